Source: an optimization exercise on an open RTL-to-GDS flow (aim: small area, a short achievable clock period and few clock cycles per item). Production flows keep margins and buffers that such runs may drop.
RTL that was checked went through simulation tests only; none was proved equivalent to the original.
Runs are listed by start time; runs that overlapped did not see each other's results, and the first one shown may already differ from the original design.
The series may have gaps, and a smaller design here may also do less where the tests do not look.
Function not checked in runs 3 to 6, 15, 21, 22, 27, 28 and 32: the RTL went through the layout flow alone.
Power figures rest on the tool's default switching activity, not on a simulated workload.

### flow/run.sh
#!/bin/bash
# synth_recipe.tcl (not shown) runs the flow's synth.tcl, then flattens the netlist and writes it again
# the make line also repeats each setting of config.mk as NAME=value (left out here)
make -C /OpenROAD-flow-scripts/flow DESIGN_CONFIG=/design/flow/config.mk WORK_HOME=/design/flow/orfs CLKGATE_MAP_FILE= SYNTH_SCRIPT=/design/flow/synth_recipe.tcl finish
### flow/config.mk
export PLATFORM = sky130hd
export DESIGN_NAME = MODULE_STATIC_PROCESS
export DESIGN_NICKNAME = MODULE_STATIC_PROCESS
export VERILOG_FILES = /design/flow/design.v
export SDC_FILE = /design/flow/constraint.sdc
export NUM_CORES = 4
export LEC_CHECK = 0
export CAP_MARGIN = 20
export CORE_MARGIN = 2
export CORE_UTILIZATION = 40
export PLACE_DENSITY = 0.6
export SLEW_MARGIN = 20
### flow/constraint.sdc
create_clock -name core_clock -period 29.0 [get_ports {clk}]
set_input_delay 5.8000 -clock core_clock [delete_from_list [all_inputs] [get_ports {clk}]]
set_output_delay 5.8000 -clock core_clock [all_outputs]
set_load 0.01 [all_outputs]
### flow/design.v
`timescale 1ns/1ps
module MODULE_STATIC_PROCESS (
    input clk,
    input rst,
    input [3:0] state_info,
    input [11:0] read_from_aux,
    input [11:0] read_from_ram,
    output reg [11:0] write2aux,
    output reg [11:0] write2ram,
    output reg [9:0] write2aux_addr,
    output reg [9:0] read_from_aux_addr,
    output reg [18:0] write2ram_addr,
    output reg[18:0] read_from_ram_addr,
    output reg ena_write_ram,
    output done
);
reg [18:0] cnt;
reg done_;
assign done=done_;
reg [4:0] cnt_buffer;
reg [11:0] color_buffer;
reg [11:0] buffer;
reg [11:0] color_reduced;
reg [15:0] color_cnt_1;
reg [15:0] color_cnt_2;
reg [15:0] color_cnt_3;
reg [15:0] color_cnt_4;
reg [15:0] color_cnt_5;
reg [15:0] color_cnt_6;
reg [15:0] color_cnt_7;
reg [15:0] color_cnt_8;
reg [15:0] color_cnt_9;
reg [15:0] color_cnt_10;
reg [15:0] color_cnt_11;
reg [15:0] color_cnt_12;
reg [15:0] color_cnt_13;
reg [15:0] color_cnt_14;
reg [15:0] color_cnt_15;
reg [15:0] color_cnt_16;
reg is_read_done;
always @(posedge clk) 
begin
    if(!rst)
    begin
      cnt=0;
      done_=0;
      cnt_buffer=0;
      color_buffer=0;
      buffer=0;
      color_reduced=0;
      color_cnt_1=0;
      color_cnt_2=0;
      color_cnt_3=0;
      color_cnt_4=0;
      color_cnt_5=0;
      color_cnt_6=0;
      color_cnt_7=0;
      color_cnt_8=0;
      color_cnt_9=0;
      color_cnt_10=0;
      color_cnt_11=0;
      color_cnt_12=0;
      color_cnt_13=0;
      color_cnt_14=0;
      color_cnt_15=0;
      color_cnt_16=0;
      is_read_done=0;
      write2aux=0;
      write2ram=0;
      write2aux_addr=0;
      read_from_aux_addr=0;
      write2ram_addr=0;
      read_from_ram_addr=0;
      ena_write_ram=0;
    end
    else if(done_==0&&(state_info==4'b1000||state_info==4'b1001))
    begin
      if(cnt_buffer==4'b0000)
      begin
        if(state_info==4'b1000)
          color_buffer=(read_from_ram[11:8]*8'd30+read_from_ram[7:4]*8'd59+read_from_ram[3:0]*8'd11)*9/8'd100;
        else if(state_info==4'b1001)
          color_buffer=(read_from_ram[11:8]*8'd30+read_from_ram[7:4]*8'd59+read_from_ram[3:0]*8'd11)*8/8'd100;
        read_from_ram_addr=cnt-641;
        cnt_buffer=cnt_buffer+1;
      end
      else if(cnt_buffer==4'b0001)  
      begin
        if(cnt%640==0||cnt<640)
            color_buffer=color_buffer-0;
        else
        begin
          color_reduced=(read_from_ram[11:8]*8'd30+read_from_ram[7:4]*8'd59+read_from_ram[3:0]*8'd11)/8'd100;
          if(color_buffer<color_reduced)
            color_buffer=0;
          else
            color_buffer=color_buffer-color_reduced;
        end
        read_from_ram_addr=cnt-640;
        cnt_buffer=cnt_buffer+1;
      end
      else if(cnt_buffer==4'b0010)  
      begin
        if(cnt<640)
            color_buffer=color_buffer-0;
        else
        begin
          color_reduced=(read_from_ram[11:8]*8'd30+read_from_ram[7:4]*8'd59+read_from_ram[3:0]*8'd11)/8'd100;
          if(color_buffer<color_reduced)
            color_buffer=0;
          else
            color_buffer=color_buffer-color_reduced;
        end
        read_from_ram_addr=cnt-639;
        cnt_buffer=cnt_buffer+1;
      end
      else if(cnt_buffer==4'b0011)  
      begin
        if(cnt<640||(cnt-639)%640==0)
            color_buffer=color_buffer-0;
        else
        begin
          color_reduced=(read_from_ram[11:8]*8'd30+read_from_ram[7:4]*8'd59+read_from_ram[3:0]*8'd11)/8'd100;
          if(color_buffer<color_reduced)
            color_buffer=0;
          else
            color_buffer=color_buffer-color_reduced;
        end
        read_from_ram_addr=cnt-1;
        cnt_buffer=cnt_buffer+1;
      end
      else if(cnt_buffer==4'b0100)  
      begin
        if(cnt%640==0)
            color_buffer=color_buffer-0;
        else
        begin
        color_reduced=(read_from_ram[11:8]*8'd30+read_from_ram[7:4]*8'd59+read_from_ram[3:0]*8'd11)/8'd100;
          if(color_buffer<color_reduced)
            color_buffer=0;
          else
            color_buffer=color_buffer-color_reduced;
        end
        read_from_ram_addr=cnt+1;
        cnt_buffer=cnt_buffer+1;
      end
      else if(cnt_buffer==4'b0101)  
      begin
        if(cnt>=639&&(cnt-639)%640==0)
          color_buffer=color_buffer-0;
        else 
        begin
          color_reduced=(read_from_ram[11:8]*8'd30+read_from_ram[7:4]*8'd59+read_from_ram[3:0]*8'd11)/8'd100;
          if(color_buffer<color_reduced)
            color_buffer=0;
          else
            color_buffer=color_buffer-color_reduced;
        end
        read_from_ram_addr=cnt+640-1;
        cnt_buffer=cnt_buffer+1;
      end
      else if(cnt_buffer==4'b0110)  
      begin
        if(cnt%640==0||cnt>640*479)
            color_buffer=color_buffer-0;
        else 
        begin
          color_reduced=(read_from_ram[11:8]*8'd30+read_from_ram[7:4]*8'd59+read_from_ram[3:0]*8'd11)/8'd100;
          if(color_buffer<color_reduced)
            color_buffer=0;
          else
            color_buffer=color_buffer-color_reduced;
        end
        read_from_ram_addr=cnt+640;
        cnt_buffer=cnt_buffer+1;
      end
      else if(cnt_buffer==4'b0111) 
      begin
        if(cnt>640*479)
            color_buffer=color_buffer-0;
        else
        begin
          color_reduced=(read_from_ram[11:8]*8'd30+read_from_ram[7:4]*8'd59+read_from_ram[3:0]*8'd11)/8'd100;
          if(color_buffer<color_reduced)
            color_buffer=0;
          else
            color_buffer=color_buffer-color_reduced;
        end
        read_from_aux_addr=(cnt-1)%640;  
        read_from_ram_addr=cnt+640+1;
        cnt_buffer=cnt_buffer+1;
      end
      else if(cnt_buffer==4'b1000)   
      begin
        if(cnt>640*479||(cnt>=630&&(cnt-639)%640==0))
            color_buffer=color_buffer-0;
        else
        begin
          color_reduced=(read_from_ram[11:8]*8'd30+read_from_ram[7:4]*8'd59+read_from_ram[3:0]*8'd11)/8'd100;
          if(color_buffer<color_reduced)
            color_buffer=0;
          else
            color_buffer=color_buffer-color_reduced;
        end
        color_buffer={color_buffer[3:0],color_buffer[3:0],color_buffer[3:0]};
        cnt=cnt+1;
        ena_write_ram=1;
        read_from_ram_addr=cnt; 
        cnt_buffer=0;
        write2ram_addr=cnt-640-2;
        read_from_aux_addr=(cnt-2)%640;
        write2ram=read_from_aux;   
        write2aux_addr=(cnt-2)%640;
        write2aux=buffer;
        buffer=color_buffer;
        if(cnt==640*480)
        begin
            done_=1;
            ena_write_ram=0;
            cnt=0;
            cnt_buffer=0;
        end
      end
    end
    else if(done_==0&& state_info==4'b1010)
    begin
          if(cnt_buffer==4'b0000)
          begin
            color_buffer=(read_from_ram[11:8]*8'd30+read_from_ram[7:4]*8'd59+read_from_ram[3:0]*8'd11)*4/8'd100;
            read_from_ram_addr=cnt-641;
            cnt_buffer=cnt_buffer+1;
          end
          else if(cnt_buffer==4'b0001)  
          begin
            if(cnt%640==0||cnt<640)
                color_buffer=color_buffer+0;
            else
            begin
              color_reduced=(read_from_ram[11:8]*8'd30+read_from_ram[7:4]*8'd59+read_from_ram[3:0]*8'd11)/8'd100;
              color_buffer=color_buffer+color_reduced;
            end
            read_from_ram_addr=cnt-640;
            cnt_buffer=cnt_buffer+1;
          end
          else if(cnt_buffer==4'b0010)  
          begin
            if(cnt<640)
                color_buffer=color_buffer-0;
            else
            begin
              color_reduced=(read_from_ram[11:8]*8'd30+read_from_ram[7:4]*8'd59+read_from_ram[3:0]*8'd11)*2/8'd100;
              color_buffer=color_buffer+color_reduced;
            end
            read_from_ram_addr=cnt-639;
            cnt_buffer=cnt_buffer+1;
          end
          else if(cnt_buffer==4'b0011)  
          begin
            if(cnt<640||(cnt-639)%640==0)
                color_buffer=color_buffer-0;
            else
            begin
              color_reduced=(read_from_ram[11:8]*8'd30+read_from_ram[7:4]*8'd59+read_from_ram[3:0]*8'd11)/8'd100;
              color_buffer=color_buffer+color_reduced;
            end
            read_from_ram_addr=cnt-1;
            cnt_buffer=cnt_buffer+1;
          end
          else if(cnt_buffer==4'b0100)  
          begin
            if(cnt%640==0)
                color_buffer=color_buffer-0;
            else
            begin
              color_reduced=(read_from_ram[11:8]*8'd30+read_from_ram[7:4]*8'd59+read_from_ram[3:0]*8'd11)*2/8'd100;
              color_buffer=color_buffer+color_reduced;
            end
            read_from_ram_addr=cnt+1;
            cnt_buffer=cnt_buffer+1;
          end
          else if(cnt_buffer==4'b0101)  
          begin
            if(cnt>=639&&(cnt-639)%640==0)
              color_buffer=color_buffer-0;
            else 
            begin
              color_reduced=(read_from_ram[11:8]*8'd30+read_from_ram[7:4]*8'd59+read_from_ram[3:0]*8'd11)*2/8'd100;
              color_buffer=color_buffer+color_reduced;
            end
            read_from_ram_addr=cnt+640-1;
            cnt_buffer=cnt_buffer+1;
          end
          else if(cnt_buffer==4'b0110)  
          begin
            if(cnt%640==0||cnt>640*479)
                color_buffer=color_buffer-0;
            else 
            begin
              color_reduced=(read_from_ram[11:8]*8'd30+read_from_ram[7:4]*8'd59+read_from_ram[3:0]*8'd11)/8'd100;
              color_buffer=color_buffer+color_reduced;
            end
            read_from_ram_addr=cnt+640;
            cnt_buffer=cnt_buffer+1;
          end
          else if(cnt_buffer==4'b0111) 
          begin
            if(cnt>640*479)
                color_buffer=color_buffer-0;
            else
            begin
              color_reduced=(read_from_ram[11:8]*8'd30+read_from_ram[7:4]*8'd59+read_from_ram[3:0]*8'd11)*2/8'd100;
              color_buffer=color_buffer+color_reduced;
            end
            read_from_aux_addr=(cnt-1)%640;  
            read_from_ram_addr=cnt+640+1;
            cnt_buffer=cnt_buffer+1;
          end
          else if(cnt_buffer==4'b1000)   
          begin
            if(cnt>640*479||(cnt>=630&&(cnt-639)%640==0))
                color_buffer=color_buffer-0;
            else
            begin
              color_reduced=(read_from_ram[11:8]*8'd30+read_from_ram[7:4]*8'd59+read_from_ram[3:0]*8'd11)/8'd100;
              color_buffer=color_buffer+color_reduced;
            end
            color_buffer=color_buffer/16;
            color_buffer={color_buffer[3:0],color_buffer[3:0],color_buffer[3:0]};
            cnt=cnt+1;
            ena_write_ram=1;
            read_from_ram_addr=cnt;  
            cnt_buffer=0;
            write2ram_addr=cnt-640-2; 
            read_from_aux_addr=(cnt-2)%640;
            write2ram=read_from_aux;   
            write2aux_addr=(cnt-2)%640;
            write2aux=buffer;
            buffer=color_buffer;
            if(cnt==640*480)
            begin
                done_=1;
                ena_write_ram=0;
                    cnt=0;
                cnt_buffer=0;
            end
          end
    end
    else if(done_==0&& state_info==4'b1011)
    begin
          if(cnt_buffer==4'b0000)
          begin
            color_buffer=12'b000000000111;
            read_from_ram_addr=cnt-641;
            cnt_buffer=cnt_buffer+1;
          end
          else if(cnt_buffer==4'b0001)  
          begin
            if(cnt%640==0||cnt<640)
                color_buffer=color_buffer+0;
            else
            begin
              color_reduced=(read_from_ram[11:8]*8'd30+read_from_ram[7:4]*8'd59+read_from_ram[3:0]*8'd11)/8'd100;
              color_buffer=color_buffer+color_reduced;
            end
            read_from_ram_addr=cnt-640;
            cnt_buffer=cnt_buffer+1;
          end
          else if(cnt_buffer==4'b0010)  
          begin
            color_buffer=color_buffer-0;
            read_from_ram_addr=cnt-639;
            cnt_buffer=cnt_buffer+1;
          end
          else if(cnt_buffer==4'b0011)  
          begin
            color_buffer=color_buffer-0;
            read_from_ram_addr=cnt-1;
            cnt_buffer=cnt_buffer+1;
          end
          else if(cnt_buffer==4'b0100)  
          begin
            color_buffer=color_buffer-0;
            read_from_ram_addr=cnt+1;
            cnt_buffer=cnt_buffer+1;
          end
          else if(cnt_buffer==4'b0101)  
          begin
            color_buffer=color_buffer-0;
            read_from_ram_addr=cnt+640-1;
            cnt_buffer=cnt_buffer+1;
          end
          else if(cnt_buffer==4'b0110)  
          begin
            color_buffer=color_buffer-0;
            read_from_ram_addr=cnt+640;
            cnt_buffer=cnt_buffer+1;
          end
          else if(cnt_buffer==4'b0111) 
          begin
            color_buffer=color_buffer-0;
            read_from_aux_addr=(cnt-1)%640;  
            read_from_ram_addr=cnt+640+1;
            cnt_buffer=cnt_buffer+1;
          end
          else if(cnt_buffer==4'b1000)   
          begin
            if(cnt>640*479||(cnt>=630&&(cnt-639)%640==0))
                color_buffer=color_buffer-0;
            else
            begin
              color_reduced=(read_from_ram[11:8]*8'd30+read_from_ram[7:4]*8'd59+read_from_ram[3:0]*8'd11)/8'd100;
              if(color_buffer>color_reduced)
                color_buffer=color_buffer-color_reduced;
              else
                color_buffer=0;
            end
            color_buffer={color_buffer[3:0],color_buffer[3:0],color_buffer[3:0]};
            cnt=cnt+1;
            ena_write_ram=1;
            read_from_ram_addr=cnt;  
            cnt_buffer=0;
            write2ram_addr=cnt-640-2; 
            read_from_aux_addr=(cnt-2)%640;
            write2ram=read_from_aux;   
            write2aux_addr=(cnt-2)%640;
            write2aux=buffer;
            buffer=color_buffer;
            if(cnt==640*480)
            begin
                done_=1;
                ena_write_ram=0;
                    cnt=0;
                cnt_buffer=0;
            end
          end
    end
    else if(done_==1'b1&&state_info<4'b1000)
    begin
      done_=1'b0;
      read_from_aux_addr=0;
      read_from_ram_addr=0;
      cnt=0;
      color_cnt_1=0;
      color_cnt_2=0;
      color_cnt_3=0;
      color_cnt_4=0;
      color_cnt_5=0;
      color_cnt_6=0;
      color_cnt_7=0;
      color_cnt_8=0;
      color_cnt_9=0;
      color_cnt_10=0;
      color_cnt_11=0;
      color_cnt_12=0;
      color_cnt_13=0;
      color_cnt_14=0;
      color_cnt_15=0;
      color_cnt_16=0;
      is_read_done=0;
    end
    else if(done_==1'b0 && state_info==4'b1100)
    begin
      if(cnt==480*640&&is_read_done==0)
      begin
        is_read_done=1;
        cnt=0;
      end
      if(is_read_done==0&&cnt<480*640)
      begin
        read_from_ram_addr=cnt;
        color_reduced=(read_from_ram[11:8]*8'd30+read_from_ram[7:4]*8'd59+read_from_ram[3:0]*8'd11)/8'd100;
        if(color_reduced[3:0]==4'b0000)
          color_cnt_1=color_cnt_1+1;
        else if(color_reduced[3:0]==4'b0001)
          color_cnt_2=color_cnt_2+1;
        else if(color_reduced[3:0]==4'b0010)
          color_cnt_3=color_cnt_3+1;
        else if(color_reduced[3:0]==4'b0011)
          color_cnt_4=color_cnt_4+1;
        else if(color_reduced[3:0]==4'b0100)
          color_cnt_5=color_cnt_5+1;
        else if(color_reduced[3:0]==4'b0101)
          color_cnt_6=color_cnt_6+1;
        else if(color_reduced[3:0]==4'b0110)
          color_cnt_7=color_cnt_7+1;
        else if(color_reduced[3:0]==4'b0111)
          color_cnt_8=color_cnt_8+1;
        else if(color_reduced[3:0]==4'b1000)
          color_cnt_9=color_cnt_9+1;
        else if(color_reduced[3:0]==4'b1001)
          color_cnt_10=color_cnt_10+1;
        else if(color_reduced[3:0]==4'b1010)
          color_cnt_11=color_cnt_11+1;
        else if(color_reduced[3:0]==4'b1011)
          color_cnt_12=color_cnt_12+1;
        else if(color_reduced[3:0]==4'b1100)
          color_cnt_13=color_cnt_13+1;
        else if(color_reduced[3:0]==4'b1101)
          color_cnt_14=color_cnt_14+1;
        else if(color_reduced[3:0]==4'b1110)
          color_cnt_15=color_cnt_15+1;
        else if(color_reduced[3:0]==4'b1111)
          color_cnt_16=color_cnt_16+1;
        cnt=cnt+1;
      end
      else if(is_read_done==1&&done_==0)
      begin
        if(cnt==640*480)
        begin
          done_=1;
          ena_write_ram=0;
        end
        else
        begin
          ena_write_ram=1;
          write2ram_addr=cnt;
          if(cnt%640<40)  
          begin
            if((480-(cnt/640))<color_cnt_1/160)
              write2ram=12'hFFD;
            else
              write2ram=12'b000000000000;
          end
          else if(cnt%640<80)
          begin
            if((480-(cnt/640))<color_cnt_2/160)
              write2ram=12'hFF0;
            else
              write2ram=12'b000000000000;
          end
          else if(cnt%640<120)
          begin
            if((480-(cnt/640))<color_cnt_3/160)
              write2ram=12'hFFF;
            else
              write2ram=12'b000000000000;
          end
          else if(cnt%640<160)
          begin
            if((480-(cnt/640))<color_cnt_4/160)
              write2ram=12'h0f0;
            else
              write2ram=12'b000000000000;
          end
          else if(cnt%640<200)
          begin
            if((480-(cnt/640))<color_cnt_5/160)
              write2ram=12'hFFE;
            else
              write2ram=12'b000000000000;
          end
          else if(cnt%640<240)
          begin
            if((480-(cnt/640))<color_cnt_6/160)
              write2ram=12'hCFC;
            else
              write2ram=12'b000000000000;
          end
          else if(cnt%640<280)
          begin
            if((480-(cnt/640))<color_cnt_7/160)
              write2ram=12'hfed;
            else
              write2ram=12'b000000000000;
          end
          else if(cnt%640<320)
          begin
            if((480-(cnt/640))<color_cnt_8/160)
              write2ram=12'h9ff;
            else
              write2ram=12'b000000000000;
          end
          else if(cnt%640<360)
          begin
            if((480-(cnt/640))<color_cnt_9/160)
              write2ram=12'hfdb;
            else
              write2ram=12'b000000000000;
          end
          else if(cnt%640<400)
          begin
            if((480-(cnt/640))<color_cnt_10/160)
              write2ram=12'hbff;
            else
              write2ram=12'b000000000000;
          end
          else if(cnt%640<440)
          begin
            if((480-(cnt/640))<color_cnt_11/160)
              write2ram=12'hfeb;
            else
              write2ram=12'b000000000000;
          end
          else if(cnt%640<480)
          begin
            if((480-(cnt/640))<color_cnt_12/160)
              write2ram=12'h8cf;
            else
              write2ram=12'b000000000000;
          end
          else if(cnt%640<520)
          begin
            if((480-(cnt/640))<color_cnt_13/160)
              write2ram=12'heef;
            else
              write2ram=12'b000000000000;
          end
          else if(cnt%640<560)
          begin
            if((480-(cnt/640))<color_cnt_14/160)
              write2ram=12'h9f9;
            else
              write2ram=12'b000000000000;
          end
          else if(cnt%640<600)
          begin
            if((480-(cnt/640))<color_cnt_15/160)
              write2ram=12'hfee;
            else
              write2ram=12'b000000000000;
          end
          else if(cnt%640<640)
          begin
            if((480-(cnt/640))<color_cnt_16/160)
              write2ram=12'hfcc;
            else
              write2ram=12'b000000000000;
          end
          cnt=cnt+1;
        end
      end
    end
end
endmodule  
==> impl_results.md, run 1 <==
* Status: finished clean
* Number of cells produced by synthesis at 8903
* Final number of setup-violating endpoints at 0
* Placer's final routability congestion estimate at 1.03
* Clock tree from TritonCTS: done
* Setup CP Type: input port to flop
* CTS sink cnt at roughly 370
* Min-delay worst type: flop to flop
* Port Buffer Count at around 110
* Vias per cell at approximately 6.3
* Boundary Pins at approximately 110
* Number of resized instances in the post-cts repair step at 0
* CTS hold repair buffers at 0
* Critical path launch point type: input port
* Total gr overflow at 0
* Share of synthesized area occupied by flip-flops and latches at 12.5%
* Critical path's slowest cell: sky130_fd_sc_hd__nor4_2
* Cell Rows at between 100 and 150
* Max clock buf depth at 3
* Final Slew Violations at 0
* Cell type contributing the most total cell area after synthesis: sky130_fd_sc_hd__dfxtp_1
* Final ANT Viol Nets at 0
* Summed negative setup slack over all endpoints at 0 ns
* Worst clock skew at just under 0.04 ns
* Post-synth net total at roughly 9.2k
* Die area at approximately 150000 µm²
* Number of violations of the max-capacitance limit at 0
* Max H-tree Level at 2
* Drt pass-1 iters at 9
* Setup repair after global routing missed its margin: no
* Final period demand of the worst path at 22.28 ns
* Antenna violations before repair at 3
* Synth Register Bits at about 370
* Total of warnings raised by yosys at 1
* Buffer cell driving the clock tree root: sky130_fd_sc_hd__clkbuf_16
* TritonCTS buffer count at ~50
* Synth top area cells: sky130_fd_sc_hd__dfxtp_1, sky130_fd_sc_hd__xnor2_1, sky130_fd_sc_hd__nor2_1
* Die Span Y at 391 µm
* Hold violation count in the final report at 0
* Initial core utilization at 40.4%
* Relative area change from synthesis to final layout at 6.85%
* Average instance area after synthesis at around 6.7 µm²
* CP Data Required Time at 29.49 ns
* CP endpoint kind: flop
* Total number of nets in the final design at roughly 9k
* Most common cell on crit path: sky130_fd_sc_hd__a21oi_1
* Synth async-reset ratio at 0%
* Setup fix buffers added after clock tree synthesis at 0
* Vias in the first global route at between 60k and 70k
* Max incr delay on CP at roughly 0.68 ns
* Synth cell types at between 100 and 150
* Total non-filler cell area in the finished layout at 63900 µm²
* Total half-perimeter wirelength after legalization and detailed placement at 154000 µm
* Drt initial violations at between 7k and 8k
* Core region area at approximately 150000 µm²
* Share of Yosys cell area claimed by the top area cell type at approximately 12%
* Routed Wire Length at 211000 µm
* Maximum number of pins on one net before global-route repair at 91
* Relative slew slack at between 20% and 30%
* Commonest register cell after synthesis: sky130_fd_sc_hd__dfxtp_1
* Maximum achievable frequency at 44.9 MHz
* Total standard cell area after synthesis at around 60000 µm²
* Number of inserted diodes at 0
* Post-detailed-placement cell area at 62100 µm²
* First-pass GRT wire length at 333000 µm
* Clock transition at the register clock pins on the worst setup and hold paths after CTS at roughly 0.06 ns
* Period utilisation layout at slightly below 80%
* Insertion delay to the later sink of the worst-skew pair at 0.67 ns
* Worst-Margin Slew at roughly 1.1 ns
* Average detailed-routed wire length per instance at slightly below 20 µm
* Post-route DRC at 0
* Die outline width at roughly 400 µm
* Share of cells above drive strength 1 at 5.64%
* Worst Path Arrival at between 20 and 25 ns
* Count of flip-flops with a built-in enable after synthesis at 0
* Critical Path Fanout Max at 13
* Total GRT Usage at between 20% and 30%
* Routed via count at around 67k
==> critical path: cells and delay by family <==
family	cells	cell delay [ns]
AOI/OAI and AO/OA	27	5.94
xor gates and xnor gates	1	0.65
adders and majority gates	14	5.57
buffers and inverters	6	1.13
and+or+nand+nor	11	3.66
==> per-stage QoR <==
step	setup WS (ns)	std cells	util, %	hold WS [ns]
floorplan	8.79	8903	-	0.432
global placement	6.44	10505	41.9	0.441
detailed placement	6.08	10505	41.9	0.447
CTS	6.73	10596	43.1	0.453
global route	5.44	10598	43.1	0.479
finish	6.72	10598	43.1	0.448
==> worst paths after layout <==
path / startpoint / to / slack (ns) / depth (start not counted)
worst min register to register: buffer[9]$_SDFFE_PN0P_ / write2aux[9]$_SDFFE_PN0P_ / 0.45 / 2
worst max-delay path: read_from_ram[10] / color_buffer[0]$_SDFFE_PN0P_ / 6.72 / 59
worst max register to register: cnt[1]$_SDFFE_PN0P_ / write2ram[6]$_SDFFE_PN0P_ / 14.41 / 44
worst min-delay path: buffer[9]$_SDFFE_PN0P_ / write2aux[9]$_SDFFE_PN0P_ / 0.45 / 2
==> per-layer routing <==
| metal | share of wire, % | GRT usage, % | wire [µm] | vias to the layer above |
|---|---|---|---|---|
| li1 | - | - | - | 32288 |
| met2 | 44 | 41.9 | 92400 | 2670 |
| met5 | 0.0033 | 0 | 7 | - |
| met1 | 44 | 35.1 | 93200 | 31663 |
| met4 | 3.5 | 8.64 | 7440 | 2 |
| met3 | 8.4 | 5.09 | 17700 | 479 |
==> cells in the final DEF, fill, tap and decap left out, types with 98 or more instances in the layout <==
cell,synthesis,layout
sky130_fd_sc_hd__a211oi_1,144,143
sky130_fd_sc_hd__a21o_1,98,98
sky130_fd_sc_hd__a21oi_1,698,697
sky130_fd_sc_hd__a31oi_1,131,130
sky130_fd_sc_hd__and3_1,111,110
sky130_fd_sc_hd__buf_4,18,111
sky130_fd_sc_hd__clkdlybuf4s50_1,0,112
sky130_fd_sc_hd__dfxtp_1,373,373
sky130_fd_sc_hd__ha_1,274,274
sky130_fd_sc_hd__inv_1,322,321
sky130_fd_sc_hd__mux2i_1,108,108
sky130_fd_sc_hd__nand2_1,861,860
sky130_fd_sc_hd__nand2b_1,111,111
sky130_fd_sc_hd__nand3_1,299,298
sky130_fd_sc_hd__nand4_1,108,108
sky130_fd_sc_hd__nor2_1,1047,1042
sky130_fd_sc_hd__nor3_1,302,298
sky130_fd_sc_hd__o211ai_1,116,116
sky130_fd_sc_hd__o21ai_0,636,636
sky130_fd_sc_hd__o22ai_1,98,98
sky130_fd_sc_hd__or3_1,103,103
sky130_fd_sc_hd__xnor2_1,480,473
sky130_fd_sc_hd__xor2_1,203,202
==> logic make-up (layout without fill, tap and decap cells) <==
| logic type | count (synthesis) | in the layout | synth area share [%] |
|---|---|---|---|
| mux | 144 | 144 | 2.50 |
| buf+inv | 907 | 672 | 6.04 |
| xor+xnor | 692 | 692 | 10.3 |
| flops | 373 | 373 | 12.5 |
| simple gates | 3537 | 3537 | 28.7 |
| fa+ha+maj | 391 | 391 | 8.22 |
| compound gates | 2859 | 2859 | 31.8 |
==> cell type report <==
class / count / area, µm²
fillers: 15399 / 84300
multi-input cells: 7623 / 49000
flip-flops and latches: 373 / 7470
well taps: 1930 / 2410
repair buffers: 226 / 1970
clock buffers: 61 / 1360
inverters: 355 / 1330
clock inverters: 30 / 393
==> cells in the mapped netlist, drive strengths merged (43+ instances only) <==
master / number
nor4: 97
ha: 274
a221oi: 64
inv: 325
o2111ai: 46
o21ai: 657
or3: 103
o221ai: 58
nand3: 301
nand2b: 111
nand2: 862
a21boi: 59
a211oi: 150
and2: 92
xnor2: 485
mux2i: 108
a31oi: 132
o21a: 70
nor3: 310
and3: 113
dfxtp: 373
maj3: 85
nor3b: 43
o31ai: 56
buf: 82
a21oi: 704
nor2b: 89
a22oi: 58
o22ai: 99
clkbuf: 465
nor2: 1055
or2: 91
a2111oi: 47
xor2: 205
nand4: 110
a21o: 98
o211ai: 120
Testbench counts, summed over its fixed seeds: cycles 27,033,624, frames 16.
Power of run 1 is left out: the tool's default activity adds up to more than one toggle a clock period on the data nets, which glitch-free logic cannot reach.
==> run 2: changes to the inputs <==
==> flow/design.v (replaced) <==
`timescale 1ns/1ps
module MODULE_STATIC_PROCESS (
    input clk,
    input rst,
    input [3:0] state_info,
    input [11:0] read_from_aux,
    input [11:0] read_from_ram,
    output reg [11:0] write2aux,
    output reg [11:0] write2ram,
    output reg [9:0] write2aux_addr,
    output reg [9:0] read_from_aux_addr,
    output reg [18:0] write2ram_addr,
    output reg [18:0] read_from_ram_addr,
    output reg ena_write_ram,
    output done
);
localparam [2:0] S_IDLE = 3'd0, S_FILT = 3'd1, S_HCLR = 3'd2, S_HCNT = 3'd3,
                 S_TL   = 3'd4, S_TC   = 3'd5, S_TW   = 3'd6, S_DONE = 3'd7;
reg [2:0] state;
reg       done_r;
assign done = done_r;
reg [1:0] op;             
wire op_blur   = (op == 2'd2);
wire op_emboss = (op == 2'd3);
wire [18:0] t = read_from_ram_addr;
reg [11:0] px;
wire [10:0] S = px[11:8] * 7'd30 + px[7:4] * 7'd59 + px[3:0] * 7'd11;
wire [3:0]  g1 = S / 11'd100;
wire [6:0]  m1 = S - g1 * 7'd100;
reg  [3:0]  e1;
always @* begin
  case (op)
    2'd0: e1 = ({4'd0, m1} * 11'd9) / 11'd100;
    2'd1: e1 = ({4'd0, m1} * 11'd8) / 11'd100;
    2'd2: e1 = m1 / 7'd25;
    default: e1 = 4'd0;
  endcase
end
reg [11:0] ea;
reg [3:0]  eg, ee;
reg        lf, rf;        
reg        topf;          
reg [11:0] c1a;
reg [3:0]  c1g, c1e;
reg [3:0]  c0tg, c0mg, c0bg;
reg        c0mh;
wire [3:0] LU = c0tg, L = c0mg, LD = c0bg;
wire [3:0] U  = c1a[11:8], CG = c1a[7:4], D = c1g;
wire [3:0] UR = ea[11:8], R = ea[7:4], DR = eg;
wire       Uh = c1a[3], Lh = c0mh, Rh = ea[1], Dh = c1e[1];
wire [3:0] CE = op_blur ? {2'b00, c1a[1:0]} : c1a[3:0];
wire mLU = ~(lf | topf);
wire mU  = ~topf;
wire mUR = ~(rf | topf);
wire mL  = ~lf;
wire mR  = ~rf;
wire mDR = ~rf;
wire [4:0] sU = op_blur ? {U, Uh} : {1'b0, U};
wire [4:0] sL = op_blur ? {L, Lh} : {1'b0, L};
wire [4:0] sR = op_blur ? {R, Rh} : {1'b0, R};
wire [4:0] sD = op_blur ? {D, Dh} : {1'b0, D};
reg [7:0] vc;
reg [7:0] tsum;
always @* begin
  case (op)
    2'd0: vc = CG * 4'd9 + CE;
    2'd1: vc = {1'b0, CG, CE[2:0]};
    2'd2: vc = {2'b00, CG, CE[1:0]};
    default: vc = 8'd7 + (mLU ? LU : 4'd0);
  endcase
  if (op_emboss)
    tsum = mDR ? DR : 4'd0;
  else
    tsum = (mLU ? LU : 4'd0) + (mU ? sU : 5'd0) + (mUR ? UR : 4'd0)
         + (mL ? sL : 5'd0) + (mR ? sR : 5'd0) + (mL ? LD : 4'd0)
         + sD + (mDR ? DR : 4'd0);
end
wire [7:0] dif = vc - tsum;
wire [7:0] sm  = vc + tsum;
wire [3:0] res = op_blur ? sm[7:4] : ((vc < tsum) ? 4'd0 : dif[3:0]);
reg [3:0]  hi [0:15];
reg [11:0] hr;            
reg [3:0]  hg;            
reg [9:0]  wd2a;          
reg [11:0] wd2d;
reg        hv3, hfirst;
wire [11:0] hbase = (hg == write2aux_addr[3:0]) ? write2aux :
                    (hg == wd2a[3:0]) ? wd2d : hr;
wire [12:0] hnew = hbase + (hfirst ? 13'd2 : 13'd1);
reg [15:0] cnt16;
reg [16:0] thr;
reg        rowok, firstrow;
reg [5:0]  col;
wire [3:0] bin = read_from_aux_addr[3:0];
wire [16:0] thr_n = thr + 17'd160;
reg [11:0] colour;
always @* begin
  case (bin)
    4'd0: colour = 12'hFFD;  4'd1: colour = 12'hFF0;
    4'd2: colour = 12'hFFF;  4'd3: colour = 12'h0F0;
    4'd4: colour = 12'hFFE;  4'd5: colour = 12'hCFC;
    4'd6: colour = 12'hFED;  4'd7: colour = 12'h9FF;
    4'd8: colour = 12'hFDB;  4'd9: colour = 12'hBFF;
    4'd10: colour = 12'hFEB; 4'd11: colour = 12'h8CF;
    4'd12: colour = 12'hEEF; 4'd13: colour = 12'h9F9;
    4'd14: colour = 12'hFEE; default: colour = 12'hFCC;
  endcase
end
localparam [18:0] T_WON  = 19'd643;       
localparam [18:0] T_WOFF = 19'd307201;    
localparam [18:0] T_TOP  = 19'd1282;      
always @(posedge clk) begin
  px <= read_from_ram;
  wd2a <= write2aux_addr;
  wd2d <= write2aux;
  if (!rst) begin
    state <= S_IDLE;
    done_r <= 1'b0;
    ena_write_ram <= 1'b0;
    read_from_ram_addr <= 19'd0;
    read_from_aux_addr <= 10'd0;
  end else begin
    case (state)
      S_IDLE: begin
        read_from_aux_addr <= 10'd0;
        if (state_info[3] && state_info[2:0] < 3'd4) begin
          op <= state_info[1:0];
          state <= S_FILT;
          read_from_ram_addr <= 19'd1;
          topf <= 1'b1;
        end else if (state_info == 4'd12) begin
          op <= 2'd3;
          state <= S_HCLR;
          write2aux_addr <= 10'd0;
          write2aux <= 12'd0;
        end
      end
      S_FILT: begin
        read_from_ram_addr <= t + 19'd1;
        read_from_aux_addr <= (read_from_aux_addr == 10'd639) ? 10'd0 : read_from_aux_addr + 10'd1;
        lf <= (read_from_aux_addr == 10'd1);
        rf <= (read_from_aux_addr == 10'd0);
        ea <= read_from_aux;
        eg <= g1;
        ee <= e1;
        write2aux_addr <= read_from_aux_addr;
        write2aux <= {read_from_aux[7:4], g1, op_blur ? {read_from_aux[1], 1'b0, e1[1:0]} : e1};
        c1a <= ea; c1g <= eg; c1e <= ee;
        c0tg <= c1a[11:8]; c0mg <= c1a[7:4]; c0bg <= c1g;
        c0mh <= c1a[1];
        if (t == T_TOP) topf <= 1'b0;
        write2ram <= {res, res, res};
        write2ram_addr <= ena_write_ram ? write2ram_addr + 19'd1 : 19'd0;
        if (t == T_WON) ena_write_ram <= 1'b1;
        if (t == T_WOFF) begin
          ena_write_ram <= 1'b0;
          done_r <= 1'b1;
          state <= S_DONE;
        end
      end
      S_HCLR: begin
        hv3 <= 1'b0;
        hi[write2aux_addr[3:0]] <= 4'd0;
        if (write2aux_addr[3:0] == 4'd15) state <= S_HCNT;
        else write2aux_addr <= write2aux_addr + 10'd1;
      end
      S_HCNT: begin
        read_from_ram_addr <= t + 19'd1;
        ena_write_ram <= (t < 19'd307200);
        write2ram_addr <= t;
        write2ram <= 12'd0;
        read_from_aux_addr <= (t == 19'd307202) ? 10'd0 : {6'd0, g1};
        hr <= read_from_aux;
        hg <= read_from_aux_addr[3:0];
        hfirst <= (t == 19'd2);
        hv3 <= (t >= 19'd2 && t <= 19'd307200);
        if (hv3) begin
          write2aux <= hnew[11:0];
          write2aux_addr <= {6'd0, hg};
          if (hnew[12]) hi[hg] <= hi[hg] + 4'd1;
        end
        if (t == 19'd307202) state <= S_TL;
      end
      S_TL: begin
        cnt16 <= {hi[bin], read_from_aux};
        thr <= 17'd320;
        firstrow <= 1'b1;
        col <= 6'd0;
        write2ram_addr <= 19'd306559 + {bin, 5'd0} + {bin, 3'd0};
        state <= S_TC;
      end
      S_TC: begin
        rowok <= (thr <= {1'b0, cnt16});
        state <= S_TW;
      end
      S_TW: begin
        if (rowok) begin
          ena_write_ram <= 1'b1;
          write2ram <= colour;
          write2ram_addr <= write2ram_addr + ((col == 6'd0 && !firstrow) ? -19'd679 : 19'd1);
          if (col == 6'd39) begin
            col <= 6'd0;
            firstrow <= 1'b0;
            thr <= thr_n;
            rowok <= (thr_n <= {1'b0, cnt16});
          end else begin
            col <= col + 6'd1;
          end
        end else begin
          ena_write_ram <= 1'b0;
          if (bin == 4'd15) begin
            done_r <= 1'b1;
            state <= S_DONE;
          end else begin
            read_from_aux_addr <= read_from_aux_addr + 10'd1;
            state <= S_TL;
          end
        end
      end
      S_DONE: begin
        if (!state_info[3]) begin
          done_r <= 1'b0;
          state <= S_IDLE;
          read_from_ram_addr <= 19'd0;
          read_from_aux_addr <= 10'd0;
        end
      end
    endcase
  end
end
endmodule
==> run 2 against run 1 <==
  * Setup slack better by 8.5 ns
  * Via count down 77%
  * First-iteration DRC count down 85%
  * Worst hold slack worse by 0.041 ns
  * Wire length down 74%
  * Clock skew down 0.019 ns
  * Fmax up 62%
  * Sequential share of layout area up 23 points
  * Critical path type is now flop to flop
  * Cell area down 63%
  * Highest routed layer is now met4
  * Critical path depth down 5
  * Flip-flop and latch count down 74
==> impl_results.md, run 2 <==
* Status: finished clean
* Count of flip-flops with a built-in enable after synthesis at between 200 and 250
* CP endpoint kind: flop
* Drt initial violations at roughly 1.1k
* CP Data Required Time at roughly 29 ns
* Post-route DRC at 0
* Boundary Pins at between 100 and 150
* Drt pass-1 iters at 6
* Final number of setup-violating endpoints at 0
* Routed Wire Length at ~54000 µm
* Number of inserted diodes at 0
* Most frequent cell after synthesis: sky130_fd_sc_hd__edfxtp_1
* Max incr delay on CP at between 0.5 and 0.6 ns
* Number of cells produced by synthesis at 1967
* Die outline width at 230 µm
* Commonest register cell after synthesis: sky130_fd_sc_hd__edfxtp_1
* Worst Path Arrival at 14.07 ns
* Average detailed-routed wire length per instance at roughly 19 µm
* Average instance area after synthesis at 10.4 µm²
* Total half-perimeter wirelength after legalization and detailed placement at around 40000 µm
* Setup CP Type: flop to flop
* Top cell types by occurrence after synthesis: sky130_fd_sc_hd__edfxtp_1, sky130_fd_sc_hd__nand2_1, sky130_fd_sc_hd__inv_1
* Most common cell on crit path: sky130_fd_sc_hd__fa_1
* Cell Rows at between 80 and 90
* Clock transition at the register clock pins on the worst setup and hold paths after CTS at roughly 0.06 ns
* Die Span Y at 230 µm
* Worst clock skew at 0.0205 ns
* Initial core utilization at 40.6%
* Relative area change from synthesis to final layout at 14.9%
* Routed via count at approximately 15k
* Synth top area cells: sky130_fd_sc_hd__edfxtp_1, sky130_fd_sc_hd__ha_1, sky130_fd_sc_hd__dfxtp_1
* CTS sink cnt at between 200 and 300
* Share of cells above drive strength 1 at 8.35%
* Total standard cell area after synthesis at between 20000 and 25000 µm²
* Die area at 52800 µm²
* Relative slew slack at slightly below 30%
* Final Slew Violations at 0
* Placer's final routability congestion estimate at 0.892
* Most common library cell in the layout ignoring fill and taps: sky130_fd_sc_hd__edfxtp_1
* Hold violation count in the final report at 0
* Number of resized instances in the post-cts repair step at 0
* Register name with the most flops: hi
* CTS hold repair buffers at 0
* Number of fill cells in the layout at between 4k and 5k
* Final ANT Viol Nets at 0
* Synth Register Bits at ~300
* Insertion delay to the later sink of the worst-skew pair at between 0.5 and 0.6 ns
* Post-synth net total at ~2.2k
* Setup repair after global routing missed its margin: no
* Critical path launch point type: flop
* Final period demand of the worst path at approximately 14 ns
* Total of warnings raised by yosys at 1
* Area of combinational cells with multiple inputs at 11300 µm²
* Max clock buf depth at 3
* Cell type contributing the most total cell area after synthesis: sky130_fd_sc_hd__edfxtp_1
* Clock tree from TritonCTS: done
* Share of synthesized area occupied by flip-flops and latches at 40.3%
* Setup fix buffers added after clock tree synthesis at 0
* Synth cell types at 97
* First-pass GRT wire length at between 80000 and 90000 µm
* Commonest non-fill, non-tap cells in the layout: sky130_fd_sc_hd__edfxtp_1, sky130_fd_sc_hd__nand2_1, sky130_fd_sc_hd__inv_1, sky130_fd_sc_hd__nor2_1, sky130_fd_sc_hd__ha_1
* Critical Path Fanout Max at 12
* Area taken by flip-flops and latches at roughly 8200 µm²
* Core region area at about 50000 µm²
* Total number of nets in the final design at about 2.3k
* Total gr overflow at 0
* Max H-tree Level at 2
* Vias in the first global route at 15.4k
* Summed negative setup slack over all endpoints at 0 ns
* Min-delay worst type: flop to flop
* Max reg flops at 64
* Number of violations of the max-capacitance limit at 0
* Critical path's slowest cell: sky130_fd_sc_hd__fa_1
* Period utilisation layout at about 48%
* Antenna violations before repair at 1
* Maximum achievable frequency at 72.6 MHz
* Buffer cell driving the clock tree root: sky130_fd_sc_hd__clkbuf_16
* TritonCTS buffer count at 35
* Port Buffer Count at approximately 110
* Vias per cell at 5.55
* Utilization after layout at a little under half
* Share of Yosys cell area claimed by the top area cell type at roughly a third
* Total GRT Usage at 20.4%
* Worst-Margin Slew at roughly 1.1 ns
* Synth async-reset ratio at 0%
* Maximum number of pins on one net before global-route repair at 50
-- run 2: cell types whose count changed in the layout (fill, tap and decap cells not counted), moves of 254 or more --
cell,delta
sky130_fd_sc_hd__nand3_1,-254
sky130_fd_sc_hd__nand2_1,-683
sky130_fd_sc_hd__o21ai_0,-563
sky130_fd_sc_hd__a21oi_1,-571
sky130_fd_sc_hd__xnor2_1,-408
sky130_fd_sc_hd__nor3_1,-270
sky130_fd_sc_hd__nor2_1,-889
sky130_fd_sc_hd__dfxtp_1,-297
-- run 2: final timing paths --
kind	slack [ns]	from	end	cells past startpoint
setup / recovery	15.22	px[10]$_DFF_P_	write2aux[0]$_SDFFCE_PP0P_	54
hold / removal	0.41	write2aux[9]$_SDFFCE_PP0P_	wd2d[9]$_DFF_P_	0
setup reg to reg	15.22	px[10]$_DFF_P_	write2aux[0]$_SDFFCE_PP0P_	54
hold reg to reg	0.41	write2aux[9]$_SDFFCE_PP0P_	wd2d[9]$_DFF_P_	0
-- run 2: critical path: cells and delay by family, from the launching register on --
family / cells / cell delay (ns)
fa+ha+maj: 11 / 4.48
compound gates: 19 / 4.15
xor+xnor: 5 / 0.67
mux: 1 / 0.19
flops: 1 / 0.48
buf+inv: 7 / 0.56
simple gates: 11 / 2.97
-- run 2: area by class of cell --
type,instances,area share (%)
Clock buffer,49,4.36
Clock inverter,15,0.539
Inverter,173,2.80
Multi-Input combinational cell,1423,48.0
Sequential cell,299,35.1
Tap cell,672,3.59
Timing Repair Buffer,138,5.63
-- run 2: cell families (layout without fill, tap and decap cells) --
logic type | count (synthesis) | count (layout) | share of synthesized area (%)
AND/OR/NAND/NOR | 591 | 591 | 14.0
XOR/XNOR | 131 | 131 | 5.95
adder cells (fa/ha/maj) | 210 | 210 | 15.1
flip-flops | 299 | 299 | 40.3
buffers and inverters | 245 | 375 | 4.68
multiplexers | 76 | 76 | 6.51
AO/OA/AOI/OAI | 415 | 415 | 13.5
-- run 2: per-stage QoR --
step,setup WS (ns),area [µm²],hold slack (ns),std cells
finish,15.22,23400,0.407,2769
global route,14.37,23400,0.415,2769
CTS,15.28,23400,0.406,2769
detailed placement,15.28,22300,0.392,2705
global placement,15.66,22300,0.379,2705
floorplan,16.50,20400,0.400,1967
-- run 2: routing by layer --
layer / part of all wire, % / track usage (%) / wire length (µm)
met5: 0 / 0 / 0
met4: 2.2 / 5.75 / 1190
met3: 5.7 / 2.98 / 3050
met2: 47 / 33.4 / 25300
met1: 45 / 28.1 / 24300
Testbench counts for the RTL of run 2, summed over its fixed seeds: cycles 5,409,376, frames 16.
Power of run 2 is left out for the same reason.
==> run 3: changes to the inputs <==
==> flow/design.v (replaced) <==
`timescale 1ns/1ps
module MODULE_STATIC_PROCESS (
    input clk,
    input rst,
    input [3:0] state_info,
    input [11:0] read_from_aux,
    input [11:0] read_from_ram,
    output reg [11:0] write2aux,
    output reg [11:0] write2ram,
    output reg [9:0] write2aux_addr,
    output reg [9:0] read_from_aux_addr,
    output reg [18:0] write2ram_addr,
    output reg [18:0] read_from_ram_addr,
    output reg ena_write_ram,
    output done
);
localparam [2:0] S_IDLE = 3'd0, S_FILT = 3'd1, S_HCLR = 3'd2, S_HCNT = 3'd3,
                 S_TL   = 3'd4, S_TC   = 3'd5, S_TW   = 3'd6, S_DONE = 3'd7;
reg [2:0] state;
reg       done_r;
assign done = done_r;
reg [3:0] st;             
reg [1:0] op;             
wire op_blur   = (op == 2'd2);
wire op_emboss = (op == 2'd3);
wire [18:0] t = read_from_ram_addr;
reg [11:0] px;
wire [3:0] R = px[11:8], G = px[7:4], B = px[3:0];
wire [47:0]  hR_T, hB_T;
wire [63:0]  hG_T;
wire [111:0] rR_T, rG_T, rB_T;
genvar gi;
generate
  for (gi = 0; gi < 16; gi = gi + 1) begin : tabs
    assign hR_T[gi*3 +: 3] = (30 * gi) / 100;
    assign hG_T[gi*4 +: 4] = (59 * gi) / 100;
    assign hB_T[gi*3 +: 3] = (11 * gi) / 100;
    assign rR_T[gi*7 +: 7] = (30 * gi) % 100;
    assign rG_T[gi*7 +: 7] = (59 * gi) % 100;
    assign rB_T[gi*7 +: 7] = (11 * gi) % 100;
  end
endgenerate
wire [2:0] hR = hR_T[R*3 +: 3], hB = hB_T[B*3 +: 3];
wire [3:0] hG = hG_T[G*4 +: 4];
wire [6:0] rR = rR_T[R*7 +: 7], rG = rG_T[G*7 +: 7], rB = rB_T[B*7 +: 7];
wire [8:0] sr = rR + rG + rB;
wire c2 = (sr >= 9'd200), c1 = (sr >= 9'd100);
wire [6:0] m1 = c2 ? sr - 9'd200 : c1 ? sr - 9'd100 : sr;
wire [3:0] g1 = hR + hG + hB + {c2, c1 & ~c2};
reg [3:0] pg;             
reg [6:0] pm;             
reg [3:0] e2;
integer j;
always @* begin
  e2 = 4'd0;
  case (op)
    2'd0: for (j = 1; j < 9; j = j + 1) if (pm >= (100 * j + 8) / 9) e2 = j;
    2'd1: for (j = 1; j < 8; j = j + 1) if (pm >= (100 * j + 7) / 8) e2 = j;
    2'd2: for (j = 1; j < 4; j = j + 1) if (pm >= 25 * j) e2 = j;
    default: e2 = 4'd0;
  endcase
end
reg [11:0] ea;
reg [3:0]  eg, ee;
reg        ez, ew, et;    
reg        row1;
wire [3:0] nTg = ea[11:8], nMg = ea[7:4], nBg = eg;
wire       nTh = ea[3],    nMh = ea[1],   nBh = ee[1];
wire [3:0] nMe = op_blur ? {2'b00, ea[1:0]} : ea[3:0];
wire [4:0] sT = op_blur ? {nTg, nTh} : {1'b0, nTg};
wire [4:0] sM = op_blur ? {nMg, nMh} : {1'b0, nMg};
wire [4:0] sB = op_blur ? {nBg, nBh} : {1'b0, nBg};
wire [3:0] dT = et ? 4'd0 : nTg;
wire [6:0] pN = dT + sM + nBg;                           
wire [6:0] plN = op_emboss ? {3'd0, dT} : pN;            
wire [6:0] prN = op_emboss ? {3'd0, nBg} : pN;           
wire [6:0] udN = op_emboss ? 7'd0 : (et ? 5'd0 : sT) + sB;
reg  [7:0] vN;
always @* begin
  case (op)
    2'd0: vN = nMg * 4'd9 + nMe;
    2'd1: vN = {1'b0, nMg, nMe[2:0]};
    2'd2: vN = {2'b00, nMg, nMe[1:0]};
    default: vN = 8'd7;
  endcase
end
reg [6:0] pl1, ud1, pl0;
reg [7:0] v1;
reg       z1, w1;
wire [6:0] aL = z1 ? 7'd0 : pl0;
wire [6:0] bR = w1 ? 7'd0 : prN;
wire [7:0] vc = op_emboss ? v1 + aL : v1;
wire [7:0] ts = op_emboss ? bR : aL + bR + ud1;
wire [7:0] dif = vc - ts;
wire [7:0] sm  = vc + ts;
wire [3:0] res = op_blur ? sm[7:4] : ((vc < ts) ? 4'd0 : dif[3:0]);
reg [3:0]  hi [0:15];
reg [3:0]  hg;            
reg [3:0]  wd2a;          
reg [11:0] wd2d;
reg        hv3, hfirst;
wire [11:0] hbase = (hg == write2aux_addr[3:0]) ? write2aux :
                    (hg == wd2a) ? wd2d : ea;
wire [12:0] hnew = hbase + (hfirst ? 13'd2 : 13'd1);
wire [3:0]  bin = read_from_aux_addr[3:0];
reg  [11:0] dcnt;         
reg         rowok, firstrow, tc1;
reg  [5:0]  col;
wire [11:0] dnext = (tc1 ? {1'b0, hi[bin], ea[11:5]} : dcnt) - 12'd5;
reg [11:0] colour;
always @* begin
  case (bin)
    4'd0: colour = 12'hFFD;  4'd1: colour = 12'hFF0;
    4'd2: colour = 12'hFFF;  4'd3: colour = 12'h0F0;
    4'd4: colour = 12'hFFE;  4'd5: colour = 12'hCFC;
    4'd6: colour = 12'hFED;  4'd7: colour = 12'h9FF;
    4'd8: colour = 12'hFDB;  4'd9: colour = 12'hBFF;
    4'd10: colour = 12'hFEB; 4'd11: colour = 12'h8CF;
    4'd12: colour = 12'hEEF; 4'd13: colour = 12'h9F9;
    4'd14: colour = 12'hFEE; default: colour = 12'hFCC;
  endcase
end
localparam [18:0] T_WON  = 19'd644;       
localparam [18:0] T_WOFF = 19'd307202;    
always @(posedge clk) begin
  px <= read_from_ram;
  st <= rst ? state_info : 4'd0;
  ea <= read_from_aux;
  pg <= g1;
  pm <= m1;
  wd2a <= write2aux_addr[3:0];
  wd2d <= write2aux;
  if (!rst) begin
    state <= S_IDLE;
    done_r <= 1'b0;
    ena_write_ram <= 1'b0;
    read_from_ram_addr <= 19'd0;
    read_from_aux_addr <= 10'd0;
  end else begin
    case (state)
      S_IDLE: begin
        read_from_aux_addr <= 10'd0;
        write2ram_addr <= 19'd0;
        if (st[3] && !st[2]) begin
          op <= st[1:0];
          state <= S_FILT;
          read_from_ram_addr <= 19'd1;
          row1 <= 1'b0;
        end else if (st == 4'd12) begin
          op <= 2'd3;
          state <= S_HCLR;
          write2aux_addr <= 10'd0;
          write2aux <= 12'd0;
        end
      end
      S_FILT: begin
        read_from_ram_addr <= t + 19'd1;
        if (t[18:1] != 18'd0)
          read_from_aux_addr <= (read_from_aux_addr == 10'd639) ? 10'd0 : read_from_aux_addr + 10'd1;
        if (t == 19'd641) row1 <= 1'b1;
        if (t == 19'd1281) row1 <= 1'b0;
        eg <= pg;
        ee <= e2;
        ez <= (read_from_aux_addr == 10'd0);
        ew <= (read_from_aux_addr == 10'd639);
        et <= row1;
        write2aux_addr <= read_from_aux_addr;
        write2aux <= {read_from_aux[7:4], pg, op_blur ? {read_from_aux[1], 1'b0, e2[1:0]} : e2};
        pl1 <= plN; ud1 <= udN; v1 <= vN; z1 <= ez; w1 <= ew;
        pl0 <= pl1;
        write2ram <= {res, res, res};
        if (ena_write_ram) write2ram_addr <= write2ram_addr + 19'd1;
        if (t == T_WON) ena_write_ram <= 1'b1;
        if (t == T_WOFF) begin
          ena_write_ram <= 1'b0;
          done_r <= 1'b1;
          state <= S_DONE;
        end
      end
      S_HCLR: begin
        hv3 <= 1'b0;
        hi[write2aux_addr[3:0]] <= 4'd0;
        if (write2aux_addr[3:0] == 4'd15) state <= S_HCNT;
        else write2aux_addr <= write2aux_addr + 10'd1;
      end
      S_HCNT: begin
        read_from_ram_addr <= t + 19'd1;
        ena_write_ram <= (t < 19'd307200);
        if (ena_write_ram) write2ram_addr <= write2ram_addr + 19'd1;
        write2ram <= 12'd0;
        read_from_aux_addr <= (t == 19'd307202) ? 10'd0 : {6'd0, g1};
        hg <= read_from_aux_addr[3:0];
        hfirst <= (t == 19'd2);
        hv3 <= (t >= 19'd2 && t <= 19'd307200);
        if (hv3) begin
          write2aux <= hnew[11:0];
          write2aux_addr <= {6'd0, hg};
          if (hnew[12]) hi[hg] <= hi[hg] + 4'd1;
        end
        if (t == 19'd307202) state <= S_TL;
      end
      S_TL: begin
        tc1 <= 1'b1;
        firstrow <= 1'b1;
        col <= 6'd0;
        write2ram_addr <= 19'd306559 + {bin, 5'd0} + {bin, 3'd0};
        state <= S_TC;
      end
      S_TC: begin
        dcnt <= dnext;
        tc1 <= 1'b0;
        rowok <= ~dnext[11];
        if (!tc1) state <= S_TW;
      end
      S_TW: begin
        if (rowok) begin
          ena_write_ram <= 1'b1;
          write2ram <= colour;
          write2ram_addr <= write2ram_addr + ((col == 6'd0 && !firstrow) ? -19'd679 : 19'd1);
          if (col == 6'd39) begin
            col <= 6'd0;
            firstrow <= 1'b0;
            dcnt <= dnext;
            rowok <= ~dnext[11];
          end else begin
            col <= col + 6'd1;
          end
        end else begin
          ena_write_ram <= 1'b0;
          if (bin == 4'd15) begin
            done_r <= 1'b1;
            state <= S_DONE;
          end else begin
            read_from_aux_addr <= read_from_aux_addr + 10'd1;
            state <= S_TL;
          end
        end
      end
      S_DONE: begin
        if (!st[3]) begin
          done_r <= 1'b0;
          state <= S_IDLE;
          read_from_ram_addr <= 19'd0;
        end
      end
    endcase
  end
end
endmodule
==> run 3 against run 2 <==
  * Final cell count down 12%
  * Global-route usage down 0.91 points
  * Sequential share of layout area up 2.3 points
  * Fmax up 55%
  * Critical path depth down 45
  * Core utilization down 0.13 points
  * Register-to-register slack better by 6.8 ns
  * Synthesized area down 13%
  * First-iteration DRC count up 2.2%
  * Setup slack better by 4.9 ns
  * Clock skew up 0.0052 ns
  * Synthesized cell count down 12%
==> impl_results.md, run 3 <==
* Status: finished clean
* Min-delay worst type: flop to flop
* Placer's final routability congestion estimate at about 0.87
* Die outline width at around 210 µm
* Final period demand of the worst path at around 8.9 ns
* Buffer cell driving the clock tree root: sky130_fd_sc_hd__clkbuf_16
* Top cell types by occurrence after synthesis: sky130_fd_sc_hd__edfxtp_1, sky130_fd_sc_hd__nand2_1, sky130_fd_sc_hd__nor2_1
* Share of synthesized area occupied by flip-flops and latches at 42.9%
* Vias per cell at around 5.5
* Cell Rows at 77
* Average detailed-routed wire length per instance at about 19 µm
* Relative area change from synthesis to final layout at 15.1%
* CTS sink cnt at 290
* Clock transition at the register clock pins on the worst setup and hold paths after CTS at 0.06 ns
* Worst R2R Path Depth at 22
* Boundary Pins at around 110
* Maximum number of pins on one net before global-route repair at 37
* Synth cell types at 85
* First-pass GRT wire length at 71600 µm
* Commonest non-fill, non-tap cells in the layout: sky130_fd_sc_hd__edfxtp_1, sky130_fd_sc_hd__nand2_1, sky130_fd_sc_hd__nor2_1, sky130_fd_sc_hd__ha_1, sky130_fd_sc_hd__clkdlybuf4s50_1
* Max incr delay on CP at about 0.73 ns
* Start of the worst register-to-register path: op[0]$_SDFFCE_PN1P_
* Total gr overflow at 0
* Most common cell on crit path: sky130_fd_sc_hd__nand2_1
* Commonest register cell after synthesis: sky130_fd_sc_hd__edfxtp_1
* Die Span Y at roughly 210 µm
* Cell type contributing the most total cell area after synthesis: sky130_fd_sc_hd__edfxtp_1
* Die area at ~46000 µm²
* Chain of cells forming the critical path: clkdlybuf4s50_1, buf_4, nand2b_1, or2_2, inv_2, nand2_1, a211oi_2, nand2_1, o32ai_1
* CTS hold repair buffers at 0
* CP Data Required Time at roughly 30 ns
* Total number of nets in the final design at a little under 2k
* Area taken by flip-flops and latches at 7640 µm²
* Total GRT Usage at 19.5%
* Worst flop-to-flop path endpoint: write2ram[7]$_DFFE_PP_
* Drt pass-1 iters at 7
* Total half-perimeter wirelength after legalization and detailed placement at 33500 µm
* Critical path launch point type: input port
* Post-synth net total at 1908
* Number of fill cells in the layout at between 4k and 5k
* Setup repair after global routing missed its margin: no
* Relative slew slack at between 30% and 40%
* Number of buffers and inverters on the critical path at 3
* Core region area at approximately 44000 µm²
* Synth top area cells: sky130_fd_sc_hd__edfxtp_1, sky130_fd_sc_hd__dfxtp_1, sky130_fd_sc_hd__ha_1
* Share of Yosys cell area claimed by the top area cell type at between 30% and 40%
* Maximum achievable frequency at ~110 MHz
* Number of violations of the max-capacitance limit at 0
* Antenna violations before repair at 1
* Power consumption at 1.55 mW
* Insertion delay to the later sink of the worst-skew pair at 0.53 ns
* Area of combinational cells with multiple inputs at ~9500 µm²
* Vias in the first global route at between 10k and 15k
* Average instance area after synthesis at 10.3 µm²
* Critical Path Fanout Max at 23
* Summed negative setup slack over all endpoints at 0 ns
* R2r setup slk at 22.00 ns
* Port Buffer Count at ~110
* Share of cells above drive strength 1 at roughly 7.5%
* Number of cells produced by synthesis at 1733
* Setup fix buffers added after clock tree synthesis at 0
* Count of flip-flops with a built-in enable after synthesis at between 150 and 200
* Routed via count at 13.3k
* Most common library cell in the layout ignoring fill and taps: sky130_fd_sc_hd__edfxtp_1
* Hold Path Stages at 0
* Synth Register Bits at 290
* Total leakage power at between 7 and 8 nW
* Routed Wire Length at 45300 µm
* Launch point of the worst hold path: pl1[0]$_DFFE_PP_
* Final hold slack at between 0.4 and 0.5 ns
* Max clock buf depth at 3
* Critical path's slowest cell: sky130_fd_sc_hd__o32ai_1
* Worst VDD drop at about 0.045 mV
* TritonCTS buffer count at 34
* Final Slew Violations at 0
* Synth async-reset ratio at 0%
* Worst clock skew at about 0.026 ns
* Hold violation count in the final report at 0
* Final number of setup-violating endpoints at 0
* Category of cells accounting for the largest share of critical-path delay: compound AO/OA/AOI/OAI gates
* Period utilisation layout at between 30% and 40%
* Post-route DRC at 0
* Max H-tree Level at 2
* Worst-Margin Slew at around 1 ns
* Max reg flops at 64
* Total of warnings raised by yosys at 1
* Register name with the most flops: hi
* Clock tree from TritonCTS: done
* Setup CP Type: input port to flop
* Initial core utilization at 40.4%
* Final ANT Viol Nets at 0
* Worst Path Arrival at 9.01 ns
* Total standard cell area after synthesis at between 15000 and 20000 µm²
* Power per unit of standard cell area at between 70 and 80 nW/µm²
* Number of resized instances in the post-cts repair step at 0
* End of the worst hold path: pl0[0]$_DFFE_PP_
* Drt initial violations at about 1.2k
* CP endpoint kind: flop
* Most frequent cell after synthesis: sky130_fd_sc_hd__edfxtp_1
-- run 3: cell types whose count changed in the layout (fill, tap and decap cells not counted), sizes merged, moves of 19 or more --
cell	delta
o21ai	+21
edfxtp	-40
inv	-70
dfxtp	+31
fa	-32
nand2	-19
a21oi	-41
ha	-31
-- run 3: logic make-up after synthesis --
kind of cell	synth area share, %
adder cells (fa/ha/maj)	11.4
AO/OA/AOI/OAI	13.2
flip-flops	42.9
multiplexers	7.91
XOR/XNOR	5.50
AND/OR/NAND/NOR	15.0
buffers and inverters	4.09
-- run 3: per-layer routing --
layer | track usage [%] | up-vias | share of wire [%]
li1 | - | 6427 | -
met1 | 26.5 | 6407 | 45
met2 | 30.8 | 378 | 45
met3 | 3.64 | 88 | 6.5
met4 | 7.55 | 0 | 3.5
met5 | 0 | - | 0
-- run 3: power breakdown --
part	internal (mW)	leakage (nW)	switching (mW)
Combinational	0.251	4.58	0.317
Sequential	0.511	2.46	0.0713
Clock	0.234	0.500	0.167
Total	0.996	7.54	0.555
-- run 3: worst max path at each step --
stage,start,end,slack (ns),cells past startpoint
5_1_grt,rst,hi[8][0]$_DFFE_PP_,19.90,9
3_5_place_dp,rst,hi[8][0]$_DFFE_PP_,19.64,9
6_report,rst,hi[8][1]$_DFFE_PP_,20.13,9
4_1_cts,rst,hi[8][0]$_DFFE_PP_,20.20,9
3_3_place_gp,rst,hi[2][0]$_DFFE_PP_,19.69,8
2_1_floorplan,rst,ee[1]$_DFFE_PP_,20.54,4
-- run 3: metrics by stage --
| step | setup WS [ns] | utilization, % | cells | instance area, µm² |
|---|---|---|---|---|
| 2_1_floorplan | 20.54 | - | 1733 | 17800 |
| 3_3_place_gp | 19.69 | 44.1 | 2370 | 19400 |
| 3_5_place_dp | 19.64 | 44.1 | 2370 | 19400 |
| 4_1_cts | 20.20 | 46.5 | 2431 | 20500 |
| 5_1_grt | 19.90 | 46.5 | 2431 | 20500 |
| 6_report | 20.13 | 46.5 | 2432 | 20500 |
-- run 3: area by class of cell --
class	instances	share of cell area [%]
clock inverters	13	0.464
inverters	104	1.91
repair buffers	124	5.93
clock buffers	48	4.57
multi-input cells	1260	46.2
well taps	592	3.62
diodes	1	0.0122
flip-flops and latches	290	37.3
-- run 3: worst register-to-register path, cell delays in order (launching register included) --
cell and delay, ns:
sky130_fd_sc_hd__edfxtp_1 0.88, sky130_fd_sc_hd__nand2b_1 0.74, sky130_fd_sc_hd__a21boi_0 0.27, sky130_fd_sc_hd__fa_1 0.55
sky130_fd_sc_hd__inv_1 0.07, sky130_fd_sc_hd__fa_1 0.47, sky130_fd_sc_hd__xor2_1 0.15, sky130_fd_sc_hd__nor2_1 0.08
sky130_fd_sc_hd__a211oi_1 0.33, sky130_fd_sc_hd__fa_1 0.49, sky130_fd_sc_hd__ha_1 0.35, sky130_fd_sc_hd__a21o_1 0.20
sky130_fd_sc_hd__a21o_1 0.19, sky130_fd_sc_hd__a21oi_1 0.17, sky130_fd_sc_hd__xnor2_1 0.15, sky130_fd_sc_hd__nand2_1 0.10
sky130_fd_sc_hd__ha_1 0.38, sky130_fd_sc_hd__nor2b_1 0.15, sky130_fd_sc_hd__o21ai_0 0.08, sky130_fd_sc_hd__a21boi_0 0.12
sky130_fd_sc_hd__o211ai_1 0.43, sky130_fd_sc_hd__o22ai_1 0.21, sky130_fd_sc_hd__nand2b_1 0.19
==> run 4: changes to the inputs <==
==> flow/design.v (replaced) <==
`timescale 1ns/1ps
module MODULE_STATIC_PROCESS (
    input clk,
    input rst,
    input [3:0] state_info,
    input [11:0] read_from_aux,
    input [11:0] read_from_ram,
    output reg [11:0] write2aux,
    output reg [11:0] write2ram,
    output reg [9:0] write2aux_addr,
    output reg [9:0] read_from_aux_addr,
    output reg [18:0] write2ram_addr,
    output reg [18:0] read_from_ram_addr,
    output reg ena_write_ram,
    output done
);
localparam [2:0] S_IDLE = 3'd0, S_FILT = 3'd1, S_HCLR = 3'd2, S_HCNT = 3'd3,
                 S_TA   = 3'd4, S_TC   = 3'd5, S_TW   = 3'd6, S_DONE = 3'd7;
reg [2:0] state;
reg       done_r;
assign done = done_r;
reg [3:0] st;             
reg [1:0] op;             
wire op_blur   = (op == 2'd2);
wire op_emboss = (op == 2'd3);
wire [18:0] t = read_from_ram_addr;
wire [9:0]  ra = read_from_aux_addr;
wire in_filt = (state == S_FILT);
wire in_hcnt = (state == S_HCNT);
reg [11:0] px;
wire [3:0] R = px[11:8], G = px[7:4], B = px[3:0];
wire [47:0]  hR_T, hB_T;
wire [63:0]  hG_T;
wire [111:0] rR_T, rG_T, rB_T;
genvar gi;
generate
  for (gi = 0; gi < 16; gi = gi + 1) begin : tabs
    assign hR_T[gi*3 +: 3] = (30 * gi) / 100;
    assign hG_T[gi*4 +: 4] = (59 * gi) / 100;
    assign hB_T[gi*3 +: 3] = (11 * gi) / 100;
    assign rR_T[gi*7 +: 7] = (30 * gi) % 100;
    assign rG_T[gi*7 +: 7] = (59 * gi) % 100;
    assign rB_T[gi*7 +: 7] = (11 * gi) % 100;
  end
endgenerate
wire [2:0] hR = hR_T[R*3 +: 3], hB = hB_T[B*3 +: 3];
wire [3:0] hG = hG_T[G*4 +: 4];
wire [6:0] rR = rR_T[R*7 +: 7], rG = rG_T[G*7 +: 7], rB = rB_T[B*7 +: 7];
wire [8:0] sr = rR + rG + rB;
wire c2 = (sr >= 9'd200), c1 = (sr >= 9'd100);
wire [6:0] m1 = c2 ? sr - 9'd200 : c1 ? sr - 9'd100 : sr;
wire [3:0] g1 = hR + hG + hB + {c2, c1 & ~c2};
reg [3:0] pg;             
reg [6:0] pm;             
reg [3:0] e2;
integer j;
always @* begin
  e2 = 4'd0;
  case (op)
    2'd0: for (j = 1; j < 9; j = j + 1) if (pm >= (100 * j + 8) / 9) e2 = j;
    2'd1: for (j = 1; j < 8; j = j + 1) if (pm >= (100 * j + 7) / 8) e2 = j;
    2'd2: for (j = 1; j < 4; j = j + 1) if (pm >= 25 * j) e2 = j;
    default: e2 = 4'd0;
  endcase
end
reg [11:0] ea;
reg [3:0]  eg, ee;
reg        ez, ew, et;    
reg        row1;
wire [3:0] nTg = ea[11:8], nMg = ea[7:4], nBg = eg;
wire       nTh = ea[3],    nMh = ea[1],   nBh = ee[1];
wire [3:0] nMe = op_blur ? {2'b00, ea[1:0]} : ea[3:0];
wire [4:0] sT = op_blur ? {nTg, nTh} : {1'b0, nTg};
wire [4:0] sM = op_blur ? {nMg, nMh} : {1'b0, nMg};
wire [4:0] sB = op_blur ? {nBg, nBh} : {1'b0, nBg};
wire [3:0] dT = et ? 4'd0 : nTg;
wire [6:0] pN = dT + sM + nBg;                            
wire [6:0] plN = ew ? 7'd0 : op_emboss ? {3'd0, dT} : pN;
wire [6:0] prN = ez ? 7'd0 : op_emboss ? {3'd0, nBg} : pN;
wire [6:0] udN = (et ? 5'd0 : sT) + sB;
reg  [7:0] vN;
always @* begin
  case (op)
    2'd0: vN = nMg * 4'd9 + nMe;
    2'd1: vN = {1'b0, nMg, nMe[2:0]};
    default: vN = {2'b00, nMg, nMe[1:0]};
  endcase
end
wire [8:0] wN = op_emboss ? 9'd7 : op_blur ? vN + udN : vN - udN;
reg [8:0] w1;
reg [6:0] pl1, pl0;
wire [8:0] acc = (op_blur | op_emboss) ? w1 + pl0 : w1 - pl0;
wire [8:0] tot = op_blur ? acc + prN : acc - prN;
wire [3:0] res = op_blur ? tot[7:4] : (tot[8] ? 4'd0 : tot[3:0]);
reg        cp;            
reg [3:0]  cpb;           
reg        hb1;           
reg [3:0]  hbb;           
reg        hv1, hv2, hv3, hfirst;
reg [4:0]  hg;            
reg [4:0]  wd2a;          
reg [11:0] wd2d;
wire [11:0] hbase = (hg == write2aux_addr[4:0]) ? write2aux :
                    (hg == wd2a) ? wd2d : ea;
wire [12:0] hnew = hbase + (hfirst ? 13'd2 : 13'd1);
wire        hcarry = hv3 & ~hg[4] & hnew[12];
wire        hold = in_hcnt & cp;
wire [3:0]  bin = ra[3:0];
reg  [11:0] dcnt;         
reg         rowok, firstrow, tc1;
reg  [5:0]  col;
wire [11:0] dnext = (tc1 ? {1'b0, ea[3:0], dcnt[6:0]} : dcnt) - 12'd5;
wire [191:0] colour_T = {12'hFCC, 12'hFEE, 12'h9F9, 12'hEEF, 12'h8CF, 12'hFEB,
                         12'hBFF, 12'hFDB, 12'h9FF, 12'hFED, 12'hCFC, 12'hFFE,
                         12'h0F0, 12'hFFF, 12'hFF0, 12'hFFD};
wire [11:0] colour = colour_T[bin*12 +: 12];
localparam [18:0] T_WON  = 19'd644;       
localparam [18:0] T_WOFF = 19'd307202;    
localparam [18:0] T_HEND = 19'd307206;    
always @(posedge clk) begin
  px <= read_from_ram;
  ea <= read_from_aux;
  pg <= g1;
  pm <= m1;
  eg <= pg;
  ee <= e2;
  ez <= (ra == 10'd0);
  ew <= (ra == 10'd639);
  et <= row1;
  w1 <= wN;
  pl1 <= plN;
  pl0 <= pl1;
  wd2a <= write2aux_addr[4:0];
  wd2d <= write2aux;
  hg <= ra[4:0];
  hv2 <= hv1;
  hv3 <= hv2;
  hfirst <= (t == 19'd2);
  hb1 <= hold;
  hbb <= cpb;
  if (hcarry) cpb <= hg[3:0];
  cp <= in_hcnt & hcarry;
  hv1 <= hold | (in_hcnt & (t <= 19'd307198));
  case (state)
    S_FILT: write2ram <= {res, res, res};
    S_TW:   write2ram <= colour;
    default: write2ram <= 12'd0;
  endcase
  case (state)
    S_FILT: begin
      write2aux_addr <= ra;
      write2aux <= {read_from_aux[7:4], pg, op_blur ? {read_from_aux[1], 1'b0, e2[1:0]} : e2};
    end
    S_HCLR: begin
      if (write2aux_addr[4:0] != 5'd31) write2aux_addr <= write2aux_addr + 10'd1;
      write2aux <= 12'd0;
    end
    S_HCNT: if (hv3) begin
      write2aux_addr <= {5'd0, hg};
      write2aux <= hnew[11:0];
    end
    S_IDLE: begin
      write2aux_addr <= 10'd0;
      write2aux <= 12'd0;
    end
    default: ;
  endcase
  case (state)
    S_IDLE: begin
      read_from_aux_addr <= 10'd0;
      write2ram_addr <= 19'd0;
      row1 <= 1'b0;
      read_from_ram_addr <= (st[3] && !st[2]) ? 19'd1 : 19'd0;
      if (st[3]) op <= st[1:0];
    end
    S_FILT: begin
      read_from_ram_addr <= t + 19'd1;
      if (t[18:1] != 18'd0)
        read_from_aux_addr <= (ra == 10'd639) ? 10'd0 : ra + 10'd1;
      if (t == 19'd641) row1 <= 1'b1;
      if (t == 19'd1281) row1 <= 1'b0;
      if (ena_write_ram) write2ram_addr <= write2ram_addr + 19'd1;
    end
    S_HCLR: read_from_ram_addr <= 19'd0;
    S_HCNT: begin
      if (!cp) read_from_ram_addr <= t + 19'd1;
      write2ram_addr <= t;
      read_from_aux_addr <= (t == T_HEND) ? 10'd0 : {5'd0, hb1, hb1 ? hbb : g1};
    end
    S_TA: begin
      read_from_aux_addr <= {5'd0, 1'b1, bin};
      tc1 <= 1'b1;
      firstrow <= 1'b1;
      col <= 6'd0;
      write2ram_addr <= 19'd306559 + {bin, 5'd0} + {bin, 3'd0};
    end
    S_TC: begin
      if (read_from_aux_addr[4]) begin
        dcnt <= {5'd0, ea[11:5]};
        read_from_aux_addr <= {6'd0, bin};
      end else begin
        dcnt <= dnext;
        tc1 <= 1'b0;
        rowok <= ~dnext[11];
      end
    end
    S_TW: begin
      if (rowok) begin
        write2ram_addr <= write2ram_addr + ((col == 6'd0 && !firstrow) ? -19'd679 : 19'd1);
        if (col == 6'd39) begin
          col <= 6'd0;
          firstrow <= 1'b0;
          dcnt <= dnext;
          rowok <= ~dnext[11];
        end else begin
          col <= col + 6'd1;
        end
      end else begin
        read_from_aux_addr <= {6'd0, bin + 4'd1};
      end
    end
    S_DONE: read_from_ram_addr <= 19'd0;
    default: ;
  endcase
end
always @(posedge clk) begin
  if (!rst) begin
    st <= 4'd0;
    state <= S_IDLE;
    done_r <= 1'b0;
    ena_write_ram <= 1'b0;
  end else begin
    st <= state_info;
    case (state)
      S_IDLE:
        if (st[3] && !st[2]) state <= S_FILT;
        else if (st == 4'd12) state <= S_HCLR;
      S_FILT: begin
        if (t == T_WON) ena_write_ram <= 1'b1;
        if (t == T_WOFF) begin
          ena_write_ram <= 1'b0;
          done_r <= 1'b1;
          state <= S_DONE;
        end
      end
      S_HCLR:
        if (write2aux_addr[4:0] == 5'd31) state <= S_HCNT;
      S_HCNT: begin
        ena_write_ram <= (t < 19'd307200);
        if (t == T_HEND) state <= S_TA;
      end
      S_TA: state <= S_TC;
      S_TC: if (!tc1) state <= S_TW;
      S_TW: begin
        ena_write_ram <= rowok;
        if (!rowok) begin
          if (bin == 4'd15) begin
            done_r <= 1'b1;
            state <= S_DONE;
          end else begin
            state <= S_TA;
          end
        end
      end
      S_DONE:
        if (!st[3]) begin
          done_r <= 1'b0;
          state <= S_IDLE;
        end
      default: ;
    endcase
  end
end
endmodule
==> run 4 against run 3 <==
  * Sequential share of layout area decreased by 5.8 points
  * Die area down 20%
  * Cell area decreased by 18%
  * Power increased by 32%
  * Non-clock buffer count grew 4
  * Combinational power grew 110%
  * First-iteration DRC count shrank 32%
  * Synthesized area decreased by 20%
  * Fmax up 15%
  * Flip-flop and latch count shrank 75
  * Critical path type is now flop to output port
  * Largest cell class unchanged
==> impl_results.md, run 4 <==
* Synth top area cells: sky130_fd_sc_hd__edfxtp_1, sky130_fd_sc_hd__dfxtp_1, sky130_fd_sc_hd__ha_1
* Routed Wire Length at between 40000 and 50000 µm
* Number of inserted diodes at 0
* Vias per cell at around 5.5
* Final period demand of the worst path at 7.73 ns
* Total gr overflow at 0
* Total standard cell area after synthesis at around 14000 µm²
* Insertion delay to the later sink of the worst-skew pair at ~0.56 ns
* Sequential fraction of design power at ~25%
* Routed via count at 11.8k
* Total half-perimeter wirelength after legalization and detailed placement at between 20000 and 30000 µm
* Share of cells above drive strength 1 at under 10%
* Antenna violations before repair at 0
* Critical path's slowest cell: sky130_fd_sc_hd__edfxtp_1
* Period utilisation layout at between 20% and 30%
* Power per unit of standard cell area at roughly 120 nW/µm²
* Total leakage power at 6.86 nW
* CTS hold repair buffers at 0
* Cell type contributing the most total cell area after synthesis: sky130_fd_sc_hd__edfxtp_1
* Max H-tree Level at 1
* Setup fix buffers added after clock tree synthesis at 0
* Combinational fraction of design power at between 50 and 60%
* Category of cells accounting for the largest share of critical-path delay: flip-flops
* Count of flip-flops with a built-in enable after synthesis at between 90 and 100
* Post-synth net total at 1726
* CP endpoint kind: output port
* Min-delay worst type: flop to flop
* Clock tree from TritonCTS: done
* Average detailed-routed wire length per instance at about 19 µm
* Boundary Pins at between 100 and 150
* Buffer cell driving the clock tree root: sky130_fd_sc_hd__clkbuf_16
* Port Buffer Count at ~110
* Initial core utilization at approximately two fifths
* Clock transition at the register clock pins on the worst setup and hold paths after CTS at roughly 0.06 ns
* Commonest non-fill, non-tap cells in the layout: sky130_fd_sc_hd__nor2_1, sky130_fd_sc_hd__nand2_1, sky130_fd_sc_hd__dfxtp_1, sky130_fd_sc_hd__ha_1, sky130_fd_sc_hd__clkdlybuf4s50_1
* Setup CP Type: flop to output port
* Number of cells produced by synthesis at 1558
* Die area at 37100 µm²
* Summed negative setup slack over all endpoints at 0 ns
* Status: finished clean
* Share of Yosys cell area claimed by the top area cell type at between 20 and 25%
* Top cell types by occurrence after synthesis: sky130_fd_sc_hd__nor2_1, sky130_fd_sc_hd__nand2_1, sky130_fd_sc_hd__dfxtp_1
* Final ANT Viol Nets at 0
* Post-route DRC at 0
* Number of violations of the max-capacitance limit at 0
* Worst clock skew at 0.0131 ns
* Worst Path Arrival at approximately 1.9 ns
* Die outline width at between 150 and 200 µm
* Most common library cell in the layout ignoring fill and taps: sky130_fd_sc_hd__nor2_1
* Internal power of the cells at between 1 and 1.5 mW
* Setup repair after global routing missed its margin: no
* Die Span Y at about 190 µm
* Hold violation count in the final report at 0
* Clock power frac at 17.2%
* Synth Register Bits at 215
* Maximum number of pins on one net before global-route repair at 45
* Synth cell types at between 80 and 90
* Placer's final routability congestion estimate at just over 0.9
* CTS sink cnt at around 220
* Max incr delay on CP at just over 0.7 ns
* Hold Path Stages at 0
* Drt pass-1 iters at 5
* Relative slew slack at between 15 and 20%
* Number of resized instances in the post-cts repair step at 0
* Total GRT Usage at ~21%
* End of the worst hold path: pl0[1]$_DFF_P_
* Worst flop-to-flop path endpoint: read_from_aux_addr[3]$_SDFFCE_PN0P_
* Final Slew Violations at 0
* Number of buffers and inverters on the critical path at 1
* Launch point of the worst hold path: pl1[1]$_SDFF_PP0_
* Share of synthesized area occupied by flip-flops and latches at 37.1%
* Average instance area after synthesis at 9.14 µm²
* Synth async-reset ratio at 0%
* Critical Path Fanout Max at 19
* Total number of nets in the final design at 1824
* Vias in the first global route at between 10k and 15k
* Chain of cells forming the critical path: clkdlybuf4s50_1
* Most frequent cell after synthesis: sky130_fd_sc_hd__nor2_1
* Worst R2R Path Depth at 26
* Utilization after layout at 47.5%
* Critical path launch point type: flop
* Net switching power at around 900 µW
* Cell Rows at 69
* Switching part of the total power at between 40 and 50%
* TritonCTS buffer count at 27
* Max clock buf depth at 3
* Start of the worst register-to-register path: px[9]$_DFF_P_
* Final number of setup-violating endpoints at 0
* First-pass GRT wire length at 61800 µm
* Worst-Margin Slew at 1.21 ns
* Drt initial violations at 796
* CP Data Required Time at 23.20 ns
* Maximum achievable frequency at approximately 130 MHz
* Core region area at approximately 35000 µm²
* Relative area change from synthesis to final layout at 17.7%
* R2r setup slk at 22.69 ns
* Commonest register cell after synthesis: sky130_fd_sc_hd__dfxtp_1
* Number of fill cells in the layout at around 3.3k
* Total of warnings raised by yosys at 1
* Worst VDD drop at 0.0874 mV
run 4: power groups by stage:
| stage | clock network, mW | logic, mW | registers, mW |
|---|---|---|---|
| after global placement | 0 | 1.15 | 0.513 |
| after CTS | 0.359 | 1.18 | 0.511 |
| after detailed placement | 0 | 1.17 | 0.518 |
| final | 0.352 | 1.18 | 0.512 |
| after global routing | 0.371 | 1.32 | 0.525 |
| after floorplan | 0 | 0.858 | 0.494 |
run 4: worst max path at each step:
stage | start | to | depth (start not counted) | slack (ns)
2_1_floorplan | read_from_aux_addr[0]$_SDFFCE_PN0P_ | read_from_aux_addr[0] | 0 | 22.68
3_3_place_gp | read_from_aux_addr[2]$_SDFFCE_PN0P_ | read_from_aux_addr[2] | 1 | 21.87
3_5_place_dp | read_from_aux_addr[2]$_SDFFCE_PN0P_ | read_from_aux_addr[2] | 1 | 21.83
4_1_cts | read_from_aux_addr[2]$_SDFFCE_PN0P_ | read_from_aux_addr[2] | 1 | 21.25
5_1_grt | read_from_aux_addr[3]$_SDFFCE_PN0P_ | read_from_aux_addr[3] | 1 | 21.16
6_report | read_from_aux_addr[2]$_SDFFCE_PN0P_ | read_from_aux_addr[2] | 1 | 21.27
run 4: cells by family after synthesis:
| kind of cell | after synthesis | synth area share (%) |
|---|---|---|
| xor gates and xnor gates | 126 | 7.85 |
| muxes | 41 | 2.96 |
| adders and majority gates | 138 | 13.3 |
| and+or+nand+nor | 487 | 16.8 |
| buffers and inverters | 171 | 4.59 |
| DFF | 215 | 37.1 |
| AOI/OAI and AO/OA | 380 | 17.4 |
run 4: worst reg2reg max path: cells and delay by family (launching register included):
| kind | cells | cell delay [ns] |
|---|---|---|
| xor gates and xnor gates | 4 | 0.96 |
| DFF | 1 | 0.46 |
| AOI/OAI and AO/OA | 7 | 1.33 |
| adders and majority gates | 7 | 2.45 |
| buffers and inverters | 7 | 0.56 |
| muxes | 1 | 0.29 |
run 4: metrics by stage:
stage	hold slack, ns	setup slack, ns	cell area (µm²)	power (mW)	instances
after floorplan	0.310	22.68	14200	1.35	1558
after global placement	0.313	21.87	15800	1.67	2088
after detailed placement	0.316	21.83	15800	1.68	2088
after CTS	0.331	21.25	16800	2.05	2137
after global routing	0.339	21.16	16800	2.21	2137
final	0.330	21.27	16800	2.04	2137
run 4: cell type report:
cell class / instances / area [µm²] / share of cell area (%)
sequential: 215 / 5290 / 31.5
clock inverter: 10 / 136 / 0.813
tap: 461 / 577 / 3.44
multi-input combinational: 1172 / 8310 / 49.6
timing repair buffer: 128 / 1240 / 7.42
clock buffer: 39 / 793 / 4.73
inverter: 112 / 420 / 2.51
run 4: layer usage:
metal | vias up | track usage (%) | share of wire, %
met5 | - | 0 | 0
met4 | 0 | 6.02 | 2.7
met3 | 61 | 3.55 | 6.7
met2 | 365 | 34.4 | 45
met1 | 5617 | 29.6 | 45
li1 | 5797 | - | -
==> run 5: changes to the inputs <==
==> flow/flow/run.sh (new file) <==
#!/bin/bash
# Standard ORFS layout, with timing repair asked to leave 21.5 ns of setup
# slack at the design's 29 ns clock (the margin ORFS documents for finding a
# design's minimum period without editing the SDC).
set -euo pipefail
bash standard.sh SETUP_SLACK_MARGIN=21.5 finish > standard.log 2>&1
==> flow/standard.sh (new file) <==
#!/bin/bash
# synth_recipe.tcl (not shown) runs the flow's synth.tcl, then flattens the netlist and writes it again
# the make line also repeats each setting of config.mk as NAME=value (left out here)
make -C /OpenROAD-flow-scripts/flow DESIGN_CONFIG=/design/flow/config.mk WORK_HOME=/design/flow/orfs CLKGATE_MAP_FILE= SYNTH_SCRIPT=/design/flow/synth_recipe.tcl "${@:-finish}"
removed: flow/run.sh
==> run 5 against run 4 <==
  * Fmax is 3.6% higher
  * Setup slack gained 0.27 ns
  * Critical endpoint is now read_from_ram_addr[4]
  * Critical path type unchanged
  * Largest cell class unchanged
  * Sequential share of layout area decreased by 0.49 points
  * Via count up 0.80%
  * Power grew 0.83%
==> impl_results.md, run 5 <==
* Die area at about 37000 µm²
* Routed Wire Length at roughly 40000 µm
* Critical path's slowest cell: sky130_fd_sc_hd__clkdlybuf4s50_1
* Total standard cell area after synthesis at between 10000 and 15000 µm²
* Internal power of the cells at approximately 1.2 mW
* Post-synth net total at 1726
* Synth async-reset ratio at 0%
* Synthesized-area fraction occupied by adder cells at around an eighth
* Clock power frac at between 10% and 20%
* Count of flip-flops with a built-in enable after synthesis at 98
* Worst-Margin Slew at 1.15 ns
* Maximum achievable frequency at 134 MHz
* Core region area at approximately 35000 µm²
* Max clock buf depth at 3
* Hold violation count in the final report at 0
* Number of buffers and inverters on the critical path at 1
* Critical path launch point type: flop
* Cell Rows at a little under 70
* CP Data Required Time at about 23 ns
* Synthesized-area fraction occupied by xor and xnor cells at between 7 and 8%
* Total GRT Usage at between 20% and 30%
* Buffer cell driving the clock tree root: sky130_fd_sc_hd__clkbuf_16
* First-pass GRT wire length at 62300 µm
* Status: finished clean
* Drt initial violations at 840
* Clock transition at the register clock pins on the worst setup and hold paths after CTS at 0.06 ns
* Placer's final routability congestion estimate at 0.933
* Relative area change from synthesis to final layout at 19.6%
* Top cell types by occurrence after synthesis: sky130_fd_sc_hd__nor2_1, sky130_fd_sc_hd__nand2_1, sky130_fd_sc_hd__dfxtp_1
* Max incr delay on CP at around 0.60 ns
* Synth Register Bits at 215
* Share of cells above drive strength 1 at 7.42%
* Post-synthesis compound-gate area fraction at 17.4%
* Total number of nets in the final design at about 1.9k
* Max H-tree Level at 1
* Number of fill cells in the layout at 3332
* Chain of cells forming the critical path: clkdlybuf4s50_1
* Worst VDD drop at 0.0874 mV
* Commonest non-fill, non-tap cells in the layout: sky130_fd_sc_hd__nor2_1, sky130_fd_sc_hd__nand2_1, sky130_fd_sc_hd__dfxtp_1, sky130_fd_sc_hd__ha_1, sky130_fd_sc_hd__clkdlybuf4s50_1
* Total gr overflow at 0
* Sequential fraction of design power at roughly a quarter
* Maximum number of pins on one net before global-route repair at 45
* Antenna violations before repair at 0
* Number of inserted diodes at 0
* Setup repair after global routing missed its margin: no
* Setup CP Type: flop to output port
* Category of cells accounting for the largest share of critical-path delay: buffers and inverters
* Share of synthesized area occupied by flip-flops and latches at 37.1%
* Vias per cell at between 5 and 6
* Die Span Y at roughly 190 µm
* Area taken by flip-flops and latches at around 5300 µm²
* TritonCTS buffer count at 27
* Net switching power at about 910 µW
* Cell type contributing the most total cell area after synthesis: sky130_fd_sc_hd__edfxtp_1
* Vias in the first global route at 11.1k
* Total of warnings raised by yosys at 1
* Drt pass-1 iters at 5
* Most common library cell in the layout ignoring fill and taps: sky130_fd_sc_hd__nor2_1
* Clock tree from TritonCTS: done
* Number of cells produced by synthesis at between 1.5k and 2k
* Routed via count at approximately 12k
* Worst clock skew at between 0.01 and 0.015 ns
* Share of Yosys cell area claimed by the top area cell type at between 20% and 30%
* Post-route DRC at 0
* Power per unit of standard cell area at about 120 nW/µm²
* Average detailed-routed wire length per instance at 18.7 µm
* Switching part of the total power at 44.0%
* Worst Path Arrival at approximately 1.7 ns
* Final number of setup-violating endpoints at 0
* Total leakage power at a little over 7 nW
* Post-detailed-placement cell area at 15800 µm²
* Relative slew slack at a little under a quarter
* Boundary Pins at 114
* Die outline width at roughly 190 µm
* Most frequent cell after synthesis: sky130_fd_sc_hd__nor2_1
* CTS sink cnt at 215
* Multiplexer share of the synthesized area at ~3.0%
* CTS hold repair buffers at 0
* Final ANT Viol Nets at 0
* Synth cell types at between 80 and 90
* CP endpoint kind: output port
* Summed negative setup slack over all endpoints at 0 ns
* Share of synthesized cell area in and, or, nand and nor gates at around 17%
* Port Buffer Count at ~110
* Final Slew Violations at 0
* Min-delay worst type: flop to flop
* Synth top area cells: sky130_fd_sc_hd__edfxtp_1, sky130_fd_sc_hd__dfxtp_1, sky130_fd_sc_hd__ha_1
* Critical Path Fanout Max at 6
* Commonest register cell after synthesis: sky130_fd_sc_hd__dfxtp_1
* Area of combinational cells with multiple inputs at slightly above 8000 µm²
* Average instance area after synthesis at approximately 9.1 µm²
* Initial core utilization at 40.3%
* Insertion delay to the later sink of the worst-skew pair at ~0.55 ns
* Combinational fraction of design power at roughly 60%
* Dominant combinational cell family by area after synthesis: compound AO/OA/AOI/OAI gates
* Period utilisation layout at between 20 and 30%
* Total half-perimeter wirelength after legalization and detailed placement at 29900 µm
* Final period demand of the worst path at about 7.5 ns
* Number of violations of the max-capacitance limit at 0
* Total non-filler cell area in the finished layout at about 17000 µm²
run 5: cell count changes in the layout (fill, tap and decap cells not counted):
cell                              previous run  this run
sky130_fd_sc_hd__clkdlybuf4s50_1           113       112
sky130_fd_sc_hd__dlymetal6s2s_1              0         1
sky130_fd_sc_hd__buf_4                      15        50
run 5: timing repair:
| item | CTS | global route |
|---|---|---|
| setup buffers | 10 | 25 |
| setup endpoints to repair | 10 | 13 |
| resized for setup | 0 | 1 |
run 5: final cells by class:
type                            count  area share, %
Tap cell                          461           3.39
Timing Repair Buffer              163           8.86
Inverter                          112           2.47
Sequential cell                   215           31.0
Clock buffer                       39           4.66
Clock inverter                     10          0.801
Multi-Input combinational cell   1172           48.8
run 5: cell families (layout without fill, tap and decap cells):
logic type,count (synthesis),after routing
simple gates,487,487
flops,215,215
buf+inv,171,324
fa+ha+maj,138,138
xor+xnor,126,126
mux,41,41
compound gates,380,380
run 5: power groups by stage:
stage	combinational, mW	clock (mW)	sequential, mW
floorplan	0.858	0	0.494
global placement	1.15	0	0.513
detailed placement	1.17	0	0.518
CTS	1.20	0.359	0.500
global route	1.35	0.371	0.509
finish	1.21	0.352	0.498
run 5: path summary, 6_finish.rpt:
path	from	slack (ns)	cells past startpoint	end
max	read_from_ram_addr[4]$_SDFFCE_PP0P_	21.54	1	read_from_ram_addr[4]
min	pl1[1]$_SDFF_PP0_	0.33	0	pl0[1]$_DFF_P_
max reg2reg	px[9]$_DFF_P_	22.67	26	read_from_aux_addr[3]$_SDFFCE_PN0P_
min reg2reg	pl1[1]$_SDFF_PP0_	0.33	0	pl0[1]$_DFF_P_
run 5: stage by stage:
stage | util (%) | total power, mW | setup WS [ns] | hold slack [ns] | std cells
after CTS | 47.7 | 2.06 | 21.50 | 0.331 | 2147
after global placement | 44.8 | 1.67 | 21.87 | 0.313 | 2088
final | 48.2 | 2.06 | 21.54 | 0.330 | 2172
after global routing | 48.2 | 2.23 | 21.50 | 0.339 | 2172
after floorplan | - | 1.35 | 22.68 | 0.310 | 1558
after detailed placement | 44.8 | 1.68 | 21.83 | 0.316 | 2088
run 5: layer usage:
layer | vias to the layer above | wire length [µm] | global-route usage, %
met2 | 384 | 18500 | 35.0
met5 | - | 0 | 0
met4 | 0 | 1160 | 6.11
met3 | 67 | 2770 | 3.66
met1 | 5618 | 18300 | 29.7
li1 | 5866 | - | -
==> run 6: changes to the inputs <==
==> flow/flow/run.sh (replaced) <==
#!/bin/bash
# Standard ORFS layout, with timing repair asked to leave extra setup slack
# at the design's 29 ns clock (the margin ORFS documents for finding a
# design's minimum period without editing the SDC), and port buffers of a
# stronger cell.
set -euo pipefail
bash standard.sh SETUP_SLACK_MARGIN=23 "BUFFER_PORTS_ARGS=-buffer_cell sky130_fd_sc_hd__buf_4" finish > standard.log 2>&1
==> run 6 against run 5 <==
  * First-iteration DRC count increased by 20%
  * Synthesized area unchanged
  * Clock skew increased by 0.0037 ns
  * Combinational power increased by 7%
  * Cell area increased by 2.9%
  * Flip-flop and latch count unchanged
  * Via count increased by 2.8%
  * Die area unchanged
  * Core utilization increased by 1.4 points
  * Final cell count increased by 2.7%
  * Sequential power decreased by 1%
  * Wire length increased by 2.9%
  * Critical path type unchanged
  * Critical endpoint is now write2aux_addr[4]
==> impl_results.md, run 6 <==
* Antenna violations before repair at 0
* Max clock buf depth at 3
* Top cell types by occurrence after synthesis: sky130_fd_sc_hd__nor2_1, sky130_fd_sc_hd__nand2_1, sky130_fd_sc_hd__dfxtp_1
* Worst clock skew at between 0.015 and 0.02 ns
* Summed negative setup slack over all endpoints at 0 ns
* Total standard cell area after synthesis at 14200 µm²
* Cell type contributing the most total cell area after synthesis: sky130_fd_sc_hd__edfxtp_1
* CP endpoint kind: output port
* Worst-Margin Slew at around 1.0 ns
* Share of Yosys cell area claimed by the top area cell type at about a fifth
* Total leakage power at ~7.6 nW
* Maximum achievable frequency at 142 MHz
* Worst Path Arrival at 1.23 ns
* R2r setup slk at approximately 23 ns
* Setup repair after global routing missed its margin: yes
* Power consumption at around 2.1 mW
* Share of synthesized cell area in and, or, nand and nor gates at roughly 17%
* Length of routed met2 wiring at 19000 µm
* Maximum number of pins on one net before global-route repair at between 40 and 50
* Die Span Y at approximately 190 µm
* Total non-filler cell area in the finished layout at roughly 18000 µm²
* Clock transition at the register clock pins on the worst setup and hold paths after CTS at 0.06 ns
* Period utilisation layout at about a quarter
* Relative area change from synthesis to final layout at 23.1%
* Power per unit of standard cell area at about 120 nW/µm²
* Min-delay worst type: flop to flop
* Most frequent cell after synthesis: sky130_fd_sc_hd__nor2_1
* Total half-perimeter wirelength after legalization and detailed placement at 29900 µm
* Synth top area cells: sky130_fd_sc_hd__edfxtp_1, sky130_fd_sc_hd__dfxtp_1, sky130_fd_sc_hd__ha_1
* Max H-tree Level at 1
* Cell Rows at 69
* Placer's final routability congestion estimate at 0.886
* Synthesized-area fraction occupied by xor and xnor cells at under 10%
* Final number of setup-violating endpoints at 0
* Critical path launch point type: flop
* Total GRT Usage at between 20 and 25%
* Critical path's slowest cell: sky130_fd_sc_hd__edfxtp_1
* CTS hold repair buffers at 0
* Final std cells w/o fill at approximately 2.2k
* Total of warnings raised by yosys at 1
* Commonest non-fill, non-tap cells in the layout: sky130_fd_sc_hd__buf_4, sky130_fd_sc_hd__nor2_1, sky130_fd_sc_hd__nand2_1, sky130_fd_sc_hd__ha_1, sky130_fd_sc_hd__inv_1
* Hold violation count in the final report at 0
* Max incr delay on CP at around 0.50 ns
* Relative slew slack at slightly below 30%
* Initial core utilization at 40.3%
* Final period demand of the worst path at 7.03 ns
* Final Slew Violations at 0
* Core region area at 35300 µm²
* Number of fill cells in the layout at 3252
* Synth async-reset ratio at 0%
* Number of violations of the max-capacitance limit at 0
* Setup CP Type: flop to output port
* Chain of cells forming the critical path: buf_6
* TritonCTS buffer count at 25
* Total number of nets in the final design at around 1.9k
* Vias per cell at between 5 and 6
* Average detailed-routed wire length per instance at 18.8 µm
* Multiplexer share of the synthesized area at around 3%
* Worst VDD drop at 0.0783 mV
* Synth Register Bits at around 220
* Critical Path Fanout Max at 2
* Count of flip-flops with a built-in enable after synthesis at between 90 and 100
* Die area at between 30000 and 40000 µm²
* Average instance area after synthesis at just over 9 µm²
* Most common library cell in the layout ignoring fill and taps: sky130_fd_sc_hd__buf_4
* Final ANT Viol Nets at 0
* Post-synthesis compound-gate area fraction at roughly 17%
* Post-route DRC at 0
* Die outline width at ~190 µm
* Drt initial violations at approximately 1.0k
* Post-synth net total at about 1.7k
* Clock tree from TritonCTS: done
* Insertion delay to the later sink of the worst-skew pair at 0.56 ns
* Routed Wire Length at about 42000 µm
* Dominant combinational cell family by area after synthesis: compound AO/OA/AOI/OAI gates
* Share of cells above drive strength 1 at a little under 20%
* Port Buffer Count at roughly 110
* CTS sink cnt at 215
* CP Data Required Time at between 20 and 25 ns
* Drt pass-1 iters at 5
* Synth cell types at just under 90
* Vias in the first global route at approximately 12k
* Sum of met3 wire segment lengths after detailed routing at approximately 2800 µm
* Number of buffers and inverters on the critical path at 1
* Synthesized-area fraction occupied by adder cells at 13.3%
* Category of cells accounting for the largest share of critical-path delay: flip-flops
* Number of inserted diodes at 0
* Share of synthesized area occupied by flip-flops and latches at 37.1%
* Number of cells produced by synthesis at roughly 1.6k
* Status: finished clean
* Buffer cell driving the clock tree root: sky130_fd_sc_hd__clkbuf_16
* Post-detailed-placement cell area at between 15000 and 20000 µm²
* Boundary Pins at 114
* Routed via count at 12.3k
* Highest metal layer with signal wires: met4
* Commonest register cell after synthesis: sky130_fd_sc_hd__dfxtp_1
* Total gr overflow at 0
* First-pass GRT wire length at 64600 µm
* Number of placed cells counting well taps at 2089
* Wl on met1 at between 15000 and 20000 µm
==> run 6: cell counts after synthesis <==
No cell type changed its count.
==> run 6: metal layers <==
| layer | up-vias | track usage [%] |
|---|---|---|
| met3 | 75 | 4.02 |
| met2 | 395 | 35.5 |
| met5 | - | 0 |
| met1 | 5820 | 31.4 |
| li1 | 5975 | - |
| met4 | 0 | 5.84 |
==> run 6: path summary, 6_finish.rpt <==
| path | to | from | depth (start not counted) |
|---|---|---|---|
| setup / recovery | write2aux_addr[4] | write2aux_addr[4]$_DFFE_PP_ | 1 |
| hold / removal | pl0[1]$_DFF_P_ | pl1[1]$_SDFF_PP0_ | 0 |
| setup reg to reg | read_from_aux_addr[3]$_SDFFCE_PN0P_ | px[7]$_DFF_P_ | 23 |
| hold reg to reg | pl0[1]$_DFF_P_ | pl1[1]$_SDFF_PP0_ | 0 |
==> run 6: final cells by class <==
type	count	area [µm²]	share of cell area (%)
Tap cell	461	577	3.29
Inverter	112	420	2.40
Sequential cell	215	5310	30.3
Clock buffer	40	763	4.35
Timing Repair Buffer	224	1990	11.3
Clock inverter	6	33.8	0.193
Multi-Input combinational cell	1172	8440	48.1
==> run 6: where the power goes <==
part | total, mW | internal [mW] | switching (mW)
clock network | 0.310 | 0.180 | 0.130
logic | 1.30 | 0.568 | 0.727
registers | 0.493 | 0.418 | 0.0752
total | 2.10 | 1.17 | 0.933
==> run 6: through the flow <==
step | worst slack [ns] | utilization (%) | hold WS, ns
floorplan | 22.68 | - | 0.310
detailed placement | 22.29 | 44.2 | 0.312
global route | 21.95 | 49.7 | 0.343
finish | 21.97 | 49.7 | 0.326
global placement | 22.32 | 44.2 | 0.313
CTS | 21.96 | 48.8 | 0.326
==> run 6: cell families (layout without fill, tap and decap cells) <==
logic type / after synthesis / after routing
and+or+nand+nor: 487 / 487
AOI/OAI and AO/OA: 380 / 380
DFF: 215 / 215
buffers and inverters: 171 / 382
adders and majority gates: 138 / 138
xor gates and xnor gates: 126 / 126
muxes: 41 / 41
==> run 6: what timing repair did <==
| action | CTS | global route |
|---|---|---|
| buffers inserted | 70 | 25 |
| resized for setup | 80 | 29 |
| endpoints found under the hold margin | 0 | 0 |
| pin swaps | 2 | 5 |
| setup endpoints to repair | 99 | 89 |
==> run 6: worst reg2reg max path, cell delays in order, from the launching register on <==
cell and delay [ns]:
sky130_fd_sc_hd__dfxtp_1 0.66, sky130_fd_sc_hd__nor2_1 0.14, sky130_fd_sc_hd__a21oi_1 0.16, sky130_fd_sc_hd__o22ai_1 0.12, sky130_fd_sc_hd__fa_1 0.61, sky130_fd_sc_hd__inv_1 0.05
sky130_fd_sc_hd__ha_1 0.32, sky130_fd_sc_hd__a211oi_2 0.24, sky130_fd_sc_hd__nor2_1 0.10, sky130_fd_sc_hd__o31ai_2 0.26, sky130_fd_sc_hd__o311a_1 0.33, sky130_fd_sc_hd__o311ai_2 0.15
sky130_fd_sc_hd__a32oi_2 0.30, sky130_fd_sc_hd__inv_2 0.08, sky130_fd_sc_hd__fa_1 0.43, sky130_fd_sc_hd__inv_1 0.07, sky130_fd_sc_hd__ha_1 0.13, sky130_fd_sc_hd__inv_1 0.05
sky130_fd_sc_hd__fa_1 0.36, sky130_fd_sc_hd__xor2_1 0.16, sky130_fd_sc_hd__xnor2_1 0.25, sky130_fd_sc_hd__xnor2_2 0.14, sky130_fd_sc_hd__mux2i_1 0.26, sky130_fd_sc_hd__o22ai_1 0.12
==> run 7: changes to the inputs <==
--- a/flow/design.v
+++ b/flow/design.v
@@ -87,9 +87,12 @@
   endcase
 end
-wire [8:0] wN = op_emboss ? 9'd7 : op_blur ? vN + udN : vN - udN;
+wire subL = ~op[1];               
+wire subR = ~op_blur;
+wire [8:0] wN = op_emboss ? 9'd8 : vN + ({2'b00, udN} ^ {9{subL}}) + {subL, subL};
+wire [8:0] lN = {2'b00, plN} ^ {9{subL}};
+wire [8:0] rN = {2'b00, prN} ^ {9{subR}};
 reg [8:0] w1;
-reg [6:0] pl1, pl0;
-wire [8:0] acc = (op_blur | op_emboss) ? w1 + pl0 : w1 - pl0;
-wire [8:0] tot = op_blur ? acc + prN : acc - prN;
+reg [8:0] pl1, pl0;
+wire [8:0] tot = w1 + pl0 + rN;
 wire [3:0] res = op_blur ? tot[7:4] : (tot[8] ? 4'd0 : tot[3:0]);
 reg        cp;            
@@ -97,17 +100,16 @@
 reg        hb1;           
 reg [3:0]  hbb;           
-reg        hv1, hv2, hv3, hfirst;
-reg [4:0]  hg;            
-reg [4:0]  wd2a;          
-reg [11:0] wd2d;
-wire [11:0] hbase = (hg == write2aux_addr[4:0]) ? write2aux :
-                    (hg == wd2a) ? wd2d : ea;
-wire [12:0] hnew = hbase + (hfirst ? 13'd2 : 13'd1);
-wire        hcarry = hv3 & ~hg[4] & hnew[12];
+reg        hv1, hv2;
+wire [11:0] hbase = ({1'b0, ra[4:0]} == write2aux_addr[5:0]) ? write2aux : read_from_aux;
+wire [12:0] hnew = hbase + 13'd1;
+wire        hcarry = hv2 & ~ra[4] & hnew[12];
 wire        hold = in_hcnt & cp;
+wire        hclr_last = (state == S_HCLR) && (write2aux_addr[4:0] == 5'd31);
 wire [3:0]  bin = ra[3:0];
-reg  [11:0] dcnt;         
+wire        tw_jump = (state == S_TW) && (t[17:12] == 6'd0) && !firstrow;
+wire [18:0] wa_next = write2ram_addr + (tw_jump ? -19'd679 : 19'd1);
+wire [11:0] dcnt = t[11:0];
+wire [5:0]  col = t[17:12];
 reg         rowok, firstrow, tc1;
-reg  [5:0]  col;
 wire [11:0] dnext = (tc1 ? {1'b0, ea[3:0], dcnt[6:0]} : dcnt) - 12'd5;
 wire [191:0] colour_T = {12'hFCC, 12'hFEE, 12'h9F9, 12'hEEF, 12'h8CF, 12'hFEB,
@@ -129,17 +131,12 @@
   et <= row1;
   w1 <= wN;
-  pl1 <= plN;
+  pl1 <= lN;
   pl0 <= pl1;
-  wd2a <= write2aux_addr[4:0];
-  wd2d <= write2aux;
-  hg <= ra[4:0];
   hv2 <= hv1;
-  hv3 <= hv2;
-  hfirst <= (t == 19'd2);
   hb1 <= hold;
   hbb <= cpb;
-  if (hcarry) cpb <= hg[3:0];
+  cpb <= ra[3:0];
   cp <= in_hcnt & hcarry;
-  hv1 <= hold | (in_hcnt & (t <= 19'd307198));
+  hv1 <= hold | (in_hcnt & (t <= 19'd307198)) | hclr_last;
   case (state)
     S_FILT: write2ram <= {res, res, res};
@@ -156,13 +153,12 @@
       write2aux <= 12'd0;
     end
-    S_HCNT: if (hv3) begin
-      write2aux_addr <= {5'd0, hg};
-      write2aux <= hnew[11:0];
-    end
     S_IDLE: begin
       write2aux_addr <= 10'd0;
       write2aux <= 12'd0;
     end
-    default: ;
+    default: begin
+      write2aux_addr <= (in_hcnt & hv2) ? {5'd0, ra[4:0]} : 10'd32;
+      write2aux <= hnew[11:0];
+    end
   endcase
   case (state)
@@ -180,7 +176,10 @@
       if (t == 19'd641) row1 <= 1'b1;
       if (t == 19'd1281) row1 <= 1'b0;
-      if (ena_write_ram) write2ram_addr <= write2ram_addr + 19'd1;
-    end
-    S_HCLR: read_from_ram_addr <= 19'd0;
+      if (ena_write_ram) write2ram_addr <= wa_next;
+    end
+    S_HCLR: begin
+      read_from_ram_addr <= 19'd0;
+      read_from_aux_addr <= {6'd0, g1};
+    end
     S_HCNT: begin
       if (!cp) read_from_ram_addr <= t + 19'd1;
@@ -192,13 +191,13 @@
       tc1 <= 1'b1;
       firstrow <= 1'b1;
-      col <= 6'd0;
+      read_from_ram_addr[17:12] <= 6'd0;
       write2ram_addr <= 19'd306559 + {bin, 5'd0} + {bin, 3'd0};
     end
     S_TC: begin
       if (read_from_aux_addr[4]) begin
-        dcnt <= {5'd0, ea[11:5]};
+        read_from_ram_addr[11:0] <= {5'd0, ea[11:5]};
         read_from_aux_addr <= {6'd0, bin};
       end else begin
-        dcnt <= dnext;
+        read_from_ram_addr[11:0] <= dnext;
         tc1 <= 1'b0;
         rowok <= ~dnext[11];
@@ -207,15 +206,15 @@
     S_TW: begin
       if (rowok) begin
-        write2ram_addr <= write2ram_addr + ((col == 6'd0 && !firstrow) ? -19'd679 : 19'd1);
+        write2ram_addr <= wa_next;
         if (col == 6'd39) begin
-          col <= 6'd0;
+          read_from_ram_addr[17:12] <= 6'd0;
           firstrow <= 1'b0;
-          dcnt <= dnext;
+          read_from_ram_addr[11:0] <= dnext;
           rowok <= ~dnext[11];
         end else begin
-          col <= col + 6'd1;
+          read_from_ram_addr[17:12] <= col + 6'd1;
         end
       end else begin
-        read_from_aux_addr <= {6'd0, bin + 4'd1};
+        read_from_aux_addr <= ra + 10'd1;
       end
     end
==> flow/flow/run.sh (replaced) <==
#!/bin/bash
# Standard ORFS layout, with timing repair asked to leave extra setup slack
# at the design's 29 ns clock (the margin ORFS documents for finding a
# design's minimum period without editing the SDC), and port buffers of a
# stronger cell than the default pick.
set -euo pipefail
bash standard.sh SETUP_SLACK_MARGIN=22 "BUFFER_PORTS_ARGS=-buffer_cell sky130_fd_sc_hd__buf_4" finish > standard.log 2>&1
==> run 7 against run 6 <==
  * Largest power group unchanged
  * Highest routed layer unchanged
  * Clock skew shrank 0.0041 ns
  * Largest cell class unchanged
  * Worst hold slack worse by 0.0036 ns
  * Wire length down 12%
  * Setup slack better by 0.059 ns
  * Still clean on timing, DRC and antenna
==> impl_results.md, run 7 <==
* Total GRT Usage at about 22%
* Total half-perimeter wirelength after legalization and detailed placement at 27300 µm
* Buffer cell driving the clock tree root: sky130_fd_sc_hd__clkbuf_16
* Number of buffers and inverters on the critical path at 1
* Synth Register Bits at about 180
* Count of flip-flops with a built-in enable after synthesis at 64
* Setup CP Type: flop to output port
* Max clock buf depth at 2
* Critical path's slowest cell: sky130_fd_sc_hd__edfxtp_1
* Die area at approximately 33000 µm²
* CP Data Required Time at roughly 23 ns
* Final Slew Violations at 0
* Final ANT Viol Nets at 0
* Post-synth net total at around 1.6k
* Total gr overflow at 0
* Commonest register cell after synthesis: sky130_fd_sc_hd__dfxtp_1
* Insertion delay to the later sink of the worst-skew pair at 0.45 ns
* Worst VDD drop at approximately 0.054 mV
* Max H-tree Level at 4
* Routed via count at 11.2k
* Critical Path Fanout Max at 6
* Routed Wire Length at about 37000 µm
* Total of warnings raised by yosys at 1
* Total standard cell area after synthesis at 12800 µm²
* Vias in the first global route at 10.6k
* Worst clock skew at 0.0124 ns
* Share of cells above drive strength 1 at 13.8%
* Relative area change from synthesis to final layout at 16.1%
* Status: finished clean
* Synth top area cells: sky130_fd_sc_hd__dfxtp_1, sky130_fd_sc_hd__edfxtp_1, sky130_fd_sc_hd__ha_1
* CTS sink cnt at 175
* Clock transition at the register clock pins on the worst setup and hold paths after CTS at around 0.08 ns
* Boundary Pins at around 110
* Die Span Y at ~180 µm
* Number of placed cells counting well taps at 1922
* Most frequent cell after synthesis: sky130_fd_sc_hd__inv_1
* CP endpoint kind: output port
* Max incr delay on CP at 0.52 ns
* Drt initial violations at roughly 870
* Maximum number of pins on one net before global-route repair at 45
* Hold violation count in the final report at 0
* Post-route DRC at 0
* Most common library cell in the layout ignoring fill and taps: sky130_fd_sc_hd__buf_4
* TritonCTS buffer count at 17
* Maximum achievable frequency at 143 MHz
* Vias per cell at 5.67
* Setup repair after global routing missed its margin: yes
* Worst-Margin Slew at slightly below 0.9 ns
* Drt pass-1 iters at 7
* Number of cells produced by synthesis at roughly 1.5k
* Number of violations of the max-capacitance limit at 0
* Power consumption at about 1.5 mW
* Synth cell types at between 70 and 80
* Initial core utilization at 40.6%
* Category of cells accounting for the largest share of critical-path delay: flip-flops
* Cell Rows at 65
* Final std cells w/o fill at a little under 2k
* Placer's final routability congestion estimate at 0.878
* Relative slew slack at approximately 42%
* Chain of cells forming the critical path: buf_4
* Average detailed-routed wire length per instance at 18.6 µm
* Final number of setup-violating endpoints at 0
* Final period demand of the worst path at around 7 ns
* Clock tree from TritonCTS: done
* Share of Yosys cell area claimed by the top area cell type at 17.4%
* Antenna violations before repair at 1
* First-pass GRT wire length at a little under 60000 µm
* Period utilisation layout at roughly 24%
* Die outline width at 183 µm
* Power per unit of standard cell area at ~100 nW/µm²
* Total leakage power at ~6.7 nW
* Number of fill cells in the layout at 3064
* Summed negative setup slack over all endpoints at 0 ns
* Synth async-reset ratio at 0%
* Total number of nets in the final design at ~1.7k
* Critical path launch point type: flop
* Min-delay worst type: flop to flop
* Average instance area after synthesis at about 8.7 µm²
* Worst Path Arrival at 1.17 ns
* Share of synthesized area occupied by flip-flops and latches at about a third
* Top cell types by occurrence after synthesis: sky130_fd_sc_hd__inv_1, sky130_fd_sc_hd__nor2_1, sky130_fd_sc_hd__ha_1
* Cell type contributing the most total cell area after synthesis: sky130_fd_sc_hd__dfxtp_1
* Port Buffer Count at roughly 110
* Core region area at about 31000 µm²
* Commonest non-fill, non-tap cells in the layout: sky130_fd_sc_hd__buf_4, sky130_fd_sc_hd__inv_1, sky130_fd_sc_hd__nor2_1, sky130_fd_sc_hd__ha_1, sky130_fd_sc_hd__dfxtp_1
-- run 7: changes by cell type after synthesis, sizes merged, moves of 8 or more --
cell and change:
nor2 -16, edfxtp -34, a21oi +8, a22oi +12, inv +13, a31oi -12, o21ai +20, o22ai -8
nor3 -18, nand2b -10, xor2 -23, nand4 -10, nand2 -17
-- run 7: report_power, final --
| group | switching [mW] | internal, mW | total [mW] |
|---|---|---|---|
| Clock | 0.120 | 0.118 | 0.238 |
| Sequential | 0.0584 | 0.329 | 0.388 |
| Combinational | 0.489 | 0.372 | 0.861 |
| Total | 0.668 | 0.820 | 1.49 |
-- run 7: path summary, 6_finish.rpt --
path | start | end | slack (ns) | cells past startpoint
max | read_from_aux_addr[6]$_DFFE_PP_ | read_from_aux_addr[6] | 22.03 | 1
min | hv1$_DFF_P_ | hv2$_DFF_P_ | 0.32 | 0
max reg2reg | px[8]$_DFF_P_ | read_from_aux_addr[3]$_DFFE_PP_ | 22.46 | 24
min reg2reg | hv1$_DFF_P_ | hv2$_DFF_P_ | 0.32 | 0
-- run 7: per-layer routing --
layer,GRT usage (%),up-vias,routed length [µm]
li1,-,5422,-
met1,30.2,5376,16800
met2,35.1,382,16600
met3,3.34,61,2170
met4,9.12,0,1290
met5,0,-,0
-- run 7: logic make-up after synthesis --
kind of cell	Yosys count	synth area share, %
xor gates and xnor gates	98	6.71
muxes	48	4.14
and+or+nand+nor	399	15.2
buffers and inverters	195	5.80
adders and majority gates	142	15.5
DFF	175	32.4
AOI/OAI and AO/OA	405	20.2
-- run 7: final cells by class --
cell class | count | area, µm² | area share, %
repair buffers | 151 | 1180 | 7.94
flip-flops and latches | 175 | 4140 | 27.9
inverters | 128 | 482 | 3.24
diodes | 1 | 2.50 | 0.0169
clock inverters | 15 | 186 | 1.26
well taps | 402 | 503 | 3.39
clock buffers | 17 | 425 | 2.87
multi-input cells | 1092 | 7920 | 53.4
-- run 7: worst register-to-register path: cells and delay by family, from the launching register on --
family	cells	cell delay, ns
xor gates and xnor gates	4	1.13
DFF	1	0.49
adders and majority gates	6	2.11
AOI/OAI and AO/OA	9	2.02
buffers and inverters	5	0.51
-- run 7: through the flow --
stage          utilization [%]  hold WS (ns)  worst slack, ns  cell area [µm²]
2_1_floorplan                -         0.310            22.05            12800
3_3_place_gp              44.4         0.310            21.80            14000
3_5_place_dp              44.4         0.314            21.72            14000
4_1_cts                   47.0         0.324            22.01            14800
5_1_grt                   47.2         0.328            22.00            14800
6_report                  47.2         0.323            22.03            14800
-- run 7: timing repair --
| item | CTS | global route |
|---|---|---|
| setup endpoints to repair | 34 | 16 |
| cloned | 1 | 0 |
| buffers inserted | 23 | 2 |
| hold buffers | 0 | 0 |
| gates resized for setup | 4 | 5 |
Testbench counts for the RTL of run 7, summed over its fixed seeds: cycles 5,410,382, frames 16.
==> run 8: changes to the inputs <==
--- a/flow/flow/run.sh
+++ b/flow/flow/run.sh
@@ -5,3 +5,3 @@
 # stronger cell than the default pick.
 set -euo pipefail
-bash standard.sh SETUP_SLACK_MARGIN=22 "BUFFER_PORTS_ARGS=-buffer_cell sky130_fd_sc_hd__buf_4" finish > standard.log 2>&1
+bash standard.sh SETUP_SLACK_MARGIN=22 "BUFFER_PORTS_ARGS=-buffer_cell sky130_fd_sc_hd__buf_2" finish > standard.log 2>&1
==> run 8 against run 7 <==
  * Still clean
  * Fmax is essentially flat
  * Global-route usage shrank 0.073 points
  * Register-to-register slack gained 0.04 ns
  * Flip-flop and latch count is the same
  * Final cell count grew 0.10%
  * Cell area shrank 2.3%
  * Sequential power is essentially flat
==> impl_results.md, run 8 <==
* Count of flip-flops with a built-in enable after synthesis at 64
* Vias per cell at between 5 and 6
* CTS sink cnt at approximately 180
* Max clock buf depth at 2
* Max H-tree Level at 4
* Final period demand of the worst path at about 7 ns
* Total gr overflow at 0
* Total half-perimeter wirelength after legalization and detailed placement at 27000 µm
* Total standard cell area after synthesis at between 10000 and 15000 µm²
* Hold violation count in the final report at 0
* Initial core utilization at around 41%
* Total number of nets in the final design at ~1.7k
* Final Slew Violations at 0
* Maximum achievable frequency at 143 MHz
* Final ANT Viol Nets at 0
* Die outline width at between 150 and 200 µm
* Commonest non-fill, non-tap cells in the layout: sky130_fd_sc_hd__inv_1, sky130_fd_sc_hd__nor2_1, sky130_fd_sc_hd__ha_1, sky130_fd_sc_hd__buf_2, sky130_fd_sc_hd__dfxtp_1
* Synth async-reset ratio at 0%
* Pre-CTS WS at between 20 and 25 ns
* Synth Register Bits at 175
* Most frequent cell after synthesis: sky130_fd_sc_hd__inv_1
* Post-route DRC at 0
* Area of combinational cells with multiple inputs at 7910 µm²
* Number of violations of the max-capacitance limit at 0
* Worst VDD drop at approximately 0.045 mV
* Final std cells w/o fill at about 2.0k
* TritonCTS buffer count at 17
* Total of warnings raised by yosys at 1
* Average detailed-routed wire length per instance at approximately 18 µm
* Worst R2R Path Depth at 24
* Relative slew slack at between 20 and 30%
* Total leakage power at between 6 and 7 nW
* Number of fill cells in the layout at 3046
* Antenna violations before repair at 2
* Drt initial violations at about 810
* First-pass GRT wire length at around 57000 µm
* Critical Path Fanout Max at 6
* Vias in the first global route at roughly 10k
* Area taken by flip-flops and latches at just over 4000 µm²
* Final number of setup-violating endpoints at 0
* Buffer cell driving the clock tree root: sky130_fd_sc_hd__clkbuf_16
* Critical path launch point type: flop
* Die Span Y at 183 µm
* Drt pass-1 iters at 5
* Boundary Pins at ~110
* Number of cells produced by synthesis at 1462
* Status: finished clean
* Share of cells above drive strength 1 at approximately 14%
* Most common library cell in the layout ignoring fill and taps: sky130_fd_sc_hd__inv_1
* Relative area change from synthesis to final layout at 13.5%
* Final hold slack at ~0.33 ns
* Cell Rows at between 60 and 70
* Core region area at 31500 µm²
* Hold Path Stages at 0
* Maximum number of pins on one net before global-route repair at 45
* Worst clock skew at 0.0169 ns
* Synth top area cells: sky130_fd_sc_hd__dfxtp_1, sky130_fd_sc_hd__edfxtp_1, sky130_fd_sc_hd__ha_1
* Insertion delay to the later sink of the worst-skew pair at 0.46 ns
* Worst setup margin at roughly 22 ns
* Post-synth net total at approximately 1.6k
* Share of synthesized area occupied by flip-flops and latches at roughly 32%
* Routed via count at 11.1k
* Commonest register cell after synthesis: sky130_fd_sc_hd__dfxtp_1
* Clock transition at the register clock pins on the worst setup and hold paths after CTS at around 0.070 ns
* Die area at between 30000 and 40000 µm²
* CP endpoint kind: output port
* Min-delay worst type: flop to flop
* Placer's final routability congestion estimate at 0.871
* Setup CP Type: flop to output port
* Top cell types by occurrence after synthesis: sky130_fd_sc_hd__inv_1, sky130_fd_sc_hd__nor2_1, sky130_fd_sc_hd__ha_1
* Port Buffer Count at 113
* Average instance area after synthesis at just under 9 µm²
* Number of placed cells counting well taps at ~1.9k
* Period utilisation layout at about a quarter
* Routed Wire Length at 36500 µm
* Cell type contributing the most total cell area after synthesis: sky130_fd_sc_hd__dfxtp_1
* Synth cell types at slightly below 80
* Summed negative setup slack over all endpoints at 0 ns
* Share of Yosys cell area claimed by the top area cell type at 17.4%
* Power per unit of standard cell area at approximately 100 nW/µm²
* Worst Path Arrival at about 1.2 ns
* CTS hold repair buffers at 0
* Clock tree from TritonCTS: done
* Setup repair after global routing missed its margin: no
* Total GRT Usage at 22.0%
* Worst-Margin Slew at around 1.1 ns
* CP Data Required Time at between 20 and 25 ns
[run 8: where the power goes]
group | switching [mW] | leakage (nW) | internal (mW)
Combinational | 0.487 | 4.68 | 0.356
Clock | 0.111 | 0.277 | 0.118
Sequential | 0.0570 | 1.67 | 0.330
[run 8: what timing repair did]
action,in CTS,in global routing
setup endpoints to repair,26,16
buffers inserted,20,7
resized for setup,2,5
cloned,0,1
[run 8: path summary, 6_finish.rpt]
| check | to | startpoint | slack (ns) |
|---|---|---|---|
| setup / recovery | read_from_aux_addr[2] | read_from_aux_addr[2]$_DFFE_PP_ | 22.02 |
| hold / removal | pl0[3]$_DFF_P_ | pl1[3]$_DFF_P_ | 0.33 |
| setup reg to reg | read_from_aux_addr[3]$_DFFE_PP_ | px[8]$_DFF_P_ | 22.50 |
| hold reg to reg | pl0[3]$_DFF_P_ | pl1[3]$_DFF_P_ | 0.33 |
[run 8: cell type report]
cell class	instances	area share [%]
antenna	1	0.0173
clock buffer	18	3.11
clock inverter	14	0.802
inverter	128	3.32
multi-input combinational	1092	54.5
sequential	175	28.6
tap	402	3.47
timing repair buffer	153	6.20
[run 8: logic make-up after synthesis]
| group | after synthesis | share of synthesized area [%] |
|---|---|---|
| and+or+nand+nor | 399 | 15.2 |
| buffers and inverters | 195 | 5.80 |
| DFF | 175 | 32.4 |
| adders and majority gates | 142 | 15.5 |
| xor gates and xnor gates | 98 | 6.71 |
| AOI/OAI and AO/OA | 405 | 20.2 |
| muxes | 48 | 4.14 |
[run 8: metal layers]
metal | up-vias | global-route usage [%] | part of all wire, %
li1 | 5431 | - | -
met1 | 5223 | 29.4 | 45
met2 | 349 | 35.5 | 46
met4 | 2 | 8.83 | 2.9
met5 | - | 0 | 0.030
met3 | 55 | 3.81 | 6.3
[run 8: critical path, stage by stage, from the launching register on]
cell,delay (ns)
sky130_fd_sc_hd__edfxtp_1,0.43
sky130_fd_sc_hd__buf_12,0.16
sky130_fd_sc_hd__buf_2,0.14
[run 8: per-stage QoR]
stage | utilization, % | power [mW] | cell area (µm²)
after detailed placement | 43.5 | 1.21 | 13700
after global placement | 43.5 | 1.19 | 13700
after CTS | 45.8 | 1.45 | 14400
after floorplan | - | 1.01 | 12800
final | 46.1 | 1.46 | 14500
after global routing | 46.1 | 1.58 | 14500
==> run 9: changes to the inputs <==
--- a/flow/config.mk
+++ b/flow/config.mk
@@ -8,5 +8,5 @@
 export CAP_MARGIN = 20
 export CORE_MARGIN = 2
-export CORE_UTILIZATION = 40
-export PLACE_DENSITY = 0.6
+export CORE_UTILIZATION = 65
+export PLACE_DENSITY = 0.75
 export SLEW_MARGIN = 20
==> run 9 against run 8 <==
  * Clock power increased by 4%
  * Synthesized cell count did not move
  * Sequential power about the same
  * Sequential share of layout area rose by 0.31 points
  * Clock skew decreased by 0.0028 ns
  * First-iteration DRC count is 31% higher
  * Power rose by 1.6%
  * Fmax barely moved
  * Cell area is 1.1% lower
  * Register-to-register slack worse by 0.19 ns
  * Core utilization is 28 points higher
  * Non-clock buffer count decreased by 2
  * Critical path type unchanged
  * Largest power group unchanged
  * Highest routed layer is now met4
==> impl_results.md, run 9 <==
* First-pass GRT wire length at about 54000 µm
* Die outline width at 144 µm
* Total half-perimeter wirelength after legalization and detailed placement at between 20000 and 30000 µm
* Max incr delay on CP at about 0.55 ns
* Switching part of the total power at roughly 45%
* Share of cells above drive strength 1 at ~14%
* CP Data Required Time at roughly 23 ns
* Share of synthesized cell area in and, or, nand and nor gates at 15.2%
* Maximum number of pins on one net before global-route repair at 46
* Hold violation count in the final report at 0
* Period utilisation layout at between 20% and 30%
* Routed via count at approximately 11k
* Core region area at 19400 µm²
* Final Slew Violations at 0
* Dominant combinational cell family by area after synthesis: compound AO/OA/AOI/OAI gates
* Total gr overflow at 0
* Port Buffer Count at 113
* Setup repair after global routing missed its margin: yes
* Synth async-reset ratio at 0%
* Boundary Pins at about 110
* Min-delay worst type: flop to flop
* Clock tree from TritonCTS: done
* Maximum achievable frequency at 143 MHz
* Synth Register Bits at ~180
* Synthesized-area fraction occupied by xor and xnor cells at under 10%
* TritonCTS buffer count at 17
* Relative area change from synthesis to final layout at 12.3%
* Worst VDD drop at 0.0605 mV
* Final ANT Viol Nets at 0
* Post-synth net total at between 1.5k and 2k
* Number of cells produced by synthesis at roughly 1.5k
* Critical Path Fanout Max at 9
* Max H-tree Level at 4
* Critical path launch point type: flop
* Chain of cells forming the critical path: buf_2
* Sequential fraction of design power at 26.2%
* Total leakage power at between 6 and 7 nW
* Most frequent cell after synthesis: sky130_fd_sc_hd__inv_1
* Insertion delay to the later sink of the worst-skew pair at 0.44 ns
* Relative slew slack at 40.4%
* Vias per cell at 6.17
* Placer's final routability congestion estimate at just under 1
* Power per unit of standard cell area at ~100 nW/µm²
* Drt initial violations at between 1k and 1.5k
* CTS hold repair buffers at 0
* CTS sink cnt at about 180
* Average detailed-routed wire length per instance at around 19 µm
* Combinational fraction of design power at 57.6%
* Worst clock skew at 0.0141 ns
* Drt pass-1 iters at 8
* Share of Yosys cell area claimed by the top area cell type at approximately 17%
* Synth top area cells: sky130_fd_sc_hd__dfxtp_1, sky130_fd_sc_hd__edfxtp_1, sky130_fd_sc_hd__ha_1
* Average instance area after synthesis at slightly below 9 µm²
* Critical path's slowest cell: sky130_fd_sc_hd__edfxtp_1
* Post-route DRC at 0
* Share of synthesized area occupied by flip-flops and latches at 32.4%
* Max clock buf depth at 2
* Worst-Margin Slew at slightly below 0.9 ns
* Cell Rows at 51
* Final period demand of the worst path at around 7.0 ns
* Internal power of the cells at between 800 and 900 µW
* Cell type contributing the most total cell area after synthesis: sky130_fd_sc_hd__dfxtp_1
* CP endpoint kind: output port
* Post-synthesis compound-gate area fraction at 20.2%
* Clock power frac at 16.1%
* Worst Path Arrival at 1.18 ns
* Number of violations of the max-capacitance limit at 0
* Pre-CTS WS at between 20 and 25 ns
* Net switching power at roughly 660 µW
* Commonest register cell after synthesis: sky130_fd_sc_hd__dfxtp_1
* Number of fill cells in the layout at ~1.6k
* Count of flip-flops with a built-in enable after synthesis at 64
* Total of warnings raised by yosys at 1
* Status: finished clean
* Routed Wire Length at approximately 35000 µm
* Die area at ~21000 µm²
* Multiplexer share of the synthesized area at between 4 and 5%
* Synthesized-area fraction occupied by adder cells at between 10% and 20%
* Clock transition at the register clock pins on the worst setup and hold paths after CTS at about 0.070 ns
* Total GRT Usage at between 30% and 40%
* Commonest non-fill, non-tap cells in the layout: sky130_fd_sc_hd__inv_1, sky130_fd_sc_hd__nor2_1, sky130_fd_sc_hd__ha_1, sky130_fd_sc_hd__buf_2, sky130_fd_sc_hd__dfxtp_1
* Setup CP Type: flop to output port
* Most common library cell in the layout ignoring fill and taps: sky130_fd_sc_hd__inv_1
* Final number of setup-violating endpoints at 0
* Number of buffers and inverters on the critical path at 1
* Synth cell types at between 70 and 80
* Vias in the first global route at 10.5k
* Buffer cell driving the clock tree root: sky130_fd_sc_hd__clkbuf_16
* Power consumption at roughly 1.5 mW
* Worst setup margin at 22.02 ns
* Total number of nets in the final design at between 1.5k and 2k
* Summed negative setup slack over all endpoints at 0 ns
* Die Span Y at 144 µm
* Category of cells accounting for the largest share of critical-path delay: flip-flops
* Top cell types by occurrence after synthesis: sky130_fd_sc_hd__inv_1, sky130_fd_sc_hd__nor2_1, sky130_fd_sc_hd__ha_1
* Number of inserted diodes at 0
* Antenna violations before repair at 0
* Initial core utilization at roughly 66%
* Total standard cell area after synthesis at 12800 µm²
==> run 9: final timing paths <==
kind / startpoint / end / slack, ns / depth (start not counted)
worst min register to register: pl1[4]$_DFF_P_ / pl0[4]$_DFF_P_ / 0.33 / 0
worst max register to register: op[0]$_DFFE_PP_ / write2ram[4]$_DFF_P_ / 22.31 / 22
worst min-delay path: pl1[4]$_DFF_P_ / pl0[4]$_DFF_P_ / 0.33 / 0
worst max-delay path: read_from_ram_addr[7]$_DFFE_PP_ / read_from_ram_addr[7] / 22.02 / 1
==> run 9: timing repair <==
action,4_1_cts,5_1_grt
pin swaps,0,1
cloned,0,1
setup buffers,8,17
setup endpoints to repair,9,22
gates resized for setup,1,5
==> run 9: power by group through the flow <==
stage | Clock, mW | Combinational, mW | Sequential, mW
global placement | 0 | 0.793 | 0.399
finish | 0.239 | 0.854 | 0.389
detailed placement | 0 | 0.808 | 0.400
global route | 0.249 | 0.948 | 0.395
floorplan | 0 | 0.627 | 0.382
CTS | 0.240 | 0.831 | 0.388
==> run 9: cell type report <==
cell class              count  area [µm²]  share of cell area (%)
clock inverters            13         148                    1.03
multi-input cells        1092        7910                    55.1
well taps                 265         332                    2.31
repair buffers            151         881                    6.14
clock buffers              19         454                    3.17
inverters                 128         484                    3.37
flip-flops and latches    175        4140                    28.9
==> run 9: routing by layer <==
metal	track usage, %	up-vias	share of wire [%]
li1	-	5405	-
met1	44.4	5407	42
met2	53.8	482	46
met3	5.76	84	8.0
met4	12.9	0	3.9
met5	0	-	0
==> run 9: per-stage QoR <==
stage          std cells  hold WS [ns]  util (%)  cell area, µm²
4_1_cts             1825         0.328      73.1           14200
6_report            1843         0.326      74.0           14400
5_1_grt             1843         0.334      74.0           14400
2_1_floorplan       1462         0.310         -           12800
3_5_place_dp        1785         0.312      69.6           13500
3_3_place_gp        1785         0.310      69.6           13500
==> run 9: worst register-to-register path, delay by kind of cell, from the launching register on <==
| family | cells | cell delay [ns] |
|---|---|---|
| compound gates | 10 | 2.43 |
| fa+ha+maj | 5 | 1.92 |
| buf+inv | 5 | 1.24 |
| flops | 1 | 0.33 |
| mux | 1 | 0.23 |
| simple gates | 1 | 0.43 |
==> run 9: logic make-up (layout without fill, tap and decap cells) <==
family          Yosys count  in the layout
simple gates            399            399
buf+inv                 195            311
compound gates          405            405
xor+xnor                 98             98
fa+ha+maj               142            142
mux                      48             48
flops                   175            175
==> run 10: changes to the inputs <==
--- a/flow/config.mk
+++ b/flow/config.mk
@@ -9,4 +9,5 @@
 export CORE_MARGIN = 2
 export CORE_UTILIZATION = 65
+export CTS_BUF_LIST = sky130_fd_sc_hd__clkbuf_4 sky130_fd_sc_hd__clkbuf_8
 export PLACE_DENSITY = 0.75
 export SLEW_MARGIN = 20
==> run 10 against run 9 <==
  * Wire length increased by 0.40%
  * Cell area fell by 0.18%
  * First-iteration DRC count up 13%
  * Worst hold slack improved by 0.0045 ns
  * Combinational power rose by 2%
  * Sequential power shrank 2%
  * Highest routed layer unchanged
==> impl_results.md, run 10 <==
* Status: finished clean
* Drt pass-1 iters at 6
* Sequential fraction of design power at 26.6%
* Worst Path Arrival at around 1.2 ns
* Synth async-reset ratio at 0%
* Average detailed-routed wire length per instance at around 19 µm
* Multiplexer share of the synthesized area at slightly above 4%
* Total standard cell area after synthesis at 12800 µm²
* Net switching power at between 600 and 700 µW
* Total of warnings raised by yosys at 1
* Share of cells above drive strength 1 at between 10 and 15%
* Most common library cell in the layout ignoring fill and taps: sky130_fd_sc_hd__inv_1
* Max H-tree Level at 4
* Worst clock skew at 0.0212 ns
* Worst setup margin at between 20 and 25 ns
* Period utilisation layout at 24.1%
* Pre-CTS WS at ~22 ns
* Maximum number of pins on one net before global-route repair at 46
* Min-delay worst type: flop to flop
* Number of cells produced by synthesis at 1462
* Share of synthesized cell area in and, or, nand and nor gates at ~15%
* Synthesized-area fraction occupied by adder cells at between 10% and 20%
* TritonCTS buffer count at 17
* Top cell types by occurrence after synthesis: sky130_fd_sc_hd__inv_1, sky130_fd_sc_hd__nor2_1, sky130_fd_sc_hd__ha_1
* Final ANT Viol Nets at 0
* Max clock buf depth at 2
* Clock power frac at a little over an eighth
* CTS hold repair buffers at 0
* Internal power of the cells at about 800 µW
* Number of placed cells counting well taps at roughly 1.8k
* Die Span Y at about 140 µm
* Final period demand of the worst path at about 7 ns
* Synth cell types at between 70 and 80
* Cell type contributing the most total cell area after synthesis: sky130_fd_sc_hd__dfxtp_1
* Synth Register Bits at 175
* Combinational fraction of design power at about three fifths
* Worst VDD drop at about 0.059 mV
* Clock transition at the register clock pins on the worst setup and hold paths after CTS at approximately 0.090 ns
* Core region area at 19400 µm²
* Setup CP Type: flop to output port
* Number of inserted diodes at 0
* Post-synth net total at roughly 1.6k
* Average instance area after synthesis at 8.74 µm²
* Die outline width at around 140 µm
* Worst-Margin Slew at 0.977 ns
* Total non-filler cell area in the finished layout at about 14000 µm²
* Relative slew slack at between 30% and 40%
* Die area at ~21000 µm²
* Final Slew Violations at 0
* Most frequent cell after synthesis: sky130_fd_sc_hd__inv_1
* Number of violations of the max-capacitance limit at 0
* Final std cells w/o fill at about 1.9k
* Summed negative setup slack over all endpoints at 0 ns
* Post-synthesis compound-gate area fraction at 20.2%
* Dominant combinational cell family by area after synthesis: compound AO/OA/AOI/OAI gates
* Placer's final routability congestion estimate at ~1
* Commonest non-fill, non-tap cells in the layout: sky130_fd_sc_hd__inv_1, sky130_fd_sc_hd__nor2_1, sky130_fd_sc_hd__ha_1, sky130_fd_sc_hd__buf_2, sky130_fd_sc_hd__dfxtp_1
* Boundary Pins at between 100 and 150
* Antenna violations before repair at 0
* Critical Path Fanout Max at 2
* Relative area change from synthesis to final layout at 12.0%
* Routed Wire Length at 34700 µm
* Switching part of the total power at roughly 46%
* Routed via count at between 10k and 15k
* Clock tree from TritonCTS: done
* R2r setup slk at about 22 ns
* Count of flip-flops with a built-in enable after synthesis at 64
* Port Buffer Count at 113
* Synthesized-area fraction occupied by xor and xnor cells at between 6 and 7%
* Utilization after layout at between 70 and 80%
* Maximum achievable frequency at between 100 and 150 MHz
* Insertion delay to the later sink of the worst-skew pair at between 0.4 and 0.5 ns
* Total GRT Usage at between 30% and 40%
* Vias in the first global route at roughly 11k
* CP Data Required Time at 23.20 ns
* Hold violation count in the final report at 0
* Synth top area cells: sky130_fd_sc_hd__dfxtp_1, sky130_fd_sc_hd__edfxtp_1, sky130_fd_sc_hd__ha_1
* Cell Rows at a little over 50
* Total leakage power at ~6.6 nW
* Setup repair after global routing missed its margin: yes
* Total number of nets in the final design at about 1.8k
* Total gr overflow at 0
* CTS sink cnt at approximately 180
* Share of synthesized area occupied by flip-flops and latches at 32.4%
* Vias per cell at slightly above 6
* Initial core utilization at ~66%
* Power per unit of standard cell area at 100 nW/µm²
* Final number of setup-violating endpoints at 0
* First-pass GRT wire length at about 54000 µm
* Commonest register cell after synthesis: sky130_fd_sc_hd__dfxtp_1
* Total half-perimeter wirelength after legalization and detailed placement at roughly 25000 µm
* CP endpoint kind: output port
* Share of Yosys cell area claimed by the top area cell type at 17.4%
* Critical path launch point type: flop
* Post-route DRC at 0
* Post-detailed-placement cell area at 13500 µm²
* Buffer cell driving the clock tree root: sky130_fd_sc_hd__clkbuf_8
* Drt initial violations at 1202
run 10: changes by cell type in the layout (fill, tap and decap cells not counted), sizes merged:
| cell | delta |
|---|---|
| buf | +19 |
| bufbuf | +1 |
| bufinv | +1 |
| clkbuf | -2 |
run 10: worst max-delay path, stage by stage (launching register included):
cell                       delay, ns
sky130_fd_sc_hd__edfxtp_1       0.44
sky130_fd_sc_hd__buf_12         0.16
sky130_fd_sc_hd__buf_6          0.11
run 10: path summary, 6_finish.rpt:
path                                                 startpoint               endpoint  cells after the start
worst max-delay path            read_from_aux_addr[2]$_DFFE_PP_  read_from_aux_addr[2]                      2
worst min-delay path                             pl1[4]$_DFF_P_         pl0[4]$_DFF_P_                      0
worst max register to register                  op[0]$_DFFE_PP_   write2ram[4]$_DFF_P_                     23
worst min register to register                   pl1[4]$_DFF_P_         pl0[4]$_DFF_P_                      0
run 10: per-layer routing:
| metal | track usage, % | vias to the layer above | share of wire, % | routed length [µm] |
|---|---|---|---|---|
| met5 | 0 | - | 0 | 0 |
| met4 | 12.9 | 0 | 3.1 | 1070 |
| met3 | 5.26 | 71 | 7.9 | 2740 |
| met2 | 53.9 | 507 | 46 | 16000 |
| met1 | 45.9 | 5377 | 43 | 14900 |
| li1 | - | 5443 | - | - |
run 10: per-stage QoR:
stage	hold WS, ns	power [mW]
finish	0.331	1.44
global route	0.341	1.55
CTS	0.334	1.41
detailed placement	0.312	1.21
global placement	0.310	1.19
floorplan	0.310	1.01
run 10: repair_timing:
item / 4_1_cts / 5_1_grt
pin swaps: 0 / 1
setup endpoints to repair: 23 / 26
resized for setup: 4 / 3
gates cloned: 1 / 0
buffers inserted: 24 / 20
run 10: logic make-up (layout without fill, tap and decap cells):
| kind of cell | after synthesis | in the layout |
|---|---|---|
| mux | 48 | 48 |
| flops | 175 | 175 |
| compound gates | 405 | 405 |
| simple gates | 399 | 399 |
| fa+ha+maj | 142 | 142 |
| xor+xnor | 98 | 98 |
| buf+inv | 195 | 330 |
run 10: cell type report:
| cell class | count | area [µm²] |
|---|---|---|
| clock inverter | 14 | 178 |
| tap | 265 | 332 |
| timing repair buffer | 170 | 1040 |
| multi-input combinational | 1092 | 7910 |
| clock buffer | 18 | 241 |
| sequential | 175 | 4140 |
| inverter | 128 | 484 |
| fill | 1560 | 5070 |
run 10: power by group through the flow:
| stage | clock, mW | combinational, mW | sequential (mW) |
|---|---|---|---|
| detailed placement | 0 | 0.808 | 0.400 |
| global placement | 0 | 0.793 | 0.399 |
| CTS | 0.186 | 0.843 | 0.383 |
| floorplan | 0 | 0.627 | 0.382 |
| global route | 0.197 | 0.964 | 0.389 |
| finish | 0.186 | 0.867 | 0.383 |
==> run 11: changes to the inputs <==
--- a/flow/design.v
+++ b/flow/design.v
@@ -20,5 +20,4 @@
 reg       done_r;
 assign done = done_r;
-reg [3:0] st;             
 reg [1:0] op;             
 wire op_blur   = (op == 2'd2);
@@ -66,6 +65,6 @@
 reg [11:0] ea;
 reg [3:0]  eg, ee;
-reg        ez, ew, et;    
-reg        row1;
+reg        ez, ew;        
+reg        row0;          
 wire [3:0] nTg = ea[11:8], nMg = ea[7:4], nBg = eg;
 wire       nTh = ea[3],    nMh = ea[1],   nBh = ee[1];
@@ -74,9 +73,9 @@
 wire [4:0] sM = op_blur ? {nMg, nMh} : {1'b0, nMg};
 wire [4:0] sB = op_blur ? {nBg, nBh} : {1'b0, nBg};
-wire [3:0] dT = et ? 4'd0 : nTg;
+wire [3:0] dT = nTg;
 wire [6:0] pN = dT + sM + nBg;                            
 wire [6:0] plN = ew ? 7'd0 : op_emboss ? {3'd0, dT} : pN;
 wire [6:0] prN = ez ? 7'd0 : op_emboss ? {3'd0, nBg} : pN;
-wire [6:0] udN = (et ? 5'd0 : sT) + sB;
+wire [6:0] udN = sT + sB;
 reg  [7:0] vN;
 always @* begin
@@ -105,6 +104,10 @@
 wire        hcarry = hv2 & ~ra[4] & hnew[12];
 wire        hold = in_hcnt & cp;
-wire        hclr_last = (state == S_HCLR) && (write2aux_addr[4:0] == 5'd31);
+wire        hclr_last = (state == S_HCLR) && (ra[4:0] == 5'd31);
 wire [3:0]  bin = ra[3:0];
+wire [9:0]  ra_inc = ra + 10'd1;
+wire [11:0] t_lo = t[11:0] + 12'd1;
+wire [6:0]  t_hi = t[18:12] + {6'd0, (state == S_TW) | (&t[11:0])};
+wire [18:0] t_inc = {t_hi, t_lo};
 wire        tw_jump = (state == S_TW) && (t[17:12] == 6'd0) && !firstrow;
 wire [18:0] wa_next = write2ram_addr + (tw_jump ? -19'd679 : 19'd1);
@@ -129,5 +132,4 @@
   ez <= (ra == 10'd0);
   ew <= (ra == 10'd639);
-  et <= row1;
   w1 <= wN;
   pl1 <= lN;
@@ -147,12 +149,9 @@
     S_FILT: begin
       write2aux_addr <= ra;
-      write2aux <= {read_from_aux[7:4], pg, op_blur ? {read_from_aux[1], 1'b0, e2[1:0]} : e2};
+      write2aux <= {row0 ? 4'd0 : read_from_aux[7:4], pg,
+                    op_blur ? {~row0 & read_from_aux[1], 1'b0, e2[1:0]} : e2};
     end
     S_HCLR: begin
-      if (write2aux_addr[4:0] != 5'd31) write2aux_addr <= write2aux_addr + 10'd1;
-      write2aux <= 12'd0;
-    end
-    S_IDLE: begin
-      write2aux_addr <= 10'd0;
+      write2aux_addr <= ra;
       write2aux <= 12'd0;
     end
@@ -166,22 +165,21 @@
       read_from_aux_addr <= 10'd0;
       write2ram_addr <= 19'd0;
-      row1 <= 1'b0;
-      read_from_ram_addr <= (st[3] && !st[2]) ? 19'd1 : 19'd0;
-      if (st[3]) op <= st[1:0];
+      row0 <= 1'b1;
+      read_from_ram_addr <= (state_info[3] && !state_info[2]) ? 19'd1 : 19'd0;
+      if (state_info[3]) op <= state_info[1:0];
     end
     S_FILT: begin
-      read_from_ram_addr <= t + 19'd1;
+      read_from_ram_addr <= t_inc;
       if (t[18:1] != 18'd0)
-        read_from_aux_addr <= (ra == 10'd639) ? 10'd0 : ra + 10'd1;
-      if (t == 19'd641) row1 <= 1'b1;
-      if (t == 19'd1281) row1 <= 1'b0;
+        read_from_aux_addr <= (ra == 10'd639) ? 10'd0 : ra_inc;
+      if (t == 19'd641) row0 <= 1'b0;
       if (ena_write_ram) write2ram_addr <= wa_next;
     end
     S_HCLR: begin
       read_from_ram_addr <= 19'd0;
-      read_from_aux_addr <= {6'd0, g1};
+      read_from_aux_addr <= ra_inc;
     end
     S_HCNT: begin
-      if (!cp) read_from_ram_addr <= t + 19'd1;
+      if (!cp) read_from_ram_addr <= t_inc;
       write2ram_addr <= t;
       read_from_aux_addr <= (t == T_HEND) ? 10'd0 : {5'd0, hb1, hb1 ? hbb : g1};
@@ -213,8 +211,8 @@
           rowok <= ~dnext[11];
         end else begin
-          read_from_ram_addr[17:12] <= col + 6'd1;
+          read_from_ram_addr[17:12] <= t_hi[5:0];
         end
       end else begin
-        read_from_aux_addr <= ra + 10'd1;
+        read_from_aux_addr <= ra_inc;
       end
     end
@@ -225,14 +223,12 @@
 always @(posedge clk) begin
   if (!rst) begin
-    st <= 4'd0;
     state <= S_IDLE;
     done_r <= 1'b0;
     ena_write_ram <= 1'b0;
   end else begin
-    st <= state_info;
     case (state)
       S_IDLE:
-        if (st[3] && !st[2]) state <= S_FILT;
-        else if (st == 4'd12) state <= S_HCLR;
+        if (state_info[3] && !state_info[2]) state <= S_FILT;
+        else if (state_info == 4'd12) state <= S_HCLR;
       S_FILT: begin
         if (t == T_WON) ena_write_ram <= 1'b1;
@@ -244,5 +240,5 @@
       end
       S_HCLR:
-        if (write2aux_addr[4:0] == 5'd31) state <= S_HCNT;
+        if (ra[4:0] == 5'd31) state <= S_HCNT;
       S_HCNT: begin
         ena_write_ram <= (t < 19'd307200);
@@ -263,5 +259,5 @@
       end
       S_DONE:
-        if (!st[3]) begin
+        if (!state_info[3]) begin
           done_r <= 1'b0;
           state <= S_IDLE;
--- a/flow/flow/run.sh
+++ b/flow/flow/run.sh
@@ -5,3 +5,3 @@
 # stronger cell than the default pick.
 set -euo pipefail
-bash standard.sh SETUP_SLACK_MARGIN=22 "BUFFER_PORTS_ARGS=-buffer_cell sky130_fd_sc_hd__buf_2" finish > standard.log 2>&1
+bash standard.sh "BUFFER_PORTS_ARGS=-buffer_cell sky130_fd_sc_hd__buf_2" finish > standard.log 2>&1
--- a/flow/config.mk
+++ b/flow/config.mk
@@ -8,6 +8,5 @@
 export CAP_MARGIN = 20
 export CORE_MARGIN = 2
-export CORE_UTILIZATION = 65
-export CTS_BUF_LIST = sky130_fd_sc_hd__clkbuf_4 sky130_fd_sc_hd__clkbuf_8
-export PLACE_DENSITY = 0.75
+export CORE_UTILIZATION = 40
+export PLACE_DENSITY = 0.6
 export SLEW_MARGIN = 20
==> run 11 against run 10 <==
  * Still clean
  * Clock-buffer cell count is the same
  * Clock skew shrank 0.0059 ns
  * Core utilization shrank 29 points
  * Synthesized cell count shrank 2.4%
  * Sequential power grew 4%
  * Register-to-register slack gained 0.29 ns
  * Via count shrank 6.7%
  * Clock power grew 23%
  * Worst hold slack lost 0.014 ns
  * Fmax shrank 4.1%
  * Non-clock buffer count shrank 47
  * Critical path type unchanged
  * Largest cell class unchanged
  * Highest routed layer is now met5
==> impl_results.md, run 11 <==
* CTS hold repair buffers at 0
* Core region area at 30400 µm²
* Number of placed cells counting well taps at roughly 1.9k
* Setup CP Type: flop to output port
* Power consumption at between 1 and 1.5 mW
* Setup repair after global routing missed its margin: no
* Pre-CTS WS at about 22 ns
* Post-synthesis compound-gate area fraction at about a fifth
* First-pass GRT wire length at around 53000 µm
* Commonest register cell after synthesis: sky130_fd_sc_hd__dfxtp_1
* Clock tree from TritonCTS: done
* Area of combinational cells with multiple inputs at about 7600 µm²
* Number of violations of the max-capacitance limit at 0
* Synthesized-area fraction occupied by adder cells at 16.1%
* Synth cell types at just over 70
* Final std cells w/o fill at between 1.5k and 2k
* Most frequent cell after synthesis: sky130_fd_sc_hd__nand2_1
* Boundary Pins at approximately 110
* Maximum number of pins on one net before global-route repair at 32
* Summed negative setup slack over all endpoints at 0 ns
* Max incr delay on CP at 0.80 ns
* Synth Register Bits at 170
* Min-delay worst type: flop to flop
* Vias in the first global route at approximately 10k
* Switching part of the total power at 44.9%
* Final period demand of the worst path at between 7 and 8 ns
* Critical path's slowest cell: sky130_fd_sc_hd__edfxtp_1
* Post-route DRC at 0
* Sequential fraction of design power at around 29%
* Number of buffers and inverters on the critical path at 1
* Port Buffer Count at 113
* Cell Rows at between 60 and 70
* Status: finished clean
* CP endpoint kind: output port
* TritonCTS buffer count at 17
* Drt initial violations at between 800 and 900
* Total number of nets in the final design at around 1.7k
* Drt pass-1 iters at 7
* Worst setup margin at 21.71 ns
* Die area at about 32000 µm²
* Setup fix buffers added after clock tree synthesis at 0
* Hold violation count in the final report at 0
* Area taken by flip-flops and latches at between 3000 and 4000 µm²
* Top cell types by occurrence after synthesis: sky130_fd_sc_hd__nand2_1, sky130_fd_sc_hd__nor2_1, sky130_fd_sc_hd__dfxtp_1
* Final ANT Viol Nets at 0
* Category of cells accounting for the largest share of critical-path delay: flip-flops
* Initial core utilization at ~40%
* Average instance area after synthesis at 8.61 µm²
* Most common library cell in the layout ignoring fill and taps: sky130_fd_sc_hd__nand2_1
* Routed via count at ~11k
* Total leakage power at about 6.2 nW
* Vias per cell at 5.57
* Worst Path Arrival at roughly 1.5 ns
* Total GRT Usage at between 20% and 30%
* Total gr overflow at 0
* Antenna violations before repair at 2
* Number of fill cells in the layout at roughly 3k
* Share of cells above drive strength 1 at ~12%
* Die Span Y at about 180 µm
* Insertion delay to the later sink of the worst-skew pair at 0.44 ns
* Number of resized instances in the post-cts repair step at 0
* Critical Path Fanout Max at 22
* Worst-Margin Slew at 1.12 ns
* Buffer cell driving the clock tree root: sky130_fd_sc_hd__clkbuf_16
* Die outline width at 179 µm
* Total standard cell area after synthesis at 12300 µm²
* Net switching power at just over 600 µW
* Share of Yosys cell area claimed by the top area cell type at about a fifth
* Worst VDD drop at around 0.06 mV
* CP Data Required Time at 23.20 ns
* Synth top area cells: sky130_fd_sc_hd__dfxtp_1, sky130_fd_sc_hd__edfxtp_1, sky130_fd_sc_hd__ha_1
* Combinational fraction of design power at a little over half
* Clock power frac at between 10% and 20%
* Maximum achievable frequency at ~140 MHz
* Count of flip-flops with a built-in enable after synthesis at 54
* Final number of setup-violating endpoints at 0
* Worst clock skew at ~0.015 ns
* Share of synthesized cell area in and, or, nand and nor gates at between 15 and 20%
* Multiplexer share of the synthesized area at 3.37%
* Routed Wire Length at ~34000 µm
* Cell type contributing the most total cell area after synthesis: sky130_fd_sc_hd__dfxtp_1
* Total of warnings raised by yosys at 1
* R2r setup slk at 22.67 ns
* Dominant combinational cell family by area after synthesis: compound AO/OA/AOI/OAI gates
* Period utilisation layout at between 20% and 30%
* Average detailed-routed wire length per instance at about 18 µm
* Final Slew Violations at 0
* Clock transition at the register clock pins on the worst setup and hold paths after CTS at 0.08 ns
* Total half-perimeter wirelength after legalization and detailed placement at about 26000 µm
* Share of synthesized area occupied by flip-flops and latches at approximately a third
* Synth async-reset ratio at 0%
* CTS sink cnt at 170
* Relative area change from synthesis to final layout at 11.9%
* Internal power of the cells at 748 µW
* Max clock buf depth at 2
* Chain of cells forming the critical path: buf_2
* Number of cells produced by synthesis at 1427
* Relative slew slack at 25.0%
* Max H-tree Level at 4
* Post-synth net total at around 1.6k
* Synthesized-area fraction occupied by xor and xnor cells at between 7 and 8%
* Placer's final routability congestion estimate at between 0.8 and 0.9
* Power per unit of standard cell area at 98.7 nW/µm²
* Critical path launch point type: flop
* Commonest non-fill, non-tap cells in the layout: sky130_fd_sc_hd__nand2_1, sky130_fd_sc_hd__nor2_1, sky130_fd_sc_hd__dfxtp_1, sky130_fd_sc_hd__ha_1, sky130_fd_sc_hd__buf_2
-- run 11: cell count changes in the layout (fill, tap and decap cells not counted), moves of 7 or more --
cell | previous run | this run
sky130_fd_sc_hd__inv_1 | 122 | 110
sky130_fd_sc_hd__a211oi_1 | 17 | 7
sky130_fd_sc_hd__clkbuf_16 | 0 | 17
sky130_fd_sc_hd__a21oi_1 | 108 | 89
sky130_fd_sc_hd__edfxtp_1 | 64 | 54
sky130_fd_sc_hd__nand2_1 | 104 | 125
sky130_fd_sc_hd__clkbuf_8 | 17 | 1
sky130_fd_sc_hd__xnor2_1 | 64 | 71
sky130_fd_sc_hd__buf_4 | 55 | 10
-- run 11: area by class of cell --
| type | instances | area share [%] |
|---|---|---|
| tap | 396 | 3.61 |
| inverter | 112 | 3.06 |
| sequential | 170 | 28.7 |
| clock inverter | 14 | 1.13 |
| timing repair buffer | 123 | 4.66 |
| antenna | 1 | 0.0182 |
| clock buffer | 18 | 3.20 |
| multi-input combinational | 1075 | 55.6 |
-- run 11: kinds of logic (layout without fill, tap and decap cells) --
family	after synthesis	after routing
simple gates	426	426
compound gates	361	361
buf+inv	182	267
flops	170	170
fa+ha+maj	141	141
xor+xnor	108	108
mux	39	39
other cells	0	1
-- run 11: layer usage --
metal	vias up	global-route usage (%)	part of all wire [%]
met2	346	35.4	47
met4	2	6.65	2.3
li1	5175	-	-
met1	5065	27.4	44
met5	-	0	0.039
met3	45	4.79	6.9
-- run 11: power groups by stage --
stage / sequential (mW) / combinational, mW / clock, mW
floorplan: 0.383 / 0.548 / 0
global placement: 0.405 / 0.710 / 0
detailed placement: 0.405 / 0.722 / 0
CTS: 0.400 / 0.728 / 0.231
global route: 0.411 / 0.826 / 0.242
finish: 0.399 / 0.728 / 0.229
-- run 11: metrics by stage --
step,util [%],hold slack (ns),cell area (µm²)
floorplan,-,0.310,12300
global placement,43.2,0.311,13100
detailed placement,43.2,0.312,13100
CTS,45.1,0.321,13700
global route,45.1,0.320,13700
finish,45.1,0.317,13700
-- run 11: worst paths after layout --
| kind | start | cells past startpoint | to |
|---|---|---|---|
| setup / recovery | read_from_aux_addr[2]$_DFFE_PP_ | 1 | read_from_aux_addr[2] |
| hold / removal | hv1$_DFF_P_ | 0 | hv2$_DFF_P_ |
| setup reg to reg | px[8]$_DFF_P_ | 23 | read_from_aux_addr[3]$_DFFE_PP_ |
| hold reg to reg | hv1$_DFF_P_ | 0 | hv2$_DFF_P_ |
Testbench counts for the RTL of run 11, summed over its fixed seeds: cycles 5,410,350, frames 16.
==> run 12: changes to the inputs <==
--- a/flow/flow/run.sh
+++ b/flow/flow/run.sh
@@ -5,3 +5,3 @@
 # stronger cell than the default pick.
 set -euo pipefail
-bash standard.sh "BUFFER_PORTS_ARGS=-buffer_cell sky130_fd_sc_hd__buf_2" finish > standard.log 2>&1
+bash standard.sh SETUP_SLACK_MARGIN=22 "BUFFER_PORTS_ARGS=-buffer_cell sky130_fd_sc_hd__buf_2" finish > standard.log 2>&1
--- a/flow/config.mk
+++ b/flow/config.mk
@@ -9,4 +9,5 @@
 export CORE_MARGIN = 2
 export CORE_UTILIZATION = 40
+export CTS_BUF_LIST = sky130_fd_sc_hd__clkbuf_8
 export PLACE_DENSITY = 0.6
 export SLEW_MARGIN = 20
==> run 12 against run 11 <==
  * Combinational power increased by 4.5%
  * Via count up 1.6%
  * Clock-buffer cell count shrank 1
  * Largest power group unchanged
  * Synthesized area did not move
  * Synthesized cell count stayed put
  * Clock skew is 0.00065 ns higher
  * Still clean
==> impl_results.md, run 12 <==
* Status: finished clean
* First-pass GRT wire length at roughly 52000 µm
* CP endpoint kind: output port
* Worst Path Arrival at about 1.2 ns
* Top cell types by occurrence after synthesis: sky130_fd_sc_hd__nand2_1, sky130_fd_sc_hd__nor2_1, sky130_fd_sc_hd__dfxtp_1
* Die outline width at about 180 µm
* Routed via count at around 11k
* Synth top area cells: sky130_fd_sc_hd__dfxtp_1, sky130_fd_sc_hd__edfxtp_1, sky130_fd_sc_hd__ha_1
* Insertion delay to the later sink of the worst-skew pair at between 0.4 and 0.5 ns
* Category of cells accounting for the largest share of critical-path delay: flip-flops
* Drt initial violations at 945
* Max H-tree Level at 4
* Total half-perimeter wirelength after legalization and detailed placement at approximately 26000 µm
* Count of flip-flops with a built-in enable after synthesis at between 50 and 60
* CTS hold repair buffers at 0
* Max incr delay on CP at approximately 0.54 ns
* Vias per cell at 5.54
* Commonest non-fill, non-tap cells in the layout: sky130_fd_sc_hd__nand2_1, sky130_fd_sc_hd__nor2_1, sky130_fd_sc_hd__dfxtp_1
* Cell Rows at 64
* Clock power frac at approximately 12%
* Buffer cell driving the clock tree root: sky130_fd_sc_hd__clkbuf_8
* Die area at roughly 32000 µm²
* Power per unit of standard cell area at between 90 and 100 nW/µm²
* Final number of setup-violating endpoints at 0
* Drt pass-1 iters at 7
* Hold violation count in the final report at 0
* Maximum number of pins on one net before global-route repair at 32
* Final hold slack at 0.329 ns
* Final period demand of the worst path at approximately 7.0 ns
* Share of cells above drive strength 1 at 13.5%
* Most frequent cell after synthesis: sky130_fd_sc_hd__nand2_1
* Net switching power at a little under 600 µW
* Worst-Margin Slew at 1.11 ns
* Synth cell types at 72
* Total leakage power at 6.26 nW
* Total standard cell area after synthesis at approximately 12000 µm²
* Synth Register Bits at between 150 and 200
* Critical path launch point type: flop
* Sequential fraction of design power at between 20% and 30%
* Number of placed cells counting well taps at 1876
* Post-route DRC at 0
* Setup CP Type: flop to output port
* Power consumption at 1.30 mW
* Average detailed-routed wire length per instance at 17.4 µm
* Switching part of the total power at 45.5%
* Utilization after layout at between 40% and 50%
* Port Buffer Count at 113
* Routed Wire Length at around 34000 µm
* Relative area change from synthesis to final layout at 12.4%
* Chain of cells forming the critical path: buf_2
* Post-synth net total at roughly 1.6k
* Synth async-reset ratio at 0%
* Period utilisation layout at about a quarter
* Share of Yosys cell area claimed by the top area cell type at a little under a fifth
* Initial core utilization at approximately two fifths
* Number of violations of the max-capacitance limit at 0
* Number of cells produced by synthesis at around 1.4k
* CP Data Required Time at 23.20 ns
* Boundary Pins at roughly 110
* Relative slew slack at between 20% and 30%
* Clock tree from TritonCTS: done
* Vias in the first global route at between 9k and 10k
* Core region area at 30400 µm²
* Internal power of the cells at just over 700 µW
* Commonest register cell after synthesis: sky130_fd_sc_hd__dfxtp_1
* Total gr overflow at 0
* Worst clock skew at about 0.016 ns
* CTS sink cnt at between 150 and 200
* Maximum achievable frequency at ~140 MHz
* TritonCTS buffer count at 17
* Min-delay worst type: flop to flop
* Critical path's slowest cell: sky130_fd_sc_hd__edfxtp_1
* Critical Path Fanout Max at 8
* Summed negative setup slack over all endpoints at 0 ns
* Antenna violations before repair at 2
* Final Slew Violations at 0
* Combinational fraction of design power at between 50% and 60%
* Final ANT Viol Nets at 0
* Clock transition at the register clock pins on the worst setup and hold paths after CTS at 0.10 ns
* Average instance area after synthesis at roughly 8.6 µm²
* Total of warnings raised by yosys at 1
* Cell type contributing the most total cell area after synthesis: sky130_fd_sc_hd__dfxtp_1
* Worst VDD drop at approximately 0.046 mV
* Max clock buf depth at 2
* Setup repair after global routing missed its margin: yes
* Share of synthesized area occupied by flip-flops and latches at 32.1%
* Final std cells w/o fill at 1951
* Total GRT Usage at 21.0%
* Placer's final routability congestion estimate at 0.880
* Number of buffers and inverters on the critical path at 1
* Total number of nets in the final design at between 1.5k and 2k
* Most common library cell in the layout ignoring fill and taps: sky130_fd_sc_hd__nand2_1
* Die Span Y at about 180 µm
## run 12: stage by stage
stage	area, µm²	worst slack [ns]
2_1_floorplan	12300	22.01
3_3_place_gp	13100	21.74
3_5_place_dp	13100	21.73
4_1_cts	13700	21.85
5_1_grt	13800	21.94
6_report	13800	21.98
## run 12: cells by family after synthesis
| kind of cell | synth area share (%) |
|---|---|
| AO/OA/AOI/OAI | 18.7 |
| buffers and inverters | 5.77 |
| AND/OR/NAND/NOR | 16.2 |
| XOR/XNOR | 7.76 |
| multiplexers | 3.37 |
| flip-flops | 32.1 |
| adder cells (fa/ha/maj) | 16.1 |
## run 12: path summary, 6_finish.rpt
check | cells past startpoint | to | slack [ns] | startpoint
max | 1 | read_from_aux_addr[2] | 21.98 | read_from_aux_addr[2]$_DFFE_PP_
min | 0 | hv2$_DFF_P_ | 0.33 | hv1$_DFF_P_
max reg2reg | 23 | read_from_aux_addr[3]$_DFFE_PP_ | 22.60 | px[8]$_DFF_P_
min reg2reg | 0 | hv2$_DFF_P_ | 0.33 | hv1$_DFF_P_
## run 12: timing repair
| action | 4_1_cts | 5_1_grt |
|---|---|---|
| buffers inserted | 27 | 13 |
| pin swaps | 0 | 0 |
| setup endpoints to repair | 27 | 5 |
| gates resized for setup | 0 | 0 |
## run 12: final cells by class
type	count	area, µm²
multi-input cells	1075	7650
inverters	112	420
clock buffers	17	234
repair buffers	163	941
diodes	3	7.51
flip-flops and latches	170	3940
fillers	3063	16600
clock inverters	15	113
well taps	396	495
## run 12: power groups by stage
stage / registers [mW] / clock network (mW) / logic (mW)
global placement: 0.404 / 0 / 0.710
CTS: 0.388 / 0.160 / 0.747
finish: 0.386 / 0.158 / 0.761
global route: 0.394 / 0.168 / 0.856
detailed placement: 0.405 / 0 / 0.721
floorplan: 0.383 / 0 / 0.548
## run 12: metal layers
layer	wire length, µm	vias to the layer above	global-route usage, %
met2	15700	361	34.4
met4	952	2	7.96
met5	13	-	0
li1	-	5255	-
met1	15100	5131	27.4
met3	2200	56	4.01
==> run 13: changes to the inputs <==
--- a/flow/config.mk
+++ b/flow/config.mk
@@ -9,5 +9,4 @@
 export CORE_MARGIN = 2
 export CORE_UTILIZATION = 40
-export CTS_BUF_LIST = sky130_fd_sc_hd__clkbuf_8
 export PLACE_DENSITY = 0.6
 export SLEW_MARGIN = 20
==> run 13 against run 12 <==
  * Still clean on timing, DRC and antenna
  * Critical path depth did not move
  * Via count down 1.3%
  * Cell area increased by 0.63%
  * Final cell count shrank 0.72%
  * Register-to-register slack improved by 0.04 ns
  * Die area unchanged
  * Wire length fell by 0.62%
  * Combinational power down 2%
  * Setup slack better by 0.049 ns
  * Flip-flop and latch count is the same
  * Critical endpoint is now read_from_ram_addr[18]
==> impl_results.md, run 13 <==
* Core region area at between 30000 and 40000 µm²
* Post-route DRC at 0
* Post-synth net total at ~1.6k
* Die area at 32100 µm²
* CTS sink cnt at 170
* Commonest register cell after synthesis: sky130_fd_sc_hd__dfxtp_1
* CP endpoint kind: output port
* Final ANT Viol Nets at 0
* Critical path's slowest cell: sky130_fd_sc_hd__edfxtp_1
* Buffer cell driving the clock tree root: sky130_fd_sc_hd__clkbuf_16
* Cell type contributing the most total cell area after synthesis: sky130_fd_sc_hd__dfxtp_1
* Count of flip-flops with a built-in enable after synthesis at between 50 and 60
* Most common library cell in the layout ignoring fill and taps: sky130_fd_sc_hd__nand2_1
* Critical path launch point type: flop
* Final period demand of the worst path at roughly 7.0 ns
* CP Data Required Time at 23.20 ns
* Initial core utilization at approximately 40%
* Relative area change from synthesis to final layout at 13.1%
* Power per unit of standard cell area at between 90 and 100 nW/µm²
* CTS hold repair buffers at 0
* Total number of nets in the final design at around 1.7k
* Average detailed-routed wire length per instance at roughly 17 µm
* Total standard cell area after synthesis at between 10000 and 15000 µm²
* Insertion delay to the later sink of the worst-skew pair at about 0.44 ns
* Total gr overflow at 0
* Port Buffer Count at around 110
* Vias per cell at around 5.5
* Share of cells above drive strength 1 at 12.7%
* Period utilisation layout at 24.0%
* Synth cell types at 72
* Die outline width at around 180 µm
* Synth Register Bits at 170
* Placer's final routability congestion estimate at between 0.8 and 0.9
* Worst-Margin Slew at between 1 and 1.5 ns
* Category of cells accounting for the largest share of critical-path delay: flip-flops
* Drt initial violations at 920
* Synth async-reset ratio at 0%
* Total half-perimeter wirelength after legalization and detailed placement at between 20000 and 30000 µm
* Number of buffers and inverters on the critical path at 1
* Routed Wire Length at about 34000 µm
* Status: finished clean
* Final number of setup-violating endpoints at 0
* Antenna violations before repair at 3
* Chain of cells forming the critical path: buf_2
* Number of violations of the max-capacitance limit at 0
* First-pass GRT wire length at approximately 52000 µm
* Critical Path Fanout Max at 7
* Setup CP Type: flop to output port
* Number of cells produced by synthesis at 1427
* Max H-tree Level at 4
* Min-delay worst type: flop to flop
* Maximum number of pins on one net before global-route repair at 32
* Setup repair after global routing missed its margin: no
* Share of synthesized area occupied by flip-flops and latches at 32.1%
* Average instance area after synthesis at about 8.6 µm²
* Number of placed cells counting well taps at 1876
* Total of warnings raised by yosys at 1
* Max incr delay on CP at approximately 0.53 ns
* Clock tree from TritonCTS: done
* Final Slew Violations at 0
* Drt pass-1 iters at 8
* Vias in the first global route at just under 10k
* R2r setup slk at roughly 23 ns
* Hold violation count in the final report at 0
* Synth top area cells: sky130_fd_sc_hd__dfxtp_1, sky130_fd_sc_hd__edfxtp_1, sky130_fd_sc_hd__ha_1
* Share of Yosys cell area claimed by the top area cell type at a little under a fifth
* Die Span Y at approximately 180 µm
* Max clock buf depth at 2
* TritonCTS buffer count at 17
* Maximum achievable frequency at between 100 and 150 MHz
* Worst clock skew at ~0.014 ns
* Clock transition at the register clock pins on the worst setup and hold paths after CTS at roughly 0.07 ns
* Most frequent cell after synthesis: sky130_fd_sc_hd__nand2_1
* Routed via count at 10.7k
* Final std cells w/o fill at between 1.5k and 2k
* Worst Path Arrival at 1.17 ns
* Boundary Pins at around 110
* Total leakage power at 6.26 nW
* Number of fill cells in the layout at between 3k and 4k
* Commonest non-fill, non-tap cells in the layout: sky130_fd_sc_hd__nand2_1, sky130_fd_sc_hd__nor2_1, sky130_fd_sc_hd__dfxtp_1, sky130_fd_sc_hd__ha_1, sky130_fd_sc_hd__buf_2
* Total GRT Usage at between 20% and 30%
* Worst VDD drop at ~0.055 mV
* Cell Rows at 64
* Top cell types by occurrence after synthesis: sky130_fd_sc_hd__nand2_1, sky130_fd_sc_hd__nor2_1, sky130_fd_sc_hd__dfxtp_1
* Relative slew slack at 23.2%
* Summed negative setup slack over all endpoints at 0 ns
-- run 13: cell counts after synthesis --
No cell type changed its count.
-- run 13: path summary, 6_finish.rpt --
check                                                          start                         endpoint  cells past startpoint
worst min register to register                           hv1$_DFF_P_                      hv2$_DFF_P_                      0
worst min-delay path                                     hv1$_DFF_P_                      hv2$_DFF_P_                      0
worst max-delay path            read_from_ram_addr[18]$_SDFFCE_PP0P_           read_from_ram_addr[18]                      1
worst max register to register                         px[8]$_DFF_P_  read_from_aux_addr[3]$_DFFE_PP_                     23
-- run 13: per-layer routing --
layer / track usage (%) / up-vias / part of all wire [%]
met5: 0 / - / 0
met4: 7.76 / 0 / 2.7
met3: 4.28 / 52 / 6.6
met2: 34.2 / 331 / 46
met1: 27.4 / 5055 / 44
li1: - / 5224 / -
-- run 13: area by class of cell --
cell class | count | area, µm² | share of cell area, %
inverter | 112 | 420 | 3.03
tap | 396 | 495 | 3.57
clock buffer | 20 | 437 | 3.14
antenna | 3 | 7.51 | 0.0541
sequential | 170 | 3940 | 28.4
multi-input combinational | 1075 | 7650 | 55.1
timing repair buffer | 149 | 836 | 6.02
clock inverter | 12 | 101 | 0.730
-- run 13: what timing repair did --
| action | 4_1_cts | 5_1_grt |
|---|---|---|
| gates cloned | 0 | 0 |
| buffers inserted | 16 | 10 |
| resized for setup | 0 | 0 |
| endpoints found under the setup margin | 16 | 5 |
-- run 13: kinds of logic (layout without fill, tap and decap cells) --
group | count (synthesis) | in the layout | synth area share, %
mux | 39 | 39 | 3.37
buf+inv | 182 | 293 | 5.77
compound gates | 361 | 361 | 18.7
other cells | 0 | 3 | 0
xor+xnor | 108 | 108 | 7.76
fa+ha+maj | 141 | 141 | 16.1
flops | 170 | 170 | 32.1
simple gates | 426 | 426 | 16.2
-- run 13: power breakdown --
| group | switching [mW] | internal, mW | leakage (nW) | total [mW] |
|---|---|---|---|---|
| Clock | 0.0975 | 0.118 | 0.261 | 0.215 |
| Combinational | 0.433 | 0.316 | 4.41 | 0.749 |
| Sequential | 0.0669 | 0.323 | 1.59 | 0.390 |
-- run 13: through the flow --
stage | total power [mW] | instance area (µm²) | hold WS (ns) | worst slack, ns | utilization [%]
after detailed placement | 1.13 | 13100 | 0.312 | 21.73 | 43.2
after global placement | 1.11 | 13100 | 0.311 | 21.74 | 43.2
after floorplan | 0.931 | 12300 | 0.310 | 22.01 | -
after global routing | 1.47 | 13900 | 0.328 | 22.00 | 45.6
after CTS | 1.35 | 13800 | 0.323 | 21.89 | 45.3
final | 1.35 | 13900 | 0.327 | 22.03 | 45.6
==> run 14: changes to the inputs <==
--- a/flow/flow/run.sh
+++ b/flow/flow/run.sh
@@ -5,3 +5,3 @@
 # stronger cell than the default pick.
 set -euo pipefail
-bash standard.sh SETUP_SLACK_MARGIN=22 "BUFFER_PORTS_ARGS=-buffer_cell sky130_fd_sc_hd__buf_2" finish > standard.log 2>&1
+bash standard.sh SETUP_SLACK_MARGIN=22.4 "BUFFER_PORTS_ARGS=-buffer_cell sky130_fd_sc_hd__buf_2" finish > standard.log 2>&1
==> run 14 against run 13 <==
  * Still clean on timing, DRC and antenna
  * Die area stayed put
  * Clock skew is 0.0032 ns higher
  * Non-clock buffer count grew 52
  * Flip-flop and latch count stayed put
  * Synthesized area stayed put
  * Fmax grew 1.2%
  * Global-route usage up 0.71 points
  * Critical endpoint unchanged
==> impl_results.md, run 14 <==
* Initial core utilization at between 40% and 50%
* Final ANT Viol Nets at 0
* Most frequent cell after synthesis: sky130_fd_sc_hd__nand2_1
* Critical Path Fanout Max at 2
* CP endpoint kind: output port
* Boundary Pins at approximately 110
* Period utilisation layout at approximately a quarter
* CTS hold repair buffers at 0
* Drt initial violations at approximately 850
* Chain of cells forming the critical path: buf_2
* Share of cells above drive strength 1 at between 10% and 20%
* Status: finished clean
* Worst Path Arrival at ~1.1 ns
* Synth Register Bits at 170
* Number of violations of the max-capacitance limit at 0
* Maximum number of pins on one net before global-route repair at 32
* Share of Yosys cell area claimed by the top area cell type at approximately a fifth
* Max H-tree Level at 4
* Buffer cell driving the clock tree root: sky130_fd_sc_hd__clkbuf_16
* Share of synthesized cell area in and, or, nand and nor gates at 16.2%
* Commonest register cell after synthesis: sky130_fd_sc_hd__dfxtp_1
* Max clock buf depth at 2
* Synthesized-area fraction occupied by adder cells at 16.1%
* Drt pass-1 iters at 6
* Post-synthesis compound-gate area fraction at between 10% and 20%
* TritonCTS buffer count at 17
* Final period demand of the worst path at ~6.9 ns
* Dominant combinational cell family by area after synthesis: compound AO/OA/AOI/OAI gates
* Commonest non-fill, non-tap cells in the layout: sky130_fd_sc_hd__nand2_1, sky130_fd_sc_hd__nor2_1, sky130_fd_sc_hd__ha_1, sky130_fd_sc_hd__inv_1, sky130_fd_sc_hd__o21ai_0
* Summed negative setup slack over all endpoints at 0 ns
* Synthesized-area fraction occupied by xor and xnor cells at under 10%
* Relative area change from synthesis to final layout at 19.8%
* Max incr delay on CP at ~0.47 ns
* Total of warnings raised by yosys at 1
* Setup CP Type: flop to output port
* Power per unit of standard cell area at between 90 and 100 nW/µm²
* Total standard cell area after synthesis at roughly 12000 µm²
* Total GRT Usage at roughly 22%
* Share of synthesized area occupied by flip-flops and latches at 32.1%
* Setup repair after global routing missed its margin: yes
* Port Buffer Count at between 100 and 150
* Cell type contributing the most total cell area after synthesis: sky130_fd_sc_hd__dfxtp_1
* Number of buffers and inverters on the critical path at 1
* Area taken by flip-flops and latches at ~4000 µm²
* Min-delay worst type: flop to flop
* Die Span Y at 179 µm
* Vias per cell at 5.49
* Total number of nets in the final design at about 1.7k
* Core region area at 30400 µm²
* Cell Rows at 64
* Synth async-reset ratio at 0%
* Clock transition at the register clock pins on the worst setup and hold paths after CTS at roughly 0.07 ns
* Total gr overflow at 0
* Final hold slack at between 0.3 and 0.4 ns
* Critical path launch point type: flop
* Number of inserted diodes at 0
* Placer's final routability congestion estimate at between 0.8 and 0.9
* Utilization after layout at 48.4%
* Die outline width at approximately 180 µm
* Total leakage power at 6.62 nW
* First-pass GRT wire length at roughly 54000 µm
* Routed Wire Length at roughly 35000 µm
* Area of combinational cells with multiple inputs at 7740 µm²
* Post-synth net total at between 1.5k and 2k
* Critical path's slowest cell: sky130_fd_sc_hd__edfxtp_1
* Number of cells produced by synthesis at about 1.4k
* Final number of setup-violating endpoints at 0
* Clock tree from TritonCTS: done
* Relative slew slack at between 30% and 40%
* Category of cells accounting for the largest share of critical-path delay: flip-flops
* Average instance area after synthesis at about 8.6 µm²
* Worst clock skew at 0.0175 ns
* CTS sink cnt at 170
* Multiplexer share of the synthesized area at 3.37%
* Maximum achievable frequency at 145 MHz
* Die area at around 32000 µm²
* CP Data Required Time at 23.20 ns
* Routed via count at ~11k
* Most common library cell in the layout ignoring fill and taps: sky130_fd_sc_hd__nand2_1
* Post-route DRC at 0
* Total half-perimeter wirelength after legalization and detailed placement at about 26000 µm
* Count of flip-flops with a built-in enable after synthesis at 54
* Final Slew Violations at 0
* Vias in the first global route at a little over 10k
* Worst VDD drop at between 0.06 and 0.07 mV
* Synth top area cells: sky130_fd_sc_hd__dfxtp_1, sky130_fd_sc_hd__edfxtp_1, sky130_fd_sc_hd__ha_1
* Worst-Margin Slew at around 0.96 ns
* Top cell types by occurrence after synthesis: sky130_fd_sc_hd__nand2_1, sky130_fd_sc_hd__nor2_1, sky130_fd_sc_hd__dfxtp_1
* Synth cell types at 72
* Antenna violations before repair at 0
* Average detailed-routed wire length per instance at 17.5 µm
* Insertion delay to the later sink of the worst-skew pair at 0.45 ns
* Hold violation count in the final report at 0
* Number of fill cells in the layout at 2941
-- run 14: cell counts after synthesis --
No cell type changed its count.
-- run 14: cell families after synthesis --
logic type / after synthesis
compound gates: 361
xor+xnor: 108
fa+ha+maj: 141
buf+inv: 182
flops: 170
mux: 39
simple gates: 426
-- run 14: per-layer routing --
metal | wire length, µm | track usage, %
met4 | 560 | 5.61
met5 | 0 | 0
met1 | 15500 | 28.3
met2 | 16800 | 36.5
met3 | 2030 | 4.33
-- run 14: final cells by class --
type                            count  share of cell area, %
Clock buffer                       23                   3.33
Tap cell                          396                   3.37
Sequential cell                   170                   27.2
Multi-Input combinational cell   1075                   52.6
Clock inverter                      9                  0.587
Inverter                          112                   2.86
Timing Repair Buffer              201                   10.1
-- run 14: final timing paths --
path / startpoint / endpoint / slack (ns) / cells after the start
min reg2reg: pl1[4]$_DFF_P_ / pl0[4]$_DFF_P_ / 0.33 / 0
min: pl1[4]$_DFF_P_ / pl0[4]$_DFF_P_ / 0.33 / 0
max: read_from_ram_addr[18]$_SDFFCE_PP0P_ / read_from_ram_addr[18] / 22.11 / 1
max reg2reg: px[8]$_DFF_P_ / read_from_aux_addr[3]$_DFFE_PP_ / 22.67 / 23
-- run 14: power breakdown --
group	switching, mW	internal (mW)	leakage, nW
Clock	0.0993	0.129	0.274
Combinational	0.464	0.366	4.75
Sequential	0.0561	0.328	1.60
Total	0.620	0.823	6.62
-- run 14: worst register-to-register path: cells and delay by family (launching register included) --
kind,cells,cell delay (ns)
multiplexers,2,0.38
XOR/XNOR,3,0.57
AO/OA/AOI/OAI,5,1.28
buffers and inverters,4,0.46
AND/OR/NAND/NOR,2,0.48
flip-flops,1,0.53
adder cells (fa/ha/maj),7,2.47
-- run 14: timing repair --
item | CTS | global route
setup buffers | 68 | 10
cloned | 0 | 0
endpoints found under the setup margin | 89 | 98
resized for setup | 66 | 24
hold endpoints to repair | 0 | 0
pin swaps | 13 | 4
-- run 14: metrics by stage --
stage | area, µm² | setup slack [ns] | total power [mW] | std cells
global route | 14700 | 22.09 | 1.56 | 1986
floorplan | 12300 | 22.04 | 0.935 | 1427
CTS | 14500 | 22.12 | 1.43 | 1976
finish | 14700 | 22.11 | 1.44 | 1986
global placement | 13200 | 21.78 | 1.12 | 1876
detailed placement | 13200 | 21.76 | 1.13 | 1876
==> run 15: changes to the inputs <==
--- a/flow/design.v
+++ b/flow/design.v
@@ -52,15 +52,13 @@
 reg [3:0] pg;             
 reg [6:0] pm;             
-reg [3:0] e2;
+reg [3:0] e8, e9;
 integer j;
 always @* begin
-  e2 = 4'd0;
-  case (op)
-    2'd0: for (j = 1; j < 9; j = j + 1) if (pm >= (100 * j + 8) / 9) e2 = j;
-    2'd1: for (j = 1; j < 8; j = j + 1) if (pm >= (100 * j + 7) / 8) e2 = j;
-    2'd2: for (j = 1; j < 4; j = j + 1) if (pm >= 25 * j) e2 = j;
-    default: e2 = 4'd0;
-  endcase
-end
+  e8 = 4'd0;
+  e9 = 4'd0;
+  for (j = 1; j < 9; j = j + 1) if (pm >= (100 * j + 8) / 9) e8 = j;
+  for (j = 1; j < 8; j = j + 1) if (pm >= (100 * j + 7) / 8) e9 = j;
+end
+wire [3:0] e2 = (op == 2'd0) ? e8 : op[1] ? {1'b0, e9[3:1]} : e9;
 reg [11:0] ea;
 reg [3:0]  eg, ee;
--- a/flow/flow/run.sh
+++ b/flow/flow/run.sh
@@ -5,3 +5,3 @@
 # stronger cell than the default pick.
 set -euo pipefail
-bash standard.sh SETUP_SLACK_MARGIN=22.4 "BUFFER_PORTS_ARGS=-buffer_cell sky130_fd_sc_hd__buf_2" finish > standard.log 2>&1
+bash standard.sh SETUP_SLACK_MARGIN=22 "BUFFER_PORTS_ARGS=-buffer_cell sky130_fd_sc_hd__buf_2" finish > standard.log 2>&1
==> run 15 against run 14 <==
  * Register-to-register slack lost 0.13 ns
  * Sequential power about the same
  * First-iteration DRC count is 0.35% lower
  * Clock skew rose by 0.00068 ns
  * Non-clock buffer count is 55 lower
  * Clock power rose by 7%
  * Largest cell class unchanged
==> impl_results.md, run 15 <==
* Status: finished clean
* Sum of met3 wire segment lengths after detailed routing at between 1500 and 2000 µm
* Port Buffer Count at between 100 and 150
* Relative slew slack at between 20 and 30%
* Area taken by flip-flops and latches at 3940 µm²
* Power per unit of standard cell area at approximately 100 nW/µm²
* Post-route DRC at 0
* Routed Wire Length at 32900 µm
* Boundary Pins at 114
* CP endpoint kind: output port
* Core region area at 29800 µm²
* Relative area change from synthesis to final layout at 13.7%
* Count of flip-flops with a built-in enable after synthesis at 54
* Post-synth net total at between 1.5k and 2k
* Worst R2R Path Depth at 22
* Total leakage power at 6.26 nW
* Setup CP Type: flop to output port
* Summed negative setup slack over all endpoints at 0 ns
* Cell Rows at between 60 and 70
* Share of Yosys cell area claimed by the top area cell type at 19.1%
* Die outline width at approximately 180 µm
* Total GRT Usage at a little over a fifth
* Clock tree from TritonCTS: done
* Total number of nets in the final design at between 1.5k and 2k
* Synth cell types at between 90 and 100
* Utilization after layout at between 40% and 50%
* Max clock buf depth at 2
* Commonest register cell after synthesis: sky130_fd_sc_hd__dfxtp_1
* Net switching power at between 600 and 700 µW
* Final Slew Violations at 0
* Hold Path Stages at 0
* Drt initial violations at 843
* Most frequent cell after synthesis: sky130_fd_sc_hd__nor2_1
* Startpoint of the worst setup timing path: read_from_ram_addr[18]$_SDFFCE_PP0P_
* Worst Path Arrival at roughly 1.2 ns
* Share of cells above drive strength 1 at between 10% and 20%
* Area of combinational cells with multiple inputs at about 7500 µm²
* Number of violations of the max-capacitance limit at 0
* Category of cells accounting for the largest share of critical-path delay: flip-flops
* Setup repair after global routing missed its margin: yes
* Share of synthesized area occupied by flip-flops and latches at around a third
* Average instance area after synthesis at roughly 8.8 µm²
* CTS sink cnt at 170
* Start of the worst register-to-register path: op[0]$_DFFE_PP_
* Commonest non-fill, non-tap cells in the layout: sky130_fd_sc_hd__nor2_1, sky130_fd_sc_hd__inv_1, sky130_fd_sc_hd__dfxtp_1, sky130_fd_sc_hd__buf_2, sky130_fd_sc_hd__ha_1
* Post-detailed-placement cell area at about 13000 µm²
* Antenna violations before repair at 1
* Average detailed-routed wire length per instance at roughly 17 µm
* Insertion delay to the later sink of the worst-skew pair at around 0.44 ns
* Placer's final routability congestion estimate at around 0.86
* Critical path launch point type: flop
* Vias in the first global route at about 10k
* CP Data Required Time at 23.20 ns
* Combinational fraction of design power at between 50% and 60%
* Worst-Margin Slew at approximately 1.1 ns
* Initial core utilization at 40.8%
* Clock power frac at between 10% and 20%
* Vias per cell at 5.50
* Final period demand of the worst path at 6.96 ns
* Chain of cells forming the critical path: buf_2
* Cell type contributing the most total cell area after synthesis: sky130_fd_sc_hd__dfxtp_1
* Synth top area cells: sky130_fd_sc_hd__dfxtp_1, sky130_fd_sc_hd__edfxtp_1, sky130_fd_sc_hd__ha_1
* Top cell types by occurrence after synthesis: sky130_fd_sc_hd__nor2_1, sky130_fd_sc_hd__inv_1, sky130_fd_sc_hd__dfxtp_1
* Final ANT Viol Nets at 0
* Die area at around 32000 µm²
* Most common library cell in the layout ignoring fill and taps: sky130_fd_sc_hd__nor2_1
* Launch point of the worst hold path: pl1[4]$_DFF_P_
* Maximum achievable frequency at between 100 and 150 MHz
* Wl on met1 at 15900 µm
* Maximum number of pins on one net before global-route repair at 31
* Hold violation count in the final report at 0
* CTS hold repair buffers at 0
* Final number of setup-violating endpoints at 0
* Period utilisation layout at roughly a quarter
* Internal power of the cells at approximately 780 µW
* R2r setup slk at roughly 23 ns
* Number of cells produced by synthesis at between 1k and 1.5k
* End of the worst hold path: pl0[4]$_DFF_P_
* Max incr delay on CP at approximately 0.53 ns
* Highest metal layer with signal wires: met4
* Synth Register Bits at 170
* Sequential fraction of design power at between 20% and 30%
* Critical path's slowest cell: sky130_fd_sc_hd__edfxtp_1
* Worst VDD drop at roughly 0.05 mV
* Total non-filler cell area in the finished layout at around 14000 µm²
* Total half-perimeter wirelength after legalization and detailed placement at between 20000 and 25000 µm
* Routed via count at 10.4k
* Total gr overflow at 0
* Worst clock skew at 0.0181 ns
* Drt pass-1 iters at 5
* First-pass GRT wire length at roughly 52000 µm
* Die Span Y at 178 µm
* Worst flop-to-flop path endpoint: write2ram[11]$_DFF_P_
* Switching part of the total power at 44.1%
* Clock transition at the register clock pins on the worst setup and hold paths after CTS at 0.07 ns
* Buffer cell driving the clock tree root: sky130_fd_sc_hd__clkbuf_16
* Number of fill cells in the layout at a little under 3k
* Total standard cell area after synthesis at between 10000 and 15000 µm²
* Critical Path Fanout Max at 7
* Min-delay worst type: flop to flop
* Number of buffers and inverters on the critical path at 1
* Total of warnings raised by yosys at 1
* Power consumption at approximately 1.4 mW
* TritonCTS buffer count at 17
* Synth async-reset ratio at 0%
* Length of routed met2 wiring at roughly 15000 µm
* Max H-tree Level at 4
run 15: changes by cell type in the layout (fill, tap and decap cells not counted), moves of 9 or more:
cell / previous run / this run
sky130_fd_sc_hd__a211o_1: 11 / 0
sky130_fd_sc_hd__inv_1: 110 / 120
sky130_fd_sc_hd__buf_6: 37 / 1
sky130_fd_sc_hd__nand2_1: 124 / 106
sky130_fd_sc_hd__a21o_1: 23 / 11
sky130_fd_sc_hd__dfxtp_2: 18 / 0
sky130_fd_sc_hd__dfxtp_1: 89 / 116
sky130_fd_sc_hd__o21ai_0: 100 / 78
sky130_fd_sc_hd__buf_4: 89 / 32
sky130_fd_sc_hd__buf_2: 73 / 113
sky130_fd_sc_hd__dfxtp_4: 9 / 0
run 15: per-layer routing:
metal | track usage (%) | vias to the layer above
met5 | 0 | -
met4 | 5.25 | 0
met3 | 3.22 | 29
met2 | 32.4 | 321
met1 | 30.5 | 4992
li1 | - | 5030
run 15: layout make-up:
class | count | area share, %
Tap cell | 390 | 3.53
Antenna cell | 1 | 0.0181
Timing Repair Buffer | 146 | 5.91
Sequential cell | 170 | 28.5
Multi-Input combinational cell | 1021 | 54.0
Clock inverter | 15 | 1.49
Clock buffer | 17 | 3.08
Inverter | 125 | 3.40
run 15: stage by stage:
stage          hold slack [ns]  setup WS [ns]  cells
2_1_floorplan            0.310          22.08   1379
3_3_place_gp             0.311          21.82   1830
3_5_place_dp             0.312          21.78   1830
4_1_cts                  0.327          22.01   1878
5_1_grt                  0.328          21.98   1884
6_report                 0.324          22.04   1885
run 15: cells by family after synthesis:
| logic type | count (synthesis) | synth area share [%] |
|---|---|---|
| simple gates | 413 | 16.7 |
| compound gates | 323 | 16.9 |
| fa+ha+maj | 138 | 15.9 |
| mux | 46 | 4.29 |
| buf+inv | 188 | 6.28 |
| xor+xnor | 101 | 7.45 |
| flops | 170 | 32.5 |
run 15: repair_timing:
item	in CTS	in global routing
endpoints found under the setup margin	16	16
gates resized for setup	0	1
pin swaps	0	0
hold endpoints to repair	0	0
setup buffers	16	6
run 15: how the worst max path moves through the flow:
stage          slack, ns                     end  cells past startpoint
5_1_grt            21.98  read_from_ram_addr[18]                      1
3_5_place_dp       21.78   write2aux[10]$_DFF_P_                      8
4_1_cts            22.01  read_from_ram_addr[18]                      1
3_3_place_gp       21.82   write2aux[10]$_DFF_P_                      8
6_report           22.04  read_from_ram_addr[18]                      1
2_1_floorplan      22.08   write2aux[11]$_DFF_P_                      6
run 15: power by group through the flow:
stage	sequential, mW	clock [mW]	combinational, mW
after CTS	0.385	0.249	0.757
after global placement	0.401	0	0.720
final	0.384	0.245	0.760
after global routing	0.394	0.258	0.858
after detailed placement	0.401	0	0.731
after floorplan	0.381	0	0.563
==> run 16: changes to the inputs <==
--- a/flow/design.v
+++ b/flow/design.v
@@ -106,12 +106,24 @@
 wire [9:0]  ra_inc = ra + 10'd1;
 wire [11:0] t_lo = t[11:0] + 12'd1;
-wire [6:0]  t_hi = t[18:12] + {6'd0, (state == S_TW) | (&t[11:0])};
+wire [6:0]  t_hi = t[18:12] + {6'd0, in_tw | (&t[11:0])};
 wire [18:0] t_inc = {t_hi, t_lo};
-wire        tw_jump = (state == S_TW) && (t[17:12] == 6'd0) && !firstrow;
-wire [18:0] wa_next = write2ram_addr + (tw_jump ? -19'd679 : 19'd1);
 wire [11:0] dcnt = t[11:0];
 wire [5:0]  col = t[17:12];
-reg         rowok, firstrow, tc1;
-wire [11:0] dnext = (tc1 ? {1'b0, ea[3:0], dcnt[6:0]} : dcnt) - 12'd5;
+reg         tc1, dir;     
+wire        in_tw = (state == S_TW);
+wire        dok = ~dcnt[11];                        
+wire [11:0] dm5 = dcnt - 12'd5;
+wire        bottom = (write2ram_addr[18:7] >= 12'd2395);    
+wire        go_up = ~dir & dok & ~dm5[11];
+wire        go_down = dir & ~bottom;
+wire        go_right = ~go_up & ~go_down;
+wire        bar_end = go_right & (col == 6'd39);
+wire        wr_step = ~in_tw | go_right;
+wire [7:0]  wa_lo = {1'b0, write2ram_addr[6:0]} + {7'd0, wr_step};
+wire [11:0] wa_hi = write2ram_addr[18:7] +
+                    (wr_step ? {11'd0, wa_lo[7]} : go_up ? -12'd5 : 12'd5);
+wire [18:0] wa_next = {wa_hi, wa_lo[6:0]};
+wire [11:0] dnext = (tc1 ? {1'b0, ea[3:0], dcnt[6:0]} : dcnt) +
+                    ((in_tw & go_down) ? 12'd5 : -12'd5);
 wire [191:0] colour_T = {12'hFCC, 12'hFEE, 12'h9F9, 12'hEEF, 12'h8CF, 12'hFEB,
                          12'hBFF, 12'hFDB, 12'h9FF, 12'hFED, 12'hCFC, 12'hFFE,
@@ -141,5 +153,5 @@
   case (state)
     S_FILT: write2ram <= {res, res, res};
-    S_TW:   write2ram <= colour;
+    S_TA, S_TC, S_TW: write2ram <= colour;
     default: write2ram <= 12'd0;
   endcase
@@ -180,5 +192,5 @@
     S_HCNT: begin
       if (!cp) read_from_ram_addr <= t_inc;
-      write2ram_addr <= t;
+      write2ram_addr <= (t == T_HEND) ? 19'd306560 : t;
       read_from_aux_addr <= (t == T_HEND) ? 10'd0 : {5'd0, hb1, hb1 ? hbb : g1};
     end
@@ -186,7 +198,6 @@
       read_from_aux_addr <= {5'd0, 1'b1, bin};
       tc1 <= 1'b1;
-      firstrow <= 1'b1;
+      dir <= 1'b0;
       read_from_ram_addr[17:12] <= 6'd0;
-      write2ram_addr <= 19'd306559 + {bin, 5'd0} + {bin, 3'd0};
     end
     S_TC: begin
@@ -197,21 +208,14 @@
         read_from_ram_addr[11:0] <= dnext;
         tc1 <= 1'b0;
-        rowok <= ~dnext[11];
       end
     end
     S_TW: begin
-      if (rowok) begin
-        write2ram_addr <= wa_next;
-        if (col == 6'd39) begin
-          read_from_ram_addr[17:12] <= 6'd0;
-          firstrow <= 1'b0;
-          read_from_ram_addr[11:0] <= dnext;
-          rowok <= ~dnext[11];
-        end else begin
-          read_from_ram_addr[17:12] <= t_hi[5:0];
-        end
-      end else begin
-        read_from_aux_addr <= ra_inc;
-      end
+      write2ram_addr <= wa_next;
+      if (!go_right) read_from_ram_addr[11:0] <= dnext;
+      if (go_right) begin
+        read_from_ram_addr[17:12] <= t_hi[5:0];
+        dir <= go_up | (~dir & dok);
+      end
+      if (bar_end) read_from_aux_addr <= ra_inc;
     end
     S_DONE: read_from_ram_addr <= 19'd0;
@@ -244,8 +248,11 @@
       end
       S_TA: state <= S_TC;
-      S_TC: if (!tc1) state <= S_TW;
+      S_TC: if (!tc1) begin
+        ena_write_ram <= ~dnext[11];
+        state <= S_TW;
+      end
       S_TW: begin
-        ena_write_ram <= rowok;
-        if (!rowok) begin
+        ena_write_ram <= ~bar_end & (dir | dok);
+        if (bar_end) begin
           if (bin == 4'd15) begin
             done_r <= 1'b1;
==> run 16 against run 15 <==
  * Still clean on timing, DRC and antenna
  * Critical path type unchanged
  * Largest cell class unchanged
  * Via count fell by 1.2%
  * Sequential power rose by 5%
  * Highest routed layer unchanged
  * Clock skew decreased by 0.0061 ns
==> impl_results.md, run 16 <==
* Status: finished clean
* CP endpoint kind: output port
* Setup repair after global routing missed its margin: no
* Boundary Pins at around 110
* Worst setup margin at roughly 22 ns
* Average instance area after synthesis at just under 9 µm²
* Drt initial violations at roughly 880
* Vias in the first global route at between 9k and 10k
* Total gr overflow at 0
* CTS hold repair buffers at 0
* Clock tree from TritonCTS: done
* Count of flip-flops with a built-in enable after synthesis at 53
* Hold violation count in the final report at 0
* Total GRT Usage at a little over a fifth
* Total leakage power at around 6 nW
* Buffer cell driving the clock tree root: sky130_fd_sc_hd__clkbuf_16
* Final number of setup-violating endpoints at 0
* Period utilisation layout at ~24%
* Worst-Margin Slew at around 1.1 ns
* Power per unit of standard cell area at around 110 nW/µm²
* Commonest non-fill, non-tap cells in the layout: sky130_fd_sc_hd__inv_1, sky130_fd_sc_hd__nand2_1, sky130_fd_sc_hd__dfxtp_1, sky130_fd_sc_hd__buf_2, sky130_fd_sc_hd__ha_1
* Summed negative setup slack over all endpoints at 0 ns
* Vias per cell at 5.45
* Post-route DRC at 0
* Total of warnings raised by yosys at 1
* Drt pass-1 iters at 5
* Number of buffers and inverters on the critical path at 1
* Most common library cell in the layout ignoring fill and taps: sky130_fd_sc_hd__inv_1
* Area of combinational cells with multiple inputs at between 7000 and 8000 µm²
* Die outline width at between 150 and 200 µm
* Number of placed cells counting well taps at approximately 1.8k
* Commonest register cell after synthesis: sky130_fd_sc_hd__dfxtp_1
* Cell type contributing the most total cell area after synthesis: sky130_fd_sc_hd__dfxtp_1
* Total half-perimeter wirelength after legalization and detailed placement at 24400 µm
* Average detailed-routed wire length per instance at around 18 µm
* Critical path launch point type: flop
* Worst VDD drop at roughly 0.067 mV
* Worst Path Arrival at 1.17 ns
* Area taken by flip-flops and latches at around 4000 µm²
* Critical Path Fanout Max at 7
* Most frequent cell after synthesis: sky130_fd_sc_hd__inv_1
* Total standard cell area after synthesis at ~12000 µm²
* Antenna violations before repair at 2
* Top cell types by occurrence after synthesis: sky130_fd_sc_hd__inv_1, sky130_fd_sc_hd__nand2_1, sky130_fd_sc_hd__dfxtp_1
* Port Buffer Count at roughly 110
* Min-delay worst type: flop to flop
* Max clock buf depth at 2
* Routed via count at about 10k
* Utilization after layout at between 40% and 50%
* Synth cell types at 72
* Share of Yosys cell area claimed by the top area cell type at between 10% and 20%
* Max incr delay on CP at 0.52 ns
* Final Slew Violations at 0
* Number of fill cells in the layout at about 2.9k
* Die area at approximately 31000 µm²
* Setup CP Type: flop to output port
* Pre-CTS WS at between 20 and 25 ns
* Synth top area cells: sky130_fd_sc_hd__dfxtp_1, sky130_fd_sc_hd__edfxtp_1, sky130_fd_sc_hd__ha_1
* Number of cells produced by synthesis at around 1.4k
* Worst clock skew at ~0.012 ns
* Share of synthesized area occupied by flip-flops and latches at 32.6%
* Synth async-reset ratio at 0%
* Placer's final routability congestion estimate at roughly 0.87
* First-pass GRT wire length at 52600 µm
* Share of cells above drive strength 1 at between 10 and 15%
* Total number of nets in the final design at 1646
* Clock transition at the register clock pins on the worst setup and hold paths after CTS at 0.07 ns
* Final period demand of the worst path at about 7 ns
* Post-synth net total at 1540
* Initial core utilization at approximately two fifths
* Core region area at roughly 30000 µm²
* Critical path's slowest cell: sky130_fd_sc_hd__edfxtp_1
* TritonCTS buffer count at 17
* CP Data Required Time at between 20 and 25 ns
* Synth Register Bits at 169
* Insertion delay to the later sink of the worst-skew pair at 0.44 ns
* Final ANT Viol Nets at 0
* Chain of cells forming the critical path: buf_2
* Max H-tree Level at 4
* Die Span Y at approximately 180 µm
* Final std cells w/o fill at approximately 1.9k
* Cell Rows at 63
* Routed Wire Length at about 33000 µm
* Relative slew slack at between 20% and 30%
* Category of cells accounting for the largest share of critical-path delay: flip-flops
* Relative area change from synthesis to final layout at 14.1%
* CTS sink cnt at 169
* Number of violations of the max-capacitance limit at 0
* Maximum number of pins on one net before global-route repair at 32
* Maximum achievable frequency at roughly 140 MHz
## run 16: area by class of cell
type                            count  share of cell area, %
Sequential cell                   169                   28.6
Inverter                          131                   3.62
Clock inverter                     12                  0.905
Antenna cell                        3                 0.0548
Timing Repair inverter              1                 0.0365
Multi-Input combinational cell   1014                   54.1
Tap cell                          390                   3.56
Timing Repair Buffer              140                   5.61
Clock buffer                       20                   3.57
## run 16: layer usage
metal  vias up  part of all wire [%]  global-route usage [%]
met1      4836                    47                    30.1
met3        37                   6.7                    4.02
met5         -                     0                       0
li1       5014                     -                       -
met4         0                   1.9                    6.54
met2       358                    45                    32.7
## run 16: stage by stage
stage	hold slack [ns]	instance area, µm²	total power [mW]
4_1_cts	0.325	13600	1.54
3_5_place_dp	0.312	12900	1.29
6_report	0.324	13700	1.55
2_1_floorplan	0.310	12000	1.06
5_1_grt	0.332	13700	1.69
3_3_place_gp	0.311	12900	1.28
## run 16: cells by family (layout without fill, tap and decap cells)
| family | after synthesis | count (layout) | synth area share (%) |
|---|---|---|---|
| AOI/OAI and AO/OA | 330 | 330 | 17.2 |
| xor gates and xnor gates | 101 | 101 | 7.50 |
| adders and majority gates | 142 | 142 | 16.6 |
| buffers and inverters | 185 | 304 | 5.99 |
| DFF | 169 | 169 | 32.6 |
| muxes | 46 | 46 | 4.21 |
| other | 0 | 3 | 0 |
| and+or+nand+nor | 395 | 395 | 15.8 |
## run 16: repair_timing
| item | 4_1_cts | 5_1_grt |
|---|---|---|
| gates cloned | 0 | 1 |
| buffers inserted | 14 | 8 |
| resized for setup | 0 | 4 |
| hold endpoints to repair | 0 | 0 |
| endpoints found under the setup margin | 14 | 17 |
## run 16: power breakdown
part | leakage, nW | switching, mW | internal [mW]
Sequential | 1.57 | 0.0731 | 0.330
Combinational | 4.31 | 0.526 | 0.381
Clock | 0.301 | 0.105 | 0.133
## run 16: path summary, 6_finish.rpt
kind	endpoint	from	cells past startpoint	slack, ns
setup / recovery	read_from_ram_addr[3]	read_from_ram_addr[3]$_DFFE_PP_	1	22.03
hold / removal	hbb[0]$_DFF_P_	cpb[0]$_DFF_P_	0	0.32
setup reg to reg	write2ram[9]$_DFF_P_	op[0]$_DFFE_PP_	24	22.54
hold reg to reg	hbb[0]$_DFF_P_	cpb[0]$_DFF_P_	0	0.32
Testbench counts for the RTL of run 16, summed over its fixed seeds: cycles 5,411,422, frames 16.
==> run 17: changes to the inputs <==
--- a/flow/config.mk
+++ b/flow/config.mk
@@ -9,4 +9,7 @@
 export CORE_MARGIN = 2
 export CORE_UTILIZATION = 40
+export CTS_BUF_LIST = sky130_fd_sc_hd__clkbuf_8
+export CTS_CLUSTER_DIAMETER = 150
+export CTS_CLUSTER_SIZE = 40
 export PLACE_DENSITY = 0.6
 export SLEW_MARGIN = 20
==> run 17 against run 16 <==
  * Die area did not move
  * Still clean
  * Sequential share of layout area rose by 0.15 points
  * Highest routed layer unchanged
  * First-iteration DRC count fell by 0.11%
  * Power fell by 2.8%
  * Critical endpoint is now read_from_aux_addr[8]
  * Global-route usage rose by 0.083 points
  * Sequential power fell by 1%
==> impl_results.md, run 17 <==
* CP Data Required Time at 23.20 ns
* Worst clock skew at 0.0160 ns
* Number of violations of the max-capacitance limit at 0
* Synth top area cells: sky130_fd_sc_hd__dfxtp_1, sky130_fd_sc_hd__edfxtp_1, sky130_fd_sc_hd__ha_1
* Relative slew slack at about 30%
* Insertion delay to the later sink of the worst-skew pair at 0.47 ns
* Antenna violations before repair at 2
* Vias in the first global route at roughly 9.8k
* CP endpoint kind: output port
* Final Slew Violations at 0
* Synth Register Bits at between 150 and 200
* R2r setup slk at 22.52 ns
* Wl on met1 at around 16000 µm
* Core region area at approximately 30000 µm²
* Synth async-reset ratio at 0%
* Die Span Y at approximately 180 µm
* Placer's final routability congestion estimate at between 0.8 and 0.9
* Maximum achievable frequency at roughly 140 MHz
* Boundary Pins at approximately 110
* Utilization after layout at roughly 46%
* Clock transition at the register clock pins on the worst setup and hold paths after CTS at 0.09 ns
* Total of warnings raised by yosys at 1
* Commonest register cell after synthesis: sky130_fd_sc_hd__dfxtp_1
* Status: finished clean
* Most common library cell in the layout ignoring fill and taps: sky130_fd_sc_hd__inv_1
* Total standard cell area after synthesis at ~12000 µm²
* Most frequent cell after synthesis: sky130_fd_sc_hd__inv_1
* Critical path's slowest cell: sky130_fd_sc_hd__edfxtp_1
* Cell Rows at 63
* Drt pass-1 iters at 6
* Post-route DRC at 0
* Relative area change from synthesis to final layout at 13.5%
* Min-delay worst type: flop to flop
* Final period demand of the worst path at ~6.9 ns
* Length of routed met2 wiring at 14600 µm
* Number of cells produced by synthesis at 1368
* Final ANT Viol Nets at 0
* Hold Path Stages at 0
* Share of cells above drive strength 1 at between 10% and 20%
* Maximum number of pins on one net before global-route repair at 32
* Setup CP Type: flop to output port
* Synth cell types at 72
* Drt initial violations at between 800 and 900
* Chain of cells forming the critical path: buf_2
* Max H-tree Level at 4
* TritonCTS buffer count at 17
* Average detailed-routed wire length per instance at between 15 and 20 µm
* Summed negative setup slack over all endpoints at 0 ns
* Routed via count at 10.3k
* Total leakage power at 6.18 nW
* Sum of met3 wire segment lengths after detailed routing at between 2000 and 2500 µm
* Average instance area after synthesis at roughly 8.8 µm²
* Highest metal layer with signal wires: met4
* CTS sink cnt at between 150 and 200
* End of the worst hold path: hbb[0]$_DFF_P_
* Routed Wire Length at 33100 µm
* Category of cells accounting for the largest share of critical-path delay: flip-flops
* Number of fill cells in the layout at roughly 2.9k
* Max clock buf depth at 2
* Area of combinational cells with multiple inputs at between 7000 and 8000 µm²
* Worst flop-to-flop path endpoint: write2ram[9]$_DFF_P_
* Hold violation count in the final report at 0
* Die outline width at 177 µm
* Post-synth net total at 1540
* Vias per cell at 5.45
* Max incr delay on CP at ~0.5 ns
* Cell type contributing the most total cell area after synthesis: sky130_fd_sc_hd__dfxtp_1
* Share of synthesized area occupied by flip-flops and latches at about a third
* Number of buffers and inverters on the critical path at 1
* Total half-perimeter wirelength after legalization and detailed placement at 24400 µm
* Worst R2R Path Depth at 24
* Total number of nets in the final design at between 1.5k and 2k
* First-pass GRT wire length at 52800 µm
* Critical path launch point type: flop
* Top cell types by occurrence after synthesis: sky130_fd_sc_hd__inv_1, sky130_fd_sc_hd__nand2_1, sky130_fd_sc_hd__dfxtp_1
* Commonest non-fill, non-tap cells in the layout: sky130_fd_sc_hd__inv_1, sky130_fd_sc_hd__nand2_1, sky130_fd_sc_hd__dfxtp_1, sky130_fd_sc_hd__buf_2, sky130_fd_sc_hd__ha_1
* Initial core utilization at between 40% and 50%
* Final number of setup-violating endpoints at 0
* Buffer cell driving the clock tree root: sky130_fd_sc_hd__clkbuf_8
* Total gr overflow at 0
* Worst VDD drop at around 0.065 mV
* Total GRT Usage at 21.4%
* Worst Path Arrival at roughly 1.2 ns
* Die area at around 31000 µm²
* Launch point of the worst hold path: cpb[0]$_DFF_P_
* Power per unit of standard cell area at 110 nW/µm²
* Worst-Margin Slew at about 1.1 ns
* Start of the worst register-to-register path: op[0]$_DFFE_PP_
* Critical Path Fanout Max at 5
* Period utilisation layout at a little under a quarter
* Count of flip-flops with a built-in enable after synthesis at 53
* Share of Yosys cell area claimed by the top area cell type at a little under 20%
* CTS hold repair buffers at 0
* Setup repair after global routing missed its margin: no
* Area taken by flip-flops and latches at around 4000 µm²
* Port Buffer Count at ~110
* Clock tree from TritonCTS: done
run 17: cell counts after synthesis:
Identical to the previous run, type by type.
run 17: worst reg2reg max path: cells and delay by family, from the launching register on:
kind / cells / cell delay [ns]
DFF: 1 / 0.33
muxes: 2 / 0.38
adders and majority gates: 5 / 1.84
and+or+nand+nor: 2 / 0.49
AOI/OAI and AO/OA: 9 / 1.85
xor gates and xnor gates: 1 / 0.32
buffers and inverters: 5 / 1.13
run 17: power by group:
part           switching [mW]  internal [mW]
clock                  0.0961         0.0897
sequential             0.0697          0.330
combinational           0.534          0.385
run 17: how the worst max path moves through the flow:
stage	start	to	slack, ns	cells after the start
final	read_from_aux_addr[8]$_DFFE_PP_	read_from_aux_addr[8]	22.05	1
after global routing	read_from_aux_addr[7]$_DFFE_PP_	read_from_aux_addr[7]	22.00	1
after CTS	read_from_ram_addr[17]$_SDFFCE_PP0P_	read_from_ram_addr[17]	22.01	1
after detailed placement	read_from_aux[0]	write2aux[10]$_DFF_P_	21.67	7
after global placement	read_from_aux[0]	write2aux[10]$_DFF_P_	21.65	7
after floorplan	read_from_aux[3]	write2aux[10]$_DFF_P_	21.90	6
run 17: area by class of cell:
type                    instances  share of cell area (%)
clock buffers                  18                    1.82
well taps                     390                    3.58
diodes                          2                  0.0367
repair inverters                1                  0.0367
inverters                     131                    3.64
multi-input cells            1014                    54.3
clock inverters                14                    1.35
repair buffers                155                    6.47
flip-flops and latches        169                    28.7
run 17: kinds of logic after synthesis:
group	count (synthesis)	synth area share, %
xor+xnor	101	7.50
compound gates	330	17.2
mux	46	4.21
buf+inv	185	5.99
simple gates	395	15.8
flops	169	32.6
fa+ha+maj	142	16.6
run 17: metrics by stage:
| step | total power, mW | cells | cell area [µm²] | hold WS (ns) | setup WS [ns] |
|---|---|---|---|---|---|
| floorplan | 1.06 | 1368 | 12000 | 0.310 | 21.90 |
| global placement | 1.28 | 1822 | 12900 | 0.311 | 21.65 |
| detailed placement | 1.29 | 1822 | 12900 | 0.312 | 21.67 |
| CTS | 1.50 | 1875 | 13500 | 0.331 | 22.01 |
| global route | 1.64 | 1894 | 13600 | 0.336 | 22.00 |
| finish | 1.50 | 1894 | 13600 | 0.330 | 22.05 |
run 17: repair_timing:
action	in CTS	in global routing
setup endpoints to repair	21	19
buffers inserted	21	16
resized for setup	0	4
cloned	0	1
run 17: layer usage:
layer | vias to the layer above | track usage (%)
li1 | 5039 | -
met1 | 4886 | 30.3
met2 | 345 | 32.8
met3 | 44 | 4.04
met4 | 0 | 6.47
met5 | - | 0
==> run 18: changes to the inputs <==
--- a/flow/config.mk
+++ b/flow/config.mk
@@ -8,8 +8,6 @@
 export CAP_MARGIN = 20
 export CORE_MARGIN = 2
-export CORE_UTILIZATION = 40
+export CORE_UTILIZATION = 55
 export CTS_BUF_LIST = sky130_fd_sc_hd__clkbuf_8
-export CTS_CLUSTER_DIAMETER = 150
-export CTS_CLUSTER_SIZE = 40
-export PLACE_DENSITY = 0.6
+export PLACE_DENSITY = 0.7
 export SLEW_MARGIN = 20
==> run 18 against run 17 <==
  * Wire length down 1.6%
  * Critical path depth stayed put
  * Clock-buffer cell count rose by 1
  * Largest power group unchanged
==> impl_results.md, run 18 <==
* Status: finished clean
* Total half-perimeter wirelength after legalization and detailed placement at between 20000 and 25000 µm
* Commonest non-fill, non-tap cells in the layout: sky130_fd_sc_hd__inv_1, sky130_fd_sc_hd__nand2_1, sky130_fd_sc_hd__dfxtp_1, sky130_fd_sc_hd__buf_2, sky130_fd_sc_hd__ha_1
* CTS hold repair buffers at 0
* Power per unit of standard cell area at between 100 and 150 nW/µm²
* Launch point of the worst hold path: pl1[7]$_DFF_P_
* Synth cell types at slightly above 70
* Routed via count at 10.3k
* Post-route DRC at 0
* Met2 track utilization from global routing at approximately 42%
* Insertion delay to the later sink of the worst-skew pair at approximately 0.48 ns
* Synth async-reset ratio at 0%
* Total GRT Usage at around 28%
* Critical path's slowest cell: sky130_fd_sc_hd__dfxtp_1
* Commonest register cell after synthesis: sky130_fd_sc_hd__dfxtp_1
* Relative area change from synthesis to final layout at 11.5%
* Category of cells accounting for the largest share of critical-path delay: flip-flops
* Maximum number of pins on one net before global-route repair at 32
* Critical Path Fanout Max at 2
* Antenna violations before repair at 2
* Vias per cell at ~5.8
* Hold violation count in the final report at 0
* Number of cells produced by synthesis at 1368
* Placer's final routability congestion estimate at around 0.93
* Power consumption at between 1 and 1.5 mW
* CTS sink cnt at 169
* Final Slew Violations at 0
* Final ANT Viol Nets at 0
* TritonCTS buffer count at 17
* Startpoint of the worst setup timing path: write2aux[7]$_DFF_P_
* Max clock buf depth at 2
* Clock tree from TritonCTS: done
* Initial core utilization at a little under three fifths
* CP Data Required Time at 23.20 ns
* Final number of setup-violating endpoints at 0
* Critical path launch point type: flop
* Worst clock skew at around 0.028 ns
* Worst setup margin at 22.03 ns
* Total number of nets in the final design at 1654
* Share of cells above drive strength 1 at between 10 and 15%
* Share of Yosys cell area claimed by the top area cell type at between 10% and 20%
* Synth Register Bits at roughly 170
* Average detailed-routed wire length per instance at ~18 µm
* Final period demand of the worst path at between 6 and 7 ns
* Cell type contributing the most total cell area after synthesis: sky130_fd_sc_hd__dfxtp_1
* First-pass GRT wire length at ~50000 µm
* Drt pass-1 iters at 5
* Start of the worst register-to-register path: px[9]$_DFF_P_
* Pre-CTS WS at 21.61 ns
* Buffer cell driving the clock tree root: sky130_fd_sc_hd__clkbuf_8
* Most frequent cell after synthesis: sky130_fd_sc_hd__inv_1
* Setup repair after global routing missed its margin: no
* Vias in the first global route at between 9k and 10k
* Cell Rows at 54
* Clock transition at the register clock pins on the worst setup and hold paths after CTS at around 0.090 ns
* Die outline width at approximately 150 µm
* Number of buffers and inverters on the critical path at 1
* Top cell types by occurrence after synthesis: sky130_fd_sc_hd__inv_1, sky130_fd_sc_hd__nand2_1, sky130_fd_sc_hd__dfxtp_1
* R2r setup slk at 22.48 ns
* Total gr overflow at 0
* Die area at 23000 µm²
* Total of warnings raised by yosys at 1
* Total standard cell area after synthesis at between 10000 and 15000 µm²
* Worst-Margin Slew at roughly 1.2 ns
* Final hold slack at 0.331 ns
* Highest-utilization routing layer at the global route stage: met1
* Worst R2R Path Depth at 25
* Port Buffer Count at 113
* Boundary Pins at approximately 110
* CP endpoint kind: output port
* End of the worst hold path: pl0[7]$_DFF_P_
* Drt initial violations at about 900
* Summed negative setup slack over all endpoints at 0 ns
* Average instance area after synthesis at between 8 and 9 µm²
* Synth top area cells: sky130_fd_sc_hd__dfxtp_1, sky130_fd_sc_hd__edfxtp_1, sky130_fd_sc_hd__ha_1
* Number of violations of the max-capacitance limit at 0
* Core region area at between 20000 and 25000 µm²
* Count of flip-flops with a built-in enable after synthesis at between 50 and 60
* Maximum achievable frequency at approximately 140 MHz
* Routing usage on met1 at between 40 and 50%
* Min-delay worst type: flop to flop
* Chain of cells forming the critical path: buf_2
* Number of inserted diodes at 0
* Met3 Resource Use GR at 5.33%
* Worst Path Arrival at about 1.2 ns
* Hold Path Stages at 0
* Setup CP Type: flop to output port
* Max H-tree Level at 4
* Post-synth net total at around 1.5k
* Most common library cell in the layout ignoring fill and taps: sky130_fd_sc_hd__inv_1
* Relative slew slack at 21.7%
* Worst VDD drop at ~0.065 mV
* Share of synthesized area occupied by flip-flops and latches at 32.6%
* Die Span Y at ~150 µm
* Max incr delay on CP at 0.51 ns
* Routed Wire Length at 32600 µm
* Worst flop-to-flop path endpoint: read_from_aux_addr[3]$_DFFE_PP_
* Period utilisation layout at between 20% and 30%
* Total leakage power at between 6 and 7 nW
[run 18: cell counts after synthesis]
No cell type changed its count.
[run 18: cell families (layout without fill, tap and decap cells)]
logic type	Yosys count	in the layout	share of synthesized area, %
multiplexers	46	46	4.21
flip-flops	169	169	32.6
buffers and inverters	185	312	5.99
AO/OA/AOI/OAI	330	330	17.2
XOR/XNOR	101	101	7.50
adder cells (fa/ha/maj)	142	142	16.6
AND/OR/NAND/NOR	395	395	15.8
[run 18: timing repair]
action | 4_1_cts | 5_1_grt
gates resized for setup | 0 | 2
endpoints found under the setup margin | 23 | 9
gates cloned | 0 | 1
buffers inserted | 23 | 5
[run 18: layout make-up]
cell class,count,area (µm²)
Fill cell,1916,8250
Multi-Input combinational cell,1014,7380
Sequential cell,169,3910
Timing Repair Buffer,148,836
Inverter,131,495
Tap cell,280,350
Clock buffer,19,262
Clock inverter,13,130
Timing Repair inverter,1,5.00
[run 18: worst max-delay path by stage]
stage               cells after the start  slack (ns)                     end
finish                                  1       22.03            write2aux[7]
global route                            1       22.00  read_from_ram_addr[10]
CTS                                     1       22.02   read_from_aux_addr[7]
detailed placement                      7       21.61   write2aux[10]$_DFF_P_
global placement                        7       21.67   write2aux[10]$_DFF_P_
floorplan                               6       21.90   write2aux[10]$_DFF_P_
[run 18: where the power goes]
| part | total (mW) | switching, mW | internal [mW] |
|---|---|---|---|
| registers | 0.403 | 0.0737 | 0.330 |
| logic | 0.918 | 0.532 | 0.386 |
| clock network | 0.172 | 0.0909 | 0.0809 |
| total | 1.49 | 0.696 | 0.797 |
[run 18: stage by stage]
step / utilization (%) / instance area (µm²) / std cells
floorplan: - / 12000 / 1368
global placement: 58.9 / 12700 / 1713
detailed placement: 59.0 / 12800 / 1714
CTS: 61.6 / 13300 / 1769
global route: 61.9 / 13400 / 1775
finish: 61.9 / 13400 / 1775
[run 18: layer usage]
layer  vias to the layer above  routed length [µm]
li1                       5012                   -
met1                      4890               15200
met2                       390               14200
met3                        45                2650
met4                         0                 542
met5                         -                   0
==> run 19: changes to the inputs <==
--- a/flow/design.v
+++ b/flow/design.v
@@ -176,5 +176,5 @@
       write2ram_addr <= 19'd0;
       row0 <= 1'b1;
-      read_from_ram_addr <= (state_info[3] && !state_info[2]) ? 19'd1 : 19'd0;
+      read_from_ram_addr <= 19'd0;
       if (state_info[3]) op <= state_info[1:0];
     end
==> run 19 against run 18 <==
  * Critical path type unchanged
  * Cell area grew 0.79%
  * Clock-buffer cell count shrank 2
  * Non-clock buffer count grew 6
  * Final cell count grew 1.0%
  * Synthesized cell count grew 0.73%
  * Critical endpoint is now read_from_ram_addr[18]
==> impl_results.md, run 19 <==
* Most common library cell in the layout ignoring fill and taps: sky130_fd_sc_hd__nand2_1
* Total GRT Usage at a little over a quarter
* Hold violation count in the final report at 0
* Boundary Pins at ~110
* Vias in the first global route at 9870
* Relative slew slack at roughly 33%
* Final period demand of the worst path at between 6 and 7 ns
* Routed via count at 10.5k
* Total of warnings raised by yosys at 1
* Die area at roughly 23000 µm²
* Post-route DRC at 0
* Number of cells produced by synthesis at ~1.4k
* Worst flop-to-flop path endpoint: write2ram[11]$_DFF_P_
* Sequential fraction of design power at roughly 26%
* CP Data Required Time at 23.20 ns
* Startpoint of the worst setup timing path: read_from_ram_addr[18]$_SDFFCE_PP0P_
* Worst clock skew at around 0.024 ns
* Critical path's slowest cell: sky130_fd_sc_hd__edfxtp_1
* Routed Wire Length at ~32000 µm
* Min-delay worst type: flop to flop
* Final Slew Violations at 0
* Antenna violations before repair at 1
* Maximum achievable frequency at 143 MHz
* Initial core utilization at 55.6%
* Commonest non-fill, non-tap cells in the layout: sky130_fd_sc_hd__nand2_1, sky130_fd_sc_hd__inv_1, sky130_fd_sc_hd__dfxtp_1, sky130_fd_sc_hd__buf_2
* Summed negative setup slack over all endpoints at 0 ns
* Final ANT Viol Nets at 0
* Clock transition at the register clock pins on the worst setup and hold paths after CTS at 0.11 ns
* Clock power frac at a little under an eighth
* Count of flip-flops with a built-in enable after synthesis at 53
* Number of violations of the max-capacitance limit at 0
* Total leakage power at between 6 and 7 nW
* Top cell types by occurrence after synthesis: sky130_fd_sc_hd__nand2_1, sky130_fd_sc_hd__inv_1, sky130_fd_sc_hd__dfxtp_1
* Period utilisation layout at between 20% and 30%
* Internal power of the cells at about 810 µW
* Total standard cell area after synthesis at 12100 µm²
* Synth Register Bits at 169
* Max H-tree Level at 4
* Cell type contributing the most total cell area after synthesis: sky130_fd_sc_hd__dfxtp_1
* Post-synth net total at ~1.5k
* Share of synthesized area occupied by flip-flops and latches at between 30% and 40%
* Post-detailed-placement cell area at roughly 13000 µm²
* Core region area at 21700 µm²
* Critical Path Fanout Max at 4
* Worst VDD drop at ~0.074 mV
* Setup CP Type: flop to output port
* CP endpoint kind: output port
* Combinational fraction of design power at 63.0%
* Status: finished clean
* Max clock buf depth at 2
* Buffer cell driving the clock tree root: sky130_fd_sc_hd__clkbuf_8
* Die outline width at 152 µm
* Worst R2R Path Depth at 23
* Critical path launch point type: flop
* Drt pass-1 iters at 5
* Worst Path Arrival at about 1.2 ns
* Clock tree from TritonCTS: done
* Launch point of the worst hold path: hv1$_DFF_P_
* R2r setup slk at 22.61 ns
* Synth cell types at 89
* Number of buffers and inverters on the critical path at 1
* CTS sink cnt at around 170
* Hold Path Stages at 0
* Total non-filler cell area in the finished layout at 13500 µm²
* Switching part of the total power at a little under half
* Total half-perimeter wirelength after legalization and detailed placement at approximately 24000 µm
* Vias per cell at ~5.8
* Insertion delay to the later sink of the worst-skew pair at roughly 0.48 ns
* Share of cells above drive strength 1 at 14.8%
* First-pass GRT wire length at slightly above 50000 µm
* Average detailed-routed wire length per instance at approximately 18 µm
* Start of the worst register-to-register path: op[0]$_DFFE_PP_
* Total gr overflow at 0
* Synth top area cells: sky130_fd_sc_hd__dfxtp_1, sky130_fd_sc_hd__edfxtp_1, sky130_fd_sc_hd__ha_1
* Worst-Margin Slew at 1.01 ns
* Power per unit of standard cell area at between 100 and 150 nW/µm²
* TritonCTS buffer count at 17
* End of the worst hold path: hv2$_DFF_P_
* Drt initial violations at between 600 and 700
* Synth async-reset ratio at 0%
* Max incr delay on CP at about 0.50 ns
* Placer's final routability congestion estimate at a little under 0.9
* Cell Rows at 54
* Chain of cells forming the critical path: buf_2
* Port Buffer Count at between 100 and 150
* Final number of setup-violating endpoints at 0
* Net switching power at between 700 and 800 µW
* Setup repair after global routing missed its margin: yes
* Maximum number of pins on one net before global-route repair at 28
* Total number of nets in the final design at 1669
* Commonest register cell after synthesis: sky130_fd_sc_hd__dfxtp_1
* Category of cells accounting for the largest share of critical-path delay: flip-flops
* Die Span Y at between 150 and 200 µm
* Share of Yosys cell area claimed by the top area cell type at approximately 19%
* Relative area change from synthesis to final layout at 11.7%
* Average instance area after synthesis at approximately 8.8 µm²
* Most frequent cell after synthesis: sky130_fd_sc_hd__nand2_1
==> run 19: logic make-up after synthesis <==
logic type      synth area share (%)
fa+ha+maj                       16.4
buf+inv                         5.60
simple gates                    17.6
xor+xnor                        7.32
mux                             3.84
flops                           32.4
compound gates                  16.8
==> run 19: layout make-up <==
cell class | count | area [µm²]
repair buffers | 154 | 871
well taps | 280 | 350
inverters | 120 | 454
clock buffers | 17 | 234
flip-flops and latches | 169 | 3910
fillers | 1928 | 8210
repair inverters | 1 | 5.00
multi-input cells | 1035 | 7480
diodes | 2 | 5.00
clock inverters | 15 | 161
==> run 19: what timing repair did <==
item	CTS	global route
gates resized for setup	0	2
setup buffers	20	12
cloned	0	1
setup endpoints to repair	20	20
pin swaps	0	0
hold endpoints to repair	0	0
hold buffers	0	0
==> run 19: per-layer routing <==
layer  wire (µm)  vias up  track usage [%]
met5           0        -                0
met4         624        0             7.92
met3        2170       49             4.71
met2       14300      390             42.8
met1       14800     4948             39.2
li1            -     5075                -
==> run 19: power by group through the flow <==
stage | logic (mW) | clock network [mW] | registers [mW]
6_report | 0.969 | 0.173 | 0.397
5_1_grt | 1.08 | 0.185 | 0.405
4_1_cts | 0.953 | 0.174 | 0.397
3_5_place_dp | 0.914 | 0 | 0.419
3_3_place_gp | 0.895 | 0 | 0.418
2_1_floorplan | 0.696 | 0 | 0.394
==> run 19: how the worst max path moves through the flow <==
stage / endpoint / slack (ns) / depth (start not counted)
after floorplan: write2aux[10]$_DFF_P_ / 22.12 / 6
after global placement: write2aux[10]$_DFF_P_ / 21.85 / 7
after detailed placement: write2aux[10]$_DFF_P_ / 21.81 / 7
after CTS: read_from_aux_addr[3] / 21.89 / 1
after global routing: read_from_ram_addr[18] / 21.99 / 1
final: read_from_ram_addr[18] / 22.03 / 1
==> run 19: stage by stage <==
stage | power (mW) | setup slack, ns | hold slack [ns] | cells | utilization [%]
2_1_floorplan | 1.09 | 22.12 | 0.310 | 1378 | -
3_3_place_gp | 1.31 | 21.85 | 0.310 | 1726 | 59.1
3_5_place_dp | 1.33 | 21.81 | 0.312 | 1726 | 59.1
4_1_cts | 1.52 | 21.89 | 0.335 | 1778 | 61.6
5_1_grt | 1.67 | 21.99 | 0.341 | 1792 | 62.1
6_report | 1.54 | 22.03 | 0.335 | 1793 | 62.1
Testbench counts for the RTL of run 19, summed over its fixed seeds: cycles 5,411,430, frames 16.
==> run 20: changes to the inputs <==
--- a/flow/config.mk
+++ b/flow/config.mk
@@ -10,4 +10,6 @@
 export CORE_UTILIZATION = 55
 export CTS_BUF_LIST = sky130_fd_sc_hd__clkbuf_8
+export CTS_CLUSTER_DIAMETER = 150
+export CTS_CLUSTER_SIZE = 40
 export PLACE_DENSITY = 0.7
 export SLEW_MARGIN = 20
==> run 20 against run 19 <==
  * Worst hold slack unchanged
  * Sequential share of layout area unchanged
  * Register-to-register slack about the same
  * Sequential power barely moved
  * First-iteration DRC count unchanged
  * Still clean
  * Final cell count unchanged
==> impl_results.md, run 20 <==
* Status: finished clean
* Period utilisation layout at between 20% and 30%
* Cell type contributing the most total cell area after synthesis: sky130_fd_sc_hd__dfxtp_1
* Share of synthesized area occupied by flip-flops and latches at around 32%
* Max clock buf depth at 2
* Final ANT Viol Nets at 0
* Worst Path Arrival at 1.17 ns
* Number of violations of the max-capacitance limit at 0
* Critical path launch point type: flop
* Cell Rows at 54
* Buffer cell driving the clock tree root: sky130_fd_sc_hd__clkbuf_8
* Hold violation count in the final report at 0
* Number of fill cells in the layout at 1928
* Die area at 23100 µm²
* Maximum number of pins on one net before global-route repair at 28
* Drt pass-1 iters at 5
* Average instance area after synthesis at roughly 9 µm²
* Post-synth net total at 1549
* Critical path's slowest cell: sky130_fd_sc_hd__edfxtp_1
* Power per unit of standard cell area at around 110 nW/µm²
* Maximum achievable frequency at roughly 140 MHz
* First-pass GRT wire length at 51500 µm
* Most common library cell in the layout ignoring fill and taps: sky130_fd_sc_hd__nand2_1
* Antenna violations before repair at 1
* Synth async-reset ratio at 0%
* Worst R2R Path Depth at 23
* Core region area at 21700 µm²
* Final period demand of the worst path at 6.97 ns
* Share of cells above drive strength 1 at approximately 15%
* Insertion delay to the later sink of the worst-skew pair at about 0.48 ns
* Share of Yosys cell area claimed by the top area cell type at between 10% and 20%
* Routed Wire Length at about 32000 µm
* Die Span Y at between 150 and 200 µm
* Synth Register Bits at between 150 and 200
* Post-route DRC at 0
* Total GRT Usage at roughly 27%
* Number of cells produced by synthesis at between 1k and 1.5k
* Synth top area cells: sky130_fd_sc_hd__dfxtp_1, sky130_fd_sc_hd__edfxtp_1, sky130_fd_sc_hd__ha_1
* Clock transition at the register clock pins on the worst setup and hold paths after CTS at between 0.1 and 0.15 ns
* Total standard cell area after synthesis at between 10000 and 15000 µm²
* Worst clock skew at around 0.024 ns
* TritonCTS buffer count at 17
* Average detailed-routed wire length per instance at between 15 and 20 µm
* Hold Path Stages at 0
* Total of warnings raised by yosys at 1
* Total gr overflow at 0
* Max incr delay on CP at roughly 0.50 ns
* Top cell types by occurrence after synthesis: sky130_fd_sc_hd__nand2_1, sky130_fd_sc_hd__inv_1, sky130_fd_sc_hd__dfxtp_1
* Setup CP Type: flop to output port
* Critical Path Fanout Max at 4
* Final hold slack at 0.335 ns
* Final Slew Violations at 0
* Total half-perimeter wirelength after legalization and detailed placement at between 20000 and 25000 µm
* CTS hold repair buffers at 0
* CTS sink cnt at 169
* Clock tree from TritonCTS: done
* Commonest register cell after synthesis: sky130_fd_sc_hd__dfxtp_1
* Category of cells accounting for the largest share of critical-path delay: flip-flops
* Max H-tree Level at 4
* Min-delay worst type: flop to flop
* Relative slew slack at between 30% and 40%
* Total number of nets in the final design at 1669
* Relative area change from synthesis to final layout at 11.7%
* Boundary Pins at 114
* Setup repair after global routing missed its margin: yes
* Worst-Margin Slew at ~1.0 ns
* R2r setup slk at ~23 ns
* Commonest non-fill, non-tap cells in the layout: sky130_fd_sc_hd__nand2_1, sky130_fd_sc_hd__inv_1, sky130_fd_sc_hd__dfxtp_1, sky130_fd_sc_hd__buf_2
* Start of the worst register-to-register path: op[0]$_DFFE_PP_
* Chain of cells forming the critical path: buf_2
* Most frequent cell after synthesis: sky130_fd_sc_hd__nand2_1
* Placer's final routability congestion estimate at a little under 0.9
* Vias per cell at roughly 5.8
* Synth cell types at 89
* End of the worst hold path: hv2$_DFF_P_
* CP Data Required Time at 23.20 ns
* Initial core utilization at between 50% and 60%
* Vias in the first global route at 9870
* Number of buffers and inverters on the critical path at 1
* Port Buffer Count at 113
* Drt initial violations at 688
* Final number of setup-violating endpoints at 0
* Count of flip-flops with a built-in enable after synthesis at 53
* Worst flop-to-flop path endpoint: write2ram[11]$_DFF_P_
* Routed via count at between 10k and 15k
* CP endpoint kind: output port
* Total leakage power at 6.12 nW
* Worst VDD drop at approximately 0.074 mV
* Die outline width at 152 µm
* Summed negative setup slack over all endpoints at 0 ns
* Launch point of the worst hold path: hv1$_DFF_P_
[run 20: cell counts in the layout (fill, tap and decap cells not counted)]
Identical to the previous run, type by type.
[run 20: final cells by class]
type                            count  area [µm²]  area share, %
Sequential cell                   169        3910           29.0
Clock inverter                     15         161           1.20
Inverter                          120         454           3.37
Antenna cell                        2        5.00         0.0371
Timing Repair Buffer              154         871           6.46
Tap cell                          280         350           2.60
Multi-Input combinational cell   1035        7480           55.5
Timing Repair inverter              1        5.00         0.0371
Clock buffer                       17         234           1.74
[run 20: what timing repair did]
action                                  in CTS  in global routing
endpoints found under the setup margin      20                 20
setup buffers                               20                 12
pin swaps                                    0                  0
cloned                                       0                  1
resized for setup                            0                  2
[run 20: power breakdown]
group	internal, mW	leakage [nW]	switching, mW
Clock	0.0779	0.193	0.0953
Combinational	0.399	4.35	0.570
Sequential	0.333	1.57	0.0638
Total	0.810	6.12	0.729
[run 20: worst max path at each step]
| stage | from | to | depth (start not counted) |
|---|---|---|---|
| after floorplan | read_from_aux[1] | write2aux[10]$_DFF_P_ | 6 |
| after global placement | read_from_aux[4] | write2aux[10]$_DFF_P_ | 7 |
| after detailed placement | read_from_aux[4] | write2aux[10]$_DFF_P_ | 7 |
| after CTS | read_from_aux_addr[3]$_DFFE_PP_ | read_from_aux_addr[3] | 1 |
| after global routing | read_from_ram_addr[18]$_SDFFCE_PP0P_ | read_from_ram_addr[18] | 1 |
| final | read_from_ram_addr[18]$_SDFFCE_PP0P_ | read_from_ram_addr[18] | 1 |
[run 20: per-layer routing]
layer	GRT usage [%]	vias up	routed length, µm
met5	0	-	0
met4	7.92	0	624
met3	4.71	49	2170
met2	42.8	390	14300
met1	39.2	4948	14800
li1	-	5075	-
[run 20: cells by family (layout without fill, tap and decap cells)]
| family | count (synthesis) | count (layout) | synth area share [%] |
|---|---|---|---|
| other cells | 0 | 2 | 0 |
| fa+ha+maj | 141 | 141 | 16.4 |
| mux | 43 | 43 | 3.84 |
| compound gates | 315 | 315 | 16.8 |
| buf+inv | 174 | 307 | 5.60 |
| flops | 169 | 169 | 32.4 |
| xor+xnor | 97 | 97 | 7.32 |
| simple gates | 439 | 439 | 17.6 |
[run 20: per-stage QoR]
step / instances / power, mW / area, µm² / setup slack (ns) / util (%)
floorplan: 1378 / 1.09 / 12100 / 22.12 / -
global placement: 1726 / 1.31 / 12800 / 21.85 / 59.1
detailed placement: 1726 / 1.33 / 12800 / 21.81 / 59.1
CTS: 1778 / 1.52 / 13400 / 21.89 / 61.6
global route: 1792 / 1.67 / 13500 / 21.99 / 62.1
finish: 1793 / 1.54 / 13500 / 22.03 / 62.1
==> run 21: changes to the inputs <==
--- a/flow/design.v
+++ b/flow/design.v
@@ -50,6 +50,6 @@
 wire [6:0] m1 = c2 ? sr - 9'd200 : c1 ? sr - 9'd100 : sr;
 wire [3:0] g1 = hR + hG + hB + {c2, c1 & ~c2};
-reg [3:0] pg;             
-reg [6:0] pm;             
+wire [3:0] pg = g1;
+wire [6:0] pm = m1;
 reg [3:0] e8, e9;
 integer j;
@@ -130,12 +130,10 @@
                          12'h0F0, 12'hFFF, 12'hFF0, 12'hFFD};
 wire [11:0] colour = colour_T[bin*12 +: 12];
-localparam [18:0] T_WON  = 19'd644;       
-localparam [18:0] T_WOFF = 19'd307202;    
+localparam [18:0] T_WON  = 19'd643;       
+localparam [18:0] T_WOFF = 19'd307201;    
 localparam [18:0] T_HEND = 19'd307206;    
 always @(posedge clk) begin
   px <= read_from_ram;
   ea <= read_from_aux;
-  pg <= g1;
-  pm <= m1;
   eg <= pg;
   ee <= e2;
@@ -181,7 +179,7 @@
     S_FILT: begin
       read_from_ram_addr <= t_inc;
-      if (t[18:1] != 18'd0)
+      if (t != 19'd0)
         read_from_aux_addr <= (ra == 10'd639) ? 10'd0 : ra_inc;
-      if (t == 19'd641) row0 <= 1'b0;
+      if (t == 19'd640) row0 <= 1'b0;
       if (ena_write_ram) write2ram_addr <= wa_next;
     end
--- a/flow/config.mk
+++ b/flow/config.mk
@@ -10,6 +10,4 @@
 export CORE_UTILIZATION = 55
 export CTS_BUF_LIST = sky130_fd_sc_hd__clkbuf_8
-export CTS_CLUSTER_DIAMETER = 150
-export CTS_CLUSTER_SIZE = 40
 export PLACE_DENSITY = 0.7
 export SLEW_MARGIN = 20
==> run 21 against run 20 <==
  * Cell area down 2.5%
  * Global-route usage up 0.63 points
  * Largest cell class unchanged
  * Flip-flop and latch count down 11
  * Synthesized cell count down 2.2%
  * Worst hold slack worse by 0.0021 ns
  * Critical path depth unchanged
  * Wire length down 2.0%
  * Still clean on timing, DRC and antenna
  * Via count down 1.8%
==> impl_results.md, run 21 <==
* Cell type contributing the most total cell area after synthesis: sky130_fd_sc_hd__dfxtp_1
* Die area at ~23000 µm²
* Period utilisation layout at approximately 24%
* Share of cells above drive strength 1 at about 15%
* Commonest non-fill, non-tap cells in the layout: sky130_fd_sc_hd__nand2_1, sky130_fd_sc_hd__buf_2, sky130_fd_sc_hd__ha_1, sky130_fd_sc_hd__inv_1, sky130_fd_sc_hd__dfxtp_1
* R2r setup slk at roughly 23 ns
* Die outline width at around 150 µm
* Synth cell types at about 90
* Maximum achievable frequency at approximately 140 MHz
* Buffer cell driving the clock tree root: sky130_fd_sc_hd__clkbuf_8
* Number of cells produced by synthesis at between 1k and 1.5k
* Die Span Y at 150 µm
* First-pass GRT wire length at ~50000 µm
* Total gr overflow at 0
* Critical Path Fanout Max at 6
* Setup CP Type: flop to output port
* Post-route DRC at 0
* Max clock buf depth at 2
* CTS sink cnt at approximately 160
* Worst-Margin Slew at 1.02 ns
* Final Slew Violations at 0
* Cell Rows at 53
* Vias in the first global route at 9629
* Relative slew slack at between 30% and 40%
* Worst R2R Path Depth at 26
* Number of violations of the max-capacitance limit at 0
* Summed negative setup slack over all endpoints at 0 ns
* Average detailed-routed wire length per instance at ~18 µm
* Final number of setup-violating endpoints at 0
* Total half-perimeter wirelength after legalization and detailed placement at roughly 23000 µm
* Synth async-reset ratio at 0%
* Hold violation count in the final report at 0
* Critical path launch point type: flop
* Clock tree from TritonCTS: done
* Count of flip-flops with a built-in enable after synthesis at between 50 and 60
* Maximum number of pins on one net before global-route repair at 38
* Relative area change from synthesis to final layout at 11.7%
* Worst Path Arrival at roughly 1.2 ns
* Min-delay worst type: flop to flop
* Boundary Pins at roughly 110
* TritonCTS buffer count at 17
* Total non-filler cell area in the finished layout at between 10000 and 15000 µm²
* Post-synth net total at between 1.5k and 2k
* Max H-tree Level at 4
* Port Buffer Count at around 110
* Antenna violations before repair at 4
* Total GRT Usage at about 28%
* CP endpoint kind: output port
* Category of cells accounting for the largest share of critical-path delay: flip-flops
* Synth Register Bits at between 150 and 200
* Start of the worst register-to-register path: op[0]$_DFFE_PP_
* Insertion delay to the later sink of the worst-skew pair at 0.48 ns
* Total stage count of the critical path at 1
* CP Data Required Time at ~23 ns
* Startpoint of the worst setup timing path: read_from_ram_addr[16]$_SDFFCE_PP0P_
* Total standard cell area after synthesis at approximately 12000 µm²
* Vias per cell at roughly 6
* Setup repair after global routing missed its margin: no
* Final ANT Viol Nets at 0
* Destination of the critical timing path: read_from_ram_addr[16]
* Status: finished clean
* Average instance area after synthesis at 8.73 µm²
* Top cell types by occurrence after synthesis: sky130_fd_sc_hd__nand2_1, sky130_fd_sc_hd__ha_1, sky130_fd_sc_hd__dfxtp_1, sky130_fd_sc_hd__inv_1, sky130_fd_sc_hd__nor2_1
* Share of Yosys cell area claimed by the top area cell type at around 18%
* Most frequent cell after synthesis: sky130_fd_sc_hd__nand2_1
* Max incr delay on CP at about 0.5 ns
* Synth top area cells: sky130_fd_sc_hd__dfxtp_1, sky130_fd_sc_hd__edfxtp_1, sky130_fd_sc_hd__ha_1
* Chain of cells forming the critical path: buf_2
* Critical path's slowest cell: sky130_fd_sc_hd__edfxtp_1
* Initial core utilization at around 56%
* Drt initial violations at between 900 and 1k
* Routed via count at a little over 10k
* Placer's final routability congestion estimate at between 0.9 and 1
* Core region area at about 21000 µm²
* Routed Wire Length at 31300 µm
* Pre-CTS WS at around 22 ns
* Worst clock skew at ~0.021 ns
* Final period demand of the worst path at approximately 7 ns
* Total number of nets in the final design at between 1.5k and 2k
* Worst setup margin at between 20 and 25 ns
* Clock transition at the register clock pins on the worst setup and hold paths after CTS at ~0.11 ns
* Most common library cell in the layout ignoring fill and taps: sky130_fd_sc_hd__nand2_1
* Drt pass-1 iters at 5
* Number of buffers and inverters on the critical path at 1
* Share of synthesized area occupied by flip-flops and latches at a little under a third
* Worst flop-to-flop path endpoint: write2ram[6]$_DFF_P_
* Commonest register cell after synthesis: sky130_fd_sc_hd__dfxtp_1
* Post-detailed-placement cell area at 12500 µm²
* Total of warnings raised by yosys at 1
-- run 21: area by class of cell --
class | count | area [µm²]
repair buffers | 148 | 826
clock inverters | 15 | 186
flip-flops and latches | 158 | 3690
fillers | 1811 | 7880
multi-input cells | 1019 | 7440
well taps | 275 | 344
inverters | 108 | 408
diodes | 3 | 7.51
clock buffers | 17 | 234
-- run 21: how the worst min path moves through the flow --
stage	from	to	slack (ns)	cells past startpoint
2_1_floorplan	cpb[0]$_DFF_P_	hbb[0]$_DFF_P_	0.31	0
3_3_place_gp	hv1$_DFF_P_	hv2$_DFF_P_	0.31	0
3_5_place_dp	pl1[1]$_DFF_P_	pl0[1]$_DFF_P_	0.31	0
4_1_cts	pl1[4]$_DFF_P_	pl0[4]$_DFF_P_	0.34	0
5_1_grt	cpb[0]$_DFF_P_	hbb[0]$_DFF_P_	0.34	0
6_report	pl1[4]$_DFF_P_	pl0[4]$_DFF_P_	0.33	0
-- run 21: kinds of logic (layout without fill, tap and decap cells) --
logic type | Yosys count | count (layout) | synth area share [%]
compound gates | 343 | 343 | 18.9
other cells | 0 | 3 | 0
mux | 40 | 40 | 3.67
flops | 158 | 158 | 31.4
buf+inv | 171 | 288 | 5.69
simple gates | 392 | 392 | 15.6
xor+xnor | 102 | 102 | 7.72
fa+ha+maj | 142 | 142 | 17.0
-- run 21: repair_timing --
| item | 4_1_cts | 5_1_grt |
|---|---|---|
| setup endpoints to repair | 19 | 18 |
| gates resized for setup | 0 | 5 |
| hold buffers | 0 | 0 |
| buffers inserted | 20 | 10 |
-- run 21: worst register-to-register path, stage by stage (launching register included) --
cell                       delay [ns]
sky130_fd_sc_hd__edfxtp_1        0.37
sky130_fd_sc_hd__buf_4           0.26
sky130_fd_sc_hd__inv_2           0.22
sky130_fd_sc_hd__nand2_2         0.24
sky130_fd_sc_hd__inv_4           0.32
sky130_fd_sc_hd__mux2i_1         0.15
sky130_fd_sc_hd__fa_1            0.51
sky130_fd_sc_hd__inv_1           0.05
sky130_fd_sc_hd__ha_1            0.22
sky130_fd_sc_hd__fa_1            0.54
sky130_fd_sc_hd__nor2b_1         0.20
sky130_fd_sc_hd__o221ai_1        0.14
sky130_fd_sc_hd__o21a_1          0.16
sky130_fd_sc_hd__fa_1            0.49
sky130_fd_sc_hd__inv_1           0.07
sky130_fd_sc_hd__ha_1            0.28
sky130_fd_sc_hd__a21o_1          0.18
sky130_fd_sc_hd__a21oi_1         0.21
sky130_fd_sc_hd__o21bai_1        0.10
sky130_fd_sc_hd__a21oi_1         0.25
sky130_fd_sc_hd__o21bai_1        0.11
sky130_fd_sc_hd__a21oi_1         0.19
sky130_fd_sc_hd__xnor2_1         0.21
sky130_fd_sc_hd__nor2_1          0.12
sky130_fd_sc_hd__a22oi_1         0.50
sky130_fd_sc_hd__o21ai_0         0.14
sky130_fd_sc_hd__and2_1          0.17
-- run 21: routing by layer --
| layer | global-route usage [%] | wire length (µm) | vias up |
|---|---|---|---|
| li1 | - | - | 4937 |
| met1 | 39.3 | 13800 | 4869 |
| met2 | 43.9 | 14100 | 407 |
| met3 | 5.30 | 2530 | 56 |
| met4 | 8.73 | 799 | 2 |
| met5 | 0 | 13 | - |
-- run 21: through the flow --
stage               instances  util [%]  hold slack (ns)
floorplan                1348         -            0.310
global placement         1678      59.3            0.310
detailed placement       1678      59.3            0.312
CTS                      1730      62.0            0.336
global route             1743      62.5            0.343
finish                   1743      62.5            0.333
Power of run 21 is not shown: the default activity estimate is doubtful for this run.
==> run 22: changes to the inputs <==
--- a/flow/design.v
+++ b/flow/design.v
@@ -50,6 +50,6 @@
 wire [6:0] m1 = c2 ? sr - 9'd200 : c1 ? sr - 9'd100 : sr;
 wire [3:0] g1 = hR + hG + hB + {c2, c1 & ~c2};
-wire [3:0] pg = g1;
-wire [6:0] pm = m1;
+reg [3:0] pg;             
+reg [6:0] pm;             
 reg [3:0] e8, e9;
 integer j;
@@ -104,8 +104,8 @@
 wire        hclr_last = (state == S_HCLR) && (ra[4:0] == 5'd31);
 wire [3:0]  bin = ra[3:0];
-wire [9:0]  ra_inc = ra + 10'd1;
-wire [11:0] t_lo = t[11:0] + 12'd1;
-wire [6:0]  t_hi = t[18:12] + {6'd0, in_tw | (&t[11:0])};
-wire [18:0] t_inc = {t_hi, t_lo};
+wire [9:0]  ra_inc = ra + {9'd0, ~in_tw | bar_end};
+wire [12:0] t_lo = {1'b0, t[11:0]} + {12'd0, ~hold};
+wire [6:0]  t_hi = t[18:12] + {6'd0, in_tw ? go_right : t_lo[12]};
+wire [18:0] t_inc = {t_hi, t_lo[11:0]};
 wire [11:0] dcnt = t[11:0];
 wire [5:0]  col = t[17:12];
@@ -114,4 +114,5 @@
 wire        dok = ~dcnt[11];                        
 wire [11:0] dm5 = dcnt - 12'd5;
+wire        in_filt_ena = in_filt & ena_write_ram;
 wire        bottom = (write2ram_addr[18:7] >= 12'd2395);    
 wire        go_up = ~dir & dok & ~dm5[11];
@@ -119,21 +120,23 @@
 wire        go_right = ~go_up & ~go_down;
 wire        bar_end = go_right & (col == 6'd39);
-wire        wr_step = ~in_tw | go_right;
+wire        wr_step = in_filt_ena | (in_tw & go_right);
 wire [7:0]  wa_lo = {1'b0, write2ram_addr[6:0]} + {7'd0, wr_step};
 wire [11:0] wa_hi = write2ram_addr[18:7] +
-                    (wr_step ? {11'd0, wa_lo[7]} : go_up ? -12'd5 : 12'd5);
+                    ((in_tw & go_up) ? -12'd5 : (in_tw & go_down) ? 12'd5 : {11'd0, wa_lo[7]});
 wire [18:0] wa_next = {wa_hi, wa_lo[6:0]};
 wire [11:0] dnext = (tc1 ? {1'b0, ea[3:0], dcnt[6:0]} : dcnt) +
-                    ((in_tw & go_down) ? 12'd5 : -12'd5);
+                    ((in_tw & go_down) ? 12'd5 : (in_tw & go_right) ? 12'd0 : -12'd5);
 wire [191:0] colour_T = {12'hFCC, 12'hFEE, 12'h9F9, 12'hEEF, 12'h8CF, 12'hFEB,
                          12'hBFF, 12'hFDB, 12'h9FF, 12'hFED, 12'hCFC, 12'hFFE,
                          12'h0F0, 12'hFFF, 12'hFF0, 12'hFFD};
 wire [11:0] colour = colour_T[bin*12 +: 12];
-localparam [18:0] T_WON  = 19'd643;       
-localparam [18:0] T_WOFF = 19'd307201;    
+localparam [18:0] T_WON  = 19'd644;       
+localparam [18:0] T_WOFF = 19'd307202;    
 localparam [18:0] T_HEND = 19'd307206;    
 always @(posedge clk) begin
   px <= read_from_ram;
   ea <= read_from_aux;
+  pg <= g1;
+  pm <= m1;
   eg <= pg;
   ee <= e2;
@@ -170,24 +173,16 @@
   endcase
   case (state)
-    S_IDLE: begin
-      read_from_aux_addr <= 10'd0;
-      write2ram_addr <= 19'd0;
-      row0 <= 1'b1;
-      read_from_ram_addr <= 19'd0;
-      if (state_info[3]) op <= state_info[1:0];
-    end
     S_FILT: begin
       read_from_ram_addr <= t_inc;
-      if (t != 19'd0)
-        read_from_aux_addr <= (ra == 10'd639) ? 10'd0 : ra_inc;
-      if (t == 19'd640) row0 <= 1'b0;
-      if (ena_write_ram) write2ram_addr <= wa_next;
+      read_from_aux_addr <= (t[18:1] == 18'd0 || ra == 10'd639) ? 10'd0 : ra_inc;
+      write2ram_addr <= wa_next;
     end
     S_HCLR: begin
       read_from_ram_addr <= 19'd0;
       read_from_aux_addr <= ra_inc;
+      write2ram_addr <= 19'd0;
     end
     S_HCNT: begin
-      if (!cp) read_from_ram_addr <= t_inc;
+      read_from_ram_addr <= t_inc;
       write2ram_addr <= (t == T_HEND) ? 19'd306560 : t;
       read_from_aux_addr <= (t == T_HEND) ? 10'd0 : {5'd0, hb1, hb1 ? hbb : g1};
@@ -195,27 +190,35 @@
     S_TA: begin
       read_from_aux_addr <= {5'd0, 1'b1, bin};
+      read_from_ram_addr <= 19'd0;
+      write2ram_addr <= wa_next;
+    end
+    S_TC: begin
+      read_from_aux_addr <= {6'd0, bin};
+      read_from_ram_addr <= {7'd0, read_from_aux_addr[4] ? {5'd0, ea[11:5]} : dnext};
+      write2ram_addr <= wa_next;
+    end
+    S_TW: begin
+      write2ram_addr <= wa_next;
+      read_from_ram_addr <= {t_hi, dnext};
+      read_from_aux_addr <= ra_inc;
+    end
+    default: begin
+      read_from_aux_addr <= 10'd0;
+      write2ram_addr <= 19'd0;
+      read_from_ram_addr <= 19'd0;
+    end
+  endcase
+  case (state)
+    S_IDLE: begin
+      row0 <= 1'b1;
+      if (state_info[3]) op <= state_info[1:0];
+    end
+    S_FILT: if (t == 19'd641) row0 <= 1'b0;
+    S_TA: begin
       tc1 <= 1'b1;
       dir <= 1'b0;
-      read_from_ram_addr[17:12] <= 6'd0;
-    end
-    S_TC: begin
-      if (read_from_aux_addr[4]) begin
-        read_from_ram_addr[11:0] <= {5'd0, ea[11:5]};
-        read_from_aux_addr <= {6'd0, bin};
-      end else begin
-        read_from_ram_addr[11:0] <= dnext;
-        tc1 <= 1'b0;
-      end
-    end
-    S_TW: begin
-      write2ram_addr <= wa_next;
-      if (!go_right) read_from_ram_addr[11:0] <= dnext;
-      if (go_right) begin
-        read_from_ram_addr[17:12] <= t_hi[5:0];
-        dir <= go_up | (~dir & dok);
-      end
-      if (bar_end) read_from_aux_addr <= ra_inc;
-    end
-    S_DONE: read_from_ram_addr <= 19'd0;
+    end
+    S_TC: if (!read_from_aux_addr[4]) tc1 <= 1'b0;
+    S_TW: if (go_right) dir <= go_up | (~dir & dok);
     default: ;
   endcase
==> run 22 against run 21 <==
  * First-iteration DRC count is 43% lower
  * Wire length fell by 0.27%
  * Clock skew fell by 0.0044 ns
  * Fmax grew 0.14%
  * Die area down 1.3%
  * Worst hold slack about the same
  * Global-route usage rose by 0.19 points
  * Critical path type unchanged
==> impl_results.md, run 22 <==
* Commonest register cell after synthesis: sky130_fd_sc_hd__dfxtp_1
* Number of cells produced by synthesis at around 1.4k
* Insertion delay to the later sink of the worst-skew pair at approximately 0.47 ns
* Routed via count at just over 10k
* Start of the worst register-to-register path: op[0]$_DFFE_PP_
* Number of fill cells in the layout at ~1.9k
* Combinational fraction of design power at around three fifths
* Most frequent cell after synthesis: sky130_fd_sc_hd__dfxtp_1
* Synth async-reset ratio at 0%
* Worst R2R Path Depth at 21
* Clock tree from TritonCTS: done
* Clock power frac at between 10% and 20%
* Post-route DRC at 0
* Average instance area after synthesis at between 8 and 9 µm²
* Internal power of the cells at roughly 710 µW
* Top cell types by occurrence after synthesis: sky130_fd_sc_hd__dfxtp_1, sky130_fd_sc_hd__nand2_1, sky130_fd_sc_hd__ha_1
* Die outline width at about 150 µm
* CP Data Required Time at 23.20 ns
* Area of combinational cells with multiple inputs at 7580 µm²
* Status: finished clean
* Total number of nets in the final design at about 1.6k
* End of the worst hold path: hv2$_DFF_P_
* Sequential fraction of design power at between 20% and 30%
* R2r setup slk at approximately 22 ns
* Final Slew Violations at 0
* Category of cells accounting for the largest share of critical-path delay: flip-flops
* Boundary Pins at between 100 and 150
* Core region area at about 21000 µm²
* Post-synth net total at between 1.5k and 2k
* Total half-perimeter wirelength after legalization and detailed placement at ~24000 µm
* Relative area change from synthesis to final layout at 10.9%
* Worst-Margin Slew at roughly 0.88 ns
* Average detailed-routed wire length per instance at 18.0 µm
* Area taken by flip-flops and latches at approximately 3500 µm²
* Final hold slack at about 0.33 ns
* Critical Path Fanout Max at 6
* Port Buffer Count at around 110
* CTS sink cnt at between 150 and 200
* Die area at about 22000 µm²
* Cell Rows at between 50 and 60
* Maximum achievable frequency at between 100 and 150 MHz
* Worst flop-to-flop path endpoint: write2ram[8]$_DFF_P_
* Drt initial violations at 535
* First-pass GRT wire length at 49300 µm
* CP endpoint kind: output port
* Net switching power at 641 µW
* Share of Yosys cell area claimed by the top area cell type at between 20 and 30%
* Placer's final routability congestion estimate at 0.965
* Critical path launch point type: flop
* Total leakage power at 5.92 nW
* Max H-tree Level at 4
* Share of synthesized area occupied by flip-flops and latches at ~30%
* Total of warnings raised by yosys at 1
* Synth cell types at 79
* Most common library cell in the layout ignoring fill and taps: sky130_fd_sc_hd__nand2_1
* Setup repair after global routing missed its margin: no
* Maximum number of pins on one net before global-route repair at 40
* Total GRT Usage at 28.2%
* Antenna violations before repair at 0
* Max clock buf depth at 2
* Initial core utilization at 55.6%
* Total standard cell area after synthesis at around 12000 µm²
* Worst Path Arrival at between 1 and 1.5 ns
* Period utilisation layout at between 20% and 30%
* Vias per cell at between 5 and 6
* Number of violations of the max-capacitance limit at 0
* Summed negative setup slack over all endpoints at 0 ns
* Share of cells above drive strength 1 at about 15%
* Worst VDD drop at ~0.065 mV
* Power per unit of standard cell area at 105 nW/µm²
* Final period demand of the worst path at 6.96 ns
* Routed Wire Length at 31200 µm
* Final number of setup-violating endpoints at 0
* Chain of cells forming the critical path: buf_2
* Synth top area cells: sky130_fd_sc_hd__dfxtp_1, sky130_fd_sc_hd__ha_1, sky130_fd_sc_hd__fa_1
* Switching part of the total power at between 40% and 50%
* Count of flip-flops with a built-in enable after synthesis at 9
* TritonCTS buffer count at 17
* Final ANT Viol Nets at 0
* Total gr overflow at 0
* Cell type contributing the most total cell area after synthesis: sky130_fd_sc_hd__dfxtp_1
* Critical path's slowest cell: sky130_fd_sc_hd__edfxtp_1
* Relative slew slack at between 40% and 50%
* Utilization after layout at about three fifths
* Max incr delay on CP at about 0.50 ns
* Number of inserted diodes at 0
* Min-delay worst type: flop to flop
* Die Span Y at between 100 and 150 µm
* Drt pass-1 iters at 5
* Worst clock skew at approximately 0.017 ns
* Hold violation count in the final report at 0
* Clock transition at the register clock pins on the worst setup and hold paths after CTS at 0.09 ns
* Synth Register Bits at between 150 and 200
* Buffer cell driving the clock tree root: sky130_fd_sc_hd__clkbuf_8
* Hold Path Stages at 0
* Power consumption at 1.35 mW
* Number of buffers and inverters on the critical path at 1
* Launch point of the worst hold path: hv1$_DFF_P_
* Setup CP Type: flop to output port
* Commonest non-fill, non-tap cells in the layout: sky130_fd_sc_hd__nand2_1, sky130_fd_sc_hd__dfxtp_1, sky130_fd_sc_hd__buf_2, sky130_fd_sc_hd__ha_1, sky130_fd_sc_hd__o21ai_0
* Vias in the first global route at about 9.4k
* CTS hold repair buffers at 0
-- run 22: cell types whose count changed after synthesis, moves of 8 or more --
cell / delta
sky130_fd_sc_hd__dfxtp_1: +55
sky130_fd_sc_hd__edfxtp_1: -44
sky130_fd_sc_hd__nor2_1: -27
sky130_fd_sc_hd__a21oi_1: -26
sky130_fd_sc_hd__a211oi_1: +11
sky130_fd_sc_hd__nand2b_1: +11
sky130_fd_sc_hd__nand2_1: +10
sky130_fd_sc_hd__a21o_1: +9
sky130_fd_sc_hd__o21ai_0: +8
sky130_fd_sc_hd__o311ai_0: +8
-- run 22: kinds of logic (layout without fill, tap and decap cells) --
family / Yosys count / after routing / synth area share (%)
compound gates: 347 / 347 / 19.6
fa+ha+maj: 140 / 140 / 17.0
simple gates: 408 / 408 / 17.1
xor+xnor: 99 / 99 / 7.47
buf+inv: 155 / 259 / 5.03
flops: 169 / 169 / 29.9
mux: 41 / 41 / 3.88
-- run 22: area by class of cell --
type,count,share of cell area (%)
multi-input combinational,1035,58.9
sequential,169,27.2
timing repair buffer,126,5.15
inverter,101,2.97
tap,275,2.67
clock buffer,18,1.92
clock inverter,14,1.20
-- run 22: power groups by stage --
stage / Sequential [mW] / Combinational (mW) / Clock [mW]
after CTS: 0.363 / 0.803 / 0.175
final: 0.365 / 0.818 / 0.171
after global placement: 0.374 / 0.769 / 0
after floorplan: 0.340 / 0.616 / 0
after detailed placement: 0.375 / 0.782 / 0
after global routing: 0.372 / 0.915 / 0.185
-- run 22: metal layers --
layer | wire length [µm] | up-vias | track usage (%)
li1 | - | 4983 | -
met1 | 14400 | 4837 | 40.4
met2 | 14100 | 365 | 43.6
met3 | 2260 | 39 | 5.75
met4 | 503 | 0 | 7.10
met5 | 0 | - | 0
-- run 22: metrics by stage --
stage,instances,cell area [µm²],worst slack [ns]
3_5_place_dp,1698,12400,21.65
3_3_place_gp,1698,12400,21.69
6_report,1738,12900,22.04
2_1_floorplan,1359,11600,21.94
4_1_cts,1735,12800,21.84
5_1_grt,1738,12900,22.00
-- run 22: worst max-delay path by stage --
stage	start	endpoint	slack (ns)	depth (start not counted)
after global routing	op[0]$_DFFE_PP_	write2ram[8]$_DFF_P_	22.00	21
after CTS	read_from_aux_addr[3]$_DFFE_PP_	read_from_aux_addr[3]	21.84	1
after detailed placement	read_from_aux[1]	write2aux[10]$_DFF_P_	21.65	8
after floorplan	read_from_aux[1]	write2aux[10]$_DFF_P_	21.94	7
final	read_from_aux_addr[3]$_DFFE_PP_	read_from_aux_addr[3]	22.04	1
after global placement	read_from_aux[1]	write2aux[10]$_DFF_P_	21.69	8
-- run 22: what timing repair did --
item	CTS	global route
endpoints found under the setup margin	19	15
cloned	0	0
gates resized for setup	14	10
setup buffers	5	2
==> run 23: changes to the inputs <==
--- a/flow/design.v
+++ b/flow/design.v
@@ -50,6 +50,6 @@
 wire [6:0] m1 = c2 ? sr - 9'd200 : c1 ? sr - 9'd100 : sr;
 wire [3:0] g1 = hR + hG + hB + {c2, c1 & ~c2};
-reg [3:0] pg;             
-reg [6:0] pm;             
+wire [3:0] pg = g1;
+wire [6:0] pm = m1;
 reg [3:0] e8, e9;
 integer j;
@@ -131,12 +131,10 @@
                          12'h0F0, 12'hFFF, 12'hFF0, 12'hFFD};
 wire [11:0] colour = colour_T[bin*12 +: 12];
-localparam [18:0] T_WON  = 19'd644;       
-localparam [18:0] T_WOFF = 19'd307202;    
+localparam [18:0] T_WON  = 19'd643;       
+localparam [18:0] T_WOFF = 19'd307201;    
 localparam [18:0] T_HEND = 19'd307206;    
 always @(posedge clk) begin
   px <= read_from_ram;
   ea <= read_from_aux;
-  pg <= g1;
-  pm <= m1;
   eg <= pg;
   ee <= e2;
@@ -175,5 +173,5 @@
     S_FILT: begin
       read_from_ram_addr <= t_inc;
-      read_from_aux_addr <= (t[18:1] == 18'd0 || ra == 10'd639) ? 10'd0 : ra_inc;
+      read_from_aux_addr <= (t == 19'd0 || ra == 10'd639) ? 10'd0 : ra_inc;
       write2ram_addr <= wa_next;
     end
@@ -214,5 +212,5 @@
       if (state_info[3]) op <= state_info[1:0];
     end
-    S_FILT: if (t == 19'd641) row0 <= 1'b0;
+    S_FILT: if (t == 19'd640) row0 <= 1'b0;
     S_TA: begin
       tc1 <= 1'b1;
==> run 23 against run 22 <==
  * Critical path depth is the same
  * Flip-flop and latch count down 11
  * Clock-buffer cell count fell by 1
  * Via count is 2.1% lower
  * Largest cell class unchanged
  * Non-clock buffer count is 2 lower
  * Final cell count is the same
  * Fmax barely moved
  * Clock power about the same
  * Sequential power fell by about 20%
==> impl_results.md, run 23 <==
* Maximum achievable frequency at approximately 140 MHz
* Worst R2R Path Depth at 23
* Relative slew slack at a little under a third
* Total non-filler cell area in the finished layout at ~13000 µm²
* Hold Path Stages at 0
* Post-detailed-placement cell area at between 10000 and 15000 µm²
* Average detailed-routed wire length per instance at 17.1 µm
* Most frequent cell after synthesis: sky130_fd_sc_hd__dfxtp_1
* Worst VDD drop at about 0.08 mV
* Critical path launch point type: flop
* Cell type contributing the most total cell area after synthesis: sky130_fd_sc_hd__dfxtp_1
* Placer's final routability congestion estimate at 0.882
* Clock tree from TritonCTS: done
* Critical path's slowest cell: sky130_fd_sc_hd__dfxtp_2
* Cell Rows at 52
* Setup repair after global routing missed its margin: no
* Share of Yosys cell area claimed by the top area cell type at between 20 and 30%
* Max H-tree Level at 4
* Die Span Y at ~150 µm
* Total leakage power at slightly below 6 nW
* Total gr overflow at 0
* Relative area change from synthesis to final layout at 10.7%
* Synth top area cells: sky130_fd_sc_hd__dfxtp_1, sky130_fd_sc_hd__ha_1, sky130_fd_sc_hd__xnor2_1
* Port Buffer Count at 113
* Insertion delay to the later sink of the worst-skew pair at 0.47 ns
* Commonest non-fill, non-tap cells in the layout: sky130_fd_sc_hd__dfxtp_1, sky130_fd_sc_hd__nand2_1, sky130_fd_sc_hd__inv_1, sky130_fd_sc_hd__buf_2, sky130_fd_sc_hd__ha_1
* Worst Path Arrival at between 1 and 1.5 ns
* Synth Register Bits at between 150 and 200
* Setup CP Type: flop to output port
* Vias per cell at about 5.8
* Total number of nets in the final design at ~1.6k
* Period utilisation layout at roughly a quarter
* Vias in the first global route at 9364
* Total GRT Usage at between 20% and 30%
* Synth async-reset ratio at 0%
* Average instance area after synthesis at ~8.4 µm²
* TritonCTS buffer count at 17
* R2r setup slk at ~22 ns
* Final period demand of the worst path at roughly 7 ns
* Max incr delay on CP at ~0.5 ns
* Commonest register cell after synthesis: sky130_fd_sc_hd__dfxtp_1
* Drt pass-1 iters at 5
* Number of cells produced by synthesis at ~1.4k
* Count of flip-flops with a built-in enable after synthesis at 9
* Share of cells above drive strength 1 at between 10% and 20%
* Core region area at a little over 20000 µm²
* Routed Wire Length at about 30000 µm
* Clock transition at the register clock pins on the worst setup and hold paths after CTS at around 0.090 ns
* Buffer cell driving the clock tree root: sky130_fd_sc_hd__clkbuf_8
* Final Slew Violations at 0
* Die outline width at about 150 µm
* CTS sink cnt at 158
* Final number of setup-violating endpoints at 0
* Most common library cell in the layout ignoring fill and taps: sky130_fd_sc_hd__dfxtp_1
* Boundary Pins at between 100 and 150
* Total stage count of the critical path at 1
* Worst clock skew at approximately 0.019 ns
* Top cell types by occurrence after synthesis: sky130_fd_sc_hd__dfxtp_1, sky130_fd_sc_hd__nand2_1, sky130_fd_sc_hd__inv_1
* Critical Path Fanout Max at 12
* Initial core utilization at a little under three fifths
* Total of warnings raised by yosys at 1
* Post-synth net total at approximately 1.5k
* Power per unit of standard cell area at 95.1 nW/µm²
* Maximum number of pins on one net before global-route repair at 37
* Max clock buf depth at 2
* Power consumption at around 1.2 mW
* First-pass GRT wire length at approximately 48000 µm
* Routed via count at between 10k and 15k
* Share of synthesized area occupied by flip-flops and latches at 28.3%
* CP Data Required Time at approximately 23 ns
* CP endpoint kind: output port
* Category of cells accounting for the largest share of critical-path delay: flip-flops
* Synth cell types at 88
* Min-delay worst type: flop to flop
* Post-route DRC at 0
* Status: finished clean
* Number of violations of the max-capacitance limit at 0
* Worst-Margin Slew at around 1.0 ns
* Chain of cells forming the critical path: buf_2
* Hold violation count in the final report at 0
* Total standard cell area after synthesis at 11500 µm²
* Die area at about 22000 µm²
* Final ANT Viol Nets at 0
* Total half-perimeter wirelength after legalization and detailed placement at between 20000 and 25000 µm
* Number of buffers and inverters on the critical path at 1
* Drt initial violations at 712
* Summed negative setup slack over all endpoints at 0 ns
* Antenna violations before repair at 1
## run 23: layer usage
layer / track usage [%] / vias to the layer above / part of all wire [%]
met5: 0 / - / 0
met4: 8.48 / 0 / 2.4
met3: 4.97 / 47 / 6.4
met2: 44.2 / 307 / 46
met1: 37.1 / 4692 / 45
li1: - / 4959 / -
## run 23: stage by stage
step | cells | worst slack [ns] | hold WS, ns | utilization [%]
after floorplan | 1365 | 22.00 | 0.310 | -
after global placement | 1696 | 21.73 | 0.311 | 60.0
after detailed placement | 1696 | 21.68 | 0.312 | 60.0
after CTS | 1734 | 22.01 | 0.335 | 62.2
after global routing | 1737 | 22.00 | 0.335 | 62.4
final | 1738 | 22.04 | 0.334 | 62.4
## run 23: what timing repair did
action	CTS	global route
resized for setup	9	7
pin swaps	0	1
gates cloned	0	1
setup endpoints to repair	13	18
setup buffers	6	2
hold buffers	0	0
## run 23: area by class of cell
type,count,area [µm²]
inverters,119,450
diodes,1,2.50
well taps,270,338
repair buffers,124,648
fillers,1822,7650
clock buffers,17,234
clock inverters,15,153
flip-flops and latches,158,3270
multi-input cells,1033,7620
repair inverters,1,5.00
## run 23: power by group
| group | internal, mW | switching [mW] |
|---|---|---|
| registers | 0.262 | 0.0302 |
| clock network | 0.0714 | 0.0961 |
| logic | 0.312 | 0.437 |
| total | 0.645 | 0.564 |
## run 23: logic make-up (layout without fill, tap and decap cells)
| kind of cell | after synthesis | in the layout | share of synthesized area [%] |
|---|---|---|---|
| XOR/XNOR | 102 | 102 | 7.94 |
| AO/OA/AOI/OAI | 353 | 353 | 20.0 |
| multiplexers | 44 | 44 | 4.06 |
| buffers and inverters | 174 | 276 | 5.87 |
| AND/OR/NAND/NOR | 394 | 394 | 16.7 |
| flip-flops | 158 | 158 | 28.3 |
| adder cells (fa/ha/maj) | 140 | 140 | 17.1 |
| other | 0 | 1 | 0 |
## run 23: path summary, 6_finish.rpt
| kind | from | end |
|---|---|---|
| worst max-delay path | read_from_aux_addr[4]$_DFF_P_ | read_from_aux_addr[4] |
| worst min-delay path | pl1[4]$_DFF_P_ | pl0[4]$_DFF_P_ |
| worst max register to register | px[8]$_DFF_P_ | read_from_aux_addr[3]$_DFFE_PP_ |
| worst min register to register | pl1[4]$_DFF_P_ | pl0[4]$_DFF_P_ |
Testbench counts for the RTL of run 23, summed over its fixed seeds: cycles 5,411,422, frames 16.
==> run 24: changes to the inputs <==
--- a/flow/design.v
+++ b/flow/design.v
@@ -104,5 +104,5 @@
 wire        hclr_last = (state == S_HCLR) && (ra[4:0] == 5'd31);
 wire [3:0]  bin = ra[3:0];
-wire [9:0]  ra_inc = ra + {9'd0, ~in_tw | bar_end};
+wire [9:0]  ra_inc = ra + {9'd0, in_tw ? bar_end : (in_filt | (state == S_HCLR))};
 wire [12:0] t_lo = {1'b0, t[11:0]} + {12'd0, ~hold};
 wire [6:0]  t_hi = t[18:12] + {6'd0, in_tw ? go_right : t_lo[12]};
@@ -187,10 +187,10 @@
     end
     S_TA: begin
-      read_from_aux_addr <= {5'd0, 1'b1, bin};
+      read_from_aux_addr <= {5'd0, 1'b1, ra_inc[3:0]};
       read_from_ram_addr <= 19'd0;
       write2ram_addr <= wa_next;
     end
     S_TC: begin
-      read_from_aux_addr <= {6'd0, bin};
+      read_from_aux_addr <= {6'd0, ra_inc[3:0]};
       read_from_ram_addr <= {7'd0, read_from_aux_addr[4] ? {5'd0, ea[11:5]} : dnext};
       write2ram_addr <= wa_next;
--- a/flow/config.mk
+++ b/flow/config.mk
@@ -8,6 +8,6 @@
 export CAP_MARGIN = 20
 export CORE_MARGIN = 2
-export CORE_UTILIZATION = 55
+export CORE_UTILIZATION = 62
 export CTS_BUF_LIST = sky130_fd_sc_hd__clkbuf_8
-export PLACE_DENSITY = 0.7
+export PLACE_DENSITY = 0.75
 export SLEW_MARGIN = 20
==> run 24 against run 23 <==
  * Clock power barely moved
  * Register-to-register slack gained 0.26 ns
  * Setup slack better by 0.028 ns
  * Core utilization up 7.5 points
  * Global-route usage up 2.5 points
  * Sequential share of layout area rose by 0.14 points
  * Final cell count decreased by 2.0%
  * Combinational power up 21%
  * Clock skew decreased by 0.0024 ns
  * Cell area is 1.2% lower
  * Critical endpoint unchanged
  * Largest cell class unchanged
==> impl_results.md, run 24 <==
* Relative area change from synthesis to final layout at 10.4%
* Die Span Y at 140 µm
* CP endpoint kind: output port
* Maximum number of pins on one net before global-route repair at 38
* Number of fill cells in the layout at ~1.5k
* Total leakage power at roughly 6 nW
* Max incr delay on CP at between 0.4 and 0.5 ns
* Average detailed-routed wire length per instance at 17.1 µm
* R2r setup slk at 22.66 ns
* Switching part of the total power at 48.4%
* Utilization after layout at 70.0%
* Hold violation count in the final report at 0
* Chain of cells forming the critical path: buf_2
* Total GRT Usage at around 30%
* Relative slew slack at between 30 and 40%
* Power consumption at 1.39 mW
* Critical path's slowest cell: sky130_fd_sc_hd__dfxtp_2
* Synth top area cells: sky130_fd_sc_hd__dfxtp_1, sky130_fd_sc_hd__ha_1, sky130_fd_sc_hd__fa_1
* First-pass GRT wire length at 46900 µm
* Combinational fraction of design power at around 65%
* Number of placed cells counting well taps at ~1.7k
* Count of flip-flops with a built-in enable after synthesis at 5
* Max clock buf depth at 2
* Initial core utilization at 63.4%
* Synth Register Bits at 158
* Die outline width at between 100 and 150 µm
* Cell Rows at between 40 and 50
* CP Data Required Time at between 20 and 25 ns
* Top cell types by occurrence after synthesis: sky130_fd_sc_hd__dfxtp_1, sky130_fd_sc_hd__nand2_1, sky130_fd_sc_hd__inv_1
* Port Buffer Count at about 110
* Net switching power at about 670 µW
* Internal power of the cells at about 720 µW
* Post-detailed-placement cell area at approximately 12000 µm²
* Worst Path Arrival at ~1.1 ns
* Total of warnings raised by yosys at 1
* Share of synthesized area occupied by flip-flops and latches at between 20% and 30%
* Share of Yosys cell area claimed by the top area cell type at roughly 27%
* Maximum achievable frequency at 144 MHz
* CTS hold repair buffers at 0
* Drt pass-1 iters at 6
* Area taken by flip-flops and latches at approximately 3200 µm²
* Clock transition at the register clock pins on the worst setup and hold paths after CTS at ~0.090 ns
* Area of combinational cells with multiple inputs at about 7500 µm²
* Number of violations of the max-capacitance limit at 0
* Vias per cell at around 6
* Post-route DRC at 0
* Setup repair after global routing missed its margin: no
* Final std cells w/o fill at 1703
* Routed via count at 9993
* Final period demand of the worst path at around 7 ns
* Most common library cell in the layout ignoring fill and taps: sky130_fd_sc_hd__nand2_1
* Final number of setup-violating endpoints at 0
* Total standard cell area after synthesis at between 10000 and 15000 µm²
* Total number of nets in the final design at 1629
* Post-synth net total at around 1.5k
* Antenna violations before repair at 2
* Sequential fraction of design power at 22.4%
* Setup CP Type: flop to output port
* Synth async-reset ratio at 0%
* TritonCTS buffer count at 17
* Die area at between 15000 and 20000 µm²
* Critical Path Fanout Max at 10
* Worst-Margin Slew at roughly 0.94 ns
* Vias in the first global route at 9453
* Core region area at ~18000 µm²
* Buffer cell driving the clock tree root: sky130_fd_sc_hd__clkbuf_8
* Drt initial violations at a little over 700
* Boundary Pins at approximately 110
* Summed negative setup slack over all endpoints at 0 ns
* Power per unit of standard cell area at ~110 nW/µm²
* Category of cells accounting for the largest share of critical-path delay: flip-flops
* Worst clock skew at roughly 0.017 ns
* Commonest register cell after synthesis: sky130_fd_sc_hd__dfxtp_1
* Final Slew Violations at 0
* Number of buffers and inverters on the critical path at 1
* Clock power frac at between 10 and 15%
* Commonest non-fill, non-tap cells in the layout: sky130_fd_sc_hd__nand2_1, sky130_fd_sc_hd__dfxtp_1, sky130_fd_sc_hd__inv_1, sky130_fd_sc_hd__buf_2, sky130_fd_sc_hd__ha_1
* Total gr overflow at 0
* Period utilisation layout at roughly a quarter
* CTS sink cnt at 158
* Share of cells above drive strength 1 at 14.6%
* Critical path launch point type: flop
* Routed Wire Length at ~29000 µm
* Placer's final routability congestion estimate at 0.941
* Worst VDD drop at approximately 0.07 mV
* Min-delay worst type: flop to flop
* Status: finished clean
* Final ANT Viol Nets at 0
* Clock tree from TritonCTS: done
* Number of cells produced by synthesis at 1377
* Insertion delay to the later sink of the worst-skew pair at 0.48 ns
* Total non-filler cell area in the finished layout at about 13000 µm²
* Average instance area after synthesis at approximately 8.3 µm²
* Cell type contributing the most total cell area after synthesis: sky130_fd_sc_hd__dfxtp_1
* Synth cell types at 87
* Total half-perimeter wirelength after legalization and detailed placement at between 20000 and 25000 µm
* Most frequent cell after synthesis: sky130_fd_sc_hd__dfxtp_1
* Max H-tree Level at 4
-- run 24: stage by stage --
stage               setup slack (ns)  hold slack (ns)
floorplan                      21.89            0.310
global placement               21.65            0.310
detailed placement             21.59            0.312
CTS                            21.88            0.328
global route                   22.00            0.335
finish                         22.07            0.332
-- run 24: power by group through the flow --
stage               registers, mW  clock network [mW]  logic, mW
floorplan                   0.299                   0      0.693
global placement            0.314                   0      0.869
detailed placement          0.314                   0      0.885
CTS                         0.310               0.173      0.894
global route                0.316               0.180       1.01
finish                      0.311               0.170      0.906
-- run 24: cell type report --
cell class	count	area share, %
diodes	2	0.0398
well taps	229	2.28
clock inverters	15	1.30
repair buffers	122	5.04
flip-flops and latches	158	25.8
inverters	123	3.67
multi-input cells	1037	60.0
clock buffers	17	1.86
-- run 24: worst paths after layout --
path	startpoint	end	depth (start not counted)
hold / removal	pl1[1]$_DFF_P_	pl0[1]$_DFF_P_	0
setup / recovery	read_from_aux_addr[4]$_DFF_P_	read_from_aux_addr[4]	1
hold reg to reg	pl1[1]$_DFF_P_	pl0[1]$_DFF_P_	0
setup reg to reg	px[8]$_DFF_P_	read_from_aux_addr[3]$_DFF_P_	21
-- run 24: cell families after synthesis --
group,after synthesis,share of synthesized area [%]
fa+ha+maj,140,17.3
xor+xnor,101,8.00
simple gates,417,17.5
flops,158,28.2
buf+inv,182,6.06
compound gates,338,19.1
mux,41,3.80
-- run 24: layer usage --
layer | share of wire, % | track usage, % | routed length [µm] | up-vias
met5 | 0.024 | 0 | 7 | -
met4 | 3.0 | 10.5 | 889 | 2
met1 | 44 | 38.7 | 12700 | 4672
li1 | - | - | - | 4902
met2 | 46 | 49.4 | 13500 | 350
met3 | 6.9 | 6.26 | 2000 | 67
-- run 24: what timing repair did --
action                     4_1_cts  5_1_grt
resized for setup               16       10
setup endpoints to repair       15       10
setup buffers                    0        3
Testbench counts for the RTL of run 24, summed over its fixed seeds: cycles 5,411,422, frames 16.
==> run 25: changes to the inputs <==
--- a/flow/flow/run.sh
+++ b/flow/flow/run.sh
@@ -5,3 +5,3 @@
 # stronger cell than the default pick.
 set -euo pipefail
-bash standard.sh SETUP_SLACK_MARGIN=22 "BUFFER_PORTS_ARGS=-buffer_cell sky130_fd_sc_hd__buf_2" finish > standard.log 2>&1
+bash standard.sh SETUP_SLACK_MARGIN=22 "BUFFER_PORTS_ARGS=-buffer_cell sky130_fd_sc_hd__buf_1" finish > standard.log 2>&1
--- a/flow/config.mk
+++ b/flow/config.mk
@@ -8,6 +8,6 @@
 export CAP_MARGIN = 20
 export CORE_MARGIN = 2
-export CORE_UTILIZATION = 62
+export CORE_UTILIZATION = 55
 export CTS_BUF_LIST = sky130_fd_sc_hd__clkbuf_8
-export PLACE_DENSITY = 0.75
+export PLACE_DENSITY = 0.7
 export SLEW_MARGIN = 20
==> run 25 against run 24 <==
  * First-iteration DRC count decreased by 7.3%
  * Synthesized cell count did not move
  * Largest cell class unchanged
  * Power grew 1.2%
  * Non-clock buffer count fell by 1
  * Register-to-register slack got worse by 0.03 ns
  * Combinational power rose by 0.6%
  * Clock-buffer cell count is the same
  * Largest power group unchanged
  * Clock power up 5%
  * Core utilization fell by 8.0 points
  * Still clean
==> impl_results.md, run 25 <==
* Share of cells above drive strength 1 at around 7.6%
* Total leakage power at about 5.5 nW
* Worst VDD drop at between 0.06 and 0.07 mV
* Critical path's slowest cell: sky130_fd_sc_hd__dfxtp_4
* Boundary Pins at around 110
* Final ANT Viol Nets at 0
* Final period demand of the worst path at about 7.0 ns
* Commonest non-fill, non-tap cells in the layout: sky130_fd_sc_hd__nand2_1, sky130_fd_sc_hd__dfxtp_1, sky130_fd_sc_hd__inv_1, sky130_fd_sc_hd__ha_1, sky130_fd_sc_hd__buf_1
* Setup repair after global routing missed its margin: yes
* Synth Register Bits at 158
* Total gr overflow at 0
* Final hold slack at ~0.33 ns
* Final std cells w/o fill at 1741
* Pre-CTS WS at between 20 and 25 ns
* Synth cell types at a little under 90
* Placer's final routability congestion estimate at just over 0.9
* Total half-perimeter wirelength after legalization and detailed placement at between 20000 and 25000 µm
* Total of warnings raised by yosys at 1
* Number of inserted diodes at 0
* Drt initial violations at 670
* Post-route DRC at 0
* Final Slew Violations at 0
* Top cell types by occurrence after synthesis: sky130_fd_sc_hd__dfxtp_1, sky130_fd_sc_hd__nand2_1, sky130_fd_sc_hd__inv_1
* Cell type contributing the most total cell area after synthesis: sky130_fd_sc_hd__dfxtp_1
* Initial core utilization at a little under three fifths
* Share of synthesized area occupied by flip-flops and latches at around 28%
* Average detailed-routed wire length per instance at 17.1 µm
* Worst setup margin at between 20 and 25 ns
* Synth async-reset ratio at 0%
* Maximum number of pins on one net before global-route repair at 38
* Min-delay worst type: flop to flop
* Number of buffers and inverters on the critical path at 1
* Power consumption at 1.40 mW
* Vias per cell at about 5.7
* Share of Yosys cell area claimed by the top area cell type at between 20% and 30%
* Number of violations of the max-capacitance limit at 0
* Worst clock skew at roughly 0.022 ns
* CP Data Required Time at 23.20 ns
* TritonCTS buffer count at 17
* Category of cells accounting for the largest share of critical-path delay: flip-flops
* CTS hold repair buffers at 0
* First-pass GRT wire length at about 48000 µm
* Die outline width at between 100 and 150 µm
* Port Buffer Count at approximately 110
* Worst Path Arrival at 1.18 ns
* Clock transition at the register clock pins on the worst setup and hold paths after CTS at 0.11 ns
* Average instance area after synthesis at just over 8 µm²
* Drt pass-1 iters at 6
* Max incr delay on CP at just over 0.5 ns
* Area of combinational cells with multiple inputs at 7560 µm²
* Number of fill cells in the layout at 1815
* Clock tree from TritonCTS: done
* Cell Rows at 52
* Most common library cell in the layout ignoring fill and taps: sky130_fd_sc_hd__nand2_1
* Setup CP Type: flop to output port
* Total standard cell area after synthesis at about 11000 µm²
* CP endpoint kind: output port
* Status: finished clean
* Number of cells produced by synthesis at approximately 1.4k
* Core region area at ~20000 µm²
* Final number of setup-violating endpoints at 0
* Power per unit of standard cell area at 111 nW/µm²
* Critical path launch point type: flop
* Chain of cells forming the critical path: buf_1
* Period utilisation layout at approximately 24%
* Worst-Margin Slew at roughly 1.1 ns
* Most frequent cell after synthesis: sky130_fd_sc_hd__dfxtp_1
* Buffer cell driving the clock tree root: sky130_fd_sc_hd__clkbuf_8
* Number of placed cells counting well taps at between 1.5k and 2k
* Post-synth net total at around 1.5k
* Max H-tree Level at 4
* Vias in the first global route at 9569
* Area taken by flip-flops and latches at approximately 3300 µm²
* CTS sink cnt at roughly 160
* Total number of nets in the final design at roughly 1.6k
* Summed negative setup slack over all endpoints at 0 ns
* Hold violation count in the final report at 0
* Die area at about 22000 µm²
* Max clock buf depth at 2
* Total GRT Usage at roughly 28%
* Insertion delay to the later sink of the worst-skew pair at between 0.4 and 0.5 ns
* Count of flip-flops with a built-in enable after synthesis at 5
* Maximum achievable frequency at between 100 and 150 MHz
* Relative slew slack at roughly 26%
* Relative area change from synthesis to final layout at 10.5%
* Commonest register cell after synthesis: sky130_fd_sc_hd__dfxtp_1
* Routed Wire Length at approximately 30000 µm
* Synth top area cells: sky130_fd_sc_hd__dfxtp_1, sky130_fd_sc_hd__ha_1, sky130_fd_sc_hd__fa_1
* Critical Path Fanout Max at 26
* Routed via count at a little under 10k
* Antenna violations before repair at 0
* Die Span Y at between 100 and 150 µm
==> run 25: cell families (layout without fill, tap and decap cells) <==
logic type | after synthesis | count (layout) | share of synthesized area [%]
AND/OR/NAND/NOR | 417 | 417 | 17.5
flip-flops | 158 | 158 | 28.2
AO/OA/AOI/OAI | 338 | 338 | 19.1
multiplexers | 41 | 41 | 3.80
XOR/XNOR | 101 | 101 | 8.00
buffers and inverters | 182 | 276 | 6.06
adder cells (fa/ha/maj) | 140 | 140 | 17.3
==> run 25: power by group <==
group / leakage, nW / switching, mW / internal, mW
combinational: 3.92 / 0.537 / 0.374
sequential: 1.32 / 0.0441 / 0.269
clock: 0.222 / 0.103 / 0.0753
==> run 25: path summary, 6_finish.rpt <==
check,slack [ns],start,cells after the start,endpoint
min reg2reg,0.33,pl1[2]$_DFF_P_,0,pl0[2]$_DFF_P_
max,22.02,read_from_aux_addr[2]$_DFF_P_,1,read_from_aux_addr[2]
min,0.33,pl1[2]$_DFF_P_,0,pl0[2]$_DFF_P_
max reg2reg,22.63,px[8]$_DFF_P_,21,read_from_aux_addr[3]$_DFF_P_
==> run 25: per-layer routing <==
layer  GRT usage [%]  routed length (µm)
met5               0                   0
met4            8.19                 548
met3            6.23                2150
met2            45.6               13800
met1            36.2               13300
==> run 25: per-stage QoR <==
| step | area (µm²) | utilization, % |
|---|---|---|
| 2_1_floorplan | 11400 | - |
| 3_3_place_gp | 12000 | 59.1 |
| 3_5_place_dp | 12000 | 59.1 |
| 4_1_cts | 12500 | 61.5 |
| 5_1_grt | 12600 | 62.0 |
| 6_report | 12600 | 62.0 |
==> run 25: cell type report <==
class                      count  area share, %
multi-input combinational   1037           60.1
timing repair buffer         121           4.09
clock buffer                  17           1.86
clock inverter                15           1.71
tap                          270           2.69
inverter                     123           3.67
sequential                   158           25.9
==> run 25: what timing repair did <==
item / 4_1_cts / 5_1_grt
endpoints found under the setup margin: 15 / 17
buffers inserted: 0 / 1
resized for setup: 17 / 31
pin swaps: 0 / 3
==> run 26: changes to the inputs <==
--- a/flow/flow/run.sh
+++ b/flow/flow/run.sh
@@ -5,3 +5,3 @@
 # stronger cell than the default pick.
 set -euo pipefail
-bash standard.sh SETUP_SLACK_MARGIN=22 "BUFFER_PORTS_ARGS=-buffer_cell sky130_fd_sc_hd__buf_1" finish > standard.log 2>&1
+bash standard.sh SETUP_SLACK_MARGIN=22 "BUFFER_PORTS_ARGS=-buffer_cell sky130_fd_sc_hd__buf_2" finish > standard.log 2>&1
==> run 26 against run 25 <==
  * Still clean on timing, DRC and antenna
  * Die area is the same
  * Wire length decreased by 0.63%
  * Non-clock buffer count rose by 1
  * Synthesized cell count stayed put
  * Register-to-register slack better by 0.15 ns
  * Critical path depth is the same
  * Clock power decreased by 4%
  * Core utilization up 0.23 points
  * Largest cell class unchanged
  * Largest power group unchanged
==> impl_results.md, run 26 <==
* Critical Path Fanout Max at 11
* Total standard cell area after synthesis at about 11000 µm²
* Synthesized-area fraction occupied by adder cells at between 15 and 20%
* Count of flip-flops with a built-in enable after synthesis at 5
* Post-route DRC at 0
* First-pass GRT wire length at between 40000 and 50000 µm
* Period utilisation layout at between 20% and 30%
* Final ANT Viol Nets at 0
* Maximum achievable frequency at between 100 and 150 MHz
* Min-delay worst type: flop to flop
* Total of warnings raised by yosys at 1
* Dominant combinational cell family by area after synthesis: compound AO/OA/AOI/OAI gates
* Multiplexer share of the synthesized area at 3.80%
* CTS hold repair buffers at 0
* Relative slew slack at 30.7%
* Final period demand of the worst path at 6.96 ns
* Worst clock skew at 0.0207 ns
* Commonest register cell after synthesis: sky130_fd_sc_hd__dfxtp_1
* Drt initial violations at 592
* Setup repair after global routing missed its margin: no
* Power per unit of standard cell area at around 110 nW/µm²
* Total leakage power at slightly below 6 nW
* Category of cells accounting for the largest share of critical-path delay: flip-flops
* Vias in the first global route at approximately 9.5k
* Setup CP Type: flop to output port
* Die Span Y at roughly 150 µm
* Die outline width at 148 µm
* Die area at between 20000 and 25000 µm²
* Total number of nets in the final design at 1629
* Most frequent cell after synthesis: sky130_fd_sc_hd__dfxtp_1
* Core region area at 20300 µm²
* Final Slew Violations at 0
* Average instance area after synthesis at ~8.3 µm²
* Initial core utilization at 56.1%
* Critical path's slowest cell: sky130_fd_sc_hd__dfxtp_2
* Relative area change from synthesis to final layout at 10.9%
* Number of violations of the max-capacitance limit at 0
* Maximum number of pins on one net before global-route repair at 38
* Antenna violations before repair at 3
* Post-synthesis compound-gate area fraction at between 10% and 20%
* Synth async-reset ratio at 0%
* Final std cells w/o fill at roughly 1.7k
* Max H-tree Level at 4
* Final number of setup-violating endpoints at 0
* Commonest non-fill, non-tap cells in the layout: sky130_fd_sc_hd__nand2_1, sky130_fd_sc_hd__dfxtp_1, sky130_fd_sc_hd__inv_1, sky130_fd_sc_hd__buf_2, sky130_fd_sc_hd__ha_1
* CTS sink cnt at ~160
* Synth Register Bits at ~160
* Routed Wire Length at approximately 30000 µm
* Synth top area cells: sky130_fd_sc_hd__dfxtp_1, sky130_fd_sc_hd__ha_1, sky130_fd_sc_hd__fa_1
* Final hold slack at ~0.32 ns
* Placer's final routability congestion estimate at a little under 1
* Insertion delay to the later sink of the worst-skew pair at 0.48 ns
* Chain of cells forming the critical path: buf_2
* Synthesized-area fraction occupied by xor and xnor cells at ~8.0%
* Most common library cell in the layout ignoring fill and taps: sky130_fd_sc_hd__nand2_1
* Port Buffer Count at ~110
* Hold violation count in the final report at 0
* Drt pass-1 iters at 5
* Synth cell types at 87
* Top cell types by occurrence after synthesis: sky130_fd_sc_hd__dfxtp_1, sky130_fd_sc_hd__nand2_1, sky130_fd_sc_hd__inv_1
* Max incr delay on CP at roughly 0.49 ns
* Summed negative setup slack over all endpoints at 0 ns
* Number of buffers and inverters on the critical path at 1
* Critical path launch point type: flop
* Clock transition at the register clock pins on the worst setup and hold paths after CTS at between 0.1 and 0.15 ns
* Share of cells above drive strength 1 at ~15%
* Cell type contributing the most total cell area after synthesis: sky130_fd_sc_hd__dfxtp_1
* Worst Path Arrival at about 1.2 ns
* Number of placed cells counting well taps at between 1.5k and 2k
* Buffer cell driving the clock tree root: sky130_fd_sc_hd__clkbuf_8
* Boundary Pins at 114
* Number of cells produced by synthesis at 1377
* Status: finished clean
* Max clock buf depth at 2
* CP Data Required Time at approximately 23 ns
* Share of synthesized cell area in and, or, nand and nor gates at 17.5%
* Vias per cell at roughly 5.6
* Routed via count at 9858
* Total GRT Usage at 27.1%
* Total gr overflow at 0
* Share of synthesized area occupied by flip-flops and latches at approximately 28%
* Average detailed-routed wire length per instance at between 15 and 20 µm
* Clock tree from TritonCTS: done
* CP endpoint kind: output port
* Worst-Margin Slew at about 1.0 ns
* Post-synth net total at around 1.5k
* TritonCTS buffer count at 17
* Total half-perimeter wirelength after legalization and detailed placement at approximately 22000 µm
* Share of Yosys cell area claimed by the top area cell type at approximately 27%
* Worst VDD drop at 0.0615 mV
* Cell Rows at between 50 and 60
-- run 26: cell counts after synthesis --
Identical to the previous run, type by type.
-- run 26: timing repair --
item	in CTS	in global routing
buffers inserted	0	1
resized for setup	16	10
pin swaps	0	0
endpoints found under the setup margin	16	8
-- run 26: routing by layer --
metal / share of wire (%) / wire length [µm] / track usage, %
met3: 6.3 / 1850 / 5.22
met5: 0.024 / 7 / 0
met2: 46 / 13600 / 44.3
met1: 45 / 13400 / 36.0
met4: 2.4 / 719 / 9.38
-- run 26: power by group --
group / total (mW) / switching [mW] / leakage, nW / internal (mW)
combinational: 0.906 / 0.532 / 4.34 / 0.374
sequential: 0.310 / 0.0421 / 1.31 / 0.268
clock: 0.172 / 0.104 / 0.208 / 0.0683
total: 1.39 / 0.678 / 5.86 / 0.711
-- run 26: path summary, 6_finish.rpt --
kind                                                    start                       endpoint  slack [ns]  cells past startpoint
worst max-delay path            read_from_ram_addr[3]$_DFF_P_          read_from_ram_addr[3]       22.04                      1
worst min-delay path                           pl1[4]$_DFF_P_                 pl0[4]$_DFF_P_        0.32                      0
worst max register to register                  px[8]$_DFF_P_  read_from_aux_addr[3]$_DFF_P_       22.78                     21
worst min register to register                 pl1[4]$_DFF_P_                 pl0[4]$_DFF_P_        0.32                      0
-- run 26: layout make-up --
class                      count  area [µm²]
antenna                        3        7.51
fill                        1856        7670
timing repair buffer         122         646
multi-input combinational   1037        7520
clock buffer                  18         248
inverter                     123         462
tap                          270         338
sequential                   158        3240
clock inverter                14         166
-- run 26: through the flow --
| step | total power, mW | instance area, µm² | utilization (%) | worst slack (ns) |
|---|---|---|---|---|
| floorplan | 0.992 | 11400 | - | 21.89 |
| global placement | 1.20 | 12200 | 59.9 | 21.65 |
| detailed placement | 1.20 | 12200 | 59.9 | 21.57 |
| CTS | 1.39 | 12600 | 62.0 | 21.87 |
| global route | 1.51 | 12600 | 62.2 | 22.01 |
| finish | 1.39 | 12600 | 62.2 | 22.04 |
-- run 26: cell families (layout without fill, tap and decap cells) --
group | after synthesis | after routing
AOI/OAI and AO/OA | 338 | 338
xor gates and xnor gates | 101 | 101
buffers and inverters | 182 | 277
other | 0 | 3
DFF | 158 | 158
and+or+nand+nor | 417 | 417
adders and majority gates | 140 | 140
muxes | 41 | 41
==> run 27: changes to the inputs <==
--- a/flow/design.v
+++ b/flow/design.v
@@ -89,7 +89,6 @@
 wire [8:0] lN = {2'b00, plN} ^ {9{subL}};
 wire [8:0] rN = {2'b00, prN} ^ {9{subR}};
-reg [8:0] w1;
-reg [8:0] pl1, pl0;
-wire [8:0] tot = w1 + pl0 + rN;
+reg [8:0] pl1, wl;
+wire [8:0] tot = wl + rN;
 wire [3:0] res = op_blur ? tot[7:4] : (tot[8] ? 4'd0 : tot[3:0]);
 reg        cp;            
@@ -141,7 +140,6 @@
   ez <= (ra == 10'd0);
   ew <= (ra == 10'd639);
-  w1 <= wN;
+  wl <= wN + pl1;
   pl1 <= lN;
-  pl0 <= pl1;
   hv2 <= hv1;
   hb1 <= hold;
==> run 27 against run 26 <==
  * Flip-flop and latch count shrank 7
  * Critical endpoint is now write2aux[9]$_DFF_P_
  * Via count shrank 0.44%
  * Still clean
  * Setup slack lost 0.10 ns
  * Critical path type is now input port to flop
  * Fmax shrank 1.5%
  * Sequential share of layout area shrank 0.69 points
==> impl_results.md, run 27 <==
* Count of flip-flops with a built-in enable after synthesis at 5
* Post-route DRC at 0
* Initial core utilization at about 56%
* Vias in the first global route at around 9.4k
* Min-delay worst type: flop to flop
* Worst flop-to-flop path endpoint: write2aux[0]$_DFF_P_
* Drt pass-1 iters at 5
* Launch point of the worst hold path: cpb[0]$_DFF_P_
* Synth cell types at 80
* Maximum number of pins on one net before global-route repair at 34
* Most common library cell in the layout ignoring fill and taps: sky130_fd_sc_hd__nand2_1
* Number of fill cells in the layout at 1800
* Final ANT Viol Nets at 0
* Top cell types by occurrence after synthesis: sky130_fd_sc_hd__dfxtp_1, sky130_fd_sc_hd__nand2_1, sky130_fd_sc_hd__ha_1
* CP Data Required Time at 29.30 ns
* Setup repair after global routing missed its margin: yes
* Final Slew Violations at 0
* Final number of setup-violating endpoints at 0
* Multiplexer share of the synthesized area at about 3.9%
* Total gr overflow at 0
* Maximum achievable frequency at 142 MHz
* Total non-filler cell area in the finished layout at about 12000 µm²
* Number of cells produced by synthesis at about 1.3k
* Summed negative setup slack over all endpoints at 0 ns
* Critical path's slowest cell: sky130_fd_sc_hd__or4_4
* CTS hold repair buffers at 0
* Clock tree from TritonCTS: done
* CP endpoint kind: flop
* Cell type contributing the most total cell area after synthesis: sky130_fd_sc_hd__dfxtp_1
* Boundary Pins at between 100 and 150
* Most frequent cell after synthesis: sky130_fd_sc_hd__dfxtp_1
* Worst R2R Path Depth at 20
* Dominant combinational cell family by area after synthesis: compound AO/OA/AOI/OAI gates
* Post-synth net total at 1520
* TritonCTS buffer count at 17
* Routed via count at between 9k and 10k
* Cell Rows at 52
* Placer's final routability congestion estimate at 0.895
* Worst clock skew at roughly 0.016 ns
* Chain of cells forming the critical path: buf_8, mux2i_4, or3_4, or4_4, nor3_4, xor2_1, o21ai_1
* Category of cells accounting for the largest share of critical-path delay: simple AND/OR/NAND/NOR gates
* Synth top area cells: sky130_fd_sc_hd__dfxtp_1, sky130_fd_sc_hd__ha_1, sky130_fd_sc_hd__xnor2_1
* Antenna violations before repair at 2
* Setup CP Type: input port to flop
* Total GRT Usage at around a quarter
* Worst-Margin Slew at ~1.1 ns
* Number of violations of the max-capacitance limit at 0
* Share of synthesized cell area in and, or, nand and nor gates at between 10% and 20%
* Max clock buf depth at 2
* Critical Path Fanout Max at 3
* Synth async-reset ratio at 0%
* Routed Wire Length at 28700 µm
* Number of buffers and inverters on the critical path at 1
* Average detailed-routed wire length per instance at between 15 and 20 µm
* Pre-CTS WS at 21.49 ns
* Average instance area after synthesis at 8.30 µm²
* Commonest non-fill, non-tap cells in the layout: sky130_fd_sc_hd__nand2_1, sky130_fd_sc_hd__dfxtp_1, sky130_fd_sc_hd__ha_1, sky130_fd_sc_hd__buf_2, sky130_fd_sc_hd__o21ai_0
* Final period demand of the worst path at between 7 and 8 ns
* CTS sink cnt at roughly 150
* Insertion delay to the later sink of the worst-skew pair at 0.46 ns
* Total standard cell area after synthesis at about 11000 µm²
* Status: finished clean
* Total number of nets in the final design at about 1.6k
* Worst Path Arrival at 7.37 ns
* Core region area at between 20000 and 25000 µm²
* Total half-perimeter wirelength after legalization and detailed placement at between 20000 and 25000 µm
* Synth Register Bits at ~150
* Buffer cell driving the clock tree root: sky130_fd_sc_hd__clkbuf_8
* First-pass GRT wire length at between 40000 and 50000 µm
* Start of the worst register-to-register path: px[9]$_DFF_P_
* Share of Yosys cell area claimed by the top area cell type at between 20% and 30%
* Synthesized-area fraction occupied by xor and xnor cells at under 10%
* Total stage count of the critical path at 7
* Port Buffer Count at around 110
* Die Span Y at 147 µm
* Share of synthesized area occupied by flip-flops and latches at 27.5%
* Critical path launch point type: input port
* Post-synthesis compound-gate area fraction at roughly a fifth
* Die outline width at 147 µm
* Vias per cell at roughly 5.7
* Period utilisation layout at about a quarter
* Clock transition at the register clock pins on the worst setup and hold paths after CTS at about 0.090 ns
* Hold violation count in the final report at 0
* Commonest register cell after synthesis: sky130_fd_sc_hd__dfxtp_1
* Relative slew slack at around a quarter
* Total of warnings raised by yosys at 1
* Max incr delay on CP at 0.53 ns
* Die area at around 21000 µm²
* Relative area change from synthesis to final layout at 11.0%
* Worst setup margin at around 22 ns
* Drt initial violations at between 600 and 700
* R2r setup slk at 22.76 ns
* Max H-tree Level at 4
* Hold Path Stages at 0
* Post-detailed-placement cell area at ~12000 µm²
* Synthesized-area fraction occupied by adder cells at ~17%
* End of the worst hold path: hbb[0]$_DFF_P_
* Share of cells above drive strength 1 at between 10 and 15%
## run 27: what timing repair did
| action | CTS | global route |
|---|---|---|
| endpoints found under the setup margin | 11 | 13 |
| setup buffers | 0 | 3 |
| hold endpoints to repair | 0 | 0 |
| gates resized for setup | 11 | 21 |
| pin swaps | 0 | 3 |
## run 27: worst register-to-register path, stage by stage, from the launching register on
cell	delay [ns]
sky130_fd_sc_hd__dfxtp_1	0.47
sky130_fd_sc_hd__inv_1	0.14
sky130_fd_sc_hd__ha_1	0.34
sky130_fd_sc_hd__nor3b_1	0.15
sky130_fd_sc_hd__a221oi_1	0.40
sky130_fd_sc_hd__fa_1	0.52
sky130_fd_sc_hd__fa_1	0.48
sky130_fd_sc_hd__xnor2_1	0.39
sky130_fd_sc_hd__inv_1	0.27
sky130_fd_sc_hd__ha_1	0.27
sky130_fd_sc_hd__a21o_1	0.20
sky130_fd_sc_hd__a31oi_1	0.25
sky130_fd_sc_hd__o21ai_2	0.19
sky130_fd_sc_hd__nand3_1	0.19
sky130_fd_sc_hd__inv_2	0.08
sky130_fd_sc_hd__xnor2_1	0.71
sky130_fd_sc_hd__a31o_2	0.31
sky130_fd_sc_hd__nand3_1	0.09
sky130_fd_sc_hd__o211a_1	0.14
sky130_fd_sc_hd__o21a_1	0.20
sky130_fd_sc_hd__o41ai_2	0.37
## run 27: cells by family after synthesis
kind of cell               count (synthesis)
buffers and inverters                    150
xor gates and xnor gates                 114
muxes                                     40
and+or+nand+nor                          395
DFF                                      151
AOI/OAI and AO/OA                        354
adders and majority gates                143
## run 27: worst max path at each step
| stage | from | to |
|---|---|---|
| floorplan | read_from_aux[0] | write2aux[9]$_DFF_P_ |
| global placement | read_from_aux[0] | write2aux[11]$_DFF_P_ |
| detailed placement | read_from_aux[2] | write2aux[9]$_DFF_P_ |
| CTS | read_from_aux_addr[3]$_DFF_P_ | read_from_aux_addr[3] |
| global route | read_from_aux[2] | write2aux[9]$_DFF_P_ |
| finish | read_from_aux[2] | write2aux[9]$_DFF_P_ |
## run 27: cell type report
class / count / area, µm² / share of cell area [%]
clock buffer: 17 / 234 / 1.89
inverter: 89 / 334 / 2.69
timing repair buffer: 123 / 659 / 5.31
sequential: 151 / 3100 / 25.0
clock inverter: 15 / 141 / 1.14
antenna: 1 / 2.50 / 0.0202
tap: 270 / 338 / 2.72
multi-input combinational: 1046 / 7600 / 61.2
## run 27: through the flow
stage,std cells,hold slack [ns],utilization [%]
2_1_floorplan,1347,0.310,-
3_3_place_gp,1676,0.311,59.3
3_5_place_dp,1676,0.314,59.3
4_1_cts,1708,0.335,61.3
5_1_grt,1712,0.339,61.7
6_report,1712,0.334,61.7
## run 27: per-layer routing
| metal | track usage, % | wire length, µm | up-vias |
|---|---|---|---|
| li1 | - | - | 4877 |
| met1 | 35.7 | 13000 | 4628 |
| met2 | 44.6 | 13600 | 279 |
| met3 | 4.00 | 1590 | 31 |
| met4 | 8.11 | 474 | 0 |
| met5 | 0 | 0 | - |
Power of run 27 is not shown: the default activity estimate is doubtful for this run.
==> run 28: changes to the inputs <==
--- a/flow/design.v
+++ b/flow/design.v
@@ -89,6 +89,7 @@
 wire [8:0] lN = {2'b00, plN} ^ {9{subL}};
 wire [8:0] rN = {2'b00, prN} ^ {9{subR}};
-reg [8:0] pl1, wl;
-wire [8:0] tot = wl + rN;
+reg [8:0] w1;
+reg [8:0] pl1, pl0;
+wire [8:0] tot = w1 + pl0 + rN;
 wire [3:0] res = op_blur ? tot[7:4] : (tot[8] ? 4'd0 : tot[3:0]);
 reg        cp;            
@@ -126,8 +127,17 @@
 wire [11:0] dnext = (tc1 ? {1'b0, ea[3:0], dcnt[6:0]} : dcnt) +
                     ((in_tw & go_down) ? 12'd5 : (in_tw & go_right) ? 12'd0 : -12'd5);
-wire [191:0] colour_T = {12'hFCC, 12'hFEE, 12'h9F9, 12'hEEF, 12'h8CF, 12'hFEB,
-                         12'hBFF, 12'hFDB, 12'h9FF, 12'hFED, 12'hCFC, 12'hFFE,
-                         12'h0F0, 12'hFFF, 12'hFF0, 12'hFFD};
-wire [11:0] colour = colour_T[bin*12 +: 12];
+wire [11:0] colour;
+assign colour[0] = ~((bin == 4'd1) | (bin == 4'd3) | (bin == 4'd4) | (bin == 4'd5) | (bin == 4'd14) | (bin == 4'd15));
+assign colour[1] = ~((bin == 4'd0) | (bin == 4'd1) | (bin == 4'd3) | (bin == 4'd5) | (bin == 4'd6) | (bin == 4'd13) | (bin == 4'd15));
+assign colour[2] = ~((bin == 4'd1) | (bin == 4'd3) | (bin == 4'd8) | (bin == 4'd10) | (bin == 4'd13));
+assign colour[3] = ~((bin == 4'd1) | (bin == 4'd3));
+assign colour[4] = ~((bin == 4'd6) | (bin == 4'd10) | (bin == 4'd11) | (bin == 4'd12) | (bin == 4'd14) | (bin == 4'd15));
+assign colour[5] = ~((bin == 4'd8) | (bin == 4'd11) | (bin == 4'd15));
+assign colour[6] = 1'b1;
+assign colour[7] = 1'b1;
+assign colour[8] = ~((bin == 4'd3) | (bin == 4'd5) | (bin == 4'd11) | (bin == 4'd12));
+assign colour[9] = ~((bin == 4'd3) | (bin == 4'd5) | (bin == 4'd7) | (bin == 4'd11) | (bin == 4'd13));
+assign colour[10] = ~((bin == 4'd3) | (bin == 4'd7) | (bin == 4'd9) | (bin == 4'd11) | (bin == 4'd13));
+assign colour[11] = ~((bin == 4'd3));
 localparam [18:0] T_WON  = 19'd643;       
 localparam [18:0] T_WOFF = 19'd307201;    
@@ -140,6 +150,7 @@
   ez <= (ra == 10'd0);
   ew <= (ra == 10'd639);
-  wl <= wN + pl1;
+  w1 <= wN;
   pl1 <= lN;
+  pl0 <= pl1;
   hv2 <= hv1;
   hb1 <= hold;
==> run 28 against run 27 <==
  * Still clean on timing, DRC and antenna
  * Setup slack improved by 0.14 ns
  * Highest routed layer unchanged
  * Synthesized area rose by 2.2%
  * Cell area rose by 2.4%
==> impl_results.md, run 28 <==
* Hold violation count in the final report at 0
* Synth cell types at 95
* Highest metal layer with signal wires: met4
* Worst Path Arrival at between 1 and 1.5 ns
* Share of synthesized area occupied by flip-flops and latches at roughly 28%
* Synth top area cells: sky130_fd_sc_hd__dfxtp_1, sky130_fd_sc_hd__ha_1, sky130_fd_sc_hd__xnor2_1
* Initial core utilization at between 50% and 60%
* Critical path launch point type: flop
* Relative slew slack at 32.0%
* Number of placed cells counting well taps at around 1.7k
* Share of Yosys cell area claimed by the top area cell type at a little over a quarter
* Setup repair after global routing missed its margin: no
* Total number of nets in the final design at between 1.5k and 2k
* Total of warnings raised by yosys at 1
* Count of flip-flops with a built-in enable after synthesis at 5
* Category of cells accounting for the largest share of critical-path delay: flip-flops
* Setup fix buffers added after clock tree synthesis at 0
* Final std cells w/o fill at about 1.7k
* Cell type contributing the most total cell area after synthesis: sky130_fd_sc_hd__dfxtp_1
* Worst VDD drop at about 0.073 mV
* Vias in the first global route at between 9k and 10k
* Total GRT Usage at approximately 28%
* Worst-Margin Slew at approximately 1 ns
* Cell Rows at between 50 and 60
* Maximum number of pins on one net before global-route repair at 36
* Wl on met1 at ~13000 µm
* Synth Register Bits at approximately 160
* Critical path's slowest cell: sky130_fd_sc_hd__dfxtp_1
* CP endpoint kind: output port
* Power per unit of standard cell area at roughly 110 nW/µm²
* Commonest non-fill, non-tap cells in the layout: sky130_fd_sc_hd__dfxtp_1, sky130_fd_sc_hd__nand2_1, sky130_fd_sc_hd__buf_2, sky130_fd_sc_hd__inv_1
* Average instance area after synthesis at around 8.3 µm²
* CP Data Required Time at about 23 ns
* Maximum achievable frequency at between 100 and 150 MHz
* Core region area at 20300 µm²
* Drt initial violations at 630
* Most frequent cell after synthesis: sky130_fd_sc_hd__dfxtp_1
* Setup CP Type: flop to output port
* Post-detailed-placement cell area at 12200 µm²
* Total standard cell area after synthesis at ~11000 µm²
* Number of fill cells in the layout at about 1.8k
* Average detailed-routed wire length per instance at 17.3 µm
* Status: finished clean
* Vias per cell at just under 6
* Final hold slack at roughly 0.33 ns
* Total half-perimeter wirelength after legalization and detailed placement at 22900 µm
* Number of cells produced by synthesis at 1371
* Sum of met3 wire segment lengths after detailed routing at between 1500 and 2000 µm
* Worst setup margin at approximately 22 ns
* Max clock buf depth at 2
* Number of violations of the max-capacitance limit at 0
* CTS hold repair buffers at 0
* Most common library cell in the layout ignoring fill and taps: sky130_fd_sc_hd__dfxtp_1
* Final Slew Violations at 0
* Clock tree from TritonCTS: done
* Top cell types by occurrence after synthesis: sky130_fd_sc_hd__dfxtp_1, sky130_fd_sc_hd__nand2_1, sky130_fd_sc_hd__inv_1
* Synth async-reset ratio at 0%
* Final period demand of the worst path at 6.93 ns
* Die outline width at around 150 µm
* Min-delay worst type: flop to flop
* Die Span Y at approximately 150 µm
* Insertion delay to the later sink of the worst-skew pair at 0.47 ns
* Boundary Pins at roughly 110
* Final ANT Viol Nets at 0
* Buffer cell driving the clock tree root: sky130_fd_sc_hd__clkbuf_8
* Max incr delay on CP at about 0.47 ns
* CTS sink cnt at ~160
* Summed negative setup slack over all endpoints at 0 ns
* Length of routed met2 wiring at between 10000 and 15000 µm
* Post-route DRC at 0
* Commonest register cell after synthesis: sky130_fd_sc_hd__dfxtp_1
* Chain of cells forming the critical path: buf_2
* First-pass GRT wire length at between 40000 and 50000 µm
* Drt pass-1 iters at 5
* Max H-tree Level at 4
* Post-synth net total at 1535
* Routed Wire Length at roughly 30000 µm
* Total non-filler cell area in the finished layout at between 10000 and 15000 µm²
* Clock transition at the register clock pins on the worst setup and hold paths after CTS at roughly 0.1 ns
* Relative area change from synthesis to final layout at 11.3%
* Share of cells above drive strength 1 at 14.6%
* Pre-CTS WS at 21.70 ns
* Period utilisation layout at a little under a quarter
* Worst clock skew at about 0.02 ns
* Port Buffer Count at approximately 110
* Final number of setup-violating endpoints at 0
* Total leakage power at between 5 and 6 nW
* Critical Path Fanout Max at 6
* Die area at between 20000 and 25000 µm²
* Total gr overflow at 0
* Routed via count at 10.1k
* TritonCTS buffer count at 17
* Number of buffers and inverters on the critical path at 1
* Placer's final routability congestion estimate at between 0.9 and 1
* Antenna violations before repair at 1
## run 28: layout make-up
type | count | area (µm²) | area share [%]
multi-input combinational | 1049 | 7600 | 59.8
sequential | 158 | 3250 | 25.6
timing repair buffer | 122 | 633 | 4.98
inverter | 113 | 428 | 3.37
tap | 270 | 338 | 2.66
clock buffer | 18 | 248 | 1.95
clock inverter | 14 | 203 | 1.60
timing repair inverter | 1 | 5.00 | 0.0394
antenna | 2 | 5.00 | 0.0394
## run 28: kinds of logic after synthesis
logic type | count (synthesis) | share of synthesized area (%)
AOI/OAI and AO/OA | 374 | 21.4
xor gates and xnor gates | 105 | 8.12
adders and majority gates | 134 | 16.6
buffers and inverters | 164 | 5.42
DFF | 158 | 28.1
muxes | 36 | 3.23
and+or+nand+nor | 400 | 17.1
## run 28: repair_timing
| action | in CTS | in global routing |
|---|---|---|
| pin swaps | 0 | 0 |
| gates cloned | 0 | 1 |
| resized for setup | 16 | 10 |
| endpoints found under the setup margin | 15 | 17 |
## run 28: power by group
part	switching [mW]	internal (mW)	total [mW]
combinational	0.557	0.389	0.946
sequential	0.0487	0.272	0.320
clock	0.0901	0.0978	0.188
total	0.696	0.758	1.45
## run 28: metrics by stage
stage                     total power, mW  util [%]
after global routing                 1.59      62.6
after CTS                            1.44      62.4
final                                1.45      62.6
after global placement               1.23      60.1
after detailed placement             1.25      60.1
after floorplan                      1.03         -
## run 28: worst paths after layout
check / from / to / slack, ns / cells after the start
max reg2reg: op[0]$_DFFE_PP_ / write2ram[0]$_DFF_P_ / 22.53 / 26
min reg2reg: cpb[3]$_DFF_P_ / hbb[3]$_DFF_P_ / 0.33 / 0
max: read_from_ram_addr[8]$_DFF_P_ / read_from_ram_addr[8] / 22.07 / 1
min: cpb[3]$_DFF_P_ / hbb[3]$_DFF_P_ / 0.33 / 0
## run 28: metal layers
metal / track usage, % / vias up
li1: - / 4994
met1: 37.0 / 4757
met2: 45.0 / 310
met3: 5.64 / 55
met4: 9.00 / 0
met5: 0 / -
==> run 29: changes to the inputs <==
--- a/flow/design.v
+++ b/flow/design.v
@@ -62,9 +62,10 @@
 wire [3:0] e2 = (op == 2'd0) ? e8 : op[1] ? {1'b0, e9[3:1]} : e9;
 reg [11:0] ea;
-reg [3:0]  eg, ee;
+reg [3:0]  eg;
+reg        ee1;           
 reg        ez, ew;        
 reg        row0;          
 wire [3:0] nTg = ea[11:8], nMg = ea[7:4], nBg = eg;
-wire       nTh = ea[3],    nMh = ea[1],   nBh = ee[1];
+wire       nTh = ea[3],    nMh = ea[1],   nBh = ee1;
 wire [3:0] nMe = op_blur ? {2'b00, ea[1:0]} : ea[3:0];
 wire [4:0] sT = op_blur ? {nTg, nTh} : {1'b0, nTg};
@@ -104,8 +105,4 @@
 wire        hclr_last = (state == S_HCLR) && (ra[4:0] == 5'd31);
 wire [3:0]  bin = ra[3:0];
-wire [9:0]  ra_inc = ra + {9'd0, in_tw ? bar_end : (in_filt | (state == S_HCLR))};
-wire [12:0] t_lo = {1'b0, t[11:0]} + {12'd0, ~hold};
-wire [6:0]  t_hi = t[18:12] + {6'd0, in_tw ? go_right : t_lo[12]};
-wire [18:0] t_inc = {t_hi, t_lo[11:0]};
 wire [11:0] dcnt = t[11:0];
 wire [5:0]  col = t[17:12];
@@ -120,4 +117,8 @@
 wire        go_right = ~go_up & ~go_down;
 wire        bar_end = go_right & (col == 6'd39);
+wire [9:0]  ra_inc = ra + {9'd0, in_tw ? bar_end : (in_filt | (state == S_HCLR))};
+wire [12:0] t_lo = {1'b0, t[11:0]} + {12'd0, ~hold};
+wire [6:0]  t_hi = t[18:12] + {6'd0, in_tw ? go_right : t_lo[12]};
+wire [18:0] t_inc = {t_hi, t_lo[11:0]};
 wire        wr_step = in_filt_ena | (in_tw & go_right);
 wire [7:0]  wa_lo = {1'b0, write2ram_addr[6:0]} + {7'd0, wr_step};
@@ -127,17 +128,8 @@
 wire [11:0] dnext = (tc1 ? {1'b0, ea[3:0], dcnt[6:0]} : dcnt) +
                     ((in_tw & go_down) ? 12'd5 : (in_tw & go_right) ? 12'd0 : -12'd5);
-wire [11:0] colour;
-assign colour[0] = ~((bin == 4'd1) | (bin == 4'd3) | (bin == 4'd4) | (bin == 4'd5) | (bin == 4'd14) | (bin == 4'd15));
-assign colour[1] = ~((bin == 4'd0) | (bin == 4'd1) | (bin == 4'd3) | (bin == 4'd5) | (bin == 4'd6) | (bin == 4'd13) | (bin == 4'd15));
-assign colour[2] = ~((bin == 4'd1) | (bin == 4'd3) | (bin == 4'd8) | (bin == 4'd10) | (bin == 4'd13));
-assign colour[3] = ~((bin == 4'd1) | (bin == 4'd3));
-assign colour[4] = ~((bin == 4'd6) | (bin == 4'd10) | (bin == 4'd11) | (bin == 4'd12) | (bin == 4'd14) | (bin == 4'd15));
-assign colour[5] = ~((bin == 4'd8) | (bin == 4'd11) | (bin == 4'd15));
-assign colour[6] = 1'b1;
-assign colour[7] = 1'b1;
-assign colour[8] = ~((bin == 4'd3) | (bin == 4'd5) | (bin == 4'd11) | (bin == 4'd12));
-assign colour[9] = ~((bin == 4'd3) | (bin == 4'd5) | (bin == 4'd7) | (bin == 4'd11) | (bin == 4'd13));
-assign colour[10] = ~((bin == 4'd3) | (bin == 4'd7) | (bin == 4'd9) | (bin == 4'd11) | (bin == 4'd13));
-assign colour[11] = ~((bin == 4'd3));
+wire [191:0] colour_T = {12'hFCC, 12'hFEE, 12'h9F9, 12'hEEF, 12'h8CF, 12'hFEB,
+                         12'hBFF, 12'hFDB, 12'h9FF, 12'hFED, 12'hCFC, 12'hFFE,
+                         12'h0F0, 12'hFFF, 12'hFF0, 12'hFFD};
+wire [11:0] colour = colour_T[bin*12 +: 12];
 localparam [18:0] T_WON  = 19'd643;       
 localparam [18:0] T_WOFF = 19'd307201;    
@@ -147,5 +139,5 @@
   ea <= read_from_aux;
   eg <= pg;
-  ee <= e2;
+  ee1 <= e2[1];
   ez <= (ra == 10'd0);
   ew <= (ra == 10'd639);
@@ -175,5 +167,5 @@
     end
     default: begin
-      write2aux_addr <= (in_hcnt & hv2) ? {5'd0, ra[4:0]} : 10'd32;
+      write2aux_addr <= (in_hcnt & hv2) ? ra : 10'd32;
       write2aux <= hnew[11:0];
     end
==> run 29 against run 28 <==
  * Clock-buffer cell count decreased by 1
  * Synthesized area fell by 1.1%
  * Via count down 1.4%
  * Sequential share of layout area increased by 0.32 points
  * Die area shrank 1.1%
  * Wire length is 2.4% lower
  * Synthesized cell count down 2.7%
  * Global-route usage decreased by 0.41 points
  * Combinational power is 5.1% lower
  * Non-clock buffer count shrank 3
  * Critical path type unchanged
==> impl_results.md, run 29 <==
* Utilization after layout at approximately 62%
* Critical Path Fanout Max at 11
* Most frequent cell after synthesis: sky130_fd_sc_hd__dfxtp_1
* Power consumption at 1.40 mW
* Launch point of the worst hold path: pl1[5]$_DFF_P_
* Hold violation count in the final report at 0
* Dominant combinational cell family by area after synthesis: compound AO/OA/AOI/OAI gates
* Maximum number of pins on one net before global-route repair at 36
* Share of Yosys cell area claimed by the top area cell type at 27.1%
* Max H-tree Level at 4
* Number of placed cells counting well taps at ~1.7k
* Synthesized-area fraction occupied by adder cells at between 15 and 20%
* Total GRT Usage at 27.2%
* Core region area at about 20000 µm²
* Summed negative setup slack over all endpoints at 0 ns
* CTS sink cnt at between 150 and 200
* Vias per cell at a little under 6
* CP Data Required Time at roughly 23 ns
* Port Buffer Count at 113
* Post-route DRC at 0
* TritonCTS buffer count at 17
* Setup repair after global routing missed its margin: no
* Insertion delay to the later sink of the worst-skew pair at about 0.48 ns
* Count of flip-flops with a built-in enable after synthesis at 5
* Worst setup margin at 22.05 ns
* Commonest register cell after synthesis: sky130_fd_sc_hd__dfxtp_1
* Min-delay worst type: flop to flop
* Share of cells above drive strength 1 at between 10% and 20%
* Chain of cells forming the critical path: buf_2
* Final std cells w/o fill at 1704
* Share of synthesized cell area in and, or, nand and nor gates at approximately 17%
* Critical path's slowest cell: sky130_fd_sc_hd__dfxtp_2
* Worst R2R Path Depth at 26
* Post-synth net total at 1506
* Final ANT Viol Nets at 0
* Synth cell types at 84
* Max incr delay on CP at 0.48 ns
* End of the worst hold path: pl0[5]$_DFF_P_
* Maximum achievable frequency at around 140 MHz
* Routed via count at 9972
* Clock tree from TritonCTS: done
* Total of warnings raised by yosys at 1
* Worst flop-to-flop path endpoint: write2ram[5]$_DFF_P_
* Cell type contributing the most total cell area after synthesis: sky130_fd_sc_hd__dfxtp_1
* Most common library cell in the layout ignoring fill and taps: sky130_fd_sc_hd__dfxtp_1
* Post-synthesis compound-gate area fraction at approximately 19%
* Die Span Y at 147 µm
* Antenna violations before repair at 3
* Power per unit of standard cell area at around 110 nW/µm²
* Cell Rows at 52
* Buffer cell driving the clock tree root: sky130_fd_sc_hd__clkbuf_8
* Top cell types by occurrence after synthesis: sky130_fd_sc_hd__dfxtp_1, sky130_fd_sc_hd__nand2_1, sky130_fd_sc_hd__ha_1
* Total number of nets in the final design at roughly 1.6k
* Routed Wire Length at about 30000 µm
* Number of violations of the max-capacitance limit at 0
* Synth top area cells: sky130_fd_sc_hd__dfxtp_1, sky130_fd_sc_hd__ha_1, sky130_fd_sc_hd__fa_1
* Max clock buf depth at 2
* Worst Path Arrival at approximately 1.2 ns
* First-pass GRT wire length at about 48000 µm
* Synth Register Bits at 158
* R2r setup slk at around 22 ns
* Relative slew slack at between 30% and 40%
* Average detailed-routed wire length per instance at about 17 µm
* Total standard cell area after synthesis at 11300 µm²
* Total leakage power at ~5.8 nW
* Start of the worst register-to-register path: op[0]$_DFFE_PP_
* Clock transition at the register clock pins on the worst setup and hold paths after CTS at about 0.10 ns
* Number of buffers and inverters on the critical path at 1
* Final period demand of the worst path at around 7.0 ns
* Critical path launch point type: flop
* Setup CP Type: flop to output port
* Final number of setup-violating endpoints at 0
* Relative area change from synthesis to final layout at 11.0%
* Average instance area after synthesis at 8.47 µm²
* Placer's final routability congestion estimate at between 0.8 and 0.9
* Total gr overflow at 0
* Period utilisation layout at approximately a quarter
* Share of synthesized area occupied by flip-flops and latches at around 28%
* Hold Path Stages at 0
* Commonest non-fill, non-tap cells in the layout: sky130_fd_sc_hd__dfxtp_1, sky130_fd_sc_hd__nand2_1, sky130_fd_sc_hd__buf_2, sky130_fd_sc_hd__ha_1, sky130_fd_sc_hd__nor2_1
* Die outline width at about 150 µm
* Drt pass-1 iters at 7
* Synthesized-area fraction occupied by xor and xnor cells at under 10%
* Multiplexer share of the synthesized area at around 4.1%
* Boundary Pins at 114
* Number of cells produced by synthesis at between 1k and 1.5k
* CP endpoint kind: output port
* Initial core utilization at a little under three fifths
* Drt initial violations at between 700 and 800
* Final Slew Violations at 0
* Total half-perimeter wirelength after legalization and detailed placement at roughly 22000 µm
* Category of cells accounting for the largest share of critical-path delay: flip-flops
* Worst clock skew at between 0.02 and 0.025 ns
* Status: finished clean
* Synth async-reset ratio at 0%
* Die area at 21700 µm²
* Worst VDD drop at approximately 0.057 mV
* Worst-Margin Slew at a little over 1 ns
* Pre-CTS WS at 21.63 ns
* Vias in the first global route at ~9.3k
-- run 29: changes by cell type after synthesis, moves of 8 or more --
cell	previous run	this run
sky130_fd_sc_hd__inv_1	110	101
sky130_fd_sc_hd__o21ai_0	107	77
sky130_fd_sc_hd__nor2_1	85	102
sky130_fd_sc_hd__o21bai_1	21	13
sky130_fd_sc_hd__a21oi_1	94	80
sky130_fd_sc_hd__a22o_1	5	17
sky130_fd_sc_hd__ha_1	105	113
sky130_fd_sc_hd__nand3_1	41	33
sky130_fd_sc_hd__o22ai_1	13	21
-- run 29: how the worst max path moves through the flow --
stage	to	slack [ns]	cells after the start	start
floorplan	state[1]$_SDFFE_PN0P_	21.85	8	state_info[1]
detailed placement	state[1]$_SDFFE_PN0P_	21.63	8	state_info[1]
global route	read_from_ram_addr[10]	22.00	1	read_from_ram_addr[10]$_DFF_P_
global placement	state[1]$_SDFFE_PN0P_	21.64	8	state_info[1]
CTS	read_from_aux_addr[3]	21.88	1	read_from_aux_addr[3]$_DFF_P_
finish	read_from_ram_addr[1]	22.05	1	read_from_ram_addr[1]$_DFF_P_
-- run 29: routing by layer --
layer,global-route usage [%],routed length (µm),vias up
li1,-,-,4847
met1,38.0,13700,4743
met2,43.2,13400,331
met3,5.56,1800,49
met4,7.45,562,2
met5,0,13,-
-- run 29: kinds of logic (layout without fill, tap and decap cells) --
group	after synthesis	in the layout
XOR/XNOR	99	99
AND/OR/NAND/NOR	406	406
multiplexers	41	41
buffers and inverters	157	255
adder cells (fa/ha/maj)	142	142
AO/OA/AOI/OAI	331	331
flip-flops	158	158
other	0	2
-- run 29: final cells by class --
class                           instances  area [µm²]
Fill cell                            1824        7630
Multi-Input combinational cell       1019        7520
Sequential cell                       158        3240
Timing Repair inverter                  1        5.00
Inverter                              103         390
Tap cell                              270         338
Antenna cell                            2        5.00
Clock inverter                         15         189
Timing Repair Buffer                  119         611
Clock buffer                           17         234
-- run 29: power by group --
part | internal [mW] | switching [mW]
sequential | 0.274 | 0.0528
combinational | 0.372 | 0.526
clock | 0.0740 | 0.101
total | 0.720 | 0.680
-- run 29: through the flow --
stage,hold slack [ns],area [µm²]
2_1_floorplan,0.310,11300
3_3_place_gp,0.311,12000
3_5_place_dp,0.312,12000
4_1_cts,0.328,12500
5_1_grt,0.328,12500
6_report,0.329,12500
-- run 29: what timing repair did --
item / in CTS / in global routing
gates cloned: 0 / 1
hold buffers: 0 / 0
pin swaps: 0 / 0
setup buffers: 0 / 2
setup endpoints to repair: 14 / 21
gates resized for setup: 15 / 12
Testbench counts for the RTL of run 29, summed over its fixed seeds: cycles 5,411,422, frames 16.
==> run 30: changes to the inputs <==
--- a/flow/config.mk
+++ b/flow/config.mk
@@ -8,6 +8,6 @@
 export CAP_MARGIN = 20
 export CORE_MARGIN = 2
-export CORE_UTILIZATION = 55
+export CORE_UTILIZATION = 62
 export CTS_BUF_LIST = sky130_fd_sc_hd__clkbuf_8
-export PLACE_DENSITY = 0.7
+export PLACE_DENSITY = 0.75
 export SLEW_MARGIN = 20
==> run 30 against run 29 <==
  * Critical path depth unchanged
  * Clock power about the same
  * Largest cell class unchanged
  * Power decreased by 0.39%
  * Synthesized cell count unchanged
  * Clock skew increased by 0.00073 ns
  * Setup slack worse by 0.012 ns
  * Cell area shrank 0.35%
  * First-iteration DRC count rose by 14%
==> impl_results.md, run 30 <==
* Number of fill cells in the layout at 1517
* Critical path launch point type: flop
* Vias per cell at 6.00
* Die area at 19300 µm²
* CP Data Required Time at 23.20 ns
* Relative slew slack at roughly 34%
* Synth Register Bits at ~160
* Post-route DRC at 0
* Placer's final routability congestion estimate at between 0.9 and 1
* Number of inserted diodes at 0
* Min-delay worst type: flop to flop
* Routed via count at 9971
* Vias in the first global route at ~9.3k
* Status: finished clean
* Maximum achievable frequency at 144 MHz
* Sum of met3 wire segment lengths after detailed routing at 2200 µm
* Hold violation count in the final report at 0
* Core region area at approximately 18000 µm²
* Power per unit of standard cell area at ~110 nW/µm²
* Cell Rows at between 40 and 50
* Wl on met1 at about 13000 µm
* Total of warnings raised by yosys at 1
* Port Buffer Count at about 110
* Top cell types by occurrence after synthesis: sky130_fd_sc_hd__dfxtp_1, sky130_fd_sc_hd__nand2_1, sky130_fd_sc_hd__ha_1
* Total standard cell area after synthesis at around 11000 µm²
* Total leakage power at ~5.8 nW
* Average instance area after synthesis at between 8 and 9 µm²
* Share of Yosys cell area claimed by the top area cell type at a little over a quarter
* Post-synth net total at roughly 1.5k
* Critical path's slowest cell: sky130_fd_sc_hd__dfxtp_1
* Final number of setup-violating endpoints at 0
* Drt initial violations at a little under 900
* Antenna violations before repair at 1
* Summed negative setup slack over all endpoints at 0 ns
* Number of buffers and inverters on the critical path at 1
* Commonest non-fill, non-tap cells in the layout: sky130_fd_sc_hd__dfxtp_1, sky130_fd_sc_hd__nand2_1, sky130_fd_sc_hd__buf_2, sky130_fd_sc_hd__ha_1, sky130_fd_sc_hd__nor2_1
* Total gr overflow at 0
* Setup repair after global routing missed its margin: no
* Cell type contributing the most total cell area after synthesis: sky130_fd_sc_hd__dfxtp_1
* Boundary Pins at about 110
* Clock tree from TritonCTS: done
* Die Span Y at 139 µm
* Commonest register cell after synthesis: sky130_fd_sc_hd__dfxtp_1
* Total GRT Usage at 29.8%
* Die outline width at about 140 µm
* Number of cells produced by synthesis at between 1k and 1.5k
* Worst VDD drop at around 0.085 mV
* R2r setup slk at 22.45 ns
* Critical Path Fanout Max at 7
* TritonCTS buffer count at 17
* Share of cells above drive strength 1 at roughly 15%
* Most common library cell in the layout ignoring fill and taps: sky130_fd_sc_hd__dfxtp_1
* Setup CP Type: flop to output port
* Max H-tree Level at 4
* Highest metal layer with signal wires: met4
* Buffer cell driving the clock tree root: sky130_fd_sc_hd__clkbuf_8
* CTS sink cnt at about 160
* Final period demand of the worst path at roughly 7 ns
* Max clock buf depth at 2
* Final ANT Viol Nets at 0
* Final Slew Violations at 0
* Length of routed met2 wiring at roughly 13000 µm
* Worst Path Arrival at between 1 and 1.5 ns
* First-pass GRT wire length at roughly 47000 µm
* Insertion delay to the later sink of the worst-skew pair at about 0.48 ns
* Worst clock skew at between 0.02 and 0.025 ns
* Average detailed-routed wire length per instance at roughly 18 µm
* CTS hold repair buffers at 0
* Period utilisation layout at 24.0%
* Total half-perimeter wirelength after legalization and detailed placement at roughly 22000 µm
* Clock transition at the register clock pins on the worst setup and hold paths after CTS at about 0.11 ns
* Count of flip-flops with a built-in enable after synthesis at 5
* Drt pass-1 iters at 6
* Maximum number of pins on one net before global-route repair at 36
* Most frequent cell after synthesis: sky130_fd_sc_hd__dfxtp_1
* Synth async-reset ratio at 0%
* Worst-Margin Slew at 0.984 ns
* Initial core utilization at 63.1%
* Pre-CTS WS at approximately 22 ns
* Max incr delay on CP at slightly above 0.5 ns
* Share of synthesized area occupied by flip-flops and latches at 28.4%
* Chain of cells forming the critical path: buf_2
* Routed Wire Length at a little under 30000 µm
* Synth cell types at 84
* Category of cells accounting for the largest share of critical-path delay: flip-flops
* Number of violations of the max-capacitance limit at 0
* Relative area change from synthesis to final layout at 10.6%
* Worst setup margin at 22.04 ns
* Total number of nets in the final design at 1591
* CP endpoint kind: output port
* Synth top area cells: sky130_fd_sc_hd__dfxtp_1, sky130_fd_sc_hd__ha_1, sky130_fd_sc_hd__fa_1
==> run 30: cell types whose count changed in the layout (fill, tap and decap cells not counted), sizes merged <==
cell / change
diode: -2
clkinvlp: +1
clkinv: +1
bufinv: -1
inv: -1
==> run 30: cell families (layout without fill, tap and decap cells) <==
| logic type | after synthesis | in the layout | share of synthesized area (%) |
|---|---|---|---|
| AND/OR/NAND/NOR | 406 | 406 | 17.5 |
| flip-flops | 158 | 158 | 28.4 |
| AO/OA/AOI/OAI | 331 | 331 | 19.3 |
| buffers and inverters | 157 | 255 | 5.31 |
| multiplexers | 41 | 41 | 4.10 |
| XOR/XNOR | 99 | 99 | 7.74 |
| adder cells (fa/ha/maj) | 142 | 142 | 17.7 |
==> run 30: final timing paths <==
check | start | to | depth (start not counted)
worst min register to register | cpb[2]$_DFF_P_ | hbb[2]$_DFF_P_ | 0
worst min-delay path | cpb[2]$_DFF_P_ | hbb[2]$_DFF_P_ | 0
worst max-delay path | read_from_ram_addr[8]$_DFF_P_ | read_from_ram_addr[8] | 1
worst max register to register | px[8]$_DFF_P_ | read_from_aux_addr[3]$_DFF_P_ | 26
==> run 30: final cells by class <==
cell class,instances,area [µm²],share of cell area (%)
clock buffer,17,234,1.87
clock inverter,15,193,1.54
inverter,103,394,3.15
multi-input combinational,1019,7530,60.2
sequential,158,3250,26.0
tap,229,287,2.29
timing repair buffer,119,611,4.89
timing repair inverter,1,5.00,0.0401
==> run 30: repair_timing <==
item | 4_1_cts | 5_1_grt
endpoints found under the setup margin | 15 | 22
gates resized for setup | 16 | 14
cloned | 0 | 1
setup buffers | 0 | 2
==> run 30: worst reg2reg max path, cell delays in order, from the launching register on <==
cell and delay [ns]:
sky130_fd_sc_hd__dfxtp_1 0.49, sky130_fd_sc_hd__inv_1 0.15, sky130_fd_sc_hd__ha_1 0.30, sky130_fd_sc_hd__inv_1 0.06, sky130_fd_sc_hd__mux4_2 0.48, sky130_fd_sc_hd__fa_1 0.55, sky130_fd_sc_hd__inv_1 0.07, sky130_fd_sc_hd__ha_1 0.31
sky130_fd_sc_hd__a21o_1 0.23, sky130_fd_sc_hd__a21oi_1 0.24, sky130_fd_sc_hd__xnor2_1 0.14, sky130_fd_sc_hd__inv_1 0.14, sky130_fd_sc_hd__ha_1 0.28, sky130_fd_sc_hd__a21boi_0 0.27, sky130_fd_sc_hd__inv_1 0.13, sky130_fd_sc_hd__o311a_1 0.44
sky130_fd_sc_hd__and4_1 0.26, sky130_fd_sc_hd__a31oi_4 0.25, sky130_fd_sc_hd__inv_1 0.08, sky130_fd_sc_hd__ha_1 0.19, sky130_fd_sc_hd__ha_1 0.20, sky130_fd_sc_hd__fa_1 0.38, sky130_fd_sc_hd__xnor2_1 0.15, sky130_fd_sc_hd__xnor2_1 0.23
sky130_fd_sc_hd__xnor2_2 0.13, sky130_fd_sc_hd__mux2i_1 0.21, sky130_fd_sc_hd__o22ai_1 0.12
==> run 30: where the power goes <==
| part | internal [mW] | switching, mW |
|---|---|---|
| logic | 0.371 | 0.526 |
| registers | 0.274 | 0.0515 |
| clock network | 0.0673 | 0.104 |
| total | 0.712 | 0.682 |
==> run 30: metal layers <==
metal  track usage (%)  vias to the layer above
met5                 0                        -
met3              6.80                       48
met4              8.08                        0
met2              47.8                      372
li1                  -                     4863
met1              40.8                     4688
==> run 30: per-stage QoR <==
step           hold slack, ns  cells  power, mW  util (%)  area (µm²)
2_1_floorplan           0.310   1334      0.999         -       11300
3_3_place_gp            0.311   1626       1.20      66.9       12000
3_5_place_dp            0.314   1626       1.21      66.9       12000
4_1_cts                 0.334   1658       1.39      69.4       12400
5_1_grt                 0.344   1661       1.52      69.8       12500
6_report                0.332   1661       1.39      69.8       12500
==> run 31: changes to the inputs <==
--- a/flow/flow/run.sh
+++ b/flow/flow/run.sh
@@ -5,3 +5,3 @@
 # stronger cell than the default pick.
 set -euo pipefail
-bash standard.sh SETUP_SLACK_MARGIN=22 "BUFFER_PORTS_ARGS=-buffer_cell sky130_fd_sc_hd__buf_2" finish > standard.log 2>&1
+bash standard.sh SETUP_SLACK_MARGIN=21.8 "BUFFER_PORTS_ARGS=-buffer_cell sky130_fd_sc_hd__buf_2" finish > standard.log 2>&1
--- a/flow/config.mk
+++ b/flow/config.mk
@@ -8,6 +8,6 @@
 export CAP_MARGIN = 20
 export CORE_MARGIN = 2
-export CORE_UTILIZATION = 62
+export CORE_UTILIZATION = 55
 export CTS_BUF_LIST = sky130_fd_sc_hd__clkbuf_8
-export PLACE_DENSITY = 0.75
+export PLACE_DENSITY = 0.7
 export SLEW_MARGIN = 20
==> run 31 against run 30 <==
  * Final cell count is 2.5% higher
  * Sequential power barely moved
  * Power is 0.28% lower
  * Critical path type unchanged
  * Sequential share of layout area is 0.17 points lower
  * Highest routed layer is now met5
  * Critical path depth unchanged
  * Core utilization decreased by 8.0 points
  * Synthesized area unchanged
  * Non-clock buffer count is 1 lower
  * Cell area is 0.19% lower
  * Fmax fell by 2.1%
  * Worst hold slack worse by 0.013 ns
  * Clock skew shrank 0.0047 ns
==> impl_results.md, run 31 <==
* Critical path's slowest cell: sky130_fd_sc_hd__dfxtp_1
* Clock tree from TritonCTS: done
* Sum of met3 wire segment lengths after detailed routing at between 1500 and 2000 µm
* Highest metal layer with signal wires: met5
* Maximum achievable frequency at around 140 MHz
* Final number of setup-violating endpoints at 0
* Length of routed met2 wiring at roughly 13000 µm
* Relative slew slack at between 30% and 40%
* Total gr overflow at 0
* Internal power of the cells at ~720 µW
* Chain of cells forming the critical path: buf_2
* Die area at around 22000 µm²
* CTS sink cnt at about 160
* Share of cells above drive strength 1 at between 10% and 20%
* R2r setup slk at roughly 22 ns
* Clock power frac at about 13%
* Max clock buf depth at 2
* Total of warnings raised by yosys at 1
* Final period demand of the worst path at 7.12 ns
* Max incr delay on CP at between 0.6 and 0.7 ns
* Worst clock skew at between 0.015 and 0.02 ns
* Drt initial violations at between 800 and 900
* Most frequent cell after synthesis: sky130_fd_sc_hd__dfxtp_1
* Launch point of the worst hold path: pl1[7]$_DFF_P_
* Wl on met1 at roughly 13000 µm
* Most common library cell in the layout ignoring fill and taps: sky130_fd_sc_hd__dfxtp_1
* Antenna violations before repair at 4
* Number of fill cells in the layout at approximately 1.8k
* Share of Yosys cell area claimed by the top area cell type at between 20 and 30%
* Cell type contributing the most total cell area after synthesis: sky130_fd_sc_hd__dfxtp_1
* Synth async-reset ratio at 0%
* Synth cell types at 84
* Average detailed-routed wire length per instance at 16.9 µm
* Switching part of the total power at between 40% and 50%
* Worst-Margin Slew at about 0.95 ns
* Min-delay worst type: flop to flop
* Total standard cell area after synthesis at ~11000 µm²
* Drt pass-1 iters at 5
* Combinational fraction of design power at about 64%
* Worst VDD drop at about 0.059 mV
* Commonest non-fill, non-tap cells in the layout: sky130_fd_sc_hd__dfxtp_1, sky130_fd_sc_hd__nand2_1, sky130_fd_sc_hd__ha_1, sky130_fd_sc_hd__buf_2, sky130_fd_sc_hd__nor2_1
* CP Data Required Time at around 23 ns
* Number of buffers and inverters on the critical path at 1
* Synth top area cells: sky130_fd_sc_hd__dfxtp_1, sky130_fd_sc_hd__ha_1, sky130_fd_sc_hd__fa_1
* Cell Rows at 52
* Critical path launch point type: flop
* Sequential fraction of design power at between 20% and 30%
* Synth Register Bits at 158
* End of the worst hold path: pl0[7]$_DFF_P_
* Share of synthesized area occupied by flip-flops and latches at between 20 and 30%
* Routed Wire Length at a little under 30000 µm
* Vias in the first global route at just over 9k
* Maximum number of pins on one net before global-route repair at 36
* Total half-perimeter wirelength after legalization and detailed placement at approximately 22000 µm
* Post-synth net total at 1506
* Worst R2R Path Depth at 24
* Area taken by flip-flops and latches at about 3200 µm²
* Total leakage power at roughly 5.7 nW
* Vias per cell at between 5 and 6
* Number of violations of the max-capacitance limit at 0
* Die outline width at 147 µm
* TritonCTS buffer count at 17
* Hold Path Stages at 0
* Total GRT Usage at between 20 and 30%
* Die Span Y at 147 µm
* Critical Path Fanout Max at 10
* Relative area change from synthesis to final layout at 10.4%
* Insertion delay to the later sink of the worst-skew pair at 0.48 ns
* Hold violation count in the final report at 0
* Commonest register cell after synthesis: sky130_fd_sc_hd__dfxtp_1
* Top cell types by occurrence after synthesis: sky130_fd_sc_hd__dfxtp_1, sky130_fd_sc_hd__nand2_1, sky130_fd_sc_hd__ha_1
* Average instance area after synthesis at around 8.5 µm²
* Buffer cell driving the clock tree root: sky130_fd_sc_hd__clkbuf_8
* Final ANT Viol Nets at 0
* Power per unit of standard cell area at approximately 110 nW/µm²
* Power consumption at 1.39 mW
* Routed via count at just under 10k
* Placer's final routability congestion estimate at 0.942
* Clock transition at the register clock pins on the worst setup and hold paths after CTS at ~0.10 ns
* Total number of nets in the final design at between 1.5k and 2k
* Start of the worst register-to-register path: px[8]$_DFF_P_
* Max H-tree Level at 4
* Setup CP Type: flop to output port
* Status: finished clean
* Number of cells produced by synthesis at between 1k and 1.5k
* Startpoint of the worst setup timing path: read_from_ram_addr[3]$_DFF_P_
* First-pass GRT wire length at 47100 µm
* Category of cells accounting for the largest share of critical-path delay: flip-flops
* Count of flip-flops with a built-in enable after synthesis at 5
* Period utilisation layout at between 20% and 30%
* Boundary Pins at 114
* Worst Path Arrival at around 1.3 ns
* Initial core utilization at approximately 56%
* Summed negative setup slack over all endpoints at 0 ns
* Worst flop-to-flop path endpoint: read_from_aux_addr[3]$_DFF_P_
* CP endpoint kind: output port
* Core region area at around 20000 µm²
* Port Buffer Count at 113
* Net switching power at between 600 and 700 µW
* Setup fix buffers added after clock tree synthesis at 0
* Setup repair after global routing missed its margin: no
* Area of combinational cells with multiple inputs at approximately 7500 µm²
* Final Slew Violations at 0
* Post-route DRC at 0
[run 31: power groups by stage]
stage                     clock network, mW  registers (mW)  logic [mW]
after floorplan                           0           0.312       0.684
after global placement                    0           0.328       0.867
after detailed placement                  0           0.328       0.873
after CTS                             0.182           0.324       0.883
after global routing                  0.190           0.331        1.01
final                                 0.179           0.325       0.886
[run 31: repair_timing]
action | 4_1_cts | 5_1_grt
gates resized for setup | 2 | 1
hold buffers | 0 | 0
endpoints found under the setup margin | 2 | 1
gates cloned | 0 | 0
[run 31: cell type report]
class / instances / share of cell area [%]
clock inverter: 15 / 1.61
clock buffer: 17 / 1.88
multi-input combinational: 1019 / 60.0
tap: 270 / 2.71
timing repair buffer: 118 / 4.84
inverter: 103 / 3.10
sequential: 158 / 25.8
antenna: 3 / 0.0602
[run 31: worst max-delay path by stage]
| stage | endpoint | slack [ns] | cells after the start |
|---|---|---|---|
| after floorplan | state[1]$_SDFFE_PN0P_ | 21.83 | 8 |
| after global placement | cp$_DFF_P_ | 21.53 | 8 |
| after detailed placement | cp$_DFF_P_ | 21.49 | 8 |
| after CTS | read_from_aux_addr[3] | 21.86 | 1 |
| after global routing | read_from_ram_addr[3] | 21.82 | 1 |
| final | read_from_ram_addr[3] | 21.88 | 1 |
[run 31: stage by stage]
stage               std cells  instance area, µm²  setup slack (ns)  hold slack [ns]  utilization [%]
floorplan                1334               11300             21.83            0.310                -
global placement         1668               12000             21.53            0.310             59.6
detailed placement       1668               12000             21.49            0.315             59.6
CTS                      1700               12500             21.86            0.325             61.8
global route             1702               12500             21.82            0.335             61.8
finish                   1703               12500             21.88            0.319             61.8
[run 31: metal layers]
metal,GRT usage [%],vias up
li1,-,4869
met1,37.6,4670
met2,42.1,293
met3,6.49,40
met4,7.88,2
met5,0,-
[run 31: kinds of logic after synthesis]
kind of cell,share of synthesized area (%)
muxes,4.10
AOI/OAI and AO/OA,19.3
adders and majority gates,17.7
buffers and inverters,5.31
DFF,28.4
xor gates and xnor gates,7.74
and+or+nand+nor,17.5
==> run 32: changes to the inputs <==
--- a/flow/design.v
+++ b/flow/design.v
@@ -90,7 +90,6 @@
 wire [8:0] lN = {2'b00, plN} ^ {9{subL}};
 wire [8:0] rN = {2'b00, prN} ^ {9{subR}};
-reg [8:0] w1;
-reg [8:0] pl1, pl0;
-wire [8:0] tot = w1 + pl0 + rN;
+reg [8:0] pl1, wl;
+wire [8:0] tot = wl + rN;
 wire [3:0] res = op_blur ? tot[7:4] : (tot[8] ? 4'd0 : tot[3:0]);
 reg        cp;            
@@ -142,7 +141,6 @@
   ez <= (ra == 10'd0);
   ew <= (ra == 10'd639);
-  w1 <= wN;
+  wl <= wN + pl1;
   pl1 <= lN;
-  pl0 <= pl1;
   hv2 <= hv1;
   hb1 <= hold;
--- a/flow/flow/run.sh
+++ b/flow/flow/run.sh
@@ -5,3 +5,3 @@
 # stronger cell than the default pick.
 set -euo pipefail
-bash standard.sh SETUP_SLACK_MARGIN=21.8 "BUFFER_PORTS_ARGS=-buffer_cell sky130_fd_sc_hd__buf_2" finish > standard.log 2>&1
+bash standard.sh SETUP_SLACK_MARGIN=22 "BUFFER_PORTS_ARGS=-buffer_cell sky130_fd_sc_hd__buf_2" finish > standard.log 2>&1
==> run 32 against run 31 <==
  * Power rose by 7.9%
  * Cell area rose by 0.58%
  * Via count rose by 0.71%
  * Critical path depth did not move
  * Highest routed layer is now met4
  * Wire length rose by 1.8%
  * Still clean on timing, DRC and antenna
  * Largest power group unchanged
  * Die area rose by 0.20%
  * Clock power fell by 2%
  * Sequential power fell by 4%
  * Final cell count rose by 2.3%
  * Clock-buffer cell count did not move
  * Combinational power rose by 14%
==> impl_results.md, run 32 <==
* Status: finished clean
* Placer's final routability congestion estimate at 0.929
* Launch point of the worst hold path: cpb[3]$_DFF_P_
* Vias in the first global route at 9396
* Clock tree from TritonCTS: done
* Boundary Pins at 114
* Die outline width at roughly 150 µm
* Power consumption at 1.50 mW
* Total of warnings raised by yosys at 1
* Clock transition at the register clock pins on the worst setup and hold paths after CTS at 0.10 ns
* Maximum achievable frequency at between 100 and 150 MHz
* Hold violation count in the final report at 0
* CP Data Required Time at about 23 ns
* Share of Yosys cell area claimed by the top area cell type at 25.8%
* Post-route DRC at 0
* Critical path's slowest cell: sky130_fd_sc_hd__dfxtp_4
* Total standard cell area after synthesis at between 10000 and 15000 µm²
* Worst R2R Path Depth at 26
* R2r setup slk at between 20 and 25 ns
* Total number of nets in the final design at between 1.5k and 2k
* CTS sink cnt at 151
* Routed via count at ~9.9k
* Die Span Y at about 150 µm
* Critical path launch point type: flop
* Synth Register Bits at 151
* Core region area at slightly above 20000 µm²
* Most common library cell in the layout ignoring fill and taps: sky130_fd_sc_hd__nand2_1
* Switching part of the total power at 48.7%
* Number of fill cells in the layout at 1851
* Start of the worst register-to-register path: op[1]$_DFFE_PP_
* Area of combinational cells with multiple inputs at around 7700 µm²
* Antenna violations before repair at 0
* Vias per cell at approximately 5.7
* Synth top area cells: sky130_fd_sc_hd__dfxtp_1, sky130_fd_sc_hd__ha_1, sky130_fd_sc_hd__xnor2_1
* Internal power of the cells at 769 µW
* First-pass GRT wire length at 47700 µm
* Worst Path Arrival at 1.18 ns
* Buffer cell driving the clock tree root: sky130_fd_sc_hd__clkbuf_8
* Average detailed-routed wire length per instance at ~17 µm
* Worst flop-to-flop path endpoint: write2ram[10]$_DFF_P_
* End of the worst hold path: hbb[3]$_DFF_P_
* Period utilisation layout at 24.1%
* Number of buffers and inverters on the critical path at 1
* CP endpoint kind: output port
* Insertion delay to the later sink of the worst-skew pair at ~0.48 ns
* Commonest non-fill, non-tap cells in the layout: sky130_fd_sc_hd__nand2_1, sky130_fd_sc_hd__dfxtp_1, sky130_fd_sc_hd__ha_1, sky130_fd_sc_hd__o21ai_0, sky130_fd_sc_hd__buf_2
* Cell Rows at 52
* Number of violations of the max-capacitance limit at 0
* Setup repair after global routing missed its margin: yes
* Final hold slack at ~0.34 ns
* Critical Path Fanout Max at 26
* Category of cells accounting for the largest share of critical-path delay: flip-flops
* TritonCTS buffer count at 17
* Clock power frac at between 10% and 20%
* Final number of setup-violating endpoints at 0
* Worst-Margin Slew at between 1 and 1.5 ns
* Combinational fraction of design power at ~68%
* Cell type contributing the most total cell area after synthesis: sky130_fd_sc_hd__dfxtp_1
* Power per unit of standard cell area at about 120 nW/µm²
* Drt pass-1 iters at 6
* Final Slew Violations at 0
* Area taken by flip-flops and latches at ~3100 µm²
* Commonest register cell after synthesis: sky130_fd_sc_hd__dfxtp_1
* Final ANT Viol Nets at 0
* Count of flip-flops with a built-in enable after synthesis at 5
* Chain of cells forming the critical path: buf_2
* Setup CP Type: flop to output port
* Hold Path Stages at 0
* Max clock buf depth at 2
* Share of synthesized area occupied by flip-flops and latches at 27.2%
* Top cell types by occurrence after synthesis: sky130_fd_sc_hd__dfxtp_1, sky130_fd_sc_hd__nand2_1, sky130_fd_sc_hd__ha_1
* Total half-perimeter wirelength after legalization and detailed placement at 22300 µm
* Share of cells above drive strength 1 at 14.3%
* Initial core utilization at around 56%
* Average instance area after synthesis at 8.23 µm²
* Min-delay worst type: flop to flop
* Die area at 21700 µm²
* Worst clock skew at ~0.015 ns
* Relative area change from synthesis to final layout at 10.8%
* Summed negative setup slack over all endpoints at 0 ns
* Max H-tree Level at 4
* Max incr delay on CP at roughly 0.52 ns
* Total GRT Usage at a little over a quarter
* Total leakage power at 5.62 nW
* Most frequent cell after synthesis: sky130_fd_sc_hd__dfxtp_1
* Post-synth net total at about 1.6k
* Total gr overflow at 0
* Synth cell types at 82
* Relative slew slack at 23.3%
* Net switching power at about 730 µW
* Utilization after layout at between 60% and 70%
* Final period demand of the worst path at about 7.0 ns
* Sequential fraction of design power at between 20 and 25%
* Number of cells produced by synthesis at ~1.4k
* Drt initial violations at 761
* Worst VDD drop at between 0.08 and 0.09 mV
* Synth async-reset ratio at 0%
* Port Buffer Count at approximately 110
* Routed Wire Length at roughly 29000 µm
* Maximum number of pins on one net before global-route repair at 30
-- run 32: cell types whose count changed after synthesis, sizes merged, moves of 7 or more --
cell / previous run / this run
a21oi: 84 / 92
a22o: 17 / 3
dfxtp: 153 / 146
fa: 29 / 22
ha: 113 / 122
nand4: 11 / 4
o21ai: 81 / 122
xnor2: 65 / 80
-- run 32: power by group through the flow --
| stage | Clock [mW] | Sequential [mW] | Combinational (mW) |
|---|---|---|---|
| 2_1_floorplan | 0 | 0.300 | 0.785 |
| 3_3_place_gp | 0 | 0.313 | 0.979 |
| 3_5_place_dp | 0 | 0.312 | 0.988 |
| 4_1_cts | 0.177 | 0.309 | 1.00 |
| 5_1_grt | 0.185 | 0.317 | 1.14 |
| 6_report | 0.175 | 0.311 | 1.01 |
-- run 32: cell families after synthesis --
logic type                 after synthesis  share of synthesized area (%)
AOI/OAI and AO/OA                      359                           20.2
DFF                                    151                           27.2
adders and majority gates              144                           17.4
and+or+nand+nor                        414                           17.4
xor gates and xnor gates               109                           8.43
muxes                                   42                           3.95
buffers and inverters                  157                           5.52
-- run 32: repair_timing --
item | CTS | global route
gates resized for setup | 18 | 13
setup buffers | 0 | 1
endpoints found under the setup margin | 17 | 12
hold buffers | 0 | 0
hold endpoints to repair | 0 | 0
-- run 32: worst max path at each step --
stage                                 end  cells past startpoint  slack [ns]                           from
global placement     write2aux[4]$_DFF_P_                     10       21.66               read_from_aux[0]
global route        read_from_aux_addr[2]                      1       21.97  read_from_aux_addr[2]$_DFF_P_
finish              read_from_aux_addr[2]                      1       22.02  read_from_aux_addr[2]$_DFF_P_
floorplan           write2aux[11]$_DFF_P_                      6       22.02               read_from_aux[0]
CTS                 read_from_aux_addr[2]                      1       21.89  read_from_aux_addr[2]$_DFF_P_
detailed placement   write2aux[4]$_DFF_P_                     10       21.56               read_from_aux[0]
-- run 32: area by class of cell --
cell class | instances | area share, %
Tap cell | 270 | 2.69
Multi-Input combinational cell | 1068 | 61.1
Clock buffer | 17 | 1.87
Sequential cell | 151 | 24.8
Inverter | 100 | 3.01
Antenna cell | 1 | 0.0200
Clock inverter | 15 | 1.60
Timing Repair Buffer | 120 | 4.93
-- run 32: per-layer routing --
layer / track usage (%) / routed length (µm) / up-vias
li1: - / - / 4958
met1: 37.1 / 13400 / 4663
met2: 44.5 / 13800 / 286
met3: 5.34 / 1680 / 37
met4: 6.59 / 473 / 0
met5: 0 / 0 / -
-- run 32: per-stage QoR --
stage	worst slack [ns]	instances	area, µm²
after floorplan	22.02	1376	11300
after global placement	21.66	1708	12000
after detailed placement	21.56	1708	12000
after CTS	21.89	1740	12500
after global routing	21.97	1741	12500
final	22.02	1742	12500

==> port drivers added, routing unchanged <==
No port has a modelled driver above. Below, the same layouts with a new extraction and two added sets of constraints.
Step 1 assumes that a clkbuf_16 drives the clock port and a buf_2 every other input.
Step 2 adds t to the input delays and takes it off the output delays; t is the mean of the earliest and latest rising clock arrival at the registers after step 1. Input paths then give back, and output paths get back, about the clock's delay inside the block.
Three values: no drivers, after step 1, after step 2; two values: the first two.
run	t, ns	setup slack, ns	latest minus earliest clock arrival (ns)
run 1	0.728	6.724 / 6.778 / 6.050	0.040 / 0.040
run 2	0.599	15.219 / 15.219 / 15.219	0.029 / 0.028
run 3	0.576	20.134 / 20.170 / 19.594	0.025 / 0.026
run 4	0.601	21.274 / 21.222 / 21.823	0.018 / 0.018
run 5	0.601	21.540 / 21.487 / 22.089	0.017 / 0.017
run 6	0.605	21.969 / 21.915 / 22.520	0.016 / 0.017
run 7	0.492	22.029 / 21.979 / 21.692	0.013 / 0.013
run 8	0.500	22.023 / 21.970 / 21.732	0.017 / 0.017
run 9	0.477	22.016 / 21.969 / 21.714	0.015 / 0.015
run 10	0.527	22.008 / 21.964 / 21.698	0.023 / 0.022
run 11	0.487	21.709 / 21.657 / 21.569	0.016 / 0.017
run 12	0.516	21.983 / 21.939 / 21.682	0.022 / 0.023
run 13	0.481	22.032 / 21.983 / 21.708	0.018 / 0.019
run 14	0.489	22.112 / 22.058 / 21.806	0.021 / 0.021
run 15	0.483	22.037 / 21.988 / 21.759	0.018 / 0.018
run 16	0.481	22.032 / 21.984 / 21.631	0.014 / 0.014
run 17	0.506	22.053 / 22.007 / 21.649	0.017 / 0.017
run 18	0.515	22.027 / 21.981 / 21.547	0.028 / 0.028
run 19	0.511	22.028 / 21.986 / 21.784	0.025 / 0.024
run 20	0.511	22.028 / 21.986 / 21.784	0.025 / 0.024
run 21	0.510	22.034 / 21.994 / 21.633	0.022 / 0.023
run 22	0.506	22.044 / 22.000 / 21.630	0.017 / 0.017
run 23	0.508	22.038 / 21.994 / 21.663	0.020 / 0.019
run 24	0.516	22.066 / 22.024 / 21.594	0.016 / 0.017
run 25	0.515	22.017 / 21.977 / 21.571	0.022 / 0.022
run 26	0.518	22.037 / 21.993 / 21.573	0.021 / 0.021
run 27	0.492	21.935 / 21.919 / 21.427	0.016 / 0.016
run 28	0.504	22.072 / 22.030 / 21.673	0.021 / 0.020
run 29	0.516	22.048 / 22.006 / 21.622	0.020 / 0.021
run 30	0.506	22.036 / 21.993 / 21.662	0.023 / 0.023
run 31	0.511	21.885 / 21.843 / 21.445	0.017 / 0.018
run 32	0.510	22.024 / 21.983 / 21.670	0.016 / 0.016
After both steps every run listed still meets setup and hold. For run 1, which loses most, drivers alone change the setup slack by +0.054 ns; drivers and shift together by -0.674 ns.
